Background: an optimization exercise with open tools, aiming at small area. Do not read the settings as production practice.
Where RTL was checked, it was by simulation tests only, not by an equivalence proof against the original.
Runs are listed by start time; runs that overlapped did not see each other's results, and the first one shown may already differ from the original design.
Some runs may be left out. An edit can pass the tests and still lose a function that they never use.
Function not checked in run 2: the RTL went through the layout flow alone.
Power figures rest on the tool's default switching activity, not on a simulated workload.

--- run.sh ---
#!/bin/bash
# synth_recipe.tcl (not shown) runs the flow's synth.tcl, then flattens the netlist and writes it again
# the make line also repeats each setting of config.mk as NAME=value (left out here)
make -C /OpenROAD-flow-scripts/flow DESIGN_CONFIG=/design/flow/config.mk WORK_HOME=/design/flow/orfs CLKGATE_MAP_FILE= SYNTH_SCRIPT=/design/flow/synth_recipe.tcl finish
--- config.mk ---
export PLATFORM = sky130hd
export DESIGN_NAME = core_top
export DESIGN_NICKNAME = core_top
export VERILOG_FILES = /design/flow/design.v
export SDC_FILE = /design/flow/constraint.sdc
export NUM_CORES = 4
export LEC_CHECK = 0
export CAP_MARGIN = 40
export CORE_MARGIN = 2
export CORE_UTILIZATION = 55
export CTS_BUF_LIST = sky130_fd_sc_hd__clkbuf_8
export PLACE_DENSITY = 0.62
export SLEW_MARGIN = 30
export SYNTH_HIERARCHICAL = 1
export SYNTH_MINIMUM_KEEP_SIZE = 0
--- design.v ---
module add_rc #(parameter W = 32) (
    input  wire [W-1:0] a,
    input  wire [W-1:0] b,
    input  wire         ci,
    output wire [W-1:0] s,
    output wire         co
  );
  wire [W:0] c;
  assign c[0] = ci;
  genvar i;
  generate
    for (i = 0; i < W; i = i + 1)
    begin : bit_
      mul_fa u (.a(a[i]), .b(b[i]), .c(c[i]), .s(s[i]), .co(c[i+1]));
    end
  endgenerate
  assign co = c[W];
endmodule
module add_r #(parameter W = 32) (
    input  wire [W-1:0] a,
    input  wire [W-1:0] b,
    output wire [W-1:0] s,
    output wire         co
  );
  wire [W:0] c;
  genvar i;
  mul_ha u0 (.a(a[0]), .b(b[0]), .s(s[0]), .co(c[1]));
  generate
    for (i = 1; i < W; i = i + 1)
    begin : bit_
      mul_fa u (.a(a[i]), .b(b[i]), .c(c[i]), .s(s[i]), .co(c[i+1]));
    end
  endgenerate
  assign co = c[W];
endmodule
module inc_r #(parameter W = 32) (
    input  wire [W-1:0] a,
    input  wire         ci,
    output wire [W-1:0] s
  );
  wire [W:0] c;
  assign c[0] = ci;
  genvar i;
  generate
    for (i = 0; i < W; i = i + 1)
    begin : bit_
      mul_ha u (.a(a[i]), .b(c[i]), .s(s[i]), .co(c[i+1]));
    end
  endgenerate
endmodule
module carry_r #(parameter W = 32) (
    input  wire [W-1:0] a,
    input  wire [W-1:0] b,
    input  wire         ci,
    output wire         co
  );
  wire [W:0] c;
  assign c[0] = ci;
  genvar i;
  generate
    for (i = 0; i < W; i = i + 1)
    begin : bit_
      cell_maj u (.a(a[i]), .b(b[i]), .c(c[i]), .y(c[i+1]));
    end
  endgenerate
  assign co = c[W];
endmodule
module cell_maj (input wire a, input wire b, input wire c, output wire y);
  assign y = (a & b) | (a & c) | (b & c);
endmodule
module cell_aoi222 (input wire a1, input wire b1, input wire a2, input wire b2,
                    input wire a3, input wire b3, output wire y);
  assign y = ~((a1 & b1) | (a2 & b2) | (a3 & b3));
endmodule
module cell_aoi22 (input wire a1, input wire b1, input wire a2, input wire b2, output wire y);
  assign y = ~((a1 & b1) | (a2 & b2));
endmodule
module sel31 (
    input  wire [30:0]  sel,
    input  wire [991:0] d,
    output wire [31:0]  y
  );
  genvar i, j;
  generate
    for (j = 0; j < 32; j = j + 1)
    begin : bit_
      wire [10:0] n;
      for (i = 0; i < 10; i = i + 1)
      begin : grp
        cell_aoi222 u (.a1(sel[3*i]),   .b1(d[32*(3*i)+j]),
                       .a2(sel[3*i+1]), .b2(d[32*(3*i+1)+j]),
                       .a3(sel[3*i+2]), .b3(d[32*(3*i+2)+j]), .y(n[i]));
      end
      assign n[10] = ~(sel[30] & d[32*30+j]);
      assign y[j] = ~(&n);
    end
  endgenerate
endmodule
module mul_rows (
    input  wire [31:0] a_i,
    input  wire [31:0] b_i,
    input  wire        as_i,
    input  wire        bs_i,
    output wire [63:0] x_o,
    output wire [63:0] y_o
  );
  wire a32 = as_i & a_i[31];
  wire [33:0] A = {a32, a32, a_i};
  wire [33:0] An = ~A;
  wire [34:0] Bx = {{2{bs_i & b_i[31]}}, b_i, 1'b0};
  wire one0 = Bx[1] ^ Bx[0];
  wire two0 = (Bx[2] & ~Bx[1] & ~Bx[0]) | (~Bx[2] & Bx[1] & Bx[0]);
  wire neg0 = Bx[2];
  wire one0_n = ~one0;
  wire two0_n = ~two0;
  wire [33:0] pp0;
  assign pp0[0] = neg0 ^ (one0 & A[0]);
  wire s0_1;
  cell_o22ai q0_1 (.a1(one0_n), .a2(An[1]), .b1(two0_n), .b2(An[0]), .y(s0_1));
  cell_xor2 p0_1 (.a(neg0), .b(s0_1), .y(pp0[1]));
  wire s0_2;
  cell_o22ai q0_2 (.a1(one0_n), .a2(An[2]), .b1(two0_n), .b2(An[1]), .y(s0_2));
  cell_xor2 p0_2 (.a(neg0), .b(s0_2), .y(pp0[2]));
  wire s0_3;
  cell_o22ai q0_3 (.a1(one0_n), .a2(An[3]), .b1(two0_n), .b2(An[2]), .y(s0_3));
  cell_xor2 p0_3 (.a(neg0), .b(s0_3), .y(pp0[3]));
  wire s0_4;
  cell_o22ai q0_4 (.a1(one0_n), .a2(An[4]), .b1(two0_n), .b2(An[3]), .y(s0_4));
  cell_xor2 p0_4 (.a(neg0), .b(s0_4), .y(pp0[4]));
  wire s0_5;
  cell_o22ai q0_5 (.a1(one0_n), .a2(An[5]), .b1(two0_n), .b2(An[4]), .y(s0_5));
  cell_xor2 p0_5 (.a(neg0), .b(s0_5), .y(pp0[5]));
  wire s0_6;
  cell_o22ai q0_6 (.a1(one0_n), .a2(An[6]), .b1(two0_n), .b2(An[5]), .y(s0_6));
  cell_xor2 p0_6 (.a(neg0), .b(s0_6), .y(pp0[6]));
  wire s0_7;
  cell_o22ai q0_7 (.a1(one0_n), .a2(An[7]), .b1(two0_n), .b2(An[6]), .y(s0_7));
  cell_xor2 p0_7 (.a(neg0), .b(s0_7), .y(pp0[7]));
  wire s0_8;
  cell_o22ai q0_8 (.a1(one0_n), .a2(An[8]), .b1(two0_n), .b2(An[7]), .y(s0_8));
  cell_xor2 p0_8 (.a(neg0), .b(s0_8), .y(pp0[8]));
  wire s0_9;
  cell_o22ai q0_9 (.a1(one0_n), .a2(An[9]), .b1(two0_n), .b2(An[8]), .y(s0_9));
  cell_xor2 p0_9 (.a(neg0), .b(s0_9), .y(pp0[9]));
  wire s0_10;
  cell_o22ai q0_10 (.a1(one0_n), .a2(An[10]), .b1(two0_n), .b2(An[9]), .y(s0_10));
  cell_xor2 p0_10 (.a(neg0), .b(s0_10), .y(pp0[10]));
  wire s0_11;
  cell_o22ai q0_11 (.a1(one0_n), .a2(An[11]), .b1(two0_n), .b2(An[10]), .y(s0_11));
  cell_xor2 p0_11 (.a(neg0), .b(s0_11), .y(pp0[11]));
  wire s0_12;
  cell_o22ai q0_12 (.a1(one0_n), .a2(An[12]), .b1(two0_n), .b2(An[11]), .y(s0_12));
  cell_xor2 p0_12 (.a(neg0), .b(s0_12), .y(pp0[12]));
  wire s0_13;
  cell_o22ai q0_13 (.a1(one0_n), .a2(An[13]), .b1(two0_n), .b2(An[12]), .y(s0_13));
  cell_xor2 p0_13 (.a(neg0), .b(s0_13), .y(pp0[13]));
  wire s0_14;
  cell_o22ai q0_14 (.a1(one0_n), .a2(An[14]), .b1(two0_n), .b2(An[13]), .y(s0_14));
  cell_xor2 p0_14 (.a(neg0), .b(s0_14), .y(pp0[14]));
  wire s0_15;
  cell_o22ai q0_15 (.a1(one0_n), .a2(An[15]), .b1(two0_n), .b2(An[14]), .y(s0_15));
  cell_xor2 p0_15 (.a(neg0), .b(s0_15), .y(pp0[15]));
  wire s0_16;
  cell_o22ai q0_16 (.a1(one0_n), .a2(An[16]), .b1(two0_n), .b2(An[15]), .y(s0_16));
  cell_xor2 p0_16 (.a(neg0), .b(s0_16), .y(pp0[16]));
  wire s0_17;
  cell_o22ai q0_17 (.a1(one0_n), .a2(An[17]), .b1(two0_n), .b2(An[16]), .y(s0_17));
  cell_xor2 p0_17 (.a(neg0), .b(s0_17), .y(pp0[17]));
  wire s0_18;
  cell_o22ai q0_18 (.a1(one0_n), .a2(An[18]), .b1(two0_n), .b2(An[17]), .y(s0_18));
  cell_xor2 p0_18 (.a(neg0), .b(s0_18), .y(pp0[18]));
  wire s0_19;
  cell_o22ai q0_19 (.a1(one0_n), .a2(An[19]), .b1(two0_n), .b2(An[18]), .y(s0_19));
  cell_xor2 p0_19 (.a(neg0), .b(s0_19), .y(pp0[19]));
  wire s0_20;
  cell_o22ai q0_20 (.a1(one0_n), .a2(An[20]), .b1(two0_n), .b2(An[19]), .y(s0_20));
  cell_xor2 p0_20 (.a(neg0), .b(s0_20), .y(pp0[20]));
  wire s0_21;
  cell_o22ai q0_21 (.a1(one0_n), .a2(An[21]), .b1(two0_n), .b2(An[20]), .y(s0_21));
  cell_xor2 p0_21 (.a(neg0), .b(s0_21), .y(pp0[21]));
  wire s0_22;
  cell_o22ai q0_22 (.a1(one0_n), .a2(An[22]), .b1(two0_n), .b2(An[21]), .y(s0_22));
  cell_xor2 p0_22 (.a(neg0), .b(s0_22), .y(pp0[22]));
  wire s0_23;
  cell_o22ai q0_23 (.a1(one0_n), .a2(An[23]), .b1(two0_n), .b2(An[22]), .y(s0_23));
  cell_xor2 p0_23 (.a(neg0), .b(s0_23), .y(pp0[23]));
  wire s0_24;
  cell_o22ai q0_24 (.a1(one0_n), .a2(An[24]), .b1(two0_n), .b2(An[23]), .y(s0_24));
  cell_xor2 p0_24 (.a(neg0), .b(s0_24), .y(pp0[24]));
  wire s0_25;
  cell_o22ai q0_25 (.a1(one0_n), .a2(An[25]), .b1(two0_n), .b2(An[24]), .y(s0_25));
  cell_xor2 p0_25 (.a(neg0), .b(s0_25), .y(pp0[25]));
  wire s0_26;
  cell_o22ai q0_26 (.a1(one0_n), .a2(An[26]), .b1(two0_n), .b2(An[25]), .y(s0_26));
  cell_xor2 p0_26 (.a(neg0), .b(s0_26), .y(pp0[26]));
  wire s0_27;
  cell_o22ai q0_27 (.a1(one0_n), .a2(An[27]), .b1(two0_n), .b2(An[26]), .y(s0_27));
  cell_xor2 p0_27 (.a(neg0), .b(s0_27), .y(pp0[27]));
  wire s0_28;
  cell_o22ai q0_28 (.a1(one0_n), .a2(An[28]), .b1(two0_n), .b2(An[27]), .y(s0_28));
  cell_xor2 p0_28 (.a(neg0), .b(s0_28), .y(pp0[28]));
  wire s0_29;
  cell_o22ai q0_29 (.a1(one0_n), .a2(An[29]), .b1(two0_n), .b2(An[28]), .y(s0_29));
  cell_xor2 p0_29 (.a(neg0), .b(s0_29), .y(pp0[29]));
  wire s0_30;
  cell_o22ai q0_30 (.a1(one0_n), .a2(An[30]), .b1(two0_n), .b2(An[29]), .y(s0_30));
  cell_xor2 p0_30 (.a(neg0), .b(s0_30), .y(pp0[30]));
  wire s0_31;
  cell_o22ai q0_31 (.a1(one0_n), .a2(An[31]), .b1(two0_n), .b2(An[30]), .y(s0_31));
  cell_xor2 p0_31 (.a(neg0), .b(s0_31), .y(pp0[31]));
  wire s0_32;
  cell_o22ai q0_32 (.a1(one0_n), .a2(An[32]), .b1(two0_n), .b2(An[31]), .y(s0_32));
  cell_xor2 p0_32 (.a(neg0), .b(s0_32), .y(pp0[32]));
  wire s0_33;
  cell_o22ai q0_33 (.a1(one0_n), .a2(An[33]), .b1(two0_n), .b2(An[32]), .y(s0_33));
  cell_xnor2 p0_33 (.a(neg0), .b(s0_33), .y(pp0[33]));
  wire one1 = Bx[3] ^ Bx[2];
  wire two1 = (Bx[4] & ~Bx[3] & ~Bx[2]) | (~Bx[4] & Bx[3] & Bx[2]);
  wire neg1 = Bx[4];
  wire one1_n = ~one1;
  wire two1_n = ~two1;
  wire [33:0] pp1;
  assign pp1[0] = neg1 ^ (one1 & A[0]);
  wire s1_1;
  cell_o22ai q1_1 (.a1(one1_n), .a2(An[1]), .b1(two1_n), .b2(An[0]), .y(s1_1));
  cell_xor2 p1_1 (.a(neg1), .b(s1_1), .y(pp1[1]));
  wire s1_2;
  cell_o22ai q1_2 (.a1(one1_n), .a2(An[2]), .b1(two1_n), .b2(An[1]), .y(s1_2));
  cell_xor2 p1_2 (.a(neg1), .b(s1_2), .y(pp1[2]));
  wire s1_3;
  cell_o22ai q1_3 (.a1(one1_n), .a2(An[3]), .b1(two1_n), .b2(An[2]), .y(s1_3));
  cell_xor2 p1_3 (.a(neg1), .b(s1_3), .y(pp1[3]));
  wire s1_4;
  cell_o22ai q1_4 (.a1(one1_n), .a2(An[4]), .b1(two1_n), .b2(An[3]), .y(s1_4));
  cell_xor2 p1_4 (.a(neg1), .b(s1_4), .y(pp1[4]));
  wire s1_5;
  cell_o22ai q1_5 (.a1(one1_n), .a2(An[5]), .b1(two1_n), .b2(An[4]), .y(s1_5));
  cell_xor2 p1_5 (.a(neg1), .b(s1_5), .y(pp1[5]));
  wire s1_6;
  cell_o22ai q1_6 (.a1(one1_n), .a2(An[6]), .b1(two1_n), .b2(An[5]), .y(s1_6));
  cell_xor2 p1_6 (.a(neg1), .b(s1_6), .y(pp1[6]));
  wire s1_7;
  cell_o22ai q1_7 (.a1(one1_n), .a2(An[7]), .b1(two1_n), .b2(An[6]), .y(s1_7));
  cell_xor2 p1_7 (.a(neg1), .b(s1_7), .y(pp1[7]));
  wire s1_8;
  cell_o22ai q1_8 (.a1(one1_n), .a2(An[8]), .b1(two1_n), .b2(An[7]), .y(s1_8));
  cell_xor2 p1_8 (.a(neg1), .b(s1_8), .y(pp1[8]));
  wire s1_9;
  cell_o22ai q1_9 (.a1(one1_n), .a2(An[9]), .b1(two1_n), .b2(An[8]), .y(s1_9));
  cell_xor2 p1_9 (.a(neg1), .b(s1_9), .y(pp1[9]));
  wire s1_10;
  cell_o22ai q1_10 (.a1(one1_n), .a2(An[10]), .b1(two1_n), .b2(An[9]), .y(s1_10));
  cell_xor2 p1_10 (.a(neg1), .b(s1_10), .y(pp1[10]));
  wire s1_11;
  cell_o22ai q1_11 (.a1(one1_n), .a2(An[11]), .b1(two1_n), .b2(An[10]), .y(s1_11));
  cell_xor2 p1_11 (.a(neg1), .b(s1_11), .y(pp1[11]));
  wire s1_12;
  cell_o22ai q1_12 (.a1(one1_n), .a2(An[12]), .b1(two1_n), .b2(An[11]), .y(s1_12));
  cell_xor2 p1_12 (.a(neg1), .b(s1_12), .y(pp1[12]));
  wire s1_13;
  cell_o22ai q1_13 (.a1(one1_n), .a2(An[13]), .b1(two1_n), .b2(An[12]), .y(s1_13));
  cell_xor2 p1_13 (.a(neg1), .b(s1_13), .y(pp1[13]));
  wire s1_14;
  cell_o22ai q1_14 (.a1(one1_n), .a2(An[14]), .b1(two1_n), .b2(An[13]), .y(s1_14));
  cell_xor2 p1_14 (.a(neg1), .b(s1_14), .y(pp1[14]));
  wire s1_15;
  cell_o22ai q1_15 (.a1(one1_n), .a2(An[15]), .b1(two1_n), .b2(An[14]), .y(s1_15));
  cell_xor2 p1_15 (.a(neg1), .b(s1_15), .y(pp1[15]));
  wire s1_16;
  cell_o22ai q1_16 (.a1(one1_n), .a2(An[16]), .b1(two1_n), .b2(An[15]), .y(s1_16));
  cell_xor2 p1_16 (.a(neg1), .b(s1_16), .y(pp1[16]));
  wire s1_17;
  cell_o22ai q1_17 (.a1(one1_n), .a2(An[17]), .b1(two1_n), .b2(An[16]), .y(s1_17));
  cell_xor2 p1_17 (.a(neg1), .b(s1_17), .y(pp1[17]));
  wire s1_18;
  cell_o22ai q1_18 (.a1(one1_n), .a2(An[18]), .b1(two1_n), .b2(An[17]), .y(s1_18));
  cell_xor2 p1_18 (.a(neg1), .b(s1_18), .y(pp1[18]));
  wire s1_19;
  cell_o22ai q1_19 (.a1(one1_n), .a2(An[19]), .b1(two1_n), .b2(An[18]), .y(s1_19));
  cell_xor2 p1_19 (.a(neg1), .b(s1_19), .y(pp1[19]));
  wire s1_20;
  cell_o22ai q1_20 (.a1(one1_n), .a2(An[20]), .b1(two1_n), .b2(An[19]), .y(s1_20));
  cell_xor2 p1_20 (.a(neg1), .b(s1_20), .y(pp1[20]));
  wire s1_21;
  cell_o22ai q1_21 (.a1(one1_n), .a2(An[21]), .b1(two1_n), .b2(An[20]), .y(s1_21));
  cell_xor2 p1_21 (.a(neg1), .b(s1_21), .y(pp1[21]));
  wire s1_22;
  cell_o22ai q1_22 (.a1(one1_n), .a2(An[22]), .b1(two1_n), .b2(An[21]), .y(s1_22));
  cell_xor2 p1_22 (.a(neg1), .b(s1_22), .y(pp1[22]));
  wire s1_23;
  cell_o22ai q1_23 (.a1(one1_n), .a2(An[23]), .b1(two1_n), .b2(An[22]), .y(s1_23));
  cell_xor2 p1_23 (.a(neg1), .b(s1_23), .y(pp1[23]));
  wire s1_24;
  cell_o22ai q1_24 (.a1(one1_n), .a2(An[24]), .b1(two1_n), .b2(An[23]), .y(s1_24));
  cell_xor2 p1_24 (.a(neg1), .b(s1_24), .y(pp1[24]));
  wire s1_25;
  cell_o22ai q1_25 (.a1(one1_n), .a2(An[25]), .b1(two1_n), .b2(An[24]), .y(s1_25));
  cell_xor2 p1_25 (.a(neg1), .b(s1_25), .y(pp1[25]));
  wire s1_26;
  cell_o22ai q1_26 (.a1(one1_n), .a2(An[26]), .b1(two1_n), .b2(An[25]), .y(s1_26));
  cell_xor2 p1_26 (.a(neg1), .b(s1_26), .y(pp1[26]));
  wire s1_27;
  cell_o22ai q1_27 (.a1(one1_n), .a2(An[27]), .b1(two1_n), .b2(An[26]), .y(s1_27));
  cell_xor2 p1_27 (.a(neg1), .b(s1_27), .y(pp1[27]));
  wire s1_28;
  cell_o22ai q1_28 (.a1(one1_n), .a2(An[28]), .b1(two1_n), .b2(An[27]), .y(s1_28));
  cell_xor2 p1_28 (.a(neg1), .b(s1_28), .y(pp1[28]));
  wire s1_29;
  cell_o22ai q1_29 (.a1(one1_n), .a2(An[29]), .b1(two1_n), .b2(An[28]), .y(s1_29));
  cell_xor2 p1_29 (.a(neg1), .b(s1_29), .y(pp1[29]));
  wire s1_30;
  cell_o22ai q1_30 (.a1(one1_n), .a2(An[30]), .b1(two1_n), .b2(An[29]), .y(s1_30));
  cell_xor2 p1_30 (.a(neg1), .b(s1_30), .y(pp1[30]));
  wire s1_31;
  cell_o22ai q1_31 (.a1(one1_n), .a2(An[31]), .b1(two1_n), .b2(An[30]), .y(s1_31));
  cell_xor2 p1_31 (.a(neg1), .b(s1_31), .y(pp1[31]));
  wire s1_32;
  cell_o22ai q1_32 (.a1(one1_n), .a2(An[32]), .b1(two1_n), .b2(An[31]), .y(s1_32));
  cell_xor2 p1_32 (.a(neg1), .b(s1_32), .y(pp1[32]));
  wire s1_33;
  cell_o22ai q1_33 (.a1(one1_n), .a2(An[33]), .b1(two1_n), .b2(An[32]), .y(s1_33));
  cell_xnor2 p1_33 (.a(neg1), .b(s1_33), .y(pp1[33]));
  wire one2 = Bx[5] ^ Bx[4];
  wire two2 = (Bx[6] & ~Bx[5] & ~Bx[4]) | (~Bx[6] & Bx[5] & Bx[4]);
  wire neg2 = Bx[6];
  wire one2_n = ~one2;
  wire two2_n = ~two2;
  wire [33:0] pp2;
  assign pp2[0] = neg2 ^ (one2 & A[0]);
  wire s2_1;
  cell_o22ai q2_1 (.a1(one2_n), .a2(An[1]), .b1(two2_n), .b2(An[0]), .y(s2_1));
  cell_xor2 p2_1 (.a(neg2), .b(s2_1), .y(pp2[1]));
  wire s2_2;
  cell_o22ai q2_2 (.a1(one2_n), .a2(An[2]), .b1(two2_n), .b2(An[1]), .y(s2_2));
  cell_xor2 p2_2 (.a(neg2), .b(s2_2), .y(pp2[2]));
  wire s2_3;
  cell_o22ai q2_3 (.a1(one2_n), .a2(An[3]), .b1(two2_n), .b2(An[2]), .y(s2_3));
  cell_xor2 p2_3 (.a(neg2), .b(s2_3), .y(pp2[3]));
  wire s2_4;
  cell_o22ai q2_4 (.a1(one2_n), .a2(An[4]), .b1(two2_n), .b2(An[3]), .y(s2_4));
  cell_xor2 p2_4 (.a(neg2), .b(s2_4), .y(pp2[4]));
  wire s2_5;
  cell_o22ai q2_5 (.a1(one2_n), .a2(An[5]), .b1(two2_n), .b2(An[4]), .y(s2_5));
  cell_xor2 p2_5 (.a(neg2), .b(s2_5), .y(pp2[5]));
  wire s2_6;
  cell_o22ai q2_6 (.a1(one2_n), .a2(An[6]), .b1(two2_n), .b2(An[5]), .y(s2_6));
  cell_xor2 p2_6 (.a(neg2), .b(s2_6), .y(pp2[6]));
  wire s2_7;
  cell_o22ai q2_7 (.a1(one2_n), .a2(An[7]), .b1(two2_n), .b2(An[6]), .y(s2_7));
  cell_xor2 p2_7 (.a(neg2), .b(s2_7), .y(pp2[7]));
  wire s2_8;
  cell_o22ai q2_8 (.a1(one2_n), .a2(An[8]), .b1(two2_n), .b2(An[7]), .y(s2_8));
  cell_xor2 p2_8 (.a(neg2), .b(s2_8), .y(pp2[8]));
  wire s2_9;
  cell_o22ai q2_9 (.a1(one2_n), .a2(An[9]), .b1(two2_n), .b2(An[8]), .y(s2_9));
  cell_xor2 p2_9 (.a(neg2), .b(s2_9), .y(pp2[9]));
  wire s2_10;
  cell_o22ai q2_10 (.a1(one2_n), .a2(An[10]), .b1(two2_n), .b2(An[9]), .y(s2_10));
  cell_xor2 p2_10 (.a(neg2), .b(s2_10), .y(pp2[10]));
  wire s2_11;
  cell_o22ai q2_11 (.a1(one2_n), .a2(An[11]), .b1(two2_n), .b2(An[10]), .y(s2_11));
  cell_xor2 p2_11 (.a(neg2), .b(s2_11), .y(pp2[11]));
  wire s2_12;
  cell_o22ai q2_12 (.a1(one2_n), .a2(An[12]), .b1(two2_n), .b2(An[11]), .y(s2_12));
  cell_xor2 p2_12 (.a(neg2), .b(s2_12), .y(pp2[12]));
  wire s2_13;
  cell_o22ai q2_13 (.a1(one2_n), .a2(An[13]), .b1(two2_n), .b2(An[12]), .y(s2_13));
  cell_xor2 p2_13 (.a(neg2), .b(s2_13), .y(pp2[13]));
  wire s2_14;
  cell_o22ai q2_14 (.a1(one2_n), .a2(An[14]), .b1(two2_n), .b2(An[13]), .y(s2_14));
  cell_xor2 p2_14 (.a(neg2), .b(s2_14), .y(pp2[14]));
  wire s2_15;
  cell_o22ai q2_15 (.a1(one2_n), .a2(An[15]), .b1(two2_n), .b2(An[14]), .y(s2_15));
  cell_xor2 p2_15 (.a(neg2), .b(s2_15), .y(pp2[15]));
  wire s2_16;
  cell_o22ai q2_16 (.a1(one2_n), .a2(An[16]), .b1(two2_n), .b2(An[15]), .y(s2_16));
  cell_xor2 p2_16 (.a(neg2), .b(s2_16), .y(pp2[16]));
  wire s2_17;
  cell_o22ai q2_17 (.a1(one2_n), .a2(An[17]), .b1(two2_n), .b2(An[16]), .y(s2_17));
  cell_xor2 p2_17 (.a(neg2), .b(s2_17), .y(pp2[17]));
  wire s2_18;
  cell_o22ai q2_18 (.a1(one2_n), .a2(An[18]), .b1(two2_n), .b2(An[17]), .y(s2_18));
  cell_xor2 p2_18 (.a(neg2), .b(s2_18), .y(pp2[18]));
  wire s2_19;
  cell_o22ai q2_19 (.a1(one2_n), .a2(An[19]), .b1(two2_n), .b2(An[18]), .y(s2_19));
  cell_xor2 p2_19 (.a(neg2), .b(s2_19), .y(pp2[19]));
  wire s2_20;
  cell_o22ai q2_20 (.a1(one2_n), .a2(An[20]), .b1(two2_n), .b2(An[19]), .y(s2_20));
  cell_xor2 p2_20 (.a(neg2), .b(s2_20), .y(pp2[20]));
  wire s2_21;
  cell_o22ai q2_21 (.a1(one2_n), .a2(An[21]), .b1(two2_n), .b2(An[20]), .y(s2_21));
  cell_xor2 p2_21 (.a(neg2), .b(s2_21), .y(pp2[21]));
  wire s2_22;
  cell_o22ai q2_22 (.a1(one2_n), .a2(An[22]), .b1(two2_n), .b2(An[21]), .y(s2_22));
  cell_xor2 p2_22 (.a(neg2), .b(s2_22), .y(pp2[22]));
  wire s2_23;
  cell_o22ai q2_23 (.a1(one2_n), .a2(An[23]), .b1(two2_n), .b2(An[22]), .y(s2_23));
  cell_xor2 p2_23 (.a(neg2), .b(s2_23), .y(pp2[23]));
  wire s2_24;
  cell_o22ai q2_24 (.a1(one2_n), .a2(An[24]), .b1(two2_n), .b2(An[23]), .y(s2_24));
  cell_xor2 p2_24 (.a(neg2), .b(s2_24), .y(pp2[24]));
  wire s2_25;
  cell_o22ai q2_25 (.a1(one2_n), .a2(An[25]), .b1(two2_n), .b2(An[24]), .y(s2_25));
  cell_xor2 p2_25 (.a(neg2), .b(s2_25), .y(pp2[25]));
  wire s2_26;
  cell_o22ai q2_26 (.a1(one2_n), .a2(An[26]), .b1(two2_n), .b2(An[25]), .y(s2_26));
  cell_xor2 p2_26 (.a(neg2), .b(s2_26), .y(pp2[26]));
  wire s2_27;
  cell_o22ai q2_27 (.a1(one2_n), .a2(An[27]), .b1(two2_n), .b2(An[26]), .y(s2_27));
  cell_xor2 p2_27 (.a(neg2), .b(s2_27), .y(pp2[27]));
  wire s2_28;
  cell_o22ai q2_28 (.a1(one2_n), .a2(An[28]), .b1(two2_n), .b2(An[27]), .y(s2_28));
  cell_xor2 p2_28 (.a(neg2), .b(s2_28), .y(pp2[28]));
  wire s2_29;
  cell_o22ai q2_29 (.a1(one2_n), .a2(An[29]), .b1(two2_n), .b2(An[28]), .y(s2_29));
  cell_xor2 p2_29 (.a(neg2), .b(s2_29), .y(pp2[29]));
  wire s2_30;
  cell_o22ai q2_30 (.a1(one2_n), .a2(An[30]), .b1(two2_n), .b2(An[29]), .y(s2_30));
  cell_xor2 p2_30 (.a(neg2), .b(s2_30), .y(pp2[30]));
  wire s2_31;
  cell_o22ai q2_31 (.a1(one2_n), .a2(An[31]), .b1(two2_n), .b2(An[30]), .y(s2_31));
  cell_xor2 p2_31 (.a(neg2), .b(s2_31), .y(pp2[31]));
  wire s2_32;
  cell_o22ai q2_32 (.a1(one2_n), .a2(An[32]), .b1(two2_n), .b2(An[31]), .y(s2_32));
  cell_xor2 p2_32 (.a(neg2), .b(s2_32), .y(pp2[32]));
  wire s2_33;
  cell_o22ai q2_33 (.a1(one2_n), .a2(An[33]), .b1(two2_n), .b2(An[32]), .y(s2_33));
  cell_xnor2 p2_33 (.a(neg2), .b(s2_33), .y(pp2[33]));
  wire one3 = Bx[7] ^ Bx[6];
  wire two3 = (Bx[8] & ~Bx[7] & ~Bx[6]) | (~Bx[8] & Bx[7] & Bx[6]);
  wire neg3 = Bx[8];
  wire one3_n = ~one3;
  wire two3_n = ~two3;
  wire [33:0] pp3;
  assign pp3[0] = neg3 ^ (one3 & A[0]);
  wire s3_1;
  cell_o22ai q3_1 (.a1(one3_n), .a2(An[1]), .b1(two3_n), .b2(An[0]), .y(s3_1));
  cell_xor2 p3_1 (.a(neg3), .b(s3_1), .y(pp3[1]));
  wire s3_2;
  cell_o22ai q3_2 (.a1(one3_n), .a2(An[2]), .b1(two3_n), .b2(An[1]), .y(s3_2));
  cell_xor2 p3_2 (.a(neg3), .b(s3_2), .y(pp3[2]));
  wire s3_3;
  cell_o22ai q3_3 (.a1(one3_n), .a2(An[3]), .b1(two3_n), .b2(An[2]), .y(s3_3));
  cell_xor2 p3_3 (.a(neg3), .b(s3_3), .y(pp3[3]));
  wire s3_4;
  cell_o22ai q3_4 (.a1(one3_n), .a2(An[4]), .b1(two3_n), .b2(An[3]), .y(s3_4));
  cell_xor2 p3_4 (.a(neg3), .b(s3_4), .y(pp3[4]));
  wire s3_5;
  cell_o22ai q3_5 (.a1(one3_n), .a2(An[5]), .b1(two3_n), .b2(An[4]), .y(s3_5));
  cell_xor2 p3_5 (.a(neg3), .b(s3_5), .y(pp3[5]));
  wire s3_6;
  cell_o22ai q3_6 (.a1(one3_n), .a2(An[6]), .b1(two3_n), .b2(An[5]), .y(s3_6));
  cell_xor2 p3_6 (.a(neg3), .b(s3_6), .y(pp3[6]));
  wire s3_7;
  cell_o22ai q3_7 (.a1(one3_n), .a2(An[7]), .b1(two3_n), .b2(An[6]), .y(s3_7));
  cell_xor2 p3_7 (.a(neg3), .b(s3_7), .y(pp3[7]));
  wire s3_8;
  cell_o22ai q3_8 (.a1(one3_n), .a2(An[8]), .b1(two3_n), .b2(An[7]), .y(s3_8));
  cell_xor2 p3_8 (.a(neg3), .b(s3_8), .y(pp3[8]));
  wire s3_9;
  cell_o22ai q3_9 (.a1(one3_n), .a2(An[9]), .b1(two3_n), .b2(An[8]), .y(s3_9));
  cell_xor2 p3_9 (.a(neg3), .b(s3_9), .y(pp3[9]));
  wire s3_10;
  cell_o22ai q3_10 (.a1(one3_n), .a2(An[10]), .b1(two3_n), .b2(An[9]), .y(s3_10));
  cell_xor2 p3_10 (.a(neg3), .b(s3_10), .y(pp3[10]));
  wire s3_11;
  cell_o22ai q3_11 (.a1(one3_n), .a2(An[11]), .b1(two3_n), .b2(An[10]), .y(s3_11));
  cell_xor2 p3_11 (.a(neg3), .b(s3_11), .y(pp3[11]));
  wire s3_12;
  cell_o22ai q3_12 (.a1(one3_n), .a2(An[12]), .b1(two3_n), .b2(An[11]), .y(s3_12));
  cell_xor2 p3_12 (.a(neg3), .b(s3_12), .y(pp3[12]));
  wire s3_13;
  cell_o22ai q3_13 (.a1(one3_n), .a2(An[13]), .b1(two3_n), .b2(An[12]), .y(s3_13));
  cell_xor2 p3_13 (.a(neg3), .b(s3_13), .y(pp3[13]));
  wire s3_14;
  cell_o22ai q3_14 (.a1(one3_n), .a2(An[14]), .b1(two3_n), .b2(An[13]), .y(s3_14));
  cell_xor2 p3_14 (.a(neg3), .b(s3_14), .y(pp3[14]));
  wire s3_15;
  cell_o22ai q3_15 (.a1(one3_n), .a2(An[15]), .b1(two3_n), .b2(An[14]), .y(s3_15));
  cell_xor2 p3_15 (.a(neg3), .b(s3_15), .y(pp3[15]));
  wire s3_16;
  cell_o22ai q3_16 (.a1(one3_n), .a2(An[16]), .b1(two3_n), .b2(An[15]), .y(s3_16));
  cell_xor2 p3_16 (.a(neg3), .b(s3_16), .y(pp3[16]));
  wire s3_17;
  cell_o22ai q3_17 (.a1(one3_n), .a2(An[17]), .b1(two3_n), .b2(An[16]), .y(s3_17));
  cell_xor2 p3_17 (.a(neg3), .b(s3_17), .y(pp3[17]));
  wire s3_18;
  cell_o22ai q3_18 (.a1(one3_n), .a2(An[18]), .b1(two3_n), .b2(An[17]), .y(s3_18));
  cell_xor2 p3_18 (.a(neg3), .b(s3_18), .y(pp3[18]));
  wire s3_19;
  cell_o22ai q3_19 (.a1(one3_n), .a2(An[19]), .b1(two3_n), .b2(An[18]), .y(s3_19));
  cell_xor2 p3_19 (.a(neg3), .b(s3_19), .y(pp3[19]));
  wire s3_20;
  cell_o22ai q3_20 (.a1(one3_n), .a2(An[20]), .b1(two3_n), .b2(An[19]), .y(s3_20));
  cell_xor2 p3_20 (.a(neg3), .b(s3_20), .y(pp3[20]));
  wire s3_21;
  cell_o22ai q3_21 (.a1(one3_n), .a2(An[21]), .b1(two3_n), .b2(An[20]), .y(s3_21));
  cell_xor2 p3_21 (.a(neg3), .b(s3_21), .y(pp3[21]));
  wire s3_22;
  cell_o22ai q3_22 (.a1(one3_n), .a2(An[22]), .b1(two3_n), .b2(An[21]), .y(s3_22));
  cell_xor2 p3_22 (.a(neg3), .b(s3_22), .y(pp3[22]));
  wire s3_23;
  cell_o22ai q3_23 (.a1(one3_n), .a2(An[23]), .b1(two3_n), .b2(An[22]), .y(s3_23));
  cell_xor2 p3_23 (.a(neg3), .b(s3_23), .y(pp3[23]));
  wire s3_24;
  cell_o22ai q3_24 (.a1(one3_n), .a2(An[24]), .b1(two3_n), .b2(An[23]), .y(s3_24));
  cell_xor2 p3_24 (.a(neg3), .b(s3_24), .y(pp3[24]));
  wire s3_25;
  cell_o22ai q3_25 (.a1(one3_n), .a2(An[25]), .b1(two3_n), .b2(An[24]), .y(s3_25));
  cell_xor2 p3_25 (.a(neg3), .b(s3_25), .y(pp3[25]));
  wire s3_26;
  cell_o22ai q3_26 (.a1(one3_n), .a2(An[26]), .b1(two3_n), .b2(An[25]), .y(s3_26));
  cell_xor2 p3_26 (.a(neg3), .b(s3_26), .y(pp3[26]));
  wire s3_27;
  cell_o22ai q3_27 (.a1(one3_n), .a2(An[27]), .b1(two3_n), .b2(An[26]), .y(s3_27));
  cell_xor2 p3_27 (.a(neg3), .b(s3_27), .y(pp3[27]));
  wire s3_28;
  cell_o22ai q3_28 (.a1(one3_n), .a2(An[28]), .b1(two3_n), .b2(An[27]), .y(s3_28));
  cell_xor2 p3_28 (.a(neg3), .b(s3_28), .y(pp3[28]));
  wire s3_29;
  cell_o22ai q3_29 (.a1(one3_n), .a2(An[29]), .b1(two3_n), .b2(An[28]), .y(s3_29));
  cell_xor2 p3_29 (.a(neg3), .b(s3_29), .y(pp3[29]));
  wire s3_30;
  cell_o22ai q3_30 (.a1(one3_n), .a2(An[30]), .b1(two3_n), .b2(An[29]), .y(s3_30));
  cell_xor2 p3_30 (.a(neg3), .b(s3_30), .y(pp3[30]));
  wire s3_31;
  cell_o22ai q3_31 (.a1(one3_n), .a2(An[31]), .b1(two3_n), .b2(An[30]), .y(s3_31));
  cell_xor2 p3_31 (.a(neg3), .b(s3_31), .y(pp3[31]));
  wire s3_32;
  cell_o22ai q3_32 (.a1(one3_n), .a2(An[32]), .b1(two3_n), .b2(An[31]), .y(s3_32));
  cell_xor2 p3_32 (.a(neg3), .b(s3_32), .y(pp3[32]));
  wire s3_33;
  cell_o22ai q3_33 (.a1(one3_n), .a2(An[33]), .b1(two3_n), .b2(An[32]), .y(s3_33));
  cell_xnor2 p3_33 (.a(neg3), .b(s3_33), .y(pp3[33]));
  wire one4 = Bx[9] ^ Bx[8];
  wire two4 = (Bx[10] & ~Bx[9] & ~Bx[8]) | (~Bx[10] & Bx[9] & Bx[8]);
  wire neg4 = Bx[10];
  wire one4_n = ~one4;
  wire two4_n = ~two4;
  wire [33:0] pp4;
  assign pp4[0] = neg4 ^ (one4 & A[0]);
  wire s4_1;
  cell_o22ai q4_1 (.a1(one4_n), .a2(An[1]), .b1(two4_n), .b2(An[0]), .y(s4_1));
  cell_xor2 p4_1 (.a(neg4), .b(s4_1), .y(pp4[1]));
  wire s4_2;
  cell_o22ai q4_2 (.a1(one4_n), .a2(An[2]), .b1(two4_n), .b2(An[1]), .y(s4_2));
  cell_xor2 p4_2 (.a(neg4), .b(s4_2), .y(pp4[2]));
  wire s4_3;
  cell_o22ai q4_3 (.a1(one4_n), .a2(An[3]), .b1(two4_n), .b2(An[2]), .y(s4_3));
  cell_xor2 p4_3 (.a(neg4), .b(s4_3), .y(pp4[3]));
  wire s4_4;
  cell_o22ai q4_4 (.a1(one4_n), .a2(An[4]), .b1(two4_n), .b2(An[3]), .y(s4_4));
  cell_xor2 p4_4 (.a(neg4), .b(s4_4), .y(pp4[4]));
  wire s4_5;
  cell_o22ai q4_5 (.a1(one4_n), .a2(An[5]), .b1(two4_n), .b2(An[4]), .y(s4_5));
  cell_xor2 p4_5 (.a(neg4), .b(s4_5), .y(pp4[5]));
  wire s4_6;
  cell_o22ai q4_6 (.a1(one4_n), .a2(An[6]), .b1(two4_n), .b2(An[5]), .y(s4_6));
  cell_xor2 p4_6 (.a(neg4), .b(s4_6), .y(pp4[6]));
  wire s4_7;
  cell_o22ai q4_7 (.a1(one4_n), .a2(An[7]), .b1(two4_n), .b2(An[6]), .y(s4_7));
  cell_xor2 p4_7 (.a(neg4), .b(s4_7), .y(pp4[7]));
  wire s4_8;
  cell_o22ai q4_8 (.a1(one4_n), .a2(An[8]), .b1(two4_n), .b2(An[7]), .y(s4_8));
  cell_xor2 p4_8 (.a(neg4), .b(s4_8), .y(pp4[8]));
  wire s4_9;
  cell_o22ai q4_9 (.a1(one4_n), .a2(An[9]), .b1(two4_n), .b2(An[8]), .y(s4_9));
  cell_xor2 p4_9 (.a(neg4), .b(s4_9), .y(pp4[9]));
  wire s4_10;
  cell_o22ai q4_10 (.a1(one4_n), .a2(An[10]), .b1(two4_n), .b2(An[9]), .y(s4_10));
  cell_xor2 p4_10 (.a(neg4), .b(s4_10), .y(pp4[10]));
  wire s4_11;
  cell_o22ai q4_11 (.a1(one4_n), .a2(An[11]), .b1(two4_n), .b2(An[10]), .y(s4_11));
  cell_xor2 p4_11 (.a(neg4), .b(s4_11), .y(pp4[11]));
  wire s4_12;
  cell_o22ai q4_12 (.a1(one4_n), .a2(An[12]), .b1(two4_n), .b2(An[11]), .y(s4_12));
  cell_xor2 p4_12 (.a(neg4), .b(s4_12), .y(pp4[12]));
  wire s4_13;
  cell_o22ai q4_13 (.a1(one4_n), .a2(An[13]), .b1(two4_n), .b2(An[12]), .y(s4_13));
  cell_xor2 p4_13 (.a(neg4), .b(s4_13), .y(pp4[13]));
  wire s4_14;
  cell_o22ai q4_14 (.a1(one4_n), .a2(An[14]), .b1(two4_n), .b2(An[13]), .y(s4_14));
  cell_xor2 p4_14 (.a(neg4), .b(s4_14), .y(pp4[14]));
  wire s4_15;
  cell_o22ai q4_15 (.a1(one4_n), .a2(An[15]), .b1(two4_n), .b2(An[14]), .y(s4_15));
  cell_xor2 p4_15 (.a(neg4), .b(s4_15), .y(pp4[15]));
  wire s4_16;
  cell_o22ai q4_16 (.a1(one4_n), .a2(An[16]), .b1(two4_n), .b2(An[15]), .y(s4_16));
  cell_xor2 p4_16 (.a(neg4), .b(s4_16), .y(pp4[16]));
  wire s4_17;
  cell_o22ai q4_17 (.a1(one4_n), .a2(An[17]), .b1(two4_n), .b2(An[16]), .y(s4_17));
  cell_xor2 p4_17 (.a(neg4), .b(s4_17), .y(pp4[17]));
  wire s4_18;
  cell_o22ai q4_18 (.a1(one4_n), .a2(An[18]), .b1(two4_n), .b2(An[17]), .y(s4_18));
  cell_xor2 p4_18 (.a(neg4), .b(s4_18), .y(pp4[18]));
  wire s4_19;
  cell_o22ai q4_19 (.a1(one4_n), .a2(An[19]), .b1(two4_n), .b2(An[18]), .y(s4_19));
  cell_xor2 p4_19 (.a(neg4), .b(s4_19), .y(pp4[19]));
  wire s4_20;
  cell_o22ai q4_20 (.a1(one4_n), .a2(An[20]), .b1(two4_n), .b2(An[19]), .y(s4_20));
  cell_xor2 p4_20 (.a(neg4), .b(s4_20), .y(pp4[20]));
  wire s4_21;
  cell_o22ai q4_21 (.a1(one4_n), .a2(An[21]), .b1(two4_n), .b2(An[20]), .y(s4_21));
  cell_xor2 p4_21 (.a(neg4), .b(s4_21), .y(pp4[21]));
  wire s4_22;
  cell_o22ai q4_22 (.a1(one4_n), .a2(An[22]), .b1(two4_n), .b2(An[21]), .y(s4_22));
  cell_xor2 p4_22 (.a(neg4), .b(s4_22), .y(pp4[22]));
  wire s4_23;
  cell_o22ai q4_23 (.a1(one4_n), .a2(An[23]), .b1(two4_n), .b2(An[22]), .y(s4_23));
  cell_xor2 p4_23 (.a(neg4), .b(s4_23), .y(pp4[23]));
  wire s4_24;
  cell_o22ai q4_24 (.a1(one4_n), .a2(An[24]), .b1(two4_n), .b2(An[23]), .y(s4_24));
  cell_xor2 p4_24 (.a(neg4), .b(s4_24), .y(pp4[24]));
  wire s4_25;
  cell_o22ai q4_25 (.a1(one4_n), .a2(An[25]), .b1(two4_n), .b2(An[24]), .y(s4_25));
  cell_xor2 p4_25 (.a(neg4), .b(s4_25), .y(pp4[25]));
  wire s4_26;
  cell_o22ai q4_26 (.a1(one4_n), .a2(An[26]), .b1(two4_n), .b2(An[25]), .y(s4_26));
  cell_xor2 p4_26 (.a(neg4), .b(s4_26), .y(pp4[26]));
  wire s4_27;
  cell_o22ai q4_27 (.a1(one4_n), .a2(An[27]), .b1(two4_n), .b2(An[26]), .y(s4_27));
  cell_xor2 p4_27 (.a(neg4), .b(s4_27), .y(pp4[27]));
  wire s4_28;
  cell_o22ai q4_28 (.a1(one4_n), .a2(An[28]), .b1(two4_n), .b2(An[27]), .y(s4_28));
  cell_xor2 p4_28 (.a(neg4), .b(s4_28), .y(pp4[28]));
  wire s4_29;
  cell_o22ai q4_29 (.a1(one4_n), .a2(An[29]), .b1(two4_n), .b2(An[28]), .y(s4_29));
  cell_xor2 p4_29 (.a(neg4), .b(s4_29), .y(pp4[29]));
  wire s4_30;
  cell_o22ai q4_30 (.a1(one4_n), .a2(An[30]), .b1(two4_n), .b2(An[29]), .y(s4_30));
  cell_xor2 p4_30 (.a(neg4), .b(s4_30), .y(pp4[30]));
  wire s4_31;
  cell_o22ai q4_31 (.a1(one4_n), .a2(An[31]), .b1(two4_n), .b2(An[30]), .y(s4_31));
  cell_xor2 p4_31 (.a(neg4), .b(s4_31), .y(pp4[31]));
  wire s4_32;
  cell_o22ai q4_32 (.a1(one4_n), .a2(An[32]), .b1(two4_n), .b2(An[31]), .y(s4_32));
  cell_xor2 p4_32 (.a(neg4), .b(s4_32), .y(pp4[32]));
  wire s4_33;
  cell_o22ai q4_33 (.a1(one4_n), .a2(An[33]), .b1(two4_n), .b2(An[32]), .y(s4_33));
  cell_xnor2 p4_33 (.a(neg4), .b(s4_33), .y(pp4[33]));
  wire one5 = Bx[11] ^ Bx[10];
  wire two5 = (Bx[12] & ~Bx[11] & ~Bx[10]) | (~Bx[12] & Bx[11] & Bx[10]);
  wire neg5 = Bx[12];
  wire one5_n = ~one5;
  wire two5_n = ~two5;
  wire [33:0] pp5;
  assign pp5[0] = neg5 ^ (one5 & A[0]);
  wire s5_1;
  cell_o22ai q5_1 (.a1(one5_n), .a2(An[1]), .b1(two5_n), .b2(An[0]), .y(s5_1));
  cell_xor2 p5_1 (.a(neg5), .b(s5_1), .y(pp5[1]));
  wire s5_2;
  cell_o22ai q5_2 (.a1(one5_n), .a2(An[2]), .b1(two5_n), .b2(An[1]), .y(s5_2));
  cell_xor2 p5_2 (.a(neg5), .b(s5_2), .y(pp5[2]));
  wire s5_3;
  cell_o22ai q5_3 (.a1(one5_n), .a2(An[3]), .b1(two5_n), .b2(An[2]), .y(s5_3));
  cell_xor2 p5_3 (.a(neg5), .b(s5_3), .y(pp5[3]));
  wire s5_4;
  cell_o22ai q5_4 (.a1(one5_n), .a2(An[4]), .b1(two5_n), .b2(An[3]), .y(s5_4));
  cell_xor2 p5_4 (.a(neg5), .b(s5_4), .y(pp5[4]));
  wire s5_5;
  cell_o22ai q5_5 (.a1(one5_n), .a2(An[5]), .b1(two5_n), .b2(An[4]), .y(s5_5));
  cell_xor2 p5_5 (.a(neg5), .b(s5_5), .y(pp5[5]));
  wire s5_6;
  cell_o22ai q5_6 (.a1(one5_n), .a2(An[6]), .b1(two5_n), .b2(An[5]), .y(s5_6));
  cell_xor2 p5_6 (.a(neg5), .b(s5_6), .y(pp5[6]));
  wire s5_7;
  cell_o22ai q5_7 (.a1(one5_n), .a2(An[7]), .b1(two5_n), .b2(An[6]), .y(s5_7));
  cell_xor2 p5_7 (.a(neg5), .b(s5_7), .y(pp5[7]));
  wire s5_8;
  cell_o22ai q5_8 (.a1(one5_n), .a2(An[8]), .b1(two5_n), .b2(An[7]), .y(s5_8));
  cell_xor2 p5_8 (.a(neg5), .b(s5_8), .y(pp5[8]));
  wire s5_9;
  cell_o22ai q5_9 (.a1(one5_n), .a2(An[9]), .b1(two5_n), .b2(An[8]), .y(s5_9));
  cell_xor2 p5_9 (.a(neg5), .b(s5_9), .y(pp5[9]));
  wire s5_10;
  cell_o22ai q5_10 (.a1(one5_n), .a2(An[10]), .b1(two5_n), .b2(An[9]), .y(s5_10));
  cell_xor2 p5_10 (.a(neg5), .b(s5_10), .y(pp5[10]));
  wire s5_11;
  cell_o22ai q5_11 (.a1(one5_n), .a2(An[11]), .b1(two5_n), .b2(An[10]), .y(s5_11));
  cell_xor2 p5_11 (.a(neg5), .b(s5_11), .y(pp5[11]));
  wire s5_12;
  cell_o22ai q5_12 (.a1(one5_n), .a2(An[12]), .b1(two5_n), .b2(An[11]), .y(s5_12));
  cell_xor2 p5_12 (.a(neg5), .b(s5_12), .y(pp5[12]));
  wire s5_13;
  cell_o22ai q5_13 (.a1(one5_n), .a2(An[13]), .b1(two5_n), .b2(An[12]), .y(s5_13));
  cell_xor2 p5_13 (.a(neg5), .b(s5_13), .y(pp5[13]));
  wire s5_14;
  cell_o22ai q5_14 (.a1(one5_n), .a2(An[14]), .b1(two5_n), .b2(An[13]), .y(s5_14));
  cell_xor2 p5_14 (.a(neg5), .b(s5_14), .y(pp5[14]));
  wire s5_15;
  cell_o22ai q5_15 (.a1(one5_n), .a2(An[15]), .b1(two5_n), .b2(An[14]), .y(s5_15));
  cell_xor2 p5_15 (.a(neg5), .b(s5_15), .y(pp5[15]));
  wire s5_16;
  cell_o22ai q5_16 (.a1(one5_n), .a2(An[16]), .b1(two5_n), .b2(An[15]), .y(s5_16));
  cell_xor2 p5_16 (.a(neg5), .b(s5_16), .y(pp5[16]));
  wire s5_17;
  cell_o22ai q5_17 (.a1(one5_n), .a2(An[17]), .b1(two5_n), .b2(An[16]), .y(s5_17));
  cell_xor2 p5_17 (.a(neg5), .b(s5_17), .y(pp5[17]));
  wire s5_18;
  cell_o22ai q5_18 (.a1(one5_n), .a2(An[18]), .b1(two5_n), .b2(An[17]), .y(s5_18));
  cell_xor2 p5_18 (.a(neg5), .b(s5_18), .y(pp5[18]));
  wire s5_19;
  cell_o22ai q5_19 (.a1(one5_n), .a2(An[19]), .b1(two5_n), .b2(An[18]), .y(s5_19));
  cell_xor2 p5_19 (.a(neg5), .b(s5_19), .y(pp5[19]));
  wire s5_20;
  cell_o22ai q5_20 (.a1(one5_n), .a2(An[20]), .b1(two5_n), .b2(An[19]), .y(s5_20));
  cell_xor2 p5_20 (.a(neg5), .b(s5_20), .y(pp5[20]));
  wire s5_21;
  cell_o22ai q5_21 (.a1(one5_n), .a2(An[21]), .b1(two5_n), .b2(An[20]), .y(s5_21));
  cell_xor2 p5_21 (.a(neg5), .b(s5_21), .y(pp5[21]));
  wire s5_22;
  cell_o22ai q5_22 (.a1(one5_n), .a2(An[22]), .b1(two5_n), .b2(An[21]), .y(s5_22));
  cell_xor2 p5_22 (.a(neg5), .b(s5_22), .y(pp5[22]));
  wire s5_23;
  cell_o22ai q5_23 (.a1(one5_n), .a2(An[23]), .b1(two5_n), .b2(An[22]), .y(s5_23));
  cell_xor2 p5_23 (.a(neg5), .b(s5_23), .y(pp5[23]));
  wire s5_24;
  cell_o22ai q5_24 (.a1(one5_n), .a2(An[24]), .b1(two5_n), .b2(An[23]), .y(s5_24));
  cell_xor2 p5_24 (.a(neg5), .b(s5_24), .y(pp5[24]));
  wire s5_25;
  cell_o22ai q5_25 (.a1(one5_n), .a2(An[25]), .b1(two5_n), .b2(An[24]), .y(s5_25));
  cell_xor2 p5_25 (.a(neg5), .b(s5_25), .y(pp5[25]));
  wire s5_26;
  cell_o22ai q5_26 (.a1(one5_n), .a2(An[26]), .b1(two5_n), .b2(An[25]), .y(s5_26));
  cell_xor2 p5_26 (.a(neg5), .b(s5_26), .y(pp5[26]));
  wire s5_27;
  cell_o22ai q5_27 (.a1(one5_n), .a2(An[27]), .b1(two5_n), .b2(An[26]), .y(s5_27));
  cell_xor2 p5_27 (.a(neg5), .b(s5_27), .y(pp5[27]));
  wire s5_28;
  cell_o22ai q5_28 (.a1(one5_n), .a2(An[28]), .b1(two5_n), .b2(An[27]), .y(s5_28));
  cell_xor2 p5_28 (.a(neg5), .b(s5_28), .y(pp5[28]));
  wire s5_29;
  cell_o22ai q5_29 (.a1(one5_n), .a2(An[29]), .b1(two5_n), .b2(An[28]), .y(s5_29));
  cell_xor2 p5_29 (.a(neg5), .b(s5_29), .y(pp5[29]));
  wire s5_30;
  cell_o22ai q5_30 (.a1(one5_n), .a2(An[30]), .b1(two5_n), .b2(An[29]), .y(s5_30));
  cell_xor2 p5_30 (.a(neg5), .b(s5_30), .y(pp5[30]));
  wire s5_31;
  cell_o22ai q5_31 (.a1(one5_n), .a2(An[31]), .b1(two5_n), .b2(An[30]), .y(s5_31));
  cell_xor2 p5_31 (.a(neg5), .b(s5_31), .y(pp5[31]));
  wire s5_32;
  cell_o22ai q5_32 (.a1(one5_n), .a2(An[32]), .b1(two5_n), .b2(An[31]), .y(s5_32));
  cell_xor2 p5_32 (.a(neg5), .b(s5_32), .y(pp5[32]));
  wire s5_33;
  cell_o22ai q5_33 (.a1(one5_n), .a2(An[33]), .b1(two5_n), .b2(An[32]), .y(s5_33));
  cell_xnor2 p5_33 (.a(neg5), .b(s5_33), .y(pp5[33]));
  wire one6 = Bx[13] ^ Bx[12];
  wire two6 = (Bx[14] & ~Bx[13] & ~Bx[12]) | (~Bx[14] & Bx[13] & Bx[12]);
  wire neg6 = Bx[14];
  wire one6_n = ~one6;
  wire two6_n = ~two6;
  wire [33:0] pp6;
  assign pp6[0] = neg6 ^ (one6 & A[0]);
  wire s6_1;
  cell_o22ai q6_1 (.a1(one6_n), .a2(An[1]), .b1(two6_n), .b2(An[0]), .y(s6_1));
  cell_xor2 p6_1 (.a(neg6), .b(s6_1), .y(pp6[1]));
  wire s6_2;
  cell_o22ai q6_2 (.a1(one6_n), .a2(An[2]), .b1(two6_n), .b2(An[1]), .y(s6_2));
  cell_xor2 p6_2 (.a(neg6), .b(s6_2), .y(pp6[2]));
  wire s6_3;
  cell_o22ai q6_3 (.a1(one6_n), .a2(An[3]), .b1(two6_n), .b2(An[2]), .y(s6_3));
  cell_xor2 p6_3 (.a(neg6), .b(s6_3), .y(pp6[3]));
  wire s6_4;
  cell_o22ai q6_4 (.a1(one6_n), .a2(An[4]), .b1(two6_n), .b2(An[3]), .y(s6_4));
  cell_xor2 p6_4 (.a(neg6), .b(s6_4), .y(pp6[4]));
  wire s6_5;
  cell_o22ai q6_5 (.a1(one6_n), .a2(An[5]), .b1(two6_n), .b2(An[4]), .y(s6_5));
  cell_xor2 p6_5 (.a(neg6), .b(s6_5), .y(pp6[5]));
  wire s6_6;
  cell_o22ai q6_6 (.a1(one6_n), .a2(An[6]), .b1(two6_n), .b2(An[5]), .y(s6_6));
  cell_xor2 p6_6 (.a(neg6), .b(s6_6), .y(pp6[6]));
  wire s6_7;
  cell_o22ai q6_7 (.a1(one6_n), .a2(An[7]), .b1(two6_n), .b2(An[6]), .y(s6_7));
  cell_xor2 p6_7 (.a(neg6), .b(s6_7), .y(pp6[7]));
  wire s6_8;
  cell_o22ai q6_8 (.a1(one6_n), .a2(An[8]), .b1(two6_n), .b2(An[7]), .y(s6_8));
  cell_xor2 p6_8 (.a(neg6), .b(s6_8), .y(pp6[8]));
  wire s6_9;
  cell_o22ai q6_9 (.a1(one6_n), .a2(An[9]), .b1(two6_n), .b2(An[8]), .y(s6_9));
  cell_xor2 p6_9 (.a(neg6), .b(s6_9), .y(pp6[9]));
  wire s6_10;
  cell_o22ai q6_10 (.a1(one6_n), .a2(An[10]), .b1(two6_n), .b2(An[9]), .y(s6_10));
  cell_xor2 p6_10 (.a(neg6), .b(s6_10), .y(pp6[10]));
  wire s6_11;
  cell_o22ai q6_11 (.a1(one6_n), .a2(An[11]), .b1(two6_n), .b2(An[10]), .y(s6_11));
  cell_xor2 p6_11 (.a(neg6), .b(s6_11), .y(pp6[11]));
  wire s6_12;
  cell_o22ai q6_12 (.a1(one6_n), .a2(An[12]), .b1(two6_n), .b2(An[11]), .y(s6_12));
  cell_xor2 p6_12 (.a(neg6), .b(s6_12), .y(pp6[12]));
  wire s6_13;
  cell_o22ai q6_13 (.a1(one6_n), .a2(An[13]), .b1(two6_n), .b2(An[12]), .y(s6_13));
  cell_xor2 p6_13 (.a(neg6), .b(s6_13), .y(pp6[13]));
  wire s6_14;
  cell_o22ai q6_14 (.a1(one6_n), .a2(An[14]), .b1(two6_n), .b2(An[13]), .y(s6_14));
  cell_xor2 p6_14 (.a(neg6), .b(s6_14), .y(pp6[14]));
  wire s6_15;
  cell_o22ai q6_15 (.a1(one6_n), .a2(An[15]), .b1(two6_n), .b2(An[14]), .y(s6_15));
  cell_xor2 p6_15 (.a(neg6), .b(s6_15), .y(pp6[15]));
  wire s6_16;
  cell_o22ai q6_16 (.a1(one6_n), .a2(An[16]), .b1(two6_n), .b2(An[15]), .y(s6_16));
  cell_xor2 p6_16 (.a(neg6), .b(s6_16), .y(pp6[16]));
  wire s6_17;
  cell_o22ai q6_17 (.a1(one6_n), .a2(An[17]), .b1(two6_n), .b2(An[16]), .y(s6_17));
  cell_xor2 p6_17 (.a(neg6), .b(s6_17), .y(pp6[17]));
  wire s6_18;
  cell_o22ai q6_18 (.a1(one6_n), .a2(An[18]), .b1(two6_n), .b2(An[17]), .y(s6_18));
  cell_xor2 p6_18 (.a(neg6), .b(s6_18), .y(pp6[18]));
  wire s6_19;
  cell_o22ai q6_19 (.a1(one6_n), .a2(An[19]), .b1(two6_n), .b2(An[18]), .y(s6_19));
  cell_xor2 p6_19 (.a(neg6), .b(s6_19), .y(pp6[19]));
  wire s6_20;
  cell_o22ai q6_20 (.a1(one6_n), .a2(An[20]), .b1(two6_n), .b2(An[19]), .y(s6_20));
  cell_xor2 p6_20 (.a(neg6), .b(s6_20), .y(pp6[20]));
  wire s6_21;
  cell_o22ai q6_21 (.a1(one6_n), .a2(An[21]), .b1(two6_n), .b2(An[20]), .y(s6_21));
  cell_xor2 p6_21 (.a(neg6), .b(s6_21), .y(pp6[21]));
  wire s6_22;
  cell_o22ai q6_22 (.a1(one6_n), .a2(An[22]), .b1(two6_n), .b2(An[21]), .y(s6_22));
  cell_xor2 p6_22 (.a(neg6), .b(s6_22), .y(pp6[22]));
  wire s6_23;
  cell_o22ai q6_23 (.a1(one6_n), .a2(An[23]), .b1(two6_n), .b2(An[22]), .y(s6_23));
  cell_xor2 p6_23 (.a(neg6), .b(s6_23), .y(pp6[23]));
  wire s6_24;
  cell_o22ai q6_24 (.a1(one6_n), .a2(An[24]), .b1(two6_n), .b2(An[23]), .y(s6_24));
  cell_xor2 p6_24 (.a(neg6), .b(s6_24), .y(pp6[24]));
  wire s6_25;
  cell_o22ai q6_25 (.a1(one6_n), .a2(An[25]), .b1(two6_n), .b2(An[24]), .y(s6_25));
  cell_xor2 p6_25 (.a(neg6), .b(s6_25), .y(pp6[25]));
  wire s6_26;
  cell_o22ai q6_26 (.a1(one6_n), .a2(An[26]), .b1(two6_n), .b2(An[25]), .y(s6_26));
  cell_xor2 p6_26 (.a(neg6), .b(s6_26), .y(pp6[26]));
  wire s6_27;
  cell_o22ai q6_27 (.a1(one6_n), .a2(An[27]), .b1(two6_n), .b2(An[26]), .y(s6_27));
  cell_xor2 p6_27 (.a(neg6), .b(s6_27), .y(pp6[27]));
  wire s6_28;
  cell_o22ai q6_28 (.a1(one6_n), .a2(An[28]), .b1(two6_n), .b2(An[27]), .y(s6_28));
  cell_xor2 p6_28 (.a(neg6), .b(s6_28), .y(pp6[28]));
  wire s6_29;
  cell_o22ai q6_29 (.a1(one6_n), .a2(An[29]), .b1(two6_n), .b2(An[28]), .y(s6_29));
  cell_xor2 p6_29 (.a(neg6), .b(s6_29), .y(pp6[29]));
  wire s6_30;
  cell_o22ai q6_30 (.a1(one6_n), .a2(An[30]), .b1(two6_n), .b2(An[29]), .y(s6_30));
  cell_xor2 p6_30 (.a(neg6), .b(s6_30), .y(pp6[30]));
  wire s6_31;
  cell_o22ai q6_31 (.a1(one6_n), .a2(An[31]), .b1(two6_n), .b2(An[30]), .y(s6_31));
  cell_xor2 p6_31 (.a(neg6), .b(s6_31), .y(pp6[31]));
  wire s6_32;
  cell_o22ai q6_32 (.a1(one6_n), .a2(An[32]), .b1(two6_n), .b2(An[31]), .y(s6_32));
  cell_xor2 p6_32 (.a(neg6), .b(s6_32), .y(pp6[32]));
  wire s6_33;
  cell_o22ai q6_33 (.a1(one6_n), .a2(An[33]), .b1(two6_n), .b2(An[32]), .y(s6_33));
  cell_xnor2 p6_33 (.a(neg6), .b(s6_33), .y(pp6[33]));
  wire one7 = Bx[15] ^ Bx[14];
  wire two7 = (Bx[16] & ~Bx[15] & ~Bx[14]) | (~Bx[16] & Bx[15] & Bx[14]);
  wire neg7 = Bx[16];
  wire one7_n = ~one7;
  wire two7_n = ~two7;
  wire [33:0] pp7;
  assign pp7[0] = neg7 ^ (one7 & A[0]);
  wire s7_1;
  cell_o22ai q7_1 (.a1(one7_n), .a2(An[1]), .b1(two7_n), .b2(An[0]), .y(s7_1));
  cell_xor2 p7_1 (.a(neg7), .b(s7_1), .y(pp7[1]));
  wire s7_2;
  cell_o22ai q7_2 (.a1(one7_n), .a2(An[2]), .b1(two7_n), .b2(An[1]), .y(s7_2));
  cell_xor2 p7_2 (.a(neg7), .b(s7_2), .y(pp7[2]));
  wire s7_3;
  cell_o22ai q7_3 (.a1(one7_n), .a2(An[3]), .b1(two7_n), .b2(An[2]), .y(s7_3));
  cell_xor2 p7_3 (.a(neg7), .b(s7_3), .y(pp7[3]));
  wire s7_4;
  cell_o22ai q7_4 (.a1(one7_n), .a2(An[4]), .b1(two7_n), .b2(An[3]), .y(s7_4));
  cell_xor2 p7_4 (.a(neg7), .b(s7_4), .y(pp7[4]));
  wire s7_5;
  cell_o22ai q7_5 (.a1(one7_n), .a2(An[5]), .b1(two7_n), .b2(An[4]), .y(s7_5));
  cell_xor2 p7_5 (.a(neg7), .b(s7_5), .y(pp7[5]));
  wire s7_6;
  cell_o22ai q7_6 (.a1(one7_n), .a2(An[6]), .b1(two7_n), .b2(An[5]), .y(s7_6));
  cell_xor2 p7_6 (.a(neg7), .b(s7_6), .y(pp7[6]));
  wire s7_7;
  cell_o22ai q7_7 (.a1(one7_n), .a2(An[7]), .b1(two7_n), .b2(An[6]), .y(s7_7));
  cell_xor2 p7_7 (.a(neg7), .b(s7_7), .y(pp7[7]));
  wire s7_8;
  cell_o22ai q7_8 (.a1(one7_n), .a2(An[8]), .b1(two7_n), .b2(An[7]), .y(s7_8));
  cell_xor2 p7_8 (.a(neg7), .b(s7_8), .y(pp7[8]));
  wire s7_9;
  cell_o22ai q7_9 (.a1(one7_n), .a2(An[9]), .b1(two7_n), .b2(An[8]), .y(s7_9));
  cell_xor2 p7_9 (.a(neg7), .b(s7_9), .y(pp7[9]));
  wire s7_10;
  cell_o22ai q7_10 (.a1(one7_n), .a2(An[10]), .b1(two7_n), .b2(An[9]), .y(s7_10));
  cell_xor2 p7_10 (.a(neg7), .b(s7_10), .y(pp7[10]));
  wire s7_11;
  cell_o22ai q7_11 (.a1(one7_n), .a2(An[11]), .b1(two7_n), .b2(An[10]), .y(s7_11));
  cell_xor2 p7_11 (.a(neg7), .b(s7_11), .y(pp7[11]));
  wire s7_12;
  cell_o22ai q7_12 (.a1(one7_n), .a2(An[12]), .b1(two7_n), .b2(An[11]), .y(s7_12));
  cell_xor2 p7_12 (.a(neg7), .b(s7_12), .y(pp7[12]));
  wire s7_13;
  cell_o22ai q7_13 (.a1(one7_n), .a2(An[13]), .b1(two7_n), .b2(An[12]), .y(s7_13));
  cell_xor2 p7_13 (.a(neg7), .b(s7_13), .y(pp7[13]));
  wire s7_14;
  cell_o22ai q7_14 (.a1(one7_n), .a2(An[14]), .b1(two7_n), .b2(An[13]), .y(s7_14));
  cell_xor2 p7_14 (.a(neg7), .b(s7_14), .y(pp7[14]));
  wire s7_15;
  cell_o22ai q7_15 (.a1(one7_n), .a2(An[15]), .b1(two7_n), .b2(An[14]), .y(s7_15));
  cell_xor2 p7_15 (.a(neg7), .b(s7_15), .y(pp7[15]));
  wire s7_16;
  cell_o22ai q7_16 (.a1(one7_n), .a2(An[16]), .b1(two7_n), .b2(An[15]), .y(s7_16));
  cell_xor2 p7_16 (.a(neg7), .b(s7_16), .y(pp7[16]));
  wire s7_17;
  cell_o22ai q7_17 (.a1(one7_n), .a2(An[17]), .b1(two7_n), .b2(An[16]), .y(s7_17));
  cell_xor2 p7_17 (.a(neg7), .b(s7_17), .y(pp7[17]));
  wire s7_18;
  cell_o22ai q7_18 (.a1(one7_n), .a2(An[18]), .b1(two7_n), .b2(An[17]), .y(s7_18));
  cell_xor2 p7_18 (.a(neg7), .b(s7_18), .y(pp7[18]));
  wire s7_19;
  cell_o22ai q7_19 (.a1(one7_n), .a2(An[19]), .b1(two7_n), .b2(An[18]), .y(s7_19));
  cell_xor2 p7_19 (.a(neg7), .b(s7_19), .y(pp7[19]));
  wire s7_20;
  cell_o22ai q7_20 (.a1(one7_n), .a2(An[20]), .b1(two7_n), .b2(An[19]), .y(s7_20));
  cell_xor2 p7_20 (.a(neg7), .b(s7_20), .y(pp7[20]));
  wire s7_21;
  cell_o22ai q7_21 (.a1(one7_n), .a2(An[21]), .b1(two7_n), .b2(An[20]), .y(s7_21));
  cell_xor2 p7_21 (.a(neg7), .b(s7_21), .y(pp7[21]));
  wire s7_22;
  cell_o22ai q7_22 (.a1(one7_n), .a2(An[22]), .b1(two7_n), .b2(An[21]), .y(s7_22));
  cell_xor2 p7_22 (.a(neg7), .b(s7_22), .y(pp7[22]));
  wire s7_23;
  cell_o22ai q7_23 (.a1(one7_n), .a2(An[23]), .b1(two7_n), .b2(An[22]), .y(s7_23));
  cell_xor2 p7_23 (.a(neg7), .b(s7_23), .y(pp7[23]));
  wire s7_24;
  cell_o22ai q7_24 (.a1(one7_n), .a2(An[24]), .b1(two7_n), .b2(An[23]), .y(s7_24));
  cell_xor2 p7_24 (.a(neg7), .b(s7_24), .y(pp7[24]));
  wire s7_25;
  cell_o22ai q7_25 (.a1(one7_n), .a2(An[25]), .b1(two7_n), .b2(An[24]), .y(s7_25));
  cell_xor2 p7_25 (.a(neg7), .b(s7_25), .y(pp7[25]));
  wire s7_26;
  cell_o22ai q7_26 (.a1(one7_n), .a2(An[26]), .b1(two7_n), .b2(An[25]), .y(s7_26));
  cell_xor2 p7_26 (.a(neg7), .b(s7_26), .y(pp7[26]));
  wire s7_27;
  cell_o22ai q7_27 (.a1(one7_n), .a2(An[27]), .b1(two7_n), .b2(An[26]), .y(s7_27));
  cell_xor2 p7_27 (.a(neg7), .b(s7_27), .y(pp7[27]));
  wire s7_28;
  cell_o22ai q7_28 (.a1(one7_n), .a2(An[28]), .b1(two7_n), .b2(An[27]), .y(s7_28));
  cell_xor2 p7_28 (.a(neg7), .b(s7_28), .y(pp7[28]));
  wire s7_29;
  cell_o22ai q7_29 (.a1(one7_n), .a2(An[29]), .b1(two7_n), .b2(An[28]), .y(s7_29));
  cell_xor2 p7_29 (.a(neg7), .b(s7_29), .y(pp7[29]));
  wire s7_30;
  cell_o22ai q7_30 (.a1(one7_n), .a2(An[30]), .b1(two7_n), .b2(An[29]), .y(s7_30));
  cell_xor2 p7_30 (.a(neg7), .b(s7_30), .y(pp7[30]));
  wire s7_31;
  cell_o22ai q7_31 (.a1(one7_n), .a2(An[31]), .b1(two7_n), .b2(An[30]), .y(s7_31));
  cell_xor2 p7_31 (.a(neg7), .b(s7_31), .y(pp7[31]));
  wire s7_32;
  cell_o22ai q7_32 (.a1(one7_n), .a2(An[32]), .b1(two7_n), .b2(An[31]), .y(s7_32));
  cell_xor2 p7_32 (.a(neg7), .b(s7_32), .y(pp7[32]));
  wire s7_33;
  cell_o22ai q7_33 (.a1(one7_n), .a2(An[33]), .b1(two7_n), .b2(An[32]), .y(s7_33));
  cell_xnor2 p7_33 (.a(neg7), .b(s7_33), .y(pp7[33]));
  wire one8 = Bx[17] ^ Bx[16];
  wire two8 = (Bx[18] & ~Bx[17] & ~Bx[16]) | (~Bx[18] & Bx[17] & Bx[16]);
  wire neg8 = Bx[18];
  wire one8_n = ~one8;
  wire two8_n = ~two8;
  wire [33:0] pp8;
  assign pp8[0] = neg8 ^ (one8 & A[0]);
  wire s8_1;
  cell_o22ai q8_1 (.a1(one8_n), .a2(An[1]), .b1(two8_n), .b2(An[0]), .y(s8_1));
  cell_xor2 p8_1 (.a(neg8), .b(s8_1), .y(pp8[1]));
  wire s8_2;
  cell_o22ai q8_2 (.a1(one8_n), .a2(An[2]), .b1(two8_n), .b2(An[1]), .y(s8_2));
  cell_xor2 p8_2 (.a(neg8), .b(s8_2), .y(pp8[2]));
  wire s8_3;
  cell_o22ai q8_3 (.a1(one8_n), .a2(An[3]), .b1(two8_n), .b2(An[2]), .y(s8_3));
  cell_xor2 p8_3 (.a(neg8), .b(s8_3), .y(pp8[3]));
  wire s8_4;
  cell_o22ai q8_4 (.a1(one8_n), .a2(An[4]), .b1(two8_n), .b2(An[3]), .y(s8_4));
  cell_xor2 p8_4 (.a(neg8), .b(s8_4), .y(pp8[4]));
  wire s8_5;
  cell_o22ai q8_5 (.a1(one8_n), .a2(An[5]), .b1(two8_n), .b2(An[4]), .y(s8_5));
  cell_xor2 p8_5 (.a(neg8), .b(s8_5), .y(pp8[5]));
  wire s8_6;
  cell_o22ai q8_6 (.a1(one8_n), .a2(An[6]), .b1(two8_n), .b2(An[5]), .y(s8_6));
  cell_xor2 p8_6 (.a(neg8), .b(s8_6), .y(pp8[6]));
  wire s8_7;
  cell_o22ai q8_7 (.a1(one8_n), .a2(An[7]), .b1(two8_n), .b2(An[6]), .y(s8_7));
  cell_xor2 p8_7 (.a(neg8), .b(s8_7), .y(pp8[7]));
  wire s8_8;
  cell_o22ai q8_8 (.a1(one8_n), .a2(An[8]), .b1(two8_n), .b2(An[7]), .y(s8_8));
  cell_xor2 p8_8 (.a(neg8), .b(s8_8), .y(pp8[8]));
  wire s8_9;
  cell_o22ai q8_9 (.a1(one8_n), .a2(An[9]), .b1(two8_n), .b2(An[8]), .y(s8_9));
  cell_xor2 p8_9 (.a(neg8), .b(s8_9), .y(pp8[9]));
  wire s8_10;
  cell_o22ai q8_10 (.a1(one8_n), .a2(An[10]), .b1(two8_n), .b2(An[9]), .y(s8_10));
  cell_xor2 p8_10 (.a(neg8), .b(s8_10), .y(pp8[10]));
  wire s8_11;
  cell_o22ai q8_11 (.a1(one8_n), .a2(An[11]), .b1(two8_n), .b2(An[10]), .y(s8_11));
  cell_xor2 p8_11 (.a(neg8), .b(s8_11), .y(pp8[11]));
  wire s8_12;
  cell_o22ai q8_12 (.a1(one8_n), .a2(An[12]), .b1(two8_n), .b2(An[11]), .y(s8_12));
  cell_xor2 p8_12 (.a(neg8), .b(s8_12), .y(pp8[12]));
  wire s8_13;
  cell_o22ai q8_13 (.a1(one8_n), .a2(An[13]), .b1(two8_n), .b2(An[12]), .y(s8_13));
  cell_xor2 p8_13 (.a(neg8), .b(s8_13), .y(pp8[13]));
  wire s8_14;
  cell_o22ai q8_14 (.a1(one8_n), .a2(An[14]), .b1(two8_n), .b2(An[13]), .y(s8_14));
  cell_xor2 p8_14 (.a(neg8), .b(s8_14), .y(pp8[14]));
  wire s8_15;
  cell_o22ai q8_15 (.a1(one8_n), .a2(An[15]), .b1(two8_n), .b2(An[14]), .y(s8_15));
  cell_xor2 p8_15 (.a(neg8), .b(s8_15), .y(pp8[15]));
  wire s8_16;
  cell_o22ai q8_16 (.a1(one8_n), .a2(An[16]), .b1(two8_n), .b2(An[15]), .y(s8_16));
  cell_xor2 p8_16 (.a(neg8), .b(s8_16), .y(pp8[16]));
  wire s8_17;
  cell_o22ai q8_17 (.a1(one8_n), .a2(An[17]), .b1(two8_n), .b2(An[16]), .y(s8_17));
  cell_xor2 p8_17 (.a(neg8), .b(s8_17), .y(pp8[17]));
  wire s8_18;
  cell_o22ai q8_18 (.a1(one8_n), .a2(An[18]), .b1(two8_n), .b2(An[17]), .y(s8_18));
  cell_xor2 p8_18 (.a(neg8), .b(s8_18), .y(pp8[18]));
  wire s8_19;
  cell_o22ai q8_19 (.a1(one8_n), .a2(An[19]), .b1(two8_n), .b2(An[18]), .y(s8_19));
  cell_xor2 p8_19 (.a(neg8), .b(s8_19), .y(pp8[19]));
  wire s8_20;
  cell_o22ai q8_20 (.a1(one8_n), .a2(An[20]), .b1(two8_n), .b2(An[19]), .y(s8_20));
  cell_xor2 p8_20 (.a(neg8), .b(s8_20), .y(pp8[20]));
  wire s8_21;
  cell_o22ai q8_21 (.a1(one8_n), .a2(An[21]), .b1(two8_n), .b2(An[20]), .y(s8_21));
  cell_xor2 p8_21 (.a(neg8), .b(s8_21), .y(pp8[21]));
  wire s8_22;
  cell_o22ai q8_22 (.a1(one8_n), .a2(An[22]), .b1(two8_n), .b2(An[21]), .y(s8_22));
  cell_xor2 p8_22 (.a(neg8), .b(s8_22), .y(pp8[22]));
  wire s8_23;
  cell_o22ai q8_23 (.a1(one8_n), .a2(An[23]), .b1(two8_n), .b2(An[22]), .y(s8_23));
  cell_xor2 p8_23 (.a(neg8), .b(s8_23), .y(pp8[23]));
  wire s8_24;
  cell_o22ai q8_24 (.a1(one8_n), .a2(An[24]), .b1(two8_n), .b2(An[23]), .y(s8_24));
  cell_xor2 p8_24 (.a(neg8), .b(s8_24), .y(pp8[24]));
  wire s8_25;
  cell_o22ai q8_25 (.a1(one8_n), .a2(An[25]), .b1(two8_n), .b2(An[24]), .y(s8_25));
  cell_xor2 p8_25 (.a(neg8), .b(s8_25), .y(pp8[25]));
  wire s8_26;
  cell_o22ai q8_26 (.a1(one8_n), .a2(An[26]), .b1(two8_n), .b2(An[25]), .y(s8_26));
  cell_xor2 p8_26 (.a(neg8), .b(s8_26), .y(pp8[26]));
  wire s8_27;
  cell_o22ai q8_27 (.a1(one8_n), .a2(An[27]), .b1(two8_n), .b2(An[26]), .y(s8_27));
  cell_xor2 p8_27 (.a(neg8), .b(s8_27), .y(pp8[27]));
  wire s8_28;
  cell_o22ai q8_28 (.a1(one8_n), .a2(An[28]), .b1(two8_n), .b2(An[27]), .y(s8_28));
  cell_xor2 p8_28 (.a(neg8), .b(s8_28), .y(pp8[28]));
  wire s8_29;
  cell_o22ai q8_29 (.a1(one8_n), .a2(An[29]), .b1(two8_n), .b2(An[28]), .y(s8_29));
  cell_xor2 p8_29 (.a(neg8), .b(s8_29), .y(pp8[29]));
  wire s8_30;
  cell_o22ai q8_30 (.a1(one8_n), .a2(An[30]), .b1(two8_n), .b2(An[29]), .y(s8_30));
  cell_xor2 p8_30 (.a(neg8), .b(s8_30), .y(pp8[30]));
  wire s8_31;
  cell_o22ai q8_31 (.a1(one8_n), .a2(An[31]), .b1(two8_n), .b2(An[30]), .y(s8_31));
  cell_xor2 p8_31 (.a(neg8), .b(s8_31), .y(pp8[31]));
  wire s8_32;
  cell_o22ai q8_32 (.a1(one8_n), .a2(An[32]), .b1(two8_n), .b2(An[31]), .y(s8_32));
  cell_xor2 p8_32 (.a(neg8), .b(s8_32), .y(pp8[32]));
  wire s8_33;
  cell_o22ai q8_33 (.a1(one8_n), .a2(An[33]), .b1(two8_n), .b2(An[32]), .y(s8_33));
  cell_xnor2 p8_33 (.a(neg8), .b(s8_33), .y(pp8[33]));
  wire one9 = Bx[19] ^ Bx[18];
  wire two9 = (Bx[20] & ~Bx[19] & ~Bx[18]) | (~Bx[20] & Bx[19] & Bx[18]);
  wire neg9 = Bx[20];
  wire one9_n = ~one9;
  wire two9_n = ~two9;
  wire [33:0] pp9;
  assign pp9[0] = neg9 ^ (one9 & A[0]);
  wire s9_1;
  cell_o22ai q9_1 (.a1(one9_n), .a2(An[1]), .b1(two9_n), .b2(An[0]), .y(s9_1));
  cell_xor2 p9_1 (.a(neg9), .b(s9_1), .y(pp9[1]));
  wire s9_2;
  cell_o22ai q9_2 (.a1(one9_n), .a2(An[2]), .b1(two9_n), .b2(An[1]), .y(s9_2));
  cell_xor2 p9_2 (.a(neg9), .b(s9_2), .y(pp9[2]));
  wire s9_3;
  cell_o22ai q9_3 (.a1(one9_n), .a2(An[3]), .b1(two9_n), .b2(An[2]), .y(s9_3));
  cell_xor2 p9_3 (.a(neg9), .b(s9_3), .y(pp9[3]));
  wire s9_4;
  cell_o22ai q9_4 (.a1(one9_n), .a2(An[4]), .b1(two9_n), .b2(An[3]), .y(s9_4));
  cell_xor2 p9_4 (.a(neg9), .b(s9_4), .y(pp9[4]));
  wire s9_5;
  cell_o22ai q9_5 (.a1(one9_n), .a2(An[5]), .b1(two9_n), .b2(An[4]), .y(s9_5));
  cell_xor2 p9_5 (.a(neg9), .b(s9_5), .y(pp9[5]));
  wire s9_6;
  cell_o22ai q9_6 (.a1(one9_n), .a2(An[6]), .b1(two9_n), .b2(An[5]), .y(s9_6));
  cell_xor2 p9_6 (.a(neg9), .b(s9_6), .y(pp9[6]));
  wire s9_7;
  cell_o22ai q9_7 (.a1(one9_n), .a2(An[7]), .b1(two9_n), .b2(An[6]), .y(s9_7));
  cell_xor2 p9_7 (.a(neg9), .b(s9_7), .y(pp9[7]));
  wire s9_8;
  cell_o22ai q9_8 (.a1(one9_n), .a2(An[8]), .b1(two9_n), .b2(An[7]), .y(s9_8));
  cell_xor2 p9_8 (.a(neg9), .b(s9_8), .y(pp9[8]));
  wire s9_9;
  cell_o22ai q9_9 (.a1(one9_n), .a2(An[9]), .b1(two9_n), .b2(An[8]), .y(s9_9));
  cell_xor2 p9_9 (.a(neg9), .b(s9_9), .y(pp9[9]));
  wire s9_10;
  cell_o22ai q9_10 (.a1(one9_n), .a2(An[10]), .b1(two9_n), .b2(An[9]), .y(s9_10));
  cell_xor2 p9_10 (.a(neg9), .b(s9_10), .y(pp9[10]));
  wire s9_11;
  cell_o22ai q9_11 (.a1(one9_n), .a2(An[11]), .b1(two9_n), .b2(An[10]), .y(s9_11));
  cell_xor2 p9_11 (.a(neg9), .b(s9_11), .y(pp9[11]));
  wire s9_12;
  cell_o22ai q9_12 (.a1(one9_n), .a2(An[12]), .b1(two9_n), .b2(An[11]), .y(s9_12));
  cell_xor2 p9_12 (.a(neg9), .b(s9_12), .y(pp9[12]));
  wire s9_13;
  cell_o22ai q9_13 (.a1(one9_n), .a2(An[13]), .b1(two9_n), .b2(An[12]), .y(s9_13));
  cell_xor2 p9_13 (.a(neg9), .b(s9_13), .y(pp9[13]));
  wire s9_14;
  cell_o22ai q9_14 (.a1(one9_n), .a2(An[14]), .b1(two9_n), .b2(An[13]), .y(s9_14));
  cell_xor2 p9_14 (.a(neg9), .b(s9_14), .y(pp9[14]));
  wire s9_15;
  cell_o22ai q9_15 (.a1(one9_n), .a2(An[15]), .b1(two9_n), .b2(An[14]), .y(s9_15));
  cell_xor2 p9_15 (.a(neg9), .b(s9_15), .y(pp9[15]));
  wire s9_16;
  cell_o22ai q9_16 (.a1(one9_n), .a2(An[16]), .b1(two9_n), .b2(An[15]), .y(s9_16));
  cell_xor2 p9_16 (.a(neg9), .b(s9_16), .y(pp9[16]));
  wire s9_17;
  cell_o22ai q9_17 (.a1(one9_n), .a2(An[17]), .b1(two9_n), .b2(An[16]), .y(s9_17));
  cell_xor2 p9_17 (.a(neg9), .b(s9_17), .y(pp9[17]));
  wire s9_18;
  cell_o22ai q9_18 (.a1(one9_n), .a2(An[18]), .b1(two9_n), .b2(An[17]), .y(s9_18));
  cell_xor2 p9_18 (.a(neg9), .b(s9_18), .y(pp9[18]));
  wire s9_19;
  cell_o22ai q9_19 (.a1(one9_n), .a2(An[19]), .b1(two9_n), .b2(An[18]), .y(s9_19));
  cell_xor2 p9_19 (.a(neg9), .b(s9_19), .y(pp9[19]));
  wire s9_20;
  cell_o22ai q9_20 (.a1(one9_n), .a2(An[20]), .b1(two9_n), .b2(An[19]), .y(s9_20));
  cell_xor2 p9_20 (.a(neg9), .b(s9_20), .y(pp9[20]));
  wire s9_21;
  cell_o22ai q9_21 (.a1(one9_n), .a2(An[21]), .b1(two9_n), .b2(An[20]), .y(s9_21));
  cell_xor2 p9_21 (.a(neg9), .b(s9_21), .y(pp9[21]));
  wire s9_22;
  cell_o22ai q9_22 (.a1(one9_n), .a2(An[22]), .b1(two9_n), .b2(An[21]), .y(s9_22));
  cell_xor2 p9_22 (.a(neg9), .b(s9_22), .y(pp9[22]));
  wire s9_23;
  cell_o22ai q9_23 (.a1(one9_n), .a2(An[23]), .b1(two9_n), .b2(An[22]), .y(s9_23));
  cell_xor2 p9_23 (.a(neg9), .b(s9_23), .y(pp9[23]));
  wire s9_24;
  cell_o22ai q9_24 (.a1(one9_n), .a2(An[24]), .b1(two9_n), .b2(An[23]), .y(s9_24));
  cell_xor2 p9_24 (.a(neg9), .b(s9_24), .y(pp9[24]));
  wire s9_25;
  cell_o22ai q9_25 (.a1(one9_n), .a2(An[25]), .b1(two9_n), .b2(An[24]), .y(s9_25));
  cell_xor2 p9_25 (.a(neg9), .b(s9_25), .y(pp9[25]));
  wire s9_26;
  cell_o22ai q9_26 (.a1(one9_n), .a2(An[26]), .b1(two9_n), .b2(An[25]), .y(s9_26));
  cell_xor2 p9_26 (.a(neg9), .b(s9_26), .y(pp9[26]));
  wire s9_27;
  cell_o22ai q9_27 (.a1(one9_n), .a2(An[27]), .b1(two9_n), .b2(An[26]), .y(s9_27));
  cell_xor2 p9_27 (.a(neg9), .b(s9_27), .y(pp9[27]));
  wire s9_28;
  cell_o22ai q9_28 (.a1(one9_n), .a2(An[28]), .b1(two9_n), .b2(An[27]), .y(s9_28));
  cell_xor2 p9_28 (.a(neg9), .b(s9_28), .y(pp9[28]));
  wire s9_29;
  cell_o22ai q9_29 (.a1(one9_n), .a2(An[29]), .b1(two9_n), .b2(An[28]), .y(s9_29));
  cell_xor2 p9_29 (.a(neg9), .b(s9_29), .y(pp9[29]));
  wire s9_30;
  cell_o22ai q9_30 (.a1(one9_n), .a2(An[30]), .b1(two9_n), .b2(An[29]), .y(s9_30));
  cell_xor2 p9_30 (.a(neg9), .b(s9_30), .y(pp9[30]));
  wire s9_31;
  cell_o22ai q9_31 (.a1(one9_n), .a2(An[31]), .b1(two9_n), .b2(An[30]), .y(s9_31));
  cell_xor2 p9_31 (.a(neg9), .b(s9_31), .y(pp9[31]));
  wire s9_32;
  cell_o22ai q9_32 (.a1(one9_n), .a2(An[32]), .b1(two9_n), .b2(An[31]), .y(s9_32));
  cell_xor2 p9_32 (.a(neg9), .b(s9_32), .y(pp9[32]));
  wire s9_33;
  cell_o22ai q9_33 (.a1(one9_n), .a2(An[33]), .b1(two9_n), .b2(An[32]), .y(s9_33));
  cell_xnor2 p9_33 (.a(neg9), .b(s9_33), .y(pp9[33]));
  wire one10 = Bx[21] ^ Bx[20];
  wire two10 = (Bx[22] & ~Bx[21] & ~Bx[20]) | (~Bx[22] & Bx[21] & Bx[20]);
  wire neg10 = Bx[22];
  wire one10_n = ~one10;
  wire two10_n = ~two10;
  wire [33:0] pp10;
  assign pp10[0] = neg10 ^ (one10 & A[0]);
  wire s10_1;
  cell_o22ai q10_1 (.a1(one10_n), .a2(An[1]), .b1(two10_n), .b2(An[0]), .y(s10_1));
  cell_xor2 p10_1 (.a(neg10), .b(s10_1), .y(pp10[1]));
  wire s10_2;
  cell_o22ai q10_2 (.a1(one10_n), .a2(An[2]), .b1(two10_n), .b2(An[1]), .y(s10_2));
  cell_xor2 p10_2 (.a(neg10), .b(s10_2), .y(pp10[2]));
  wire s10_3;
  cell_o22ai q10_3 (.a1(one10_n), .a2(An[3]), .b1(two10_n), .b2(An[2]), .y(s10_3));
  cell_xor2 p10_3 (.a(neg10), .b(s10_3), .y(pp10[3]));
  wire s10_4;
  cell_o22ai q10_4 (.a1(one10_n), .a2(An[4]), .b1(two10_n), .b2(An[3]), .y(s10_4));
  cell_xor2 p10_4 (.a(neg10), .b(s10_4), .y(pp10[4]));
  wire s10_5;
  cell_o22ai q10_5 (.a1(one10_n), .a2(An[5]), .b1(two10_n), .b2(An[4]), .y(s10_5));
  cell_xor2 p10_5 (.a(neg10), .b(s10_5), .y(pp10[5]));
  wire s10_6;
  cell_o22ai q10_6 (.a1(one10_n), .a2(An[6]), .b1(two10_n), .b2(An[5]), .y(s10_6));
  cell_xor2 p10_6 (.a(neg10), .b(s10_6), .y(pp10[6]));
  wire s10_7;
  cell_o22ai q10_7 (.a1(one10_n), .a2(An[7]), .b1(two10_n), .b2(An[6]), .y(s10_7));
  cell_xor2 p10_7 (.a(neg10), .b(s10_7), .y(pp10[7]));
  wire s10_8;
  cell_o22ai q10_8 (.a1(one10_n), .a2(An[8]), .b1(two10_n), .b2(An[7]), .y(s10_8));
  cell_xor2 p10_8 (.a(neg10), .b(s10_8), .y(pp10[8]));
  wire s10_9;
  cell_o22ai q10_9 (.a1(one10_n), .a2(An[9]), .b1(two10_n), .b2(An[8]), .y(s10_9));
  cell_xor2 p10_9 (.a(neg10), .b(s10_9), .y(pp10[9]));
  wire s10_10;
  cell_o22ai q10_10 (.a1(one10_n), .a2(An[10]), .b1(two10_n), .b2(An[9]), .y(s10_10));
  cell_xor2 p10_10 (.a(neg10), .b(s10_10), .y(pp10[10]));
  wire s10_11;
  cell_o22ai q10_11 (.a1(one10_n), .a2(An[11]), .b1(two10_n), .b2(An[10]), .y(s10_11));
  cell_xor2 p10_11 (.a(neg10), .b(s10_11), .y(pp10[11]));
  wire s10_12;
  cell_o22ai q10_12 (.a1(one10_n), .a2(An[12]), .b1(two10_n), .b2(An[11]), .y(s10_12));
  cell_xor2 p10_12 (.a(neg10), .b(s10_12), .y(pp10[12]));
  wire s10_13;
  cell_o22ai q10_13 (.a1(one10_n), .a2(An[13]), .b1(two10_n), .b2(An[12]), .y(s10_13));
  cell_xor2 p10_13 (.a(neg10), .b(s10_13), .y(pp10[13]));
  wire s10_14;
  cell_o22ai q10_14 (.a1(one10_n), .a2(An[14]), .b1(two10_n), .b2(An[13]), .y(s10_14));
  cell_xor2 p10_14 (.a(neg10), .b(s10_14), .y(pp10[14]));
  wire s10_15;
  cell_o22ai q10_15 (.a1(one10_n), .a2(An[15]), .b1(two10_n), .b2(An[14]), .y(s10_15));
  cell_xor2 p10_15 (.a(neg10), .b(s10_15), .y(pp10[15]));
  wire s10_16;
  cell_o22ai q10_16 (.a1(one10_n), .a2(An[16]), .b1(two10_n), .b2(An[15]), .y(s10_16));
  cell_xor2 p10_16 (.a(neg10), .b(s10_16), .y(pp10[16]));
  wire s10_17;
  cell_o22ai q10_17 (.a1(one10_n), .a2(An[17]), .b1(two10_n), .b2(An[16]), .y(s10_17));
  cell_xor2 p10_17 (.a(neg10), .b(s10_17), .y(pp10[17]));
  wire s10_18;
  cell_o22ai q10_18 (.a1(one10_n), .a2(An[18]), .b1(two10_n), .b2(An[17]), .y(s10_18));
  cell_xor2 p10_18 (.a(neg10), .b(s10_18), .y(pp10[18]));
  wire s10_19;
  cell_o22ai q10_19 (.a1(one10_n), .a2(An[19]), .b1(two10_n), .b2(An[18]), .y(s10_19));
  cell_xor2 p10_19 (.a(neg10), .b(s10_19), .y(pp10[19]));
  wire s10_20;
  cell_o22ai q10_20 (.a1(one10_n), .a2(An[20]), .b1(two10_n), .b2(An[19]), .y(s10_20));
  cell_xor2 p10_20 (.a(neg10), .b(s10_20), .y(pp10[20]));
  wire s10_21;
  cell_o22ai q10_21 (.a1(one10_n), .a2(An[21]), .b1(two10_n), .b2(An[20]), .y(s10_21));
  cell_xor2 p10_21 (.a(neg10), .b(s10_21), .y(pp10[21]));
  wire s10_22;
  cell_o22ai q10_22 (.a1(one10_n), .a2(An[22]), .b1(two10_n), .b2(An[21]), .y(s10_22));
  cell_xor2 p10_22 (.a(neg10), .b(s10_22), .y(pp10[22]));
  wire s10_23;
  cell_o22ai q10_23 (.a1(one10_n), .a2(An[23]), .b1(two10_n), .b2(An[22]), .y(s10_23));
  cell_xor2 p10_23 (.a(neg10), .b(s10_23), .y(pp10[23]));
  wire s10_24;
  cell_o22ai q10_24 (.a1(one10_n), .a2(An[24]), .b1(two10_n), .b2(An[23]), .y(s10_24));
  cell_xor2 p10_24 (.a(neg10), .b(s10_24), .y(pp10[24]));
  wire s10_25;
  cell_o22ai q10_25 (.a1(one10_n), .a2(An[25]), .b1(two10_n), .b2(An[24]), .y(s10_25));
  cell_xor2 p10_25 (.a(neg10), .b(s10_25), .y(pp10[25]));
  wire s10_26;
  cell_o22ai q10_26 (.a1(one10_n), .a2(An[26]), .b1(two10_n), .b2(An[25]), .y(s10_26));
  cell_xor2 p10_26 (.a(neg10), .b(s10_26), .y(pp10[26]));
  wire s10_27;
  cell_o22ai q10_27 (.a1(one10_n), .a2(An[27]), .b1(two10_n), .b2(An[26]), .y(s10_27));
  cell_xor2 p10_27 (.a(neg10), .b(s10_27), .y(pp10[27]));
  wire s10_28;
  cell_o22ai q10_28 (.a1(one10_n), .a2(An[28]), .b1(two10_n), .b2(An[27]), .y(s10_28));
  cell_xor2 p10_28 (.a(neg10), .b(s10_28), .y(pp10[28]));
  wire s10_29;
  cell_o22ai q10_29 (.a1(one10_n), .a2(An[29]), .b1(two10_n), .b2(An[28]), .y(s10_29));
  cell_xor2 p10_29 (.a(neg10), .b(s10_29), .y(pp10[29]));
  wire s10_30;
  cell_o22ai q10_30 (.a1(one10_n), .a2(An[30]), .b1(two10_n), .b2(An[29]), .y(s10_30));
  cell_xor2 p10_30 (.a(neg10), .b(s10_30), .y(pp10[30]));
  wire s10_31;
  cell_o22ai q10_31 (.a1(one10_n), .a2(An[31]), .b1(two10_n), .b2(An[30]), .y(s10_31));
  cell_xor2 p10_31 (.a(neg10), .b(s10_31), .y(pp10[31]));
  wire s10_32;
  cell_o22ai q10_32 (.a1(one10_n), .a2(An[32]), .b1(two10_n), .b2(An[31]), .y(s10_32));
  cell_xor2 p10_32 (.a(neg10), .b(s10_32), .y(pp10[32]));
  wire s10_33;
  cell_o22ai q10_33 (.a1(one10_n), .a2(An[33]), .b1(two10_n), .b2(An[32]), .y(s10_33));
  cell_xnor2 p10_33 (.a(neg10), .b(s10_33), .y(pp10[33]));
  wire one11 = Bx[23] ^ Bx[22];
  wire two11 = (Bx[24] & ~Bx[23] & ~Bx[22]) | (~Bx[24] & Bx[23] & Bx[22]);
  wire neg11 = Bx[24];
  wire one11_n = ~one11;
  wire two11_n = ~two11;
  wire [33:0] pp11;
  assign pp11[0] = neg11 ^ (one11 & A[0]);
  wire s11_1;
  cell_o22ai q11_1 (.a1(one11_n), .a2(An[1]), .b1(two11_n), .b2(An[0]), .y(s11_1));
  cell_xor2 p11_1 (.a(neg11), .b(s11_1), .y(pp11[1]));
  wire s11_2;
  cell_o22ai q11_2 (.a1(one11_n), .a2(An[2]), .b1(two11_n), .b2(An[1]), .y(s11_2));
  cell_xor2 p11_2 (.a(neg11), .b(s11_2), .y(pp11[2]));
  wire s11_3;
  cell_o22ai q11_3 (.a1(one11_n), .a2(An[3]), .b1(two11_n), .b2(An[2]), .y(s11_3));
  cell_xor2 p11_3 (.a(neg11), .b(s11_3), .y(pp11[3]));
  wire s11_4;
  cell_o22ai q11_4 (.a1(one11_n), .a2(An[4]), .b1(two11_n), .b2(An[3]), .y(s11_4));
  cell_xor2 p11_4 (.a(neg11), .b(s11_4), .y(pp11[4]));
  wire s11_5;
  cell_o22ai q11_5 (.a1(one11_n), .a2(An[5]), .b1(two11_n), .b2(An[4]), .y(s11_5));
  cell_xor2 p11_5 (.a(neg11), .b(s11_5), .y(pp11[5]));
  wire s11_6;
  cell_o22ai q11_6 (.a1(one11_n), .a2(An[6]), .b1(two11_n), .b2(An[5]), .y(s11_6));
  cell_xor2 p11_6 (.a(neg11), .b(s11_6), .y(pp11[6]));
  wire s11_7;
  cell_o22ai q11_7 (.a1(one11_n), .a2(An[7]), .b1(two11_n), .b2(An[6]), .y(s11_7));
  cell_xor2 p11_7 (.a(neg11), .b(s11_7), .y(pp11[7]));
  wire s11_8;
  cell_o22ai q11_8 (.a1(one11_n), .a2(An[8]), .b1(two11_n), .b2(An[7]), .y(s11_8));
  cell_xor2 p11_8 (.a(neg11), .b(s11_8), .y(pp11[8]));
  wire s11_9;
  cell_o22ai q11_9 (.a1(one11_n), .a2(An[9]), .b1(two11_n), .b2(An[8]), .y(s11_9));
  cell_xor2 p11_9 (.a(neg11), .b(s11_9), .y(pp11[9]));
  wire s11_10;
  cell_o22ai q11_10 (.a1(one11_n), .a2(An[10]), .b1(two11_n), .b2(An[9]), .y(s11_10));
  cell_xor2 p11_10 (.a(neg11), .b(s11_10), .y(pp11[10]));
  wire s11_11;
  cell_o22ai q11_11 (.a1(one11_n), .a2(An[11]), .b1(two11_n), .b2(An[10]), .y(s11_11));
  cell_xor2 p11_11 (.a(neg11), .b(s11_11), .y(pp11[11]));
  wire s11_12;
  cell_o22ai q11_12 (.a1(one11_n), .a2(An[12]), .b1(two11_n), .b2(An[11]), .y(s11_12));
  cell_xor2 p11_12 (.a(neg11), .b(s11_12), .y(pp11[12]));
  wire s11_13;
  cell_o22ai q11_13 (.a1(one11_n), .a2(An[13]), .b1(two11_n), .b2(An[12]), .y(s11_13));
  cell_xor2 p11_13 (.a(neg11), .b(s11_13), .y(pp11[13]));
  wire s11_14;
  cell_o22ai q11_14 (.a1(one11_n), .a2(An[14]), .b1(two11_n), .b2(An[13]), .y(s11_14));
  cell_xor2 p11_14 (.a(neg11), .b(s11_14), .y(pp11[14]));
  wire s11_15;
  cell_o22ai q11_15 (.a1(one11_n), .a2(An[15]), .b1(two11_n), .b2(An[14]), .y(s11_15));
  cell_xor2 p11_15 (.a(neg11), .b(s11_15), .y(pp11[15]));
  wire s11_16;
  cell_o22ai q11_16 (.a1(one11_n), .a2(An[16]), .b1(two11_n), .b2(An[15]), .y(s11_16));
  cell_xor2 p11_16 (.a(neg11), .b(s11_16), .y(pp11[16]));
  wire s11_17;
  cell_o22ai q11_17 (.a1(one11_n), .a2(An[17]), .b1(two11_n), .b2(An[16]), .y(s11_17));
  cell_xor2 p11_17 (.a(neg11), .b(s11_17), .y(pp11[17]));
  wire s11_18;
  cell_o22ai q11_18 (.a1(one11_n), .a2(An[18]), .b1(two11_n), .b2(An[17]), .y(s11_18));
  cell_xor2 p11_18 (.a(neg11), .b(s11_18), .y(pp11[18]));
  wire s11_19;
  cell_o22ai q11_19 (.a1(one11_n), .a2(An[19]), .b1(two11_n), .b2(An[18]), .y(s11_19));
  cell_xor2 p11_19 (.a(neg11), .b(s11_19), .y(pp11[19]));
  wire s11_20;
  cell_o22ai q11_20 (.a1(one11_n), .a2(An[20]), .b1(two11_n), .b2(An[19]), .y(s11_20));
  cell_xor2 p11_20 (.a(neg11), .b(s11_20), .y(pp11[20]));
  wire s11_21;
  cell_o22ai q11_21 (.a1(one11_n), .a2(An[21]), .b1(two11_n), .b2(An[20]), .y(s11_21));
  cell_xor2 p11_21 (.a(neg11), .b(s11_21), .y(pp11[21]));
  wire s11_22;
  cell_o22ai q11_22 (.a1(one11_n), .a2(An[22]), .b1(two11_n), .b2(An[21]), .y(s11_22));
  cell_xor2 p11_22 (.a(neg11), .b(s11_22), .y(pp11[22]));
  wire s11_23;
  cell_o22ai q11_23 (.a1(one11_n), .a2(An[23]), .b1(two11_n), .b2(An[22]), .y(s11_23));
  cell_xor2 p11_23 (.a(neg11), .b(s11_23), .y(pp11[23]));
  wire s11_24;
  cell_o22ai q11_24 (.a1(one11_n), .a2(An[24]), .b1(two11_n), .b2(An[23]), .y(s11_24));
  cell_xor2 p11_24 (.a(neg11), .b(s11_24), .y(pp11[24]));
  wire s11_25;
  cell_o22ai q11_25 (.a1(one11_n), .a2(An[25]), .b1(two11_n), .b2(An[24]), .y(s11_25));
  cell_xor2 p11_25 (.a(neg11), .b(s11_25), .y(pp11[25]));
  wire s11_26;
  cell_o22ai q11_26 (.a1(one11_n), .a2(An[26]), .b1(two11_n), .b2(An[25]), .y(s11_26));
  cell_xor2 p11_26 (.a(neg11), .b(s11_26), .y(pp11[26]));
  wire s11_27;
  cell_o22ai q11_27 (.a1(one11_n), .a2(An[27]), .b1(two11_n), .b2(An[26]), .y(s11_27));
  cell_xor2 p11_27 (.a(neg11), .b(s11_27), .y(pp11[27]));
  wire s11_28;
  cell_o22ai q11_28 (.a1(one11_n), .a2(An[28]), .b1(two11_n), .b2(An[27]), .y(s11_28));
  cell_xor2 p11_28 (.a(neg11), .b(s11_28), .y(pp11[28]));
  wire s11_29;
  cell_o22ai q11_29 (.a1(one11_n), .a2(An[29]), .b1(two11_n), .b2(An[28]), .y(s11_29));
  cell_xor2 p11_29 (.a(neg11), .b(s11_29), .y(pp11[29]));
  wire s11_30;
  cell_o22ai q11_30 (.a1(one11_n), .a2(An[30]), .b1(two11_n), .b2(An[29]), .y(s11_30));
  cell_xor2 p11_30 (.a(neg11), .b(s11_30), .y(pp11[30]));
  wire s11_31;
  cell_o22ai q11_31 (.a1(one11_n), .a2(An[31]), .b1(two11_n), .b2(An[30]), .y(s11_31));
  cell_xor2 p11_31 (.a(neg11), .b(s11_31), .y(pp11[31]));
  wire s11_32;
  cell_o22ai q11_32 (.a1(one11_n), .a2(An[32]), .b1(two11_n), .b2(An[31]), .y(s11_32));
  cell_xor2 p11_32 (.a(neg11), .b(s11_32), .y(pp11[32]));
  wire s11_33;
  cell_o22ai q11_33 (.a1(one11_n), .a2(An[33]), .b1(two11_n), .b2(An[32]), .y(s11_33));
  cell_xnor2 p11_33 (.a(neg11), .b(s11_33), .y(pp11[33]));
  wire one12 = Bx[25] ^ Bx[24];
  wire two12 = (Bx[26] & ~Bx[25] & ~Bx[24]) | (~Bx[26] & Bx[25] & Bx[24]);
  wire neg12 = Bx[26];
  wire one12_n = ~one12;
  wire two12_n = ~two12;
  wire [33:0] pp12;
  assign pp12[0] = neg12 ^ (one12 & A[0]);
  wire s12_1;
  cell_o22ai q12_1 (.a1(one12_n), .a2(An[1]), .b1(two12_n), .b2(An[0]), .y(s12_1));
  cell_xor2 p12_1 (.a(neg12), .b(s12_1), .y(pp12[1]));
  wire s12_2;
  cell_o22ai q12_2 (.a1(one12_n), .a2(An[2]), .b1(two12_n), .b2(An[1]), .y(s12_2));
  cell_xor2 p12_2 (.a(neg12), .b(s12_2), .y(pp12[2]));
  wire s12_3;
  cell_o22ai q12_3 (.a1(one12_n), .a2(An[3]), .b1(two12_n), .b2(An[2]), .y(s12_3));
  cell_xor2 p12_3 (.a(neg12), .b(s12_3), .y(pp12[3]));
  wire s12_4;
  cell_o22ai q12_4 (.a1(one12_n), .a2(An[4]), .b1(two12_n), .b2(An[3]), .y(s12_4));
  cell_xor2 p12_4 (.a(neg12), .b(s12_4), .y(pp12[4]));
  wire s12_5;
  cell_o22ai q12_5 (.a1(one12_n), .a2(An[5]), .b1(two12_n), .b2(An[4]), .y(s12_5));
  cell_xor2 p12_5 (.a(neg12), .b(s12_5), .y(pp12[5]));
  wire s12_6;
  cell_o22ai q12_6 (.a1(one12_n), .a2(An[6]), .b1(two12_n), .b2(An[5]), .y(s12_6));
  cell_xor2 p12_6 (.a(neg12), .b(s12_6), .y(pp12[6]));
  wire s12_7;
  cell_o22ai q12_7 (.a1(one12_n), .a2(An[7]), .b1(two12_n), .b2(An[6]), .y(s12_7));
  cell_xor2 p12_7 (.a(neg12), .b(s12_7), .y(pp12[7]));
  wire s12_8;
  cell_o22ai q12_8 (.a1(one12_n), .a2(An[8]), .b1(two12_n), .b2(An[7]), .y(s12_8));
  cell_xor2 p12_8 (.a(neg12), .b(s12_8), .y(pp12[8]));
  wire s12_9;
  cell_o22ai q12_9 (.a1(one12_n), .a2(An[9]), .b1(two12_n), .b2(An[8]), .y(s12_9));
  cell_xor2 p12_9 (.a(neg12), .b(s12_9), .y(pp12[9]));
  wire s12_10;
  cell_o22ai q12_10 (.a1(one12_n), .a2(An[10]), .b1(two12_n), .b2(An[9]), .y(s12_10));
  cell_xor2 p12_10 (.a(neg12), .b(s12_10), .y(pp12[10]));
  wire s12_11;
  cell_o22ai q12_11 (.a1(one12_n), .a2(An[11]), .b1(two12_n), .b2(An[10]), .y(s12_11));
  cell_xor2 p12_11 (.a(neg12), .b(s12_11), .y(pp12[11]));
  wire s12_12;
  cell_o22ai q12_12 (.a1(one12_n), .a2(An[12]), .b1(two12_n), .b2(An[11]), .y(s12_12));
  cell_xor2 p12_12 (.a(neg12), .b(s12_12), .y(pp12[12]));
  wire s12_13;
  cell_o22ai q12_13 (.a1(one12_n), .a2(An[13]), .b1(two12_n), .b2(An[12]), .y(s12_13));
  cell_xor2 p12_13 (.a(neg12), .b(s12_13), .y(pp12[13]));
  wire s12_14;
  cell_o22ai q12_14 (.a1(one12_n), .a2(An[14]), .b1(two12_n), .b2(An[13]), .y(s12_14));
  cell_xor2 p12_14 (.a(neg12), .b(s12_14), .y(pp12[14]));
  wire s12_15;
  cell_o22ai q12_15 (.a1(one12_n), .a2(An[15]), .b1(two12_n), .b2(An[14]), .y(s12_15));
  cell_xor2 p12_15 (.a(neg12), .b(s12_15), .y(pp12[15]));
  wire s12_16;
  cell_o22ai q12_16 (.a1(one12_n), .a2(An[16]), .b1(two12_n), .b2(An[15]), .y(s12_16));
  cell_xor2 p12_16 (.a(neg12), .b(s12_16), .y(pp12[16]));
  wire s12_17;
  cell_o22ai q12_17 (.a1(one12_n), .a2(An[17]), .b1(two12_n), .b2(An[16]), .y(s12_17));
  cell_xor2 p12_17 (.a(neg12), .b(s12_17), .y(pp12[17]));
  wire s12_18;
  cell_o22ai q12_18 (.a1(one12_n), .a2(An[18]), .b1(two12_n), .b2(An[17]), .y(s12_18));
  cell_xor2 p12_18 (.a(neg12), .b(s12_18), .y(pp12[18]));
  wire s12_19;
  cell_o22ai q12_19 (.a1(one12_n), .a2(An[19]), .b1(two12_n), .b2(An[18]), .y(s12_19));
  cell_xor2 p12_19 (.a(neg12), .b(s12_19), .y(pp12[19]));
  wire s12_20;
  cell_o22ai q12_20 (.a1(one12_n), .a2(An[20]), .b1(two12_n), .b2(An[19]), .y(s12_20));
  cell_xor2 p12_20 (.a(neg12), .b(s12_20), .y(pp12[20]));
  wire s12_21;
  cell_o22ai q12_21 (.a1(one12_n), .a2(An[21]), .b1(two12_n), .b2(An[20]), .y(s12_21));
  cell_xor2 p12_21 (.a(neg12), .b(s12_21), .y(pp12[21]));
  wire s12_22;
  cell_o22ai q12_22 (.a1(one12_n), .a2(An[22]), .b1(two12_n), .b2(An[21]), .y(s12_22));
  cell_xor2 p12_22 (.a(neg12), .b(s12_22), .y(pp12[22]));
  wire s12_23;
  cell_o22ai q12_23 (.a1(one12_n), .a2(An[23]), .b1(two12_n), .b2(An[22]), .y(s12_23));
  cell_xor2 p12_23 (.a(neg12), .b(s12_23), .y(pp12[23]));
  wire s12_24;
  cell_o22ai q12_24 (.a1(one12_n), .a2(An[24]), .b1(two12_n), .b2(An[23]), .y(s12_24));
  cell_xor2 p12_24 (.a(neg12), .b(s12_24), .y(pp12[24]));
  wire s12_25;
  cell_o22ai q12_25 (.a1(one12_n), .a2(An[25]), .b1(two12_n), .b2(An[24]), .y(s12_25));
  cell_xor2 p12_25 (.a(neg12), .b(s12_25), .y(pp12[25]));
  wire s12_26;
  cell_o22ai q12_26 (.a1(one12_n), .a2(An[26]), .b1(two12_n), .b2(An[25]), .y(s12_26));
  cell_xor2 p12_26 (.a(neg12), .b(s12_26), .y(pp12[26]));
  wire s12_27;
  cell_o22ai q12_27 (.a1(one12_n), .a2(An[27]), .b1(two12_n), .b2(An[26]), .y(s12_27));
  cell_xor2 p12_27 (.a(neg12), .b(s12_27), .y(pp12[27]));
  wire s12_28;
  cell_o22ai q12_28 (.a1(one12_n), .a2(An[28]), .b1(two12_n), .b2(An[27]), .y(s12_28));
  cell_xor2 p12_28 (.a(neg12), .b(s12_28), .y(pp12[28]));
  wire s12_29;
  cell_o22ai q12_29 (.a1(one12_n), .a2(An[29]), .b1(two12_n), .b2(An[28]), .y(s12_29));
  cell_xor2 p12_29 (.a(neg12), .b(s12_29), .y(pp12[29]));
  wire s12_30;
  cell_o22ai q12_30 (.a1(one12_n), .a2(An[30]), .b1(two12_n), .b2(An[29]), .y(s12_30));
  cell_xor2 p12_30 (.a(neg12), .b(s12_30), .y(pp12[30]));
  wire s12_31;
  cell_o22ai q12_31 (.a1(one12_n), .a2(An[31]), .b1(two12_n), .b2(An[30]), .y(s12_31));
  cell_xor2 p12_31 (.a(neg12), .b(s12_31), .y(pp12[31]));
  wire s12_32;
  cell_o22ai q12_32 (.a1(one12_n), .a2(An[32]), .b1(two12_n), .b2(An[31]), .y(s12_32));
  cell_xor2 p12_32 (.a(neg12), .b(s12_32), .y(pp12[32]));
  wire s12_33;
  cell_o22ai q12_33 (.a1(one12_n), .a2(An[33]), .b1(two12_n), .b2(An[32]), .y(s12_33));
  cell_xnor2 p12_33 (.a(neg12), .b(s12_33), .y(pp12[33]));
  wire one13 = Bx[27] ^ Bx[26];
  wire two13 = (Bx[28] & ~Bx[27] & ~Bx[26]) | (~Bx[28] & Bx[27] & Bx[26]);
  wire neg13 = Bx[28];
  wire one13_n = ~one13;
  wire two13_n = ~two13;
  wire [33:0] pp13;
  assign pp13[0] = neg13 ^ (one13 & A[0]);
  wire s13_1;
  cell_o22ai q13_1 (.a1(one13_n), .a2(An[1]), .b1(two13_n), .b2(An[0]), .y(s13_1));
  cell_xor2 p13_1 (.a(neg13), .b(s13_1), .y(pp13[1]));
  wire s13_2;
  cell_o22ai q13_2 (.a1(one13_n), .a2(An[2]), .b1(two13_n), .b2(An[1]), .y(s13_2));
  cell_xor2 p13_2 (.a(neg13), .b(s13_2), .y(pp13[2]));
  wire s13_3;
  cell_o22ai q13_3 (.a1(one13_n), .a2(An[3]), .b1(two13_n), .b2(An[2]), .y(s13_3));
  cell_xor2 p13_3 (.a(neg13), .b(s13_3), .y(pp13[3]));
  wire s13_4;
  cell_o22ai q13_4 (.a1(one13_n), .a2(An[4]), .b1(two13_n), .b2(An[3]), .y(s13_4));
  cell_xor2 p13_4 (.a(neg13), .b(s13_4), .y(pp13[4]));
  wire s13_5;
  cell_o22ai q13_5 (.a1(one13_n), .a2(An[5]), .b1(two13_n), .b2(An[4]), .y(s13_5));
  cell_xor2 p13_5 (.a(neg13), .b(s13_5), .y(pp13[5]));
  wire s13_6;
  cell_o22ai q13_6 (.a1(one13_n), .a2(An[6]), .b1(two13_n), .b2(An[5]), .y(s13_6));
  cell_xor2 p13_6 (.a(neg13), .b(s13_6), .y(pp13[6]));
  wire s13_7;
  cell_o22ai q13_7 (.a1(one13_n), .a2(An[7]), .b1(two13_n), .b2(An[6]), .y(s13_7));
  cell_xor2 p13_7 (.a(neg13), .b(s13_7), .y(pp13[7]));
  wire s13_8;
  cell_o22ai q13_8 (.a1(one13_n), .a2(An[8]), .b1(two13_n), .b2(An[7]), .y(s13_8));
  cell_xor2 p13_8 (.a(neg13), .b(s13_8), .y(pp13[8]));
  wire s13_9;
  cell_o22ai q13_9 (.a1(one13_n), .a2(An[9]), .b1(two13_n), .b2(An[8]), .y(s13_9));
  cell_xor2 p13_9 (.a(neg13), .b(s13_9), .y(pp13[9]));
  wire s13_10;
  cell_o22ai q13_10 (.a1(one13_n), .a2(An[10]), .b1(two13_n), .b2(An[9]), .y(s13_10));
  cell_xor2 p13_10 (.a(neg13), .b(s13_10), .y(pp13[10]));
  wire s13_11;
  cell_o22ai q13_11 (.a1(one13_n), .a2(An[11]), .b1(two13_n), .b2(An[10]), .y(s13_11));
  cell_xor2 p13_11 (.a(neg13), .b(s13_11), .y(pp13[11]));
  wire s13_12;
  cell_o22ai q13_12 (.a1(one13_n), .a2(An[12]), .b1(two13_n), .b2(An[11]), .y(s13_12));
  cell_xor2 p13_12 (.a(neg13), .b(s13_12), .y(pp13[12]));
  wire s13_13;
  cell_o22ai q13_13 (.a1(one13_n), .a2(An[13]), .b1(two13_n), .b2(An[12]), .y(s13_13));
  cell_xor2 p13_13 (.a(neg13), .b(s13_13), .y(pp13[13]));
  wire s13_14;
  cell_o22ai q13_14 (.a1(one13_n), .a2(An[14]), .b1(two13_n), .b2(An[13]), .y(s13_14));
  cell_xor2 p13_14 (.a(neg13), .b(s13_14), .y(pp13[14]));
  wire s13_15;
  cell_o22ai q13_15 (.a1(one13_n), .a2(An[15]), .b1(two13_n), .b2(An[14]), .y(s13_15));
  cell_xor2 p13_15 (.a(neg13), .b(s13_15), .y(pp13[15]));
  wire s13_16;
  cell_o22ai q13_16 (.a1(one13_n), .a2(An[16]), .b1(two13_n), .b2(An[15]), .y(s13_16));
  cell_xor2 p13_16 (.a(neg13), .b(s13_16), .y(pp13[16]));
  wire s13_17;
  cell_o22ai q13_17 (.a1(one13_n), .a2(An[17]), .b1(two13_n), .b2(An[16]), .y(s13_17));
  cell_xor2 p13_17 (.a(neg13), .b(s13_17), .y(pp13[17]));
  wire s13_18;
  cell_o22ai q13_18 (.a1(one13_n), .a2(An[18]), .b1(two13_n), .b2(An[17]), .y(s13_18));
  cell_xor2 p13_18 (.a(neg13), .b(s13_18), .y(pp13[18]));
  wire s13_19;
  cell_o22ai q13_19 (.a1(one13_n), .a2(An[19]), .b1(two13_n), .b2(An[18]), .y(s13_19));
  cell_xor2 p13_19 (.a(neg13), .b(s13_19), .y(pp13[19]));
  wire s13_20;
  cell_o22ai q13_20 (.a1(one13_n), .a2(An[20]), .b1(two13_n), .b2(An[19]), .y(s13_20));
  cell_xor2 p13_20 (.a(neg13), .b(s13_20), .y(pp13[20]));
  wire s13_21;
  cell_o22ai q13_21 (.a1(one13_n), .a2(An[21]), .b1(two13_n), .b2(An[20]), .y(s13_21));
  cell_xor2 p13_21 (.a(neg13), .b(s13_21), .y(pp13[21]));
  wire s13_22;
  cell_o22ai q13_22 (.a1(one13_n), .a2(An[22]), .b1(two13_n), .b2(An[21]), .y(s13_22));
  cell_xor2 p13_22 (.a(neg13), .b(s13_22), .y(pp13[22]));
  wire s13_23;
  cell_o22ai q13_23 (.a1(one13_n), .a2(An[23]), .b1(two13_n), .b2(An[22]), .y(s13_23));
  cell_xor2 p13_23 (.a(neg13), .b(s13_23), .y(pp13[23]));
  wire s13_24;
  cell_o22ai q13_24 (.a1(one13_n), .a2(An[24]), .b1(two13_n), .b2(An[23]), .y(s13_24));
  cell_xor2 p13_24 (.a(neg13), .b(s13_24), .y(pp13[24]));
  wire s13_25;
  cell_o22ai q13_25 (.a1(one13_n), .a2(An[25]), .b1(two13_n), .b2(An[24]), .y(s13_25));
  cell_xor2 p13_25 (.a(neg13), .b(s13_25), .y(pp13[25]));
  wire s13_26;
  cell_o22ai q13_26 (.a1(one13_n), .a2(An[26]), .b1(two13_n), .b2(An[25]), .y(s13_26));
  cell_xor2 p13_26 (.a(neg13), .b(s13_26), .y(pp13[26]));
  wire s13_27;
  cell_o22ai q13_27 (.a1(one13_n), .a2(An[27]), .b1(two13_n), .b2(An[26]), .y(s13_27));
  cell_xor2 p13_27 (.a(neg13), .b(s13_27), .y(pp13[27]));
  wire s13_28;
  cell_o22ai q13_28 (.a1(one13_n), .a2(An[28]), .b1(two13_n), .b2(An[27]), .y(s13_28));
  cell_xor2 p13_28 (.a(neg13), .b(s13_28), .y(pp13[28]));
  wire s13_29;
  cell_o22ai q13_29 (.a1(one13_n), .a2(An[29]), .b1(two13_n), .b2(An[28]), .y(s13_29));
  cell_xor2 p13_29 (.a(neg13), .b(s13_29), .y(pp13[29]));
  wire s13_30;
  cell_o22ai q13_30 (.a1(one13_n), .a2(An[30]), .b1(two13_n), .b2(An[29]), .y(s13_30));
  cell_xor2 p13_30 (.a(neg13), .b(s13_30), .y(pp13[30]));
  wire s13_31;
  cell_o22ai q13_31 (.a1(one13_n), .a2(An[31]), .b1(two13_n), .b2(An[30]), .y(s13_31));
  cell_xor2 p13_31 (.a(neg13), .b(s13_31), .y(pp13[31]));
  wire s13_32;
  cell_o22ai q13_32 (.a1(one13_n), .a2(An[32]), .b1(two13_n), .b2(An[31]), .y(s13_32));
  cell_xor2 p13_32 (.a(neg13), .b(s13_32), .y(pp13[32]));
  wire s13_33;
  cell_o22ai q13_33 (.a1(one13_n), .a2(An[33]), .b1(two13_n), .b2(An[32]), .y(s13_33));
  cell_xnor2 p13_33 (.a(neg13), .b(s13_33), .y(pp13[33]));
  wire one14 = Bx[29] ^ Bx[28];
  wire two14 = (Bx[30] & ~Bx[29] & ~Bx[28]) | (~Bx[30] & Bx[29] & Bx[28]);
  wire neg14 = Bx[30];
  wire one14_n = ~one14;
  wire two14_n = ~two14;
  wire [33:0] pp14;
  assign pp14[0] = neg14 ^ (one14 & A[0]);
  wire s14_1;
  cell_o22ai q14_1 (.a1(one14_n), .a2(An[1]), .b1(two14_n), .b2(An[0]), .y(s14_1));
  cell_xor2 p14_1 (.a(neg14), .b(s14_1), .y(pp14[1]));
  wire s14_2;
  cell_o22ai q14_2 (.a1(one14_n), .a2(An[2]), .b1(two14_n), .b2(An[1]), .y(s14_2));
  cell_xor2 p14_2 (.a(neg14), .b(s14_2), .y(pp14[2]));
  wire s14_3;
  cell_o22ai q14_3 (.a1(one14_n), .a2(An[3]), .b1(two14_n), .b2(An[2]), .y(s14_3));
  cell_xor2 p14_3 (.a(neg14), .b(s14_3), .y(pp14[3]));
  wire s14_4;
  cell_o22ai q14_4 (.a1(one14_n), .a2(An[4]), .b1(two14_n), .b2(An[3]), .y(s14_4));
  cell_xor2 p14_4 (.a(neg14), .b(s14_4), .y(pp14[4]));
  wire s14_5;
  cell_o22ai q14_5 (.a1(one14_n), .a2(An[5]), .b1(two14_n), .b2(An[4]), .y(s14_5));
  cell_xor2 p14_5 (.a(neg14), .b(s14_5), .y(pp14[5]));
  wire s14_6;
  cell_o22ai q14_6 (.a1(one14_n), .a2(An[6]), .b1(two14_n), .b2(An[5]), .y(s14_6));
  cell_xor2 p14_6 (.a(neg14), .b(s14_6), .y(pp14[6]));
  wire s14_7;
  cell_o22ai q14_7 (.a1(one14_n), .a2(An[7]), .b1(two14_n), .b2(An[6]), .y(s14_7));
  cell_xor2 p14_7 (.a(neg14), .b(s14_7), .y(pp14[7]));
  wire s14_8;
  cell_o22ai q14_8 (.a1(one14_n), .a2(An[8]), .b1(two14_n), .b2(An[7]), .y(s14_8));
  cell_xor2 p14_8 (.a(neg14), .b(s14_8), .y(pp14[8]));
  wire s14_9;
  cell_o22ai q14_9 (.a1(one14_n), .a2(An[9]), .b1(two14_n), .b2(An[8]), .y(s14_9));
  cell_xor2 p14_9 (.a(neg14), .b(s14_9), .y(pp14[9]));
  wire s14_10;
  cell_o22ai q14_10 (.a1(one14_n), .a2(An[10]), .b1(two14_n), .b2(An[9]), .y(s14_10));
  cell_xor2 p14_10 (.a(neg14), .b(s14_10), .y(pp14[10]));
  wire s14_11;
  cell_o22ai q14_11 (.a1(one14_n), .a2(An[11]), .b1(two14_n), .b2(An[10]), .y(s14_11));
  cell_xor2 p14_11 (.a(neg14), .b(s14_11), .y(pp14[11]));
  wire s14_12;
  cell_o22ai q14_12 (.a1(one14_n), .a2(An[12]), .b1(two14_n), .b2(An[11]), .y(s14_12));
  cell_xor2 p14_12 (.a(neg14), .b(s14_12), .y(pp14[12]));
  wire s14_13;
  cell_o22ai q14_13 (.a1(one14_n), .a2(An[13]), .b1(two14_n), .b2(An[12]), .y(s14_13));
  cell_xor2 p14_13 (.a(neg14), .b(s14_13), .y(pp14[13]));
  wire s14_14;
  cell_o22ai q14_14 (.a1(one14_n), .a2(An[14]), .b1(two14_n), .b2(An[13]), .y(s14_14));
  cell_xor2 p14_14 (.a(neg14), .b(s14_14), .y(pp14[14]));
  wire s14_15;
  cell_o22ai q14_15 (.a1(one14_n), .a2(An[15]), .b1(two14_n), .b2(An[14]), .y(s14_15));
  cell_xor2 p14_15 (.a(neg14), .b(s14_15), .y(pp14[15]));
  wire s14_16;
  cell_o22ai q14_16 (.a1(one14_n), .a2(An[16]), .b1(two14_n), .b2(An[15]), .y(s14_16));
  cell_xor2 p14_16 (.a(neg14), .b(s14_16), .y(pp14[16]));
  wire s14_17;
  cell_o22ai q14_17 (.a1(one14_n), .a2(An[17]), .b1(two14_n), .b2(An[16]), .y(s14_17));
  cell_xor2 p14_17 (.a(neg14), .b(s14_17), .y(pp14[17]));
  wire s14_18;
  cell_o22ai q14_18 (.a1(one14_n), .a2(An[18]), .b1(two14_n), .b2(An[17]), .y(s14_18));
  cell_xor2 p14_18 (.a(neg14), .b(s14_18), .y(pp14[18]));
  wire s14_19;
  cell_o22ai q14_19 (.a1(one14_n), .a2(An[19]), .b1(two14_n), .b2(An[18]), .y(s14_19));
  cell_xor2 p14_19 (.a(neg14), .b(s14_19), .y(pp14[19]));
  wire s14_20;
  cell_o22ai q14_20 (.a1(one14_n), .a2(An[20]), .b1(two14_n), .b2(An[19]), .y(s14_20));
  cell_xor2 p14_20 (.a(neg14), .b(s14_20), .y(pp14[20]));
  wire s14_21;
  cell_o22ai q14_21 (.a1(one14_n), .a2(An[21]), .b1(two14_n), .b2(An[20]), .y(s14_21));
  cell_xor2 p14_21 (.a(neg14), .b(s14_21), .y(pp14[21]));
  wire s14_22;
  cell_o22ai q14_22 (.a1(one14_n), .a2(An[22]), .b1(two14_n), .b2(An[21]), .y(s14_22));
  cell_xor2 p14_22 (.a(neg14), .b(s14_22), .y(pp14[22]));
  wire s14_23;
  cell_o22ai q14_23 (.a1(one14_n), .a2(An[23]), .b1(two14_n), .b2(An[22]), .y(s14_23));
  cell_xor2 p14_23 (.a(neg14), .b(s14_23), .y(pp14[23]));
  wire s14_24;
  cell_o22ai q14_24 (.a1(one14_n), .a2(An[24]), .b1(two14_n), .b2(An[23]), .y(s14_24));
  cell_xor2 p14_24 (.a(neg14), .b(s14_24), .y(pp14[24]));
  wire s14_25;
  cell_o22ai q14_25 (.a1(one14_n), .a2(An[25]), .b1(two14_n), .b2(An[24]), .y(s14_25));
  cell_xor2 p14_25 (.a(neg14), .b(s14_25), .y(pp14[25]));
  wire s14_26;
  cell_o22ai q14_26 (.a1(one14_n), .a2(An[26]), .b1(two14_n), .b2(An[25]), .y(s14_26));
  cell_xor2 p14_26 (.a(neg14), .b(s14_26), .y(pp14[26]));
  wire s14_27;
  cell_o22ai q14_27 (.a1(one14_n), .a2(An[27]), .b1(two14_n), .b2(An[26]), .y(s14_27));
  cell_xor2 p14_27 (.a(neg14), .b(s14_27), .y(pp14[27]));
  wire s14_28;
  cell_o22ai q14_28 (.a1(one14_n), .a2(An[28]), .b1(two14_n), .b2(An[27]), .y(s14_28));
  cell_xor2 p14_28 (.a(neg14), .b(s14_28), .y(pp14[28]));
  wire s14_29;
  cell_o22ai q14_29 (.a1(one14_n), .a2(An[29]), .b1(two14_n), .b2(An[28]), .y(s14_29));
  cell_xor2 p14_29 (.a(neg14), .b(s14_29), .y(pp14[29]));
  wire s14_30;
  cell_o22ai q14_30 (.a1(one14_n), .a2(An[30]), .b1(two14_n), .b2(An[29]), .y(s14_30));
  cell_xor2 p14_30 (.a(neg14), .b(s14_30), .y(pp14[30]));
  wire s14_31;
  cell_o22ai q14_31 (.a1(one14_n), .a2(An[31]), .b1(two14_n), .b2(An[30]), .y(s14_31));
  cell_xor2 p14_31 (.a(neg14), .b(s14_31), .y(pp14[31]));
  wire s14_32;
  cell_o22ai q14_32 (.a1(one14_n), .a2(An[32]), .b1(two14_n), .b2(An[31]), .y(s14_32));
  cell_xor2 p14_32 (.a(neg14), .b(s14_32), .y(pp14[32]));
  wire s14_33;
  cell_o22ai q14_33 (.a1(one14_n), .a2(An[33]), .b1(two14_n), .b2(An[32]), .y(s14_33));
  cell_xnor2 p14_33 (.a(neg14), .b(s14_33), .y(pp14[33]));
  wire one15 = Bx[31] ^ Bx[30];
  wire two15 = (Bx[32] & ~Bx[31] & ~Bx[30]) | (~Bx[32] & Bx[31] & Bx[30]);
  wire neg15 = Bx[32];
  wire one15_n = ~one15;
  wire two15_n = ~two15;
  wire [33:0] pp15;
  assign pp15[0] = neg15 ^ (one15 & A[0]);
  wire s15_1;
  cell_o22ai q15_1 (.a1(one15_n), .a2(An[1]), .b1(two15_n), .b2(An[0]), .y(s15_1));
  cell_xor2 p15_1 (.a(neg15), .b(s15_1), .y(pp15[1]));
  wire s15_2;
  cell_o22ai q15_2 (.a1(one15_n), .a2(An[2]), .b1(two15_n), .b2(An[1]), .y(s15_2));
  cell_xor2 p15_2 (.a(neg15), .b(s15_2), .y(pp15[2]));
  wire s15_3;
  cell_o22ai q15_3 (.a1(one15_n), .a2(An[3]), .b1(two15_n), .b2(An[2]), .y(s15_3));
  cell_xor2 p15_3 (.a(neg15), .b(s15_3), .y(pp15[3]));
  wire s15_4;
  cell_o22ai q15_4 (.a1(one15_n), .a2(An[4]), .b1(two15_n), .b2(An[3]), .y(s15_4));
  cell_xor2 p15_4 (.a(neg15), .b(s15_4), .y(pp15[4]));
  wire s15_5;
  cell_o22ai q15_5 (.a1(one15_n), .a2(An[5]), .b1(two15_n), .b2(An[4]), .y(s15_5));
  cell_xor2 p15_5 (.a(neg15), .b(s15_5), .y(pp15[5]));
  wire s15_6;
  cell_o22ai q15_6 (.a1(one15_n), .a2(An[6]), .b1(two15_n), .b2(An[5]), .y(s15_6));
  cell_xor2 p15_6 (.a(neg15), .b(s15_6), .y(pp15[6]));
  wire s15_7;
  cell_o22ai q15_7 (.a1(one15_n), .a2(An[7]), .b1(two15_n), .b2(An[6]), .y(s15_7));
  cell_xor2 p15_7 (.a(neg15), .b(s15_7), .y(pp15[7]));
  wire s15_8;
  cell_o22ai q15_8 (.a1(one15_n), .a2(An[8]), .b1(two15_n), .b2(An[7]), .y(s15_8));
  cell_xor2 p15_8 (.a(neg15), .b(s15_8), .y(pp15[8]));
  wire s15_9;
  cell_o22ai q15_9 (.a1(one15_n), .a2(An[9]), .b1(two15_n), .b2(An[8]), .y(s15_9));
  cell_xor2 p15_9 (.a(neg15), .b(s15_9), .y(pp15[9]));
  wire s15_10;
  cell_o22ai q15_10 (.a1(one15_n), .a2(An[10]), .b1(two15_n), .b2(An[9]), .y(s15_10));
  cell_xor2 p15_10 (.a(neg15), .b(s15_10), .y(pp15[10]));
  wire s15_11;
  cell_o22ai q15_11 (.a1(one15_n), .a2(An[11]), .b1(two15_n), .b2(An[10]), .y(s15_11));
  cell_xor2 p15_11 (.a(neg15), .b(s15_11), .y(pp15[11]));
  wire s15_12;
  cell_o22ai q15_12 (.a1(one15_n), .a2(An[12]), .b1(two15_n), .b2(An[11]), .y(s15_12));
  cell_xor2 p15_12 (.a(neg15), .b(s15_12), .y(pp15[12]));
  wire s15_13;
  cell_o22ai q15_13 (.a1(one15_n), .a2(An[13]), .b1(two15_n), .b2(An[12]), .y(s15_13));
  cell_xor2 p15_13 (.a(neg15), .b(s15_13), .y(pp15[13]));
  wire s15_14;
  cell_o22ai q15_14 (.a1(one15_n), .a2(An[14]), .b1(two15_n), .b2(An[13]), .y(s15_14));
  cell_xor2 p15_14 (.a(neg15), .b(s15_14), .y(pp15[14]));
  wire s15_15;
  cell_o22ai q15_15 (.a1(one15_n), .a2(An[15]), .b1(two15_n), .b2(An[14]), .y(s15_15));
  cell_xor2 p15_15 (.a(neg15), .b(s15_15), .y(pp15[15]));
  wire s15_16;
  cell_o22ai q15_16 (.a1(one15_n), .a2(An[16]), .b1(two15_n), .b2(An[15]), .y(s15_16));
  cell_xor2 p15_16 (.a(neg15), .b(s15_16), .y(pp15[16]));
  wire s15_17;
  cell_o22ai q15_17 (.a1(one15_n), .a2(An[17]), .b1(two15_n), .b2(An[16]), .y(s15_17));
  cell_xor2 p15_17 (.a(neg15), .b(s15_17), .y(pp15[17]));
  wire s15_18;
  cell_o22ai q15_18 (.a1(one15_n), .a2(An[18]), .b1(two15_n), .b2(An[17]), .y(s15_18));
  cell_xor2 p15_18 (.a(neg15), .b(s15_18), .y(pp15[18]));
  wire s15_19;
  cell_o22ai q15_19 (.a1(one15_n), .a2(An[19]), .b1(two15_n), .b2(An[18]), .y(s15_19));
  cell_xor2 p15_19 (.a(neg15), .b(s15_19), .y(pp15[19]));
  wire s15_20;
  cell_o22ai q15_20 (.a1(one15_n), .a2(An[20]), .b1(two15_n), .b2(An[19]), .y(s15_20));
  cell_xor2 p15_20 (.a(neg15), .b(s15_20), .y(pp15[20]));
  wire s15_21;
  cell_o22ai q15_21 (.a1(one15_n), .a2(An[21]), .b1(two15_n), .b2(An[20]), .y(s15_21));
  cell_xor2 p15_21 (.a(neg15), .b(s15_21), .y(pp15[21]));
  wire s15_22;
  cell_o22ai q15_22 (.a1(one15_n), .a2(An[22]), .b1(two15_n), .b2(An[21]), .y(s15_22));
  cell_xor2 p15_22 (.a(neg15), .b(s15_22), .y(pp15[22]));
  wire s15_23;
  cell_o22ai q15_23 (.a1(one15_n), .a2(An[23]), .b1(two15_n), .b2(An[22]), .y(s15_23));
  cell_xor2 p15_23 (.a(neg15), .b(s15_23), .y(pp15[23]));
  wire s15_24;
  cell_o22ai q15_24 (.a1(one15_n), .a2(An[24]), .b1(two15_n), .b2(An[23]), .y(s15_24));
  cell_xor2 p15_24 (.a(neg15), .b(s15_24), .y(pp15[24]));
  wire s15_25;
  cell_o22ai q15_25 (.a1(one15_n), .a2(An[25]), .b1(two15_n), .b2(An[24]), .y(s15_25));
  cell_xor2 p15_25 (.a(neg15), .b(s15_25), .y(pp15[25]));
  wire s15_26;
  cell_o22ai q15_26 (.a1(one15_n), .a2(An[26]), .b1(two15_n), .b2(An[25]), .y(s15_26));
  cell_xor2 p15_26 (.a(neg15), .b(s15_26), .y(pp15[26]));
  wire s15_27;
  cell_o22ai q15_27 (.a1(one15_n), .a2(An[27]), .b1(two15_n), .b2(An[26]), .y(s15_27));
  cell_xor2 p15_27 (.a(neg15), .b(s15_27), .y(pp15[27]));
  wire s15_28;
  cell_o22ai q15_28 (.a1(one15_n), .a2(An[28]), .b1(two15_n), .b2(An[27]), .y(s15_28));
  cell_xor2 p15_28 (.a(neg15), .b(s15_28), .y(pp15[28]));
  wire s15_29;
  cell_o22ai q15_29 (.a1(one15_n), .a2(An[29]), .b1(two15_n), .b2(An[28]), .y(s15_29));
  cell_xor2 p15_29 (.a(neg15), .b(s15_29), .y(pp15[29]));
  wire s15_30;
  cell_o22ai q15_30 (.a1(one15_n), .a2(An[30]), .b1(two15_n), .b2(An[29]), .y(s15_30));
  cell_xor2 p15_30 (.a(neg15), .b(s15_30), .y(pp15[30]));
  wire s15_31;
  cell_o22ai q15_31 (.a1(one15_n), .a2(An[31]), .b1(two15_n), .b2(An[30]), .y(s15_31));
  cell_xor2 p15_31 (.a(neg15), .b(s15_31), .y(pp15[31]));
  wire s15_32;
  cell_o22ai q15_32 (.a1(one15_n), .a2(An[32]), .b1(two15_n), .b2(An[31]), .y(s15_32));
  cell_xor2 p15_32 (.a(neg15), .b(s15_32), .y(pp15[32]));
  wire s15_33;
  cell_o22ai q15_33 (.a1(one15_n), .a2(An[33]), .b1(two15_n), .b2(An[32]), .y(s15_33));
  cell_xnor2 p15_33 (.a(neg15), .b(s15_33), .y(pp15[33]));
  wire one16 = Bx[33] ^ Bx[32];
  wire two16 = (Bx[34] & ~Bx[33] & ~Bx[32]) | (~Bx[34] & Bx[33] & Bx[32]);
  wire neg16 = Bx[34];
  wire one16_n = ~one16;
  wire two16_n = ~two16;
  wire [33:0] pp16;
  assign pp16[0] = neg16 ^ (one16 & A[0]);
  wire s16_1;
  cell_o22ai q16_1 (.a1(one16_n), .a2(An[1]), .b1(two16_n), .b2(An[0]), .y(s16_1));
  cell_xor2 p16_1 (.a(neg16), .b(s16_1), .y(pp16[1]));
  wire s16_2;
  cell_o22ai q16_2 (.a1(one16_n), .a2(An[2]), .b1(two16_n), .b2(An[1]), .y(s16_2));
  cell_xor2 p16_2 (.a(neg16), .b(s16_2), .y(pp16[2]));
  wire s16_3;
  cell_o22ai q16_3 (.a1(one16_n), .a2(An[3]), .b1(two16_n), .b2(An[2]), .y(s16_3));
  cell_xor2 p16_3 (.a(neg16), .b(s16_3), .y(pp16[3]));
  wire s16_4;
  cell_o22ai q16_4 (.a1(one16_n), .a2(An[4]), .b1(two16_n), .b2(An[3]), .y(s16_4));
  cell_xor2 p16_4 (.a(neg16), .b(s16_4), .y(pp16[4]));
  wire s16_5;
  cell_o22ai q16_5 (.a1(one16_n), .a2(An[5]), .b1(two16_n), .b2(An[4]), .y(s16_5));
  cell_xor2 p16_5 (.a(neg16), .b(s16_5), .y(pp16[5]));
  wire s16_6;
  cell_o22ai q16_6 (.a1(one16_n), .a2(An[6]), .b1(two16_n), .b2(An[5]), .y(s16_6));
  cell_xor2 p16_6 (.a(neg16), .b(s16_6), .y(pp16[6]));
  wire s16_7;
  cell_o22ai q16_7 (.a1(one16_n), .a2(An[7]), .b1(two16_n), .b2(An[6]), .y(s16_7));
  cell_xor2 p16_7 (.a(neg16), .b(s16_7), .y(pp16[7]));
  wire s16_8;
  cell_o22ai q16_8 (.a1(one16_n), .a2(An[8]), .b1(two16_n), .b2(An[7]), .y(s16_8));
  cell_xor2 p16_8 (.a(neg16), .b(s16_8), .y(pp16[8]));
  wire s16_9;
  cell_o22ai q16_9 (.a1(one16_n), .a2(An[9]), .b1(two16_n), .b2(An[8]), .y(s16_9));
  cell_xor2 p16_9 (.a(neg16), .b(s16_9), .y(pp16[9]));
  wire s16_10;
  cell_o22ai q16_10 (.a1(one16_n), .a2(An[10]), .b1(two16_n), .b2(An[9]), .y(s16_10));
  cell_xor2 p16_10 (.a(neg16), .b(s16_10), .y(pp16[10]));
  wire s16_11;
  cell_o22ai q16_11 (.a1(one16_n), .a2(An[11]), .b1(two16_n), .b2(An[10]), .y(s16_11));
  cell_xor2 p16_11 (.a(neg16), .b(s16_11), .y(pp16[11]));
  wire s16_12;
  cell_o22ai q16_12 (.a1(one16_n), .a2(An[12]), .b1(two16_n), .b2(An[11]), .y(s16_12));
  cell_xor2 p16_12 (.a(neg16), .b(s16_12), .y(pp16[12]));
  wire s16_13;
  cell_o22ai q16_13 (.a1(one16_n), .a2(An[13]), .b1(two16_n), .b2(An[12]), .y(s16_13));
  cell_xor2 p16_13 (.a(neg16), .b(s16_13), .y(pp16[13]));
  wire s16_14;
  cell_o22ai q16_14 (.a1(one16_n), .a2(An[14]), .b1(two16_n), .b2(An[13]), .y(s16_14));
  cell_xor2 p16_14 (.a(neg16), .b(s16_14), .y(pp16[14]));
  wire s16_15;
  cell_o22ai q16_15 (.a1(one16_n), .a2(An[15]), .b1(two16_n), .b2(An[14]), .y(s16_15));
  cell_xor2 p16_15 (.a(neg16), .b(s16_15), .y(pp16[15]));
  wire s16_16;
  cell_o22ai q16_16 (.a1(one16_n), .a2(An[16]), .b1(two16_n), .b2(An[15]), .y(s16_16));
  cell_xor2 p16_16 (.a(neg16), .b(s16_16), .y(pp16[16]));
  wire s16_17;
  cell_o22ai q16_17 (.a1(one16_n), .a2(An[17]), .b1(two16_n), .b2(An[16]), .y(s16_17));
  cell_xor2 p16_17 (.a(neg16), .b(s16_17), .y(pp16[17]));
  wire s16_18;
  cell_o22ai q16_18 (.a1(one16_n), .a2(An[18]), .b1(two16_n), .b2(An[17]), .y(s16_18));
  cell_xor2 p16_18 (.a(neg16), .b(s16_18), .y(pp16[18]));
  wire s16_19;
  cell_o22ai q16_19 (.a1(one16_n), .a2(An[19]), .b1(two16_n), .b2(An[18]), .y(s16_19));
  cell_xor2 p16_19 (.a(neg16), .b(s16_19), .y(pp16[19]));
  wire s16_20;
  cell_o22ai q16_20 (.a1(one16_n), .a2(An[20]), .b1(two16_n), .b2(An[19]), .y(s16_20));
  cell_xor2 p16_20 (.a(neg16), .b(s16_20), .y(pp16[20]));
  wire s16_21;
  cell_o22ai q16_21 (.a1(one16_n), .a2(An[21]), .b1(two16_n), .b2(An[20]), .y(s16_21));
  cell_xor2 p16_21 (.a(neg16), .b(s16_21), .y(pp16[21]));
  wire s16_22;
  cell_o22ai q16_22 (.a1(one16_n), .a2(An[22]), .b1(two16_n), .b2(An[21]), .y(s16_22));
  cell_xor2 p16_22 (.a(neg16), .b(s16_22), .y(pp16[22]));
  wire s16_23;
  cell_o22ai q16_23 (.a1(one16_n), .a2(An[23]), .b1(two16_n), .b2(An[22]), .y(s16_23));
  cell_xor2 p16_23 (.a(neg16), .b(s16_23), .y(pp16[23]));
  wire s16_24;
  cell_o22ai q16_24 (.a1(one16_n), .a2(An[24]), .b1(two16_n), .b2(An[23]), .y(s16_24));
  cell_xor2 p16_24 (.a(neg16), .b(s16_24), .y(pp16[24]));
  wire s16_25;
  cell_o22ai q16_25 (.a1(one16_n), .a2(An[25]), .b1(two16_n), .b2(An[24]), .y(s16_25));
  cell_xor2 p16_25 (.a(neg16), .b(s16_25), .y(pp16[25]));
  wire s16_26;
  cell_o22ai q16_26 (.a1(one16_n), .a2(An[26]), .b1(two16_n), .b2(An[25]), .y(s16_26));
  cell_xor2 p16_26 (.a(neg16), .b(s16_26), .y(pp16[26]));
  wire s16_27;
  cell_o22ai q16_27 (.a1(one16_n), .a2(An[27]), .b1(two16_n), .b2(An[26]), .y(s16_27));
  cell_xor2 p16_27 (.a(neg16), .b(s16_27), .y(pp16[27]));
  wire s16_28;
  cell_o22ai q16_28 (.a1(one16_n), .a2(An[28]), .b1(two16_n), .b2(An[27]), .y(s16_28));
  cell_xor2 p16_28 (.a(neg16), .b(s16_28), .y(pp16[28]));
  wire s16_29;
  cell_o22ai q16_29 (.a1(one16_n), .a2(An[29]), .b1(two16_n), .b2(An[28]), .y(s16_29));
  cell_xor2 p16_29 (.a(neg16), .b(s16_29), .y(pp16[29]));
  wire s16_30;
  cell_o22ai q16_30 (.a1(one16_n), .a2(An[30]), .b1(two16_n), .b2(An[29]), .y(s16_30));
  cell_xor2 p16_30 (.a(neg16), .b(s16_30), .y(pp16[30]));
  wire s16_31;
  cell_o22ai q16_31 (.a1(one16_n), .a2(An[31]), .b1(two16_n), .b2(An[30]), .y(s16_31));
  cell_xor2 p16_31 (.a(neg16), .b(s16_31), .y(pp16[31]));
  wire s16_32;
  cell_o22ai q16_32 (.a1(one16_n), .a2(An[32]), .b1(two16_n), .b2(An[31]), .y(s16_32));
  cell_xor2 p16_32 (.a(neg16), .b(s16_32), .y(pp16[32]));
  wire s16_33;
  cell_o22ai q16_33 (.a1(one16_n), .a2(An[33]), .b1(two16_n), .b2(An[32]), .y(s16_33));
  cell_xnor2 p16_33 (.a(neg16), .b(s16_33), .y(pp16[33]));
  wire t1, t2;
  mul_ha ht1 (.a(pp0[24]), .b(pp1[22]), .s(t1), .co(t2));
  wire t3, t4;
  mul_ha ht3 (.a(pp0[25]), .b(pp1[23]), .s(t3), .co(t4));
  wire t5, t6;
  mul_fa ft5 (.a(pp0[26]), .b(pp1[24]), .c(pp2[22]), .s(t5), .co(t6));
  wire t7, t8;
  mul_ha ht7 (.a(pp3[20]), .b(pp4[18]), .s(t7), .co(t8));
  wire t9, t10;
  mul_fa ft9 (.a(pp0[27]), .b(pp1[25]), .c(pp2[23]), .s(t9), .co(t10));
  wire t11, t12;
  mul_ha ht11 (.a(pp3[21]), .b(pp4[19]), .s(t11), .co(t12));
  wire t13, t14;
  mul_fa ft13 (.a(pp0[28]), .b(pp1[26]), .c(pp2[24]), .s(t13), .co(t14));
  wire t15, t16;
  mul_fa ft15 (.a(pp3[22]), .b(pp4[20]), .c(pp5[18]), .s(t15), .co(t16));
  wire t17, t18;
  mul_ha ht17 (.a(pp6[16]), .b(pp7[14]), .s(t17), .co(t18));
  wire t19, t20;
  mul_fa ft19 (.a(pp0[29]), .b(pp1[27]), .c(pp2[25]), .s(t19), .co(t20));
  wire t21, t22;
  mul_fa ft21 (.a(pp3[23]), .b(pp4[21]), .c(pp5[19]), .s(t21), .co(t22));
  wire t23, t24;
  mul_ha ht23 (.a(pp6[17]), .b(pp7[15]), .s(t23), .co(t24));
  wire t25, t26;
  mul_fa ft25 (.a(pp0[30]), .b(pp1[28]), .c(pp2[26]), .s(t25), .co(t26));
  wire t27, t28;
  mul_fa ft27 (.a(pp3[24]), .b(pp4[22]), .c(pp5[20]), .s(t27), .co(t28));
  wire t29, t30;
  mul_fa ft29 (.a(pp6[18]), .b(pp7[16]), .c(pp8[14]), .s(t29), .co(t30));
  wire t31, t32;
  mul_ha ht31 (.a(pp9[12]), .b(pp10[10]), .s(t31), .co(t32));
  wire t33, t34;
  mul_fa ft33 (.a(pp0[31]), .b(pp1[29]), .c(pp2[27]), .s(t33), .co(t34));
  wire t35, t36;
  mul_fa ft35 (.a(pp3[25]), .b(pp4[23]), .c(pp5[21]), .s(t35), .co(t36));
  wire t37, t38;
  mul_fa ft37 (.a(pp6[19]), .b(pp7[17]), .c(pp8[15]), .s(t37), .co(t38));
  wire t39, t40;
  mul_ha ht39 (.a(pp9[13]), .b(pp10[11]), .s(t39), .co(t40));
  wire t41, t42;
  mul_fa ft41 (.a(pp0[32]), .b(pp1[30]), .c(pp2[28]), .s(t41), .co(t42));
  wire t43, t44;
  mul_fa ft43 (.a(pp3[26]), .b(pp4[24]), .c(pp5[22]), .s(t43), .co(t44));
  wire t45, t46;
  mul_fa ft45 (.a(pp6[20]), .b(pp7[18]), .c(pp8[16]), .s(t45), .co(t46));
  wire t47, t48;
  mul_fa ft47 (.a(pp9[14]), .b(pp10[12]), .c(pp11[10]), .s(t47), .co(t48));
  wire t49, t50;
  mul_ha ht49 (.a(pp12[8]), .b(pp13[6]), .s(t49), .co(t50));
  wire t51, t52;
  mul_fa ft51 (.a(pp0[33]), .b(pp1[31]), .c(pp2[29]), .s(t51), .co(t52));
  wire t53, t54;
  mul_fa ft53 (.a(pp3[27]), .b(pp4[25]), .c(pp5[23]), .s(t53), .co(t54));
  wire t55, t56;
  mul_fa ft55 (.a(pp6[21]), .b(pp7[19]), .c(pp8[17]), .s(t55), .co(t56));
  wire t57, t58;
  mul_fa ft57 (.a(pp9[15]), .b(pp10[13]), .c(pp11[11]), .s(t57), .co(t58));
  wire t59, t60;
  mul_fa ft59 (.a(pp12[9]), .b(pp13[7]), .c(pp14[5]), .s(t59), .co(t60));
  wire t61, t62;
  mul_fa ft61 (.a(pp1[32]), .b(pp2[30]), .c(pp3[28]), .s(t61), .co(t62));
  wire t63, t64;
  mul_fa ft63 (.a(pp4[26]), .b(pp5[24]), .c(pp6[22]), .s(t63), .co(t64));
  wire t65, t66;
  mul_fa ft65 (.a(pp7[20]), .b(pp8[18]), .c(pp9[16]), .s(t65), .co(t66));
  wire t67, t68;
  mul_fa ft67 (.a(pp10[14]), .b(pp11[12]), .c(pp12[10]), .s(t67), .co(t68));
  wire t69, t70;
  mul_ha ht69 (.a(pp13[8]), .b(pp14[6]), .s(t69), .co(t70));
  wire t71, t72;
  mul_fa ft71 (.a(pp1[33]), .b(pp2[31]), .c(pp3[29]), .s(t71), .co(t72));
  wire t73, t74;
  mul_fa ft73 (.a(pp4[27]), .b(pp5[25]), .c(pp6[23]), .s(t73), .co(t74));
  wire t75, t76;
  mul_fa ft75 (.a(pp7[21]), .b(pp8[19]), .c(pp9[17]), .s(t75), .co(t76));
  wire t77, t78;
  mul_fa ft77 (.a(pp10[15]), .b(pp11[13]), .c(pp12[11]), .s(t77), .co(t78));
  wire t79, t80;
  mul_fa ft79 (.a(pp2[32]), .b(pp3[30]), .c(pp4[28]), .s(t79), .co(t80));
  wire t81, t82;
  mul_fa ft81 (.a(pp5[26]), .b(pp6[24]), .c(pp7[22]), .s(t81), .co(t82));
  wire t83, t84;
  mul_fa ft83 (.a(pp8[20]), .b(pp9[18]), .c(pp10[16]), .s(t83), .co(t84));
  wire t85, t86;
  mul_ha ht85 (.a(pp11[14]), .b(pp12[12]), .s(t85), .co(t86));
  wire t87, t88;
  mul_fa ft87 (.a(pp2[33]), .b(pp3[31]), .c(pp4[29]), .s(t87), .co(t88));
  wire t89, t90;
  mul_fa ft89 (.a(pp5[27]), .b(pp6[25]), .c(pp7[23]), .s(t89), .co(t90));
  wire t91, t92;
  mul_fa ft91 (.a(pp8[21]), .b(pp9[19]), .c(pp10[17]), .s(t91), .co(t92));
  wire t93, t94;
  mul_fa ft93 (.a(pp3[32]), .b(pp4[30]), .c(pp5[28]), .s(t93), .co(t94));
  wire t95, t96;
  mul_fa ft95 (.a(pp6[26]), .b(pp7[24]), .c(pp8[22]), .s(t95), .co(t96));
  wire t97, t98;
  mul_ha ht97 (.a(pp9[20]), .b(pp10[18]), .s(t97), .co(t98));
  wire t99, t100;
  mul_fa ft99 (.a(pp3[33]), .b(pp4[31]), .c(pp5[29]), .s(t99), .co(t100));
  wire t101, t102;
  mul_fa ft101 (.a(pp6[27]), .b(pp7[25]), .c(pp8[23]), .s(t101), .co(t102));
  wire t103, t104;
  mul_fa ft103 (.a(pp4[32]), .b(pp5[30]), .c(pp6[28]), .s(t103), .co(t104));
  wire t105, t106;
  mul_ha ht105 (.a(pp7[26]), .b(pp8[24]), .s(t105), .co(t106));
  wire t107, t108;
  mul_fa ft107 (.a(pp4[33]), .b(pp5[31]), .c(pp6[29]), .s(t107), .co(t108));
  wire t109, t110;
  mul_ha ht109 (.a(pp5[32]), .b(pp6[30]), .s(t109), .co(t110));
  wire t111, t112;
  mul_ha ht111 (.a(pp0[16]), .b(pp1[14]), .s(t111), .co(t112));
  wire t113, t114;
  mul_ha ht113 (.a(pp0[17]), .b(pp1[15]), .s(t113), .co(t114));
  wire t115, t116;
  mul_fa ft115 (.a(pp0[18]), .b(pp1[16]), .c(pp2[14]), .s(t115), .co(t116));
  wire t117, t118;
  mul_ha ht117 (.a(pp3[12]), .b(pp4[10]), .s(t117), .co(t118));
  wire t119, t120;
  mul_fa ft119 (.a(pp0[19]), .b(pp1[17]), .c(pp2[15]), .s(t119), .co(t120));
  wire t121, t122;
  mul_ha ht121 (.a(pp3[13]), .b(pp4[11]), .s(t121), .co(t122));
  wire t123, t124;
  mul_fa ft123 (.a(pp0[20]), .b(pp1[18]), .c(pp2[16]), .s(t123), .co(t124));
  wire t125, t126;
  mul_fa ft125 (.a(pp3[14]), .b(pp4[12]), .c(pp5[10]), .s(t125), .co(t126));
  wire t127, t128;
  mul_ha ht127 (.a(pp6[8]), .b(pp7[6]), .s(t127), .co(t128));
  wire t129, t130;
  mul_fa ft129 (.a(pp0[21]), .b(pp1[19]), .c(pp2[17]), .s(t129), .co(t130));
  wire t131, t132;
  mul_fa ft131 (.a(pp3[15]), .b(pp4[13]), .c(pp5[11]), .s(t131), .co(t132));
  wire t133, t134;
  mul_ha ht133 (.a(pp6[9]), .b(pp7[7]), .s(t133), .co(t134));
  wire t135, t136;
  mul_fa ft135 (.a(pp0[22]), .b(pp1[20]), .c(pp2[18]), .s(t135), .co(t136));
  wire t137, t138;
  mul_fa ft137 (.a(pp3[16]), .b(pp4[14]), .c(pp5[12]), .s(t137), .co(t138));
  wire t139, t140;
  mul_fa ft139 (.a(pp6[10]), .b(pp7[8]), .c(pp8[6]), .s(t139), .co(t140));
  wire t141, t142;
  mul_ha ht141 (.a(pp9[4]), .b(pp10[2]), .s(t141), .co(t142));
  wire t143, t144;
  mul_fa ft143 (.a(pp0[23]), .b(pp1[21]), .c(pp2[19]), .s(t143), .co(t144));
  wire t145, t146;
  mul_fa ft145 (.a(pp3[17]), .b(pp4[15]), .c(pp5[13]), .s(t145), .co(t146));
  wire t147, t148;
  mul_fa ft147 (.a(pp6[11]), .b(pp7[9]), .c(pp8[7]), .s(t147), .co(t148));
  wire t149, t150;
  mul_ha ht149 (.a(pp9[5]), .b(pp10[3]), .s(t149), .co(t150));
  wire t151, t152;
  mul_fa ft151 (.a(pp2[20]), .b(pp3[18]), .c(pp4[16]), .s(t151), .co(t152));
  wire t153, t154;
  mul_fa ft153 (.a(pp5[14]), .b(pp6[12]), .c(pp7[10]), .s(t153), .co(t154));
  wire t155, t156;
  mul_fa ft155 (.a(pp8[8]), .b(pp9[6]), .c(pp10[4]), .s(t155), .co(t156));
  wire t157, t158;
  mul_fa ft157 (.a(pp11[2]), .b(pp12[0]), .c(neg12), .s(t157), .co(t158));
  wire t159, t160;
  mul_fa ft159 (.a(pp2[21]), .b(pp3[19]), .c(pp4[17]), .s(t159), .co(t160));
  wire t161, t162;
  mul_fa ft161 (.a(pp5[15]), .b(pp6[13]), .c(pp7[11]), .s(t161), .co(t162));
  wire t163, t164;
  mul_fa ft163 (.a(pp8[9]), .b(pp9[7]), .c(pp10[5]), .s(t163), .co(t164));
  wire t165, t166;
  mul_fa ft165 (.a(pp11[3]), .b(pp12[1]), .c(t2), .s(t165), .co(t166));
  wire t167, t168;
  mul_fa ft167 (.a(pp5[16]), .b(pp6[14]), .c(pp7[12]), .s(t167), .co(t168));
  wire t169, t170;
  mul_fa ft169 (.a(pp8[10]), .b(pp9[8]), .c(pp10[6]), .s(t169), .co(t170));
  wire t171, t172;
  mul_fa ft171 (.a(pp11[4]), .b(pp12[2]), .c(pp13[0]), .s(t171), .co(t172));
  wire t173, t174;
  mul_fa ft173 (.a(neg13), .b(t4), .c(t5), .s(t173), .co(t174));
  wire t175, t176;
  mul_fa ft175 (.a(pp5[17]), .b(pp6[15]), .c(pp7[13]), .s(t175), .co(t176));
  wire t177, t178;
  mul_fa ft177 (.a(pp8[11]), .b(pp9[9]), .c(pp10[7]), .s(t177), .co(t178));
  wire t179, t180;
  mul_fa ft179 (.a(pp11[5]), .b(pp12[3]), .c(pp13[1]), .s(t179), .co(t180));
  wire t181, t182;
  mul_fa ft181 (.a(t6), .b(t8), .c(t9), .s(t181), .co(t182));
  wire t183, t184;
  mul_fa ft183 (.a(pp8[12]), .b(pp9[10]), .c(pp10[8]), .s(t183), .co(t184));
  wire t185, t186;
  mul_fa ft185 (.a(pp11[6]), .b(pp12[4]), .c(pp13[2]), .s(t185), .co(t186));
  wire t187, t188;
  mul_fa ft187 (.a(pp14[0]), .b(neg14), .c(t10), .s(t187), .co(t188));
  wire t189, t190;
  mul_fa ft189 (.a(t12), .b(t13), .c(t15), .s(t189), .co(t190));
  wire t191, t192;
  mul_fa ft191 (.a(pp8[13]), .b(pp9[11]), .c(pp10[9]), .s(t191), .co(t192));
  wire t193, t194;
  mul_fa ft193 (.a(pp11[7]), .b(pp12[5]), .c(pp13[3]), .s(t193), .co(t194));
  wire t195, t196;
  mul_fa ft195 (.a(pp14[1]), .b(t14), .c(t16), .s(t195), .co(t196));
  wire t197, t198;
  mul_fa ft197 (.a(t18), .b(t19), .c(t21), .s(t197), .co(t198));
  wire t199, t200;
  mul_fa ft199 (.a(pp11[8]), .b(pp12[6]), .c(pp13[4]), .s(t199), .co(t200));
  wire t201, t202;
  mul_fa ft201 (.a(pp14[2]), .b(pp15[0]), .c(neg15), .s(t201), .co(t202));
  wire t203, t204;
  mul_fa ft203 (.a(t20), .b(t22), .c(t24), .s(t203), .co(t204));
  wire t205, t206;
  mul_fa ft205 (.a(t25), .b(t27), .c(t29), .s(t205), .co(t206));
  wire t207, t208;
  mul_fa ft207 (.a(pp11[9]), .b(pp12[7]), .c(pp13[5]), .s(t207), .co(t208));
  wire t209, t210;
  mul_fa ft209 (.a(pp14[3]), .b(pp15[1]), .c(t26), .s(t209), .co(t210));
  wire t211, t212;
  mul_fa ft211 (.a(t28), .b(t30), .c(t32), .s(t211), .co(t212));
  wire t213, t214;
  mul_fa ft213 (.a(t33), .b(t35), .c(t37), .s(t213), .co(t214));
  wire t215, t216;
  mul_fa ft215 (.a(pp14[4]), .b(pp15[2]), .c(pp16[0]), .s(t215), .co(t216));
  wire t217, t218;
  mul_fa ft217 (.a(neg16), .b(t34), .c(t36), .s(t217), .co(t218));
  wire t219, t220;
  mul_fa ft219 (.a(t38), .b(t40), .c(t41), .s(t219), .co(t220));
  wire t221, t222;
  mul_fa ft221 (.a(t43), .b(t45), .c(t47), .s(t221), .co(t222));
  wire t223, t224;
  mul_fa ft223 (.a(pp15[3]), .b(pp16[1]), .c(t42), .s(t223), .co(t224));
  wire t225, t226;
  mul_fa ft225 (.a(t44), .b(t46), .c(t48), .s(t225), .co(t226));
  wire t227, t228;
  mul_fa ft227 (.a(t50), .b(t51), .c(t53), .s(t227), .co(t228));
  wire t229, t230;
  mul_fa ft229 (.a(t55), .b(t57), .c(t59), .s(t229), .co(t230));
  wire t231, t232;
  mul_fa ft231 (.a(pp15[4]), .b(pp16[2]), .c(t52), .s(t231), .co(t232));
  wire t233, t234;
  mul_fa ft233 (.a(t54), .b(t56), .c(t58), .s(t233), .co(t234));
  wire t235, t236;
  mul_fa ft235 (.a(t60), .b(t61), .c(t63), .s(t235), .co(t236));
  wire t237, t238;
  mul_fa ft237 (.a(t65), .b(t67), .c(t69), .s(t237), .co(t238));
  wire t239, t240;
  mul_fa ft239 (.a(pp13[9]), .b(pp14[7]), .c(pp15[5]), .s(t239), .co(t240));
  wire t241, t242;
  mul_fa ft241 (.a(pp16[3]), .b(t62), .c(t64), .s(t241), .co(t242));
  wire t243, t244;
  mul_fa ft243 (.a(t66), .b(t68), .c(t70), .s(t243), .co(t244));
  wire t245, t246;
  mul_fa ft245 (.a(t71), .b(t73), .c(t75), .s(t245), .co(t246));
  wire t247, t248;
  mul_fa ft247 (.a(pp13[10]), .b(pp14[8]), .c(pp15[6]), .s(t247), .co(t248));
  wire t249, t250;
  mul_fa ft249 (.a(pp16[4]), .b(t72), .c(t74), .s(t249), .co(t250));
  wire t251, t252;
  mul_fa ft251 (.a(t76), .b(t78), .c(t79), .s(t251), .co(t252));
  wire t253, t254;
  mul_fa ft253 (.a(t81), .b(t83), .c(t85), .s(t253), .co(t254));
  wire t255, t256;
  mul_fa ft255 (.a(pp11[15]), .b(pp12[13]), .c(pp13[11]), .s(t255), .co(t256));
  wire t257, t258;
  mul_fa ft257 (.a(pp14[9]), .b(pp15[7]), .c(pp16[5]), .s(t257), .co(t258));
  wire t259, t260;
  mul_fa ft259 (.a(t80), .b(t82), .c(t84), .s(t259), .co(t260));
  wire t261, t262;
  mul_fa ft261 (.a(t86), .b(t87), .c(t89), .s(t261), .co(t262));
  wire t263, t264;
  mul_fa ft263 (.a(pp11[16]), .b(pp12[14]), .c(pp13[12]), .s(t263), .co(t264));
  wire t265, t266;
  mul_fa ft265 (.a(pp14[10]), .b(pp15[8]), .c(pp16[6]), .s(t265), .co(t266));
  wire t267, t268;
  mul_fa ft267 (.a(t88), .b(t90), .c(t92), .s(t267), .co(t268));
  wire t269, t270;
  mul_fa ft269 (.a(t93), .b(t95), .c(t97), .s(t269), .co(t270));
  wire t271, t272;
  mul_fa ft271 (.a(pp9[21]), .b(pp10[19]), .c(pp11[17]), .s(t271), .co(t272));
  wire t273, t274;
  mul_fa ft273 (.a(pp12[15]), .b(pp13[13]), .c(pp14[11]), .s(t273), .co(t274));
  wire t275, t276;
  mul_fa ft275 (.a(pp15[9]), .b(pp16[7]), .c(t94), .s(t275), .co(t276));
  wire t277, t278;
  mul_fa ft277 (.a(t96), .b(t98), .c(t99), .s(t277), .co(t278));
  wire t279, t280;
  mul_fa ft279 (.a(pp9[22]), .b(pp10[20]), .c(pp11[18]), .s(t279), .co(t280));
  wire t281, t282;
  mul_fa ft281 (.a(pp12[16]), .b(pp13[14]), .c(pp14[12]), .s(t281), .co(t282));
  wire t283, t284;
  mul_fa ft283 (.a(pp15[10]), .b(pp16[8]), .c(t100), .s(t283), .co(t284));
  wire t285, t286;
  mul_fa ft285 (.a(t102), .b(t103), .c(t105), .s(t285), .co(t286));
  wire t287, t288;
  mul_fa ft287 (.a(pp7[27]), .b(pp8[25]), .c(pp9[23]), .s(t287), .co(t288));
  wire t289, t290;
  mul_fa ft289 (.a(pp10[21]), .b(pp11[19]), .c(pp12[17]), .s(t289), .co(t290));
  wire t291, t292;
  mul_fa ft291 (.a(pp13[15]), .b(pp14[13]), .c(pp15[11]), .s(t291), .co(t292));
  wire t293, t294;
  mul_fa ft293 (.a(pp16[9]), .b(t104), .c(t106), .s(t293), .co(t294));
  wire t295, t296;
  mul_fa ft295 (.a(pp7[28]), .b(pp8[26]), .c(pp9[24]), .s(t295), .co(t296));
  wire t297, t298;
  mul_fa ft297 (.a(pp10[22]), .b(pp11[20]), .c(pp12[18]), .s(t297), .co(t298));
  wire t299, t300;
  mul_fa ft299 (.a(pp13[16]), .b(pp14[14]), .c(pp15[12]), .s(t299), .co(t300));
  wire t301, t302;
  mul_fa ft301 (.a(pp16[10]), .b(t108), .c(t109), .s(t301), .co(t302));
  wire t303, t304;
  mul_fa ft303 (.a(pp5[33]), .b(pp6[31]), .c(pp7[29]), .s(t303), .co(t304));
  wire t305, t306;
  mul_fa ft305 (.a(pp8[27]), .b(pp9[25]), .c(pp10[23]), .s(t305), .co(t306));
  wire t307, t308;
  mul_fa ft307 (.a(pp11[21]), .b(pp12[19]), .c(pp13[17]), .s(t307), .co(t308));
  wire t309, t310;
  mul_fa ft309 (.a(pp14[15]), .b(pp15[13]), .c(pp16[11]), .s(t309), .co(t310));
  wire t311, t312;
  mul_fa ft311 (.a(pp6[32]), .b(pp7[30]), .c(pp8[28]), .s(t311), .co(t312));
  wire t313, t314;
  mul_fa ft313 (.a(pp9[26]), .b(pp10[24]), .c(pp11[22]), .s(t313), .co(t314));
  wire t315, t316;
  mul_fa ft315 (.a(pp12[20]), .b(pp13[18]), .c(pp14[16]), .s(t315), .co(t316));
  wire t317, t318;
  mul_ha ht317 (.a(pp15[14]), .b(pp16[12]), .s(t317), .co(t318));
  wire t319, t320;
  mul_fa ft319 (.a(pp6[33]), .b(pp7[31]), .c(pp8[29]), .s(t319), .co(t320));
  wire t321, t322;
  mul_fa ft321 (.a(pp9[27]), .b(pp10[25]), .c(pp11[23]), .s(t321), .co(t322));
  wire t323, t324;
  mul_fa ft323 (.a(pp12[21]), .b(pp13[19]), .c(pp14[17]), .s(t323), .co(t324));
  wire t325, t326;
  mul_fa ft325 (.a(pp7[32]), .b(pp8[30]), .c(pp9[28]), .s(t325), .co(t326));
  wire t327, t328;
  mul_fa ft327 (.a(pp10[26]), .b(pp11[24]), .c(pp12[22]), .s(t327), .co(t328));
  wire t329, t330;
  mul_ha ht329 (.a(pp13[20]), .b(pp14[18]), .s(t329), .co(t330));
  wire t331, t332;
  mul_fa ft331 (.a(pp7[33]), .b(pp8[31]), .c(pp9[29]), .s(t331), .co(t332));
  wire t333, t334;
  mul_fa ft333 (.a(pp10[27]), .b(pp11[25]), .c(pp12[23]), .s(t333), .co(t334));
  wire t335, t336;
  mul_fa ft335 (.a(pp8[32]), .b(pp9[30]), .c(pp10[28]), .s(t335), .co(t336));
  wire t337, t338;
  mul_ha ht337 (.a(pp11[26]), .b(pp12[24]), .s(t337), .co(t338));
  wire t339, t340;
  mul_fa ft339 (.a(pp8[33]), .b(pp9[31]), .c(pp10[29]), .s(t339), .co(t340));
  wire t341, t342;
  mul_ha ht341 (.a(pp9[32]), .b(pp10[30]), .s(t341), .co(t342));
  wire t343, t344;
  mul_ha ht343 (.a(pp0[10]), .b(pp1[8]), .s(t343), .co(t344));
  wire t345, t346;
  mul_ha ht345 (.a(pp0[11]), .b(pp1[9]), .s(t345), .co(t346));
  wire t347, t348;
  mul_fa ft347 (.a(pp0[12]), .b(pp1[10]), .c(pp2[8]), .s(t347), .co(t348));
  wire t349, t350;
  mul_ha ht349 (.a(pp3[6]), .b(pp4[4]), .s(t349), .co(t350));
  wire t351, t352;
  mul_fa ft351 (.a(pp0[13]), .b(pp1[11]), .c(pp2[9]), .s(t351), .co(t352));
  wire t353, t354;
  mul_ha ht353 (.a(pp3[7]), .b(pp4[5]), .s(t353), .co(t354));
  wire t355, t356;
  mul_fa ft355 (.a(pp0[14]), .b(pp1[12]), .c(pp2[10]), .s(t355), .co(t356));
  wire t357, t358;
  mul_fa ft357 (.a(pp3[8]), .b(pp4[6]), .c(pp5[4]), .s(t357), .co(t358));
  wire t359, t360;
  mul_ha ht359 (.a(pp6[2]), .b(pp7[0]), .s(t359), .co(t360));
  wire t361, t362;
  mul_fa ft361 (.a(pp0[15]), .b(pp1[13]), .c(pp2[11]), .s(t361), .co(t362));
  wire t363, t364;
  mul_fa ft363 (.a(pp3[9]), .b(pp4[7]), .c(pp5[5]), .s(t363), .co(t364));
  wire t365, t366;
  mul_ha ht365 (.a(pp6[3]), .b(pp7[1]), .s(t365), .co(t366));
  wire t367, t368;
  mul_fa ft367 (.a(pp2[12]), .b(pp3[10]), .c(pp4[8]), .s(t367), .co(t368));
  wire t369, t370;
  mul_fa ft369 (.a(pp5[6]), .b(pp6[4]), .c(pp7[2]), .s(t369), .co(t370));
  wire t371, t372;
  mul_fa ft371 (.a(pp8[0]), .b(neg8), .c(t111), .s(t371), .co(t372));
  wire t373, t374;
  mul_fa ft373 (.a(pp2[13]), .b(pp3[11]), .c(pp4[9]), .s(t373), .co(t374));
  wire t375, t376;
  mul_fa ft375 (.a(pp5[7]), .b(pp6[5]), .c(pp7[3]), .s(t375), .co(t376));
  wire t377, t378;
  mul_fa ft377 (.a(pp8[1]), .b(t112), .c(t113), .s(t377), .co(t378));
  wire t379, t380;
  mul_fa ft379 (.a(pp5[8]), .b(pp6[6]), .c(pp7[4]), .s(t379), .co(t380));
  wire t381, t382;
  mul_fa ft381 (.a(pp8[2]), .b(pp9[0]), .c(neg9), .s(t381), .co(t382));
  wire t383, t384;
  mul_fa ft383 (.a(t114), .b(t115), .c(t117), .s(t383), .co(t384));
  wire t385, t386;
  mul_fa ft385 (.a(pp5[9]), .b(pp6[7]), .c(pp7[5]), .s(t385), .co(t386));
  wire t387, t388;
  mul_fa ft387 (.a(pp8[3]), .b(pp9[1]), .c(t116), .s(t387), .co(t388));
  wire t389, t390;
  mul_fa ft389 (.a(t118), .b(t119), .c(t121), .s(t389), .co(t390));
  wire t391, t392;
  mul_fa ft391 (.a(pp8[4]), .b(pp9[2]), .c(pp10[0]), .s(t391), .co(t392));
  wire t393, t394;
  mul_fa ft393 (.a(neg10), .b(t120), .c(t122), .s(t393), .co(t394));
  wire t395, t396;
  mul_fa ft395 (.a(t123), .b(t125), .c(t127), .s(t395), .co(t396));
  wire t397, t398;
  mul_fa ft397 (.a(pp8[5]), .b(pp9[3]), .c(pp10[1]), .s(t397), .co(t398));
  wire t399, t400;
  mul_fa ft399 (.a(t124), .b(t126), .c(t128), .s(t399), .co(t400));
  wire t401, t402;
  mul_fa ft401 (.a(t129), .b(t131), .c(t133), .s(t401), .co(t402));
  wire t403, t404;
  mul_fa ft403 (.a(pp11[0]), .b(neg11), .c(t130), .s(t403), .co(t404));
  wire t405, t406;
  mul_fa ft405 (.a(t132), .b(t134), .c(t135), .s(t405), .co(t406));
  wire t407, t408;
  mul_fa ft407 (.a(t137), .b(t139), .c(t141), .s(t407), .co(t408));
  wire t409, t410;
  mul_fa ft409 (.a(pp11[1]), .b(t136), .c(t138), .s(t409), .co(t410));
  wire t411, t412;
  mul_fa ft411 (.a(t140), .b(t142), .c(t143), .s(t411), .co(t412));
  wire t413, t414;
  mul_fa ft413 (.a(t145), .b(t147), .c(t149), .s(t413), .co(t414));
  wire t415, t416;
  mul_fa ft415 (.a(t1), .b(t144), .c(t146), .s(t415), .co(t416));
  wire t417, t418;
  mul_fa ft417 (.a(t148), .b(t150), .c(t151), .s(t417), .co(t418));
  wire t419, t420;
  mul_fa ft419 (.a(t153), .b(t155), .c(t157), .s(t419), .co(t420));
  wire t421, t422;
  mul_fa ft421 (.a(t3), .b(t152), .c(t154), .s(t421), .co(t422));
  wire t423, t424;
  mul_fa ft423 (.a(t156), .b(t158), .c(t159), .s(t423), .co(t424));
  wire t425, t426;
  mul_fa ft425 (.a(t161), .b(t163), .c(t165), .s(t425), .co(t426));
  wire t427, t428;
  mul_fa ft427 (.a(t7), .b(t160), .c(t162), .s(t427), .co(t428));
  wire t429, t430;
  mul_fa ft429 (.a(t164), .b(t166), .c(t167), .s(t429), .co(t430));
  wire t431, t432;
  mul_fa ft431 (.a(t169), .b(t171), .c(t173), .s(t431), .co(t432));
  wire t433, t434;
  mul_fa ft433 (.a(t11), .b(t168), .c(t170), .s(t433), .co(t434));
  wire t435, t436;
  mul_fa ft435 (.a(t172), .b(t174), .c(t175), .s(t435), .co(t436));
  wire t437, t438;
  mul_fa ft437 (.a(t177), .b(t179), .c(t181), .s(t437), .co(t438));
  wire t439, t440;
  mul_fa ft439 (.a(t17), .b(t176), .c(t178), .s(t439), .co(t440));
  wire t441, t442;
  mul_fa ft441 (.a(t180), .b(t182), .c(t183), .s(t441), .co(t442));
  wire t443, t444;
  mul_fa ft443 (.a(t185), .b(t187), .c(t189), .s(t443), .co(t444));
  wire t445, t446;
  mul_fa ft445 (.a(t23), .b(t184), .c(t186), .s(t445), .co(t446));
  wire t447, t448;
  mul_fa ft447 (.a(t188), .b(t190), .c(t191), .s(t447), .co(t448));
  wire t449, t450;
  mul_fa ft449 (.a(t193), .b(t195), .c(t197), .s(t449), .co(t450));
  wire t451, t452;
  mul_fa ft451 (.a(t31), .b(t192), .c(t194), .s(t451), .co(t452));
  wire t453, t454;
  mul_fa ft453 (.a(t196), .b(t198), .c(t199), .s(t453), .co(t454));
  wire t455, t456;
  mul_fa ft455 (.a(t201), .b(t203), .c(t205), .s(t455), .co(t456));
  wire t457, t458;
  mul_fa ft457 (.a(t39), .b(t200), .c(t202), .s(t457), .co(t458));
  wire t459, t460;
  mul_fa ft459 (.a(t204), .b(t206), .c(t207), .s(t459), .co(t460));
  wire t461, t462;
  mul_fa ft461 (.a(t209), .b(t211), .c(t213), .s(t461), .co(t462));
  wire t463, t464;
  mul_fa ft463 (.a(t49), .b(t208), .c(t210), .s(t463), .co(t464));
  wire t465, t466;
  mul_fa ft465 (.a(t212), .b(t214), .c(t215), .s(t465), .co(t466));
  wire t467, t468;
  mul_fa ft467 (.a(t217), .b(t219), .c(t221), .s(t467), .co(t468));
  wire t469, t470;
  mul_fa ft469 (.a(t216), .b(t218), .c(t220), .s(t469), .co(t470));
  wire t471, t472;
  mul_fa ft471 (.a(t222), .b(t223), .c(t225), .s(t471), .co(t472));
  wire t473, t474;
  assign t473 = ~(t227 ^ t229);
  assign t474 = t227 | t229;
  wire t475, t476;
  mul_fa ft475 (.a(t224), .b(t226), .c(t228), .s(t475), .co(t476));
  wire t477, t478;
  mul_fa ft477 (.a(t230), .b(t231), .c(t233), .s(t477), .co(t478));
  wire t479, t480;
  assign t479 = ~(t235 ^ t237);
  assign t480 = t235 | t237;
  wire t481, t482;
  mul_fa ft481 (.a(t77), .b(t232), .c(t234), .s(t481), .co(t482));
  wire t483, t484;
  mul_fa ft483 (.a(t236), .b(t238), .c(t239), .s(t483), .co(t484));
  wire t485, t486;
  mul_fa ft485 (.a(t241), .b(t243), .c(t245), .s(t485), .co(t486));
  wire t487, t488;
  mul_fa ft487 (.a(t240), .b(t242), .c(t244), .s(t487), .co(t488));
  wire t489, t490;
  mul_fa ft489 (.a(t246), .b(t247), .c(t249), .s(t489), .co(t490));
  wire t491, t492;
  assign t491 = ~(t251 ^ t253);
  assign t492 = t251 | t253;
  wire t493, t494;
  mul_fa ft493 (.a(t91), .b(t248), .c(t250), .s(t493), .co(t494));
  wire t495, t496;
  mul_fa ft495 (.a(t252), .b(t254), .c(t255), .s(t495), .co(t496));
  wire t497, t498;
  mul_fa ft497 (.a(t257), .b(t259), .c(t261), .s(t497), .co(t498));
  wire t499, t500;
  mul_fa ft499 (.a(t256), .b(t258), .c(t260), .s(t499), .co(t500));
  wire t501, t502;
  mul_fa ft501 (.a(t262), .b(t263), .c(t265), .s(t501), .co(t502));
  wire t503, t504;
  assign t503 = ~(t267 ^ t269);
  assign t504 = t267 | t269;
  wire t505, t506;
  mul_fa ft505 (.a(t101), .b(t264), .c(t266), .s(t505), .co(t506));
  wire t507, t508;
  mul_fa ft507 (.a(t268), .b(t270), .c(t271), .s(t507), .co(t508));
  wire t509, t510;
  mul_fa ft509 (.a(t273), .b(t275), .c(t277), .s(t509), .co(t510));
  wire t511, t512;
  mul_fa ft511 (.a(t272), .b(t274), .c(t276), .s(t511), .co(t512));
  wire t513, t514;
  mul_fa ft513 (.a(t278), .b(t279), .c(t281), .s(t513), .co(t514));
  wire t515, t516;
  assign t515 = ~(t283 ^ t285);
  assign t516 = t283 | t285;
  wire t517, t518;
  mul_fa ft517 (.a(t107), .b(t280), .c(t282), .s(t517), .co(t518));
  wire t519, t520;
  mul_fa ft519 (.a(t284), .b(t286), .c(t287), .s(t519), .co(t520));
  wire t521, t522;
  mul_fa ft521 (.a(t289), .b(t291), .c(t293), .s(t521), .co(t522));
  wire t523, t524;
  mul_fa ft523 (.a(t288), .b(t290), .c(t292), .s(t523), .co(t524));
  wire t525, t526;
  mul_fa ft525 (.a(t294), .b(t295), .c(t297), .s(t525), .co(t526));
  wire t527, t528;
  assign t527 = ~(t299 ^ t301);
  assign t528 = t299 | t301;
  wire t529, t530;
  mul_fa ft529 (.a(t110), .b(t296), .c(t298), .s(t529), .co(t530));
  wire t531, t532;
  mul_fa ft531 (.a(t300), .b(t302), .c(t303), .s(t531), .co(t532));
  wire t533, t534;
  mul_fa ft533 (.a(t305), .b(t307), .c(t309), .s(t533), .co(t534));
  wire t535, t536;
  mul_fa ft535 (.a(t304), .b(t306), .c(t308), .s(t535), .co(t536));
  wire t537, t538;
  mul_fa ft537 (.a(t310), .b(t311), .c(t313), .s(t537), .co(t538));
  wire t539, t540;
  assign t539 = ~(t315 ^ t317);
  assign t540 = t315 | t317;
  wire t541, t542;
  mul_fa ft541 (.a(pp15[15]), .b(pp16[13]), .c(t312), .s(t541), .co(t542));
  wire t543, t544;
  mul_fa ft543 (.a(t314), .b(t316), .c(t318), .s(t543), .co(t544));
  wire t545, t546;
  mul_fa ft545 (.a(t319), .b(t321), .c(t323), .s(t545), .co(t546));
  wire t547, t548;
  mul_fa ft547 (.a(pp15[16]), .b(pp16[14]), .c(t320), .s(t547), .co(t548));
  wire t549, t550;
  mul_fa ft549 (.a(t322), .b(t324), .c(t325), .s(t549), .co(t550));
  wire t551, t552;
  assign t551 = ~(t327 ^ t329);
  assign t552 = t327 | t329;
  wire t553, t554;
  mul_fa ft553 (.a(pp13[21]), .b(pp14[19]), .c(pp15[17]), .s(t553), .co(t554));
  wire t555, t556;
  mul_fa ft555 (.a(pp16[15]), .b(t326), .c(t328), .s(t555), .co(t556));
  wire t557, t558;
  mul_fa ft557 (.a(t330), .b(t331), .c(t333), .s(t557), .co(t558));
  wire t559, t560;
  mul_fa ft559 (.a(pp13[22]), .b(pp14[20]), .c(pp15[18]), .s(t559), .co(t560));
  wire t561, t562;
  mul_fa ft561 (.a(pp16[16]), .b(t332), .c(t334), .s(t561), .co(t562));
  wire t563, t564;
  assign t563 = ~(t335 ^ t337);
  assign t564 = t335 | t337;
  wire t565, t566;
  mul_fa ft565 (.a(pp11[27]), .b(pp12[25]), .c(pp13[23]), .s(t565), .co(t566));
  wire t567, t568;
  mul_fa ft567 (.a(pp14[21]), .b(pp15[19]), .c(pp16[17]), .s(t567), .co(t568));
  wire t569, t570;
  mul_fa ft569 (.a(t336), .b(t338), .c(t339), .s(t569), .co(t570));
  wire t571, t572;
  mul_fa ft571 (.a(pp11[28]), .b(pp12[26]), .c(pp13[24]), .s(t571), .co(t572));
  wire t573, t574;
  mul_fa ft573 (.a(pp14[22]), .b(pp15[20]), .c(pp16[18]), .s(t573), .co(t574));
  wire t575, t576;
  assign t575 = ~(t340 ^ t341);
  assign t576 = t340 | t341;
  wire t577, t578;
  mul_fa ft577 (.a(pp9[33]), .b(pp10[31]), .c(pp11[29]), .s(t577), .co(t578));
  wire t579, t580;
  mul_fa ft579 (.a(pp12[27]), .b(pp13[25]), .c(pp14[23]), .s(t579), .co(t580));
  wire t581, t582;
  mul_fa ft581 (.a(pp15[21]), .b(pp16[19]), .c(t342), .s(t581), .co(t582));
  wire t583, t584;
  mul_fa ft583 (.a(pp10[32]), .b(pp11[30]), .c(pp12[28]), .s(t583), .co(t584));
  wire t585, t586;
  mul_fa ft585 (.a(pp13[26]), .b(pp14[24]), .c(pp15[22]), .s(t585), .co(t586));
  wire t587, t588;
  assign t587 = ~pp16[20];
  assign t588 = pp16[20];
  wire t589, t590;
  mul_fa ft589 (.a(pp10[33]), .b(pp11[31]), .c(pp12[29]), .s(t589), .co(t590));
  wire t591, t592;
  mul_fa ft591 (.a(pp13[27]), .b(pp14[25]), .c(pp15[23]), .s(t591), .co(t592));
  wire t593, t594;
  mul_fa ft593 (.a(pp11[32]), .b(pp12[30]), .c(pp13[28]), .s(t593), .co(t594));
  wire t595, t596;
  mul_ha ht595 (.a(pp14[26]), .b(pp15[24]), .s(t595), .co(t596));
  wire t597, t598;
  mul_fa ft597 (.a(pp11[33]), .b(pp12[31]), .c(pp13[29]), .s(t597), .co(t598));
  wire t599, t600;
  mul_ha ht599 (.a(pp12[32]), .b(pp13[30]), .s(t599), .co(t600));
  wire t601, t602;
  mul_ha ht601 (.a(pp0[6]), .b(pp1[4]), .s(t601), .co(t602));
  wire t603, t604;
  mul_ha ht603 (.a(pp0[7]), .b(pp1[5]), .s(t603), .co(t604));
  wire t605, t606;
  mul_fa ft605 (.a(pp0[8]), .b(pp1[6]), .c(pp2[4]), .s(t605), .co(t606));
  wire t607, t608;
  mul_ha ht607 (.a(pp3[2]), .b(pp4[0]), .s(t607), .co(t608));
  wire t609, t610;
  mul_fa ft609 (.a(pp0[9]), .b(pp1[7]), .c(pp2[5]), .s(t609), .co(t610));
  wire t611, t612;
  mul_ha ht611 (.a(pp3[3]), .b(pp4[1]), .s(t611), .co(t612));
  wire t613, t614;
  mul_fa ft613 (.a(pp2[6]), .b(pp3[4]), .c(pp4[2]), .s(t613), .co(t614));
  wire t615, t616;
  mul_fa ft615 (.a(pp5[0]), .b(neg5), .c(t343), .s(t615), .co(t616));
  wire t617, t618;
  mul_fa ft617 (.a(pp2[7]), .b(pp3[5]), .c(pp4[3]), .s(t617), .co(t618));
  wire t619, t620;
  mul_fa ft619 (.a(pp5[1]), .b(t344), .c(t345), .s(t619), .co(t620));
  wire t621, t622;
  mul_fa ft621 (.a(pp5[2]), .b(pp6[0]), .c(neg6), .s(t621), .co(t622));
  wire t623, t624;
  mul_fa ft623 (.a(t346), .b(t347), .c(t349), .s(t623), .co(t624));
  wire t625, t626;
  mul_fa ft625 (.a(pp5[3]), .b(pp6[1]), .c(t348), .s(t625), .co(t626));
  wire t627, t628;
  mul_fa ft627 (.a(t350), .b(t351), .c(t353), .s(t627), .co(t628));
  wire t629, t630;
  mul_fa ft629 (.a(neg7), .b(t352), .c(t354), .s(t629), .co(t630));
  wire t631, t632;
  mul_fa ft631 (.a(t355), .b(t357), .c(t359), .s(t631), .co(t632));
  wire t633, t634;
  mul_fa ft633 (.a(t356), .b(t358), .c(t360), .s(t633), .co(t634));
  wire t635, t636;
  mul_fa ft635 (.a(t361), .b(t363), .c(t365), .s(t635), .co(t636));
  wire t637, t638;
  mul_fa ft637 (.a(t362), .b(t364), .c(t366), .s(t637), .co(t638));
  wire t639, t640;
  mul_fa ft639 (.a(t367), .b(t369), .c(t371), .s(t639), .co(t640));
  wire t641, t642;
  mul_fa ft641 (.a(t368), .b(t370), .c(t372), .s(t641), .co(t642));
  wire t643, t644;
  mul_fa ft643 (.a(t373), .b(t375), .c(t377), .s(t643), .co(t644));
  wire t645, t646;
  mul_fa ft645 (.a(t374), .b(t376), .c(t378), .s(t645), .co(t646));
  wire t647, t648;
  mul_fa ft647 (.a(t379), .b(t381), .c(t383), .s(t647), .co(t648));
  wire t649, t650;
  mul_fa ft649 (.a(t380), .b(t382), .c(t384), .s(t649), .co(t650));
  wire t651, t652;
  mul_fa ft651 (.a(t385), .b(t387), .c(t389), .s(t651), .co(t652));
  wire t653, t654;
  mul_fa ft653 (.a(t386), .b(t388), .c(t390), .s(t653), .co(t654));
  wire t655, t656;
  mul_fa ft655 (.a(t391), .b(t393), .c(t395), .s(t655), .co(t656));
  wire t657, t658;
  mul_fa ft657 (.a(t392), .b(t394), .c(t396), .s(t657), .co(t658));
  wire t659, t660;
  mul_fa ft659 (.a(t397), .b(t399), .c(t401), .s(t659), .co(t660));
  wire t661, t662;
  mul_fa ft661 (.a(t398), .b(t400), .c(t402), .s(t661), .co(t662));
  wire t663, t664;
  mul_fa ft663 (.a(t403), .b(t405), .c(t407), .s(t663), .co(t664));
  wire t665, t666;
  mul_fa ft665 (.a(t404), .b(t406), .c(t408), .s(t665), .co(t666));
  wire t667, t668;
  mul_fa ft667 (.a(t409), .b(t411), .c(t413), .s(t667), .co(t668));
  wire t669, t670;
  mul_fa ft669 (.a(t410), .b(t412), .c(t414), .s(t669), .co(t670));
  wire t671, t672;
  mul_fa ft671 (.a(t415), .b(t417), .c(t419), .s(t671), .co(t672));
  wire t673, t674;
  mul_fa ft673 (.a(t416), .b(t418), .c(t420), .s(t673), .co(t674));
  wire t675, t676;
  mul_fa ft675 (.a(t421), .b(t423), .c(t425), .s(t675), .co(t676));
  wire t677, t678;
  mul_fa ft677 (.a(t422), .b(t424), .c(t426), .s(t677), .co(t678));
  wire t679, t680;
  mul_fa ft679 (.a(t427), .b(t429), .c(t431), .s(t679), .co(t680));
  wire t681, t682;
  mul_fa ft681 (.a(t428), .b(t430), .c(t432), .s(t681), .co(t682));
  wire t683, t684;
  mul_fa ft683 (.a(t433), .b(t435), .c(t437), .s(t683), .co(t684));
  wire t685, t686;
  mul_fa ft685 (.a(t434), .b(t436), .c(t438), .s(t685), .co(t686));
  wire t687, t688;
  mul_fa ft687 (.a(t439), .b(t441), .c(t443), .s(t687), .co(t688));
  wire t689, t690;
  mul_fa ft689 (.a(t440), .b(t442), .c(t444), .s(t689), .co(t690));
  wire t691, t692;
  mul_fa ft691 (.a(t445), .b(t447), .c(t449), .s(t691), .co(t692));
  wire t693, t694;
  mul_fa ft693 (.a(t446), .b(t448), .c(t450), .s(t693), .co(t694));
  wire t695, t696;
  mul_fa ft695 (.a(t451), .b(t453), .c(t455), .s(t695), .co(t696));
  wire t697, t698;
  mul_fa ft697 (.a(t452), .b(t454), .c(t456), .s(t697), .co(t698));
  wire t699, t700;
  mul_fa ft699 (.a(t457), .b(t459), .c(t461), .s(t699), .co(t700));
  wire t701, t702;
  mul_fa ft701 (.a(t458), .b(t460), .c(t462), .s(t701), .co(t702));
  wire t703, t704;
  mul_fa ft703 (.a(t463), .b(t465), .c(t467), .s(t703), .co(t704));
  wire t705, t706;
  mul_fa ft705 (.a(t464), .b(t466), .c(t468), .s(t705), .co(t706));
  wire t707, t708;
  mul_fa ft707 (.a(t469), .b(t471), .c(t473), .s(t707), .co(t708));
  wire t709, t710;
  mul_fa ft709 (.a(t470), .b(t472), .c(t474), .s(t709), .co(t710));
  wire t711, t712;
  mul_fa ft711 (.a(t475), .b(t477), .c(t479), .s(t711), .co(t712));
  wire t713, t714;
  mul_fa ft713 (.a(t476), .b(t478), .c(t480), .s(t713), .co(t714));
  wire t715, t716;
  mul_fa ft715 (.a(t481), .b(t483), .c(t485), .s(t715), .co(t716));
  wire t717, t718;
  mul_fa ft717 (.a(t482), .b(t484), .c(t486), .s(t717), .co(t718));
  wire t719, t720;
  mul_fa ft719 (.a(t487), .b(t489), .c(t491), .s(t719), .co(t720));
  wire t721, t722;
  mul_fa ft721 (.a(t488), .b(t490), .c(t492), .s(t721), .co(t722));
  wire t723, t724;
  mul_fa ft723 (.a(t493), .b(t495), .c(t497), .s(t723), .co(t724));
  wire t725, t726;
  mul_fa ft725 (.a(t494), .b(t496), .c(t498), .s(t725), .co(t726));
  wire t727, t728;
  mul_fa ft727 (.a(t499), .b(t501), .c(t503), .s(t727), .co(t728));
  wire t729, t730;
  mul_fa ft729 (.a(t500), .b(t502), .c(t504), .s(t729), .co(t730));
  wire t731, t732;
  mul_fa ft731 (.a(t505), .b(t507), .c(t509), .s(t731), .co(t732));
  wire t733, t734;
  mul_fa ft733 (.a(t506), .b(t508), .c(t510), .s(t733), .co(t734));
  wire t735, t736;
  mul_fa ft735 (.a(t511), .b(t513), .c(t515), .s(t735), .co(t736));
  wire t737, t738;
  mul_fa ft737 (.a(t512), .b(t514), .c(t516), .s(t737), .co(t738));
  wire t739, t740;
  mul_fa ft739 (.a(t517), .b(t519), .c(t521), .s(t739), .co(t740));
  wire t741, t742;
  mul_fa ft741 (.a(t518), .b(t520), .c(t522), .s(t741), .co(t742));
  wire t743, t744;
  mul_fa ft743 (.a(t523), .b(t525), .c(t527), .s(t743), .co(t744));
  wire t745, t746;
  mul_fa ft745 (.a(t524), .b(t526), .c(t528), .s(t745), .co(t746));
  wire t747, t748;
  mul_fa ft747 (.a(t529), .b(t531), .c(t533), .s(t747), .co(t748));
  wire t749, t750;
  mul_fa ft749 (.a(t530), .b(t532), .c(t534), .s(t749), .co(t750));
  wire t751, t752;
  mul_fa ft751 (.a(t535), .b(t537), .c(t539), .s(t751), .co(t752));
  wire t753, t754;
  mul_fa ft753 (.a(t536), .b(t538), .c(t540), .s(t753), .co(t754));
  wire t755, t756;
  mul_fa ft755 (.a(t541), .b(t543), .c(t545), .s(t755), .co(t756));
  wire t757, t758;
  mul_fa ft757 (.a(t542), .b(t544), .c(t546), .s(t757), .co(t758));
  wire t759, t760;
  mul_fa ft759 (.a(t547), .b(t549), .c(t551), .s(t759), .co(t760));
  wire t761, t762;
  mul_fa ft761 (.a(t548), .b(t550), .c(t552), .s(t761), .co(t762));
  wire t763, t764;
  mul_fa ft763 (.a(t553), .b(t555), .c(t557), .s(t763), .co(t764));
  wire t765, t766;
  mul_fa ft765 (.a(t554), .b(t556), .c(t558), .s(t765), .co(t766));
  wire t767, t768;
  mul_fa ft767 (.a(t559), .b(t561), .c(t563), .s(t767), .co(t768));
  wire t769, t770;
  mul_fa ft769 (.a(t560), .b(t562), .c(t564), .s(t769), .co(t770));
  wire t771, t772;
  mul_fa ft771 (.a(t565), .b(t567), .c(t569), .s(t771), .co(t772));
  wire t773, t774;
  mul_fa ft773 (.a(t566), .b(t568), .c(t570), .s(t773), .co(t774));
  wire t775, t776;
  mul_fa ft775 (.a(t571), .b(t573), .c(t575), .s(t775), .co(t776));
  wire t777, t778;
  mul_fa ft777 (.a(t572), .b(t574), .c(t576), .s(t777), .co(t778));
  wire t779, t780;
  mul_fa ft779 (.a(t577), .b(t579), .c(t581), .s(t779), .co(t780));
  wire t781, t782;
  mul_fa ft781 (.a(t578), .b(t580), .c(t582), .s(t781), .co(t782));
  wire t783, t784;
  mul_fa ft783 (.a(t583), .b(t585), .c(t587), .s(t783), .co(t784));
  wire t785, t786;
  mul_fa ft785 (.a(pp16[21]), .b(t584), .c(t586), .s(t785), .co(t786));
  wire t787, t788;
  mul_fa ft787 (.a(t588), .b(t589), .c(t591), .s(t787), .co(t788));
  wire t789, t790;
  mul_fa ft789 (.a(pp16[22]), .b(t590), .c(t592), .s(t789), .co(t790));
  wire t791, t792;
  assign t791 = ~(t593 ^ t595);
  assign t792 = t593 | t595;
  wire t793, t794;
  mul_fa ft793 (.a(pp14[27]), .b(pp15[25]), .c(pp16[23]), .s(t793), .co(t794));
  wire t795, t796;
  mul_fa ft795 (.a(t594), .b(t596), .c(t597), .s(t795), .co(t796));
  wire t797, t798;
  mul_fa ft797 (.a(pp14[28]), .b(pp15[26]), .c(pp16[24]), .s(t797), .co(t798));
  wire t799, t800;
  assign t799 = ~(t598 ^ t599);
  assign t800 = t598 | t599;
  wire t801, t802;
  mul_fa ft801 (.a(pp12[33]), .b(pp13[31]), .c(pp14[29]), .s(t801), .co(t802));
  wire t803, t804;
  mul_fa ft803 (.a(pp15[27]), .b(pp16[25]), .c(t600), .s(t803), .co(t804));
  wire t805, t806;
  mul_fa ft805 (.a(pp13[32]), .b(pp14[30]), .c(pp15[28]), .s(t805), .co(t806));
  wire t807, t808;
  assign t807 = ~pp16[26];
  assign t808 = pp16[26];
  wire t809, t810;
  mul_fa ft809 (.a(pp13[33]), .b(pp14[31]), .c(pp15[29]), .s(t809), .co(t810));
  wire t811, t812;
  mul_ha ht811 (.a(pp14[32]), .b(pp15[30]), .s(t811), .co(t812));
  wire t813, t814;
  mul_ha ht813 (.a(pp0[4]), .b(pp1[2]), .s(t813), .co(t814));
  wire t815, t816;
  mul_ha ht815 (.a(pp0[5]), .b(pp1[3]), .s(t815), .co(t816));
  wire t817, t818;
  mul_fa ft817 (.a(pp2[2]), .b(pp3[0]), .c(neg3), .s(t817), .co(t818));
  wire t819, t820;
  mul_fa ft819 (.a(pp2[3]), .b(pp3[1]), .c(t602), .s(t819), .co(t820));
  wire t821, t822;
  mul_fa ft821 (.a(neg4), .b(t604), .c(t605), .s(t821), .co(t822));
  wire t823, t824;
  mul_fa ft823 (.a(t606), .b(t608), .c(t609), .s(t823), .co(t824));
  wire t825, t826;
  mul_fa ft825 (.a(t610), .b(t612), .c(t613), .s(t825), .co(t826));
  wire t827, t828;
  mul_fa ft827 (.a(t614), .b(t616), .c(t617), .s(t827), .co(t828));
  wire t829, t830;
  mul_fa ft829 (.a(t618), .b(t620), .c(t621), .s(t829), .co(t830));
  wire t831, t832;
  mul_fa ft831 (.a(t622), .b(t624), .c(t625), .s(t831), .co(t832));
  wire t833, t834;
  mul_fa ft833 (.a(t626), .b(t628), .c(t629), .s(t833), .co(t834));
  wire t835, t836;
  mul_fa ft835 (.a(t630), .b(t632), .c(t633), .s(t835), .co(t836));
  wire t837, t838;
  mul_fa ft837 (.a(t634), .b(t636), .c(t637), .s(t837), .co(t838));
  wire t839, t840;
  mul_fa ft839 (.a(t638), .b(t640), .c(t641), .s(t839), .co(t840));
  wire t841, t842;
  mul_fa ft841 (.a(t642), .b(t644), .c(t645), .s(t841), .co(t842));
  wire t843, t844;
  mul_fa ft843 (.a(t646), .b(t648), .c(t649), .s(t843), .co(t844));
  wire t845, t846;
  mul_fa ft845 (.a(t650), .b(t652), .c(t653), .s(t845), .co(t846));
  wire t847, t848;
  mul_fa ft847 (.a(t654), .b(t656), .c(t657), .s(t847), .co(t848));
  wire t849, t850;
  mul_fa ft849 (.a(t658), .b(t660), .c(t661), .s(t849), .co(t850));
  wire t851, t852;
  mul_fa ft851 (.a(t662), .b(t664), .c(t665), .s(t851), .co(t852));
  wire t853, t854;
  mul_fa ft853 (.a(t666), .b(t668), .c(t669), .s(t853), .co(t854));
  wire t855, t856;
  mul_fa ft855 (.a(t670), .b(t672), .c(t673), .s(t855), .co(t856));
  wire t857, t858;
  mul_fa ft857 (.a(t674), .b(t676), .c(t677), .s(t857), .co(t858));
  wire t859, t860;
  mul_fa ft859 (.a(t678), .b(t680), .c(t681), .s(t859), .co(t860));
  wire t861, t862;
  mul_fa ft861 (.a(t682), .b(t684), .c(t685), .s(t861), .co(t862));
  wire t863, t864;
  mul_fa ft863 (.a(t686), .b(t688), .c(t689), .s(t863), .co(t864));
  wire t865, t866;
  mul_fa ft865 (.a(t690), .b(t692), .c(t693), .s(t865), .co(t866));
  wire t867, t868;
  mul_fa ft867 (.a(t694), .b(t696), .c(t697), .s(t867), .co(t868));
  wire t869, t870;
  mul_fa ft869 (.a(t698), .b(t700), .c(t701), .s(t869), .co(t870));
  wire t871, t872;
  mul_fa ft871 (.a(t702), .b(t704), .c(t705), .s(t871), .co(t872));
  wire t873, t874;
  mul_fa ft873 (.a(t706), .b(t708), .c(t709), .s(t873), .co(t874));
  wire t875, t876;
  mul_fa ft875 (.a(t710), .b(t712), .c(t713), .s(t875), .co(t876));
  wire t877, t878;
  mul_fa ft877 (.a(t714), .b(t716), .c(t717), .s(t877), .co(t878));
  wire t879, t880;
  mul_fa ft879 (.a(t718), .b(t720), .c(t721), .s(t879), .co(t880));
  wire t881, t882;
  mul_fa ft881 (.a(t722), .b(t724), .c(t725), .s(t881), .co(t882));
  wire t883, t884;
  mul_fa ft883 (.a(t726), .b(t728), .c(t729), .s(t883), .co(t884));
  wire t885, t886;
  mul_fa ft885 (.a(t730), .b(t732), .c(t733), .s(t885), .co(t886));
  wire t887, t888;
  mul_fa ft887 (.a(t734), .b(t736), .c(t737), .s(t887), .co(t888));
  wire t889, t890;
  mul_fa ft889 (.a(t738), .b(t740), .c(t741), .s(t889), .co(t890));
  wire t891, t892;
  mul_fa ft891 (.a(t742), .b(t744), .c(t745), .s(t891), .co(t892));
  wire t893, t894;
  mul_fa ft893 (.a(t746), .b(t748), .c(t749), .s(t893), .co(t894));
  wire t895, t896;
  mul_fa ft895 (.a(t750), .b(t752), .c(t753), .s(t895), .co(t896));
  wire t897, t898;
  mul_fa ft897 (.a(t754), .b(t756), .c(t757), .s(t897), .co(t898));
  wire t899, t900;
  mul_fa ft899 (.a(t758), .b(t760), .c(t761), .s(t899), .co(t900));
  wire t901, t902;
  mul_fa ft901 (.a(t762), .b(t764), .c(t765), .s(t901), .co(t902));
  wire t903, t904;
  mul_fa ft903 (.a(t766), .b(t768), .c(t769), .s(t903), .co(t904));
  wire t905, t906;
  mul_fa ft905 (.a(t770), .b(t772), .c(t773), .s(t905), .co(t906));
  wire t907, t908;
  mul_fa ft907 (.a(t774), .b(t776), .c(t777), .s(t907), .co(t908));
  wire t909, t910;
  mul_fa ft909 (.a(t778), .b(t780), .c(t781), .s(t909), .co(t910));
  wire t911, t912;
  mul_fa ft911 (.a(t782), .b(t784), .c(t785), .s(t911), .co(t912));
  wire t913, t914;
  mul_fa ft913 (.a(t786), .b(t788), .c(t789), .s(t913), .co(t914));
  wire t915, t916;
  mul_fa ft915 (.a(t790), .b(t792), .c(t793), .s(t915), .co(t916));
  wire t917, t918;
  mul_fa ft917 (.a(t794), .b(t796), .c(t797), .s(t917), .co(t918));
  wire t919, t920;
  mul_fa ft919 (.a(t798), .b(t800), .c(t801), .s(t919), .co(t920));
  wire t921, t922;
  mul_fa ft921 (.a(t802), .b(t804), .c(t805), .s(t921), .co(t922));
  wire t923, t924;
  mul_fa ft923 (.a(pp16[27]), .b(t806), .c(t808), .s(t923), .co(t924));
  wire t925, t926;
  mul_fa ft925 (.a(pp16[28]), .b(t810), .c(t811), .s(t925), .co(t926));
  wire t927, t928;
  mul_fa ft927 (.a(pp14[33]), .b(pp15[31]), .c(pp16[29]), .s(t927), .co(t928));
  wire t929, t930;
  mul_ha ht929 (.a(pp15[32]), .b(pp16[30]), .s(t929), .co(t930));
  wire t931, t932;
  mul_ha ht931 (.a(pp0[2]), .b(pp1[0]), .s(t931), .co(t932));
  wire t933, t934;
  mul_ha ht933 (.a(pp0[3]), .b(pp1[1]), .s(t933), .co(t934));
  wire t935, t936;
  mul_fa ft935 (.a(pp2[0]), .b(neg2), .c(t813), .s(t935), .co(t936));
  wire t937, t938;
  mul_fa ft937 (.a(pp2[1]), .b(t814), .c(t815), .s(t937), .co(t938));
  wire t939, t940;
  mul_fa ft939 (.a(t601), .b(t816), .c(t817), .s(t939), .co(t940));
  wire t941, t942;
  mul_fa ft941 (.a(t603), .b(t818), .c(t819), .s(t941), .co(t942));
  wire t943, t944;
  mul_fa ft943 (.a(t607), .b(t820), .c(t821), .s(t943), .co(t944));
  wire t945, t946;
  mul_fa ft945 (.a(t611), .b(t822), .c(t823), .s(t945), .co(t946));
  wire t947, t948;
  mul_fa ft947 (.a(t615), .b(t824), .c(t825), .s(t947), .co(t948));
  wire t949, t950;
  mul_fa ft949 (.a(t619), .b(t826), .c(t827), .s(t949), .co(t950));
  wire t951, t952;
  mul_fa ft951 (.a(t623), .b(t828), .c(t829), .s(t951), .co(t952));
  wire t953, t954;
  mul_fa ft953 (.a(t627), .b(t830), .c(t831), .s(t953), .co(t954));
  wire t955, t956;
  mul_fa ft955 (.a(t631), .b(t832), .c(t833), .s(t955), .co(t956));
  wire t957, t958;
  mul_fa ft957 (.a(t635), .b(t834), .c(t835), .s(t957), .co(t958));
  wire t959, t960;
  mul_fa ft959 (.a(t639), .b(t836), .c(t837), .s(t959), .co(t960));
  wire t961, t962;
  mul_fa ft961 (.a(t643), .b(t838), .c(t839), .s(t961), .co(t962));
  wire t963, t964;
  mul_fa ft963 (.a(t647), .b(t840), .c(t841), .s(t963), .co(t964));
  wire t965, t966;
  mul_fa ft965 (.a(t651), .b(t842), .c(t843), .s(t965), .co(t966));
  wire t967, t968;
  mul_fa ft967 (.a(t655), .b(t844), .c(t845), .s(t967), .co(t968));
  wire t969, t970;
  mul_fa ft969 (.a(t659), .b(t846), .c(t847), .s(t969), .co(t970));
  wire t971, t972;
  mul_fa ft971 (.a(t663), .b(t848), .c(t849), .s(t971), .co(t972));
  wire t973, t974;
  mul_fa ft973 (.a(t667), .b(t850), .c(t851), .s(t973), .co(t974));
  wire t975, t976;
  mul_fa ft975 (.a(t671), .b(t852), .c(t853), .s(t975), .co(t976));
  wire t977, t978;
  mul_fa ft977 (.a(t675), .b(t854), .c(t855), .s(t977), .co(t978));
  wire t979, t980;
  mul_fa ft979 (.a(t679), .b(t856), .c(t857), .s(t979), .co(t980));
  wire t981, t982;
  mul_fa ft981 (.a(t683), .b(t858), .c(t859), .s(t981), .co(t982));
  wire t983, t984;
  mul_fa ft983 (.a(t687), .b(t860), .c(t861), .s(t983), .co(t984));
  wire t985, t986;
  mul_fa ft985 (.a(t691), .b(t862), .c(t863), .s(t985), .co(t986));
  wire t987, t988;
  mul_fa ft987 (.a(t695), .b(t864), .c(t865), .s(t987), .co(t988));
  wire t989, t990;
  mul_fa ft989 (.a(t699), .b(t866), .c(t867), .s(t989), .co(t990));
  wire t991, t992;
  mul_fa ft991 (.a(t703), .b(t868), .c(t869), .s(t991), .co(t992));
  wire t993, t994;
  mul_fa ft993 (.a(t707), .b(t870), .c(t871), .s(t993), .co(t994));
  wire t995, t996;
  mul_fa ft995 (.a(t711), .b(t872), .c(t873), .s(t995), .co(t996));
  wire t997, t998;
  mul_fa ft997 (.a(t715), .b(t874), .c(t875), .s(t997), .co(t998));
  wire t999, t1000;
  mul_fa ft999 (.a(t719), .b(t876), .c(t877), .s(t999), .co(t1000));
  wire t1001, t1002;
  mul_fa ft1001 (.a(t723), .b(t878), .c(t879), .s(t1001), .co(t1002));
  wire t1003, t1004;
  mul_fa ft1003 (.a(t727), .b(t880), .c(t881), .s(t1003), .co(t1004));
  wire t1005, t1006;
  mul_fa ft1005 (.a(t731), .b(t882), .c(t883), .s(t1005), .co(t1006));
  wire t1007, t1008;
  mul_fa ft1007 (.a(t735), .b(t884), .c(t885), .s(t1007), .co(t1008));
  wire t1009, t1010;
  mul_fa ft1009 (.a(t739), .b(t886), .c(t887), .s(t1009), .co(t1010));
  wire t1011, t1012;
  mul_fa ft1011 (.a(t743), .b(t888), .c(t889), .s(t1011), .co(t1012));
  wire t1013, t1014;
  mul_fa ft1013 (.a(t747), .b(t890), .c(t891), .s(t1013), .co(t1014));
  wire t1015, t1016;
  mul_fa ft1015 (.a(t751), .b(t892), .c(t893), .s(t1015), .co(t1016));
  wire t1017, t1018;
  mul_fa ft1017 (.a(t755), .b(t894), .c(t895), .s(t1017), .co(t1018));
  wire t1019, t1020;
  mul_fa ft1019 (.a(t759), .b(t896), .c(t897), .s(t1019), .co(t1020));
  wire t1021, t1022;
  mul_fa ft1021 (.a(t763), .b(t898), .c(t899), .s(t1021), .co(t1022));
  wire t1023, t1024;
  mul_fa ft1023 (.a(t767), .b(t900), .c(t901), .s(t1023), .co(t1024));
  wire t1025, t1026;
  mul_fa ft1025 (.a(t771), .b(t902), .c(t903), .s(t1025), .co(t1026));
  wire t1027, t1028;
  mul_fa ft1027 (.a(t775), .b(t904), .c(t905), .s(t1027), .co(t1028));
  wire t1029, t1030;
  mul_fa ft1029 (.a(t779), .b(t906), .c(t907), .s(t1029), .co(t1030));
  wire t1031, t1032;
  mul_fa ft1031 (.a(t783), .b(t908), .c(t909), .s(t1031), .co(t1032));
  wire t1033, t1034;
  mul_fa ft1033 (.a(t787), .b(t910), .c(t911), .s(t1033), .co(t1034));
  wire t1035, t1036;
  mul_fa ft1035 (.a(t791), .b(t912), .c(t913), .s(t1035), .co(t1036));
  wire t1037, t1038;
  mul_fa ft1037 (.a(t795), .b(t914), .c(t915), .s(t1037), .co(t1038));
  wire t1039, t1040;
  mul_fa ft1039 (.a(t799), .b(t916), .c(t917), .s(t1039), .co(t1040));
  wire t1041, t1042;
  mul_fa ft1041 (.a(t803), .b(t918), .c(t919), .s(t1041), .co(t1042));
  wire t1043, t1044;
  mul_fa ft1043 (.a(t807), .b(t920), .c(t921), .s(t1043), .co(t1044));
  wire t1045, t1046;
  mul_fa ft1045 (.a(t809), .b(t922), .c(t923), .s(t1045), .co(t1046));
  wire t1047, t1048;
  assign t1047 = ~(t924 ^ t925);
  assign t1048 = t924 | t925;
  wire t1049, t1050;
  mul_fa ft1049 (.a(t812), .b(t926), .c(t927), .s(t1049), .co(t1050));
  wire t1051, t1052;
  assign t1051 = ~(t928 ^ t929);
  assign t1052 = t928 | t929;
  wire t1053, t1054;
  mul_fa ft1053 (.a(pp15[33]), .b(pp16[31]), .c(t930), .s(t1053), .co(t1054));
  assign x_o = {t1052, t1050, t1048, t1046, t1044, t1042, t1040, t1038, t1036, t1034, t1032, t1030, t1028, t1026, t1024, t1022, t1020, t1018, t1016, t1014, t1012, t1010, t1008, t1006, t1004, t1002, t1000, t998, t996, t994, t992, t990, t988, t986, t984, t982, t980, t978, t976, t974, t972, t970, t968, t966, t964, t962, t960, t958, t956, t954, t952, t950, t948, t946, t944, t942, t940, t938, t936, t934, t932, neg1, pp0[1], pp0[0]};
  assign y_o = {t1053, t1051, t1049, t1047, t1045, t1043, t1041, t1039, t1037, t1035, t1033, t1031, t1029, t1027, t1025, t1023, t1021, t1019, t1017, t1015, t1013, t1011, t1009, t1007, t1005, t1003, t1001, t999, t997, t995, t993, t991, t989, t987, t985, t983, t981, t979, t977, t975, t973, t971, t969, t967, t965, t963, t961, t959, t957, t955, t953, t951, t949, t947, t945, t943, t941, t939, t937, t935, t933, t931, 1'b0, neg0};
endmodule
module cell_o22ai (input wire a1, input wire a2, input wire b1, input wire b2, output wire y);
  assign y = ~((a1 | a2) & (b1 | b2));
endmodule
module cell_xor2 (input wire a, input wire b, output wire y);
  assign y = a ^ b;
endmodule
module cell_xnor2 (input wire a, input wire b, output wire y);
  assign y = ~(a ^ b);
endmodule
module mul_fa (input wire a, input wire b, input wire c, output wire s, output wire co);
  assign s  = a ^ b ^ c;
  assign co = (a & b) | (a & c) | (b & c);
endmodule
module mul_ha (input wire a, input wire b, output wire s, output wire co);
  assign s  = a ^ b;
  assign co = a & b;
endmodule
module core_top (
    input wire clk_i,
    input wire rst_n_i,
    input wire irq_i,
    output wire [8'd32-1:0] ibus_addr_o,
    input wire [8'd32-1:0] ibus_data_i,
    output wire [8'd32-1:0] dbus_addr_o,
    output dbus_rd_o,
    output dbus_we_o,
    output wire [2:0] dbus_size_o,
    output wire [8'd32-1:0]dbus_data_o,
    input wire [8'd32-1:0] dbus_data_i
  );
  function [81:0] idu_decode;
  input [31:0] inst_data_i;
  reg [6:0] inst_func7;
  reg [4:0] inst_rs2;
  reg [4:0] inst_rs1;
  reg [2:0] inst_func3;
  reg [4:0] inst_rd;
  reg [6:0] inst_opcode;
  reg inst_rs1_all0, inst_func3_all0, inst_rd_all0;
  reg inst_is_ecall, inst_is_ebreak, inst_is_mret, inst_is_wfi, inst_is_csrrx, inst_is_csrri;
  reg [1:0] inst_set;
  reg [6:0] inst_type;
  reg [19:0] uimm;
  reg [11:0] csr;
  reg [31:0] inst_func;
  reg reg_raddr1_vld, reg_raddr2_vld, reg_waddr_vld, imm_vld, csr_vld;
  begin
    inst_func7  = inst_data_i[31:25];
    inst_rs2    = inst_data_i[24:20];
    inst_rs1    = inst_data_i[19:15];
    inst_func3  = inst_data_i[14:12];
    inst_rd     = inst_data_i[11: 7];
    inst_opcode = inst_data_i[6: 0];
    inst_rs1_all0   = ~(|inst_rs1);
    inst_func3_all0 = ~(|inst_func3);
    inst_rd_all0    = ~(|inst_rd);
    inst_is_ecall  = (inst_data_i[31:20] == 12'h000) && inst_rs1_all0 && inst_func3_all0 && inst_rd_all0;
    inst_is_ebreak = (inst_data_i[31:20] == 12'h001) && inst_rs1_all0 && inst_func3_all0 && inst_rd_all0;
    inst_is_mret   = (inst_data_i[31:20] == 12'h302) && inst_rs1_all0 && inst_func3_all0 && inst_rd_all0;
    inst_is_wfi    = (inst_data_i[31:20] == 12'h105) && inst_rs1_all0 && inst_func3_all0;
    inst_is_csrrx  = (~inst_func3[2]) && (~inst_func3_all0);
    inst_is_csrri  = (inst_func3[2]) && (~inst_func3_all0);
    case (inst_opcode)
      7'b0000011, 7'b1100111, 7'b0010011: begin inst_set = 2'b01; inst_type = 7'b0000100; end
      7'b0010111, 7'b0110111:             begin inst_set = 2'b01; inst_type = 7'b0100000; end
      7'b0100011:                         begin inst_set = 2'b01; inst_type = 7'b0001000; end
      7'b0110011:                         begin inst_set = inst_func7[0] ? 2'b10 : 2'b01; inst_type = 7'b0000010; end
      7'b1010011, 7'b1000011, 7'b1000111, 7'b1001111, 7'b1001011:
                                          begin inst_set = 2'b00; inst_type = 7'b0000010; end
      7'b1100011:                         begin inst_set = 2'b01; inst_type = 7'b0010000; end
      7'b1101111:                         begin inst_set = 2'b01; inst_type = 7'b1000000; end
      7'b1110011:                         begin inst_set = 2'b01; inst_type = 7'b0000001; end
      default:                            begin inst_set = 2'b00; inst_type = 7'b0000000; end
    endcase
    uimm = 20'b0;
    csr  = 12'b0;
    case (inst_type)
      7'b0000100: uimm = {8'b0, inst_data_i[31:20]};
      7'b0001000: uimm = {8'b0, inst_data_i[31:25], inst_data_i[11:7]};
      7'b0010000: uimm = {8'b0, inst_data_i[31], inst_data_i[7], inst_data_i[30:25], inst_data_i[11:8]};
      7'b0100000: uimm = inst_data_i[31:12];
      7'b1000000: uimm = {inst_data_i[31], inst_data_i[19:12], inst_data_i[20], inst_data_i[30:21]};
      7'b0000001: begin
        uimm = inst_is_csrri ? {15'b0, inst_rs1} : 20'b0;
        csr  = {inst_func7, inst_rs2};
      end
      default: ;
    endcase
    inst_func = 32'b0_0_00_0000_0000_0000_0000_0000_0000_0000;
    case (inst_opcode)
      7'b0000011: begin
        case (inst_func3)
          3'b000  : inst_func = 32'b0_0_00_0000_0000_0000_0100_0000_0000_0000 | 32'b0_1_00_0000_0000_0000_0000_0000_0000_0000 | 32'b0_0_01_0000_0000_0000_0000_0000_0000_0000;
          3'b001  : inst_func = 32'b0_0_00_0000_0000_0000_0100_0000_0000_0000 | 32'b0_1_00_0000_0000_0000_0000_0000_0000_0000 | 32'b0_0_10_0000_0000_0000_0000_0000_0000_0000;
          3'b010  : inst_func = 32'b0_0_00_0000_0000_0000_0100_0000_0000_0000 | 32'b0_1_00_0000_0000_0000_0000_0000_0000_0000;
          3'b100 : inst_func = 32'b0_0_00_0000_0000_0000_0100_0000_0000_0000 | 32'b0_1_00_0000_0000_0000_0000_0000_0000_0000 | 32'b0_0_01_0000_0000_0000_0000_0000_0000_0000 | 32'b1_0_00_0000_0000_0000_0000_0000_0000_0000;
          3'b101 : inst_func = 32'b0_0_00_0000_0000_0000_0100_0000_0000_0000 | 32'b0_1_00_0000_0000_0000_0000_0000_0000_0000 | 32'b0_0_10_0000_0000_0000_0000_0000_0000_0000 | 32'b1_0_00_0000_0000_0000_0000_0000_0000_0000;
          default: ;
        endcase
      end
      7'b0010011: begin
        case (inst_func3)
          3'b000  : inst_func = 32'b0_0_00_0000_1000_0000_0000_0000_0000_0000 | 32'b0_1_00_0000_0000_0000_0000_0000_0000_0000;
          3'b001  : inst_func = 32'b0_0_00_0000_0010_0000_0000_0000_0000_0000 | 32'b0_1_00_0000_0000_0000_0000_0000_0000_0000;
          3'b010  : inst_func = 32'b0_0_00_0000_0000_0000_1000_0000_0000_0000 | 32'b0_1_00_0000_0000_0000_0000_0000_0000_0000;
          3'b011 : inst_func = 32'b0_0_00_0000_0000_0000_1000_0000_0000_0000 | 32'b0_1_00_0000_0000_0000_0000_0000_0000_0000 | 32'b1_0_00_0000_0000_0000_0000_0000_0000_0000;
          3'b100  : inst_func = 32'b0_0_00_0000_0000_0001_0000_0000_0000_0000 | 32'b0_1_00_0000_0000_0000_0000_0000_0000_0000;
          3'b101  : inst_func = (inst_func7[5] ? 32'b0_0_00_0000_0000_1000_0000_0000_0000_0000 : 32'b0_0_00_0000_0001_0000_0000_0000_0000_0000) | 32'b0_1_00_0000_0000_0000_0000_0000_0000_0000;
          3'b110   : inst_func = 32'b0_0_00_0000_0000_0100_0000_0000_0000_0000  | 32'b0_1_00_0000_0000_0000_0000_0000_0000_0000;
          3'b111  : inst_func = 32'b0_0_00_0000_0000_0010_0000_0000_0000_0000 | 32'b0_1_00_0000_0000_0000_0000_0000_0000_0000;
        endcase
      end
      7'b0010111: inst_func = 32'b0_0_00_0000_0000_0000_0000_0001_0000_0000;
      7'b0100011: begin
        case (inst_func3)
          3'b000 : inst_func = 32'b0_0_00_0000_0000_0000_0010_0000_0000_0000 | 32'b0_1_00_0000_0000_0000_0000_0000_0000_0000 | 32'b0_0_01_0000_0000_0000_0000_0000_0000_0000;
          3'b001 : inst_func = 32'b0_0_00_0000_0000_0000_0010_0000_0000_0000 | 32'b0_1_00_0000_0000_0000_0000_0000_0000_0000 | 32'b0_0_10_0000_0000_0000_0000_0000_0000_0000;
          3'b010 : inst_func = 32'b0_0_00_0000_0000_0000_0010_0000_0000_0000 | 32'b0_1_00_0000_0000_0000_0000_0000_0000_0000;
          default: ;
        endcase
      end
      7'b0110011: begin
        if (inst_func7[0]) begin
          case (inst_func3)
            3'b000    : inst_func = 32'b0_0_00_0000_1000_0000_0000_0000_0000_0000;
            3'b001   : inst_func = 32'b0_0_00_0000_1000_0000_0000_0000_0000_0000 | 32'b0_1_00_0000_0000_0000_0000_0000_0000_0000;
            3'b010 : inst_func = 32'b0_0_00_0000_1000_0000_0000_0000_0000_0000 | 32'b1_0_10_0000_0000_0000_0000_0000_0000_0000 | 32'b0_1_00_0000_0000_0000_0000_0000_0000_0000;
            3'b011  : inst_func = 32'b0_0_00_0000_1000_0000_0000_0000_0000_0000 | 32'b1_0_01_0000_0000_0000_0000_0000_0000_0000 | 32'b1_0_10_0000_0000_0000_0000_0000_0000_0000 | 32'b0_1_00_0000_0000_0000_0000_0000_0000_0000;
            3'b100    : inst_func = 32'b0_0_00_0000_0100_0000_0000_0000_0000_0000;
            3'b101   : inst_func = 32'b0_0_00_0000_0100_0000_0000_0000_0000_0000 | 32'b1_0_01_0000_0000_0000_0000_0000_0000_0000 | 32'b1_0_10_0000_0000_0000_0000_0000_0000_0000;
            3'b110    : inst_func = 32'b0_0_00_0000_0010_0000_0000_0000_0000_0000;
            3'b111   : inst_func = 32'b0_0_00_0000_0010_0000_0000_0000_0000_0000 | 32'b1_0_01_0000_0000_0000_0000_0000_0000_0000 | 32'b1_0_10_0000_0000_0000_0000_0000_0000_0000;
          endcase
        end else begin
          case (inst_func3)
            3'b000  : inst_func = (inst_func7[5] ? 32'b0_0_00_0000_0100_0000_0000_0000_0000_0000 : 32'b0_0_00_0000_1000_0000_0000_0000_0000_0000);
            3'b001  : inst_func = 32'b0_0_00_0000_0010_0000_0000_0000_0000_0000;
            3'b010  : inst_func = 32'b0_0_00_0000_0000_0000_1000_0000_0000_0000;
            3'b011 : inst_func = 32'b0_0_00_0000_0000_0000_1000_0000_0000_0000 | 32'b1_0_00_0000_0000_0000_0000_0000_0000_0000;
            3'b100  : inst_func = 32'b0_0_00_0000_0000_0001_0000_0000_0000_0000;
            3'b101  : inst_func = (inst_func7[5] ? 32'b0_0_00_0000_0000_1000_0000_0000_0000_0000 : 32'b0_0_00_0000_0001_0000_0000_0000_0000_0000);
            3'b110   : inst_func = 32'b0_0_00_0000_0000_0100_0000_0000_0000_0000;
            3'b111  : inst_func = 32'b0_0_00_0000_0000_0010_0000_0000_0000_0000;
          endcase
        end
      end
      7'b0110111: inst_func = 32'b0_0_00_0000_0000_0000_0000_0000_1000_0000 | 32'b0_1_00_0000_0000_0000_0000_0000_0000_0000;
      7'b1010011: begin
        inst_func[13] = inst_func7[0];
        case (inst_func7[6:2])
          5'b00000   : inst_func[12:0] = 14'b0_001_0000000_000;
          5'b00001   : inst_func[12:0] = 14'b0_001_1000000_000;
          5'b00010   : inst_func[12:0] = 14'b0_010_1000000_000;
          5'b00011   : inst_func[12:0] = 14'b0_100_1000000_000;
          5'b01011  : inst_func[12:0] = 14'b0_100_0100000_000;
          5'b00101   : inst_func[12:0] = inst_func3[0] ? 14'b0_001_0100000_001 : 14'b0_001_0100000_010;
          5'b10100   : inst_func[12:0] = inst_func3[0] ? 14'b0_001_0010000_010
                                         : inst_func3[1] ? 14'b0_001_0010000_001 : 14'b0_001_0010000_011;
          5'b00100  : inst_func[12:0] = inst_func3[0] ? 14'b0_001_0000100_001
                                         : inst_func3[1] ? 14'b0_001_0000100_010 : 14'b0_001_0000100_000;
          5'b11110  : inst_func[12:0] = 14'b0_001_0001000_010;
          5'b11100  : inst_func[12:0] = inst_func3[0] ? 14'b0_001_0000001_000 : 14'b0_001_0001000_001;
          5'b11010 : inst_func[12:0] = 14'b0_001_0000010_101;
          5'b11000 : inst_func[12:0] = 14'b0_001_0000010_011;
          5'b01000 : inst_func[12:0] = inst_func7[0] ? 14'b0_001_0000010_000 : 14'b0_001_0000010_001;
          default: ;
        endcase
      end
      7'b1100011: begin
        case (inst_func3)
          3'b000  : inst_func = 32'b0_0_00_0000_0000_0000_0000_1000_0000_0000 | 32'b0_0_00_1000_0000_0000_0000_0000_0000_0000;
          3'b001  : inst_func = 32'b0_0_00_0000_0000_0000_0000_1000_0000_0000 | 32'b0_0_00_0100_0000_0000_0000_0000_0000_0000;
          3'b100  : inst_func = 32'b0_0_00_0000_0000_0000_0000_1000_0000_0000 | 32'b0_0_00_0010_0000_0000_0000_0000_0000_0000;
          3'b101  : inst_func = 32'b0_0_00_0000_0000_0000_0000_1000_0000_0000 | 32'b0_0_00_0001_0000_0000_0000_0000_0000_0000 | 32'b0_0_00_1000_0000_0000_0000_0000_0000_0000;
          3'b110 : inst_func = 32'b0_0_00_0000_0000_0000_0000_1000_0000_0000 | 32'b0_0_00_0010_0000_0000_0000_0000_0000_0000 | 32'b1_0_00_0000_0000_0000_0000_0000_0000_0000;
          3'b111 : inst_func = 32'b0_0_00_0000_0000_0000_0000_1000_0000_0000 | 32'b0_0_00_0001_0000_0000_0000_0000_0000_0000 | 32'b0_0_00_1000_0000_0000_0000_0000_0000_0000 | 32'b1_0_00_0000_0000_0000_0000_0000_0000_0000;
          default: ;
        endcase
      end
      7'b1101111: inst_func = 32'b0_0_00_0000_0000_0000_0000_0100_0000_0000;
      7'b1100111: inst_func = 32'b0_0_00_0000_0000_0000_0000_0010_0000_0000;
      7'b1110011: begin
        case (inst_func3)
          3'b000: begin
            case ({inst_is_ecall, inst_is_ebreak, inst_is_mret, inst_is_wfi})
              4'b1000 : inst_func = 32'b0_0_00_0000_0000_0000_0000_0000_0100_0000;
              4'b0100 : inst_func = 32'b0_0_00_0000_0000_0000_0000_0000_0010_0000;
              4'b0010 : inst_func = 32'b0_0_00_0000_0000_0000_0000_0000_0001_0000;
              4'b0001 : inst_func = 32'b0_0_00_0000_0000_0000_0000_0000_0000_1000;
              default : inst_func = 32'b0_0_00_0000_0000_0000_0000_0000_0000_0000;
            endcase
          end
          3'b001  : inst_func = 32'b0_0_00_0000_0000_0000_0000_0000_0000_0100;
          3'b010  : inst_func = 32'b0_0_00_0000_0000_0000_0000_0000_0000_0010;
          3'b011  : inst_func = 32'b0_0_00_0000_0000_0000_0000_0000_0000_0001;
          3'b101 : inst_func = 32'b0_0_00_0000_0000_0000_0000_0000_0000_0100 | 32'b0_1_00_0000_0000_0000_0000_0000_0000_0000;
          3'b110 : inst_func = 32'b0_0_00_0000_0000_0000_0000_0000_0000_0010 | 32'b0_1_00_0000_0000_0000_0000_0000_0000_0000;
          3'b111 : inst_func = 32'b0_0_00_0000_0000_0000_0000_0000_0000_0001 | 32'b0_1_00_0000_0000_0000_0000_0000_0000_0000;
          default: ;
        endcase
      end
      default: ;
    endcase
    case (inst_type)
      7'b0000010: begin  
        reg_raddr1_vld = 1'b1; reg_raddr2_vld = 1'b1;
        reg_waddr_vld  = (inst_set != 2'b00);
      end
      7'b0000100: begin reg_raddr1_vld = 1'b1; reg_raddr2_vld = 1'b0; reg_waddr_vld = 1'b1; end  
      7'b0001000: begin reg_raddr1_vld = 1'b1; reg_raddr2_vld = 1'b1; reg_waddr_vld = 1'b0; end  
      7'b0010000: begin reg_raddr1_vld = 1'b1; reg_raddr2_vld = 1'b1; reg_waddr_vld = 1'b0; end  
      7'b0100000: begin reg_raddr1_vld = 1'b0; reg_raddr2_vld = 1'b0; reg_waddr_vld = 1'b1; end  
      7'b1000000: begin reg_raddr1_vld = 1'b0; reg_raddr2_vld = 1'b0; reg_waddr_vld = 1'b1; end  
      7'b0000001: begin reg_raddr1_vld = inst_is_csrrx; reg_raddr2_vld = 1'b0; reg_waddr_vld = 1'b1; end  
      default:    begin reg_raddr1_vld = 1'b0; reg_raddr2_vld = 1'b0; reg_waddr_vld = 1'b0; end
    endcase
    idu_decode = {reg_waddr_vld, csr, uimm,
                  {5{reg_waddr_vld}} & inst_rd,
                  {5{reg_raddr2_vld}} & inst_rs2,
                  {5{reg_raddr1_vld}} & inst_rs1,
                  inst_func, inst_set};
  end
endfunction
  wire hold_flag;
  wire jump_flag;
  wire [31:0] jump_addr;
  reg hold_stall_flag;
  reg jump_stall_flag;
  always @ (posedge clk_i or negedge rst_n_i)
  begin
    if (!rst_n_i)
    begin
      hold_stall_flag <= 1'b0;
      jump_stall_flag <= 1'b0;
    end
    else
    begin
      hold_stall_flag <= hold_flag;
      jump_stall_flag <= jump_flag;
    end
  end
  reg [31:0] pc;
  always @ (posedge clk_i or negedge rst_n_i)
  begin
    if (!rst_n_i)
      pc <= 32'h0;
    else if (jump_flag)
      pc <= jump_addr;
    else if (!hold_flag)
      pc <= pc_inc;
  end
  assign ibus_addr_o = pc;
  wire [29:0] pc_inc_hi;
  inc_r #(30) u_pc_inc (.a(pc[31:2]), .ci(1'b1), .s(pc_inc_hi));
  wire [31:0] pc_inc = {pc_inc_hi, pc[1:0]};
  reg [31:0] idu_inst_data_t;
  always @ (posedge clk_i)
  begin
    if (!hold_stall_flag)
      idu_inst_data_t <= ibus_data_i;
  end
  wire [31:0] idu_inst_data = hold_stall_flag ? idu_inst_data_t : ibus_data_i;
  reg [31:0] ex_inst;
  reg        ex_vld;
  wire [81:0] dec = idu_decode(ex_inst);
  wire        dec_waddr_vld = dec[81];
  wire [11:0] dec_csr       = dec[80:69];
  wire [19:0] dec_uimm      = dec[68:49];
  wire [4:0]  dec_waddr     = dec[48:44];
  wire [4:0]  dec_raddr2    = dec[43:39];
  wire [4:0]  dec_raddr1    = dec[38:34];
  wire [31:0] dec_func      = dec[33:2];
  wire [1:0]  dec_set       = dec[1:0];
  wire [4:0]  rf_waddr;
  wire        rf_we;
  wire [31:0] rf_wdata;
  wire [31:0] xreg [0:31];
  assign xreg[0] = 32'b0;
  genvar g;
  generate
    for (g = 1; g < 32; g = g + 1)
    begin : rf
      reg [31:0] r;
      always @ (posedge clk_i)
      begin
        if (rf_we && (rf_waddr == g))
          r <= rf_wdata;
      end
      assign xreg[g] = r;
    end
  endgenerate
  wire [4:0] ex_rs1 = dec_raddr1;
  wire [4:0] ex_rs2 = dec_raddr2;
  wire [31:0] rsel1;
  wire [31:0] rsel2;
  wire [1023:0] rdat;
  assign rsel1[0] = 1'b0;
  assign rsel2[0] = 1'b0;
  assign rdat[31:0] = 32'b0;
  generate
    for (g = 1; g < 32; g = g + 1)
    begin : rsel
      assign rsel1[g] = (ex_rs1 == g);
      assign rsel2[g] = (ex_rs2 == g);
      assign rdat[32*g +: 32] = xreg[g];
    end
  endgenerate
  wire [31:0] ex_r1;
  wire [31:0] ex_r2;
  sel31 u_rs1 (.sel(rsel1[31:1]), .d(rdat[1023:32]), .y(ex_r1));
  sel31 u_rs2 (.sel(rsel2[31:1]), .d(rdat[1023:32]), .y(ex_r2));
  wire int_req;
  wire flush_flag = jump_flag || jump_stall_flag || hold_flag;
  always @ (posedge clk_i or negedge rst_n_i)
  begin
    if (!rst_n_i)
      ex_vld <= 1'b0;
    else
      ex_vld <= ~flush_flag;
  end
  always @ (posedge clk_i)
  begin
    ex_inst <= idu_inst_data;
  end
  wire [1:0]  ex_set       = {2{ex_vld}} & dec_set;
  wire [31:0] ex_func      = {32{ex_vld}} & dec_func;
  wire        ex_waddr_vld = ex_vld & dec_waddr_vld;
  wire [4:0]  ex_waddr     = dec_waddr;
  wire [11:0] ex_csr       = dec_csr;
  wire [19:0] ex_uimm      = dec_uimm;
  wire set_i = ex_set[0];
  wire set_m = ex_set[1];
  wire [31:0] f = ex_func;
  wire subop_unsign = f[31];
  wire subop_immv   = f[30];
  wire op_add   = set_i & f[23];
  wire op_sub   = set_i & f[22];
  wire op_sll   = set_i & f[21];
  wire op_srl   = set_i & f[20];
  wire op_sra   = set_i & f[19];
  wire op_or    = set_i & f[18];
  wire op_and   = set_i & f[17];
  wire op_xor   = set_i & f[16];
  wire op_slt   = set_i & f[15];
  wire op_load  = set_i & f[14];
  wire op_store = set_i & f[13];
  wire op_b     = set_i & f[11];
  wire op_jal   = set_i & f[10];
  wire op_jalr  = set_i & f[9];
  wire op_auipc = set_i & f[8];
  wire op_lui   = set_i & f[7];
  wire op_csrrw = set_i & f[2];
  wire op_csrrs = set_i & f[1];
  wire op_csrrc = set_i & f[0];
  wire op_csr   = op_csrrw | op_csrrs | op_csrrc;
  wire op_mul   = set_m & f[23];
  wire op_div   = set_m & f[22];
  wire op_rem   = set_m & f[21];
  wire [31:0] imm12s = {{20{ex_uimm[11]}}, ex_uimm[11:0]};
  wire [31:0] imm12z = {20'b0, ex_uimm[11:0]};
  wire [31:0] op1_data = (op_csr & subop_immv) ? {27'b0, ex_uimm[4:0]} : ex_r1;
  wire [31:0] op2_data = (op_slt | op_load | op_store) ? (subop_immv ? imm12s : ex_r2)
                       : op_csr ? 32'b0
                       : (subop_immv ? (subop_unsign ? imm12z : imm12s) : ex_r2);
  wire        alu_sub = op_sub | op_slt | op_b;
  wire [31:0] alu_b   = op_jalr ? imm12s : op2_data;
  wire        ext1    = ~subop_unsign & op1_data[31];
  wire        ext2    = ~subop_unsign & alu_b[31];
  wire [32:0] alu_bx  = {ext2, alu_b} ^ {33{alu_sub}};
  wire [32:0] alu_sum;
  add_rc #(33) u_alu_add (.a({ext1, op1_data}), .b(alu_bx), .ci(alu_sub), .s(alu_sum), .co());
  wire alu_zero = ~(|alu_sum[31:0]);
  wire alu_neg  = alu_sum[32];
  wire bxx_valid = (~subop_unsign & ((f[27] & alu_zero) | (f[26] & ~alu_zero) | (f[25] & alu_neg) | (f[24] & ~alu_neg)))
                 | ( subop_unsign & ((f[25] & alu_neg) | (f[24] & ~alu_neg)));
  wire [31:0] inst_addr = pc - 32'h8;
  wire [31:0] link_addr = pc - 32'h4;
  wire [31:0] pc_off = op_b   ? {{19{ex_uimm[11]}}, ex_uimm[11:0], 1'b0}
                     : op_jal ? {{11{ex_uimm[11]}}, ex_uimm[19:0], 1'b0}
                     :          {ex_uimm[19:0], 12'b0};
  wire [31:0] pc_sum;
  add_r #(32) u_pc_add (.a(inst_addr), .b(pc_off), .s(pc_sum), .co());
  wire u1 = f[31] & f[28];
  wire u2 = f[31] & f[29];
  wire [4:0] shamt = op2_data[4:0];
  wire       sh_right = op_srl | op_sra;
  wire [31:0] sh_dec = 32'b1 << shamt;
  wire [31:0] sh_onehot;
  assign sh_onehot[0] = sh_dec[0];
  generate
    for (g = 1; g < 32; g = g + 1)
    begin : shsel
      assign sh_onehot[g] = sh_right ? sh_dec[32 - g] : sh_dec[g];
    end
  endgenerate
  wire [31:0] mul_b  = set_m ? ex_r2 : sh_onehot;
  wire        mul_as = set_m ? ~u1 : op_sra;
  wire        mul_bs = set_m & ~u2;
  wire        mul_hi = set_m ? f[30] : (sh_right & (shamt != 5'd0));
  wire [63:0] mul_x;
  wire [63:0] mul_y;
  mul_rows u_mul_rows (
             .a_i  (ex_r1),
             .b_i  (mul_b),
             .as_i (mul_as),
             .bs_i (mul_bs),
             .x_o  (mul_x),
             .y_o  (mul_y)
           );
  wire [15:0] mul_l0, mul_m0, mul_m1, mul_a0, mul_a1, mul_b0, mul_b1;
  wire        mul_c16, mul_cm0, mul_cm1, mul_ca0, mul_ca1;
  add_r  #(16) u_mul_l0 (.a(mul_x[15:0]),  .b(mul_y[15:0]),  .s(mul_l0), .co(mul_c16));
  add_r  #(16) u_mul_m0 (.a(mul_x[31:16]), .b(mul_y[31:16]), .s(mul_m0), .co(mul_cm0));
  add_rc #(16) u_mul_m1 (.a(mul_x[31:16]), .b(mul_y[31:16]), .ci(1'b1), .s(mul_m1), .co(mul_cm1));
  add_r  #(16) u_mul_a0 (.a(mul_x[47:32]), .b(mul_y[47:32]), .s(mul_a0), .co(mul_ca0));
  add_rc #(16) u_mul_a1 (.a(mul_x[47:32]), .b(mul_y[47:32]), .ci(1'b1), .s(mul_a1), .co(mul_ca1));
  add_r  #(16) u_mul_b0 (.a(mul_x[63:48]), .b(mul_y[63:48]), .s(mul_b0), .co());
  add_rc #(16) u_mul_b1 (.a(mul_x[63:48]), .b(mul_y[63:48]), .ci(1'b1), .s(mul_b1), .co());
  wire [31:0] mul_lo  = {mul_c16 ? mul_m1 : mul_m0, mul_l0};
  wire        mul_c32 = mul_c16 ? mul_cm1 : mul_cm0;
  wire [15:0] mul_bs0 = mul_ca0 ? mul_b1 : mul_b0;    
  wire [15:0] mul_bs1 = mul_ca1 ? mul_b1 : mul_b0;    
  wire [31:0] mul_hs  = mul_c32 ? {mul_bs1, mul_a1} : {mul_bs0, mul_a0};
  wire [31:0] mul_res = mul_hi ? mul_hs : mul_lo;
  wire div_sa = ~u1 & ex_r1[31];
  wire div_sb = ~u2 & ex_r2[31];
  wire [31:0] div_a;
  wire [31:0] div_b;
  inc_r #(32) u_div_nega (.a(ex_r1 ^ {32{div_sa}}), .ci(div_sa), .s(div_a));
  inc_r #(32) u_div_negb (.a(ex_r2 ^ {32{div_sb}}), .ci(div_sb), .s(div_b));
  wire        div_start = op_div | op_rem;
  wire        div_bz    = ~(|div_b);
  wire        div_age;
  carry_r #(32) u_div_cmp (.a(div_a), .b(~div_b), .ci(1'b1), .co(div_age));
  wire        div_bgt   = ~div_age;
  reg [5:0]  div_cnt;
  reg [31:0] div_d;
  reg [64:0] div_s;
  reg        div_early;
  reg        div_zero;
  reg        div_qs;
  reg        div_rs;
  reg        div_op;
  reg [4:0]  div_waddr;
  always @ (posedge clk_i or negedge rst_n_i)
  begin
    if (!rst_n_i)
      div_cnt <= 6'd33;
    else if (div_start)
      div_cnt <= (div_bz | div_bgt) ? 6'd32 : 6'd0;
    else if (div_cnt <= 6'd32)
      div_cnt <= div_cnt + 6'd1;
  end
  wire div_step = (div_cnt < 6'd32);
  wire div_stop = (div_cnt == 6'd32);
  wire [32:0] div_u    = div_s[63:31];
  wire [32:0] div_t;
  add_rc #(33) u_div_step (.a(div_u), .b({1'b0, div_d} ^ {33{~div_u[32]}}), .ci(~div_u[32]), .s(div_t), .co());
  always @ (posedge clk_i)
  begin
    div_s <= div_start ? {33'b0, div_a} : {div_t, div_s[30:0], ~div_t[32]};
  end
  always @ (posedge clk_i)
  begin
    if (div_start)
    begin
      div_d     <= div_b;
      div_early <= div_bz | div_bgt;
      div_zero  <= div_bz;
      div_qs    <= div_sa ^ div_sb;
      div_rs    <= div_sa;
      div_op    <= op_div;
      div_waddr <= ex_waddr;
    end
  end
  wire [31:0] div_rem_b;
  add_r #(32) u_div_back (.a(div_s[63:32]), .b(div_d), .s(div_rem_b), .co());
  wire [31:0] div_rem_c = div_s[64] ? div_rem_b : div_s[63:32];
  wire [31:0] div_q_t   = div_zero ? 32'hffff_ffff : (div_early ? 32'b0 : div_s[31:0]);
  wire [31:0] div_r_t   = div_early ? div_s[31:0] : div_rem_c;
  wire [31:0] div_v     = div_op ? div_q_t : div_r_t;
  wire        div_n     = div_op ? div_qs : div_rs;
  wire [31:0] div_res;
  inc_r #(32) u_div_negr (.a(div_v ^ {32{div_n}}), .ci(div_n), .s(div_res));
  wire [31:0] csr_rdata;
  wire [31:0] exu_csr_wdata = ({32{op_csrrw}} & op1_data)
                            | ({32{op_csrrs}} & (csr_rdata | op1_data))
                            | ({32{op_csrrc}} & (csr_rdata & ~op1_data));
  wire exu_csr_waddr_vld = ~int_req & op_csr;
  wire sel_adder = op_add | op_sub | op_load | op_store;
  wire sel_mul   = op_sll | op_srl | op_sra | op_mul;
  wire [31:0] iresult = ({32{sel_adder}} & alu_sum[31:0])
                      | ({32{sel_mul}}   & mul_res)
                      | ({32{op_or}}     & (op1_data | op2_data))
                      | ({32{op_and}}    & (op1_data & op2_data))
                      | ({32{op_xor}}    & (op1_data ^ op2_data))
                      | {31'b0, op_slt & alu_neg}
                      | ({32{op_jal | op_jalr}} & link_addr)
                      | ({32{op_auipc}}  & pc_sum)
                      | ({32{op_lui}}    & {ex_uimm, 12'b0})
                      | ({32{op_csr}}    & csr_rdata)
                      | ({32{div_stop}}  & div_res);
  wire exu_jump_flag = (op_b & bxx_valid) | op_jal | op_jalr;
  wire [31:0] exu_jump_addr = op_jalr ? {alu_sum[31:1], 1'b0} : pc_sum;
  wire mem_en_flag = ~int_req & (op_load | op_store);
  wire exu_hold_flag = ~int_req & (op_store | op_load | div_step | op_div | op_rem);
  wire [4:0] reg_waddr_wb = div_stop ? div_waddr : ({5{ex_waddr_vld}} & ex_waddr);
  wire       reg_waddr_wb_vld = div_stop | ex_waddr_vld;
  wire [31:0] csr_mtvec;
  wire [31:0] csr_mepc;
  wire [31:0] csr_mstatus;
  localparam S_IDLE = 3'd0;
  localparam S_MEPC = 3'd1;
  localparam S_MSTATUS = 3'd2;
  localparam S_MCAUSE = 3'd3;
  localparam S_MRET = 3'd4;
  wire op_ecall  = set_i & f[6];
  wire op_ebreak = set_i & f[5];
  wire op_mret   = set_i & f[4];
  reg [1:0] irq;
  always @ (posedge clk_i or negedge rst_n_i)
  begin
    if (!rst_n_i)
      irq <= 2'b00;
    else
      irq <= {irq[0], irq_i};
  end
  reg irq_vld_temp;
  wire irq_vld = (~irq[1] & irq[0]) | irq_vld_temp;
  wire global_int_en = csr_mstatus[3];
  wire global_int_si = csr_mstatus[31];
  wire trap_sw  = op_ecall | op_ebreak;
  wire trap_irq = global_int_en & irq_vld;
  wire trap_si  = global_int_en & global_int_si;
  wire st_mepc  = trap_sw | (~op_mret & (trap_irq | trap_si));
  wire st_mret  = ~trap_sw & op_mret;
  wire st_idle  = ~st_mepc & ~st_mret;
  always @ (posedge clk_i or negedge rst_n_i)
  begin
    if (!rst_n_i)
      irq_vld_temp <= 1'b0;
    else
      irq_vld_temp <= st_idle & irq_vld;
  end
  wire [2:0] cause_sel = trap_sw ? (op_ecall ? 3'd1 : 3'd2)
                       : trap_irq ? 3'd3 : 3'd4;
  wire [31:0] clint_inst_addr = inst_addr;
  wire [31:0] clint_jump_addr = exu_jump_addr - 32'h4;
  wire [31:0] break_addr_n = exu_jump_flag ? clint_jump_addr : clint_inst_addr;
  reg [2:0]  csr_state;
  reg [2:0]  break_cause;
  always @ (posedge clk_i or negedge rst_n_i)
  begin
    if (!rst_n_i)
    begin
      csr_state   <= S_IDLE;
      break_cause <= 3'd0;
    end
    else
    begin
      case (csr_state)
        S_IDLE: begin
          if (st_mepc)
          begin
            csr_state   <= S_MEPC;
            break_cause <= cause_sel;
          end
          else if (st_mret)
          begin
            csr_state   <= S_MRET;
            break_cause <= 3'd0;
          end
        end
        S_MEPC:    csr_state <= S_MSTATUS;
        S_MSTATUS: csr_state <= S_MCAUSE;
        S_MCAUSE:  csr_state <= S_IDLE;
        default:   csr_state <= S_IDLE;
      endcase
    end
  end
  wire [31:0] break_cause_val = (break_cause == 3'd1) ? 32'd11
                              : (break_cause == 3'd2) ? 32'd3
                              : (break_cause == 3'd3) ? 32'h8000_0003
                              : (break_cause == 3'd4) ? 32'h8000_0004
                              : 32'd0;
  reg [1:0]  int_waddr;
  reg [31:0] int_wdata;
  always @ (posedge clk_i or negedge rst_n_i)
  begin
    if (!rst_n_i)
      int_waddr <= 2'd0;
    else
    begin
      case (csr_state)
        S_MEPC:    int_waddr <= 2'd1;
        S_MSTATUS: int_waddr <= 2'd2;
        S_MCAUSE:  int_waddr <= 2'd3;
        S_MRET:    int_waddr <= 2'd2;
        default:   int_waddr <= 2'd0;
      endcase
    end
  end
  always @ (posedge clk_i)
  begin
    case (csr_state)
      S_IDLE:    int_wdata <= break_addr_n;
      S_MSTATUS: int_wdata <= {csr_mstatus[31:4], 1'b0, csr_mstatus[2:0]};
      S_MCAUSE:  int_wdata <= break_cause_val;
      S_MRET:    int_wdata <= {csr_mstatus[31:4], csr_mstatus[7], csr_mstatus[2:0]};
      default:   ;
    endcase
  end
  wire int_csr_vld = (int_waddr != 2'd0);
  wire [11:0] int_csr_waddr = (int_waddr == 2'd1) ? 12'h341
                            : (int_waddr == 2'd2) ? 12'h300
                            : (int_waddr == 2'd3) ? 12'h342
                            : 12'h000;
  reg        int_req_r;
  reg [31:0] int_addr;
  wire [29:0] mtvec_inc;
  inc_r #(30) u_mtvec_inc (.a(csr_mtvec[31:2]), .ci(1'b1), .s(mtvec_inc));
  wire [31:0] mtvec_adj = (break_cause == 3'd4) ? {mtvec_inc, csr_mtvec[1:0]} : csr_mtvec;
  always @ (posedge clk_i or negedge rst_n_i)
  begin
    if (!rst_n_i)
      int_req_r <= 1'b0;
    else
      int_req_r <= (csr_state == S_MCAUSE) | (csr_state == S_MRET);
  end
  always @ (posedge clk_i)
  begin
    int_addr <= (csr_state == S_MRET) ? csr_mepc : mtvec_adj;
  end
  assign int_req = int_req_r;
  wire int_hold_flag = (csr_state != S_IDLE) | int_csr_vld;
  assign hold_flag = exu_hold_flag | int_hold_flag;
  assign jump_flag = exu_jump_flag | int_req;
  assign jump_addr = int_req ? int_addr : exu_jump_addr;
  wire [11:0] csr_waddr = int_csr_vld ? int_csr_waddr : ex_csr;
  wire        csr_we    = exu_csr_waddr_vld | int_csr_vld;
  wire [31:0] csr_wdata = int_csr_vld ? int_wdata : exu_csr_wdata;
  reg [31:0] r_mtvec, r_mepc, r_mcause, r_mie, r_mip, r_mtval, r_mscratch, r_mstatus;
  reg [63:0] r_cycle;
  wire [63:0] cycle_inc;
  inc_r #(64) u_cycle_inc (.a(r_cycle), .ci(1'b1), .s(cycle_inc));
  always @ (posedge clk_i or negedge rst_n_i)
  begin
    if (!rst_n_i)
      r_cycle <= 64'h0;
    else
      r_cycle <= cycle_inc;
  end
  always @ (posedge clk_i or negedge rst_n_i)
  begin
    if (!rst_n_i)
    begin
      r_mtvec    <= 32'h0;
      r_mepc     <= 32'h0;
      r_mcause   <= 32'h0;
      r_mie      <= 32'h0;
      r_mip      <= 32'h0;
      r_mtval    <= 32'h0;
      r_mscratch <= 32'h0;
      r_mstatus  <= 32'h0000_0060;
    end
    else if (csr_we)
    begin
      case (csr_waddr)
        12'h305    : r_mtvec    <= csr_wdata;
        12'h341     : r_mepc     <= csr_wdata;
        12'h342   : r_mcause   <= csr_wdata;
        12'h304      : r_mie      <= csr_wdata;
        12'h344      : r_mip      <= csr_wdata;
        12'h343    : r_mtval    <= csr_wdata;
        12'h340 : r_mscratch <= csr_wdata;
        12'h300  : r_mstatus  <= csr_wdata;
        default: ;
      endcase
    end
  end
  assign csr_rdata = ({32{ex_csr == 12'h305}}    & r_mtvec)
                   | ({32{ex_csr == 12'h341}}     & r_mepc)
                   | ({32{ex_csr == 12'h342}}   & r_mcause)
                   | ({32{ex_csr == 12'h304}}      & r_mie)
                   | ({32{ex_csr == 12'h344}}      & r_mip)
                   | ({32{ex_csr == 12'h343}}    & r_mtval)
                   | ({32{ex_csr == 12'h340}} & r_mscratch)
                   | ({32{ex_csr == 12'h300}}  & r_mstatus)
                   | ({32{ex_csr == 12'hc80}}   & r_cycle[63:32])
                   | ({32{ex_csr == 12'hc00}}    & r_cycle[31:0]);
  assign csr_mtvec   = r_mtvec;
  assign csr_mepc    = r_mepc;
  assign csr_mstatus = r_mstatus;
  reg [4:0] mau_func_t;    
  reg [1:0] mau_addr_t;
  always @ (posedge clk_i)
  begin
    mau_func_t <= {f[31], f[29:28], f[14:13]};
    mau_addr_t <= iresult[1:0];
  end
  wire st_byte = (f[29:28] == 2'b01);
  wire st_half = (f[29:28] == 2'b10);
  wire st_word = (f[29:28] == 2'b00);
  assign dbus_addr_o = alu_sum[31:0];
  assign dbus_size_o = {st_word, st_half, st_byte};
  assign dbus_data_o = st_byte ? {4{ex_r2[7:0]}} : st_half ? {2{ex_r2[15:0]}} : ex_r2;
  assign dbus_rd_o   = mem_en_flag & ~hold_stall_flag & f[14];
  assign dbus_we_o   = mem_en_flag & ~hold_stall_flag & f[13];
  wire ld_vld  = hold_stall_flag & mau_func_t[1];
  wire ld_sign = ~mau_func_t[4];
  wire [7:0] ld_b8 = (mau_addr_t == 2'd0) ? dbus_data_i[7:0]
                   : (mau_addr_t == 2'd1) ? dbus_data_i[15:8]
                   : (mau_addr_t == 2'd2) ? dbus_data_i[23:16]
                   :                        dbus_data_i[31:24];
  wire [15:0] ld_h16 = mau_addr_t[1] ? dbus_data_i[31:16] : dbus_data_i[15:0];
  wire [31:0] ld_data = (mau_func_t[3:2] == 2'b01) ? {{24{ld_sign & ld_b8[7]}}, ld_b8}
                      : (mau_func_t[3:2] == 2'b10) ? {{16{ld_sign & ld_h16[15]}}, ld_h16}
                      : (mau_func_t[3:2] == 2'b00) ? dbus_data_i
                      : 32'b0;
  reg [4:0] mau_reg_addr;
  reg       mau_reg_addr_vld;
  always @ (posedge clk_i or negedge rst_n_i)
  begin
    if (!rst_n_i)
    begin
      mau_reg_addr     <= 5'b0;
      mau_reg_addr_vld <= 1'b0;
    end
    else
    begin
      mau_reg_addr     <= reg_waddr_wb;
      mau_reg_addr_vld <= reg_waddr_wb_vld;
    end
  end
  wire [4:0] wb_addr = ld_vld ? mau_reg_addr : reg_waddr_wb;
  wire       wb_vld  = ld_vld ? mau_reg_addr_vld : (reg_waddr_wb_vld & ~exu_hold_flag);
  assign rf_waddr = wb_addr;
  assign rf_we    = wb_vld & (wb_addr != 5'd0);
  assign rf_wdata = ld_vld ? ld_data : iresult;
endmodule
--- constraint.sdc ---
create_clock -name core_clock -period 25.0 [get_ports {clk_i}]
set_input_delay 5.0000 -clock core_clock [delete_from_list [all_inputs] [get_ports {clk_i}]]
set_output_delay 5.0000 -clock core_clock [all_outputs]
set_load 0.01 [all_outputs]
==> run notes, run 1 <==
- Vias in the first global route: roughly 86000
- DIE HEIGHT: 441 µm
- DRT Pass-1 Iters: 21
- Largest family of logic cells by synthesized area: compound AO/OA/AOI/OAI gates
- Gpl congestion: 1.06
- Detailed placement HPWL: 318000 µm
- CTS tree: built
- Top cells by area, synth: edfxtp_1 31%, fa_1 13%, dfrtp_1 8.9%
- Total CTS buffers: approximately 280
- Combinational power share: 0.433
- Setup violators final: 0
- Post-Route WL: 463000 µm
- Global-route wire length before repair: 642000 µm
- Hold/Removal Path Class: flop to flop
- Synth top area share: 0.314
- Static leakage: 49.7 nW
- Final antenna-violating net count: 0
- Sequential-to-total area share from yosys stat: 0.425
- Max-Cap Viols: 0
- RSZ-0062 raised after global routing: no
- Compound-Gate Fraction of Synth Area: 0.187
- Period utilisation layout: 0.986
- Worst setup EP type: output port
- Skew-Pair Late Insertion Delay: around 1100 ps
- Clock transition at path regs: 60 ps
- Num ports: 168
- Cell taking the most area after synthesis: edfxtp_1
- Initial antenna violation count: 27
- Clk buf depth: 4
- Hold Vio Cnt, Final: 0
- Clock period minus worst slack: 24640 ps
- Register bit total from synthesis: 1586
- Delay-heaviest family, CP: adder cells
- Starting DRT DRC Count: 18400
- Critical Path RT: 20000 ps
- Crit path arrival time: 19640 ps
- Top-count cell post-synth: edfxtp_1
- Adder-cell share of the synthesized area: 0.179
- Distinct cells, synth: 109
- IO buf count: 167
- Sw frac: 0.423
- CP max stage delay: 690 ps
- Power per cell area: between 80 and 90 nW/µm²
- Worst-Margin Slew: 1230 ps
- NetSw: around 0.0043 W
- Outcome: no timing/DRC/antenna violations
- Layout Nets: 10500
- Initial core utilization: 0.553
- Worst clock skew: about 120 ps
- Vias per cell: 7.44
- Largest net degree at the start of global routing: around 120
- Worst rel slew slack: 0.178
- Highest net fanout along the worst path: 30
- Share of cells above drive strength 1: 0.121
- Post-Synthesis Cells: 8989
- Simple-gate share of the synthesized area: 0.0795
- Max VDD drop: 0.0000790 V
- Xor and xnor area share after synthesis: 0.0706
- # resized after CTS: 0
- Setup Buffers After CTS: 0
- Max stage delay cell, worst path: edfxtp_1
- Setup TNS: 0 ps
- Startpoint types: flop
- Clock power share: 0.222
- Number of synthesized flops with an enable pin: 1098
- Global route overflow: 0
- Sequential share of power: 0.345
- Top_reg_cell synth: edfxtp_1
- Total chip power: 0.0101 W
- # clock sinks: roughly 1600
- Post-Syn Area: roughly 110000 µm²
- Worst path bufs/invs: 3
- Most instantiated cells after synthesis: 1098 x edfxtp_1, 717 x nand2_1, 703 x fa_1, 688 x xor2_1, 681 x a222oi_1
- Internal power: 0.00582 W
- DR DRC count: 0
- Syn_area_per_cell: 11.7 µm²
- CORE AREA: 190000 µm²
- Die area: 195000 µm²
- # hold bufs at CTS: 0
- Syn. warnings: 7
- H-tree lvl count: 5
- DR WL/cell: approximately 38 µm
- Cell mode on critical path: fa_1
- Overall routing resource usage: 0.466
- Multiplexer share of the synthesized area: 0.0243
- Layout area overhead: 11.3%
- Post-synth ARST share: 0.239
- Fmax: 0.0406 GHz
- Routed vias: 89800
- Final Max Tran Viols: 0
- Die width: 441 µm
- Setup CP Type: flop to output port
- FP Rows: 160
- CTS Root Cell: clkbuf_8
cell type report:
| cell class | instances | area, µm² |
|---|---|---|
| diodes | 12 | 30.0 |
| clock buffers | 307 | 4230 |
| clock inverters | 151 | 757 |
| fillers | 15100 | 73000 |
| inverters | 232 | 871 |
| multi-input cells | 6680 | 58200 |
| flip-flops and latches | 1586 | 44600 |
| well taps | 2511 | 3140 |
| repair buffers | 592 | 5150 |
tightest hold or removal path, cell delays in order, from the launching register on:
cell and delay, ps:
dfxtp_1 320, nand2_1 60, nand2_1 40
routing by layer:
layer	global-route usage	wire, µm
met1	0.559	154000
met2	0.693	201000
met3	0.140	60500
met4	0.386	48100
met5	0.00220	116
power by group through the flow:
stage / clock [W] / sequential [W] / combinational, W
final: 0.00224 / 0.00348 / 0.00437
after global routing: 0.00237 / 0.00350 / 0.00455
after CTS: 0.00225 / 0.00347 / 0.00417
after detailed placement: 0 / 0.00352 / 0.00415
after global placement: 0 / 0.00351 / 0.00404
after floorplan: 0 / 0.00341 / 0.00246
final timing paths:
| check | slack (ps) | cells after the start | end | startpoint |
|---|---|---|---|---|
| worst max-delay path | 360 | 46 | dbus_addr_o[31] | idu_inst_data_t[2]$_DFFE_PN_ |
| worst min-delay path | 400 | 2 | div_s[11]$_DFF_P_ | div_s[10]$_DFF_P_ |
| worst max register to register | 3770 | 56 | pc[25]$_DFFE_PN0P_ | idu_inst_data_t[2]$_DFFE_PN_ |
| worst min register to register | 400 | 2 | div_s[11]$_DFF_P_ | div_s[10]$_DFF_P_ |
| max in group asynchronous | 19680 | 5 | r_mip[0]$_DFFE_PN0P_ | rst_n_i |
| min in group asynchronous | 3830 | 1 | r_cycle[53]$_DFF_PN0_ | rst_n_i |
layout by cell type (no fill, tap or decap), types with 258 or more instances in the layout:
master    netlist  routed
a21oi_1       289     258
a222oi_1      681     681
buf_4         155     374
clkbuf_8        0     308
dfrtp_1       375     374
edfxtp_1     1098    1098
fa_1          703     703
ha_1          354     354
inv_1         228     311
nand2_1       717     714
nor2_1        406     329
o21ai_0       480     470
o22ai_1       578     577
xor2_1        688     688
per-module statistics from Yosys, one instance, submodules excluded, excerpt:
module	flops+latches	copies in the design	cell area [µm²]	cells inside
cell_aoi222	0	640	10.0	1
cell_maj	0	32	11.3	1
cell_o22ai	0	559	6.26	1
cell_xnor2	0	16	8.76	1
cell_xor2	0	543	8.76	1
core_top	1586	1	68500	5602
mul_fa	0	703	20.0	1
mul_ha	0	270	12.5	1
mul_rows	0	1	2200	362
sel31	0	2	915	131
state kept, by name (all words and copies together), names as in the netlist, 4 cells and up, named ones only:
name / cells
r_mscratch: 32
r_cycle: 64
div_cnt: 6
r_mcause: 32
div_waddr: 5
r_mtval: 32
r_mepc: 32
r_mstatus: 32
div_s: 65
mau_reg_addr: 5
r_mip: 32
int_wdata: 32
int_addr: 32
div_d: 32
pc: 32
r_mie: 32
idu_inst_data_t: 32
mau_func_t: 4
r_mtvec: 32
rf.r: 992
through the flow:
step           std cells  instance area (µm²)  hold WS [ps]   util  worst slack (ps)
5_1_grt            12100               117000           435  0.616              56.1
3_3_place_gp       11500               111000           418  0.585              1930
4_1_cts            12000               117000           407  0.614               689
3_5_place_dp       11600               112000           401  0.588              1890
2_1_floorplan       9025               105000           354      -              1780
6_report           12100               117000           404  0.616               358
cells by family after synthesis:
logic type,Yosys count
AOI/OAI and AO/OA,2666
xor gates and xnor gates,847
adders and majority gates,1089
buffers and inverters,759
DFF,1586
muxes,246
other,4
and+or+nand+nor,1792
==> inputs of run 2 (changes only) <==
--- a/design.v
+++ b/design.v
@@ -97,4 +97,40 @@
   endgenerate
 endmodule
+module sel10 (
+    input  wire [9:0]   sel,
+    input  wire [319:0] d,
+    output wire [31:0]  y
+  );
+  genvar j;
+  generate
+    for (j = 0; j < 32; j = j + 1)
+    begin : bit_
+      wire [3:0] n;
+      cell_aoi222 u0 (.a1(sel[0]), .b1(d[j]),       .a2(sel[1]), .b2(d[32+j]),  .a3(sel[2]), .b3(d[64+j]),  .y(n[0]));
+      cell_aoi222 u1 (.a1(sel[3]), .b1(d[96+j]),    .a2(sel[4]), .b2(d[128+j]), .a3(sel[5]), .b3(d[160+j]), .y(n[1]));
+      cell_aoi222 u2 (.a1(sel[6]), .b1(d[192+j]),   .a2(sel[7]), .b2(d[224+j]), .a3(sel[8]), .b3(d[256+j]), .y(n[2]));
+      assign n[3] = ~(sel[9] & d[288+j]);
+      assign y[j] = ~(&n);
+    end
+  endgenerate
+endmodule
+module sel8 (
+    input  wire [7:0]   sel,
+    input  wire [255:0] d,
+    output wire [31:0]  y
+  );
+  genvar j;
+  generate
+    for (j = 0; j < 32; j = j + 1)
+    begin : bit_
+      wire [3:0] n;
+      cell_aoi222 u0 (.a1(sel[7]), .b1(d[224+j]), .a2(sel[6]), .b2(d[192+j]), .a3(sel[5]), .b3(d[160+j]), .y(n[0]));
+      cell_aoi222 u1 (.a1(sel[4]), .b1(d[128+j]), .a2(sel[3]), .b2(d[96+j]),  .a3(sel[2]), .b3(d[64+j]),  .y(n[1]));
+      assign n[2] = ~(sel[1] & d[32+j]);
+      assign n[3] = ~(sel[0] & d[j]);
+      assign y[j] = ~(&n);
+    end
+  endgenerate
+endmodule
 module mul_rows (
     input  wire [31:0] a_i,
@@ -3359,6 +3395,7 @@
   wire bxx_valid = (~subop_unsign & ((f[27] & alu_zero) | (f[26] & ~alu_zero) | (f[25] & alu_neg) | (f[24] & ~alu_neg)))
                  | ( subop_unsign & ((f[25] & alu_neg) | (f[24] & ~alu_neg)));
-  wire [31:0] inst_addr = pc - 32'h8;
-  wire [31:0] link_addr = pc - 32'h4;
+  wire [28:0] pc_hi_dec = pc[31:3] - 29'd1;
+  wire [31:0] inst_addr = {pc_hi_dec, pc[2:0]};
+  wire [31:0] link_addr = pc[2] ? {pc[31:3], 1'b0, pc[1:0]} : {pc_hi_dec, 1'b1, pc[1:0]};
   wire [31:0] pc_off = op_b   ? {{19{ex_uimm[11]}}, ex_uimm[11:0], 1'b0}
                      : op_jal ? {{11{ex_uimm[11]}}, ex_uimm[19:0], 1'b0}
@@ -3475,15 +3512,12 @@
   wire sel_adder = op_add | op_sub | op_load | op_store;
   wire sel_mul   = op_sll | op_srl | op_sra | op_mul;
-  wire [31:0] iresult = ({32{sel_adder}} & alu_sum[31:0])
-                      | ({32{sel_mul}}   & mul_res)
-                      | ({32{op_or}}     & (op1_data | op2_data))
-                      | ({32{op_and}}    & (op1_data & op2_data))
-                      | ({32{op_xor}}    & (op1_data ^ op2_data))
-                      | {31'b0, op_slt & alu_neg}
-                      | ({32{op_jal | op_jalr}} & link_addr)
-                      | ({32{op_auipc}}  & pc_sum)
-                      | ({32{op_lui}}    & {ex_uimm, 12'b0})
-                      | ({32{op_csr}}    & csr_rdata)
-                      | ({32{div_stop}}  & div_res);
+  wire [31:0] logic_res = op_or ? (op1_data | op2_data) : op_and ? (op1_data & op2_data) : (op1_data ^ op2_data);
+  wire [31:0] iresult_w;
+  sel8 u_res (.sel({sel_adder, sel_mul, op_or | op_and | op_xor, op_jal | op_jalr, op_auipc,
+                    op_csr, op_lui, div_stop}),
+              .d({alu_sum[31:0], mul_res, logic_res, link_addr, pc_sum,
+                  csr_rdata, ex_uimm, 12'b0, div_res}),
+              .y(iresult_w));
+  wire [31:0] iresult = {iresult_w[31:1], iresult_w[0] | (op_slt & alu_neg)};
   wire exu_jump_flag = (op_b & bxx_valid) | op_jal | op_jalr;
   wire [31:0] exu_jump_addr = op_jalr ? {alu_sum[31:1], 1'b0} : pc_sum;
@@ -3664,14 +3698,12 @@
     end
   end
-  assign csr_rdata = ({32{ex_csr == 12'h305}}    & r_mtvec)
-                   | ({32{ex_csr == 12'h341}}     & r_mepc)
-                   | ({32{ex_csr == 12'h342}}   & r_mcause)
-                   | ({32{ex_csr == 12'h304}}      & r_mie)
-                   | ({32{ex_csr == 12'h344}}      & r_mip)
-                   | ({32{ex_csr == 12'h343}}    & r_mtval)
-                   | ({32{ex_csr == 12'h340}} & r_mscratch)
-                   | ({32{ex_csr == 12'h300}}  & r_mstatus)
-                   | ({32{ex_csr == 12'hc80}}   & r_cycle[63:32])
-                   | ({32{ex_csr == 12'hc00}}    & r_cycle[31:0]);
+  wire [9:0] csr_rsel = {ex_csr == 12'h305,  ex_csr == 12'h341,  ex_csr == 12'h342,
+                         ex_csr == 12'h304,    ex_csr == 12'h344,   ex_csr == 12'h343,
+                         ex_csr == 12'h340, ex_csr == 12'h300,
+                         ex_csr == 12'hc80, ex_csr == 12'hc00};
+  sel10 u_csr_rd (.sel(csr_rsel),
+                  .d({r_mtvec, r_mepc, r_mcause, r_mie, r_mip, r_mtval, r_mscratch, r_mstatus,
+                      r_cycle[63:32], r_cycle[31:0]}),
+                  .y(csr_rdata));
   assign csr_mtvec   = r_mtvec;
   assign csr_mepc    = r_mepc;
==> flow/run.sh (new file) <==
#!/bin/bash
# Layout flow: the standard flow (standard.sh), with clock tree synthesis
# options of our own (no dummy loads, larger sink clusters).
set -o pipefail
cp standard.sh standard_sh.log
cp config.mk config_mk.log
export CTS_ARGS="-sink_clustering_enable -repair_clock_nets -buf_list sky130_fd_sc_hd__clkbuf_8 -dont_use_dummy_load"
bash standard.sh > standard.log 2>&1
status=$?
ls -la out > out_listing.log 2>&1
exit $status
==> standard.sh (new file) <==
#!/bin/bash
# synth_recipe.tcl (not shown) runs the flow's synth.tcl, then flattens the netlist and writes it again
# the make line also repeats each setting of config.mk as NAME=value (left out here)
make -C /OpenROAD-flow-scripts/flow DESIGN_CONFIG=/design/flow/config.mk WORK_HOME=/design/flow/orfs CLKGATE_MAP_FILE= SYNTH_SCRIPT=/design/flow/synth_recipe.tcl "${@:-finish}"
removed: run.sh
==> run notes, run 2 <==
- Outcome: no timing/DRC/antenna violations (unchanged)
- Highest net fanout along the worst path: 31 (was 30)
- Num ports: 168 (unchanged)
- Worst rel slew slack: 0.211 (was 0.178)
- DRT Pass-1 Iters: 14 (was 21)
- Detailed placement HPWL: 331000 µm (was 318000 µm)
- Post-synth ARST share: 0.239 (unchanged)
- Register bit total from synthesis: 1586 (unchanged)
- IO buf count: 167 (unchanged)
- Largest net degree at the start of global routing: 98 (was 119)
- Fmax: 0.0409 GHz (was 0.0406 GHz)
- Critical path origin: idu_inst_data_t[3]$_DFFE_PN_ (was idu_inst_data_t[2]$_DFFE_PN_)
- Crit path capture: dbus_addr_o[31] (unchanged)
- Largest regs: rf.r (992), div_s (65), r_cycle (64) (unchanged)
- Area occupied by multi-input gates: 58200 µm² (about the same)
- Gpl congestion: 1.09 (was 1.06)
- GR met1 Demand/Resource: 0.626 (was 0.559)
- R2r worst-path depth: 53 (was 56)
- Cell count after placement: 11500 (was 11600)
- Final std cells w/o fill: 11900 (was 12100)
- # fillers: 15000 (was 15100)
- Distinct cells, synth: 99 (was 109)
- Commonest non-fill, non-tap cells in the layout: 1098 x edfxtp_1, 805 x a222oi_1, 703 x fa_1, 675 x nand2_1, 627 x xor2_1 (was 1098 x edfxtp_1, 714 x nand2_1, 703 x fa_1, 688 x xor2_1, 681 x a222oi_1)
- Worst reg-to-reg setup slack: 3410 ps (was 3770 ps)
- Post-Syn Area: 105000 µm² (about the same)
- DR DRC count: 0 (unchanged)
- Global-route wire length before repair: 666000 µm (was 642000 µm)
- Syn. warnings: 7 (unchanged)
- Static leakage: 48.9 nW (was 49.7 nW)
- Final core occ: 0.614 (was 0.616)
- Post-Route WL: 485000 µm (was 463000 µm)
- Synth top area share: 0.315 (was 0.314)
- Critical Path RT: 20000 ps (about the same)
- Period utilisation layout: 0.978 (was 0.986)
- Reg-to-reg critical path startpoint: idu_inst_data_t[3]$_DFFE_PN_ (was idu_inst_data_t[2]$_DFFE_PN_)
- Layout area overhead: 11.2% (was 11.3%)
- DR WL/cell: 40.8 µm (was 38.3 µm)
- Largest family of logic cells by synthesized area: compound AO/OA/AOI/OAI gates (unchanged)
- Busiest grt layer: met2 (unchanged)
- Total CTS buffers: 288 (was 283)
- Layout Nets: 10400 (was 10500)
- Skew-Pair Late Insertion Delay: 1070 ps (was 1060 ps)
- Cell taking the most area after synthesis: edfxtp_1 (unchanged)
- Top cells by area, synth: edfxtp_1 31%, fa_1 13%, dfrtp_1 9.0% (was edfxtp_1 31%, fa_1 13%, dfrtp_1 8.9%)
- Starting DRT DRC Count: 21500 (was 18400)
- Final antenna-violating net count: 0 (unchanged)
- Setup TNS: 0 ps (unchanged)
- Startpoint types: flop (unchanged)
- Place WS: 1850 ps (was 1890 ps)
- # resized after CTS: 0 (unchanged)
- Crit path arrival time: 19450 ps (was 19640 ps)
- Top-count cell post-synth: edfxtp_1 (unchanged)
- H-tree lvl count: 5 (unchanged)
- Adder-cell share of the synthesized area: 0.180 (was 0.179)
- Multiplexer share of the synthesized area: 0.0288 (was 0.0243)
- DIE HEIGHT: 441 µm (about the same)
- Syn_area_per_cell: 11.8 µm² (was 11.7 µm²)
- # hold bufs at CTS: 0 (unchanged)
- CTS tree: built (unchanged)
- Simple-gate share of the synthesized area: 0.0820 (was 0.0795)
- Xor and xnor area share after synthesis: 0.0703 (was 0.0706)
- Clock period minus worst slack: 24450 ps (was 24640 ps)
- Clock transition at path regs: 60 ps (about the same)
- Routed vias: 91600 (was 89800)
- Max stage delay cell, worst path: clkdlybuf4s50_1 (was edfxtp_1)
- Sequential-to-total area share from yosys stat: 0.426 (was 0.425)
- Global route overflow: 0 (unchanged)
- Clk buf depth: 4 (unchanged)
- Max reg flops: 992 (unchanged)
- Commonest non-fill, non-tap cell in the layout: edfxtp_1 (unchanged)
- Largest Register: rf.r (unchanged)
- Number of synthesized flops with an enable pin: 1098 (unchanged)
- Hold Vio Cnt, Final: 0 (unchanged)
- Setup CP Type: flop to output port (unchanged)
- Most instantiated cells after synthesis: 1098 x edfxtp_1, 805 x a222oi_1, 703 x fa_1, 688 x nand2_1, 627 x xor2_1 (was 1098 x edfxtp_1, 717 x nand2_1, 703 x fa_1, 688 x xor2_1, 681 x a222oi_1)
- Setup Buffers After CTS: 0 (unchanged)
- Worst setup margin: 549 ps (was 358 ps)
- Overall routing resource usage: 0.490 (was 0.466)
- CTS Root Cell: clkbuf_8 (unchanged)
- Setup violators final: 0 (unchanged)
- Post-Synthesis Cells: 8851 (was 8989)
- CP max stage delay: 640 ps (was 690 ps)
- Met2 usage: 0.682 (was 0.693)
- Initial core utilization: 0.552 (was 0.553)
- Worst-Margin Slew: 1180 ps (was 1230 ps)
- Share of cells above drive strength 1: 0.117 (was 0.121)
- Vias per cell: 7.72 (was 7.44)
- # clock sinks: 1586 (unchanged)
- Top_reg_cell synth: edfxtp_1 (unchanged)
- RSZ-0062 raised after global routing: no (unchanged)
- Max-Cap Viols: 0 (unchanged)
- Cell mode on critical path: fa_1 (unchanged)
- Initial antenna violation count: 42 (was 27)
- Compound-Gate Fraction of Synth Area: 0.180 (was 0.187)
- Die area: 194000 µm² (was 195000 µm²)
- Final Max Tran Viols: 0 (unchanged)
- Worst setup EP type: output port (unchanged)
- Power per cell area: 90.0 nW/µm² (was 86.2 nW/µm²)
- Worst clock skew: 125 ps (was 123 ps)
- CORE AREA: 190000 µm² (about the same)
- Hold/Removal Path Class: flop to flop (unchanged)
- Die width: 441 µm (about the same)
- Vias in the first global route: 86700 (was 86300)
- Grt met3 use: 0.186 (was 0.140)
- FP Rows: 160 (unchanged)
- RR Endpoint: rf[28].r[21]$_DFFE_PP_ (was pc[25]$_DFFE_PN0P_)
- Max VDD drop: 0.000123 V (was 0.0000790 V)
- Flip-flop and latch area: 44600 µm² (about the same)
==> run 2: logic make-up (layout without fill, tap and decap cells) <==
kind of cell | Yosys count | in the layout
fa+ha+maj | 1087 | 1087
buf+inv | 722 | 1146
other cells | 4 | 86
xor+xnor | 841 | 841
compound gates | 2484 | 2484
simple gates | 1837 | 1837
flops | 1586 | 1586
mux | 290 | 290
==> run 2: area by class of cell <==
type,count,area share
diodes,34,0.000730
flip-flops and latches,1586,0.383
multi-input cells,6591,0.500
well taps,2511,0.0270
repair buffers,601,0.0470
clock buffers,288,0.0340
inverters,257,0.00828
==> run 2: per-layer routing <==
layer / routed length, µm / part of all wire
met1: 169000 / 0.35
met2: 198000 / 0.41
met3: 74800 / 0.15
met4: 42000 / 0.087
met5: 425 / 0.00088
==> run 2: per-module statistics from Yosys (local to each module, per instance), excerpt <==
module / cell area, µm² / flops+latches / copies in the design
cell_aoi222: 10.0 / 0 / 800
cell_maj: 11.3 / 0 / 32
cell_xnor2: 8.76 / 0 / 16
cell_xor2: 8.76 / 0 / 543
core_top: 65800 / 1586 / 1
mul_ha: 12.5 / 0 / 270
mul_rows: 2200 / 0 / 1
sel10: 354 / 0 / 1
sel31: 915 / 0 / 2
sel8: 452 / 0 / 1
==> run 2: stage by stage <==
step                instance area, µm²  hold WS (ps)  power (W)
finish                          117000           417     0.0105
global route                    116000           415     0.0108
CTS                             116000           408     0.0102
detailed placement              112000           401    0.00824
global placement                111000           404    0.00810
floorplan                       105000           374    0.00627
==> run 2: power breakdown <==
group	total (W)	switching, W	internal [W]
clock	0.00202	0.00101	0.00101
sequential	0.00349	0.000258	0.00323
combinational	0.00497	0.00328	0.00169
total	0.0105	0.00455	0.00594
==> run 2: critical path, delay by kind of cell, from the launching register on <==
kind / cells / cell delay (ps)
fa+ha+maj: 32 / 13150
compound gates: 7 / 1200
xor+xnor: 1 / 160
simple gates: 6 / 2210
buf+inv: 2 / 1110
flops: 1 / 630
==> run 2: how the worst min path moves through the flow <==
stage               cells after the start               end  slack (ps)                       from
floorplan                               0  irq[1]$_DFF_PN0_         370           irq[0]$_DFF_PN0_
CTS                                     1  ex_vld$_DFF_PN0_         410  jump_stall_flag$_DFF_PN0_
detailed placement                      1  ex_vld$_DFF_PN0_         400  jump_stall_flag$_DFF_PN0_
global route                            1  ex_vld$_DFF_PN0_         410  jump_stall_flag$_DFF_PN0_
global placement                        1  ex_vld$_DFF_PN0_         400  jump_stall_flag$_DFF_PN0_
finish                                  1  ex_vld$_DFF_PN0_         420  jump_stall_flag$_DFF_PN0_
==> inputs of run 3 (changes only) <==
--- a/design.v
+++ b/design.v
@@ -3050,4 +3050,17 @@
     input wire [8'd32-1:0] dbus_data_i
   );
+  function [15:0] cinc16;
+    input [15:0] s;
+    input        c;
+    integer k;
+    reg [15:0] p;
+    begin
+      p[0] = 1'b1;
+      for (k = 1; k < 16; k = k + 1)
+        p[k] = p[k-1] & s[k-1];
+      for (k = 0; k < 16; k = k + 1)
+        cinc16[k] = s[k] ^ (c & p[k]);
+    end
+  endfunction
   function [81:0] idu_decode;
   input [31:0] inst_data_i;
@@ -3281,7 +3294,6 @@
       idu_inst_data_t <= ibus_data_i;
   end
-  wire [31:0] idu_inst_data = hold_stall_flag ? idu_inst_data_t : ibus_data_i;
-  reg [31:0] ex_inst;
-  reg        ex_vld;
+  wire [31:0] ex_inst = idu_inst_data_t;
+  reg         ex_vld;
   wire [81:0] dec = idu_decode(ex_inst);
   wire        dec_waddr_vld = dec[81];
@@ -3311,6 +3323,6 @@
     end
   endgenerate
-  wire [4:0] ex_rs1 = dec_raddr1;
-  wire [4:0] ex_rs2 = dec_raddr2;
+  wire [4:0] ex_rs1 = ex_inst[19:15];
+  wire [4:0] ex_rs2 = ex_inst[24:20];
   wire [31:0] rsel1;
   wire [31:0] rsel2;
@@ -3340,8 +3352,4 @@
       ex_vld <= ~flush_flag;
   end
-  always @ (posedge clk_i)
-  begin
-    ex_inst <= idu_inst_data;
-  end
   wire [1:0]  ex_set       = {2{ex_vld}} & dec_set;
   wire [31:0] ex_func      = {32{ex_vld}} & dec_func;
@@ -3389,6 +3397,11 @@
   wire        ext2    = ~subop_unsign & alu_b[31];
   wire [32:0] alu_bx  = {ext2, alu_b} ^ {33{alu_sub}};
-  wire [32:0] alu_sum;
-  add_rc #(33) u_alu_add (.a({ext1, op1_data}), .b(alu_bx), .ci(alu_sub), .s(alu_sum), .co());
+  wire [32:0] alu_a = {ext1, op1_data};
+  wire [16:0] alu_lo;
+  wire        alu_c17;
+  wire [15:0] alu_h0;
+  add_rc #(17) u_alu_lo (.a(alu_a[16:0]),  .b(alu_bx[16:0]),  .ci(alu_sub), .s(alu_lo), .co(alu_c17));
+  add_r  #(16) u_alu_h0 (.a(alu_a[32:17]), .b(alu_bx[32:17]), .s(alu_h0), .co());
+  wire [32:0] alu_sum = {cinc16(alu_h0, alu_c17), alu_lo};
   wire alu_zero = ~(|alu_sum[31:0]);
   wire alu_neg  = alu_sum[32];
@@ -3430,18 +3443,14 @@
              .y_o  (mul_y)
            );
-  wire [15:0] mul_l0, mul_m0, mul_m1, mul_a0, mul_a1, mul_b0, mul_b1;
-  wire        mul_c16, mul_cm0, mul_cm1, mul_ca0, mul_ca1;
+  wire [15:0] mul_l0, mul_m0, mul_a0, mul_b0;
+  wire        mul_c16, mul_cm0, mul_ca0;
   add_r  #(16) u_mul_l0 (.a(mul_x[15:0]),  .b(mul_y[15:0]),  .s(mul_l0), .co(mul_c16));
   add_r  #(16) u_mul_m0 (.a(mul_x[31:16]), .b(mul_y[31:16]), .s(mul_m0), .co(mul_cm0));
-  add_rc #(16) u_mul_m1 (.a(mul_x[31:16]), .b(mul_y[31:16]), .ci(1'b1), .s(mul_m1), .co(mul_cm1));
   add_r  #(16) u_mul_a0 (.a(mul_x[47:32]), .b(mul_y[47:32]), .s(mul_a0), .co(mul_ca0));
-  add_rc #(16) u_mul_a1 (.a(mul_x[47:32]), .b(mul_y[47:32]), .ci(1'b1), .s(mul_a1), .co(mul_ca1));
   add_r  #(16) u_mul_b0 (.a(mul_x[63:48]), .b(mul_y[63:48]), .s(mul_b0), .co());
-  add_rc #(16) u_mul_b1 (.a(mul_x[63:48]), .b(mul_y[63:48]), .ci(1'b1), .s(mul_b1), .co());
-  wire [31:0] mul_lo  = {mul_c16 ? mul_m1 : mul_m0, mul_l0};
-  wire        mul_c32 = mul_c16 ? mul_cm1 : mul_cm0;
-  wire [15:0] mul_bs0 = mul_ca0 ? mul_b1 : mul_b0;    
-  wire [15:0] mul_bs1 = mul_ca1 ? mul_b1 : mul_b0;    
-  wire [31:0] mul_hs  = mul_c32 ? {mul_bs1, mul_a1} : {mul_bs0, mul_a0};
+  wire        mul_c32 = mul_cm0 | (mul_c16 & (&mul_m0));
+  wire        mul_c48 = mul_ca0 | (mul_c32 & (&mul_a0));
+  wire [31:0] mul_lo  = {cinc16(mul_m0, mul_c16), mul_l0};
+  wire [31:0] mul_hs  = {cinc16(mul_b0, mul_c48), cinc16(mul_a0, mul_c32)};
   wire [31:0] mul_res = mul_hi ? mul_hs : mul_lo;
   wire div_sa = ~u1 & ex_r1[31];
==> run.sh (new file) <==
#!/bin/bash
# synth_recipe.tcl (not shown) runs the flow's synth.tcl, then flattens the netlist and writes it again
# the make line also repeats each setting of config.mk as NAME=value (left out here)
make -C /OpenROAD-flow-scripts/flow DESIGN_CONFIG=/design/flow/config.mk WORK_HOME=/design/flow/orfs CLKGATE_MAP_FILE= SYNTH_SCRIPT=/design/flow/synth_recipe.tcl finish
removed: flow/run.sh
removed: standard.sh
==> run notes, run 3 <==
- Top cells by area, synth: edfxtp_1 32%, fa_1 13%, dfrtp_1 9.0% (was edfxtp_1 31%, fa_1 13%, dfrtp_1 9.0%)
- Setup violators final: 0 (unchanged)
- Clock period minus worst slack: 19490 ps (was 24450 ps)
- Final antenna-violating net count: 0 (unchanged)
- Startpoint types: flop (unchanged)
- DR WL/cell: 38.0 µm (was 40.8 µm)
- Sequential-to-total area share from yosys stat: 0.429 (was 0.426)
- Post-Route WL: 459000 µm (was 485000 µm)
- Commonest non-fill, non-tap cells in the layout: 1098 x edfxtp_1, 802 x a222oi_1, 759 x nand2_1, 654 x fa_1, 651 x xor2_1 (was 1098 x edfxtp_1, 805 x a222oi_1, 703 x fa_1, 675 x nand2_1, 627 x xor2_1)
- Synth top area share: 0.317 (was 0.315)
- Largest regs: rf.r (992), div_s (65), r_cycle (64) (unchanged)
- CTS Root Cell: clkbuf_8 (unchanged)
- DRT Pass-1 Iters: 17 (was 14)
- Largest Register: rf.r (unchanged)
- Worst clock skew: 129 ps (was 125 ps)
- Highest net fanout along the worst path: 40 (was 31)
- Vias per cell: 7.46 (was 7.72)
- Routed vias: 90100 (was 91600)
- Num ports: 168 (unchanged)
- Total CTS buffers: 286 (was 288)
- H-tree lvl count: 5 (unchanged)
- # fillers: 15100 (was 15000)
- Initial core utilization: 0.554 (was 0.552)
- Starting DRT DRC Count: 19400 (was 21500)
- Vias in the first global route: 85500 (was 86700)
- CTS tree: built (unchanged)
- Setup CP Type: flop to flop (was flop to output port)
- Post-Syn Area: 104000 µm² (was 105000 µm²)
- Fmax: 0.0513 GHz (was 0.0409 GHz)
- Distinct cells, synth: 92 (was 99)
- Number of synthesized flops with an enable pin: 1098 (unchanged)
- Detailed placement HPWL: 307000 µm (was 331000 µm)
- Initial antenna violation count: 37 (was 42)
- Period utilisation layout: 0.780 (was 0.978)
- Critical Path RT: 25690 ps (was 20000 ps)
- Crit path arrival time: 20180 ps (was 19450 ps)
- Worst-Margin Slew: 1140 ps (was 1180 ps)
- Global-route wire length before repair: 638000 µm (was 666000 µm)
- IO buf count: 167 (unchanged)
- Largest net degree at the start of global routing: 111 (was 98)
- CORE AREA: 188000 µm² (was 190000 µm²)
- Setup TNS: 0 ps (unchanged)
- Share of cells above drive strength 1: 0.119 (was 0.117)
- Clock transition at path regs: 60 ps (about the same)
- Clk buf depth: 4 (unchanged)
- DIE HEIGHT: 439 µm (was 441 µm)
- Setup Buffers After CTS: 0 (unchanged)
- Hold/Removal Path Class: flop to flop (unchanged)
- Die area: 193000 µm² (was 194000 µm²)
- Max-Cap Viols: 0 (unchanged)
- Syn_area_per_cell: 11.7 µm² (was 11.8 µm²)
- Top_reg_cell synth: edfxtp_1 (unchanged)
- Syn. warnings: 7 (unchanged)
- Cell mode on critical path: fa_1 (unchanged)
- RSZ-0062 raised after global routing: no (unchanged)
- Global route overflow: 0 (unchanged)
- Max stage delay cell, worst path: edfxtp_1 (was clkdlybuf4s50_1)
- Layout area overhead: 11.8% (was 11.2%)
- Hold Vio Cnt, Final: 0 (unchanged)
- Top-count cell post-synth: edfxtp_1 (unchanged)
- Gpl congestion: 1.13 (was 1.09)
- DR DRC count: 0 (unchanged)
- # hold bufs at CTS: 0 (unchanged)
- Outcome: no timing/DRC/antenna violations (unchanged)
- Commonest non-fill, non-tap cell in the layout: edfxtp_1 (unchanged)
- # clock sinks: 1586 (unchanged)
- Post-Synthesis Cells: 8911 (was 8851)
- Most instantiated cells after synthesis: 1098 x edfxtp_1, 802 x a222oi_1, 761 x nand2_1, 654 x fa_1, 651 x xor2_1 (was 1098 x edfxtp_1, 805 x a222oi_1, 703 x fa_1, 688 x nand2_1, 627 x xor2_1)
- # resized after CTS: 0 (unchanged)
- Skew-Pair Late Insertion Delay: 1100 ps (was 1070 ps)
- Worst rel slew slack: 0.243 (was 0.211)
- Layout Nets: 10400 (about the same)
- Final Max Tran Viols: 0 (unchanged)
- Post-synth ARST share: 0.239 (unchanged)
- Worst setup EP type: flop (was output port)
- Overall routing resource usage: 0.466 (was 0.490)
- FP Rows: 159 (was 160)
- Max reg flops: 992 (unchanged)
- Die width: 439 µm (was 441 µm)
- Register bit total from synthesis: 1586 (unchanged)
- CP max stage delay: 840 ps (was 640 ps)
- Cell taking the most area after synthesis: edfxtp_1 (unchanged)
[run 3: path summary, 6_finish.rpt]
check                                          to  slack, ps  cells past startpoint                     startpoint
max reg2reg                rf[12].r[25]$_DFFE_PP_       5510                     51  idu_inst_data_t[22]$_DFFE_PN_
max                        rf[12].r[25]$_DFFE_PP_       5510                     51  idu_inst_data_t[22]$_DFFE_PN_
min in group asynchronous    r_mip[3]$_DFFE_PN0P_       3890                      1                        rst_n_i
min                              ex_vld$_DFF_PN0_        370                      1      jump_stall_flag$_DFF_PN0_
min reg2reg                      ex_vld$_DFF_PN0_        370                      1      jump_stall_flag$_DFF_PN0_
max in group asynchronous   r_mie[21]$_DFFE_PN0P_      18530                      6                        rst_n_i
[run 3: cell type report]
cell class / count / area (µm²) / area share
Sequential cell: 1586 / 44600 / 0.384
Clock buffer: 303 / 4170 / 0.0358
Timing Repair Buffer: 584 / 5060 / 0.0435
Clock inverter: 176 / 842 / 0.00723
Multi-Input combinational cell: 6632 / 57500 / 0.494
Antenna cell: 20 / 50.0 / 0.000430
Tap cell: 2495 / 3120 / 0.0268
Inverter: 277 / 1040 / 0.00893
[run 3: cells by family (layout without fill, tap and decap cells)]
kind of cell	after synthesis	in the layout	share of synthesized area
buffers and inverters	738	1340	0.0332
adders and majority gates	1043	1043	0.172
AOI/OAI and AO/OA	2497	2497	0.180
DFF	1586	1586	0.429
and+or+nand+nor	1896	1896	0.0852
muxes	249	249	0.0248
other	4	69	0.000144
xor gates and xnor gates	898	898	0.0756
[run 3: per-layer routing]
| metal | vias to the layer above | part of all wire | track usage |
|---|---|---|---|
| li1 | 35800 | - | - |
| met1 | 44600 | 0.36 | 0.615 |
| met2 | 8075 | 0.40 | 0.639 |
| met3 | 1526 | 0.16 | 0.184 |
| met4 | 34 | 0.073 | 0.284 |
| met5 | - | 0.0018 | 0.0218 |
[run 3: worst max-delay path: cells and delay by family, from the launching register on]
| family | cells | cell delay [ps] |
|---|---|---|
| xor+xnor | 2 | 350 |
| buf+inv | 4 | 1930 |
| compound gates | 10 | 3270 |
| flops | 1 | 840 |
| fa+ha+maj | 22 | 9440 |
| simple gates | 12 | 3080 |
| mux | 1 | 160 |
[run 3: metrics by stage]
stage           util  hold WS (ps)  area, µm²  std cells  worst slack (ps)
2_1_floorplan      -           354     104000       8956              5080
3_3_place_gp   0.588           368     111000      11500              6330
3_5_place_dp   0.591           375     111000      11600              6260
4_1_cts        0.617           371     116000      12000              6220
5_1_grt        0.619           359     116000      12100              5190
6_report       0.619           366     116000      12100              5510
[run 3: per-module statistics from Yosys, one instance, submodules excluded, excerpt]
module | flops+latches | cells inside | times used | area, µm²
sel10 | 0 | 67 | 1 | 354
sel8 | 0 | 70 | 1 | 452
sel31 | 0 | 131 | 2 | 915
core_top | 1586 | 5275 | 1 | 66000
cell_maj | 0 | 1 | 32 | 11.3
mul_fa | 0 | 1 | 654 | 20.0
cell_aoi222 | 0 | 1 | 800 | 10.0
cell_xnor2 | 0 | 1 | 16 | 8.76
mul_rows | 0 | 362 | 1 | 2200
cell_xor2 | 0 | 1 | 543 | 8.76
cell_o22ai | 0 | 1 | 559 | 6.26
mul_ha | 0 | 1 | 271 | 12.5
Power of run 3 is not shown: default switching activity piles up to over one toggle a cycle in this logic, so the estimate is an artifact.
==> inputs of run 4 (changes only) <==
--- a/config.mk
+++ b/config.mk
@@ -7,8 +7,10 @@
 export LEC_CHECK = 0
 export CAP_MARGIN = 40
+export CELL_PAD_IN_SITES_DETAIL_PLACEMENT = 1
+export CELL_PAD_IN_SITES_GLOBAL_PLACEMENT = 1
 export CORE_MARGIN = 2
-export CORE_UTILIZATION = 55
+export CORE_UTILIZATION = 45
 export CTS_BUF_LIST = sky130_fd_sc_hd__clkbuf_8
-export PLACE_DENSITY = 0.62
+export PLACE_DENSITY = 0.55
 export SLEW_MARGIN = 30
 export SYNTH_HIERARCHICAL = 1
==> run notes, run 4 <==
- Outcome: no timing/DRC/antenna violations (unchanged)
- Gpl congestion: 1.03 (was 1.13)
- Fmax: 0.0507 GHz (was 0.0513 GHz)
- Global-route wire length before repair: 712000 µm (was 638000 µm)
- Setup CP Type: flop to output port (was flop to flop)
- # clock sinks: 1586 (unchanged)
- DRT Pass-1 Iters: 11 (was 17)
- Worst-Margin Slew: 1070 ps (was 1140 ps)
- CP max stage delay: 910 ps (was 840 ps)
- Final Max Tran Viols: 0 (unchanged)
- Skew-Pair Late Insertion Delay: 1130 ps (was 1100 ps)
- Die width: 485 µm (was 439 µm)
- Worst setup EP type: output port (was flop)
- Initial core utilization: 0.453 (was 0.554)
- Clock period minus worst slack: 19710 ps (was 19490 ps)
- Cell mode on critical path: fa_1 (unchanged)
- Hold/Removal Path Class: flop to flop (unchanged)
- Highest net fanout along the worst path: 32 (was 40)
- Setup violators final: 0 (unchanged)
- Layout area overhead: 13.1% (was 11.8%)
- Critical path origin: idu_inst_data_t[21]$_DFFE_PN_ (was idu_inst_data_t[22]$_DFFE_PN_)
- Number of synthesized flops with an enable pin: 1098 (unchanged)
- Clock transition at path regs: 60 ps (about the same)
- Reg-to-reg critical path startpoint: idu_inst_data_t[21]$_DFFE_PN_ (was idu_inst_data_t[22]$_DFFE_PN_)
- Die area: 235000 µm² (was 193000 µm²)
- Cell taking the most area after synthesis: edfxtp_1 (unchanged)
- RR Endpoint: rf[6].r[16]$_DFFE_PP_ (was rf[12].r[25]$_DFFE_PP_)
- Hold Vio Cnt, Final: 0 (unchanged)
- DIE HEIGHT: 485 µm (was 439 µm)
- Setup Buffers After CTS: 0 (unchanged)
- Largest regs: rf.r (992), div_s (65), r_cycle (64) (unchanged)
- Distinct cells, synth: 92 (unchanged)
- Initial antenna violation count: 38 (was 37)
- Max-Cap Viols: 0 (unchanged)
- Syn_area_per_cell: 11.7 µm² (unchanged)
- Met2 usage: 0.612 (was 0.639)
- Detailed placement HPWL: 345000 µm (was 307000 µm)
- Hold path startpoint: jump_stall_flag$_DFF_PN0_ (unchanged)
- DR WL/cell: 40.6 µm (was 38.0 µm)
- Post-Route WL: 515000 µm (was 459000 µm)
- Global route overflow: 0 (unchanged)
- Grt met3 use: 0.138 (was 0.184)
- CTS tree: built (unchanged)
- Setup TNS: 0 ps (unchanged)
- Startpoint types: flop (unchanged)
- Register bit total from synthesis: 1586 (unchanged)
- Sequential-to-total area share from yosys stat: 0.429 (unchanged)
- GR met1 Demand/Resource: 0.563 (was 0.615)
- CTS Root Cell: clkbuf_8 (unchanged)
- CORE AREA: 230000 µm² (was 188000 µm²)
- Clk buf depth: 4 (unchanged)
- Top cells by area, synth: edfxtp_1 32%, fa_1 13%, dfrtp_1 9.0% (unchanged)
- Post-Syn Area: 104000 µm² (unchanged)
- Worst reg-to-reg setup slack: 5670 ps (was 5510 ps)
- R2r worst-path depth: 51 (unchanged)
- Top_reg_cell synth: edfxtp_1 (unchanged)
- Share of cells above drive strength 1: 0.123 (was 0.119)
- Commonest non-fill, non-tap cells in the layout: 1098 x edfxtp_1, 802 x a222oi_1, 757 x nand2_1, 654 x fa_1, 651 x xor2_1 (was 1098 x edfxtp_1, 802 x a222oi_1, 759 x nand2_1, 654 x fa_1, 651 x xor2_1)
- Crit path capture: dbus_addr_o[27] (was rf[12].r[25]$_DFFE_PP_)
- Total CTS buffers: 299 (was 286)
- Worst rel slew slack: 0.288 (was 0.243)
- Vias in the first global route: 91000 (was 85500)
- Largest net degree at the start of global routing: 128 (was 111)
- Vias per cell: 7.14 (was 7.46)
- Busiest grt layer: met2 (unchanged)
- Layout Nets: 10500 (was 10400)
- Final antenna-violating net count: 0 (unchanged)
- Max stage delay cell, worst path: edfxtp_1 (unchanged)
- DR DRC count: 0 (unchanged)
- Num ports: 168 (unchanged)
- IO buf count: 167 (unchanged)
- Syn. warnings: 7 (unchanged)
- # fillers: 24000 (was 15100)
- Overall routing resource usage: 0.427 (was 0.466)
- FP Rows: 176 (was 159)
- Routed vias: 90600 (was 90100)
- Worst clock skew: 169 ps (was 129 ps)
- Top-count cell post-synth: edfxtp_1 (unchanged)
- Starting DRT DRC Count: 16500 (was 19400)
- Post-synth ARST share: 0.239 (unchanged)
- Crit path arrival time: 14710 ps (was 20180 ps)
- RSZ-0062 raised after global routing: no (unchanged)
- # hold bufs at CTS: 0 (unchanged)
- Synth top area share: 0.317 (unchanged)
- Max reg flops: 992 (unchanged)
- # resized after CTS: 0 (unchanged)
- Period utilisation layout: 0.788 (was 0.780)
- Most instantiated cells after synthesis: 1098 x edfxtp_1, 802 x a222oi_1, 761 x nand2_1, 654 x fa_1, 651 x xor2_1 (unchanged)
- H-tree lvl count: 5 (unchanged)
- Critical Path RT: 20000 ps (was 25690 ps)
- Largest Register: rf.r (unchanged)
- Commonest non-fill, non-tap cell in the layout: edfxtp_1 (unchanged)
- Post-Synthesis Cells: 8911 (unchanged)
==> run 4: final cells by class <==
type                            instances  area [µm²]  area share
Timing Repair Buffer                  615        5290      0.0449
Clock buffer                          318        4380      0.0372
Tap cell                             3026        3790      0.0322
Inverter                              277        1040     0.00883
Sequential cell                      1586       44600       0.379
Multi-Input combinational cell       6632       57500       0.488
Antenna cell                           34        85.1    0.000723
Clock inverter                        199         995     0.00845
==> run 4: worst min-delay path by stage <==
stage | to | cells past startpoint | slack [ps]
after floorplan | irq[1]$_DFF_PN0_ | 0 | 350
after global placement | irq[1]$_DFF_PN0_ | 0 | 380
after detailed placement | irq[1]$_DFF_PN0_ | 0 | 380
after CTS | ex_vld$_DFF_PN0_ | 1 | 390
after global routing | pc[28]$_DFFE_PN0P_ | 1 | 420
final | ex_vld$_DFF_PN0_ | 1 | 390
==> run 4: critical path, delay by kind of cell, from the launching register on <==
family | cells | cell delay [ps]
and+or+nand+nor | 8 | 1990
adders and majority gates | 17 | 7050
muxes | 1 | 360
xor gates and xnor gates | 2 | 400
DFF | 1 | 910
AOI/OAI and AO/OA | 3 | 1240
buffers and inverters | 4 | 1650
==> run 4: per-module statistics from Yosys, one instance, submodules excluded, excerpt <==
module,copies in the design,flops+latches
cell_xnor2,16,0
mul_rows,1,0
mul_ha,271,0
cell_aoi222,800,0
cell_maj,32,0
core_top,1,1586
sel31,2,0
cell_o22ai,559,0
==> run 4: cells by family (layout without fill, tap and decap cells) <==
logic type                 Yosys count  in the layout  share of synthesized area
other                                4             83                   0.000144
xor gates and xnor gates           898            898                     0.0756
and+or+nand+nor                   1896           1896                     0.0852
buffers and inverters              738           1409                     0.0332
AOI/OAI and AO/OA                 2497           2497                      0.180
adders and majority gates         1043           1043                      0.172
DFF                               1586           1586                      0.429
muxes                              249            249                     0.0248
==> run 4: through the flow <==
step,utilization,instance area (µm²),std cells,hold WS [ps],setup slack [ps]
after floorplan,-,104000,8956,354,5080
after global placement,0.486,112000,12100,382,6220
after detailed placement,0.487,112000,12100,377,6170
after CTS,0.511,117000,12600,388,5680
after global routing,0.512,118000,12700,416,5240
final,0.512,118000,12700,390,5290
==> run 4: routing by layer <==
metal / routed length (µm) / part of all wire / vias to the layer above
li1: - / - / 35900
met1: 196000 / 0.38 / 46500
met4: 35200 / 0.068 / 22
met5: 232 / 0.00045 / -
met3: 68300 / 0.13 / 1364
met2: 215000 / 0.42 / 6736
Power of run 4 is left out for the same reason.
==> inputs of run 5 (changes only) <==
--- a/design.v
+++ b/design.v
@@ -3457,14 +3457,13 @@
   wire div_sb = ~u2 & ex_r2[31];
   wire [31:0] div_a;
-  wire [31:0] div_b;
   inc_r #(32) u_div_nega (.a(ex_r1 ^ {32{div_sa}}), .ci(div_sa), .s(div_a));
-  inc_r #(32) u_div_negb (.a(ex_r2 ^ {32{div_sb}}), .ci(div_sb), .s(div_b));
   wire        div_start = op_div | op_rem;
-  wire        div_bz    = ~(|div_b);
+  wire        div_bz    = ~(|ex_r2);
   wire        div_age;
-  carry_r #(32) u_div_cmp (.a(div_a), .b(~div_b), .ci(1'b1), .co(div_age));
+  carry_r #(32) u_div_cmp (.a(div_a), .b(ex_r2 ^ {32{~div_sb}}), .ci(~div_sb), .co(div_age));
   wire        div_bgt   = ~div_age;
   reg [5:0]  div_cnt;
-  reg [31:0] div_d;
+  reg [31:0] div_d;       
+  reg        div_dsb;     
   reg [64:0] div_s;
   reg        div_early;
@@ -3486,6 +3485,8 @@
   wire div_stop = (div_cnt == 6'd32);
   wire [32:0] div_u    = div_s[63:31];
+  wire        div_add = div_u[32];
+  wire        div_m   = ~(div_add ^ div_dsb);
   wire [32:0] div_t;
-  add_rc #(33) u_div_step (.a(div_u), .b({1'b0, div_d} ^ {33{~div_u[32]}}), .ci(~div_u[32]), .s(div_t), .co());
+  add_rc #(33) u_div_step (.a(div_u), .b({~div_add, div_d ^ {32{div_m}}}), .ci(div_m), .s(div_t), .co());
   always @ (posedge clk_i)
   begin
@@ -3496,5 +3497,6 @@
     if (div_start)
     begin
-      div_d     <= div_b;
+      div_d     <= ex_r2;
+      div_dsb   <= div_sb;
       div_early <= div_bz | div_bgt;
       div_zero  <= div_bz;
@@ -3506,5 +3508,5 @@
   end
   wire [31:0] div_rem_b;
-  add_r #(32) u_div_back (.a(div_s[63:32]), .b(div_d), .s(div_rem_b), .co());
+  add_rc #(32) u_div_back (.a(div_s[63:32]), .b(div_d ^ {32{div_dsb}}), .ci(div_dsb), .s(div_rem_b), .co());
   wire [31:0] div_rem_c = div_s[64] ? div_rem_b : div_s[63:32];
   wire [31:0] div_q_t   = div_zero ? 32'hffff_ffff : (div_early ? 32'b0 : div_s[31:0]);
==> flow/run.sh (new file) <==
#!/bin/bash
# Layout flow: the standard flow (standard.sh, unchanged), with one
# change to clock tree synthesis: no dummy loads are added to balance the
# leaf clusters.  The CTS arguments are the standard ones otherwise
# (sink clustering, clock net repair, buffer list from config.mk).
# Each tool's full output goes to standard.log in this folder.
set -o pipefail
export CTS_ARGS="-sink_clustering_enable -repair_clock_nets -buf_list sky130_fd_sc_hd__clkbuf_8 -dont_use_dummy_load"
bash standard.sh > standard.log 2>&1
==> standard.sh (new file) <==
#!/bin/bash
# synth_recipe.tcl (not shown) runs the flow's synth.tcl, then flattens the netlist and writes it again
# the make line also repeats each setting of config.mk as NAME=value (left out here)
make -C /OpenROAD-flow-scripts/flow DESIGN_CONFIG=/design/flow/config.mk WORK_HOME=/design/flow/orfs CLKGATE_MAP_FILE= SYNTH_SCRIPT=/design/flow/synth_recipe.tcl "${@:-finish}"
--- a/config.mk
+++ b/config.mk
@@ -7,10 +7,8 @@
 export LEC_CHECK = 0
 export CAP_MARGIN = 40
-export CELL_PAD_IN_SITES_DETAIL_PLACEMENT = 1
-export CELL_PAD_IN_SITES_GLOBAL_PLACEMENT = 1
 export CORE_MARGIN = 2
-export CORE_UTILIZATION = 45
+export CORE_UTILIZATION = 55
 export CTS_BUF_LIST = sky130_fd_sc_hd__clkbuf_8
-export PLACE_DENSITY = 0.55
+export PLACE_DENSITY = 0.62
 export SLEW_MARGIN = 30
 export SYNTH_HIERARCHICAL = 1
removed: run.sh
==> run notes, run 5 <==
- Post-synth ARST share: 0.239 (about the same)
- Max stage delay cell, worst path: edfxtp_1 (unchanged)
- Synth top area share: 0.317 (about the same)
- Total CTS buffers: 286 (was 299)
- Vias in the first global route: 84900 (was 91000)
- Post-Syn Area: 104000 µm² (about the same)
- Setup Buffers After CTS: 0 (unchanged)
- Worst setup EP type: flop (was output port)
- Max VDD drop: 0.000561 V
- Area occupied by multi-input gates: 57900 µm² (was 57500 µm²)
- Sequential-to-total area share from yosys stat: 0.428 (was 0.429)
- Sw frac: 0.494
- CTS tree: built (unchanged)
- Final antenna-violating net count: 0 (unchanged)
- Clock period minus worst slack: 20330 ps (was 19710 ps)
- Combinational power share: 0.636
- Overall routing resource usage: 0.473 (was 0.427)
- Crit path arrival time: 20960 ps (was 14710 ps)
- Die width: 439 µm (was 485 µm)
- NetSw: slightly above 0.007 W
- Distinct cells, synth: 106 (was 92)
- H-tree lvl count: 5 (unchanged)
- Flip-flop and latch area: 44700 µm² (was 44600 µm²)
- Largest regs: rf.r (992), div_s (65), r_cycle (64) (unchanged)
- Commonest non-fill, non-tap cells in the layout: 1099 x edfxtp_1, 806 x a222oi_1, 691 x xor2_1, 655 x fa_1, 568 x o22ai_1 (was 1098 x edfxtp_1, 802 x a222oi_1, 757 x nand2_1, 654 x fa_1, 651 x xor2_1)
- # hold bufs at CTS: 0 (unchanged)
- Worst clock skew: 152 ps (was 169 ps)
- Layout Nets: 10200 (was 10500)
- Critical Path RT: 25630 ps (was 20000 ps)
- Global-route wire length before repair: 644000 µm (was 712000 µm)
- DRT Pass-1 Iters: 20 (was 11)
- DR DRC count: 0 (unchanged)
- Vias per cell: 7.65 (was 7.14)
- Num ports: 168 (unchanged)
- # resized after CTS: 0 (unchanged)
- RSZ-0062 raised after global routing: no (unchanged)
- CTS Root Cell: clkbuf_8 (unchanged)
- Setup TNS: 0 ps (unchanged)
- Global route overflow: 0 (unchanged)
- Sequential share of power: 0.227
- Largest net degree at the start of global routing: 95 (was 128)
- Static leakage: just under 50 nW
- # clock sinks: 1587 (was 1586)
- # fillers: 15100 (was 24000)
- Syn_area_per_cell: 12.1 µm² (was 11.7 µm²)
- Highest net fanout along the worst path: 31 (was 32)
- Starting DRT DRC Count: 19000 (was 16500)
- Clock transition at path regs: 50 ps (was 60 ps)
- Max-Cap Viols: 0 (unchanged)
- Worst rel slew slack: 0.279 (was 0.288)
- Startpoint types: flop (unchanged)
- Power per cell area: 126 nW/µm²
- Total chip power: around 0.015 W
- DR WL/cell: 40.1 µm (was 40.6 µm)
- Final Max Tran Viols: 0 (unchanged)
- Worst path bufs/invs: 8 (was 4)
- DIE HEIGHT: 439 µm (was 485 µm)
- Setup violators final: 0 (unchanged)
- Most instantiated cells after synthesis: 1099 x edfxtp_1, 806 x a222oi_1, 692 x xor2_1, 655 x fa_1, 568 x o22ai_1 (was 1098 x edfxtp_1, 802 x a222oi_1, 761 x nand2_1, 654 x fa_1, 651 x xor2_1)
- Top cells by area, synth: edfxtp_1 32%, fa_1 13%, dfrtp_1 9.0% (unchanged)
- Hold/Removal Path Class: flop to flop (unchanged)
- Hold Vio Cnt, Final: 0 (unchanged)
- Worst-Margin Slew: 1080 ps (was 1070 ps)
- Initial core utilization: 0.555 (was 0.453)
- Cell taking the most area after synthesis: edfxtp_1 (unchanged)
- Routed vias: 89300 (was 90600)
- Syn. warnings: 7 (unchanged)
- IO buf count: 167 (unchanged)
- Register bit total from synthesis: 1587 (was 1586)
- Largest Register: rf.r (unchanged)
- Die area: 193000 µm² (was 235000 µm²)
- Share of cells above drive strength 1: 0.147 (was 0.123)
- Outcome: no timing/DRC/antenna violations (unchanged)
- Clk buf depth: 4 (unchanged)
- Internal power: 0.00736 W
- Skew-Pair Late Insertion Delay: 1090 ps (was 1130 ps)
- Delay-heaviest family, CP: adder cells (unchanged)
- FP Rows: 159 (was 176)
- Top_reg_cell synth: edfxtp_1 (unchanged)
- Place WS: 5370 ps (was 6170 ps)
- Fmax: 0.0492 GHz (was 0.0507 GHz)
- Layout area overhead: 11.0% (was 13.1%)
- CORE AREA: 188000 µm² (was 230000 µm²)
- Setup CP Type: flop to flop (was flop to output port)
- Detailed placement HPWL: 314000 µm (was 345000 µm)
- Period utilisation layout: 0.813 (was 0.788)
- Post-Route WL: 468000 µm (was 515000 µm)
- Post-Synthesis Cells: 8631 (was 8911)
- Max reg flops: 992 (unchanged)
- Worst setup margin: 4670 ps (was 5290 ps)
- Clock power share: 0.137
- Cell mode on critical path: fa_1 (unchanged)
- Number of synthesized flops with an enable pin: 1099 (was 1098)
- CP max stage delay: 740 ps (was 910 ps)
- Gpl congestion: 1.07 (was 1.03)
- Commonest non-fill, non-tap cell in the layout: edfxtp_1 (unchanged)
- Initial antenna violation count: 37 (was 38)
- Top-count cell post-synth: edfxtp_1 (unchanged)
run 5: changes by cell type in the layout (fill, tap and decap cells not counted), moves of 24 or more:
| cell | delta |
|---|---|
| o21ai_0 | -225 |
| mux2_2 | +223 |
| nand2_1 | -215 |
| inv_1 | -162 |
| clkinv_1 | -50 |
| xor2_1 | +40 |
| a31oi_1 | +38 |
| ha_1 | -33 |
| o2bb2ai_1 | -33 |
| clkbuf_8 | -32 |
| o31ai_1 | -29 |
| a21oi_1 | +26 |
| nor2_1 | +24 |
run 5: worst paths after layout:
kind / startpoint / to / slack (ps) / cells after the start
max: idu_inst_data_t[21]$_DFFE_PN_ / rf[8].r[25]$_DFFE_PP_ / 4670 / 58
min: irq[0]$_DFF_PN0_ / irq[1]$_DFF_PN0_ / 380 / 0
max reg2reg: idu_inst_data_t[21]$_DFFE_PN_ / rf[8].r[25]$_DFFE_PP_ / 4670 / 58
min reg2reg: irq[0]$_DFF_PN0_ / irq[1]$_DFF_PN0_ / 380 / 0
max in group asynchronous: rst_n_i / r_mtvec[24]$_DFFE_PN0P_ / 19690 / 2
min in group asynchronous: rst_n_i / pc[26]$_DFFE_PN0P_ / 4040 / 1
run 5: metrics by stage:
step	cells	util	hold WS, ps	area (µm²)
floorplan	8675	-	354	104000
global placement	11300	0.592	375	111000
detailed placement	11300	0.594	372	112000
CTS	11600	0.615	379	116000
global route	11600	0.615	389	116000
finish	11700	0.616	376	116000
run 5: final cells by class:
class | instances | share of cell area
antenna | 45 | 0.000973
timing repair buffer | 620 | 0.0447
tap | 2495 | 0.0270
clock buffer | 286 | 0.0340
inverter | 228 | 0.00739
sequential | 1587 | 0.386
multi-input combinational | 6416 | 0.500
run 5: worst reg2reg max path, delay by kind of cell, from the launching register on:
kind	cells	cell delay, ps
compound gates	8	1520
xor+xnor	2	370
fa+ha+maj	22	9300
buf+inv	8	2730
flops	1	740
mux	1	100
simple gates	17	5250
run 5: kinds of logic (layout without fill, tap and decap cells):
family / count (synthesis) / after routing / synth area share
buffers and inverters: 672 / 1134 / 0.0310
flip-flops: 1587 / 1587 / 0.428
AND/OR/NAND/NOR: 1647 / 1647 / 0.0751
AO/OA/AOI/OAI: 2302 / 2302 / 0.170
XOR/XNOR: 940 / 940 / 0.0790
other: 4 / 93 / 0.000144
adder cells (fa/ha/maj): 1011 / 1011 / 0.168
multiplexers: 468 / 468 / 0.0485
run 5: power groups by stage:
stage	clock network (W)	registers, W	logic [W]
2_1_floorplan	0	0.00330	0.00547
3_3_place_gp	0	0.00334	0.00871
3_5_place_dp	0	0.00334	0.00883
4_1_cts	0.00200	0.00329	0.00887
5_1_grt	0.00210	0.00331	0.00956
6_report	0.00200	0.00329	0.00925
run 5: modules after synthesis (local to each module, per instance), excerpt:
module | flops+latches | cell area [µm²] | times used
cell_aoi222 | 0 | 10.0 | 800
sel10 | 0 | 354 | 1
core_top | 1587 | 66600 | 1
sel31 | 0 | 915 | 2
cell_xor2 | 0 | 8.76 | 543
cell_o22ai | 0 | 6.26 | 559
sel8 | 0 | 452 | 1
mul_rows | 0 | 2200 | 1
mul_fa | 0 | 20.0 | 655
mul_ha | 0 | 12.5 | 238
cell_maj | 0 | 11.3 | 32
run 5: metal layers:
metal | up-vias | track usage | part of all wire
met4 | 30 | 0.319 | 0.081
met1 | 44300 | 0.602 | 0.35
met2 | 8295 | 0.652 | 0.41
met5 | - | 0.00149 | 0.00060
met3 | 1724 | 0.204 | 0.16
li1 | 34900 | - | -
==> inputs of run 6 (changes only) <==
==> flow/run.sh (replaced) <==
#!/bin/bash
# Layout flow: the standard flow (standard.sh, unchanged), with one
# change to clock tree synthesis: no dummy loads are added to balance the
# leaf clusters, and sink clusters of up to 12 registers within 150 um.
# The CTS arguments are the standard ones otherwise
# (sink clustering, clock net repair, buffer list from config.mk).
# Each tool's full output goes to standard.log in this folder.
set -o pipefail
export CTS_ARGS="-sink_clustering_enable -repair_clock_nets -buf_list sky130_fd_sc_hd__clkbuf_8 -dont_use_dummy_load -sink_clustering_size 12 -sink_clustering_max_diameter 150"
bash standard.sh > standard.log 2>&1
--- a/config.mk
+++ b/config.mk
@@ -6,10 +6,10 @@
 export NUM_CORES = 4
 export LEC_CHECK = 0
-export CAP_MARGIN = 40
+export CAP_MARGIN = 20
 export CORE_MARGIN = 2
-export CORE_UTILIZATION = 55
+export CORE_UTILIZATION = 45
 export CTS_BUF_LIST = sky130_fd_sc_hd__clkbuf_8
-export PLACE_DENSITY = 0.62
-export SLEW_MARGIN = 30
+export PLACE_DENSITY = 0.55
+export SLEW_MARGIN = 20
 export SYNTH_HIERARCHICAL = 1
 export SYNTH_MINIMUM_KEEP_SIZE = 0
==> run notes, run 6 <==
- Outcome: no timing/DRC/antenna violations (unchanged)
- Commonest non-fill, non-tap cell in the layout: edfxtp_1 (unchanged)
- Worst setup EP type: flop (unchanged)
- Skew-Pair Late Insertion Delay: 1030 ps (was 1090 ps)
- Layout area overhead: 9.67% (was 11.0%)
- Syn_area_per_cell: 12.1 µm² (unchanged)
- Post-synth ARST share: 0.239 (unchanged)
- Top-count cell post-synth: edfxtp_1 (unchanged)
- Clock transition at path regs: 90 ps (was 50 ps)
- Starting DRT DRC Count: 20000 (was 19000)
- Static leakage: 47.2 nW (was 48.3 nW)
- Hold/Removal Path Class: flop to flop (unchanged)
- WHS Path Cells: 0 (unchanged)
- Vias per cell: 7.35 (was 7.65)
- Num ports: 168 (unchanged)
- Post-Route WL: 503000 µm (was 468000 µm)
- Syn. warnings: 7 (unchanged)
- CTS tree: built (unchanged)
- Post-Synthesis Cells: 8631 (unchanged)
- RR Endpoint: rf[16].r[30]$_DFFE_PP_ (was rf[8].r[25]$_DFFE_PP_)
- Startpoint types: flop (unchanged)
- Worst rel slew slack: 0.161 (was 0.279)
- CTS Root Cell: clkbuf_8 (unchanged)
- Register bit total from synthesis: 1587 (unchanged)
- Largest net degree at the start of global routing: 157 (was 95)
- RSZ-0062 raised after global routing: no (unchanged)
- Highest net fanout along the worst path: 33 (was 31)
- Setup violators final: 0 (unchanged)
- Initial antenna violation count: 41 (was 37)
- Clock period minus worst slack: 21210 ps (was 20330 ps)
- Setup CP Type: flop to flop (unchanged)
- Post-Syn Area: 104000 µm² (unchanged)
- Commonest non-fill, non-tap cells in the layout: 1099 x edfxtp_1, 806 x a222oi_1, 691 x xor2_1, 655 x fa_1, 568 x o22ai_1 (unchanged)
- Final Max Tran Viols: 0 (unchanged)
- Worst-Margin Slew: 1260 ps (was 1080 ps)
- DR DRC count: 0 (unchanged)
- FP Rows: 176 (was 159)
- Hold Vio Cnt, Final: 0 (unchanged)
- Hold path startpoint: irq[0]$_DFF_PN0_ (unchanged)
- Most instantiated cells after synthesis: 1099 x edfxtp_1, 806 x a222oi_1, 692 x xor2_1, 655 x fa_1, 568 x o22ai_1 (unchanged)
- Hold Crit Endpoint: irq[1]$_DFF_PN0_ (unchanged)
- Global route overflow: 0 (unchanged)
- CP max stage delay: 1010 ps (was 740 ps)
- Setup Buffers After CTS: 0 (unchanged)
- Period utilisation layout: 0.848 (was 0.813)
- R2r worst-path depth: 54 (was 58)
- DRT Pass-1 Iters: 14 (was 20)
- Cell mode on critical path: fa_1 (unchanged)
- DR WL/cell: 41.8 µm (was 40.1 µm)
- Detailed placement HPWL: 345000 µm (was 314000 µm)
- Fmax: 0.0471 GHz (was 0.0492 GHz)
- Max VDD drop: 0.000568 V (was 0.000561 V)
- Synth top area share: 0.317 (unchanged)
- # fillers: 20500 (was 15100)
- Number of synthesized flops with an enable pin: 1099 (unchanged)
- Max-Cap Viols: 0 (unchanged)
- Share of cells above drive strength 1: 0.132 (was 0.147)
- # resized after CTS: 0 (unchanged)
- Die width: 485 µm (was 439 µm)
- # clock sinks: 1587 (unchanged)
- Largest regs: rf.r (992), div_s (65), r_cycle (64) (unchanged)
- Distinct cells, synth: 106 (unchanged)
- Global-route wire length before repair: 683000 µm (was 644000 µm)
- Crit path arrival time: 21840 ps (was 20960 ps)
- Vias in the first global route: 84000 (was 84900)
- Top cells by area, synth: edfxtp_1 32%, fa_1 13%, dfrtp_1 9.0% (unchanged)
- Placed Area: 112000 µm² (about the same)
- Worst reg-to-reg setup slack: 3790 ps (was 4670 ps)
- H-tree lvl count: 4 (was 5)
- Power per cell area: 122 nW/µm² (was 126 nW/µm²)
- Setup TNS: 0 ps (unchanged)
- DIE HEIGHT: 485 µm (was 439 µm)
- # hold bufs at CTS: 0 (unchanged)
- Largest Register: rf.r (unchanged)
- Total CTS buffers: 151 (was 286)
- Die area: 236000 µm² (was 193000 µm²)
- Final antenna-violating net count: 0 (unchanged)
- Clk buf depth: 3 (was 4)
- Sequential-to-total area share from yosys stat: 0.428 (unchanged)
- Layout Nets: 10000 (was 10200)
- Max stage delay cell, worst path: nor4b_1 (was edfxtp_1)
- Max reg flops: 992 (unchanged)
- Initial core utilization: 0.453 (was 0.555)
- Place WS: 4470 ps (was 5370 ps)
- Overall routing resource usage: 0.415 (was 0.473)
- CORE AREA: 230000 µm² (was 188000 µm²)
- Cell taking the most area after synthesis: edfxtp_1 (unchanged)
- Critical Path RT: 25630 ps (about the same)
- Routed vias: 88400 (was 89300)
- Design Area, Final: 114000 µm² (was 116000 µm²)
- Gpl congestion: 1.04 (was 1.07)
- Top_reg_cell synth: edfxtp_1 (unchanged)
- IO buf count: 167 (unchanged)
- Worst setup margin: 3790 ps (was 4670 ps)
- Reg-to-reg critical path startpoint: idu_inst_data_t[21]$_DFFE_PN_ (unchanged)
- Worst clock skew: 163 ps (was 152 ps)
[run 6: cell counts after synthesis]
No cell type changed its count.
[run 6: stage by stage]
stage          utilization  cells  hold WS, ps  power (W)
2_1_floorplan            -   8675          354    0.00878
3_3_place_gp         0.487  11900          377     0.0122
3_5_place_dp         0.487  11900          382     0.0123
4_1_cts              0.496  12000          348     0.0138
5_1_grt              0.497  12000          351     0.0145
6_report             0.497  12000          326     0.0140
[run 6: logic make-up after synthesis]
| group | share of synthesized area |
|---|---|
| compound gates | 0.170 |
| simple gates | 0.0751 |
| flops | 0.428 |
| fa+ha+maj | 0.168 |
| xor+xnor | 0.0790 |
| buf+inv | 0.0310 |
| mux | 0.0485 |
| other cells | 0.000144 |
[run 6: modules after synthesis, one instance, submodules excluded, a selection]
module	times used	flops+latches	cells	area [µm²]
mul_rows	1	0	362	2200
sel31	2	0	131	915
sel10	1	0	67	354
mul_fa	655	0	1	20.0
cell_maj	32	0	1	11.3
cell_aoi222	800	0	1	10.0
cell_xor2	543	0	1	8.76
cell_xnor2	16	0	1	8.76
cell_o22ai	559	0	1	6.26
[run 6: per-layer routing]
| metal | vias to the layer above | part of all wire | track usage |
|---|---|---|---|
| met5 | - | 0.0016 | 0.0112 |
| met4 | 50 | 0.068 | 0.230 |
| met3 | 1562 | 0.15 | 0.167 |
| met2 | 7638 | 0.40 | 0.577 |
| met1 | 44600 | 0.37 | 0.546 |
| li1 | 34500 | - | - |
[run 6: how the worst max path moves through the flow]
stage,startpoint,to,slack (ps),cells past startpoint
floorplan,idu_inst_data_t[20]$_DFFE_PN_,rf[10].r[25]$_DFFE_PP_,2520,53
global placement,idu_inst_data_t[21]$_DFFE_PN_,rf[17].r[31]$_DFFE_PP_,4840,54
detailed placement,idu_inst_data_t[21]$_DFFE_PN_,rf[30].r[31]$_DFFE_PP_,4470,54
CTS,idu_inst_data_t[21]$_DFFE_PN_,rf[10].r[25]$_DFFE_PP_,4440,54
global route,idu_inst_data_t[21]$_DFFE_PN_,rf[25].r[30]$_DFFE_PP_,3560,54
finish,idu_inst_data_t[21]$_DFFE_PN_,rf[16].r[30]$_DFFE_PP_,3790,54
[run 6: cell type report]
type                    instances  area [µm²]  area share
multi-input cells            6416       57900       0.506
flip-flops and latches       1587       44700       0.391
repair buffers                598        5030      0.0440
well taps                    3026        3790      0.0331
clock buffers                 151        2080      0.0182
inverters                     228         856     0.00749
diodes                         17        42.5    0.000372
[run 6: critical path: cells and delay by family, from the launching register on]
family	cells	cell delay, ps
buffers and inverters	5	2040
and+or+nand+nor	16	6000
AOI/OAI and AO/OA	8	2070
xor gates and xnor gates	2	360
adders and majority gates	22	9330
DFF	1	860
muxes	1	100
[run 6: power breakdown]
part           switching, W  total (W)  internal (W)
Combinational       0.00606    0.00923       0.00317
Sequential         0.000145    0.00330       0.00316
Clock              0.000900    0.00144      0.000537
Total               0.00710     0.0140       0.00687
==> inputs of run 7 (changes only) <==
==> flow/run.sh (replaced) <==
#!/bin/bash
# Layout flow: the standard flow (standard.sh, unchanged), with one
# change to clock tree synthesis: no dummy loads are added to balance the
# leaf clusters, and sink clusters of up to 9 registers within 100 um.
# The CTS arguments are the standard ones otherwise
# (sink clustering, clock net repair, buffer list from config.mk).
# Each tool's full output goes to standard.log in this folder.
set -o pipefail
export CTS_ARGS="-sink_clustering_enable -repair_clock_nets -buf_list sky130_fd_sc_hd__clkbuf_8 -dont_use_dummy_load -sink_clustering_size 9 -sink_clustering_max_diameter 100"
bash standard.sh > standard.log 2>&1
==> run notes, run 7 <==
- CP max stage delay: 940 ps (was 1010 ps)
- Largest net degree at the start of global routing: 157 (unchanged)
- Clock transition at path regs: 70 ps (was 90 ps)
- Global route overflow: 0 (unchanged)
- Startpoint types: flop (unchanged)
- RSZ-0062 raised after global routing: no (unchanged)
- Setup violators final: 0 (unchanged)
- Starting DRT DRC Count: 20300 (was 20000)
- Static leakage: 47.6 nW (was 47.2 nW)
- DRT Pass-1 Iters: 17 (was 14)
- Cell count after placement: 11900 (unchanged)
- DR WL/cell: 41.7 µm (was 41.8 µm)
- Final antenna-violating net count: 0 (unchanged)
- # resized after CTS: 0 (unchanged)
- R2r worst-path depth: 54 (unchanged)
- Worst setup EP type: flop (unchanged)
- Die area: 236000 µm² (unchanged)
- Critical path origin: idu_inst_data_t[21]$_DFFE_PN_ (unchanged)
- Final core occ: 0.500 (was 0.497)
- H-tree lvl count: 4 (unchanged)
- Highest net fanout along the worst path: 33 (unchanged)
- # hold bufs at CTS: 0 (unchanged)
- Crit path arrival time: 21570 ps (was 21840 ps)
- Crit path capture: rf[7].r[31]$_DFFE_PP_ (was rf[16].r[30]$_DFFE_PP_)
- Max-Cap Viols: 0 (unchanged)
- Layout area overhead: 10.3% (was 9.67%)
- Routed vias: 88900 (was 88400)
- DIE HEIGHT: 485 µm (unchanged)
- Final Max Tran Viols: 0 (unchanged)
- Worst reg-to-reg setup slack: 4020 ps (was 3790 ps)
- Cell taking the most area after synthesis: edfxtp_1 (unchanged)
- Register bit total from synthesis: 1587 (unchanged)
- Setup TNS: 0 ps (unchanged)
- Delay-heaviest family, CP: adder cells (unchanged)
- Initial core utilization: 0.453 (unchanged)
- Commonest non-fill, non-tap cells in the layout: 1099 x edfxtp_1, 806 x a222oi_1, 691 x xor2_1, 655 x fa_1, 568 x o22ai_1 (unchanged)
- # clock sinks: 1587 (unchanged)
- Detailed placement HPWL: 345000 µm (unchanged)
- Cell mode on critical path: fa_1 (unchanged)
- Fmax: 0.0477 GHz (was 0.0471 GHz)
- Initial antenna violation count: 54 (was 41)
- Reg-to-reg critical path startpoint: idu_inst_data_t[21]$_DFFE_PN_ (unchanged)
- Largest Register: rf.r (unchanged)
- RR Endpoint: rf[7].r[31]$_DFFE_PP_ (was rf[16].r[30]$_DFFE_PP_)
- Post-synth ARST share: 0.239 (unchanged)
- Num ports: 168 (unchanged)
- Final std cells w/o fill: 12100 (was 12000)
- Sequential-to-total area share from yosys stat: 0.428 (unchanged)
- Syn. warnings: 7 (unchanged)
- Worst path bufs/invs: 5 (unchanged)
- Global-route wire length before repair: 685000 µm (was 683000 µm)
- Syn_area_per_cell: 12.1 µm² (unchanged)
- CTS Root Cell: clkbuf_8 (unchanged)
- Setup Buffers After CTS: 0 (unchanged)
- Clk buf depth: 3 (unchanged)
- CORE AREA: 230000 µm² (unchanged)
- Hold/Removal Path Class: flop to flop (unchanged)
- IO buf count: 167 (unchanged)
- Number of synthesized flops with an enable pin: 1099 (unchanged)
- Top-count cell post-synth: edfxtp_1 (unchanged)
- Design Area, Final: 115000 µm² (was 114000 µm²)
- CTS tree: built (unchanged)
- DR DRC count: 0 (unchanged)
- Worst clock skew: 196 ps (was 163 ps)
- Worst-Margin Slew: 1290 ps (was 1260 ps)
- Distinct cells, synth: 106 (unchanged)
- Synth top area share: 0.317 (unchanged)
- Commonest non-fill, non-tap cell in the layout: edfxtp_1 (unchanged)
- Max VDD drop: 0.000566 V (was 0.000568 V)
- Largest regs: rf.r (992), div_s (65), r_cycle (64) (unchanged)
- Worst setup margin: 4020 ps (was 3790 ps)
- Vias per cell: 7.36 (was 7.35)
- Place WS: 4470 ps (unchanged)
- Critical Path RT: 25580 ps (was 25630 ps)
- Outcome: no timing/DRC/antenna violations (unchanged)
- Skew-Pair Late Insertion Delay: 1080 ps (was 1030 ps)
- Total CTS buffers: 196 (was 151)
- Gpl congestion: 1.04 (unchanged)
- Vias in the first global route: 84400 (was 84000)
- Clock period minus worst slack: 20980 ps (was 21210 ps)
- Overall routing resource usage: 0.415 (about the same)
- Worst rel slew slack: 0.138 (was 0.161)
- Post-Route WL: 504000 µm (was 503000 µm)
- FP Rows: 176 (unchanged)
- Post-Synthesis Cells: 8631 (unchanged)
- Max reg flops: 992 (unchanged)
- Die width: 485 µm (unchanged)
- # fillers: 20400 (was 20500)
- Most instantiated cells after synthesis: 1099 x edfxtp_1, 806 x a222oi_1, 692 x xor2_1, 655 x fa_1, 568 x o22ai_1 (unchanged)
- Period utilisation layout: 0.839 (was 0.848)
- Post-Syn Area: 104000 µm² (unchanged)
- Layout Nets: 10100 (was 10000)
- Share of cells above drive strength 1: 0.137 (was 0.132)
- Setup CP Type: flop to flop (unchanged)
- Top cells by area, synth: edfxtp_1 32%, fa_1 13%, dfrtp_1 9.0% (unchanged)
- Placed Area: 112000 µm² (unchanged)
- Top_reg_cell synth: edfxtp_1 (unchanged)
- Max stage delay cell, worst path: nor4b_1 (unchanged)
- Stages on worst setup path: 54 (unchanged)
- Power per cell area: 123 nW/µm² (was 122 nW/µm²)
- Hold Vio Cnt, Final: 0 (unchanged)
run 7: cell counts after synthesis:
No cell type changed its count.
run 7: where the power goes:
group / total [W] / internal (W) / switching, W
sequential: 0.00331 / 0.00316 / 0.000145
clock: 0.00163 / 0.000689 / 0.000941
combinational: 0.00923 / 0.00317 / 0.00606
total: 0.0142 / 0.00702 / 0.00714
run 7: stage by stage:
stage / hold slack (ps) / power (W)
final: 377 / 0.0142
after global routing: 392 / 0.0147
after CTS: 359 / 0.0139
after detailed placement: 382 / 0.0123
after global placement: 377 / 0.0122
after floorplan: 354 / 0.00878
run 7: cell type report:
| class | count | area (µm²) | area share |
|---|---|---|---|
| Multi-Input combinational cell | 6416 | 57900 | 0.503 |
| Sequential cell | 1587 | 44700 | 0.389 |
| Timing Repair Buffer | 598 | 5030 | 0.0437 |
| Tap cell | 3026 | 3790 | 0.0329 |
| Clock buffer | 196 | 2700 | 0.0235 |
| Inverter | 228 | 856 | 0.00744 |
| Antenna cell | 27 | 67.6 | 0.000588 |
run 7: cell families (layout without fill, tap and decap cells):
| logic type | Yosys count | in the layout | synth area share |
|---|---|---|---|
| AOI/OAI and AO/OA | 2302 | 2302 | 0.170 |
| and+or+nand+nor | 1647 | 1647 | 0.0751 |
| DFF | 1587 | 1587 | 0.428 |
| adders and majority gates | 1011 | 1011 | 0.168 |
| xor gates and xnor gates | 940 | 940 | 0.0790 |
| buffers and inverters | 672 | 1022 | 0.0310 |
| muxes | 468 | 468 | 0.0485 |
| other | 4 | 75 | 0.000144 |
run 7: per-module statistics from Yosys, one instance, submodules excluded, excerpt:
module	cells	area, µm²	copies in the design	flip-flops and latches
cell_aoi222	1	10.0	800	0
cell_maj	1	11.3	32	0
cell_o22ai	1	6.26	559	0
cell_xor2	1	8.76	543	0
core_top	5027	66600	1	1587
mul_fa	1	20.0	655	0
mul_ha	1	12.5	238	0
mul_rows	362	2200	1	0
sel10	67	354	1	0
sel31	131	915	2	0
sel8	70	452	1	0
run 7: routing by layer:
metal | GRT usage | vias up | wire length (µm)
met5 | 0.0284 | - | 1490
met4 | 0.243 | 59 | 35300
met3 | 0.171 | 1521 | 76900
met2 | 0.573 | 7572 | 203000
met1 | 0.543 | 45100 | 187000
li1 | - | 34600 | -
run 7: worst min path at each step:
stage | from | depth (start not counted) | end
after global placement | irq[0]$_DFF_PN0_ | 0 | irq[1]$_DFF_PN0_
after floorplan | irq[0]$_DFF_PN0_ | 0 | irq[1]$_DFF_PN0_
final | irq[0]$_DFF_PN0_ | 0 | irq[1]$_DFF_PN0_
after global routing | irq[0]$_DFF_PN0_ | 0 | irq[1]$_DFF_PN0_
after detailed placement | irq[0]$_DFF_PN0_ | 0 | irq[1]$_DFF_PN0_
after CTS | div_s[13]$_DFF_P_ | 2 | div_s[14]$_DFF_P_

==> separate check: timing with driven ports <==
How much do the figures lean on ideal ports? The routed layouts below were timed once more, with nothing changed but the port constraints. Step 1 (the two cells are an assumption about what drives the block):
set clk [get_ports {clk_i}]
set_driving_cell -lib_cell sky130_fd_sc_hd__clkbuf_16 $clk
set_driving_cell -lib_cell sky130_fd_sc_hd__buf_2 [delete_from_list [all_inputs] $clk]
Step 2 also shifts input and output timing later by t, the mid clock arrival at the registers, as if the neighbouring blocks saw the same clock. Three values: no drivers, after step 1, after step 2; two values: the first two.
run | t, ns | slack for setup (ns) | pins driven straight from the clock port
run 1 | 1.094 | 0.358 / 0.258 / 1.352 | 1
run 2 | 1.111 | 0.549 / 0.447 / 1.558 | 1
run 3 | 1.139 | 5.512 / 5.512 / 5.512 | 1
run 4 | 1.147 | 5.293 / 5.187 / 5.673 | 1
run 5 | 1.107 | 4.666 / 4.622 / 4.666 | 1
run 6 | 1.046 | 3.790 / 3.790 / 3.790 | 1
run 7 | 1.083 | 4.016 / 4.016 / 4.016 | 1
After both steps every run listed still meets setup and hold.
